Context: an optimization exercise on an open-source flow, tuned for small area and a short achievable clock period. The choices shown serve that exercise and are no tape-out recipe.
Where RTL was checked, it was by simulation tests only, not by an equivalence proof against the original.
Order is by start time. A run may have started before the one above it ended, and the first run may already hold edits.
Not every run is shown, and edits may drop behaviour that the tests do not exercise.
For runs 2 to 16, 23, 24, 30 and 40 to 42, only the layout was checked, not whether the RTL still works.
No activity file was given, so power comes from the tool's default toggle rates.

==> design/flow/design.v <==
package FPU_pkg;
    parameter F_LENGHT=16;
    parameter F_SIGN=1;
    parameter F_MANT=7;
    parameter F_EXP= 8;
    parameter F_EXP_BIAS=(2 ** (F_EXP-1))-1;
    parameter EXP_MAX= (2**F_EXP)-1;
    parameter INF_E_F			=	15'b111111110000000;  
	parameter SNAN_E_F			=	15'b111111110111111;  
	parameter QNAN_E_F			=	15'b111111111000000;  
	parameter ZERO_E_F			=	15'b000000000000000;  
endpackage 
import FPU_pkg::*;
module lampFPU_FMA( clk,rst,
sign_op1_i,mant_op1_i,exp_op1_i,isZ_op1_i,isInf_op1_i, isSNAN_op1_i, isQNAN_op1_i,
sign_op2_i,mant_op2_i,exp_op2_i,isZ_op2_i,isInf_op2_i, isSNAN_op2_i, isQNAN_op2_i,
sign_op3_i,mant_op3_i,exp_op3_i,isInf_op3_i, isSNAN_op3_i, isQNAN_op3_i,
doFMU_i,is_mult_sub_i,is_add_sub_i,  
res_sign_o,res_mant_o, res_exp_o,
is_Overflow_o,is_Underflow_o,is_to_round_o,valid_o
);
input clk,rst;
input [F_SIGN-1:0]          sign_op1_i;
input [(F_MANT-1)+1:0]      mant_op1_i;  
input [(F_EXP-1)+1:0]       exp_op1_i;
input                       isZ_op1_i;
input						isInf_op1_i;
input						isSNAN_op1_i;
input						isQNAN_op1_i;
input [F_SIGN-1:0]          sign_op2_i;
input [(F_MANT-1)+1:0]      mant_op2_i;  
input [(F_EXP-1)+1:0]       exp_op2_i;
input                       isZ_op2_i;
input						isInf_op2_i;
input						isSNAN_op2_i;
input						isQNAN_op2_i;
input [F_SIGN-1:0]          sign_op3_i;
input [(F_MANT-1)+1:0]      mant_op3_i;  
input [(F_EXP+1)-1:0]       exp_op3_i;
input						isInf_op3_i;
input						isSNAN_op3_i;
input						isQNAN_op3_i;
input                       doFMU_i;
input                       is_mult_sub_i;
input                       is_add_sub_i;
output logic [F_SIGN-1:0]          res_sign_o;
output logic [5+(F_MANT-1):0]      res_mant_o;  
output logic [F_EXP-1:0]           res_exp_o;
output logic                       is_Overflow_o;
output logic                       is_Underflow_o;
output logic                       is_to_round_o;
output logic                       valid_o;
logic [2*(F_MANT+1)-1:0]        ext_mult_mant_temp; 
logic [F_SIGN-1:0]              mult_sign;  
logic [F_EXP-1+1:0]             biased_mult_exp_denorm,biased_out_exp_denorm;  
logic [F_EXP-1+1:0]             op3_mant_allign;
logic [3*(F_MANT+1)-1:0]        op3_mant_shift_temp;  
logic                         op3GreaterProd;                                                    
logic [3*(F_MANT+1)-1:0]      mant_small_temp;  
logic [3*(F_MANT+1)-1:0]      mant_high_temp;
logic [3*(F_MANT+1)-1+1:0]    mant_small_temp_comp2;
logic [3*(F_MANT+1)-1+1:0]        out_mant_denorm,out_mant_denorm_r;  
logic [3*(F_MANT+1)-1:0]          out_mant_norm;
logic [F_EXP-1+1:0]               res_exp_o_denorm,res_exp_o_denorm_r;
logic [F_EXP-1+1:0]               res_exp_o_norm;
logic                             sign_postnorm,sign_postnorm_r;
logic                           doOpSub;
logic                           mult_GT_op3;
logic                           sign_initial_temp;
logic [F_EXP-1+1:0]             norm_left_shift;
logic [F_EXP-1+1:0]             norm_right_shift;
logic                           sticky_allign,sticky_allign_r;
logic                           sticky_denorm;
logic                           sticky_norm;
logic [F_SIGN-1:0]              res_sign;
logic [(F_MANT-1)+5:0]          res_mant;
logic [F_EXP-1:0]               res_exp; 
logic                           is_Overflow_postnorm,is_Overflow_postmult,is_Overflow;
logic                           is_Underflow_postnorm,is_Underflow;
logic                           is_to_round;
logic                           doFMU_r;
logic							is_mult_sub_r;
logic							is_add_sub_r;
logic                           isZ_op1_r;
logic							isInf_op1_r;
logic							isSNAN_op1_r;
logic							isQNAN_op1_r;
logic                           isZ_op2_r;
logic							isInf_op2_r;
logic							isSNAN_op2_r;
logic							isQNAN_op2_r;
logic							isInf_op3_r;
logic							isSNAN_op3_r;
logic							isQNAN_op3_r;
logic                           mult_sign_r;
logic                           op3_sign_r;
logic							isCheckNanInfValid;
logic							isZeroRes;
logic							isCheckInfRes;
logic							isCheckNanRes;
logic							isCheckSignRes;
logic                           valid;
    function automatic logic[$clog2(F_MANT+3)-1:0 ] FUNC_left_LeadingZeroes(input [F_MANT+3-1:0] up_denorm_mant);
        casez(up_denorm_mant)
            10'b0000000000: FUNC_left_LeadingZeroes = 0;
            10'b0000000001: FUNC_left_LeadingZeroes = 0;   
            10'b000000001?: FUNC_left_LeadingZeroes = 1;
            10'b00000001??: FUNC_left_LeadingZeroes = 2;
            10'b0000001???: FUNC_left_LeadingZeroes = 3;
            10'b000001????: FUNC_left_LeadingZeroes = 4;
            10'b00001?????: FUNC_left_LeadingZeroes = 5;   
            10'b0001??????: FUNC_left_LeadingZeroes = 6;   
            10'b001???????: FUNC_left_LeadingZeroes = 7;   
            10'b01????????: FUNC_left_LeadingZeroes = 8;   
            10'b1?????????: FUNC_left_LeadingZeroes = 9;   
        endcase
    endfunction
     function automatic logic[$clog2(2*F_MANT)-1:0 ] FUNC_right_LeadingZeroes(input [2*F_MANT-1:0] low_denorm_mant);
        casez(low_denorm_mant)
            14'b1?????????????: FUNC_right_LeadingZeroes = 1;
            14'b01????????????: FUNC_right_LeadingZeroes = 2;
            14'b001???????????: FUNC_right_LeadingZeroes = 3;
            14'b0001??????????: FUNC_right_LeadingZeroes = 4;
            14'b00001?????????: FUNC_right_LeadingZeroes = 5;
            14'b000001????????: FUNC_right_LeadingZeroes = 6;
            14'b0000001???????: FUNC_right_LeadingZeroes = 7;
            14'b00000001??????: FUNC_right_LeadingZeroes = 8;
            14'b000000001?????: FUNC_right_LeadingZeroes = 9;
            14'b0000000001????: FUNC_right_LeadingZeroes = 10;
            14'b00000000001???: FUNC_right_LeadingZeroes = 11;
            14'b000000000001??: FUNC_right_LeadingZeroes = 12;
            14'b0000000000001?: FUNC_right_LeadingZeroes = 13;
            14'b00000000000001: FUNC_right_LeadingZeroes = 14;
            default: FUNC_right_LeadingZeroes = 0;
        endcase 
     endfunction
     function automatic logic FUNC_allign_StickyBit(input [F_EXP-1:0] right_shift,
     input [3*(F_MANT+1)-1:0] mant);
        case(right_shift)
            8'd0: FUNC_allign_StickyBit = 1'b0;
            8'd1: FUNC_allign_StickyBit = 1'b0;
            8'd2: FUNC_allign_StickyBit = 1'b0;
            8'd3: FUNC_allign_StickyBit = 1'b0;
            8'd4: FUNC_allign_StickyBit = 1'b0;
            8'd5: FUNC_allign_StickyBit = 1'b0;
            8'd6: FUNC_allign_StickyBit = 1'b0;
            8'd7: FUNC_allign_StickyBit = 1'b0;
            8'd8: FUNC_allign_StickyBit = mant[7];
            8'd9: FUNC_allign_StickyBit = |mant[7+:1];
            8'd10: FUNC_allign_StickyBit = |mant[7+:2];
            8'd11: FUNC_allign_StickyBit = |mant[7+:3];
            8'd12: FUNC_allign_StickyBit = |mant[7+:4];
            8'd13: FUNC_allign_StickyBit = |mant[7+:5];
            8'd14: FUNC_allign_StickyBit = |mant[7+:6];
            8'd15: FUNC_allign_StickyBit = |mant[7+:7];
            default: FUNC_allign_StickyBit = |mant[7+:7];
        endcase
     endfunction
     function automatic logic FUNC_calcStickyBit(input [F_MANT-1-2:0] lower_bits);  
        FUNC_calcStickyBit = |lower_bits;
     endfunction
	function automatic logic[3:0] FUNC_calcInfNanRes (
				input isMultSub_i, input isOpSub_i,
				input isZero_op1_i, isInf_op1_i,  input isSNan_op1_i, input isQNan_op1_i,
				input isZero_op2_i, isInf_op2_i,  input isSNan_op2_i, input isQNan_op2_i,
				input sign_mult_i,input sign_op3_i,
				input isInf_op3_i, input isSNan_op3_i, input isQNan_op3_i
			);
		logic realMult_sign,realOp3_sign;
		logic isNan_op1;
		logic isNan_op2;
		logic isNan_op3;
		logic isValidRes, isInfRes, isNanRes, signRes;
		isNan_op1 = isSNan_op1_i || isQNan_op1_i;
		isNan_op2 = isSNan_op2_i || isQNan_op2_i;
		isNan_op3 = isSNan_op3_i || isQNan_op3_i;
		isNanRes = 0; isInfRes = 0; signRes = 0;
		realMult_sign   = sign_mult_i ^ isMultSub_i;
		realOp3_sign 	= sign_op3_i ^ isOpSub_i;
		isValidRes 		= (isZero_op1_i|| isZero_op2_i ||isInf_op1_i || isInf_op2_i ||isInf_op3_i|| isNan_op1 || isNan_op2||isNan_op3) ? 1 : 0;
		if (isNan_op1)
		begin  
			isInfRes = 0; isNanRes = 1; signRes = sign_mult_i;
		end
		else if (isNan_op2)
		begin
			isInfRes = 0; isNanRes = 1; signRes = sign_mult_i;
		end
		else if (isNan_op3)
		begin
			isInfRes = 0; isNanRes = 1; signRes = sign_op3_i;
		end
		else  
		begin
			case({isZero_op1_i,isZero_op2_i,isInf_op1_i,isInf_op2_i,realMult_sign,realOp3_sign,isInf_op3_i})
			     7'b00_00_00_0:begin isNanRes = 0; isInfRes = 0; signRes = 0;   end
			     7'b00_00_00_1:begin isNanRes = 0; isInfRes = 1; signRes = 0;   end
			     7'b00_00_01_0:begin isNanRes = 0; isInfRes = 0; signRes = 0;   end
			     7'b00_00_01_1:begin isNanRes = 0; isInfRes = 1; signRes = 1;   end
			     7'b00_00_10_0:begin isNanRes = 0; isInfRes = 0; signRes = 0;   end
			     7'b00_00_10_1:begin isNanRes = 0; isInfRes = 1; signRes = 1;   end
			     7'b00_00_11_0:begin isNanRes = 0; isInfRes = 0; signRes = 0;   end
			     7'b00_00_11_1:begin isNanRes = 0; isInfRes = 1; signRes = 0;   end
			     7'b00_01_00_0:begin isNanRes = 0; isInfRes = 1; signRes = 0;   end
			     7'b00_01_00_1:begin isNanRes = 0; isInfRes = 1; signRes = 0;   end
			     7'b00_01_01_0:begin isNanRes = 0; isInfRes = 1; signRes = 0;   end
			     7'b00_01_01_1:begin isNanRes = 1; isInfRes = 0; signRes = 1;   end
			     7'b00_01_10_0:begin isNanRes = 0; isInfRes = 1; signRes = 1;   end
			     7'b00_01_10_1:begin isNanRes = 1; isInfRes = 0; signRes = 1;   end
			     7'b00_01_11_0:begin isNanRes = 0; isInfRes = 1; signRes = 1;   end
			     7'b00_01_11_1:begin isNanRes = 0; isInfRes = 1; signRes = 1;   end
			     7'b00_10_00_0:begin isNanRes = 0; isInfRes = 1; signRes = 0;   end
			     7'b00_10_00_1:begin isNanRes = 0; isInfRes = 1; signRes = 0;   end
			     7'b00_10_01_0:begin isNanRes = 0; isInfRes = 1; signRes = 0;   end
			     7'b00_10_01_1:begin isNanRes = 1; isInfRes = 0; signRes = 1;   end
				 7'b00_10_10_0:begin isNanRes = 0; isInfRes = 1; signRes = 1;   end
			     7'b00_10_10_1:begin isNanRes = 1; isInfRes = 0; signRes = 1;   end
			     7'b00_10_11_0:begin isNanRes = 0; isInfRes = 1; signRes = 1;   end
			     7'b00_10_11_1:begin isNanRes = 0; isInfRes = 1; signRes = 1;   end
			     7'b00_11_00_0:begin isNanRes = 0; isInfRes = 1; signRes = 0;   end
			     7'b00_11_00_1:begin isNanRes = 0; isInfRes = 1; signRes = 0;   end
			     7'b00_11_01_0:begin isNanRes = 0; isInfRes = 1; signRes = 0;   end			     
			     7'b00_11_01_1:begin isNanRes = 1; isInfRes = 0; signRes = 1;   end
			     7'b00_11_10_0:begin isNanRes = 0; isInfRes = 1; signRes = 1;   end
			     7'b00_11_10_1:begin isNanRes = 1; isInfRes = 0; signRes = 1;   end
			     7'b00_11_11_0:begin isNanRes = 0; isInfRes = 1; signRes = 1;   end
			     7'b00_11_11_1:begin isNanRes = 0; isInfRes = 1; signRes = 1;   end
			     7'b01_00_00_0:begin isNanRes = 0; isInfRes = 0; signRes = 0;   end
			     7'b01_00_00_1:begin isNanRes = 0; isInfRes = 1; signRes = 0;   end
			     7'b01_00_01_0:begin isNanRes = 0; isInfRes = 0; signRes = 1;   end
			     7'b01_00_01_1:begin isNanRes = 0; isInfRes = 1; signRes = 1;   end
			     7'b01_00_10_0:begin isNanRes = 0; isInfRes = 0; signRes = 0;   end
			     7'b01_00_10_1:begin isNanRes = 0; isInfRes = 1; signRes = 0;   end
			     7'b01_00_11_0:begin isNanRes = 0; isInfRes = 0; signRes = 1;   end
			     7'b01_00_11_1:begin isNanRes = 0; isInfRes = 1; signRes = 1;   end
			     7'b01_01_00_0:begin isNanRes = 1; isInfRes = 0; signRes = 0;   end
			     7'b01_01_00_1:begin isNanRes = 1; isInfRes = 0; signRes = 0;   end
			     7'b01_01_01_0:begin isNanRes = 1; isInfRes = 0; signRes = 1;   end
			     7'b01_01_01_1:begin isNanRes = 0; isInfRes = 0; signRes = 1;   end
			     7'b01_01_10_0:begin isNanRes = 1; isInfRes = 0; signRes = 1;   end
			     7'b01_01_10_1:begin isNanRes = 1; isInfRes = 0; signRes = 0;   end
			     7'b01_01_11_1:begin isNanRes = 1; isInfRes = 0; signRes = 1;   end
			     7'b01_10_00_0:begin isNanRes = 1; isInfRes = 0; signRes = 0;   end
			     7'b01_10_00_1:begin isNanRes = 1; isInfRes = 0; signRes = 0;   end
			     7'b01_10_01_0:begin isNanRes = 1; isInfRes = 0; signRes = 1;   end
			     7'b01_10_01_1:begin isNanRes = 1; isInfRes = 0; signRes = 1;   end
			     7'b01_10_10_0:begin isNanRes = 1; isInfRes = 0; signRes = 1;   end
			     7'b01_10_10_1:begin isNanRes = 1; isInfRes = 0; signRes = 1;   end
			     7'b01_10_11_0:begin isNanRes = 1; isInfRes = 0; signRes = 1;   end
			     7'b01_10_11_1:begin isNanRes = 1; isInfRes = 0; signRes = 1;   end
			     7'b01_11_00_0:begin isNanRes = 1; isInfRes = 0; signRes = 0;   end
			     7'b01_11_00_1:begin isNanRes = 1; isInfRes = 0; signRes = 0;   end
			     7'b01_11_01_0:begin isNanRes = 1; isInfRes = 0; signRes = 1;   end
			     7'b01_11_01_1:begin isNanRes = 1; isInfRes = 0; signRes = 1;   end
			     7'b01_11_10_0:begin isNanRes = 1; isInfRes = 0; signRes = 1;   end
			     7'b01_11_10_1:begin isNanRes = 1; isInfRes = 0; signRes = 1;   end
			     7'b01_11_11_1:begin isNanRes = 1; isInfRes = 0; signRes = 1;   end
			     7'b10_00_00_0:begin isNanRes = 0; isInfRes = 0; signRes = 0;   end
			     7'b10_00_00_1:begin isNanRes = 0; isInfRes = 1; signRes = 0;   end
			     7'b10_00_01_0:begin isNanRes = 0; isInfRes = 0; signRes = 1;   end
			     7'b10_00_01_1:begin isNanRes = 0; isInfRes = 1; signRes = 1;   end
			     7'b10_00_10_0:begin isNanRes = 0; isInfRes = 0; signRes = 0;   end
			     7'b10_00_10_1:begin isNanRes = 0; isInfRes = 1; signRes = 0;   end
			     7'b10_00_11_0:begin isNanRes = 0; isInfRes = 0; signRes = 1;   end
			     7'b10_00_11_1:begin isNanRes = 0; isInfRes = 1; signRes = 1;   end
			     7'b10_01_00_0:begin isNanRes = 1; isInfRes = 0; signRes = 0;   end
			     7'b10_01_00_1:begin isNanRes = 1; isInfRes = 0; signRes = 0;   end
			     7'b10_01_01_0:begin isNanRes = 1; isInfRes = 0; signRes = 1;   end
			     7'b10_01_01_1:begin isNanRes = 1; isInfRes = 0; signRes = 1;   end
			     7'b10_01_10_0:begin isNanRes = 1; isInfRes = 0; signRes = 1;   end
			     7'b10_01_10_1:begin isNanRes = 1; isInfRes = 0; signRes = 1;   end
			     7'b10_01_11_0:begin isNanRes = 1; isInfRes = 0; signRes = 1;   end
			     7'b10_01_11_1:begin isNanRes = 1; isInfRes = 0; signRes = 1;   end
			     7'b10_10_00_0:begin isNanRes = 1; isInfRes = 0; signRes = 0;   end
			     7'b10_10_00_1:begin isNanRes = 1; isInfRes = 0; signRes = 0;   end
			     7'b10_10_01_0:begin isNanRes = 1; isInfRes = 0; signRes = 1;   end
			     7'b10_10_01_1:begin isNanRes = 1; isInfRes = 0; signRes = 1;   end
			     7'b10_10_10_0:begin isNanRes = 1; isInfRes = 0; signRes = 1;   end
			     7'b10_10_10_1:begin isNanRes = 1; isInfRes = 0; signRes = 1;   end
			     7'b10_10_11_0:begin isNanRes = 1; isInfRes = 0; signRes = 1;   end
			     7'b10_10_11_1:begin isNanRes = 1; isInfRes = 0; signRes = 1;   end
			     7'b10_11_00_0:begin isNanRes = 1; isInfRes = 0; signRes = 0;   end
			     7'b10_11_00_1:begin isNanRes = 1; isInfRes = 0; signRes = 0;   end
			     7'b10_11_01_0:begin isNanRes = 1; isInfRes = 0; signRes = 1;   end
			     7'b10_11_01_1:begin isNanRes = 1; isInfRes = 0; signRes = 1;   end
			     7'b10_11_10_0:begin isNanRes = 1; isInfRes = 0; signRes = 1;   end
			     7'b10_11_10_1:begin isNanRes = 1; isInfRes = 0; signRes = 1;   end
			     7'b10_11_11_0:begin isNanRes = 1; isInfRes = 0; signRes = 1;   end
			     7'b10_11_11_1:begin isNanRes = 1; isInfRes = 0; signRes = 1;   end
			     7'b11_00_00_0:begin isNanRes = 0; isInfRes = 0; signRes = 0;   end
			     7'b11_00_00_1:begin isNanRes = 0; isInfRes = 1; signRes = 0;   end
			     7'b11_00_01_0:begin isNanRes = 0; isInfRes = 0; signRes = 1;   end
			     7'b11_00_01_1:begin isNanRes = 0; isInfRes = 1; signRes = 1;   end
			     7'b11_00_10_0:begin isNanRes = 0; isInfRes = 0; signRes = 0;   end
			     7'b11_00_10_1:begin isNanRes = 0; isInfRes = 1; signRes = 0;   end
			     7'b11_00_11_0:begin isNanRes = 0; isInfRes = 0; signRes = 1;   end
			     7'b11_00_11_1:begin isNanRes = 0; isInfRes = 1; signRes = 1;   end
			     7'b11_01_00_0:begin isNanRes = 1; isInfRes = 0; signRes = 0;   end
			     7'b11_01_00_1:begin isNanRes = 1; isInfRes = 0; signRes = 0;   end
			     7'b11_01_01_0:begin isNanRes = 1; isInfRes = 0; signRes = 1;   end
			     7'b11_01_01_1:begin isNanRes = 1; isInfRes = 0; signRes = 1;   end
			     7'b11_01_10_0:begin isNanRes = 1; isInfRes = 0; signRes = 1;   end
			     7'b11_01_10_1:begin isNanRes = 1; isInfRes = 0; signRes = 1;   end
			     7'b11_01_11_0:begin isNanRes = 1; isInfRes = 0; signRes = 1;   end
			     7'b11_01_11_1:begin isNanRes = 1; isInfRes = 0; signRes = 1;   end
			     7'b11_10_00_0:begin isNanRes = 1; isInfRes = 0; signRes = 0;   end
			     7'b11_10_00_1:begin isNanRes = 1; isInfRes = 0; signRes = 0;   end
			     7'b11_10_01_0:begin isNanRes = 1; isInfRes = 0; signRes = 1;   end
			     7'b11_10_01_1:begin isNanRes = 1; isInfRes = 0; signRes = 1;   end
			     7'b11_10_10_0:begin isNanRes = 1; isInfRes = 0; signRes = 1;   end
			     7'b11_10_10_1:begin isNanRes = 1; isInfRes = 0; signRes = 1;   end
			     7'b11_10_11_1:begin isNanRes = 1; isInfRes = 0; signRes = 1;   end
			     7'b11_11_00_0:begin isNanRes = 1; isInfRes = 0; signRes = 0;   end
			     7'b11_11_00_1:begin isNanRes = 1; isInfRes = 0; signRes = 0;   end
			     7'b11_11_01_0:begin isNanRes = 1; isInfRes = 0; signRes = 1;   end
			     7'b11_11_01_1:begin isNanRes = 1; isInfRes = 0; signRes = 1;   end
			     7'b11_11_10_0:begin isNanRes = 1; isInfRes = 0; signRes = 1;   end
			     7'b11_11_10_1:begin isNanRes = 1; isInfRes = 0; signRes = 1;   end
			     7'b11_11_11_0:begin isNanRes = 1; isInfRes = 0; signRes = 1;   end
			     7'b11_11_11_1:begin isNanRes = 1; isInfRes = 0; signRes = 1;   end
			endcase
		end
		FUNC_calcInfNanRes = {isValidRes, isInfRes, isNanRes, signRes};
	endfunction    
always @(posedge clk) begin
    if(rst) begin
        out_mant_denorm_r       <=  '0;
        sticky_allign_r         <=  '0;
        res_exp_o_denorm_r      <=  '0;
        doFMU_r                 <=  '0;
        is_mult_sub_r			<=	'0;
        is_add_sub_r			<=	'0;
        isZ_op1_r               <=  '0;
		isInf_op1_r				<=	'0;
		isSNAN_op1_r			<=	'0;
		isQNAN_op1_r			<=	'0;
		isZ_op2_r               <=  '0;
		isInf_op2_r				<=	'0;
		isSNAN_op2_r			<=	'0;
		isQNAN_op2_r			<=	'0;
	    isInf_op3_r				<=	'0;
		isSNAN_op3_r			<=	'0;
		isQNAN_op3_r			<=	'0;
        mult_sign_r             <=  '0;
        op3_sign_r              <=  '0;
        sign_postnorm_r         <=  '0;
        res_sign_o              <=  '0;
        res_mant_o              <=  '0;
        res_exp_o               <=  '0;
        is_Overflow_o           <=  '0;
		is_Underflow_o          <=  '0;
		is_to_round_o           <=  '0;
		valid_o                 <=  '0;
    end 
    else begin
        out_mant_denorm_r       <=  out_mant_denorm;
        sticky_allign_r         <=  sticky_allign;
        res_exp_o_denorm_r      <=  res_exp_o_denorm;
        doFMU_r                 <=  doFMU_i;
        is_mult_sub_r			<=	is_mult_sub_i;
        is_add_sub_r            <=  is_add_sub_i;
        isZ_op1_r               <=  isZ_op1_i;
		isInf_op1_r				<=	isInf_op1_i;
		isSNAN_op1_r			<=	isSNAN_op1_i;
		isQNAN_op1_r			<=	isQNAN_op1_i;
        isZ_op2_r               <=  isZ_op2_i;
		isInf_op2_r				<=	isInf_op2_i;
		isSNAN_op2_r			<=	isSNAN_op2_i;
		isQNAN_op2_r			<=	isQNAN_op2_i;
		isInf_op3_r				<=	isInf_op3_i;
		isSNAN_op3_r			<=	isSNAN_op3_i;
		isQNAN_op3_r			<=	isQNAN_op3_i;
        mult_sign_r             <=  mult_sign;
        op3_sign_r              <=  sign_op3_i;
        sign_postnorm_r         <=  sign_postnorm;
        res_mant_o              <=  res_mant;
        res_exp_o               <=  res_exp;
        res_sign_o              <=  res_sign;
        is_Overflow_o           <=  is_Overflow;
        is_Underflow_o          <=  is_Underflow;
        is_to_round_o           <=  is_to_round;
        valid_o                 <=  valid;
    end
end
always @ (*) begin
    op3_mant_allign='0;
    sticky_allign=1'b0;
    mult_GT_op3=1'b0;
    mant_small_temp='0;
    mant_high_temp='0;
    doOpSub=1'b0;
    mant_small_temp_comp2='0;
    norm_left_shift='0;
    norm_right_shift='0;
    sticky_norm=1'b0;
    is_Overflow=1'b0;
    is_Underflow=1'b0;
    is_to_round=1'b0;
    valid=doFMU_r;
    mult_sign=sign_op1_i^sign_op2_i;
    ext_mult_mant_temp=mant_op1_i*mant_op2_i;
    biased_mult_exp_denorm=exp_op1_i+exp_op2_i-F_EXP_BIAS;
    op3_mant_shift_temp={9'b0,mant_op3_i,7'b0};
    op3GreaterProd=0;
    if(biased_mult_exp_denorm>exp_op3_i)begin
        op3_mant_allign=biased_mult_exp_denorm-exp_op3_i;
        op3_mant_shift_temp=op3_mant_shift_temp>>op3_mant_allign;  
        sticky_allign=FUNC_allign_StickyBit(op3_mant_allign,op3_mant_shift_temp);
        mult_GT_op3=1;
    end
    else if(biased_mult_exp_denorm<exp_op3_i) begin 
        op3_mant_allign=exp_op3_i-biased_mult_exp_denorm;
        if(op3_mant_allign>F_MANT+2)
            op3GreaterProd=1;
        else begin   
            op3_mant_shift_temp=op3_mant_shift_temp<<op3_mant_allign;  
            mult_GT_op3=0;
        end
    end
    else begin
        if(ext_mult_mant_temp[2*F_MANT-1+1:F_MANT]>mant_op3_i)
            mult_GT_op3=1;
        else
            mult_GT_op3=0;
    end
    if (op3GreaterProd) begin
        res_exp_o_denorm=exp_op3_i;
        out_mant_denorm=op3_mant_shift_temp;
        mult_GT_op3=0;
    end
    else begin
        res_exp_o_denorm=biased_mult_exp_denorm;
        mant_small_temp= mult_GT_op3 ? {op3_mant_shift_temp}:{8'b0,ext_mult_mant_temp};
        mant_high_temp= mult_GT_op3 ? {8'b0,ext_mult_mant_temp}:{op3_mant_shift_temp};
        doOpSub=(!(is_mult_sub_i^is_add_sub_i)&&(mult_sign!=sign_op3_i))||((is_mult_sub_i^is_add_sub_i)&&(mult_sign==sign_op3_i));
        mant_small_temp_comp2=doOpSub? ({1'b0,mant_small_temp}^{(3*(F_MANT+1)){1'b1}})+1'b1:{1'b0,mant_small_temp};
        out_mant_denorm=mant_small_temp_comp2+{1'b0 ,mant_high_temp};
    end
    sign_postnorm=mult_GT_op3 ? (!is_mult_sub_i ? mult_sign : !mult_sign ):(!is_add_sub_i ? sign_op3_i : !sign_op3_i);
    is_Overflow_postnorm		= '0;
    is_Underflow_postnorm	= '0;
    if(res_exp_o_denorm_r[F_EXP+1-1]) begin
        is_Overflow_postmult=1;
        res_exp_o_norm='1;
        out_mant_norm='0;
    end
    else begin 
        is_Overflow_postmult=0;
        norm_right_shift= FUNC_left_LeadingZeroes(out_mant_denorm_r[3*(F_MANT+1)-1:2*F_MANT]);
        sticky_norm=FUNC_calcStickyBit(out_mant_denorm_r[F_MANT-1-2:0])|sticky_allign_r;
        if (norm_right_shift==0 && !out_mant_denorm_r[2*F_MANT]) begin
            norm_left_shift=FUNC_right_LeadingZeroes(out_mant_denorm_r[2*F_MANT-1:0]);
            res_exp_o_norm=res_exp_o_denorm_r-norm_left_shift;
            if(norm_left_shift>res_exp_o_denorm_r) begin
                is_Underflow_postnorm=1;
                res_exp_o_norm='0;
            end
            out_mant_norm=out_mant_denorm_r<<norm_left_shift;               
            sticky_norm=FUNC_calcStickyBit(out_mant_norm[F_MANT-1-2:0])|sticky_allign_r;
       end
        else if (norm_right_shift==0 && out_mant_denorm_r[2*F_MANT]) begin
            res_exp_o_norm=res_exp_o_denorm_r;
            out_mant_norm=out_mant_denorm_r;
        end
        else begin
            res_exp_o_norm=res_exp_o_denorm_r+norm_right_shift;
            if (res_exp_o_denorm_r[F_EXP-1+1]) begin
                is_Overflow_postnorm=1;
                res_exp_o_norm='1;
                out_mant_norm='0;
            end
            else begin
                out_mant_norm=out_mant_denorm_r>>norm_right_shift;
                sticky_norm=FUNC_calcStickyBit(out_mant_norm[F_MANT-1-2:0])|sticky_allign_r;
            end
        end
    end
    {isCheckNanInfValid, isCheckInfRes, isCheckNanRes, isCheckSignRes} = FUNC_calcInfNanRes(
					is_mult_sub_r,is_add_sub_r,												 
					isZ_op1_r, isInf_op1_r,  isSNAN_op1_r, isQNAN_op1_r,		
					isZ_op2_r, isInf_op2_r,  isSNAN_op2_r, isQNAN_op2_r,
					mult_sign_r, op3_sign_r,
					isInf_op3_r,  isSNAN_op3_r, isQNAN_op3_r									
			);
		unique if (isCheckInfRes)
			{res_sign, res_exp, res_mant}	=	{isCheckSignRes, INF_E_F, 5'b0};
		else if (isCheckNanRes)
			{res_sign, res_exp, res_mant}	=	{isCheckSignRes, QNAN_E_F, 5'b0};
		else begin
		  out_mant_norm[F_MANT-1-2]=sticky_norm|out_mant_norm[F_MANT-1-2];
		  {res_sign, res_exp, res_mant}	=	{sign_postnorm_r, res_exp_o_norm[F_EXP-1:0],out_mant_norm[2*(F_MANT+1)-1:F_MANT-1-2]};
		  is_Overflow	= is_Overflow_postnorm||is_Overflow_postmult;
		  is_Underflow	= is_Underflow_postnorm;
		  is_to_round	= ~isCheckNanInfValid;
          valid         = doFMU_r;
	      end    
  end
endmodule
==> design/flow/run.sh <==
#!/bin/bash
# synth_recipe.tcl (not shown) runs the flow's synth.tcl, then flattens the netlist and writes it again
# the make line also repeats each setting of config.mk as NAME=value (left out here)
make -C /OpenROAD-flow-scripts/flow DESIGN_CONFIG=/design/flow/config.mk WORK_HOME=/design/flow/orfs CLKGATE_MAP_FILE= SYNTH_SCRIPT=/design/flow/synth_recipe.tcl finish
==> design/flow/config.mk <==
export PLATFORM = sky130hd
export DESIGN_NAME = lampFPU_FMA
export DESIGN_NICKNAME = lampFPU_FMA
export VERILOG_FILES = /design/flow/design.v
export SDC_FILE = /design/flow/constraint.sdc
export NUM_CORES = 4
export LEC_CHECK = 0
export CAP_MARGIN = 20
export CORE_MARGIN = 2
export CORE_UTILIZATION = 40
export SLEW_MARGIN = 20
==> design/flow/constraint.sdc <==
create_clock -name core_clock -period 10.0 [get_ports {clk}]
set_input_delay 2.0000 -clock core_clock [delete_from_list [all_inputs] [get_ports {clk}]]
set_output_delay 2.0000 -clock core_clock [all_outputs]
set_load 0.01 [all_outputs]
==> impl_results.md, run 1 <==
* Post-layout min period at 9630 ps
* Die height at 171 microns
* Actual slew at the worst max-slew pin at 900 ps
* RR Startpoint: out_mant_denorm_r[6]$_SDFF_PP0_
* Final net count at 1,916
* CP Max Fanout at 7
* Mapped cell area at 11,200 sq um
* Reg2reg setup slack at 5680 ps
* Synthesis Warnings at 1
* Clock root buffer: clkbuf_16
* Worst rel slew slack at 40.0%
* Final wirelength at 34.6 mm
* Slowest CP cell: or4_4
* Metal3 WL at 1.67 mm
* TNS Setup at 0 ps
* #FFs+latches synth at 77
* Worst Path Arrival at 9860 ps
* Post-synthesis async set-or-reset flop share at 0%
* Synth area leaders: dfxtp_1, ha_1, fa_1, a21oi_1, mux2i_1
* Post-route ant nets at 0
* Max layer used: met4
* Layout cells sized above 1 at 17.6%
* Final design utilization at 51.3%
* Worst hold slack at 444 ps
* Synth top area share at 13.8%
* RSZ-0062 raised after global routing: true
* Avg WL per Cell at 16.7 microns
* DRC Markers at 0
* I/O pins at 95
* Core area at 27,600 sq um
* Clk_skew at 13.8 ps
* WP data required at 10,230 ps
* HPWL Detailed at 28.0 mm
* FP Rows at 61
* Routability cong. at 0.917
* Worst Hold Class: flip-flop to flip-flop
* Cts hold-fix bufs at 0
* Hold EP: valid_o$_SDFF_PP0_
* Most frequent CP cell: fa_1
* Delay-heaviest family, CP: adder cells
* Final Cycle Share at 96.3%
* Initial antenna violation count at 0
* Pre-antenna DRT Iters at 7
* Fillcell total at 2,732
* Leakage at 6.40 nW
* Overall Global Routing Usage at 23.4%
* Worst hold path depth at 1
* Htree depth at 3
* Post-Synthesis Cells at 1,483
* Max-slew violations at 0
* R2r endpoint: res_exp_o[4]$_SDFF_PP0_
* CTS Buffer Depth at 2
* Worst Reg2Reg Path Length in Cells at 14
* # diodes at 0
* Setup violators final at 0
* First-pass GRT wire length at 55.2 mm
* Dominant register cell in the synthesized netlist: dfxtp_1
* Worst-Skew Late Latency at 340 ps
* CP Capture Type: flip-flop
* Largest net degree at the start of global routing at 49
* Starting Density at 40.4%
* Grt ovf at 0
* Clock sink total at 77
* Multi-input gate area at 9220 sq um
* Met2 wire len at 16.2 mm
* Pwr Density at 347 nW/um^2
* Status: finished clean
* Netlist cell types at 79
* Detailed Route Iter0 Violations at 823
* Seq. cell area at 1540 sq um
* Wl on met1 at 15.7 mm
* CP Launch Type: input port
* Synth area leader: dfxtp_1
* Max-cap violation count at 0
* Register area share after synthesis at 13.8%
* Via density per instance at 5.50
* Die area at 29,300 sq um
* Most frequent cells in the layout: buf_4, nor2_1, a21oi_1
* Worst-path clk slew at 70 ps
* FMAX at 104 MHz
* Classification of the worst setup path: input port to flip-flop
* PortBufs at 94
* Hold Crit Start: doFMU_r$_SDFF_PP0_
* CP max stage delay at 600 ps
* Final Hold Fails at 0
* Vias at 11,400
* Syn avg cell area at 7.53 sq um
* CP bufs+invs at 6
* Commonest non-fill, non-tap cell in the layout: buf_4
* Vias in the first global route at 10,800
* VDD IR max at 0.208 mV
* Total Power Consumption at 4.91 mW
* Num CTS Buffers at 9
* Synth Net Count at 1,715
* Area delta synth->final at 26.9%
* Number of synthesized flops with an enable pin at 0
* CTS tree: yes
* Die Wd at 171 microns
==> layout make-up <==
| type | instances | share of cell area, % |
|---|---|---|
| Multi-Input combinational cell | 1212 | 65.1 |
| Tap cell | 378 | 3.34 |
| Clock inverter | 7 | 0.804 |
| Timing Repair Buffer | 254 | 14.9 |
| Clock buffer | 9 | 1.59 |
| Inverter | 130 | 3.44 |
| Sequential cell | 77 | 10.9 |
==> where the power goes <==
| group | internal [mW] | switching, mW | leakage (nW) | total, mW |
|---|---|---|---|---|
| Clock | 0.225 | 0.144 | 0.166 | 0.369 |
| Combinational | 1.84 | 2.25 | 5.60 | 4.09 |
| Sequential | 0.364 | 0.0873 | 0.636 | 0.451 |
| Total | 2.43 | 2.48 | 6.40 | 4.91 |
==> sequential cells by signal, indices dropped and copies added, names as in the netlist, 8 cells and up <==
name / cells
out_mant_denorm_r: 25
res_exp_o: 8
res_exp_o_denorm_r: 9
res_mant_o: 12
==> per-stage QoR <==
step | std cells | cell area (sq um) | setup WS, ps
2_1_floorplan | 1483 | 11300 | 3.69
3_3_place_gp | 2039 | 13500 | -480
3_5_place_dp | 2039 | 13500 | -711
4_1_cts | 2060 | 13900 | 0.477
5_1_grt | 2067 | 14200 | -159
6_report | 2067 | 14200 | 367
==> synthesized netlist by cell type, types with 6 or more instances <==
cell      count
ha_1        120
xor2_1       29
inv_1       126
and2_1       68
nor3_1       34
o22ai_1       6
dfxtp_1      77
o221ai_1      6
nand2_1     116
or2_2         7
o21a_1        9
nor2b_1      26
a211o_1       8
a21o_1       16
mux2i_1      60
o211ai_1     11
fa_1         42
a21oi_1     143
clkbuf_1     49
a31oi_1      20
buf_2         8
a211oi_1     26
nor4_1        9
nand4_1      14
o21bai_1     10
nand3_1      15
nor2_1      159
mux2_2       12
or3_1         9
nand2b_1     17
and3_1       14
o21ai_0      70
xnor2_1      43
==> per-layer routing <==
layer | vias to the layer above | global-route usage, %
li1 | 5616 | -
met1 | 5353 | 31.8
met2 | 345 | 38.6
met3 | 64 | 1.80
met4 | 0 | 8.88
met5 | - | 0
==> logic make-up (layout without fill, tap and decap cells) <==
family / after synthesis / in the layout / synth area share (%)
flip-flops: 77 / 77 / 13.8
XOR/XNOR: 74 / 74 / 5.94
buffers and inverters: 194 / 400 / 6.78
AND/OR/NAND/NOR: 503 / 503 / 22.2
AO/OA/AOI/OAI: 394 / 394 / 22.5
adder cells (fa/ha/maj): 162 / 162 / 21.0
multiplexers: 78 / 78 / 7.83
other: 1 / 1 / 0.0336
==> worst max path at each step <==
stage	startpoint	end	cells past startpoint
floorplan	mant_op1_i[0]	out_mant_denorm_r[24]$_SDFF_PP0_	44
detailed placement	mant_op2_i[4]	out_mant_denorm_r[19]$_SDFF_PP0_	36
global placement	mant_op1_i[2]	out_mant_denorm_r[19]$_SDFF_PP0_	38
global route	mant_op2_i[5]	out_mant_denorm_r[24]$_SDFF_PP0_	41
finish	mant_op2_i[3]	out_mant_denorm_r[24]$_SDFF_PP0_	37
CTS	mant_op1_i[3]	out_mant_denorm_r[19]$_SDFF_PP0_	42
==> timing repair <==
action	4_1_cts	5_1_grt
setup endpoints to repair	10	14
pin swaps	26	59
gates resized for setup	25	101
buffers inserted	5	7
==> inputs of run 2 (changes only) <==
==> design/flow/design.v (replaced) <==
package FPU_pkg;
    parameter F_LENGHT=16;
    parameter F_SIGN=1;
    parameter F_MANT=7;
    parameter F_EXP= 8;
    parameter F_EXP_BIAS=(2 ** (F_EXP-1))-1;
    parameter EXP_MAX= (2**F_EXP)-1;
    parameter INF_E_F			=	15'b111111110000000;  
	parameter SNAN_E_F			=	15'b111111110111111;  
	parameter QNAN_E_F			=	15'b111111111000000;  
	parameter ZERO_E_F			=	15'b000000000000000;  
endpackage 
import FPU_pkg::*;
module lampFPU_FMA( clk,rst,
sign_op1_i,mant_op1_i,exp_op1_i,isZ_op1_i,isInf_op1_i, isSNAN_op1_i, isQNAN_op1_i,
sign_op2_i,mant_op2_i,exp_op2_i,isZ_op2_i,isInf_op2_i, isSNAN_op2_i, isQNAN_op2_i,
sign_op3_i,mant_op3_i,exp_op3_i,isInf_op3_i, isSNAN_op3_i, isQNAN_op3_i,
doFMU_i,is_mult_sub_i,is_add_sub_i,  
res_sign_o,res_mant_o, res_exp_o,
is_Overflow_o,is_Underflow_o,is_to_round_o,valid_o
);
input clk,rst;
input [F_SIGN-1:0]          sign_op1_i;
input [(F_MANT-1)+1:0]      mant_op1_i;  
input [(F_EXP-1)+1:0]       exp_op1_i;
input                       isZ_op1_i;
input						isInf_op1_i;
input						isSNAN_op1_i;
input						isQNAN_op1_i;
input [F_SIGN-1:0]          sign_op2_i;
input [(F_MANT-1)+1:0]      mant_op2_i;  
input [(F_EXP-1)+1:0]       exp_op2_i;
input                       isZ_op2_i;
input						isInf_op2_i;
input						isSNAN_op2_i;
input						isQNAN_op2_i;
input [F_SIGN-1:0]          sign_op3_i;
input [(F_MANT-1)+1:0]      mant_op3_i;  
input [(F_EXP+1)-1:0]       exp_op3_i;
input						isInf_op3_i;
input						isSNAN_op3_i;
input						isQNAN_op3_i;
input                       doFMU_i;
input                       is_mult_sub_i;
input                       is_add_sub_i;
output logic [F_SIGN-1:0]          res_sign_o;
output logic [5+(F_MANT-1):0]      res_mant_o;  
output logic [F_EXP-1:0]           res_exp_o;
output logic                       is_Overflow_o;
output logic                       is_Underflow_o;
output logic                       is_to_round_o;
output logic                       valid_o;
	function automatic logic[3:0] FUNC_calcInfNanRes (
				input isMultSub_i, input isOpSub_i,
				input isZero_op1_i, isInf_op1_i,  input isSNan_op1_i, input isQNan_op1_i,
				input isZero_op2_i, isInf_op2_i,  input isSNan_op2_i, input isQNan_op2_i,
				input sign_mult_i,input sign_op3_i,
				input isInf_op3_i, input isSNan_op3_i, input isQNan_op3_i
			);
		logic realMult_sign,realOp3_sign;
		logic isNan_op1;
		logic isNan_op2;
		logic isNan_op3;
		logic isValidRes, isInfRes, isNanRes, signRes;
		isNan_op1 = isSNan_op1_i || isQNan_op1_i;
		isNan_op2 = isSNan_op2_i || isQNan_op2_i;
		isNan_op3 = isSNan_op3_i || isQNan_op3_i;
		isNanRes = 0; isInfRes = 0; signRes = 0;
		realMult_sign   = sign_mult_i ^ isMultSub_i;
		realOp3_sign 	= sign_op3_i ^ isOpSub_i;
		isValidRes 		= (isZero_op1_i|| isZero_op2_i ||isInf_op1_i || isInf_op2_i ||isInf_op3_i|| isNan_op1 || isNan_op2||isNan_op3) ? 1 : 0;
		if (isNan_op1)
		begin  
			isInfRes = 0; isNanRes = 1; signRes = sign_mult_i;
		end
		else if (isNan_op2)
		begin
			isInfRes = 0; isNanRes = 1; signRes = sign_mult_i;
		end
		else if (isNan_op3)
		begin
			isInfRes = 0; isNanRes = 1; signRes = sign_op3_i;
		end
		else  
		begin
			case({isZero_op1_i,isZero_op2_i,isInf_op1_i,isInf_op2_i,realMult_sign,realOp3_sign,isInf_op3_i})
			     7'b00_00_00_0:begin isNanRes = 0; isInfRes = 0; signRes = 0;   end
			     7'b00_00_00_1:begin isNanRes = 0; isInfRes = 1; signRes = 0;   end
			     7'b00_00_01_0:begin isNanRes = 0; isInfRes = 0; signRes = 0;   end
			     7'b00_00_01_1:begin isNanRes = 0; isInfRes = 1; signRes = 1;   end
			     7'b00_00_10_0:begin isNanRes = 0; isInfRes = 0; signRes = 0;   end
			     7'b00_00_10_1:begin isNanRes = 0; isInfRes = 1; signRes = 1;   end
			     7'b00_00_11_0:begin isNanRes = 0; isInfRes = 0; signRes = 0;   end
			     7'b00_00_11_1:begin isNanRes = 0; isInfRes = 1; signRes = 0;   end
			     7'b00_01_00_0:begin isNanRes = 0; isInfRes = 1; signRes = 0;   end
			     7'b00_01_00_1:begin isNanRes = 0; isInfRes = 1; signRes = 0;   end
			     7'b00_01_01_0:begin isNanRes = 0; isInfRes = 1; signRes = 0;   end
			     7'b00_01_01_1:begin isNanRes = 1; isInfRes = 0; signRes = 1;   end
			     7'b00_01_10_0:begin isNanRes = 0; isInfRes = 1; signRes = 1;   end
			     7'b00_01_10_1:begin isNanRes = 1; isInfRes = 0; signRes = 1;   end
			     7'b00_01_11_0:begin isNanRes = 0; isInfRes = 1; signRes = 1;   end
			     7'b00_01_11_1:begin isNanRes = 0; isInfRes = 1; signRes = 1;   end
			     7'b00_10_00_0:begin isNanRes = 0; isInfRes = 1; signRes = 0;   end
			     7'b00_10_00_1:begin isNanRes = 0; isInfRes = 1; signRes = 0;   end
			     7'b00_10_01_0:begin isNanRes = 0; isInfRes = 1; signRes = 0;   end
			     7'b00_10_01_1:begin isNanRes = 1; isInfRes = 0; signRes = 1;   end
				 7'b00_10_10_0:begin isNanRes = 0; isInfRes = 1; signRes = 1;   end
			     7'b00_10_10_1:begin isNanRes = 1; isInfRes = 0; signRes = 1;   end
			     7'b00_10_11_0:begin isNanRes = 0; isInfRes = 1; signRes = 1;   end
			     7'b00_10_11_1:begin isNanRes = 0; isInfRes = 1; signRes = 1;   end
			     7'b00_11_00_0:begin isNanRes = 0; isInfRes = 1; signRes = 0;   end
			     7'b00_11_00_1:begin isNanRes = 0; isInfRes = 1; signRes = 0;   end
			     7'b00_11_01_0:begin isNanRes = 0; isInfRes = 1; signRes = 0;   end			     
			     7'b00_11_01_1:begin isNanRes = 1; isInfRes = 0; signRes = 1;   end
			     7'b00_11_10_0:begin isNanRes = 0; isInfRes = 1; signRes = 1;   end
			     7'b00_11_10_1:begin isNanRes = 1; isInfRes = 0; signRes = 1;   end
			     7'b00_11_11_0:begin isNanRes = 0; isInfRes = 1; signRes = 1;   end
			     7'b00_11_11_1:begin isNanRes = 0; isInfRes = 1; signRes = 1;   end
			     7'b01_00_00_0:begin isNanRes = 0; isInfRes = 0; signRes = 0;   end
			     7'b01_00_00_1:begin isNanRes = 0; isInfRes = 1; signRes = 0;   end
			     7'b01_00_01_0:begin isNanRes = 0; isInfRes = 0; signRes = 1;   end
			     7'b01_00_01_1:begin isNanRes = 0; isInfRes = 1; signRes = 1;   end
			     7'b01_00_10_0:begin isNanRes = 0; isInfRes = 0; signRes = 0;   end
			     7'b01_00_10_1:begin isNanRes = 0; isInfRes = 1; signRes = 0;   end
			     7'b01_00_11_0:begin isNanRes = 0; isInfRes = 0; signRes = 1;   end
			     7'b01_00_11_1:begin isNanRes = 0; isInfRes = 1; signRes = 1;   end
			     7'b01_01_00_0:begin isNanRes = 1; isInfRes = 0; signRes = 0;   end
			     7'b01_01_00_1:begin isNanRes = 1; isInfRes = 0; signRes = 0;   end
			     7'b01_01_01_0:begin isNanRes = 1; isInfRes = 0; signRes = 1;   end
			     7'b01_01_01_1:begin isNanRes = 0; isInfRes = 0; signRes = 1;   end
			     7'b01_01_10_0:begin isNanRes = 1; isInfRes = 0; signRes = 1;   end
			     7'b01_01_10_1:begin isNanRes = 1; isInfRes = 0; signRes = 0;   end
			     7'b01_01_11_1:begin isNanRes = 1; isInfRes = 0; signRes = 1;   end
			     7'b01_10_00_0:begin isNanRes = 1; isInfRes = 0; signRes = 0;   end
			     7'b01_10_00_1:begin isNanRes = 1; isInfRes = 0; signRes = 0;   end
			     7'b01_10_01_0:begin isNanRes = 1; isInfRes = 0; signRes = 1;   end
			     7'b01_10_01_1:begin isNanRes = 1; isInfRes = 0; signRes = 1;   end
			     7'b01_10_10_0:begin isNanRes = 1; isInfRes = 0; signRes = 1;   end
			     7'b01_10_10_1:begin isNanRes = 1; isInfRes = 0; signRes = 1;   end
			     7'b01_10_11_0:begin isNanRes = 1; isInfRes = 0; signRes = 1;   end
			     7'b01_10_11_1:begin isNanRes = 1; isInfRes = 0; signRes = 1;   end
			     7'b01_11_00_0:begin isNanRes = 1; isInfRes = 0; signRes = 0;   end
			     7'b01_11_00_1:begin isNanRes = 1; isInfRes = 0; signRes = 0;   end
			     7'b01_11_01_0:begin isNanRes = 1; isInfRes = 0; signRes = 1;   end
			     7'b01_11_01_1:begin isNanRes = 1; isInfRes = 0; signRes = 1;   end
			     7'b01_11_10_0:begin isNanRes = 1; isInfRes = 0; signRes = 1;   end
			     7'b01_11_10_1:begin isNanRes = 1; isInfRes = 0; signRes = 1;   end
			     7'b01_11_11_1:begin isNanRes = 1; isInfRes = 0; signRes = 1;   end
			     7'b10_00_00_0:begin isNanRes = 0; isInfRes = 0; signRes = 0;   end
			     7'b10_00_00_1:begin isNanRes = 0; isInfRes = 1; signRes = 0;   end
			     7'b10_00_01_0:begin isNanRes = 0; isInfRes = 0; signRes = 1;   end
			     7'b10_00_01_1:begin isNanRes = 0; isInfRes = 1; signRes = 1;   end
			     7'b10_00_10_0:begin isNanRes = 0; isInfRes = 0; signRes = 0;   end
			     7'b10_00_10_1:begin isNanRes = 0; isInfRes = 1; signRes = 0;   end
			     7'b10_00_11_0:begin isNanRes = 0; isInfRes = 0; signRes = 1;   end
			     7'b10_00_11_1:begin isNanRes = 0; isInfRes = 1; signRes = 1;   end
			     7'b10_01_00_0:begin isNanRes = 1; isInfRes = 0; signRes = 0;   end
			     7'b10_01_00_1:begin isNanRes = 1; isInfRes = 0; signRes = 0;   end
			     7'b10_01_01_0:begin isNanRes = 1; isInfRes = 0; signRes = 1;   end
			     7'b10_01_01_1:begin isNanRes = 1; isInfRes = 0; signRes = 1;   end
			     7'b10_01_10_0:begin isNanRes = 1; isInfRes = 0; signRes = 1;   end
			     7'b10_01_10_1:begin isNanRes = 1; isInfRes = 0; signRes = 1;   end
			     7'b10_01_11_0:begin isNanRes = 1; isInfRes = 0; signRes = 1;   end
			     7'b10_01_11_1:begin isNanRes = 1; isInfRes = 0; signRes = 1;   end
			     7'b10_10_00_0:begin isNanRes = 1; isInfRes = 0; signRes = 0;   end
			     7'b10_10_00_1:begin isNanRes = 1; isInfRes = 0; signRes = 0;   end
			     7'b10_10_01_0:begin isNanRes = 1; isInfRes = 0; signRes = 1;   end
			     7'b10_10_01_1:begin isNanRes = 1; isInfRes = 0; signRes = 1;   end
			     7'b10_10_10_0:begin isNanRes = 1; isInfRes = 0; signRes = 1;   end
			     7'b10_10_10_1:begin isNanRes = 1; isInfRes = 0; signRes = 1;   end
			     7'b10_10_11_0:begin isNanRes = 1; isInfRes = 0; signRes = 1;   end
			     7'b10_10_11_1:begin isNanRes = 1; isInfRes = 0; signRes = 1;   end
			     7'b10_11_00_0:begin isNanRes = 1; isInfRes = 0; signRes = 0;   end
			     7'b10_11_00_1:begin isNanRes = 1; isInfRes = 0; signRes = 0;   end
			     7'b10_11_01_0:begin isNanRes = 1; isInfRes = 0; signRes = 1;   end
			     7'b10_11_01_1:begin isNanRes = 1; isInfRes = 0; signRes = 1;   end
			     7'b10_11_10_0:begin isNanRes = 1; isInfRes = 0; signRes = 1;   end
			     7'b10_11_10_1:begin isNanRes = 1; isInfRes = 0; signRes = 1;   end
			     7'b10_11_11_0:begin isNanRes = 1; isInfRes = 0; signRes = 1;   end
			     7'b10_11_11_1:begin isNanRes = 1; isInfRes = 0; signRes = 1;   end
			     7'b11_00_00_0:begin isNanRes = 0; isInfRes = 0; signRes = 0;   end
			     7'b11_00_00_1:begin isNanRes = 0; isInfRes = 1; signRes = 0;   end
			     7'b11_00_01_0:begin isNanRes = 0; isInfRes = 0; signRes = 1;   end
			     7'b11_00_01_1:begin isNanRes = 0; isInfRes = 1; signRes = 1;   end
			     7'b11_00_10_0:begin isNanRes = 0; isInfRes = 0; signRes = 0;   end
			     7'b11_00_10_1:begin isNanRes = 0; isInfRes = 1; signRes = 0;   end
			     7'b11_00_11_0:begin isNanRes = 0; isInfRes = 0; signRes = 1;   end
			     7'b11_00_11_1:begin isNanRes = 0; isInfRes = 1; signRes = 1;   end
			     7'b11_01_00_0:begin isNanRes = 1; isInfRes = 0; signRes = 0;   end
			     7'b11_01_00_1:begin isNanRes = 1; isInfRes = 0; signRes = 0;   end
			     7'b11_01_01_0:begin isNanRes = 1; isInfRes = 0; signRes = 1;   end
			     7'b11_01_01_1:begin isNanRes = 1; isInfRes = 0; signRes = 1;   end
			     7'b11_01_10_0:begin isNanRes = 1; isInfRes = 0; signRes = 1;   end
			     7'b11_01_10_1:begin isNanRes = 1; isInfRes = 0; signRes = 1;   end
			     7'b11_01_11_0:begin isNanRes = 1; isInfRes = 0; signRes = 1;   end
			     7'b11_01_11_1:begin isNanRes = 1; isInfRes = 0; signRes = 1;   end
			     7'b11_10_00_0:begin isNanRes = 1; isInfRes = 0; signRes = 0;   end
			     7'b11_10_00_1:begin isNanRes = 1; isInfRes = 0; signRes = 0;   end
			     7'b11_10_01_0:begin isNanRes = 1; isInfRes = 0; signRes = 1;   end
			     7'b11_10_01_1:begin isNanRes = 1; isInfRes = 0; signRes = 1;   end
			     7'b11_10_10_0:begin isNanRes = 1; isInfRes = 0; signRes = 1;   end
			     7'b11_10_10_1:begin isNanRes = 1; isInfRes = 0; signRes = 1;   end
			     7'b11_10_11_1:begin isNanRes = 1; isInfRes = 0; signRes = 1;   end
			     7'b11_11_00_0:begin isNanRes = 1; isInfRes = 0; signRes = 0;   end
			     7'b11_11_00_1:begin isNanRes = 1; isInfRes = 0; signRes = 0;   end
			     7'b11_11_01_0:begin isNanRes = 1; isInfRes = 0; signRes = 1;   end
			     7'b11_11_01_1:begin isNanRes = 1; isInfRes = 0; signRes = 1;   end
			     7'b11_11_10_0:begin isNanRes = 1; isInfRes = 0; signRes = 1;   end
			     7'b11_11_10_1:begin isNanRes = 1; isInfRes = 0; signRes = 1;   end
			     7'b11_11_11_0:begin isNanRes = 1; isInfRes = 0; signRes = 1;   end
			     7'b11_11_11_1:begin isNanRes = 1; isInfRes = 0; signRes = 1;   end
			endcase
		end
		FUNC_calcInfNanRes = {isValidRes, isInfRes, isNanRes, signRes};
	endfunction    
logic [15:0] prod;
logic [8:0]  exp_prod;
logic signed [10:0] align;       
logic        op3_only;           
logic        exp_gt, exp_eq;
logic        mult_gt;            
logic        mult_sign, do_sub;
logic [23:0] op3_al;
logic [8:0]  exp_pre;
logic        sign_pre;
logic        chk_valid, chk_inf, chk_nan, chk_sign, chk_spec;
logic [15:0] prod_r;             
logic [23:0] op3_r;              
logic        inv_prod_r, sub_r;
logic [7:0]  exp_r;
logic        sign_r, force_ff_r, nan_r, ovf_r, noround_r, valid_r;
always_comb begin
    mult_sign = sign_op1_i ^ sign_op2_i;
    prod      = mant_op1_i * mant_op2_i;
    exp_prod  = exp_op1_i + exp_op2_i - 9'd127;
    align     = $signed({2'b0, exp_prod}) - $signed({2'b0, exp_op3_i}) + 11'sd9;
    op3_only  = align < 0;
    exp_gt    = align > 9;
    exp_eq    = align == 9;
    mult_gt   = exp_gt | (exp_eq & (prod[14:7] > mant_op3_i));
    if (op3_only)
        op3_al = {9'b0, mant_op3_i, 7'b0};
    else if (align > 23)
        op3_al = '0;
    else
        op3_al = {mant_op3_i, 16'b0} >> align[4:0];
    do_sub    = sign_op1_i ^ sign_op2_i ^ sign_op3_i ^ is_mult_sub_i ^ is_add_sub_i;
    exp_pre   = op3_only ? exp_op3_i : exp_prod;
    sign_pre  = mult_gt ? (mult_sign ^ is_mult_sub_i) : (sign_op3_i ^ is_add_sub_i);
    {chk_valid, chk_inf, chk_nan, chk_sign} = FUNC_calcInfNanRes(
        is_mult_sub_i, is_add_sub_i,
        isZ_op1_i, isInf_op1_i, isSNAN_op1_i, isQNAN_op1_i,
        isZ_op2_i, isInf_op2_i, isSNAN_op2_i, isQNAN_op2_i,
        mult_sign, sign_op3_i,
        isInf_op3_i, isSNAN_op3_i, isQNAN_op3_i);
    chk_spec  = chk_inf | chk_nan;
end
always_ff @(posedge clk) begin
    if (rst) begin
        prod_r     <= '0;
        op3_r      <= '0;
        inv_prod_r <= 1'b0;
        sub_r      <= 1'b0;
        exp_r      <= '0;
        sign_r     <= 1'b0;
        force_ff_r <= 1'b0;
        nan_r      <= 1'b0;
        ovf_r      <= 1'b0;
        noround_r  <= 1'b0;
        valid_r    <= 1'b0;
    end else begin
        prod_r     <= op3_only ? 16'b0 : (prod ^ {16{do_sub & ~mult_gt}});
        op3_r      <= op3_al ^ {24{do_sub & mult_gt & ~op3_only}};
        inv_prod_r <= do_sub & ~mult_gt & ~op3_only;
        sub_r      <= do_sub & ~op3_only;
        exp_r      <= exp_pre[7:0];
        sign_r     <= chk_spec ? chk_sign : sign_pre;
        force_ff_r <= chk_spec | exp_pre[8];
        nan_r      <= chk_nan & ~chk_inf;
        ovf_r      <= ~chk_spec & exp_pre[8];
        noround_r  <= chk_spec | chk_valid;
        valid_r    <= doFMU_i;
    end
end
logic [24:0] sum;
logic [31:0] n0, n1, n2, n3, n4, n5;
logic [4:0]  lz;
logic        sum_zero;
logic signed [9:0] exp_adj;
logic        unf;
logic [11:0] mant_n;
logic [7:0]  exp_n;
always_comb begin
    sum = {1'b0, {8{inv_prod_r}}, prod_r} + {1'b0, op3_r} + {24'b0, sub_r};
    n0 = {sum[23:0], 8'b0};
    lz[4] = ~|n0[31:16]; n1 = lz[4] ? {n0[15:0], 16'b0} : n0;
    lz[3] = ~|n1[31:24]; n2 = lz[3] ? {n1[23:0], 8'b0}  : n1;
    lz[2] = ~|n2[31:28]; n3 = lz[2] ? {n2[27:0], 4'b0}  : n2;
    lz[1] = ~|n3[31:30]; n4 = lz[1] ? {n3[29:0], 2'b0}  : n3;
    lz[0] = ~n4[31];     n5 = lz[0] ? {n4[30:0], 1'b0}  : n4;
    sum_zero = ~n5[31];
    exp_adj  = sum_zero ? $signed({2'b0, exp_r}) : $signed({2'b0, exp_r}) + 10'sd9 - $signed({5'b0, lz});
    unf      = exp_adj < 0;
    mant_n   = {sum[24] & (lz == 5'd0), n5[31:22], |n5[21:17]};
    exp_n    = unf ? 8'b0 : exp_adj[7:0];
end
always_ff @(posedge clk) begin
    if (rst) begin
        res_sign_o     <= 1'b0;
        res_mant_o     <= '0;
        res_exp_o      <= '0;
        is_Overflow_o  <= 1'b0;
        is_Underflow_o <= 1'b0;
        is_to_round_o  <= 1'b0;
        valid_o        <= 1'b0;
    end else begin
        res_sign_o     <= sign_r;
        res_mant_o     <= force_ff_r ? {nan_r, 11'b0} : mant_n;
        res_exp_o      <= force_ff_r ? 8'hff : exp_n;
        is_Overflow_o  <= ovf_r;
        is_Underflow_o <= ~force_ff_r & unf;
        is_to_round_o  <= ~noround_r;
        valid_o        <= valid_r;
    end
end
endmodule
==> run 2 against run 1 <==
Compared with the run above:
- clock power down 11%
- sequential share of layout area is 4.0 points higher
- power down 34%
- critical path type unchanged
==> impl_results.md, run 2 <==
* Status: finished clean
* Post-Synthesis Cells at 1,175
* I/O pins at 95
* Initial antenna violation count at 0
* Most frequent cells in the layout: ha_1, inv_1, nand2_1
* Levels on crit path at 26
* Classification of the worst setup path: input port to flip-flop
* Cell area after layout at 10,900 sq um
* Post-route ant nets at 0
* Worst hold slack at 377 ps
* Post-synthesis async set-or-reset flop share at 0%
* Number of synthesized flops with an enable pin at 0
* Synth top area share at 17.2%
* Synth Net Count at 1,395
* Layout cells sized above 1 at 5.45%
* Worst-path clk slew at 60 ps
* Area delta synth->final at 15.6%
* Final worst setup slack at 1410 ps
* Num CTS Buffers at 9
* HPWL Detailed at 19.1 mm
* Synthesis Warnings at 1
* FP Rows at 56
* Delay-heaviest family, CP: adder cells
* Critical Path Source: mant_op2_i[3]
* Vias in the first global route at 7,756
* Worst rel slew slack at 35.1%
* Setup violators final at 0
* Resize count post-CTS at 0
* Die height at 158 microns
* #FFs+latches synth at 81
* Final Cycle Share at 85.9%
* WP data required at 10,200 ps
* Clk_skew at 9.03 ps
* Grt ovf at 0
* Synth area leader: dfxtp_1
* CP max stage delay at 770 ps
* Post-layout min period at 8590 ps
* Syn avg cell area at 8.02 sq um
* First-pass GRT wire length at 38.0 mm
* Max-slew violations at 0
* CTS tree: yes
* Reg2reg setup slack at 2860 ps
* CP Launch Type: input port
* Clock root buffer: clkbuf_16
* RR Startpoint: prod_r[0]$_SDFF_PP0_
* Worst Path Arrival at 8790 ps
* Cts hold-fix bufs at 0
* Starting Density at 40.4%
* Area post-placement at 10,600 sq um
* Final net count at 1,463
* Top post-synthesis cells by count: ha_1, inv_1, nand2_1
* Routability cong. at 0.920
* Pre-antenna DRT Iters at 6
* Register area share after synthesis at 17.2%
* Die Wd at 158 microns
* R2r endpoint: res_exp_o[0]$_SDFF_PP0_
* Biggest regs: op3_r: 24 flops, prod_r: 16 flops, res_mant_o: 12 flops
* Detailed Route Iter0 Violations at 478
* CTS Buffer Depth at 2
* Core area at 23,300 sq um
* Leakage at 4.82 nW
* Die area at 24,800 sq um
* CP Max Fanout at 17
* Via density per instance at 5.30
* Fillcell total at 2,344
* RSZ-0062 raised after global routing: false
* CP bufs+invs at 3
* # diodes at 0
* Max-cap violation count at 0
* Worst Hold Class: flip-flop to flip-flop
* Biggest register: op3_r
* Vias at 8,305
* Total Power Consumption at 3.25 mW
* TNS Setup at 0 ps
* Largest net degree at the start of global routing at 57
* Netlist cell types at 96
* Synth area leaders: dfxtp_1, ha_1, fa_1, a21oi_1, inv_1
* Worst-Skew Late Latency at 350 ps
* Overall Global Routing Usage at 18.8%
* CP Capture Type: flip-flop
* Dominant register cell in the synthesized netlist: dfxtp_1
* Commonest non-fill, non-tap cell in the layout: ha_1
* Actual slew at the worst max-slew pin at 971 ps
* Worst slack, placed at 1060 ps
* Worst Reg2Reg Path Length in Cells at 25
* FMAX at 116 MHz
* VDD IR max at 0.169 mV
* Htree depth at 3
* Setup crit end: prod_r[0]$_SDFF_PP0_
* Most frequent cell after synthesis: ha_1
* Slowest CP cell: nand3_1
* Post-CTS Repair Setup Buffers at 0
* Avg WL per Cell at 14.7 microns
* DRC Markers at 0
* Mapped cell area at 9430 sq um
* Clock sink total at 81
* Pwr Density at 299 nW/um^2
* Final Hold Fails at 0
* Final wirelength at 23.0 mm
* Max reg flops at 24
* PortBufs at 94
run 2: layer usage:
layer / vias up / global-route usage (%) / part of all wire (%) / wire (microns)
met2: 160 / 30.1 / 45 / 10400
li1: 4265 / - / - / -
met1: 3854 / 26.7 / 50 / 11500
met5: - / 0 / 0 / 0
met3: 26 / 2.70 / 3.5 / 802
met4: 0 / 4.50 / 1.3 / 299
run 2: logic make-up (layout without fill, tap and decap cells):
kind of cell    after synthesis  in the layout  share of synthesized area [%]
simple gates                378            378                           20.4
mux                          30             30                           3.30
xor+xnor                     84             84                           7.88
fa+ha+maj                   150            150                           23.2
flops                        81             81                           17.2
buf+inv                     153            226                           6.74
compound gates              299            299                           21.3
run 2: report_power, final:
part	switching, mW	internal (mW)
Sequential	0.0344	0.406
Combinational	1.45	1.03
Clock	0.135	0.194
run 2: worst min path at each step:
stage                                     from                       end  slack, ps  cells past startpoint
after floorplan           noround_r$_SDFF_PP0_  is_to_round_o$_SDFF_PP0_        360                      1
after global placement    noround_r$_SDFF_PP0_  is_to_round_o$_SDFF_PP0_        370                      1
after detailed placement  noround_r$_SDFF_PP0_  is_to_round_o$_SDFF_PP0_        370                      1
after CTS                 noround_r$_SDFF_PP0_  is_to_round_o$_SDFF_PP0_        380                      1
after global routing      noround_r$_SDFF_PP0_  is_to_round_o$_SDFF_PP0_        400                      1
final                     noround_r$_SDFF_PP0_  is_to_round_o$_SDFF_PP0_        380                      1
run 2: through the flow:
step,std cells,util [%]
after global placement,1551,45.4
after floorplan,1175,-
after detailed placement,1551,45.4
after CTS,1567,46.7
final,1567,46.7
after global routing,1567,46.7
run 2: cell type report:
| type | instances | area, sq um | area share, % |
|---|---|---|---|
| multi-input cells | 941 | 7180 | 65.9 |
| repair buffers | 100 | 981 | 9.00 |
| well taps | 319 | 399 | 3.66 |
| flip-flops and latches | 81 | 1620 | 14.9 |
| clock buffers | 10 | 229 | 2.10 |
| inverters | 110 | 415 | 3.81 |
| clock inverters | 6 | 67.6 | 0.620 |
==> inputs of run 3 (changes only) <==
--- a/design/flow/design.v
+++ b/design/flow/design.v
@@ -225,7 +225,5 @@
 logic        sign_pre;
 logic        chk_valid, chk_inf, chk_nan, chk_sign, chk_spec;
-logic [15:0] prod_r;             
-logic [23:0] op3_r;              
-logic        inv_prod_r, sub_r;
+logic [24:0] sum, sum_r;         
 logic [7:0]  exp_r;
 logic        sign_r, force_ff_r, nan_r, ovf_r, noround_r, valid_r;
@@ -255,11 +253,10 @@
         isInf_op3_i, isSNAN_op3_i, isQNAN_op3_i);
     chk_spec  = chk_inf | chk_nan;
+    sum = {1'b0, {8{do_sub & ~mult_gt & ~op3_only}}, op3_only ? 16'b0 : (prod ^ {16{do_sub & ~mult_gt}})}
+        + {1'b0, op3_al ^ {24{do_sub & mult_gt & ~op3_only}}} + {24'b0, do_sub & ~op3_only};
 end
 always_ff @(posedge clk) begin
     if (rst) begin
-        prod_r     <= '0;
-        op3_r      <= '0;
-        inv_prod_r <= 1'b0;
-        sub_r      <= 1'b0;
+        sum_r      <= '0;
         exp_r      <= '0;
         sign_r     <= 1'b0;
@@ -270,8 +267,5 @@
         valid_r    <= 1'b0;
     end else begin
-        prod_r     <= op3_only ? 16'b0 : (prod ^ {16{do_sub & ~mult_gt}});
-        op3_r      <= op3_al ^ {24{do_sub & mult_gt & ~op3_only}};
-        inv_prod_r <= do_sub & ~mult_gt & ~op3_only;
-        sub_r      <= do_sub & ~op3_only;
+        sum_r      <= sum;
         exp_r      <= exp_pre[7:0];
         sign_r     <= chk_spec ? chk_sign : sign_pre;
@@ -283,5 +277,4 @@
     end
 end
-logic [24:0] sum;
 logic [31:0] n0, n1, n2, n3, n4, n5;
 logic [4:0]  lz;
@@ -292,6 +285,5 @@
 logic [7:0]  exp_n;
 always_comb begin
-    sum = {1'b0, {8{inv_prod_r}}, prod_r} + {1'b0, op3_r} + {24'b0, sub_r};
-    n0 = {sum[23:0], 8'b0};
+    n0 = {sum_r[23:0], 8'b0};
     lz[4] = ~|n0[31:16]; n1 = lz[4] ? {n0[15:0], 16'b0} : n0;
     lz[3] = ~|n1[31:24]; n2 = lz[3] ? {n1[23:0], 8'b0}  : n1;
@@ -302,5 +294,5 @@
     exp_adj  = sum_zero ? $signed({2'b0, exp_r}) : $signed({2'b0, exp_r}) + 10'sd9 - $signed({5'b0, lz});
     unf      = exp_adj < 0;
-    mant_n   = {sum[24] & (lz == 5'd0), n5[31:22], |n5[21:17]};
+    mant_n   = {sum_r[24] & (lz == 5'd0), n5[31:22], |n5[21:17]};
     exp_n    = unf ? 8'b0 : exp_adj[7:0];
 end
==> run 3 against run 2 <==
Compared with the run above:
- count of clock-buffer cells in the layout is 1 higher
- die area is 5.3% lower
- cell count increased by 2.4%
- core utilization grew 4.8 points
- register-to-register slack improved by 1700 ps
- synthesized cell count down 1.8%
- final area rose by 3.2%
- combinational power rose by about 10%
- global-route usage up 1.2 points
- fmax down 12%
- non-clock buffer count grew 97
- clock skew down 5.0 ps
==> impl_results.md, run 3 <==
* Status: finished clean
* FP Rows at 54
* Worst slack, placed at -343 ps
* Htree depth at 3
* Detailed Route Iter0 Violations at 476
* Worst hold slack at 372 ps
* Final wirelength at 23.8 mm
* Final worst setup slack at 274 ps
* Synth area leader: ha_1
* Die area at 23,500 sq um
* Final Cycle Share at 97.3%
* Leakage at 5.17 nW
* Synth Net Count at 1,375
* CP Capture Type: flip-flop
* Syn avg cell area at 7.72 sq um
* Max-cap violation count at 0
* Number of synthesized flops with an enable pin at 0
* Largest net degree at the start of global routing at 60
* Die Wd at 153 microns
* Starting Density at 40.8%
* Mapped cell area at 8910 sq um
* I/O pins at 95
* Synth top area share at 15.4%
* TNS Setup at 0 ps
* Total Power Consumption at 3.43 mW
* Biggest register: sum_r
* Classification of the worst setup path: input port to flip-flop
* Initial antenna violation count at 0
* Max reg flops at 25
* Compound-Gate Fraction of Synth Area at 21.9%
* Die height at 153 microns
* CTS Buffer Depth at 2
* Post-Synthesis Cells at 1,154
* Cell area after layout at 11,200 sq um
* Delay-heaviest family, CP: adder cells
* Most frequent cells in the layout: ha_1, inv_1, buf_4
* Final Hold Fails at 0
* Post-synthesis adder-cell area fraction at 24.7%
* Clk_skew at 4.00 ps
* Register area share after synthesis at 14.4%
* Fillcell total at 2,134
* Max-slew violations at 0
* Netlist cell types at 77
* Dominant register cell in the synthesized netlist: dfxtp_1
* Via density per instance at 5.30
* Mux contribution to synthesized area at 2.47%
* Vias in the first global route at 7,932
* Synthesis Warnings at 1
* # diodes at 0
* Seq. cell area at 1280 sq um
* CP Launch Type: input port
* Worst-path clk slew at 50 ps
* Pre-antenna DRT Iters at 5
* Layout cells sized above 1 at 13.3%
* DRC Markers at 0
* Simple-Gate Fraction of Synth Area at 23.0%
* Overall Global Routing Usage at 20.0%
* Most frequent cell after synthesis: ha_1
* Busiest grt layer: met2
* CP max stage delay at 550 ps
* Area post-placement at 10,700 sq um
* Clock root buffer: clkbuf_16
* Worst-Skew Late Latency at 330 ps
* Post-synthesis async set-or-reset flop share at 0%
* Top post-synthesis cells by count: ha_1, inv_1, nor2_1
* Slowest CP cell: fa_1
* HPWL Detailed at 19.7 mm
* Core area at 21,800 sq um
* Largest family of logic cells by synthesized area: adder cells
* Routability cong. at 0.899
* Actual slew at the worst max-slew pin at 852 ps
* Worst Path Arrival at 9920 ps
* Avg WL per Cell at 14.8 microns
* Met3 usage at 1.81%
* Clock sink total at 64
* Num CTS Buffers at 9
* Reg2reg setup slack at 4600 ps
* Worst rel slew slack at 43.0%
* Area delta synth->final at 26.1%
* Worst Hold Class: flip-flop to flip-flop
* Post-route ant nets at 0
* Multi-input gate area at 7170 sq um
* CP bufs+invs at 6
* Grt ovf at 0
* Grt met2 use at 31.2%
* First-pass GRT wire length at 39.3 mm
* Synth area leaders: ha_1, dfxtp_1, fa_1, xnor2_1, a21oi_1
* Synth Area in XOR/XNOR at 6.88%
* VDD IR max at 0.141 mV
* Setup violators final at 0
* Vias at 8,508
* #FFs+latches synth at 64
* Post-layout min period at 9730 ps
* Most frequent CP cell: fa_1
* CTS tree: yes
* Biggest regs: sum_r: 25 flops, res_mant_o: 12 flops
* FMAX at 103 MHz
* Pwr Density at 305 nW/um^2
* PortBufs at 94
* Final net count at 1,540
* GRT met1 Usage at 29.1%
* WP data required at 10,200 ps
* Commonest non-fill, non-tap cell in the layout: ha_1
* CP Max Fanout at 7
* Cts hold-fix bufs at 0
-- run 3: cell count changes in the layout (fill, tap and decap cells not counted), moves of 8 or more --
cell             previous run  this run
xor2_1                     39        22
buf_4                       6       101
nand2_1                   106        88
and2_1                     35        54
a31oi_1                    19         5
a21oi_1                    87        70
a221oi_1                    9         1
dlymetal6s2s_1              0         8
clkdlybuf4s50_1            93        85
o21bai_1                   11         3
dfxtp_1                    81        64
or3_1                       8        22
and3_1                     14         6
-- run 3: worst paths after layout --
check	start	to	cells after the start
setup / recovery	mant_op1_i[1]	sum_r[23]$_SDFF_PP0_	37
hold / removal	noround_r$_SDFF_PP0_	is_to_round_o$_SDFF_PP0_	1
setup reg to reg	sum_r[16]$_SDFF_PP0_	res_exp_o[1]$_SDFF_PP0_	21
hold reg to reg	noround_r$_SDFF_PP0_	is_to_round_o$_SDFF_PP0_	1
-- run 3: timing repair --
action	CTS	global route
gates cloned	0	1
buffers inserted	0	11
setup endpoints to repair	2	15
pin swaps	0	23
gates resized for setup	2	49
-- run 3: power breakdown --
| group | switching [mW] | total (mW) | internal, mW |
|---|---|---|---|
| clock | 0.108 | 0.313 | 0.205 |
| combinational | 1.49 | 2.73 | 1.23 |
| sequential | 0.0539 | 0.385 | 0.332 |
| total | 1.66 | 3.43 | 1.77 |
-- run 3: logic make-up after synthesis --
kind of cell | after synthesis
xor gates and xnor gates | 70
adders and majority gates | 151
AOI/OAI and AO/OA | 301
and+or+nand+nor | 397
buffers and inverters | 150
DFF | 64
muxes | 21
-- run 3: layout make-up --
class | count | share of cell area [%]
Clock buffer | 11 | 2.25
Clock inverter | 5 | 0.490
Inverter | 107 | 3.57
Multi-Input combinational cell | 940 | 63.8
Sequential cell | 64 | 11.4
Tap cell | 280 | 3.12
Timing Repair Buffer | 197 | 15.4
-- run 3: metrics by stage --
stage / std cells / util [%]
CTS: 1592 / 50.5
global placement: 1576 / 49.0
detailed placement: 1576 / 49.0
global route: 1604 / 51.5
floorplan: 1154 / -
finish: 1604 / 51.5
-- run 3: metal layers --
metal  vias up  part of all wire, %
met2       164                   44
met1      3911                   50
met5         -                    0
li1       4405                    -
met3        28                  3.3
met4         0                  2.2
==> inputs of run 4 (changes only) <==
--- a/design/flow/design.v
+++ b/design/flow/design.v
@@ -218,14 +218,16 @@
 logic signed [10:0] align;       
 logic        op3_only;           
-logic        exp_gt, exp_eq;
-logic        mult_gt;            
 logic        mult_sign, do_sub;
 logic [23:0] op3_al;
 logic [8:0]  exp_pre;
-logic        sign_pre;
 logic        chk_valid, chk_inf, chk_nan, chk_sign, chk_spec;
-logic [24:0] sum, sum_r;         
+logic [15:0] prod_r;             
+logic [23:0] op3_r;              
+logic        sub_r;              
+logic        exp_gt_r;           
+logic        exp_eq_r;           
 logic [7:0]  exp_r;
-logic        sign_r, force_ff_r, nan_r, ovf_r, noround_r, valid_r;
+logic        sign_gt_r, sign_le_r;   
+logic        force_ff_r, nan_r, ovf_r, noround_r, valid_r;
 always_comb begin
     mult_sign = sign_op1_i ^ sign_op2_i;
@@ -234,7 +236,4 @@
     align     = $signed({2'b0, exp_prod}) - $signed({2'b0, exp_op3_i}) + 11'sd9;
     op3_only  = align < 0;
-    exp_gt    = align > 9;
-    exp_eq    = align == 9;
-    mult_gt   = exp_gt | (exp_eq & (prod[14:7] > mant_op3_i));
     if (op3_only)
         op3_al = {9'b0, mant_op3_i, 7'b0};
@@ -245,5 +244,4 @@
     do_sub    = sign_op1_i ^ sign_op2_i ^ sign_op3_i ^ is_mult_sub_i ^ is_add_sub_i;
     exp_pre   = op3_only ? exp_op3_i : exp_prod;
-    sign_pre  = mult_gt ? (mult_sign ^ is_mult_sub_i) : (sign_op3_i ^ is_add_sub_i);
     {chk_valid, chk_inf, chk_nan, chk_sign} = FUNC_calcInfNanRes(
         is_mult_sub_i, is_add_sub_i,
@@ -253,12 +251,15 @@
         isInf_op3_i, isSNAN_op3_i, isQNAN_op3_i);
     chk_spec  = chk_inf | chk_nan;
-    sum = {1'b0, {8{do_sub & ~mult_gt & ~op3_only}}, op3_only ? 16'b0 : (prod ^ {16{do_sub & ~mult_gt}})}
-        + {1'b0, op3_al ^ {24{do_sub & mult_gt & ~op3_only}}} + {24'b0, do_sub & ~op3_only};
 end
 always_ff @(posedge clk) begin
     if (rst) begin
-        sum_r      <= '0;
+        prod_r     <= '0;
+        op3_r      <= '0;
+        sub_r      <= 1'b0;
+        exp_gt_r   <= 1'b0;
+        exp_eq_r   <= 1'b0;
         exp_r      <= '0;
-        sign_r     <= 1'b0;
+        sign_gt_r  <= 1'b0;
+        sign_le_r  <= 1'b0;
         force_ff_r <= 1'b0;
         nan_r      <= 1'b0;
@@ -267,7 +268,12 @@
         valid_r    <= 1'b0;
     end else begin
-        sum_r      <= sum;
+        prod_r     <= op3_only ? 16'b0 : prod;
+        op3_r      <= op3_al ^ {24{do_sub & ~op3_only}};
+        sub_r      <= do_sub & ~op3_only;
+        exp_gt_r   <= align > 9;
+        exp_eq_r   <= align == 9;
         exp_r      <= exp_pre[7:0];
-        sign_r     <= chk_spec ? chk_sign : sign_pre;
+        sign_gt_r  <= chk_spec ? chk_sign : (mult_sign ^ is_mult_sub_i);
+        sign_le_r  <= chk_spec ? chk_sign : (sign_op3_i ^ is_add_sub_i);
         force_ff_r <= chk_spec | exp_pre[8];
         nan_r      <= chk_nan & ~chk_inf;
@@ -277,4 +283,6 @@
     end
 end
+logic        mult_gt;
+logic [24:0] add_a, add_b, add_p, add_g, grp_g, grp_p, carry, sum;
 logic [31:0] n0, n1, n2, n3, n4, n5;
 logic [4:0]  lz;
@@ -285,5 +293,22 @@
 logic [7:0]  exp_n;
 always_comb begin
-    n0 = {sum_r[23:0], 8'b0};
+    mult_gt = exp_gt_r | (exp_eq_r & (prod_r[14:7] > (op3_r[14:7] ^ {8{sub_r}})));
+    add_a = {9'b0, prod_r};
+    add_b = {sub_r, op3_r};
+    add_p = add_a ^ add_b;
+    add_g = add_a & add_b;
+    grp_g = add_g;
+    grp_p = add_p;
+    for (int l = 0; l < 5; l++)
+        for (int i = 0; i < 25; i++)
+            if ((i >> l) & 1) begin
+                grp_g[i] = grp_g[i] | (grp_p[i] & grp_g[((i >> l) << l) - 1]);
+                grp_p[i] = grp_p[i] & grp_p[((i >> l) << l) - 1];
+            end
+    carry[0] = sub_r & mult_gt;
+    for (int i = 1; i < 25; i++)
+        carry[i] = grp_g[i-1] | (sub_r & mult_gt & grp_p[i-1]);
+    sum = add_p ^ carry ^ {sub_r & mult_gt, {24{sub_r & ~mult_gt}}};
+    n0 = {sum[23:0], 8'b0};
     lz[4] = ~|n0[31:16]; n1 = lz[4] ? {n0[15:0], 16'b0} : n0;
     lz[3] = ~|n1[31:24]; n2 = lz[3] ? {n1[23:0], 8'b0}  : n1;
@@ -294,5 +319,5 @@
     exp_adj  = sum_zero ? $signed({2'b0, exp_r}) : $signed({2'b0, exp_r}) + 10'sd9 - $signed({5'b0, lz});
     unf      = exp_adj < 0;
-    mant_n   = {sum_r[24] & (lz == 5'd0), n5[31:22], |n5[21:17]};
+    mant_n   = {sum[24] & (lz == 5'd0), n5[31:22], |n5[21:17]};
     exp_n    = unf ? 8'b0 : exp_adj[7:0];
 end
@@ -307,5 +332,5 @@
         valid_o        <= 1'b0;
     end else begin
-        res_sign_o     <= sign_r;
+        res_sign_o     <= mult_gt ? sign_gt_r : sign_le_r;
         res_mant_o     <= force_ff_r ? {nan_r, 11'b0} : mant_n;
         res_exp_o      <= force_ff_r ? 8'hff : exp_n;
==> run 4 against run 3 <==
Compared with the run above:
- fmax rose by 12%
- combinational power decreased by 11%
- flip-flop and latch count is 19 higher
- largest power group unchanged
- synthesized cell count grew 5.7%
- final area decreased by 1.7%
- sequential power grew 22%
- largest cell class unchanged
==> impl_results.md, run 4 <==
* # diodes at 0
* Post-synthesis adder-cell area fraction at 21.8%
* Biggest register: op3_r
* Actual slew at the worst max-slew pin at 966 ps
* Final Cycle Share at 87.1%
* Synth area leader: dfxtp_1
* Largest family of logic cells by synthesized area: compound AO/OA/AOI/OAI gates
* Clock sink total at 83
* Syn avg cell area at 7.81 sq um
* Max reg flops at 24
* Detailed Route Iter0 Violations at 659
* Synth area leaders: dfxtp_1, ha_1, fa_1, xnor2_1, a21oi_1
* Synth Area in XOR/XNOR at 9.18%
* Post-CTS Repair Setup Buffers at 0
* Post-Synthesis Cells at 1,220
* Grt ovf at 0
* Pre-antenna DRT Iters at 5
* Worst Hold Class: flip-flop to flip-flop
* Post-layout min period at 8710 ps
* Max-cap violation count at 0
* Simple-Gate Fraction of Synth Area at 20.0%
* Routability cong. at 0.920
* Final wirelength at 24.9 mm
* Vias at 8,733
* CP Max Fanout at 23
* HPWL Detailed at 20.1 mm
* Area delta synth->final at 16.0%
* Final Hold Fails at 0
* Worst-Skew Late Latency at 350 ps
* Synth Net Count at 1,432
* Largest net degree at the start of global routing at 50
* First-pass GRT wire length at 41.1 mm
* Register area share after synthesis at 17.4%
* Leakage at 4.77 nW
* Overall Global Routing Usage at 20.4%
* Post-synthesis async set-or-reset flop share at 0%
* Layout cells sized above 1 at 3.95%
* Dominant register cell in the synthesized netlist: dfxtp_1
* Initial antenna violation count at 0
* CTS Buffer Depth at 2
* Total Power Consumption at 3.25 mW
* Number of synthesized flops with an enable pin at 0
* Max-slew violations at 0
* Clk_skew at 12.5 ps
* Worst rel slew slack at 35.4%
* Resize count post-CTS at 0
* CTS tree: yes
* FMAX at 115 MHz
* Die height at 158 microns
* Synth top area share at 17.4%
* #FFs+latches synth at 83
* Mux contribution to synthesized area at 2.56%
* Netlist cell types at 78
* Most frequent cells in the layout: inv_1, a21oi_1, ha_1
* Post-route ant nets at 0
* Via density per instance at 5.42
* CP max stage delay at 730 ps
* Top post-synthesis cells by count: inv_1, a21oi_1, ha_1
* RSZ-0062 raised after global routing: false
* TNS Setup at 0 ps
* Core area at 23,400 sq um
* Avg WL per Cell at 15.5 microns
* PortBufs at 94
* Num CTS Buffers at 9
* Classification of the worst setup path: flip-flop to flip-flop
* Clock root buffer: clkbuf_16
* Final net count at 1,498
* Placed Cells at 1,593
* Cts hold-fix bufs at 0
* Slowest CP cell: nor4_1
* FP Rows at 56
* Final worst setup slack at 1290 ps
* VDD IR max at 0.131 mV
* Htree depth at 3
* Setup violators final at 0
* Pwr Density at 294 nW/um^2
* I/O pins at 95
* DRC Markers at 0
* Compound-Gate Fraction of Synth Area at 22.2%
* Worst-path clk slew at 70 ps
* Mapped cell area at 9530 sq um
* Commonest non-fill, non-tap cell in the layout: inv_1
* CP Capture Type: flip-flop
* Worst slack, placed at 1540 ps
* Die Wd at 158 microns
* Most frequent cell after synthesis: inv_1
* Die area at 25,100 sq um
* Starting Density at 40.7%
* Synthesis Warnings at 1
* Worst Path Arrival at 8930 ps
* CP Launch Type: flip-flop
* Layout Cells excl Fill at 1,610
* Vias in the first global route at 8,118
* Fillcell total at 2,403
* Status: finished clean
* Biggest regs: op3_r: 24 flops, prod_r: 16 flops, res_mant_o: 12 flops
* WP data required at 10,220 ps
-- run 4: cell types whose count changed after synthesis, sizes merged, moves of 14 or more --
cell,delta
dfxtp,+19
a21oi,+25
xnor2,+30
a31oi,+14
o21ai,-24
-- run 4: cell type report --
type	instances	area, sq um	share of cell area [%]
Sequential cell	83	1660	15.0
Timing Repair Buffer	102	996	9.01
Clock buffer	11	253	2.29
Clock inverter	5	61.3	0.555
Tap cell	319	399	3.61
Multi-Input combinational cell	968	7220	65.3
Inverter	122	458	4.14
-- run 4: per-stage QoR --
stage	hold WS, ps	instance area [sq um]	util, %
after CTS	378	11000	47.2
after detailed placement	368	10700	45.8
after floorplan	363	9530	-
after global placement	369	10700	45.8
after global routing	402	11000	47.2
final	376	11000	47.2
-- run 4: path summary, 6_finish.rpt --
path / start / cells after the start / slack [ps] / endpoint
worst max-delay path: sub_r$_SDFF_PP0_ / 28 / 1290 / res_exp_o[3]$_SDFF_PP0_
worst min-delay path: noround_r$_SDFF_PP0_ / 1 / 380 / is_to_round_o$_SDFF_PP0_
worst max register to register: sub_r$_SDFF_PP0_ / 28 / 1290 / res_exp_o[3]$_SDFF_PP0_
worst min register to register: noround_r$_SDFF_PP0_ / 1 / 380 / is_to_round_o$_SDFF_PP0_
-- run 4: critical path: cells and delay by family, from the launching register on --
kind                       cells  cell delay [ps]
and+or+nand+nor               10             3080
AOI/OAI and AO/OA             10             2360
xor gates and xnor gates       3              980
DFF                            1              680
buffers and inverters          1              270
adders and majority gates      4             1200
-- run 4: kinds of logic (layout without fill, tap and decap cells) --
kind of cell             Yosys count  after routing
AO/OA/AOI/OAI                    320            320
flip-flops                        83             83
buffers and inverters            169            240
multiplexers                      20             20
AND/OR/NAND/NOR                  387            387
XOR/XNOR                          99             99
adder cells (fa/ha/maj)          142            142
-- run 4: metal layers --
| layer | GRT usage, % | share of wire, % | vias to the layer above |
|---|---|---|---|
| met1 | 28.8 | 48 | 4060 |
| met3 | 2.56 | 4.1 | 36 |
| met4 | 5.66 | 2.1 | 0 |
| li1 | - | - | 4412 |
| met5 | 0 | 0 | - |
| met2 | 32.9 | 45 | 225 |
-- run 4: where the power goes --
group	total [mW]	leakage, nW	switching [mW]	internal, mW
combinational	2.44	3.93	1.49	0.951
clock	0.345	0.156	0.137	0.208
sequential	0.471	0.685	0.0547	0.417
total	3.25	4.77	1.68	1.58
==> inputs of run 5 (changes only) <==
==> design/flow/design.v: back to that of run 2 <==
--- a/design/flow/config.mk
+++ b/design/flow/config.mk
@@ -9,3 +9,4 @@
 export CORE_MARGIN = 2
 export CORE_UTILIZATION = 40
+export SETUP_SLACK_MARGIN = 3
 export SLEW_MARGIN = 20
==> run 5 against run 4 <==
Compared with the run above:
- still clean on timing, DRC and antenna
- register-to-register slack better by 2100 ps
- sequential power is 6.4% lower
- non-clock buffer count rose by 30
- critical endpoint is now op3_r[13]$_SDFF_PP0_
- largest cell class unchanged
- highest routed layer unchanged
==> impl_results.md, run 5 <==
* Status: finished clean
* Clock root buffer: clkbuf_16
* Layout Cells excl Fill at 1,600
* Post-route ant nets at 0
* Placed Cells at 1,549
* Final net count at 1,496
* Worst Path Arrival at 7330 ps
* Total Power Consumption at 3.68 mW
* CTS tree: yes
* Leakage at 5.17 nW
* Starting Density at 40.4%
* Worst-Skew Late Latency at 350 ps
* FMAX at 140 MHz
* Synthesis Warnings at 1
* TNS Setup at 0 ps
* CTS Buffer Depth at 2
* Layout cells sized above 1 at 14.0%
* #FFs+latches synth at 81
* Worst slack, placed at 1900 ps
* VDD IR max at 0.139 mV
* Final wirelength at 24.8 mm
* Via density per instance at 5.37
* PortBufs at 94
* Worst rel slew slack at 33.4%
* Synth top area share at 17.2%
* Cell area after layout at 11,700 sq um
* I/O pins at 95
* DRC Markers at 0
* Htree depth at 3
* RSZ-0062 raised after global routing: true
* Worst Hold Class: flip-flop to flip-flop
* Grt ovf at 0
* Final Cycle Share at 71.2%
* Post-Synthesis Cells at 1,175
* Cts hold-fix bufs at 0
* Initial antenna violation count at 0
* First-pass GRT wire length at 39.6 mm
* Clock sink total at 81
* Worst hold path depth at 1
* Netlist cell types at 96
* CP max stage delay at 530 ps
* Top post-synthesis cells by count: ha_1, inv_1, nand2_1
* WP data required at 10,210 ps
* Overall Global Routing Usage at 19.8%
* HPWL Detailed at 19.2 mm
* Routability cong. at 0.931
* Commonest non-fill, non-tap cell in the layout: ha_1
* Max reg flops at 24
* Synth Net Count at 1,395
* Most frequent cells in the layout: ha_1, inv_1, nand2_1
* Post-synthesis async set-or-reset flop share at 0%
* Num CTS Buffers at 9
* Die area at 24,800 sq um
* CP Launch Type: input port
* Die height at 158 microns
* Worst Reg2Reg Path Length in Cells at 25
* Hold Crit Start: noround_r$_SDFF_PP0_
* Reg2reg setup slack at 3440 ps
* Die Wd at 158 microns
* Synth area leader: dfxtp_1
* Syn avg cell area at 8.02 sq um
* Area delta synth->final at 24.3%
* Largest net degree at the start of global routing at 57
* Post-layout min period at 7120 ps
* Area post-placement at 10,700 sq um
* Detailed Route Iter0 Violations at 566
* Core area at 23,300 sq um
* Slowest CP cell: fa_1
* Actual slew at the worst max-slew pin at 992 ps
* Mapped cell area at 9430 sq um
* Dominant register cell in the synthesized netlist: dfxtp_1
* Classification of the worst setup path: input port to flip-flop
* Final design utilization at 50.2%
* Worst-path clk slew at 60 ps
* Biggest regs: op3_r: 24 flops, prod_r: 16 flops, res_mant_o: 12 flops
* Worst hold slack at 376 ps
* Avg WL per Cell at 15.5 microns
* Number of synthesized flops with an enable pin at 0
* CP Capture Type: flip-flop
* Vias at 8,587
* Final Hold Fails at 0
* RR Startpoint: prod_r[0]$_SDFF_PP0_
* Register area share after synthesis at 17.2%
* Setup violators final at 0
* FP Rows at 56
* Pwr Density at 314 nW/um^2
* Biggest register: op3_r
* # diodes at 0
* Pre-antenna DRT Iters at 6
* CP Max Fanout at 7
* Clk_skew at 10.2 ps
* Max-cap violation count at 0
* Max-slew violations at 0
* Hold EP: is_to_round_o$_SDFF_PP0_
* Synth area leaders: dfxtp_1, ha_1, fa_1, a21oi_1, inv_1
* Final worst setup slack at 2880 ps
* R2r endpoint: res_exp_o[0]$_SDFF_PP0_
* Vias in the first global route at 8,092
* Most frequent cell after synthesis: ha_1
## run 5: per-layer routing
metal	track usage [%]	vias up	wire length, microns
li1	-	4334	-
met1	27.3	4021	11700
met2	32.2	191	11700
met3	2.09	41	859
met4	6.80	0	549
met5	0	-	0
## run 5: critical path: cells and delay by family
kind / cells / cell delay [ps]
AND/OR/NAND/NOR: 5 / 620
adder cells (fa/ha/maj): 6 / 2410
AO/OA/AOI/OAI: 10 / 1490
XOR/XNOR: 1 / 220
buffers and inverters: 7 / 570
## run 5: where the power goes
part / total, mW / internal (mW) / switching [mW]
sequential: 0.441 / 0.406 / 0.0349
clock: 0.377 / 0.245 / 0.132
combinational: 2.86 / 1.23 / 1.63
total: 3.68 / 1.88 / 1.79
## run 5: logic make-up (layout without fill, tap and decap cells)
group	after synthesis	in the layout	share of synthesized area, %
simple gates	378	379	20.4
compound gates	299	299	21.3
buf+inv	153	258	6.74
fa+ha+maj	150	150	23.2
xor+xnor	84	84	7.88
flops	81	81	17.2
mux	30	30	3.30
## run 5: area by class of cell
type / count / area [sq um]
Multi-Input combinational cell: 942 / 7580
Clock buffer: 10 / 229
Sequential cell: 81 / 1620
Tap cell: 319 / 399
Inverter: 110 / 415
Timing Repair Buffer: 132 / 1360
Fill cell: 2258 / 11600
Clock inverter: 6 / 116
## run 5: what timing repair did
item,CTS,global route
buffers inserted,13,16
endpoints found under the setup margin,42,51
cloned,3,3
pin swaps,29,22
gates resized for setup,102,43
## run 5: worst max-delay path by stage
stage               slack, ps     startpoint  depth (start not counted)                   end
detailed placement       1900  mant_op1_i[3]                         27   op3_r[7]$_SDFF_PP0_
CTS                      2900  mant_op1_i[3]                         27   op3_r[7]$_SDFF_PP0_
finish                   2880  mant_op1_i[3]                         29  op3_r[13]$_SDFF_PP0_
floorplan                3000  mant_op2_i[7]                         24  op3_r[12]$_SDFF_PP0_
global placement         1950  mant_op2_i[5]                         24   op3_r[7]$_SDFF_PP0_
global route             2640  mant_op2_i[6]                         26   op3_r[1]$_SDFF_PP0_
==> inputs of run 6 (changes only) <==
==> design/flow/design.v: back to that of run 4 <==
==> run 6 against run 5 <==
Compared with the run above:
- still clean on timing, DRC and antenna
- global-route usage grew 0.73 points
- synthesized cell count up 3.8%
- worst hold slack barely moved
- first-iteration DRC count increased by 11%
- count of clock-buffer cells in the layout up 1
- final area fell by 2.6%
- critical path type is now flip-flop to flip-flop
- largest cell class unchanged
==> impl_results.md, run 6 <==
* Status: finished clean
* CP max stage delay at 630 ps
* Routability cong. at 0.920
* Clock power share at 10.1%
* Seq. cell area at 1670 sq um
* Initial antenna violation count at 0
* Post-Synthesis Cells at 1,220
* Worst Hold Class: flip-flop to flip-flop
* Vias at 8,844
* TNS Setup at 0 ps
* RSZ-0062 raised after global routing: false
* Synth top area share at 17.4%
* Synth area leaders: dfxtp_1, ha_1, fa_1, xnor2_1, a21oi_1
* First-pass GRT wire length at 41.4 mm
* Max-cap violation count at 0
* Worst rel slew slack at 39.9%
* Final net count at 1,517
* Final Hold Fails at 0
* #FFs+latches synth at 83
* Worst hold slack at 376 ps
* Biggest regs: op3_r: 24 flops, prod_r: 16 flops, res_mant_o: 12 flops
* PortBufs at 94
* Sw Share at 51.3%
* Top post-synthesis cells by count: inv_1, a21oi_1, ha_1
* Biggest register: op3_r
* Multi-input gate area at 7410 sq um
* Cell area after layout at 11,400 sq um
* Netlist cell types at 78
* Grt ovf at 0
* Synth area leader: dfxtp_1
* Synth Net Count at 1,432
* VDD IR max at 0.137 mV
* Core area at 23,400 sq um
* CTS Buffer Depth at 2
* CP Max Fanout at 19
* Fillcell total at 2,369
* Final Cycle Share at 66.9%
* Post-route ant nets at 0
* Wl on met1 at 12.3 mm
* Synthesis Warnings at 1
* Number of synthesized flops with an enable pin at 0
* Most frequent CP cell: ha_1
* Max layer used: met4
* Max-slew violations at 0
* Die height at 158 microns
* CP Launch Type: flip-flop
* Worst-path clk slew at 70 ps
* # diodes at 0
* Slowest CP cell: or4_4
* FP Rows at 56
* Area post-placement at 10,700 sq um
* HPWL Detailed at 20.1 mm
* Classification of the worst setup path: flip-flop to flip-flop
* Post-layout min period at 6690 ps
* Clock sink total at 83
* Avg WL per Cell at 15.7 microns
* Cts hold-fix bufs at 0
* Metal3 WL at 1.05 mm
* P_sw at 1.75 mW
* WP data required at 10,220 ps
* Mapped cell area at 9530 sq um
* Overall Global Routing Usage at 20.5%
* Syn avg cell area at 7.81 sq um
* Max reg flops at 24
* DRC Markers at 0
* CTS tree: yes
* Total Power Consumption at 3.42 mW
* Register area share after synthesis at 17.4%
* Most frequent cells in the layout: inv_1, ha_1, a21oi_1
* Via density per instance at 5.43
* Clock root buffer: clkbuf_16
* Worst Path Arrival at 6910 ps
* Htree depth at 3
* Vias in the first global route at 8,179
* Commonest non-fill, non-tap cell in the layout: inv_1
* Sequential Power Share at 13.8%
* Starting Density at 40.7%
* Num CTS Buffers at 9
* Detailed Route Iter0 Violations at 627
* Worst-Skew Late Latency at 350 ps
* Pwr Density at 299 nW/um^2
* Die area at 25,100 sq um
* I/O pins at 95
* Most frequent cell after synthesis: inv_1
* Setup violators final at 0
* Largest net degree at the start of global routing at 50
* Pre-antenna DRT Iters at 5
* Cell-internal power at 1.66 mW
* Met2 wire len at 11.7 mm
* Leakage at 4.99 nW
* Final design utilization at 48.8%
* Final wirelength at 25.6 mm
* Clk_skew at 12.1 ps
* Die Wd at 158 microns
* Layout cells sized above 1 at 7.18%
* FMAX at 149 MHz
* Dominant register cell in the synthesized netlist: dfxtp_1
* CP Capture Type: flip-flop
* Post-synthesis async set-or-reset flop share at 0%
* Area delta synth->final at 19.8%
* Actual slew at the worst max-slew pin at 901 ps
* Combinational Power Share at 76.1%
-- run 6: timing repair --
action,CTS,global route
gates resized for setup,18,29
pin swaps,3,8
cloned,0,1
setup endpoints to repair,9,10
buffers inserted,5,13
-- run 6: cells by family (layout without fill, tap and decap cells) --
| logic type | after synthesis | in the layout | share of synthesized area (%) |
|---|---|---|---|
| AO/OA/AOI/OAI | 320 | 320 | 22.2 |
| XOR/XNOR | 99 | 99 | 9.18 |
| adder cells (fa/ha/maj) | 142 | 142 | 21.8 |
| buffers and inverters | 169 | 258 | 6.76 |
| flip-flops | 83 | 83 | 17.4 |
| multiplexers | 20 | 20 | 2.56 |
| AND/OR/NAND/NOR | 387 | 388 | 20.0 |
-- run 6: layout make-up --
class	count	area share [%]
clock buffer	11	2.21
clock inverter	5	0.537
inverter	122	4.07
multi-input combinational	969	64.9
sequential	83	14.6
tap	319	3.50
timing repair buffer	120	10.2
-- run 6: power groups by stage --
stage	Combinational [mW]	Sequential [mW]	Clock [mW]
floorplan	1.82	0.469	0
global placement	2.41	0.479	0
detailed placement	2.40	0.478	0
CTS	2.47	0.473	0.355
global route	2.88	0.482	0.369
finish	2.60	0.471	0.346
-- run 6: per-layer routing --
layer	global-route usage [%]	vias up
li1	-	4460
met1	28.7	4107
met3	2.89	36
met5	0	-
met4	5.19	0
met2	33.4	241
-- run 6: worst paths after layout --
kind / from / end / slack (ps) / depth (start not counted)
worst max-delay path: sub_r$_SDFF_PP0_ / res_exp_o[3]$_SDFF_PP0_ / 3310 / 28
worst min-delay path: noround_r$_SDFF_PP0_ / is_to_round_o$_SDFF_PP0_ / 380 / 1
worst max register to register: sub_r$_SDFF_PP0_ / res_exp_o[3]$_SDFF_PP0_ / 3310 / 28
worst min register to register: noround_r$_SDFF_PP0_ / is_to_round_o$_SDFF_PP0_ / 380 / 1
-- run 6: critical path, delay by kind of cell, from the launching register on --
| kind | cells | cell delay (ps) |
|---|---|---|
| AO/OA/AOI/OAI | 12 | 2610 |
| AND/OR/NAND/NOR | 8 | 1680 |
| adder cells (fa/ha/maj) | 4 | 1090 |
| XOR/XNOR | 3 | 650 |
| flip-flops | 1 | 390 |
| buffers and inverters | 1 | 120 |
-- run 6: through the flow --
stage	worst slack (ps)	instances
detailed placement	1540	1593
global placement	1760	1593
CTS	3040	1614
floorplan	3250	1220
finish	3310	1629
global route	2890	1629
==> inputs of run 7 (changes only) <==
--- a/design/flow/config.mk
+++ b/design/flow/config.mk
@@ -9,4 +9,4 @@
 export CORE_MARGIN = 2
 export CORE_UTILIZATION = 40
-export SETUP_SLACK_MARGIN = 3
+export SETUP_SLACK_MARGIN = 5
 export SLEW_MARGIN = 20
==> run 7 against run 6 <==
Compared with the run above:
- register-to-register slack improved by 480 ps
- clock skew up 3.5 ps
- cell count up 5.6%
- flip-flop and latch count is the same
- critical endpoint is now res_exp_o[4]$_SDFF_PP0_
- highest routed layer unchanged
==> impl_results.md, run 7 <==
* Max-slew violations at 0
* Most frequent cell after synthesis: inv_1
* Starting Density at 40.7%
* Worst rel slew slack at 44.9%
* Post-layout min period at 6210 ps
* Leakage at 5.69 nW
* Die area at 25,100 sq um
* Worst Path Arrival at 6430 ps
* Area post-placement at 11,100 sq um
* Post-route ant nets at 0
* Vias in the first global route at 9,013
* TNS Setup at 0 ps
* Top post-synthesis cells by count: inv_1, a21oi_1, ha_1
* CP Launch Type: flip-flop
* Area delta synth->final at 41.2%
* Clock power share at 8.8%
* Syn avg cell area at 7.81 sq um
* Synth area leaders: dfxtp_1, ha_1, fa_1, xnor2_1, a21oi_1
* Classification of the worst setup path: flip-flop to flip-flop
* Most frequent cells in the layout: inv_1, nor2_1, buf_4
* CTS Buffer Depth at 2
* CP Max Fanout at 8
* Worst Hold Class: flip-flop to flip-flop
* Biggest regs: op3_r: 24 flops, prod_r: 16 flops, res_mant_o: 12 flops
* FP Rows at 56
* Die Wd at 158 microns
* Clock root buffer: clkbuf_16
* Worst-path clk slew at 80 ps
* Final Hold Fails at 0
* Clock sink total at 83
* I/O pins at 95
* Register area share after synthesis at 17.4%
* P_sw at 2.16 mW
* Synth area leader: dfxtp_1
* Detailed Route Iter0 Violations at 647
* Via density per instance at 5.52
* Pwr Density at 319 nW/um^2
* RSZ-0062 raised after global routing: true
* Post-synthesis async set-or-reset flop share at 0%
* Setup violators final at 0
* Layout cells sized above 1 at 26.7%
* Sequential Power Share at 11.1%
* Num CTS Buffers at 9
* Post-Synthesis Cells at 1,220
* Slowest CP cell: or4_1
* DRC Markers at 0
* Pre-antenna DRT Iters at 5
* Actual slew at the worst max-slew pin at 826 ps
* Biggest register: op3_r
* Dominant register cell in the synthesized netlist: dfxtp_1
* # diodes at 0
* Fillcell total at 2,107
* PortBufs at 94
* Synthesis Warnings at 1
* Final Cycle Share at 62.1%
* Overall Global Routing Usage at 22.9%
* Largest net degree at the start of global routing at 50
* Cts hold-fix bufs at 0
* WP data required at 10,220 ps
* CTS tree: yes
* Die height at 158 microns
* Routability cong. at 0.938
* Synth top area share at 17.4%
* Combinational Power Share at 80.1%
* Core area at 23,400 sq um
* Final net count at 1,609
* Sw Share at 50.4%
* Avg WL per Cell at 16.8 microns
* Max reg flops at 24
* Commonest non-fill, non-tap cell in the layout: inv_1
* #FFs+latches synth at 83
* Worst-Skew Late Latency at 360 ps
* Clk_skew at 15.7 ps
* Status: finished clean
* Initial antenna violation count at 0
* Synth Net Count at 1,432
* VDD IR max at 0.155 mV
* First-pass GRT wire length at 45.8 mm
* Htree depth at 3
* FMAX at 161 MHz
* HPWL Detailed at 21.1 mm
* Grt ovf at 0
* Cell area after layout at 13,400 sq um
* Vias at 9,492
* Mapped cell area at 9530 sq um
* Number of synthesized flops with an enable pin at 0
* CP max stage delay at 480 ps
* CP Capture Type: flip-flop
* Netlist cell types at 78
* Cell-internal power at 2.13 mW
* Max-cap violation count at 0
* Final wirelength at 29.0 mm
==> run 7: cell counts after synthesis <==
No cell type changed its count.
==> run 7: power by group through the flow <==
stage	logic, mW	clock network [mW]	registers (mW)
floorplan	2.02	0	0.471
global placement	2.59	0	0.479
detailed placement	2.58	0	0.480
CTS	3.08	0.382	0.473
global route	3.72	0.395	0.483
finish	3.43	0.377	0.474
==> run 7: through the flow <==
stage | setup slack [ps] | hold slack (ps) | util, % | std cells | total power, mW
2_1_floorplan | 3950 | 363 | - | 1220 | 2.50
3_3_place_gp | 2400 | 370 | 47.6 | 1592 | 3.07
3_5_place_dp | 2240 | 372 | 47.6 | 1592 | 3.06
4_1_cts | 3810 | 382 | 54.5 | 1685 | 3.94
5_1_grt | 3540 | 384 | 57.5 | 1721 | 4.59
6_report | 3790 | 381 | 57.5 | 1721 | 4.28
==> run 7: worst paths after layout <==
path	cells after the start	from	to	slack, ps
worst min register to register	1	noround_r$_SDFF_PP0_	is_to_round_o$_SDFF_PP0_	380
worst min-delay path	1	noround_r$_SDFF_PP0_	is_to_round_o$_SDFF_PP0_	380
worst max-delay path	31	sub_r$_SDFF_PP0_	res_exp_o[4]$_SDFF_PP0_	3790
worst max register to register	31	sub_r$_SDFF_PP0_	res_exp_o[4]$_SDFF_PP0_	3790
==> run 7: critical path: cells and delay by family (launching register included) <==
| family | cells | cell delay, ps |
|---|---|---|
| AOI/OAI and AO/OA | 13 | 2680 |
| and+or+nand+nor | 9 | 1510 |
| adders and majority gates | 4 | 960 |
| buffers and inverters | 4 | 410 |
| DFF | 1 | 390 |
| xor gates and xnor gates | 1 | 130 |
==> run 7: final cells by class <==
cell class	instances	area, sq um	share of cell area, %
clock buffer	9	225	1.67
timing repair buffer	205	1950	14.5
sequential	83	1670	12.4
tap	319	399	2.97
clock inverter	7	110	0.819
inverter	122	483	3.59
multi-input combinational	976	8610	64.0
==> run 7: per-layer routing <==
| layer | up-vias | track usage, % | routed length [microns] |
|---|---|---|---|
| li1 | 4655 | - | - |
| met1 | 4502 | 30.1 | 13000 |
| met2 | 269 | 38.2 | 13800 |
| met3 | 66 | 2.53 | 1110 |
| met4 | 0 | 9.70 | 995 |
| met5 | - | 0 | 0 |
==> run 7: logic make-up (layout without fill, tap and decap cells) <==
logic type	Yosys count	count (layout)	share of synthesized area [%]
compound gates	320	320	22.2
xor+xnor	99	99	9.18
fa+ha+maj	142	142	21.8
buf+inv	169	343	6.76
flops	83	83	17.4
mux	20	20	2.56
simple gates	387	395	20.0
==> run 7: repair_timing <==
item	4_1_cts	5_1_grt
pin swaps	70	79
gates resized for setup	260	85
gates cloned	7	1
buffers inserted	70	35
endpoints found under the setup margin	73	73
hold endpoints to repair	0	0
==> inputs of run 8 (changes only) <==
--- a/design/flow/config.mk
+++ b/design/flow/config.mk
@@ -9,4 +9,4 @@
 export CORE_MARGIN = 2
 export CORE_UTILIZATION = 40
-export SETUP_SLACK_MARGIN = 5
+export SETUP_SLACK_MARGIN = 4
 export SLEW_MARGIN = 20
==> run 8 against run 7 <==
Compared with the run above:
- synthesized cell count stayed put
- worst hold slack better by 2.8 ps
- critical path type unchanged
- routed wire length is 5.1% lower
- largest cell class unchanged
- still clean
- core utilization is 3.7 points lower
- register-to-register slack worse by 120 ps
- highest routed layer unchanged
==> impl_results.md, run 8 <==
* Worst Reg2Reg Path Length in Cells at 30
* Worst hold path depth at 1
* Cts hold-fix bufs at 0
* First-pass GRT wire length at 42.8 mm
* Post-layout min period at 6330 ps
* Worst-Skew Late Latency at 350 ps
* Num CTS Buffers at 9
* Netlist cell types at 78
* Max-slew violations at 0
* Post-synthesis async set-or-reset flop share at 0%
* Detailed Route Iter0 Violations at 456
* Classification of the worst setup path: flip-flop to flip-flop
* Synth area leaders: dfxtp_1, ha_1, fa_1, xnor2_1, a21oi_1
* Synth Net Count at 1,432
* Placed Cells at 1,594
* Pwr Density at 312 nW/um^2
* Layout cells sized above 1 at 20.6%
* Die area at 25,100 sq um
* CP Launch Type: flip-flop
* Area post-placement at 10,900 sq um
* Post-route ant nets at 0
* Biggest register: op3_r
* Vias at 9,257
* Max reg flops at 24
* Leakage at 5.34 nW
* Worst slack, placed at 2200 ps
* Setup violators final at 0
* FP Rows at 56
* Overall Global Routing Usage at 21.1%
* Biggest regs: op3_r: 24 flops, prod_r: 16 flops, res_mant_o: 12 flops
* Slowest CP cell: o211ai_1
* FMAX at 158 MHz
* PortBufs at 94
* Final wirelength at 27.5 mm
* Syn avg cell area at 7.81 sq um
* Die Wd at 158 microns
* Synthesis Warnings at 1
* VDD IR max at 0.185 mV
* Delay-heaviest family, CP: compound AO/OA/AOI/OAI gates
* Largest net degree at the start of global routing at 50
* Vias in the first global route at 8,587
* HPWL Detailed at 20.3 mm
* Clock root buffer: clkbuf_16
* Final Hold Fails at 0
* Avg WL per Cell at 16.4 microns
* Grt ovf at 0
* Clock sink total at 83
* Mapped cell area at 9530 sq um
* Pre-antenna DRT Iters at 5
* Final design utilization at 53.8%
* Worst hold slack at 384 ps
* WP data required at 10,220 ps
* Number of synthesized flops with an enable pin at 0
* Hold Crit Start: noround_r$_SDFF_PP0_
* Area delta synth->final at 32.2%
* RR Startpoint: sub_r$_SDFF_PP0_
* Commonest non-fill, non-tap cell in the layout: inv_1
* Die height at 158 microns
* RSZ-0062 raised after global routing: true
* Register area share after synthesis at 17.4%
* R2r endpoint: res_exp_o[5]$_SDFF_PP0_
* Worst rel slew slack at 42.3%
* Post-Synthesis Cells at 1,220
* Status: finished clean
* Core area at 23,400 sq um
* Max-cap violation count at 0
* CP Capture Type: flip-flop
* Most frequent CP cell: o31a_1
* Top post-synthesis cells by count: inv_1, a21oi_1, ha_1
* TNS Setup at 0 ps
* Worst Hold Class: flip-flop to flip-flop
* CP max stage delay at 410 ps
* Most frequent cells in the layout: inv_1, nor2_1, nand2_1
* Cell area after layout at 12,600 sq um
* Total Power Consumption at 3.93 mW
* CP Max Fanout at 6
* Worst-path clk slew at 70 ps
* Via density per instance at 5.51
* CTS Buffer Depth at 2
* DRC Markers at 0
* Routability cong. at 0.936
* CTS tree: yes
* #FFs+latches synth at 83
* I/O pins at 95
* Synth top area share at 17.4%
* Final worst setup slack at 3670 ps
* # diodes at 0
* Clk_skew at 9.52 ps
* Final net count at 1,568
* Htree depth at 3
* Starting Density at 40.7%
* Initial antenna violation count at 0
* Hold EP: is_to_round_o$_SDFF_PP0_
* Dominant register cell in the synthesized netlist: dfxtp_1
* Synth area leader: dfxtp_1
* Final Cycle Share at 63.3%
* Actual slew at the worst max-slew pin at 860 ps
* Reg2reg setup slack at 3670 ps
* CP bufs+invs at 3
* Worst Path Arrival at 6550 ps
* Layout Cells excl Fill at 1,680
* Most frequent cell after synthesis: inv_1
-- run 8: changes by cell type in the layout (fill, tap and decap cells not counted), moves of 7 or more --
cell | before | now
o21ai_0 | 24 | 32
buf_12 | 12 | 2
a21oi_1 | 67 | 76
inv_1 | 104 | 111
buf_4 | 90 | 65
-- run 8: logic make-up after synthesis --
group	count (synthesis)	synth area share, %
multiplexers	20	2.56
AND/OR/NAND/NOR	387	20.0
flip-flops	83	17.4
buffers and inverters	169	6.76
AO/OA/AOI/OAI	320	22.2
XOR/XNOR	99	9.18
adder cells (fa/ha/maj)	142	21.8
-- run 8: area by class of cell --
cell class                      instances  area (sq um)
Fill cell                            2209         10800
Multi-Input combinational cell        972          8170
Sequential cell                        83          1670
Timing Repair Buffer                  168          1550
Inverter                              122           483
Tap cell                              319           399
Clock buffer                            9           225
Clock inverter                          7          98.8
-- run 8: repair_timing --
item                                    4_1_cts  5_1_grt
gates cloned                                  2        2
pin swaps                                    41       69
gates resized for setup                     147      147
buffers inserted                             35       31
endpoints found under the setup margin       55       35
-- run 8: per-layer routing --
layer / vias up / track usage [%] / part of all wire, %
li1: 4553 / - / -
met1: 4351 / 28.5 / 45
met2: 285 / 35.6 / 48
met3: 68 / 2.61 / 4.4
met4: 0 / 5.53 / 2.5
met5: - / 0 / 0
-- run 8: report_power, final --
part	leakage [nW]	switching (mW)	total [mW]	internal [mW]
clock	0.157	0.143	0.364	0.221
sequential	0.686	0.0539	0.471	0.417
combinational	4.50	1.78	3.09	1.31
-- run 8: worst register-to-register path, delay by kind of cell, from the launching register on --
| family | cells | cell delay, ps |
|---|---|---|
| xor gates and xnor gates | 2 | 260 |
| AOI/OAI and AO/OA | 13 | 2930 |
| adders and majority gates | 4 | 990 |
| and+or+nand+nor | 8 | 1280 |
| buffers and inverters | 3 | 370 |
| DFF | 1 | 380 |
-- run 8: worst max-delay path by stage --
stage,startpoint,end,cells past startpoint
3_3_place_gp,sub_r$_SDFF_PP0_,res_exp_o[5]$_SDFF_PP0_,29
3_5_place_dp,sub_r$_SDFF_PP0_,res_exp_o[5]$_SDFF_PP0_,29
4_1_cts,sub_r$_SDFF_PP0_,res_exp_o[3]$_SDFF_PP0_,29
6_report,sub_r$_SDFF_PP0_,res_exp_o[5]$_SDFF_PP0_,30
2_1_floorplan,sub_r$_SDFF_PP0_,res_exp_o[1]$_SDFF_PP0_,31
5_1_grt,sub_r$_SDFF_PP0_,res_exp_o[5]$_SDFF_PP0_,29
==> run 9: too many edits to list; what changed since run 8 <==
design/flow/design.v: 343 -> 494 lines; modules unchanged: 0
  lampFPU_FMA: edited, 330 -> 481 lines, shown in part
==> module lampFPU_FMA, changes in run 9, first 48 of 290 lines <==
@@ -201,34 +201,172 @@
 		FUNC_calcInfNanRes = {isValidRes, isInfRes, isNanRes, signRes};
 	endfunction    
-logic [15:0] prod;
-logic [8:0]  exp_prod;
-logic signed [10:0] align;       
+function automatic logic [32:0] FUNC_ksAdd(input logic [31:0] a, input logic [31:0] b, input logic cin);
+    logic [31:0] g, p, gg, pp;
+    g  = a & b;
+    p  = a ^ b;
+    gg = g;
+    pp = p;
+    gg[0] = g[0] | (p[0] & cin);
+    for (int d = 1; d < 32; d = d * 2)
+        for (int i = 31; i >= d; i--) begin
+            gg[i] = gg[i] | (pp[i] & gg[i-d]);
+            pp[i] = pp[i] & pp[i-d];
+        end
+    FUNC_ksAdd = {gg[31], p ^ {gg[30:0], cin}};
+endfunction
+logic [83:0] dd_w;               
+logic [15:0] prod_s, prod_c;     
+logic [32:0] exp_sum, align_sum, e9_prod, e9_op3;
+logic [11:0] exp_a, exp_b, exp_c;
+logic [11:0] align;              
+logic [8:0]  exp_prod;           
 logic        op3_only;           
 logic        mult_sign, do_sub;
 logic [23:0] op3_al;
-logic [8:0]  exp_pre;
 logic        chk_valid, chk_inf, chk_nan, chk_sign, chk_spec;
-logic [15:0] prod_r;             
+logic [15:0] prod_s_r, prod_c_r;     
 logic [23:0] op3_r;              
 logic        sub_r;              
 logic        exp_gt_r;           
 logic        exp_eq_r;           
-logic [7:0]  exp_r;
+logic [8:0]  exp9_r;             
 logic        sign_gt_r, sign_le_r;   
 logic        force_ff_r, nan_r, ovf_r, noround_r, valid_r;
 always_comb begin
     mult_sign = sign_op1_i ^ sign_op2_i;
-    prod      = mant_op1_i * mant_op2_i;
-    exp_prod  = exp_op1_i + exp_op2_i - 9'd127;
-    align     = $signed({2'b0, exp_prod}) - $signed({2'b0, exp_op3_i}) + 11'sd9;
-    op3_only  = align < 0;
+    dd_w[0] = (mant_op1_i[0] & mant_op2_i[6]) ^ (mant_op1_i[1] & mant_op2_i[5]);
--- a/design/flow/config.mk
+++ b/design/flow/config.mk
@@ -9,4 +9,4 @@
 export CORE_MARGIN = 2
 export CORE_UTILIZATION = 40
-export SETUP_SLACK_MARGIN = 4
+export SETUP_SLACK_MARGIN = 3
 export SLEW_MARGIN = 20
==> run 9 against run 8 <==
Compared with the run above:
- die area is 10% higher
- core utilization is 2.7 points lower
- clock skew is 2.9 ps higher
- sequential power is 21% higher
- non-clock buffer count is 15 higher
- sequential share of layout area is 1.4 points higher
- worst setup slack worse by 1400 ps
==> impl_results.md, run 9 <==
* Setup violators final at 0
* Avg WL per Cell at 16.8 microns
* Max-cap violation count at 0
* Pwr Density at 324 nW/um^2
* Classification of the worst setup path: flip-flop to flip-flop
* I/O pins at 95
* Initial antenna violation count at 0
* Synth area leaders: dfxtp_1, fa_1, ha_1, xnor2_1, and2_1
* Synthesis Warnings at 1
* Max reg flops at 24
* Post-layout min period at 7690 ps
* Clk_skew at 12.4 ps
* Leakage at 5.59 nW
* Final wirelength at 29.9 mm
* Starting Density at 40.5%
* Placed Cells at 1,687
* Worst Hold Class: flip-flop to flip-flop
* Top post-synthesis cells by count: nor2_1, dfxtp_1, inv_1
* Die Wd at 166 microns
* Register area share after synthesis at 18.4%
* Setup crit end: res_exp_o[7]$_SDFF_PP0_
* Via density per instance at 5.43
* RR Startpoint: prod_c_r[4]$_SDFF_PP0_
* Pre-antenna DRT Iters at 6
* Clock sink total at 97
* PortBufs at 94
* HPWL Detailed at 23.1 mm
* #FFs+latches synth at 97
* Final Hold Fails at 0
* Final worst setup slack at 2310 ps
* Die height at 166 microns
* Worst Reg2Reg Path Length in Cells at 39
* Most frequent cell after synthesis: nor2_1
* CP Launch Type: flip-flop
* Area post-placement at 11,800 sq um
* FMAX at 130 MHz
* Max-slew violations at 0
* Largest net degree at the start of global routing at 33
* Dominant register cell in the synthesized netlist: dfxtp_1
* VDD IR max at 0.218 mV
* Commonest non-fill, non-tap cell in the layout: nor2_1
* Syn avg cell area at 8.14 sq um
* Worst-path clk slew at 80 ps
* Post-synthesis async set-or-reset flop share at 0%
* Biggest register: op3_r
* Actual slew at the worst max-slew pin at 1010 ps
* Critical Path Source: prod_c_r[4]$_SDFF_PP0_
* FP Rows at 59
* Post-Synthesis Cells at 1,293
* Core area at 26,000 sq um
* Status: finished clean
* Most frequent cells in the layout: nor2_1, dfxtp_1, inv_1, clkdlybuf4s50_1
* R2r endpoint: res_exp_o[7]$_SDFF_PP0_
* Layout cells sized above 1 at 16.1%
* # diodes at 0
* Overall Global Routing Usage at 21.3%
* CP Capture Type: flip-flop
* Synth area leader: dfxtp_1
* Slowest CP cell: a211o_4
* WP data required at 10,250 ps
* Vias in the first global route at 9,343
* Worst-Skew Late Latency at 360 ps
* Netlist cell types at 82
* Clock root buffer: clkbuf_16
* Num CTS Buffers at 9
* First-pass GRT wire length at 48.4 mm
* Mapped cell area at 10,500 sq um
* Number of synthesized flops with an enable pin at 0
* Worst slack, placed at 1140 ps
* Die area at 27,600 sq um
* Detailed Route Iter0 Violations at 674
* Area delta synth->final at 26.1%
* Routability cong. at 0.942
* Worst rel slew slack at 32.1%
* Most frequent CP cell: o21a_1
* Final Cycle Share at 76.9%
* RSZ-0062 raised after global routing: true
* CP max stage delay at 450 ps
* Cell area after layout at 13,300 sq um
* Cts hold-fix bufs at 0
* Worst Path Arrival at 7940 ps
* CTS Buffer Depth at 2
* TNS Setup at 0 ps
* Grt ovf at 0
* Layout Cells excl Fill at 1,784
* Final net count at 1,655
* Reg2reg setup slack at 2310 ps
* Synth Net Count at 1,504
* CTS tree: yes
* Biggest regs: op3_r: 24 flops, prod_s_r: 15 flops, prod_c_r: 14 flops
* Vias at 9,695
* Synth top area share at 18.4%
* DRC Markers at 0
* Htree depth at 3
* Post-route ant nets at 0
* CP Max Fanout at 6
## run 9: cell types whose count changed after synthesis, moves of 10 or more
cell	change
and2_1	+37
a21oi_1	-29
nor2_1	+25
ha_1	-23
inv_1	-23
fa_1	+22
nand3_1	+16
xor2_1	+16
nand2_1	-15
dfxtp_1	+14
xnor2_1	+12
o21ai_0	+11
o31a_1	-10
## run 9: cell type report
type	instances	area [sq um]
fillers	2505	12700
multi-input cells	1055	8610
flip-flops and latches	97	1950
repair buffers	183	1640
well taps	335	419
inverters	98	372
clock buffers	9	225
clock inverters	7	61.3
## run 9: cell families (layout without fill, tap and decap cells)
family,count (synthesis),after routing,share of synthesized area (%)
multiplexers,26,26,2.78
flip-flops,97,97,18.4
adder cells (fa/ha/maj),141,141,21.2
AO/OA/AOI/OAI,297,298,19.3
buffers and inverters,142,297,5.33
AND/OR/NAND/NOR,463,463,22.3
XOR/XNOR,127,127,10.6
## run 9: how the worst min path moves through the flow
| stage | startpoint | to | slack [ps] | depth (start not counted) |
|---|---|---|---|---|
| after floorplan | noround_r$_SDFF_PP0_ | is_to_round_o$_SDFF_PP0_ | 360 | 1 |
| after global placement | noround_r$_SDFF_PP0_ | is_to_round_o$_SDFF_PP0_ | 370 | 1 |
| after detailed placement | noround_r$_SDFF_PP0_ | is_to_round_o$_SDFF_PP0_ | 370 | 1 |
| after CTS | noround_r$_SDFF_PP0_ | is_to_round_o$_SDFF_PP0_ | 380 | 1 |
| after global routing | noround_r$_SDFF_PP0_ | is_to_round_o$_SDFF_PP0_ | 420 | 1 |
| final | noround_r$_SDFF_PP0_ | is_to_round_o$_SDFF_PP0_ | 380 | 1 |
## run 9: metal layers
metal	wire length (microns)	GRT usage (%)	vias to the layer above
met5	0	0	-
met4	702	6.60	0
met3	1120	2.38	60
met2	14100	35.5	269
met1	14000	29.1	4543
li1	-	-	4823
## run 9: metrics by stage
step           util [%]  hold WS [ps]  power, mW
2_1_floorplan         -           363       2.66
3_5_place_dp       45.6           372       3.35
5_1_grt            51.1           420       4.63
3_3_place_gp       45.6           375       3.36
6_report           51.1           379       4.29
4_1_cts            49.7           383       4.09
## run 9: where the power goes
group	leakage [nW]	internal [mW]	switching, mW
registers	0.802	0.481	0.0882
clock network	0.141	0.174	0.161
logic	4.65	1.47	1.92
total	5.59	2.13	2.17
## run 9: worst max-delay path, delay by kind of cell, from the launching register on
family                     cells  cell delay [ps]
xor gates and xnor gates       1               90
DFF                            1              340
and+or+nand+nor               14             2300
AOI/OAI and AO/OA             17             3610
adders and majority gates      3              730
buffers and inverters          4              510
## run 9: repair_timing
| action | 4_1_cts | 5_1_grt |
|---|---|---|
| setup buffers | 57 | 23 |
| endpoints found under the setup margin | 84 | 85 |
| pin swaps | 49 | 34 |
| resized for setup | 68 | 46 |
| cloned | 1 | 0 |
==> inputs of run 10 (changes only) <==
--- a/design/flow/design.v
+++ b/design/flow/design.v
@@ -228,22 +228,40 @@
     FUNC_ksAdd = {gg[31], p ^ {gg[30:0], cin}};
 endfunction
+function automatic logic [32:0] FUNC_skAdd(input logic [31:0] a, input logic [31:0] b, input logic cin);
+    logic [31:0] g, p, gg, pp;
+    g  = a & b;
+    p  = a ^ b;
+    gg = g;
+    pp = p;
+    gg[0] = g[0] | (p[0] & cin);
+    for (int l = 0; l < 5; l++)
+        for (int i = 0; i < 32; i++)
+            if ((i >> l) & 1) begin
+                gg[i] = gg[i] | (pp[i] & gg[((i >> l) << l) - 1]);
+                pp[i] = pp[i] & pp[((i >> l) << l) - 1];
+            end
+    FUNC_skAdd = {gg[31], p ^ {gg[30:0], cin}};
+endfunction
+function automatic logic [63:0] FUNC_csa(input logic [31:0] a, input logic [31:0] b, input logic [31:0] c);
+    FUNC_csa = {((a & b) | (a & c) | (b & c)) << 1, a ^ b ^ c};
+endfunction
 logic [83:0] dd_w;               
 logic [15:0] prod_s, prod_c;     
-logic [32:0] exp_sum, align_sum, e9_prod, e9_op3;
-logic [11:0] exp_a, exp_b, exp_c;
+logic [63:0] cs_e, cs_a1, cs_a2, cs_z;
+logic [32:0] exp_sum, align_sum, e9_prod, e9_op3, low_sum, z_sum;
 logic [11:0] align;              
 logic [8:0]  exp_prod;           
 logic        op3_only;           
+logic        exp_gt, exp_eq, mant_gt, mult_gt;
 logic        mult_sign, do_sub;
 logic [23:0] op3_al;
 logic        chk_valid, chk_inf, chk_nan, chk_sign, chk_spec;
-logic [15:0] prod_s_r, prod_c_r;     
-logic [23:0] op3_r;              
-logic        sub_r;              
-logic        exp_gt_r;           
-logic        exp_eq_r;           
+logic [14:0] prod_s_r;           
+logic [14:1] prod_c_r;           
+logic [24:0] op3_r;              
+logic        cin_r;              
+logic        inv_r;              
 logic [8:0]  exp9_r;             
-logic        sign_gt_r, sign_le_r;   
-logic        force_ff_r, nan_r, ovf_r, noround_r, valid_r;
+logic        sign_r, force_ff_r, nan_r, ovf_r, noround_r, valid_r;
 always_comb begin
     mult_sign = sign_op1_i ^ sign_op2_i;
@@ -364,13 +382,14 @@
     prod_s[15] = 1'b0;
     prod_c[15] = 1'b0;
-    exp_sum  = FUNC_ksAdd({23'b0, exp_op1_i}, {23'b0, exp_op2_i} + 32'd385, 1'b0);
+    cs_e     = FUNC_csa({23'b0, exp_op1_i}, {23'b0, exp_op2_i}, 32'd385);
+    exp_sum  = FUNC_ksAdd(cs_e[31:0], cs_e[63:32], 1'b0);
     exp_prod = exp_sum[8:0];
-    exp_a = {3'b0, exp_op1_i};
-    exp_b = {3'b0, exp_op2_i};
-    exp_c = ~{3'b0, exp_op3_i};
-    align_sum = FUNC_ksAdd({20'b0, exp_a ^ exp_b ^ exp_c},
-                           {20'b0, ((exp_a & exp_b) | (exp_a & exp_c) | (exp_b & exp_c)), 1'b0} + 32'd395, 1'b0);
-    align = {align_sum[11:9] - {1'b0, exp_sum[10:9]}, align_sum[8:0]};
-    op3_only = align[11];
+    cs_a1     = FUNC_csa({23'b0, exp_op1_i}, {23'b0, exp_op2_i}, {20'b0, ~{3'b0, exp_op3_i}});
+    cs_a2     = FUNC_csa(cs_a1[31:0], cs_a1[63:32], 32'd395);
+    align_sum = FUNC_ksAdd(cs_a2[31:0], cs_a2[63:32], 1'b0);
+    align     = {align_sum[11:9] - {1'b0, exp_sum[10:9]}, align_sum[8:0]};
+    op3_only  = align[11];
+    exp_gt    = ~align[11] & (align > 12'd9);
+    exp_eq    = align == 12'd9;
     if (op3_only)
         op3_al = {9'b0, mant_op3_i, 7'b0};
@@ -379,4 +398,9 @@
     else
         op3_al = {mant_op3_i, 16'b0} >> align[4:0];
+    low_sum = FUNC_ksAdd({17'b0, prod_s[14:0]}, {17'b0, prod_c[14:0]}, 1'b0);
+    cs_z    = FUNC_csa({17'b0, prod_s[14:0]}, {17'b0, prod_c[14:0]}, {17'b0, ~mant_op3_i, 7'b0});
+    z_sum   = FUNC_ksAdd(cs_z[31:0], cs_z[63:32], 1'b0);
+    mant_gt = z_sum[16] | (z_sum[15] & ~low_sum[15]);
+    mult_gt = exp_gt | (exp_eq & mant_gt);
     do_sub  = sign_op1_i ^ sign_op2_i ^ sign_op3_i ^ is_mult_sub_i ^ is_add_sub_i;
     e9_prod = FUNC_ksAdd({24'b0, exp_prod[7:0]}, 32'd9, 1'b0);
@@ -395,10 +419,8 @@
         prod_c_r   <= '0;
         op3_r      <= '0;
-        sub_r      <= 1'b0;
-        exp_gt_r   <= 1'b0;
-        exp_eq_r   <= 1'b0;
+        cin_r      <= 1'b0;
+        inv_r      <= 1'b0;
         exp9_r     <= '0;
-        sign_gt_r  <= 1'b0;
-        sign_le_r  <= 1'b0;
+        sign_r     <= 1'b0;
         force_ff_r <= 1'b0;
         nan_r      <= 1'b0;
@@ -407,13 +429,11 @@
         valid_r    <= 1'b0;
     end else begin
-        prod_s_r   <= op3_only ? 16'b0 : prod_s;
-        prod_c_r   <= op3_only ? 16'b0 : prod_c;
-        op3_r      <= op3_al ^ {24{do_sub & ~op3_only}};
-        sub_r      <= do_sub & ~op3_only;
-        exp_gt_r   <= ~align[11] & (align > 12'd9);
-        exp_eq_r   <= align == 12'd9;
+        prod_s_r   <= op3_only ? 15'b0 : prod_s[14:0];
+        prod_c_r   <= op3_only ? 14'b0 : prod_c[14:1];
+        op3_r      <= {1'b0, op3_al} ^ {25{do_sub & ~op3_only}};
+        cin_r      <= do_sub & ~op3_only & mult_gt;
+        inv_r      <= do_sub & ~op3_only & ~mult_gt;
         exp9_r     <= (op3_only ? e9_op3[8:0] : e9_prod[8:0]) ^ 9'd9;
-        sign_gt_r  <= chk_spec ? chk_sign : (mult_sign ^ is_mult_sub_i);
-        sign_le_r  <= chk_spec ? chk_sign : (sign_op3_i ^ is_add_sub_i);
+        sign_r     <= chk_spec ? chk_sign : (mult_gt ? (mult_sign ^ is_mult_sub_i) : (sign_op3_i ^ is_add_sub_i));
         force_ff_r <= chk_spec | (op3_only ? exp_op3_i[8] : exp_prod[8]);
         nan_r      <= chk_nan & ~chk_inf;
@@ -423,8 +443,7 @@
     end
 end
-logic [32:0] prod_full, cmp_sum, exp_v;
-logic [7:0]  cmp_b;
-logic        mult_gt, late_cin;
-logic [24:0] csa_s, csa_c, add_a, add_b, add_p, add_g, grp_g, grp_p, carry, sum;
+logic [63:0] cs_m;
+logic [32:0] add_t, exp_v;
+logic [24:0] sum;
 logic [31:0] n0, n1, n2, n3, n4, n5;
 logic [4:0]  lz;
@@ -436,27 +455,7 @@
 logic [7:0]  exp_n;
 always_comb begin
-    prod_full = FUNC_ksAdd({16'b0, prod_s_r}, {16'b0, prod_c_r}, 1'b0);
-    cmp_b     = op3_r[14:7] ^ {8{~sub_r}};       
-    cmp_sum   = FUNC_ksAdd({24'b0, prod_full[14:7]}, {24'b0, cmp_b}, 1'b0);
-    mult_gt   = exp_gt_r | (exp_eq_r & cmp_sum[8]);
-    late_cin  = sub_r & mult_gt;
-    csa_s = {9'b0, prod_s_r} ^ {9'b0, prod_c_r} ^ {sub_r, op3_r};
-    csa_c = {({8'b0, prod_s_r} & {8'b0, prod_c_r}) | ({8'b0, prod_s_r} & op3_r[23:0]) | ({8'b0, prod_c_r} & op3_r[23:0]), 1'b0};
-    add_a = csa_s;
-    add_b = csa_c;
-    add_p = add_a ^ add_b;
-    add_g = add_a & add_b;
-    grp_g = add_g;
-    grp_p = add_p;
-    for (int l = 0; l < 5; l++)
-        for (int i = 0; i < 25; i++)
-            if ((i >> l) & 1) begin
-                grp_g[i] = grp_g[i] | (grp_p[i] & grp_g[((i >> l) << l) - 1]);
-                grp_p[i] = grp_p[i] & grp_p[((i >> l) << l) - 1];
-            end
-    carry[0] = late_cin;
-    for (int i = 1; i < 25; i++)
-        carry[i] = grp_g[i-1] | (late_cin & grp_p[i-1]);
-    sum = add_p ^ carry ^ {late_cin, {24{sub_r & ~mult_gt}}};
+    cs_m  = FUNC_csa({17'b0, prod_s_r}, {17'b0, prod_c_r, 1'b0}, {7'b0, op3_r});
+    add_t = FUNC_skAdd({7'b0, cs_m[24:0]}, {7'b0, cs_m[56:32]}, cin_r);
+    sum   = add_t[24:0] ^ {cin_r, {24{inv_r}}};
     sum_zero = ~|sum[23:0];
     n0 = {sum[23:0], 8'b0};
@@ -483,5 +482,5 @@
         valid_o        <= 1'b0;
     end else begin
-        res_sign_o     <= mult_gt ? sign_gt_r : sign_le_r;
+        res_sign_o     <= sign_r;
         res_mant_o     <= force_ff_r ? {nan_r, 11'b0} : mant_n;
         res_exp_o      <= force_ff_r ? 8'hff : exp_n;
==> run 10 against run 9 <==
Compared with the run above:
- clock power up 5%
- register-to-register slack gained 950 ps
- core utilization decreased by 2.4 points
- critical endpoint is now sign_r$_SDFF_PP0_
- largest power group unchanged
==> impl_results.md, run 10 <==
* Status: finished clean
* # diodes at 0
* #FFs+latches synth at 96
* Largest net degree at the start of global routing at 50
* Detailed Route Iter0 Violations at 454
* Post-route ant nets at 0
* Leakage at 5.77 nW
* Final Cycle Share at 67.9%
* Post-Synthesis Cells at 1,270
* CP bufs+invs at 4
* Clock root buffer: clkbuf_16
* Die height at 167 microns
* Synth area leaders: dfxtp_1, fa_1, ha_1, inv_1, nor2_1
* Most frequent cells in the layout: inv_1, nor2_1, dfxtp_1
* Area post-placement at 11,800 sq um
* Mapped cell area at 10,600 sq um
* Sequential Power Share at 14.7%
* CP Launch Type: input port
* CP max stage delay at 620 ps
* Commonest non-fill, non-tap cell in the layout: inv_1
* Initial antenna violation count at 0
* Vias in the first global route at 8,733
* Max-cap violation count at 0
* FP Rows at 59
* Pre-antenna DRT Iters at 5
* Synthesis Warnings at 1
* Critical path, cell by cell: clkdlybuf4s50_1, inv_2, fa_2, clkinvlp_4, ha_4, fa_2, a21o_1, a21oi_2, o21bai_1, a21oi_2, o21bai_1, a21oi_1, xor2_1, ha_2, fa_2, xor2_1, buf_6, a2111o_2, nor2_4, nand4_1, o21ai_4, mux2i_1, a211oi_1
* Synth area leader: dfxtp_1
* Overall Global Routing Usage at 18.9%
* First-pass GRT wire length at 43.2 mm
* DRC Markers at 0
* Final Hold Fails at 0
* Biggest register: op3_r
* Dominant register cell in the synthesized netlist: dfxtp_1
* Actual slew at the worst max-slew pin at 907 ps
* PortBufs at 94
* HPWL Detailed at 21.3 mm
* Sw Share at 48.3%
* Htree depth at 3
* WP data required at 10,200 ps
* Worst Hold Class: flip-flop to flip-flop
* FMAX at 147 MHz
* Seq. cell area at 1920 sq um
* Multi-input gate area at 8200 sq um
* Die Wd at 167 microns
* TNS Setup at 0 ps
* Most frequent CP cell: fa_2
* Worst rel slew slack at 39.1%
* Max reg flops at 25
* Synth Net Count at 1,513
* Cell area after layout at 12,700 sq um
* Pwr Density at 282 nW/um^2
* Vias at 9,000
* P_sw at 1.72 mW
* Post-synthesis async set-or-reset flop share at 0%
* Syn avg cell area at 8.32 sq um
* Worst-Skew Late Latency at 350 ps
* Avg WL per Cell at 15.4 microns
* Netlist cell types at 90
* Final net count at 1,618
* Number of synthesized flops with an enable pin at 0
* Die area at 27,700 sq um
* Top post-synthesis cells by count: inv_1, nor2_1, ha_1
* Biggest regs: op3_r: 25 flops, prod_s_r: 15 flops, prod_c_r: 14 flops
* Slowest CP cell: fa_2
* Cts hold-fix bufs at 0
* Final wirelength at 26.4 mm
* CTS Buffer Depth at 2
* Worst-path clk slew at 70 ps
* Total Power Consumption at 3.56 mW
* Max-slew violations at 0
* Cell-internal power at 1.84 mW
* Core area at 26,000 sq um
* Combinational Power Share at 75.4%
* CTS tree: yes
* Starting Density at 40.7%
* Layout cells sized above 1 at 12.0%
* Fillcell total at 2,544
* Classification of the worst setup path: input port to flip-flop
* I/O pins at 95
* Worst Path Arrival at 6990 ps
* Setup violators final at 0
* Clk_skew at 15.2 ps
* Final design utilization at 48.7%
* RSZ-0062 raised after global routing: false
* Delay-heaviest family, CP: adder cells
* Via density per instance at 5.25
* Num CTS Buffers at 9
* CP Max Fanout at 6
* Synth top area share at 18.2%
* Clock sink total at 96
* Routability cong. at 0.892
* CP Capture Type: flip-flop
* VDD IR max at 0.280 mV
* Grt ovf at 0
* Clock power share at 9.8%
* Worst hold slack at 376 ps
* Area delta synth->final at 19.8%
* Register area share after synthesis at 18.2%
* Post-layout min period at 6790 ps
* Most frequent cell after synthesis: inv_1
-- run 10: changes by cell type in the layout (fill, tap and decap cells not counted), moves of 9 or more --
cell / previous run / this run
inv_1: 91 / 150
buf_4: 84 / 38
xnor2_1: 82 / 42
mux2i_1: 17 / 35
nand3_1: 33 / 15
and2_1: 80 / 63
nor2_1: 115 / 132
clkdlybuf4s50_1: 91 / 75
ha_1: 74 / 89
fa_1: 59 / 70
o21ai_1: 12 / 3
-- run 10: path summary, 6_finish.rpt --
check / slack [ps] / depth (start not counted) / start / end
worst min-delay path: 380 / 1 / noround_r$_SDFF_PP0_ / is_to_round_o$_SDFF_PP0_
worst min register to register: 380 / 1 / noround_r$_SDFF_PP0_ / is_to_round_o$_SDFF_PP0_
worst max-delay path: 3210 / 23 / exp_op2_i[0] / sign_r$_SDFF_PP0_
worst max register to register: 3260 / 29 / prod_s_r[9]$_SDFF_PP0_ / res_exp_o[5]$_SDFF_PP0_
-- run 10: stage by stage --
stage	instances	worst slack [ps]
floorplan	1270	3030
finish	1714	3210
global route	1714	2970
global placement	1669	1450
detailed placement	1669	1350
CTS	1696	2980
-- run 10: logic make-up after synthesis --
| kind of cell | share of synthesized area, % |
|---|---|
| and+or+nand+nor | 19.1 |
| xor gates and xnor gates | 7.04 |
| buffers and inverters | 7.49 |
| AOI/OAI and AO/OA | 17.2 |
| muxes | 5.01 |
| adders and majority gates | 26.0 |
| DFF | 18.2 |
-- run 10: routing by layer --
layer	wire [microns]	track usage [%]
met5	0	0
met2	12600	31.8
met3	959	2.52
met1	12200	25.2
met4	538	5.73
-- run 10: final cells by class --
cell class,count,share of cell area [%]
clock buffers,10,1.89
clock inverters,5,0.514
inverters,158,4.74
multi-input cells,975,64.8
flip-flops and latches,96,15.2
well taps,335,3.31
repair buffers,135,9.59
-- run 10: power groups by stage --
stage               Sequential [mW]  Combinational [mW]  Clock (mW)
finish                        0.524                2.69       0.351
global route                  0.536                2.98       0.377
CTS                           0.525                2.52       0.363
detailed placement            0.534                2.42           0
global placement              0.533                2.40           0
floorplan                     0.531                1.88           0
-- run 10: what timing repair did --
item	in CTS	in global routing
hold endpoints to repair	0	0
pin swaps	9	31
gates cloned	0	0
buffers inserted	12	18
endpoints found under the setup margin	67	41
gates resized for setup	46	67
==> inputs of run 11 (changes only) <==
==> design/flow/design.v (replaced) <==
package FPU_pkg;
    parameter F_LENGHT=16;
    parameter F_SIGN=1;
    parameter F_MANT=7;
    parameter F_EXP= 8;
    parameter F_EXP_BIAS=(2 ** (F_EXP-1))-1;
    parameter EXP_MAX= (2**F_EXP)-1;
    parameter INF_E_F			=	15'b111111110000000;  
	parameter SNAN_E_F			=	15'b111111110111111;  
	parameter QNAN_E_F			=	15'b111111111000000;  
	parameter ZERO_E_F			=	15'b000000000000000;  
endpackage 
import FPU_pkg::*;
module lampFPU_FMA( clk,rst,
sign_op1_i,mant_op1_i,exp_op1_i,isZ_op1_i,isInf_op1_i, isSNAN_op1_i, isQNAN_op1_i,
sign_op2_i,mant_op2_i,exp_op2_i,isZ_op2_i,isInf_op2_i, isSNAN_op2_i, isQNAN_op2_i,
sign_op3_i,mant_op3_i,exp_op3_i,isInf_op3_i, isSNAN_op3_i, isQNAN_op3_i,
doFMU_i,is_mult_sub_i,is_add_sub_i,  
res_sign_o,res_mant_o, res_exp_o,
is_Overflow_o,is_Underflow_o,is_to_round_o,valid_o
);
input clk,rst;
input [F_SIGN-1:0]          sign_op1_i;
input [(F_MANT-1)+1:0]      mant_op1_i;  
input [(F_EXP-1)+1:0]       exp_op1_i;
input                       isZ_op1_i;
input						isInf_op1_i;
input						isSNAN_op1_i;
input						isQNAN_op1_i;
input [F_SIGN-1:0]          sign_op2_i;
input [(F_MANT-1)+1:0]      mant_op2_i;  
input [(F_EXP-1)+1:0]       exp_op2_i;
input                       isZ_op2_i;
input						isInf_op2_i;
input						isSNAN_op2_i;
input						isQNAN_op2_i;
input [F_SIGN-1:0]          sign_op3_i;
input [(F_MANT-1)+1:0]      mant_op3_i;  
input [(F_EXP+1)-1:0]       exp_op3_i;
input						isInf_op3_i;
input						isSNAN_op3_i;
input						isQNAN_op3_i;
input                       doFMU_i;
input                       is_mult_sub_i;
input                       is_add_sub_i;
output logic [F_SIGN-1:0]          res_sign_o;
output logic [5+(F_MANT-1):0]      res_mant_o;  
output logic [F_EXP-1:0]           res_exp_o;
output logic                       is_Overflow_o;
output logic                       is_Underflow_o;
output logic                       is_to_round_o;
output logic                       valid_o;
	function automatic logic[3:0] FUNC_calcInfNanRes (
				input isMultSub_i, input isOpSub_i,
				input isZero_op1_i, isInf_op1_i,  input isSNan_op1_i, input isQNan_op1_i,
				input isZero_op2_i, isInf_op2_i,  input isSNan_op2_i, input isQNan_op2_i,
				input sign_mult_i,input sign_op3_i,
				input isInf_op3_i, input isSNan_op3_i, input isQNan_op3_i
			);
		logic realMult_sign,realOp3_sign;
		logic isNan_op1;
		logic isNan_op2;
		logic isNan_op3;
		logic isValidRes, isInfRes, isNanRes, signRes;
		isNan_op1 = isSNan_op1_i || isQNan_op1_i;
		isNan_op2 = isSNan_op2_i || isQNan_op2_i;
		isNan_op3 = isSNan_op3_i || isQNan_op3_i;
		isNanRes = 0; isInfRes = 0; signRes = 0;
		realMult_sign   = sign_mult_i ^ isMultSub_i;
		realOp3_sign 	= sign_op3_i ^ isOpSub_i;
		isValidRes 		= (isZero_op1_i|| isZero_op2_i ||isInf_op1_i || isInf_op2_i ||isInf_op3_i|| isNan_op1 || isNan_op2||isNan_op3) ? 1 : 0;
		if (isNan_op1)
		begin  
			isInfRes = 0; isNanRes = 1; signRes = sign_mult_i;
		end
		else if (isNan_op2)
		begin
			isInfRes = 0; isNanRes = 1; signRes = sign_mult_i;
		end
		else if (isNan_op3)
		begin
			isInfRes = 0; isNanRes = 1; signRes = sign_op3_i;
		end
		else  
		begin
			case({isZero_op1_i,isZero_op2_i,isInf_op1_i,isInf_op2_i,realMult_sign,realOp3_sign,isInf_op3_i})
			     7'b00_00_00_0:begin isNanRes = 0; isInfRes = 0; signRes = 0;   end
			     7'b00_00_00_1:begin isNanRes = 0; isInfRes = 1; signRes = 0;   end
			     7'b00_00_01_0:begin isNanRes = 0; isInfRes = 0; signRes = 0;   end
			     7'b00_00_01_1:begin isNanRes = 0; isInfRes = 1; signRes = 1;   end
			     7'b00_00_10_0:begin isNanRes = 0; isInfRes = 0; signRes = 0;   end
			     7'b00_00_10_1:begin isNanRes = 0; isInfRes = 1; signRes = 1;   end
			     7'b00_00_11_0:begin isNanRes = 0; isInfRes = 0; signRes = 0;   end
			     7'b00_00_11_1:begin isNanRes = 0; isInfRes = 1; signRes = 0;   end
			     7'b00_01_00_0:begin isNanRes = 0; isInfRes = 1; signRes = 0;   end
			     7'b00_01_00_1:begin isNanRes = 0; isInfRes = 1; signRes = 0;   end
			     7'b00_01_01_0:begin isNanRes = 0; isInfRes = 1; signRes = 0;   end
			     7'b00_01_01_1:begin isNanRes = 1; isInfRes = 0; signRes = 1;   end
			     7'b00_01_10_0:begin isNanRes = 0; isInfRes = 1; signRes = 1;   end
			     7'b00_01_10_1:begin isNanRes = 1; isInfRes = 0; signRes = 1;   end
			     7'b00_01_11_0:begin isNanRes = 0; isInfRes = 1; signRes = 1;   end
			     7'b00_01_11_1:begin isNanRes = 0; isInfRes = 1; signRes = 1;   end
			     7'b00_10_00_0:begin isNanRes = 0; isInfRes = 1; signRes = 0;   end
			     7'b00_10_00_1:begin isNanRes = 0; isInfRes = 1; signRes = 0;   end
			     7'b00_10_01_0:begin isNanRes = 0; isInfRes = 1; signRes = 0;   end
			     7'b00_10_01_1:begin isNanRes = 1; isInfRes = 0; signRes = 1;   end
				 7'b00_10_10_0:begin isNanRes = 0; isInfRes = 1; signRes = 1;   end
			     7'b00_10_10_1:begin isNanRes = 1; isInfRes = 0; signRes = 1;   end
			     7'b00_10_11_0:begin isNanRes = 0; isInfRes = 1; signRes = 1;   end
			     7'b00_10_11_1:begin isNanRes = 0; isInfRes = 1; signRes = 1;   end
			     7'b00_11_00_0:begin isNanRes = 0; isInfRes = 1; signRes = 0;   end
			     7'b00_11_00_1:begin isNanRes = 0; isInfRes = 1; signRes = 0;   end
			     7'b00_11_01_0:begin isNanRes = 0; isInfRes = 1; signRes = 0;   end			     
			     7'b00_11_01_1:begin isNanRes = 1; isInfRes = 0; signRes = 1;   end
			     7'b00_11_10_0:begin isNanRes = 0; isInfRes = 1; signRes = 1;   end
			     7'b00_11_10_1:begin isNanRes = 1; isInfRes = 0; signRes = 1;   end
			     7'b00_11_11_0:begin isNanRes = 0; isInfRes = 1; signRes = 1;   end
			     7'b00_11_11_1:begin isNanRes = 0; isInfRes = 1; signRes = 1;   end
			     7'b01_00_00_0:begin isNanRes = 0; isInfRes = 0; signRes = 0;   end
			     7'b01_00_00_1:begin isNanRes = 0; isInfRes = 1; signRes = 0;   end
			     7'b01_00_01_0:begin isNanRes = 0; isInfRes = 0; signRes = 1;   end
			     7'b01_00_01_1:begin isNanRes = 0; isInfRes = 1; signRes = 1;   end
			     7'b01_00_10_0:begin isNanRes = 0; isInfRes = 0; signRes = 0;   end
			     7'b01_00_10_1:begin isNanRes = 0; isInfRes = 1; signRes = 0;   end
			     7'b01_00_11_0:begin isNanRes = 0; isInfRes = 0; signRes = 1;   end
			     7'b01_00_11_1:begin isNanRes = 0; isInfRes = 1; signRes = 1;   end
			     7'b01_01_00_0:begin isNanRes = 1; isInfRes = 0; signRes = 0;   end
			     7'b01_01_00_1:begin isNanRes = 1; isInfRes = 0; signRes = 0;   end
			     7'b01_01_01_0:begin isNanRes = 1; isInfRes = 0; signRes = 1;   end
			     7'b01_01_01_1:begin isNanRes = 0; isInfRes = 0; signRes = 1;   end
			     7'b01_01_10_0:begin isNanRes = 1; isInfRes = 0; signRes = 1;   end
			     7'b01_01_10_1:begin isNanRes = 1; isInfRes = 0; signRes = 0;   end
			     7'b01_01_11_1:begin isNanRes = 1; isInfRes = 0; signRes = 1;   end
			     7'b01_10_00_0:begin isNanRes = 1; isInfRes = 0; signRes = 0;   end
			     7'b01_10_00_1:begin isNanRes = 1; isInfRes = 0; signRes = 0;   end
			     7'b01_10_01_0:begin isNanRes = 1; isInfRes = 0; signRes = 1;   end
			     7'b01_10_01_1:begin isNanRes = 1; isInfRes = 0; signRes = 1;   end
			     7'b01_10_10_0:begin isNanRes = 1; isInfRes = 0; signRes = 1;   end
			     7'b01_10_10_1:begin isNanRes = 1; isInfRes = 0; signRes = 1;   end
			     7'b01_10_11_0:begin isNanRes = 1; isInfRes = 0; signRes = 1;   end
			     7'b01_10_11_1:begin isNanRes = 1; isInfRes = 0; signRes = 1;   end
			     7'b01_11_00_0:begin isNanRes = 1; isInfRes = 0; signRes = 0;   end
			     7'b01_11_00_1:begin isNanRes = 1; isInfRes = 0; signRes = 0;   end
			     7'b01_11_01_0:begin isNanRes = 1; isInfRes = 0; signRes = 1;   end
			     7'b01_11_01_1:begin isNanRes = 1; isInfRes = 0; signRes = 1;   end
			     7'b01_11_10_0:begin isNanRes = 1; isInfRes = 0; signRes = 1;   end
			     7'b01_11_10_1:begin isNanRes = 1; isInfRes = 0; signRes = 1;   end
			     7'b01_11_11_1:begin isNanRes = 1; isInfRes = 0; signRes = 1;   end
			     7'b10_00_00_0:begin isNanRes = 0; isInfRes = 0; signRes = 0;   end
			     7'b10_00_00_1:begin isNanRes = 0; isInfRes = 1; signRes = 0;   end
			     7'b10_00_01_0:begin isNanRes = 0; isInfRes = 0; signRes = 1;   end
			     7'b10_00_01_1:begin isNanRes = 0; isInfRes = 1; signRes = 1;   end
			     7'b10_00_10_0:begin isNanRes = 0; isInfRes = 0; signRes = 0;   end
			     7'b10_00_10_1:begin isNanRes = 0; isInfRes = 1; signRes = 0;   end
			     7'b10_00_11_0:begin isNanRes = 0; isInfRes = 0; signRes = 1;   end
			     7'b10_00_11_1:begin isNanRes = 0; isInfRes = 1; signRes = 1;   end
			     7'b10_01_00_0:begin isNanRes = 1; isInfRes = 0; signRes = 0;   end
			     7'b10_01_00_1:begin isNanRes = 1; isInfRes = 0; signRes = 0;   end
			     7'b10_01_01_0:begin isNanRes = 1; isInfRes = 0; signRes = 1;   end
			     7'b10_01_01_1:begin isNanRes = 1; isInfRes = 0; signRes = 1;   end
			     7'b10_01_10_0:begin isNanRes = 1; isInfRes = 0; signRes = 1;   end
			     7'b10_01_10_1:begin isNanRes = 1; isInfRes = 0; signRes = 1;   end
			     7'b10_01_11_0:begin isNanRes = 1; isInfRes = 0; signRes = 1;   end
			     7'b10_01_11_1:begin isNanRes = 1; isInfRes = 0; signRes = 1;   end
			     7'b10_10_00_0:begin isNanRes = 1; isInfRes = 0; signRes = 0;   end
			     7'b10_10_00_1:begin isNanRes = 1; isInfRes = 0; signRes = 0;   end
			     7'b10_10_01_0:begin isNanRes = 1; isInfRes = 0; signRes = 1;   end
			     7'b10_10_01_1:begin isNanRes = 1; isInfRes = 0; signRes = 1;   end
			     7'b10_10_10_0:begin isNanRes = 1; isInfRes = 0; signRes = 1;   end
			     7'b10_10_10_1:begin isNanRes = 1; isInfRes = 0; signRes = 1;   end
			     7'b10_10_11_0:begin isNanRes = 1; isInfRes = 0; signRes = 1;   end
			     7'b10_10_11_1:begin isNanRes = 1; isInfRes = 0; signRes = 1;   end
			     7'b10_11_00_0:begin isNanRes = 1; isInfRes = 0; signRes = 0;   end
			     7'b10_11_00_1:begin isNanRes = 1; isInfRes = 0; signRes = 0;   end
			     7'b10_11_01_0:begin isNanRes = 1; isInfRes = 0; signRes = 1;   end
			     7'b10_11_01_1:begin isNanRes = 1; isInfRes = 0; signRes = 1;   end
			     7'b10_11_10_0:begin isNanRes = 1; isInfRes = 0; signRes = 1;   end
			     7'b10_11_10_1:begin isNanRes = 1; isInfRes = 0; signRes = 1;   end
			     7'b10_11_11_0:begin isNanRes = 1; isInfRes = 0; signRes = 1;   end
			     7'b10_11_11_1:begin isNanRes = 1; isInfRes = 0; signRes = 1;   end
			     7'b11_00_00_0:begin isNanRes = 0; isInfRes = 0; signRes = 0;   end
			     7'b11_00_00_1:begin isNanRes = 0; isInfRes = 1; signRes = 0;   end
			     7'b11_00_01_0:begin isNanRes = 0; isInfRes = 0; signRes = 1;   end
			     7'b11_00_01_1:begin isNanRes = 0; isInfRes = 1; signRes = 1;   end
			     7'b11_00_10_0:begin isNanRes = 0; isInfRes = 0; signRes = 0;   end
			     7'b11_00_10_1:begin isNanRes = 0; isInfRes = 1; signRes = 0;   end
			     7'b11_00_11_0:begin isNanRes = 0; isInfRes = 0; signRes = 1;   end
			     7'b11_00_11_1:begin isNanRes = 0; isInfRes = 1; signRes = 1;   end
			     7'b11_01_00_0:begin isNanRes = 1; isInfRes = 0; signRes = 0;   end
			     7'b11_01_00_1:begin isNanRes = 1; isInfRes = 0; signRes = 0;   end
			     7'b11_01_01_0:begin isNanRes = 1; isInfRes = 0; signRes = 1;   end
			     7'b11_01_01_1:begin isNanRes = 1; isInfRes = 0; signRes = 1;   end
			     7'b11_01_10_0:begin isNanRes = 1; isInfRes = 0; signRes = 1;   end
			     7'b11_01_10_1:begin isNanRes = 1; isInfRes = 0; signRes = 1;   end
			     7'b11_01_11_0:begin isNanRes = 1; isInfRes = 0; signRes = 1;   end
			     7'b11_01_11_1:begin isNanRes = 1; isInfRes = 0; signRes = 1;   end
			     7'b11_10_00_0:begin isNanRes = 1; isInfRes = 0; signRes = 0;   end
			     7'b11_10_00_1:begin isNanRes = 1; isInfRes = 0; signRes = 0;   end
			     7'b11_10_01_0:begin isNanRes = 1; isInfRes = 0; signRes = 1;   end
			     7'b11_10_01_1:begin isNanRes = 1; isInfRes = 0; signRes = 1;   end
			     7'b11_10_10_0:begin isNanRes = 1; isInfRes = 0; signRes = 1;   end
			     7'b11_10_10_1:begin isNanRes = 1; isInfRes = 0; signRes = 1;   end
			     7'b11_10_11_1:begin isNanRes = 1; isInfRes = 0; signRes = 1;   end
			     7'b11_11_00_0:begin isNanRes = 1; isInfRes = 0; signRes = 0;   end
			     7'b11_11_00_1:begin isNanRes = 1; isInfRes = 0; signRes = 0;   end
			     7'b11_11_01_0:begin isNanRes = 1; isInfRes = 0; signRes = 1;   end
			     7'b11_11_01_1:begin isNanRes = 1; isInfRes = 0; signRes = 1;   end
			     7'b11_11_10_0:begin isNanRes = 1; isInfRes = 0; signRes = 1;   end
			     7'b11_11_10_1:begin isNanRes = 1; isInfRes = 0; signRes = 1;   end
			     7'b11_11_11_0:begin isNanRes = 1; isInfRes = 0; signRes = 1;   end
			     7'b11_11_11_1:begin isNanRes = 1; isInfRes = 0; signRes = 1;   end
			endcase
		end
		FUNC_calcInfNanRes = {isValidRes, isInfRes, isNanRes, signRes};
	endfunction    
logic [15:0] prod;
logic [8:0]  exp_prod;
logic signed [10:0] align;       
logic        op3_only;           
logic        mult_sign, do_sub;
logic [23:0] op3_al;
logic [8:0]  exp_pre;
logic        chk_valid, chk_inf, chk_nan, chk_sign, chk_spec;
logic [15:0] prod_r;             
logic [23:0] op3_r;              
logic        sub_r;              
logic        exp_gt_r;           
logic        exp_eq_r;           
logic [7:0]  exp_r;
logic        sign_gt_r, sign_le_r;   
logic        force_ff_r, nan_r, ovf_r, noround_r, valid_r;
logic        rst_r;              
always_comb begin
    mult_sign = sign_op1_i ^ sign_op2_i;
    prod      = mant_op1_i * mant_op2_i;
    exp_prod  = exp_op1_i + exp_op2_i - 9'd127;
    align     = $signed({2'b0, exp_prod}) - $signed({2'b0, exp_op3_i}) + 11'sd9;
    op3_only  = align < 0;
    if (op3_only)
        op3_al = {9'b0, mant_op3_i, 7'b0};
    else if (align > 23)
        op3_al = '0;
    else
        op3_al = {mant_op3_i, 16'b0} >> align[4:0];
    do_sub    = sign_op1_i ^ sign_op2_i ^ sign_op3_i ^ is_mult_sub_i ^ is_add_sub_i;
    exp_pre   = op3_only ? exp_op3_i : exp_prod;
    {chk_valid, chk_inf, chk_nan, chk_sign} = FUNC_calcInfNanRes(
        is_mult_sub_i, is_add_sub_i,
        isZ_op1_i, isInf_op1_i, isSNAN_op1_i, isQNAN_op1_i,
        isZ_op2_i, isInf_op2_i, isSNAN_op2_i, isQNAN_op2_i,
        mult_sign, sign_op3_i,
        isInf_op3_i, isSNAN_op3_i, isQNAN_op3_i);
    chk_spec  = chk_inf | chk_nan;
end
always_ff @(posedge clk) begin
    rst_r      <= rst;
    prod_r     <= op3_only ? 16'b0 : prod;
    op3_r      <= op3_al ^ {24{do_sub & ~op3_only}};
    sub_r      <= do_sub & ~op3_only;
    exp_gt_r   <= align > 9;
    exp_eq_r   <= align == 9;
    exp_r      <= exp_pre[7:0];
    sign_gt_r  <= chk_spec ? chk_sign : (mult_sign ^ is_mult_sub_i);
    sign_le_r  <= chk_spec ? chk_sign : (sign_op3_i ^ is_add_sub_i);
    force_ff_r <= chk_spec | exp_pre[8];
    nan_r      <= chk_nan & ~chk_inf;
    ovf_r      <= ~chk_spec & exp_pre[8];
    noround_r  <= chk_spec | chk_valid;
    valid_r    <= doFMU_i;
end
logic        mult_gt;
logic [24:0] add_a, add_b, add_p, add_g, grp_g, grp_p, carry, sum;
logic [31:0] n0, n1, n2, n3, n4, n5;
logic [4:0]  lz;
logic        sum_zero;
logic signed [9:0] exp_adj;
logic        unf;
logic [11:0] mant_n;
logic [7:0]  exp_n;
always_comb begin
    mult_gt = exp_gt_r | (exp_eq_r & (prod_r[14:7] > (op3_r[14:7] ^ {8{sub_r}})));
    add_a = {9'b0, prod_r};
    add_b = {sub_r, op3_r};
    add_p = add_a ^ add_b;
    add_g = add_a & add_b;
    grp_g = add_g;
    grp_p = add_p;
    for (int l = 0; l < 5; l++)
        for (int i = 0; i < 25; i++)
            if ((i >> l) & 1) begin
                grp_g[i] = grp_g[i] | (grp_p[i] & grp_g[((i >> l) << l) - 1]);
                grp_p[i] = grp_p[i] & grp_p[((i >> l) << l) - 1];
            end
    carry[0] = sub_r & mult_gt;
    for (int i = 1; i < 25; i++)
        carry[i] = grp_g[i-1] | (sub_r & mult_gt & grp_p[i-1]);
    sum = add_p ^ carry ^ {sub_r & mult_gt, {24{sub_r & ~mult_gt}}};
    n0 = {sum[23:0], 8'b0};
    lz[4] = ~|n0[31:16]; n1 = lz[4] ? {n0[15:0], 16'b0} : n0;
    lz[3] = ~|n1[31:24]; n2 = lz[3] ? {n1[23:0], 8'b0}  : n1;
    lz[2] = ~|n2[31:28]; n3 = lz[2] ? {n2[27:0], 4'b0}  : n2;
    lz[1] = ~|n3[31:30]; n4 = lz[1] ? {n3[29:0], 2'b0}  : n3;
    lz[0] = ~n4[31];     n5 = lz[0] ? {n4[30:0], 1'b0}  : n4;
    sum_zero = ~n5[31];
    exp_adj  = sum_zero ? $signed({2'b0, exp_r}) : $signed({2'b0, exp_r}) + 10'sd9 - $signed({5'b0, lz});
    unf      = exp_adj < 0;
    mant_n   = {sum[24] & (lz == 5'd0), n5[31:22], |n5[21:17]};
    exp_n    = unf ? 8'b0 : exp_adj[7:0];
end
always_ff @(posedge clk) begin
    if (rst | rst_r) begin
        res_sign_o     <= 1'b0;
        res_mant_o     <= '0;
        res_exp_o      <= '0;
        is_Overflow_o  <= 1'b0;
        is_Underflow_o <= 1'b0;
        is_to_round_o  <= ~rst;
        valid_o        <= 1'b0;
    end else begin
        res_sign_o     <= mult_gt ? sign_gt_r : sign_le_r;
        res_mant_o     <= force_ff_r ? {nan_r, 11'b0} : mant_n;
        res_exp_o      <= force_ff_r ? 8'hff : exp_n;
        is_Overflow_o  <= ovf_r;
        is_Underflow_o <= ~force_ff_r & unf;
        is_to_round_o  <= ~noround_r;
        valid_o        <= valid_r;
    end
end
endmodule
==> run 11 against run 10 <==
Compared with the run above:
- sequential share of layout area is 0.73 points lower
- worst hold slack better by 35 ps
- core utilization decreased by 0.91 points
- die area fell by 5.3%
- sequential power barely moved
- synthesized area shrank 5.4%
- cell count is 5.7% lower
- routed wire length shrank 1.2%
- highest routed layer unchanged
- flip-flop and latch count down 12
- power increased by 13%
==> impl_results.md, run 11 <==
* Status: finished clean
* Vias in the first global route at 8,344
* Synth top area share at 16.8%
* Overall Global Routing Usage at 20.1%
* Mapped cell area at 9990 sq um
* Die Wd at 162 microns
* CP Max Fanout at 12
* # diodes at 0
* TNS Setup at 0 ps
* Dominant register cell in the synthesized netlist: dfxtp_1
* Area post-placement at 11,100 sq um
* FP Rows at 57
* Sw Share at 51.3%
* #FFs+latches synth at 84
* Clock sink total at 84
* Leakage at 5.07 nW
* Pre-antenna DRT Iters at 5
* Worst rel slew slack at 38.3%
* Max reg flops at 24
* PortBufs at 94
* Htree depth at 3
* Commonest non-fill, non-tap cell in the layout: nor2_1
* Core area at 24,400 sq um
* Most frequent cells in the layout: nor2_1, inv_1, ha_1
* Max-slew violations at 0
* Compound-Gate Fraction of Synth Area at 20.8%
* Final design utilization at 47.8%
* P_sw at 2.07 mW
* First-pass GRT wire length at 43.0 mm
* RSZ-0062 raised after global routing: false
* Post-Synthesis Cells at 1,216
* Final net count at 1,499
* Fillcell total at 2,437
* Clk_skew at 12.3 ps
* Post-synthesis adder-cell area fraction at 20.8%
* Starting Density at 41.0%
* Setup violators final at 0
* Biggest regs: op3_r: 24 flops, prod_r: 16 flops, res_mant_o: 12 flops
* HPWL Detailed at 21.3 mm
* Grt met2 use at 33.3%
* Largest net degree at the start of global routing at 34
* Synth area leaders: dfxtp_1, ha_1, fa_1, xnor2_1, nor2_1
* Synthesis Warnings at 1
* Actual slew at the worst max-slew pin at 920 ps
* Met3 usage at 1.63%
* Largest family of logic cells by synthesized area: compound AO/OA/AOI/OAI gates
* Syn avg cell area at 8.22 sq um
* Post-synthesis async set-or-reset flop share at 0%
* Multi-input gate area at 7690 sq um
* Top post-synthesis cells by count: nor2_1, inv_1, ha_1
* Seq. cell area at 1690 sq um
* Cell area after layout at 11,700 sq um
* Num CTS Buffers at 9
* Clock power share at 9.1%
* Busiest grt layer: met2
* Initial antenna violation count at 0
* Final Hold Fails at 0
* Worst Path Arrival at 6820 ps
* Detailed Route Iter0 Violations at 541
* Placed Cells at 1,586
* Final wirelength at 26.0 mm
* Max-cap violation count at 0
* Biggest register: op3_r
* Cts hold-fix bufs at 0
* Worst Hold Class: flip-flop to flip-flop
* Synth Net Count at 1,428
* Combinational Power Share at 77.9%
* Vias at 8,658
* Post-route ant nets at 0
* WP data required at 10,240 ps
* GRT met1 Usage at 28.3%
* Via density per instance at 5.36
* Sequential Power Share at 13.0%
* CTS tree: yes
* Register area share after synthesis at 16.8%
* Worst-Skew Late Latency at 340 ps
* Post-layout min period at 6580 ps
* Netlist cell types at 100
* VDD IR max at 0.225 mV
* Layout cells sized above 1 at 7.59%
* Synth area leader: dfxtp_1
* Avg WL per Cell at 16.1 microns
* Number of synthesized flops with an enable pin at 0
* I/O pins at 95
* DRC Markers at 0
* FMAX at 152 MHz
* Routability cong. at 0.904
* Mux contribution to synthesized area at 4.96%
* CP Launch Type: flip-flop
* Most frequent cell after synthesis: nor2_1
* Die height at 162 microns
* Worst-path clk slew at 70 ps
* Grt ovf at 0
* Area delta synth->final at 16.7%
* CTS Buffer Depth at 2
* Final Cycle Share at 65.8%
* Cell-internal power at 1.97 mW
* Classification of the worst setup path: flip-flop to flip-flop
* Simple-Gate Fraction of Synth Area at 19.7%
* Die area at 26,300 sq um
* Synth Area in XOR/XNOR at 9.98%
* Clock root buffer: clkbuf_16
* CP Capture Type: flip-flop
* Pwr Density at 347 nW/um^2
* Layout Cells excl Fill at 1,616
==> run 11: metrics by stage <==
step / hold slack, ps / power [mW] / worst slack, ps
floorplan: 383 / 2.89 / 3550
global placement: 400 / 3.49 / 2580
detailed placement: 402 / 3.50 / 2400
CTS: 414 / 3.90 / 3020
global route: 433 / 4.41 / 3000
finish: 411 / 4.04 / 3420
==> run 11: logic make-up after synthesis <==
kind of cell,count (synthesis)
simple gates,386
compound gates,285
buf+inv,164
fa+ha+maj,142
xor+xnor,109
flops,84
mux,46
==> run 11: final cells by class <==
class | count | area share (%)
inverter | 110 | 3.56
multi-input combinational | 968 | 66.0
sequential | 84 | 14.5
tap | 324 | 3.48
clock inverter | 7 | 0.901
clock buffer | 9 | 1.93
timing repair buffer | 114 | 9.69
==> run 11: power by group through the flow <==
| stage | logic [mW] | clock network [mW] | registers (mW) |
|---|---|---|---|
| floorplan | 2.42 | 0 | 0.466 |
| CTS | 3.00 | 0.375 | 0.522 |
| detailed placement | 2.97 | 0 | 0.529 |
| global placement | 2.96 | 0 | 0.528 |
| global route | 3.49 | 0.388 | 0.535 |
| finish | 3.15 | 0.369 | 0.524 |
==> run 11: worst paths after layout <==
path                            depth (start not counted)            startpoint                      end  slack, ps
worst min-delay path                                    1     noround_r$_DFF_P_    is_to_round_o$_DFF_P_        410
worst max-delay path                                   24  prod_r[1]$_SDFF_PN0_  res_exp_o[5]$_SDFF_PP0_       3420
worst min register to register                          1     noround_r$_DFF_P_    is_to_round_o$_DFF_P_        410
worst max register to register                         24  prod_r[1]$_SDFF_PN0_  res_exp_o[5]$_SDFF_PP0_       3420
==> run 11: worst max-delay path, stage by stage (launching register included) <==
cell and delay (ps):
dfxtp_1 310, ha_1 430, a21oi_4 280, o21ai_4 120, a211o_1 470, a221o_1 470
o21ai_2 220, mux2i_1 390, nand4b_4 250, o31ai_2 100, a2111o_1 470, a211oi_4 360
a21o_1 240, o21ai_4 150, ha_1 230, ha_1 210, fa_1 410, a21o_1 190
a21oi_1 160, nor2b_1 80, o21ai_0 140, nand2b_1 140, a21boi_4 300, o311ai_0 180
o311a_1 170
==> run 11: routing by layer <==
| layer | part of all wire (%) | up-vias | wire [microns] |
|---|---|---|---|
| li1 | - | 4386 | - |
| met1 | 50 | 4063 | 13000 |
| met4 | 1.6 | 0 | 428 |
| met5 | 0 | - | 0 |
| met3 | 2.6 | 35 | 683 |
| met2 | 46 | 174 | 11900 |
==> run 11: timing repair <==
item                                    in CTS  in global routing
gates resized for setup                      4                 22
pin swaps                                    1                  5
setup buffers                                2                 12
endpoints found under the setup margin       9                 12
==> inputs of run 12 (changes only) <==
--- a/design/flow/design.v
+++ b/design/flow/design.v
@@ -230,5 +230,4 @@
 logic        sign_gt_r, sign_le_r;   
 logic        force_ff_r, nan_r, ovf_r, noround_r, valid_r;
-logic        rst_r;              
 always_comb begin
     mult_sign = sign_op1_i ^ sign_op2_i;
@@ -254,18 +253,33 @@
 end
 always_ff @(posedge clk) begin
-    rst_r      <= rst;
-    prod_r     <= op3_only ? 16'b0 : prod;
-    op3_r      <= op3_al ^ {24{do_sub & ~op3_only}};
-    sub_r      <= do_sub & ~op3_only;
-    exp_gt_r   <= align > 9;
-    exp_eq_r   <= align == 9;
-    exp_r      <= exp_pre[7:0];
-    sign_gt_r  <= chk_spec ? chk_sign : (mult_sign ^ is_mult_sub_i);
-    sign_le_r  <= chk_spec ? chk_sign : (sign_op3_i ^ is_add_sub_i);
-    force_ff_r <= chk_spec | exp_pre[8];
-    nan_r      <= chk_nan & ~chk_inf;
-    ovf_r      <= ~chk_spec & exp_pre[8];
-    noround_r  <= chk_spec | chk_valid;
-    valid_r    <= doFMU_i;
+    if (rst) begin
+        prod_r     <= '0;
+        op3_r      <= '0;
+        sub_r      <= 1'b0;
+        exp_gt_r   <= 1'b0;
+        exp_eq_r   <= 1'b0;
+        exp_r      <= '0;
+        sign_gt_r  <= 1'b0;
+        sign_le_r  <= 1'b0;
+        force_ff_r <= 1'b0;
+        nan_r      <= 1'b0;
+        ovf_r      <= 1'b0;
+        noround_r  <= 1'b0;
+        valid_r    <= 1'b0;
+    end else begin
+        prod_r     <= op3_only ? 16'b0 : prod;
+        op3_r      <= op3_al ^ {24{do_sub & ~op3_only}};
+        sub_r      <= do_sub & ~op3_only;
+        exp_gt_r   <= align > 9;
+        exp_eq_r   <= align == 9;
+        exp_r      <= exp_pre[7:0];
+        sign_gt_r  <= chk_spec ? chk_sign : (mult_sign ^ is_mult_sub_i);
+        sign_le_r  <= chk_spec ? chk_sign : (sign_op3_i ^ is_add_sub_i);
+        force_ff_r <= chk_spec | exp_pre[8];
+        nan_r      <= chk_nan & ~chk_inf;
+        ovf_r      <= ~chk_spec & exp_pre[8];
+        noround_r  <= chk_spec | chk_valid;
+        valid_r    <= doFMU_i;
+    end
 end
 logic        mult_gt;
@@ -309,5 +323,5 @@
 end
 always_ff @(posedge clk) begin
-    if (rst | rst_r) begin
+    if (rst) begin
         res_sign_o     <= 1'b0;
         res_mant_o     <= '0;
@@ -315,5 +329,5 @@
         is_Overflow_o  <= 1'b0;
         is_Underflow_o <= 1'b0;
-        is_to_round_o  <= ~rst;
+        is_to_round_o  <= 1'b0;
         valid_o        <= 1'b0;
     end else begin
--- a/design/flow/config.mk
+++ b/design/flow/config.mk
@@ -8,5 +8,5 @@
 export CAP_MARGIN = 20
 export CORE_MARGIN = 2
-export CORE_UTILIZATION = 40
+export CORE_UTILIZATION = 65
 export SETUP_SLACK_MARGIN = 3
 export SLEW_MARGIN = 20
==> run 12 against run 11 <==
Compared with the run above:
- clock power down 12%
- fmax shrank 3.9%
- worst setup slack got worse by 270 ps
- cell count is 7.4% lower
- synthesized cell count is 0.33% higher
- combinational power is 12% lower
- via count up 12%
- global-route usage increased by 15 points
- register-to-register slack worse by 270 ps
- final area down 3.3%
- largest power group unchanged
==> impl_results.md, run 12 <==
* Number of synthesized flops with an enable pin at 0
* Most frequent cells in the layout: inv_1, ha_1, a21oi_1
* First-pass GRT wire length at 45.1 mm
* Die height at 125 microns
* I/O pins at 95
* Slowest CP cell: or4_4
* Final wirelength at 28.4 mm
* Worst-Skew Late Latency at 350 ps
* Max reg flops at 24
* Actual slew at the worst max-slew pin at 942 ps
* Clk_skew at 9.86 ps
* Multi-input gate area at 7450 sq um
* CTS Buffer Depth at 2
* PortBufs at 94
* Seq. cell area at 1670 sq um
* Htree depth at 3
* Die area at 15,600 sq um
* Dominant register cell in the synthesized netlist: dfxtp_1
* Worst Path Arrival at 7030 ps
* Post-Synthesis Cells at 1,220
* Layout Cells excl Fill at 1,497
* Biggest regs: op3_r: 24 flops, prod_r: 16 flops, res_mant_o: 12 flops
* Avg WL per Cell at 19.0 microns
* Final Cycle Share at 68.5%
* HPWL Detailed at 21.0 mm
* Mapped cell area at 9530 sq um
* Placed Cells at 1,456
* Grt ovf at 0
* Post-layout min period at 6850 ps
* Pre-antenna DRT Iters at 6
* Max-cap violation count at 0
* Synthesis Warnings at 1
* Synth area leader: dfxtp_1
* Top post-synthesis cells by count: inv_1, a21oi_1, ha_1
* Vias in the first global route at 9,244
* Synth Net Count at 1,432
* VDD IR max at 0.194 mV
* Pwr Density at 317 nW/um^2
* Leakage at 4.99 nW
* Worst Hold Class: flip-flop to flip-flop
* Worst-path clk slew at 70 ps
* Worst rel slew slack at 37.2%
* # diodes at 0
* Largest net degree at the start of global routing at 50
* CTS tree: yes
* DRC Markers at 0
* Die Wd at 125 microns
* Cts hold-fix bufs at 0
* Max-slew violations at 0
* WP data required at 10,190 ps
* Final Hold Fails at 0
* Vias at 9,655
* CP Max Fanout at 19
* Layout cells sized above 1 at 8.00%
* Num CTS Buffers at 9
* Syn avg cell area at 7.81 sq um
* FMAX at 146 MHz
* Clock root buffer: clkbuf_16
* Commonest non-fill, non-tap cell in the layout: inv_1
* Clock sink total at 83
* Post-route ant nets at 0
* TNS Setup at 0 ps
* Final net count at 1,520
* CP Launch Type: flip-flop
* FP Rows at 44
* Most frequent cell after synthesis: inv_1
* Overall Global Routing Usage at 34.9%
* Netlist cell types at 78
* Biggest register: op3_r
* #FFs+latches synth at 83
* Total Power Consumption at 3.58 mW
* Fillcell total at 951
* CP max stage delay at 610 ps
* Register area share after synthesis at 17.4%
* Synth area leaders: dfxtp_1, ha_1, fa_1, xnor2_1, a21oi_1
* Classification of the worst setup path: flip-flop to flip-flop
* Synth top area share at 17.4%
* Via density per instance at 6.45
* Starting Density at 66.0%
* Post-synthesis async set-or-reset flop share at 0%
* Initial antenna violation count at 0
* Status: finished clean
* Routability cong. at 1.01
* CP Capture Type: flip-flop
* Core area at 14,400 sq um
* RSZ-0062 raised after global routing: false
* Detailed Route Iter0 Violations at 867
* Setup violators final at 0
* Area delta synth->final at 18.4%
run 12: cell count changes after synthesis, sizes merged, moves of 6 or more:
cell,delta
a21oi,+34
mux2i,-24
nor2,-16
a211oi,+15
or3,+12
inv,+11
buf,-10
xnor2,-10
nand3,+9
o31a,+8
nand2,+6
run 12: report_power, final:
part	total (mW)	switching [mW]	leakage (nW)	internal, mW
Clock	0.323	0.150	0.139	0.173
Sequential	0.480	0.0627	0.686	0.417
Combinational	2.78	1.69	4.16	1.08
Total	3.58	1.91	4.99	1.67
run 12: area by class of cell:
type / count / area share (%)
Clock buffer: 9 / 2.00
Clock inverter: 7 / 0.521
Tap cell: 184 / 2.04
Multi-Input combinational cell: 969 / 66.1
Timing Repair Buffer: 123 / 10.4
Inverter: 122 / 4.15
Sequential cell: 83 / 14.8
run 12: per-layer routing:
| layer | global-route usage (%) | vias up | wire, microns |
|---|---|---|---|
| met5 | 0 | - | 0 |
| met4 | 16.9 | 0 | 1530 |
| met3 | 4.92 | 131 | 2240 |
| met2 | 60.7 | 534 | 13900 |
| met1 | 42.4 | 4523 | 10700 |
| li1 | - | 4467 | - |
run 12: path summary, 6_finish.rpt:
path	endpoint	startpoint	slack (ps)	cells after the start
worst max-delay path	res_exp_o[6]$_SDFF_PP0_	sub_r$_SDFF_PP0_	3150	28
worst min-delay path	is_to_round_o$_SDFF_PP0_	noround_r$_SDFF_PP0_	380	1
worst max register to register	res_exp_o[6]$_SDFF_PP0_	sub_r$_SDFF_PP0_	3150	28
worst min register to register	is_to_round_o$_SDFF_PP0_	noround_r$_SDFF_PP0_	380	1
run 12: worst max-delay path, delay by kind of cell (launching register included):
| kind | cells | cell delay [ps] |
|---|---|---|
| adder cells (fa/ha/maj) | 4 | 1130 |
| XOR/XNOR | 2 | 460 |
| AO/OA/AOI/OAI | 12 | 2650 |
| AND/OR/NAND/NOR | 9 | 1920 |
| buffers and inverters | 1 | 110 |
| flip-flops | 1 | 390 |
run 12: timing repair:
| item | in CTS | in global routing |
|---|---|---|
| setup buffers | 14 | 10 |
| gates resized for setup | 21 | 37 |
| setup endpoints to repair | 9 | 17 |
| cloned | 0 | 1 |
| pin swaps | 3 | 12 |
run 12: per-stage QoR:
stage	hold slack [ps]	cell area, sq um	utilization [%]	setup WS [ps]
2_1_floorplan	363	9530	-	3250
3_5_place_dp	379	10500	73.1	1420
6_report	385	11300	78.2	3150
4_1_cts	388	11000	76.4	3010
5_1_grt	414	11300	78.2	2950
3_3_place_gp	370	10500	73.1	1710
run 12: logic make-up (layout without fill, tap and decap cells):
kind of cell	after synthesis	count (layout)	share of synthesized area [%]
xor gates and xnor gates	99	99	9.18
DFF	83	83	17.4
buffers and inverters	169	261	6.76
muxes	20	20	2.56
and+or+nand+nor	387	388	20.0
adders and majority gates	142	142	21.8
AOI/OAI and AO/OA	320	320	22.2
==> inputs of run 13 (changes only) <==
--- a/design/flow/config.mk
+++ b/design/flow/config.mk
@@ -6,7 +6,8 @@
 export NUM_CORES = 4
 export LEC_CHECK = 0
+export ABC_AREA = 1
 export CAP_MARGIN = 20
 export CORE_MARGIN = 2
-export CORE_UTILIZATION = 65
+export CORE_UTILIZATION = 40
 export SETUP_SLACK_MARGIN = 3
 export SLEW_MARGIN = 20
==> run 13 against run 12 <==
Compared with the run above:
- cell count increased by 30%
- synthesized cell count increased by 28%
- sequential power decreased by 4%
- die area increased by 66%
- non-clock buffer count decreased by 26
==> impl_results.md, run 13 <==
* Die area at 26,000 sq um
* CP Capture Type: flip-flop
* Worst hold path depth at 1
* Post-route ant nets at 0
* Actual slew at the worst max-slew pin at 988 ps
* Starting Density at 40.6%
* Slowest CP cell: clkdlybuf4s50_1
* Final net count at 1,827
* Worst Reg2Reg Path Length in Cells at 41
* CP max stage delay at 680 ps
* Detailed Route Iter0 Violations at 440
* Status: finished clean
* Dominant register cell in the synthesized netlist: dfxtp_1
* WP data required at 10,250 ps
* Via density per instance at 4.81
* Commonest non-fill, non-tap cell in the layout: nand2_1
* Clock sink total at 83
* Register area share after synthesis at 16.8%
* FMAX at 153 MHz
* Initial antenna violation count at 0
* Synth top area share at 16.8%
* Final wirelength at 23.7 mm
* Overall Global Routing Usage at 18.6%
* Area delta synth->final at 14.8%
* Mapped cell area at 9880 sq um
* TNS Setup at 0 ps
* # diodes at 0
* Worst-Skew Late Latency at 350 ps
* DRC Markers at 0
* HPWL Detailed at 19.7 mm
* I/O pins at 95
* Leakage at 6.06 nW
* First-pass GRT wire length at 40.1 mm
* FP Rows at 57
* Clock root buffer: clkbuf_16
* Setup violators final at 0
* Most frequent cell after synthesis: nand2_1
* Synthesis Warnings at 1
* Hold Crit Start: noround_r$_SDFF_PP0_
* Synth area leaders: dfxtp_1, nand2_1, ha_1, inv_1, fa_1
* Post-Synthesis Cells at 1,557
* Fillcell total at 2,554
* Number of synthesized flops with an enable pin at 0
* Htree depth at 3
* Biggest regs: op3_r: 24 flops, prod_r: 16 flops, res_mant_o: 12 flops
* Top post-synthesis cells by count: nand2_1, inv_1, nor2_1
* Layout cells sized above 1 at 5.49%
* Worst-path clk slew at 60 ps
* CP Launch Type: input port
* Synth Net Count at 1,769
* CP bufs+invs at 6
* Netlist cell types at 56
* #FFs+latches synth at 83
* Largest net degree at the start of global routing at 40
* Synth area leader: dfxtp_1
* Max-slew violations at 0
* Grt ovf at 0
* Avg WL per Cell at 12.2 microns
* Vias at 9,356
* RSZ-0062 raised after global routing: true
* Critical path, cell by cell: clkdlybuf4s50_1, nand2_1, fa_1, fa_1, inv_1, fa_1, inv_1, fa_1, inv_1, ha_1, nand2_1, inv_1, nor2_1, o21ai_0, nand3_1, a21boi_0, o21ai_0, nand2_1, nand2_1, inv_1, o21ai_0, nand2_1, a21oi_1, o21a_1
* Post-layout min period at 6520 ps
* CP Max Fanout at 8
* Final Hold Fails at 0
* Biggest register: op3_r
* Delay-heaviest family, CP: adder cells
* R2r endpoint: res_exp_o[7]$_SDFF_PP0_
* Post-synthesis async set-or-reset flop share at 0%
* Die Wd at 161 microns
* Pwr Density at 258 nW/um^2
* Worst rel slew slack at 33.7%
* Syn avg cell area at 6.35 sq um
* Pre-antenna DRT Iters at 5
* Total Power Consumption at 2.93 mW
* Max reg flops at 24
* PortBufs at 94
* Max-cap violation count at 0
* Clk_skew at 7.31 ps
* CTS tree: yes
* CTS Buffer Depth at 2
* Routability cong. at 0.907
* Worst Hold Class: flip-flop to flip-flop
* VDD IR max at 0.179 mV
* Classification of the worst setup path: input port to flip-flop
* Most frequent cells in the layout: nand2_1, inv_1, nor2_1
* Die height at 161 microns
* Core area at 24,300 sq um
* Hold EP: is_to_round_o$_SDFF_PP0_
* Final Cycle Share at 65.2%
* Worst Path Arrival at 6760 ps
* Vias in the first global route at 8,645
* Num CTS Buffers at 9
* RR Startpoint: sub_r$_SDFF_PP0_
* Reg2reg setup slack at 3630 ps
run 13: cell count changes after synthesis, sizes merged, moves of 22 or more:
cell    delta
a21oi     -27
xnor2     -58
nand3     +68
and2      -43
o21ai     +63
inv      +178
a211oi    -22
nor2      +48
nand2    +313
run 13: worst max path at each step:
stage,start,cells past startpoint,endpoint
2_1_floorplan,sub_r$_SDFF_PP0_,42,res_exp_o[7]$_SDFF_PP0_
3_3_place_gp,exp_op1_i[0],26,op3_r[12]$_SDFF_PP0_
3_5_place_dp,exp_op1_i[0],26,op3_r[12]$_SDFF_PP0_
4_1_cts,sub_r$_SDFF_PP0_,43,res_exp_o[7]$_SDFF_PP0_
5_1_grt,exp_op1_i[0],26,op3_r[10]$_SDFF_PP0_
6_report,mant_op1_i[5],24,prod_r[15]$_SDFF_PP0_
run 13: report_power, final:
part / total, mW / internal [mW] / leakage (nW) / switching, mW
Combinational: 2.13 / 0.762 / 5.23 / 1.37
Clock: 0.338 / 0.202 / 0.147 / 0.136
Sequential: 0.463 / 0.412 / 0.685 / 0.0503
Total: 2.93 / 1.38 / 6.06 / 1.55
run 13: layout make-up:
class / instances / area [sq um] / share of cell area [%]
inverters: 301 / 1150 / 10.1
flip-flops and latches: 83 / 1660 / 14.6
well taps: 324 / 405 / 3.57
clock inverters: 5 / 60.1 / 0.529
repair inverters: 1 / 7.51 / 0.0662
repair buffers: 97 / 976 / 8.60
clock buffers: 11 / 243 / 2.14
multi-input cells: 1122 / 6840 / 60.3
run 13: repair_timing:
| action | in CTS | in global routing |
|---|---|---|
| buffers inserted | 0 | 0 |
| hold endpoints to repair | 0 | 0 |
| resized for setup | 0 | 14 |
| setup endpoints to repair | 0 | 31 |
| hold buffers | 0 | 0 |
run 13: metrics by stage:
step | instances | cell area [sq um] | setup WS, ps | hold WS [ps] | utilization (%)
after floorplan | 1557 | 9880 | 3900 | 363 | -
after global placement | 1926 | 11000 | 3040 | 373 | 45.2
after detailed placement | 1926 | 11000 | 2910 | 372 | 45.2
after CTS | 1942 | 11300 | 3150 | 382 | 46.4
after global routing | 1944 | 11300 | 2970 | 408 | 46.7
final | 1944 | 11300 | 3480 | 379 | 46.7
run 13: cells by family (layout without fill, tap and decap cells):
group | count (synthesis) | in the layout | share of synthesized area [%]
and+or+nand+nor | 702 | 703 | 30.6
buffers and inverters | 353 | 415 | 14.2
AOI/OAI and AO/OA | 229 | 229 | 13.0
adders and majority gates | 142 | 142 | 21.0
DFF | 83 | 83 | 16.8
xor gates and xnor gates | 46 | 46 | 4.15
muxes | 2 | 2 | 0.203
run 13: per-layer routing:
layer / GRT usage, % / vias up / share of wire (%)
met4: 4.83 / 0 / 1.4
met1: 25.8 / 4188 / 50
met3: 1.67 / 23 / 3.5
met5: 0 / - / 0
met2: 31.1 / 155 / 46
li1: - / 4990 / -
==> inputs of run 14 (changes only) <==
--- a/design/flow/config.mk
+++ b/design/flow/config.mk
@@ -6,8 +6,7 @@
 export NUM_CORES = 4
 export LEC_CHECK = 0
-export ABC_AREA = 1
 export CAP_MARGIN = 20
 export CORE_MARGIN = 2
 export CORE_UTILIZATION = 40
-export SETUP_SLACK_MARGIN = 3
+export SETUP_SLACK_MARGIN = 3.5
 export SLEW_MARGIN = 20
==> run 14 against run 13 <==
Compared with the run above:
- cell count shrank 15%
- routed wire length grew 13%
- register-to-register slack lost 80 ps
- count of clock-buffer cells in the layout shrank 1
- combinational power grew 38%
- synthesized area shrank 3.6%
- first-iteration DRC count grew 27%
- synthesized cell count shrank 22%
- sequential power grew 2%
- worst setup slack gained 66 ps
- core utilization grew 4.3 points
- via count shrank 2.4%
- critical path type is now flip-flop to flip-flop
- critical endpoint is now res_exp_o[1]$_SDFF_PP0_
==> impl_results.md, run 14 <==
* Status: finished clean
* Worst-path clk slew at 70 ps
* I/O pins at 95
* Area delta synth->final at 25.2%
* Wl on met1 at 12.3 mm
* FP Rows at 56
* Number of synthesized flops with an enable pin at 0
* Final Cycle Share at 64.5%
* CP Max Fanout at 7
* Met2 wire len at 12.4 mm
* R2r endpoint: res_exp_o[1]$_SDFF_PP0_
* Final wirelength at 26.7 mm
* Biggest regs: op3_r: 24 flops, prod_r: 16 flops, res_mant_o: 12 flops
* Post-synthesis async set-or-reset flop share at 0%
* Largest net degree at the start of global routing at 50
* Final Hold Fails at 0
* Synth Area in XOR/XNOR at 9.18%
* Overall Global Routing Usage at 21.7%
* Worst Reg2Reg Path Length in Cells at 29
* Register area share after synthesis at 17.4%
* Area post-placement at 10,700 sq um
* CTS tree: yes
* Biggest register: op3_r
* CP Launch Type: flip-flop
* Synthesis Warnings at 1
* Via density per instance at 5.53
* RR Startpoint: sub_r$_SDFF_PP0_
* Synth top area share at 17.4%
* Post-route ant nets at 0
* Clock root buffer: clkbuf_16
* Largest family of logic cells by synthesized area: compound AO/OA/AOI/OAI gates
* Actual slew at the worst max-slew pin at 873 ps
* Max-cap violation count at 0
* Post-synthesis adder-cell area fraction at 21.8%
* Final net count at 1,539
* Mux contribution to synthesized area at 2.56%
* Max reg flops at 24
* Max layer used: met4
* Die height at 158 microns
* Max-slew violations at 0
* Routability cong. at 0.925
* RSZ-0062 raised after global routing: true
* Worst-Skew Late Latency at 370 ps
* Pre-antenna DRT Iters at 5
* Vias at 9,136
* Setup violators final at 0
* DRC Markers at 0
* Clk_skew at 21.1 ps
* Reg2reg setup slack at 3550 ps
* CP Capture Type: flip-flop
* CP max stage delay at 560 ps
* # diodes at 0
* Vias in the first global route at 8,634
* #FFs+latches synth at 83
* WP data required at 10,220 ps
* Netlist cell types at 78
* Pwr Density at 315 nW/um^2
* Slowest CP cell: or4_4
* Syn avg cell area at 7.81 sq um
* VDD IR max at 0.146 mV
* Hold EP: is_to_round_o$_SDFF_PP0_
* Post-layout min period at 6450 ps
* Worst Path Arrival at 6670 ps
* Synth area leaders: dfxtp_1, ha_1, fa_1, xnor2_1, a21oi_1
* Num CTS Buffers at 9
* Die area at 25,100 sq um
* Htree depth at 3
* First-pass GRT wire length at 43.7 mm
* Detailed Route Iter0 Violations at 559
* Commonest non-fill, non-tap cell in the layout: inv_1
* Fillcell total at 2,344
* PortBufs at 94
* HPWL Detailed at 20.5 mm
* Synth area leader: dfxtp_1
* Most frequent cells in the layout: inv_1, ha_1, nand2_1
* Hold Crit Start: noround_r$_SDFF_PP0_
* Core area at 23,400 sq um
* Starting Density at 40.7%
* Simple-Gate Fraction of Synth Area at 20.0%
* Classification of the worst setup path: flip-flop to flip-flop
* Cts hold-fix bufs at 0
* Most frequent cell after synthesis: inv_1
* Die Wd at 158 microns
* TNS Setup at 0 ps
* Post-Synthesis Cells at 1,220
* CTS Buffer Depth at 2
* Cell area after layout at 11,900 sq um
* Avg WL per Cell at 16.1 microns
* Initial antenna violation count at 0
* Metal3 WL at 1.20 mm
* Worst hold path depth at 1
* Mapped cell area at 9530 sq um
* Top post-synthesis cells by count: inv_1, a21oi_1, ha_1
* Leakage at 5.14 nW
* Dominant register cell in the synthesized netlist: dfxtp_1
* Worst Hold Class: flip-flop to flip-flop
* Worst rel slew slack at 41.4%
* Synth Net Count at 1,432
* Clock sink total at 83
* Compound-Gate Fraction of Synth Area at 22.2%
* Layout cells sized above 1 at 13.4%
* FMAX at 155 MHz
* Grt ovf at 0
[run 14: cell count changes after synthesis, sizes merged, moves of 16 or more]
cell / before / now
a211oi: 4 / 26
a21o: 4 / 21
a21oi: 78 / 105
a31oi: 3 / 19
and2: 0 / 43
inv: 298 / 120
nand2: 415 / 102
nand3: 87 / 19
nor2: 146 / 98
nor3: 13 / 30
o21ai: 110 / 47
or3: 0 / 19
xnor2: 20 / 78
[run 14: through the flow]
stage	utilization, %	cells	power [mW]	worst slack [ps]	hold slack (ps)
4_1_cts	48.9	1629	3.44	3510	386
5_1_grt	51.0	1651	4.08	3310	401
3_5_place_dp	45.9	1594	2.89	1470	375
6_report	51.0	1651	3.76	3550	384
3_3_place_gp	45.9	1594	2.90	1780	367
2_1_floorplan	-	1220	2.29	3530	363
[run 14: critical path: cells and delay by family (launching register included)]
family / cells / cell delay [ps]
compound gates: 12 / 2520
xor+xnor: 2 / 330
fa+ha+maj: 4 / 1030
buf+inv: 2 / 260
flops: 1 / 390
simple gates: 9 / 1750
[run 14: per-layer routing]
| metal | global-route usage (%) | vias to the layer above |
|---|---|---|
| li1 | - | 4494 |
| met1 | 29.7 | 4330 |
| met2 | 34.7 | 251 |
| met3 | 3.48 | 61 |
| met4 | 7.76 | 0 |
| met5 | 0 | - |
[run 14: how the worst max path moves through the flow]
stage / from / end / slack [ps] / cells past startpoint
5_1_grt: sub_r$_SDFF_PP0_ / res_exp_o[1]$_SDFF_PP0_ / 3310 / 29
4_1_cts: mant_op1_i[3] / prod_r[15]$_SDFF_PP0_ / 3510 / 22
2_1_floorplan: sub_r$_SDFF_PP0_ / res_exp_o[1]$_SDFF_PP0_ / 3530 / 31
3_5_place_dp: sub_r$_SDFF_PP0_ / res_exp_o[1]$_SDFF_PP0_ / 1470 / 29
6_report: sub_r$_SDFF_PP0_ / res_exp_o[1]$_SDFF_PP0_ / 3550 / 29
3_3_place_gp: sub_r$_SDFF_PP0_ / res_exp_o[1]$_SDFF_PP0_ / 1780 / 29
[run 14: cells by family (layout without fill, tap and decap cells)]
group / after synthesis / after routing
AO/OA/AOI/OAI: 320 / 320
XOR/XNOR: 99 / 99
adder cells (fa/ha/maj): 142 / 142
buffers and inverters: 169 / 279
flip-flops: 83 / 83
multiplexers: 20 / 20
AND/OR/NAND/NOR: 387 / 389
[run 14: power by group]
part | total, mW | switching (mW) | internal [mW]
registers | 0.473 | 0.0560 | 0.417
clock network | 0.350 | 0.147 | 0.203
logic | 2.94 | 1.71 | 1.23
total | 3.76 | 1.91 | 1.85
[run 14: final cells by class]
class | count | area, sq um | share of cell area [%]
clock inverter | 6 | 72.6 | 0.609
inverter | 122 | 467 | 3.91
sequential | 83 | 1670 | 14.0
multi-input combinational | 970 | 7800 | 65.4
timing repair buffer | 141 | 1280 | 10.7
clock buffer | 10 | 239 | 2.00
tap | 319 | 399 | 3.35
[run 14: what timing repair did]
item / in CTS / in global routing
setup buffers: 18 / 20
pin swaps: 10 / 44
resized for setup: 60 / 91
endpoints found under the setup margin: 23 / 48
gates cloned: 1 / 2
==> inputs of run 15 (changes only) <==
==> design/flow/flow/run.sh (new file) <==
#!/bin/bash
# Standard layout, except that the port buffers are buf_1 cells instead of
# the delay-cell buffers buffer_ports picks by default. Every port still gets a buffer.
set -euo pipefail
bash standard.sh BUFFER_PORTS_ARGS="-buffer_cell sky130_fd_sc_hd__buf_1" finish > standard_make.log 2>&1
==> design/flow/standard.sh (new file) <==
#!/bin/bash
# synth_recipe.tcl (not shown) runs the flow's synth.tcl, then flattens the netlist and writes it again
# the make line also repeats each setting of config.mk as NAME=value (left out here)
make -C /OpenROAD-flow-scripts/flow DESIGN_CONFIG=/design/flow/config.mk WORK_HOME=/design/flow/orfs CLKGATE_MAP_FILE= SYNTH_SCRIPT=/design/flow/synth_recipe.tcl "${@:-finish}"
--- a/design/flow/config.mk
+++ b/design/flow/config.mk
@@ -6,7 +6,8 @@
 export NUM_CORES = 4
 export LEC_CHECK = 0
+export ABC_AREA = 1
 export CAP_MARGIN = 20
 export CORE_MARGIN = 2
 export CORE_UTILIZATION = 40
-export SETUP_SLACK_MARGIN = 3.5
+export SETUP_SLACK_MARGIN = 3
 export SLEW_MARGIN = 20
removed: design/flow/run.sh
==> run 15 against run 14 <==
Compared with the run above:
- non-clock buffer count decreased by 43
- sequential share of layout area increased by 1.5 points
- die area increased by 3.7%
- routed wire length decreased by 10%
- worst setup slack got worse by 8.6 ps
- sequential power decreased by 2%
- clock power decreased by 3%
- global-route usage decreased by 3.1 points
- via count increased by 3.2%
- critical path depth decreased by 5
- critical path type is now input port to flip-flop
- critical endpoint is now op3_r[11]$_SDFF_PP0_
- highest routed layer unchanged
==> impl_results.md, run 15 <==
* Status: finished clean
* Synth top area share at 16.8%
* Synth Net Count at 1,769
* Vias at 9,430
* Synth Area in XOR/XNOR at 4.15%
* Starting Density at 40.6%
* Biggest regs: op3_r: 24 flops, prod_r: 16 flops, res_mant_o: 12 flops
* HPWL Detailed at 19.8 mm
* Largest family of logic cells by synthesized area: simple AND/OR/NAND/NOR gates
* Most frequent cell after synthesis: nand2_1
* R2r endpoint: res_exp_o[7]$_SDFF_PP0_
* Pre-antenna DRT Iters at 5
* Grt ovf at 0
* CP Max Fanout at 31
* Die Wd at 161 microns
* Reg2reg setup slack at 3690 ps
* Synthesis Warnings at 1
* Netlist cell types at 56
* CP max stage delay at 410 ps
* Seq. cell area at 1660 sq um
* Avg WL per Cell at 12.3 microns
* Leakage at 5.82 nW
* FP Rows at 57
* CP Launch Type: input port
* Worst hold path depth at 1
* RSZ-0062 raised after global routing: true
* TNS Setup at 0 ps
* Worst-path clk slew at 60 ps
* Biggest register: op3_r
* Fillcell total at 2,605
* Number of synthesized flops with an enable pin at 0
* Via density per instance at 4.85
* Die height at 161 microns
* Register area share after synthesis at 16.8%
* Most frequent cells in the layout: nand2_1, inv_1, nor2_1
* CP Capture Type: flip-flop
* Mux contribution to synthesized area at 0.203%
* Max-cap violation count at 0
* Num CTS Buffers at 9
* Slowest CP cell: fa_1
* Largest net degree at the start of global routing at 39
* Die area at 26,000 sq um
* Clock root buffer: clkbuf_16
* Top post-synthesis cells by count: nand2_1, inv_1, nor2_1
* Final worst setup slack at 3540 ps
* Cts hold-fix bufs at 0
* Post-CTS Repair Setup Buffers at 0
* CP bufs+invs at 7
* Post-synthesis adder-cell area fraction at 21.0%
* Htree depth at 3
* Vias in the first global route at 8,718
* #FFs+latches synth at 83
* VDD IR max at 0.148 mV
* Pwr Density at 271 nW/um^2
* PortBufs at 94
* Resize count post-CTS at 0
* Overall Global Routing Usage at 18.6%
* Actual slew at the worst max-slew pin at 639 ps
* Delay-heaviest family, CP: compound AO/OA/AOI/OAI gates
* Post-route ant nets at 0
* CTS tree: yes
* Worst Reg2Reg Path Length in Cells at 42
* Worst-Skew Late Latency at 350 ps
* Worst rel slew slack at 57.2%
* Worst Hold Class: flip-flop to flip-flop
* Critical path, cell by cell: buf_1, ha_1, ha_1, inv_1, fa_1, xnor2_1, ha_1, nand2_1, o21ai_0, a21oi_1, o21ai_0, a21oi_1, o21bai_1, xnor2_1, inv_1, nand2_1, nand2_1, buf_4, clkinv_1, nor2_4, clkinvlp_4, o21ai_0, inv_1, a211oi_1
* Post-layout min period at 6460 ps
* # diodes at 0
* Classification of the worst setup path: input port to flip-flop
* Synth area leaders: dfxtp_1, nand2_1, ha_1, inv_1, fa_1
* Initial antenna violation count at 0
* Detailed Route Iter0 Violations at 538
* Clock sink total at 83
* Hold EP: is_to_round_o$_SDFF_PP0_
* Multi-input gate area at 6840 sq um
* DRC Markers at 0
* Worst slack, placed at 2950 ps
* Syn avg cell area at 6.35 sq um
* CTS Buffer Depth at 2
* Compound-Gate Fraction of Synth Area at 13.0%
* Post-Synthesis Cells at 1,557
* RR Startpoint: sub_r$_SDFF_PP0_
* Final net count at 1,828
* Layout cells sized above 1 at 5.49%
* Mapped cell area at 9880 sq um
* Core area at 24,300 sq um
* Final Hold Fails at 0
* WP data required at 10,250 ps
* Post-synthesis async set-or-reset flop share at 0%
* Final wirelength at 23.9 mm
* Synth area leader: dfxtp_1
* Worst Path Arrival at 6710 ps
* Clk_skew at 5.74 ps
* Max reg flops at 24
* Commonest non-fill, non-tap cell in the layout: nand2_1
* Area delta synth->final at 8.81%
* Hold Crit Start: noround_r$_SDFF_PP0_
* Max-slew violations at 0
* FMAX at 155 MHz
* Setup violators final at 0
* First-pass GRT wire length at 40.6 mm
* I/O pins at 95
* Final Cycle Share at 64.6%
* Simple-Gate Fraction of Synth Area at 30.6%
* Routability cong. at 0.902
* Dominant register cell in the synthesized netlist: dfxtp_1
==> run 15: changes by cell type after synthesis, moves of 43 or more <==
cell	change
o21ai_0	+48
and2_1	-43
xnor2_1	-58
nand3_1	+65
inv_1	+163
nand2_1	+298
==> run 15: kinds of logic after synthesis <==
logic type	count (synthesis)
fa+ha+maj	142
flops	83
xor+xnor	46
mux	2
buf+inv	353
compound gates	229
simple gates	702
==> run 15: where the power goes <==
part / switching, mW / total, mW / internal [mW]
clock network: 0.138 / 0.339 / 0.202
registers: 0.0498 / 0.462 / 0.412
logic: 1.40 / 2.11 / 0.713
==> run 15: layout make-up <==
cell class              count  share of cell area (%)
multi-input cells        1122                    63.6
flip-flops and latches     83                    15.5
inverters                 301                    10.6
well taps                 324                    3.77
repair buffers             98                    3.62
clock buffers              11                    2.26
clock inverters             5                   0.558
repair inverters            1                  0.0698
==> run 15: worst max path at each step <==
stage,from,end,slack (ps),depth (start not counted)
floorplan,sub_r$_SDFF_PP0_,res_exp_o[7]$_SDFF_PP0_,3900,42
finish,exp_op1_i[1],op3_r[11]$_SDFF_PP0_,3540,24
detailed placement,exp_op1_i[1],op3_r[11]$_SDFF_PP0_,2950,24
global route,sub_r$_SDFF_PP0_,res_exp_o[6]$_SDFF_PP0_,2990,48
global placement,exp_op1_i[1],op3_r[11]$_SDFF_PP0_,3070,24
CTS,exp_op1_i[1],op3_r[11]$_SDFF_PP0_,3300,24
==> run 15: per-stage QoR <==
stage / std cells / hold slack, ps / cell area, sq um / util [%] / power, mW
after global routing: 1945 / 413 / 10800 / 44.2 / 3.28
final: 1945 / 387 / 10800 / 44.2 / 2.92
after detailed placement: 1927 / 374 / 10400 / 42.8 / 2.55
after global placement: 1927 / 368 / 10400 / 42.8 / 2.55
after CTS: 1943 / 392 / 10700 / 44.0 / 2.91
after floorplan: 1557 / 363 / 9880 / - / 2.17
==> run 15: worst register-to-register path, delay by kind of cell (launching register included) <==
family,cells,cell delay (ps)
AOI/OAI and AO/OA,5,690
adders and majority gates,4,1390
DFF,1,320
xor gates and xnor gates,2,300
buffers and inverters,8,870
and+or+nand+nor,23,2670
==> run 15: metal layers <==
metal | GRT usage, % | wire length, microns | vias up
met5 | 0 | 0 | -
met4 | 4.55 | 355 | 0
met3 | 2.08 | 867 | 26
met2 | 30.7 | 10900 | 164
met1 | 26.2 | 11900 | 4262
li1 | - | - | 4978
==> inputs of run 16 (changes only) <==
==> design/flow/flow/run.sh (replaced) <==
#!/bin/bash
# Standard layout, except that the port buffers are buf_2 cells instead of
# the delay-cell buffers buffer_ports picks by default. Every port still gets a buffer.
set -euo pipefail
bash standard.sh BUFFER_PORTS_ARGS="-buffer_cell sky130_fd_sc_hd__buf_2" finish > standard_make.log 2>&1
==> run 16 against run 15 <==
Compared with the run above:
- routed wire length down 0.59%
- clock skew about the same
- critical path depth unchanged
- still clean on timing, DRC and antenna
- register-to-register slack worse by 70 ps
- global-route usage about the same
- die area unchanged
- worst hold slack better by 4.5 ps
- power down 0.18%
- fmax down 0.57%
- critical endpoint is now op3_r[10]$_SDFF_PP0_
- first-iteration DRC count up 4.6%
- sequential share of layout area down 0.15 points
- via count down 0.52%
==> impl_results.md, run 16 <==
* Synth area leaders: dfxtp_1, nand2_1, ha_1, inv_1, fa_1
* Num CTS Buffers at 9
* Core area at 24,300 sq um
* # diodes at 0
* Worst hold slack at 392 ps
* Top post-synthesis cells by count: nand2_1, inv_1, nor2_1
* Htree depth at 3
* Status: finished clean
* Via density per instance at 4.83
* TNS Setup at 0 ps
* Worst Reg2Reg Path Length in Cells at 41
* Synthesis Warnings at 1
* Classification of the worst setup path: input port to flip-flop
* Worst slack, placed at 3090 ps
* Worst-Skew Late Latency at 340 ps
* DRC Markers at 0
* Area delta synth->final at 9.91%
* Number of synthesized flops with an enable pin at 0
* I/O pins at 95
* CP Capture Type: flip-flop
* #FFs+latches synth at 83
* Detailed Route Iter0 Violations at 563
* Setup violators final at 0
* RR Startpoint: sub_r$_SDFF_PP0_
* Netlist cell types at 56
* Critical path, cell by cell: buf_2, ha_1, ha_1, inv_1, fa_1, xnor2_1, ha_1, nand2_1, o21ai_0, a21oi_1, o21ai_0, a21oi_1, o21bai_1, xnor2_1, inv_1, nand2_1, nand2_1, buf_4, clkinv_1, nor2_2, clkinvlp_4, o21ai_0, inv_1, a211oi_1
* Leakage at 6.09 nW
* Biggest regs: op3_r: 24 flops, prod_r: 16 flops, res_mant_o: 12 flops
* Actual slew at the worst max-slew pin at 662 ps
* HPWL Detailed at 19.6 mm
* Final Cycle Share at 65.0%
* PortBufs at 94
* Post-layout min period at 6500 ps
* Routability cong. at 0.901
* Cell area after layout at 10,900 sq um
* CTS Buffer Depth at 2
* Layout cells sized above 1 at 11.2%
* Worst hold path depth at 1
* Pre-antenna DRT Iters at 5
* Overall Global Routing Usage at 18.6%
* Vias in the first global route at 8,799
* Grt ovf at 0
* FP Rows at 57
* RSZ-0062 raised after global routing: false
* Area post-placement at 10,500 sq um
* Biggest register: op3_r
* Hold Crit Start: noround_r$_SDFF_PP0_
* Final net count at 1,827
* Total Power Consumption at 2.91 mW
* FMAX at 154 MHz
* Most frequent cells in the layout: nand2_1, inv_1, nor2_1
* Worst Path Arrival at 6750 ps
* Die height at 161 microns
* Synth Net Count at 1,769
* Vias at 9,381
* Synth area leader: dfxtp_1
* WP data required at 10,250 ps
* Avg WL per Cell at 12.2 microns
* Mapped cell area at 9880 sq um
* Fillcell total at 2,547
* VDD IR max at 0.154 mV
* Max-slew violations at 0
* Die Wd at 161 microns
* Worst Hold Class: flip-flop to flip-flop
* CTS tree: yes
* CP Launch Type: input port
* Clock sink total at 83
* Synth top area share at 16.8%
* Die area at 26,000 sq um
* Worst rel slew slack at 55.7%
* Worst-path clk slew at 60 ps
* Register area share after synthesis at 16.8%
* Max-cap violation count at 0
* Final Hold Fails at 0
* Cts hold-fix bufs at 0
* Post-Synthesis Cells at 1,557
* Final wirelength at 23.8 mm
* Slowest CP cell: nor2_2
* Syn avg cell area at 6.35 sq um
* Largest net degree at the start of global routing at 36
* CP Max Fanout at 31
* Commonest non-fill, non-tap cell in the layout: nand2_1
* Starting Density at 40.6%
* Max reg flops at 24
* Clk_skew at 5.83 ps
* First-pass GRT wire length at 40.7 mm
* Initial antenna violation count at 0
* Critical Path Source: exp_op1_i[1]
* Dominant register cell in the synthesized netlist: dfxtp_1
* Final worst setup slack at 3500 ps
* Post-synthesis async set-or-reset flop share at 0%
* Pwr Density at 268 nW/um^2
* Clock root buffer: clkbuf_16
* Most frequent cell after synthesis: nand2_1
* Post-route ant nets at 0
* CP max stage delay at 420 ps
run 16: cell counts after synthesis:
No cell type changed its count.
run 16: layer usage:
layer  part of all wire (%)  GRT usage, %
met2                     45          30.6
met1                     50          26.4
met5                      0             0
met4                    1.1          4.02
met3                    3.4          2.05
run 16: cell type report:
class / count / area, sq um / area share (%)
timing repair inverter: 1 / 7.51 / 0.0691
timing repair buffer: 97 / 499 / 4.60
tap: 324 / 405 / 3.73
clock inverter: 6 / 72.6 / 0.668
inverter: 301 / 1140 / 10.5
clock buffer: 10 / 229 / 2.11
multi-input combinational: 1122 / 6840 / 63.0
sequential: 83 / 1660 / 15.3
run 16: worst paths after layout:
check / end / slack, ps
setup / recovery: op3_r[10]$_SDFF_PP0_ / 3500
hold / removal: is_to_round_o$_SDFF_PP0_ / 390
setup reg to reg: res_exp_o[6]$_SDFF_PP0_ / 3620
hold reg to reg: is_to_round_o$_SDFF_PP0_ / 390
run 16: logic make-up (layout without fill, tap and decap cells):
group / count (synthesis) / in the layout / share of synthesized area, %
adders and majority gates: 142 / 142 / 21.0
muxes: 2 / 2 / 0.203
AOI/OAI and AO/OA: 229 / 229 / 13.0
DFF: 83 / 83 / 16.8
buffers and inverters: 353 / 415 / 14.2
and+or+nand+nor: 702 / 703 / 30.6
xor gates and xnor gates: 46 / 46 / 4.15
run 16: critical path: cells and delay by family:
family,cells,cell delay (ps)
AO/OA/AOI/OAI,7,1320
XOR/XNOR,2,270
adder cells (fa/ha/maj),4,1210
AND/OR/NAND/NOR,4,600
buffers and inverters,7,1320
run 16: repair_timing:
item                       CTS  global route
setup endpoints to repair    0            11
gates resized for setup      0            10
setup buffers                0             0
run 16: power by group:
group	leakage (nW)	switching [mW]	internal, mW
Combinational	5.27	1.39	0.724
Clock	0.137	0.139	0.196
Sequential	0.685	0.0479	0.412
run 16: metrics by stage:
step / util [%] / cells
global route: 44.7 / 1944
detailed placement: 43.2 / 1926
global placement: 43.2 / 1926
finish: 44.7 / 1944
CTS: 44.5 / 1942
floorplan: - / 1557
==> inputs of run 17 (changes only) <==
--- a/design/flow/design.v
+++ b/design/flow/design.v
@@ -216,5 +216,5 @@
 logic [15:0] prod;
 logic [8:0]  exp_prod;
-logic signed [10:0] align;       
+logic [10:0] align;              
 logic        op3_only;           
 logic        mult_sign, do_sub;
@@ -234,9 +234,9 @@
     prod      = mant_op1_i * mant_op2_i;
     exp_prod  = exp_op1_i + exp_op2_i - 9'd127;
-    align     = $signed({2'b0, exp_prod}) - $signed({2'b0, exp_op3_i}) + 11'sd9;
-    op3_only  = align < 0;
+    align     = {2'b0, exp_prod} - {2'b0, exp_op3_i} + 11'd9;
+    op3_only  = align[10];
     if (op3_only)
         op3_al = {9'b0, mant_op3_i, 7'b0};
-    else if (align > 23)
+    else if (align > 11'd23)
         op3_al = '0;
     else
@@ -271,6 +271,6 @@
         op3_r      <= op3_al ^ {24{do_sub & ~op3_only}};
         sub_r      <= do_sub & ~op3_only;
-        exp_gt_r   <= align > 9;
-        exp_eq_r   <= align == 9;
+        exp_gt_r   <= ~align[10] & (align > 11'd9);
+        exp_eq_r   <= align == 11'd9;
         exp_r      <= exp_pre[7:0];
         sign_gt_r  <= chk_spec ? chk_sign : (mult_sign ^ is_mult_sub_i);
@@ -288,5 +288,5 @@
 logic [4:0]  lz;
 logic        sum_zero;
-logic signed [9:0] exp_adj;
+logic [9:0]  exp_adj;            
 logic        unf;
 logic [11:0] mant_n;
@@ -317,6 +317,6 @@
     lz[0] = ~n4[31];     n5 = lz[0] ? {n4[30:0], 1'b0}  : n4;
     sum_zero = ~n5[31];
-    exp_adj  = sum_zero ? $signed({2'b0, exp_r}) : $signed({2'b0, exp_r}) + 10'sd9 - $signed({5'b0, lz});
-    unf      = exp_adj < 0;
+    exp_adj  = sum_zero ? {2'b0, exp_r} : {2'b0, exp_r} + 10'd9 - {5'b0, lz};
+    unf      = exp_adj[9];
     mant_n   = {sum[24] & (lz == 5'd0), n5[31:22], |n5[21:17]};
     exp_n    = unf ? 8'b0 : exp_adj[7:0];
==> design/flow/flow/run.sh (replaced) <==
#!/bin/bash
# Standard layout, except that the port buffers are buf_1 cells instead of
# the delay-cell buffers buffer_ports picks by default. Every port still gets a buffer.
set -euo pipefail
bash standard.sh BUFFER_PORTS_ARGS="-buffer_cell sky130_fd_sc_hd__buf_1" finish > standard_make.log 2>&1
==> run 17 against run 16 <==
Compared with the run above:
- critical path type is now flip-flop to flip-flop
- still clean on timing, DRC and antenna
- clock skew increased by 6.5 ps
- largest power group unchanged
- via count down 0.13%
- core utilization is essentially flat
- worst hold slack got worse by 2.4 ps
- sequential power is essentially flat
- non-clock buffer count is 4 higher
- count of clock-buffer cells in the layout unchanged
- first-iteration DRC count is the same
- fmax decreased by 0.34%
- flip-flop and latch count unchanged
- largest cell class unchanged
- synthesized cell count shrank 0.45%
- critical path depth is 18 higher
==> impl_results.md, run 17 <==
* Status: finished clean
* CTS Buffer Depth at 2
* Post-layout min period at 6520 ps
* Leakage at 5.87 nW
* Initial antenna violation count at 0
* Register area share after synthesis at 16.8%
* Most frequent cell after synthesis: nand2_1
* Overall Global Routing Usage at 18.9%
* I/O pins at 95
* Synth top area share at 16.8%
* Via density per instance at 4.83
* Synth Net Count at 1,762
* Top post-synthesis cells by count: nand2_1, inv_1, nor2_1
* Pre-antenna DRT Iters at 7
* Clk_skew at 12.4 ps
* VDD IR max at 0.145 mV
* Max-slew violations at 0
* Synthesis Warnings at 1
* Area delta synth->final at 9.51%
* Worst Reg2Reg Path Length in Cells at 42
* PortBufs at 94
* Mapped cell area at 9920 sq um
* Hold Crit Start: noround_r$_SDFF_PP0_
* Cts hold-fix bufs at 0
* Worst Path Arrival at 6750 ps
* Largest net degree at the start of global routing at 36
* Actual slew at the worst max-slew pin at 961 ps
* Htree depth at 3
* Wl on met1 at 11.7 mm
* Most frequent CP cell: nand2_1
* Post-route ant nets at 0
* CTS tree: yes
* Delay-heaviest family, CP: simple AND/OR/NAND/NOR gates
* Most frequent cells in the layout: nand2_1, inv_1, nor2_1
* Worst Hold Class: flip-flop to flip-flop
* DRC Markers at 0
* Vias in the first global route at 9,001
* Worst rel slew slack at 35.8%
* CP Capture Type: flip-flop
* RSZ-0062 raised after global routing: false
* Synth area leader: dfxtp_1
* Dominant register cell in the synthesized netlist: dfxtp_1
* CP bufs+invs at 7
* Starting Density at 40.8%
* TNS Setup at 0 ps
* P_sw at 1.71 mW
* Slowest CP cell: fa_1
* Core area at 24,300 sq um
* Hold EP: is_to_round_o$_SDFF_PP0_
* Classification of the worst setup path: flip-flop to flip-flop
* CP Max Fanout at 20
* CP max stage delay at 410 ps
* Worst-path clk slew at 60 ps
* Final wirelength at 23.8 mm
* Die Wd at 161 microns
* Fillcell total at 2,570
* Die height at 161 microns
* Max-cap violation count at 0
* Biggest regs: op3_r: 24 flops, prod_r: 16 flops, res_mant_o: 12 flops
* Worst hold path depth at 1
* Max reg flops at 24
* Routability cong. at 0.917
* R2r endpoint: res_exp_o[3]$_SDFF_PP0_
* Final Hold Fails at 0
* Max layer used: met4
* Final net count at 1,823
* Synth area leaders: dfxtp_1, nand2_1, ha_1, inv_1, fa_1
* Detailed Route Iter0 Violations at 563
* Clock sink total at 83
* Syn avg cell area at 6.40 sq um
* Sequential Power Share at 14.9%
* Grt ovf at 0
* Layout Cells excl Fill at 1,940
* Num CTS Buffers at 9
* Avg WL per Cell at 12.3 microns
* Sw Share at 55.4%
* Final Cycle Share at 65.2%
* CP Launch Type: flip-flop
* #FFs+latches synth at 83
* Netlist cell types at 55
* Reg2reg setup slack at 3480 ps
* Worst-Skew Late Latency at 350 ps
* HPWL Detailed at 19.2 mm
* Placed Cells at 1,917
* Post-Synthesis Cells at 1,550
* Vias at 9,369
* Number of synthesized flops with an enable pin at 0
* FMAX at 153 MHz
* Met2 wire len at 10.9 mm
* Die area at 26,100 sq um
* Clock power share at 10.3%
* Setup violators final at 0
* First-pass GRT wire length at 41.2 mm
* Pwr Density at 284 nW/um^2
* Metal3 WL at 884 microns
* WP data required at 10,240 ps
* Biggest register: op3_r
* RR Startpoint: sub_r$_SDFF_PP0_
* Post-synthesis async set-or-reset flop share at 0%
* # diodes at 0
* Layout cells sized above 1 at 5.88%
* Commonest non-fill, non-tap cell in the layout: nand2_1
* Cell-internal power at 1.37 mW
* FP Rows at 57
* Clock root buffer: clkbuf_16
* Combinational Power Share at 74.8%
[run 17: repair_timing]
| action | in CTS | in global routing |
|---|---|---|
| setup endpoints to repair | 10 | 22 |
| pin swaps | 0 | 4 |
| setup buffers | 0 | 3 |
| hold endpoints to repair | 0 | 0 |
| resized for setup | 4 | 17 |
| cloned | 1 | 3 |
[run 17: worst max path at each step]
stage / slack [ps] / cells after the start / end / start
floorplan: 3670 / 30 / prod_r[15]$_SDFF_PP0_ / mant_op2_i[4]
global placement: 2490 / 46 / res_exp_o[6]$_SDFF_PP0_ / sub_r$_SDFF_PP0_
detailed placement: 2500 / 46 / res_exp_o[6]$_SDFF_PP0_ / sub_r$_SDFF_PP0_
CTS: 3010 / 46 / res_exp_o[3]$_SDFF_PP0_ / sub_r$_SDFF_PP0_
global route: 2970 / 46 / res_exp_o[6]$_SDFF_PP0_ / sub_r$_SDFF_PP0_
finish: 3480 / 42 / res_exp_o[3]$_SDFF_PP0_ / sub_r$_SDFF_PP0_
[run 17: layout make-up]
cell class / count / area, sq um / share of cell area, %
Multi-Input combinational cell: 1126 / 6980 / 64.2
Timing Repair Buffer: 101 / 435 / 4.01
Clock buffer: 10 / 239 / 2.20
Clock inverter: 6 / 46.3 / 0.426
Sequential cell: 83 / 1660 / 15.3
Inverter: 290 / 1090 / 10.1
Tap cell: 324 / 405 / 3.73
[run 17: layer usage]
layer,GRT usage (%),vias to the layer above
li1,-,4934
met1,26.0,4242
met2,31.8,172
met3,2.05,21
met4,4.14,0
met5,0,-
[run 17: cells by family after synthesis]
family          after synthesis  share of synthesized area (%)
simple gates                708                           31.2
compound gates              212                           12.0
fa+ha+maj                   142                           20.9
xor+xnor                     60                           5.30
buf+inv                     344                           13.7
mux                           1                          0.101
flops                        83                           16.8
[run 17: stage by stage]
stage / hold WS (ps) / power [mW] / cell area, sq um / util (%) / setup WS [ps]
3_3_place_gp: 377 / 2.69 / 10400 / 42.9 / 2490
6_report: 390 / 3.08 / 10900 / 44.7 / 3480
3_5_place_dp: 384 / 2.70 / 10400 / 42.9 / 2500
4_1_cts: 394 / 3.05 / 10700 / 44.2 / 3010
2_1_floorplan: 363 / 2.34 / 9920 / - / 3670
5_1_grt: 411 / 3.49 / 10900 / 44.7 / 2970
[run 17: power groups by stage]
| stage | clock (mW) | sequential [mW] | combinational (mW) |
|---|---|---|---|
| floorplan | 0 | 0.463 | 1.88 |
| global placement | 0 | 0.465 | 2.23 |
| detailed placement | 0 | 0.466 | 2.24 |
| CTS | 0.324 | 0.459 | 2.26 |
| global route | 0.337 | 0.467 | 2.69 |
| finish | 0.316 | 0.460 | 2.30 |
==> inputs of run 18 (changes only) <==
--- a/design/flow/design.v
+++ b/design/flow/design.v
@@ -221,4 +221,5 @@
 logic [23:0] op3_al;
 logic [8:0]  exp_pre;
+logic [8:0]  exp9_prod, exp9_op3;
 logic        chk_valid, chk_inf, chk_nan, chk_sign, chk_spec;
 logic [15:0] prod_r;             
@@ -227,5 +228,5 @@
 logic        exp_gt_r;           
 logic        exp_eq_r;           
-logic [7:0]  exp_r;
+logic [8:0]  exp9_r;             
 logic        sign_gt_r, sign_le_r;   
 logic        force_ff_r, nan_r, ovf_r, noround_r, valid_r;
@@ -244,4 +245,6 @@
     do_sub    = sign_op1_i ^ sign_op2_i ^ sign_op3_i ^ is_mult_sub_i ^ is_add_sub_i;
     exp_pre   = op3_only ? exp_op3_i : exp_prod;
+    exp9_prod = {1'b0, exp_prod[7:0]} + 9'd9;
+    exp9_op3  = {1'b0, exp_op3_i[7:0]} + 9'd9;
     {chk_valid, chk_inf, chk_nan, chk_sign} = FUNC_calcInfNanRes(
         is_mult_sub_i, is_add_sub_i,
@@ -259,5 +262,5 @@
         exp_gt_r   <= 1'b0;
         exp_eq_r   <= 1'b0;
-        exp_r      <= '0;
+        exp9_r     <= '0;
         sign_gt_r  <= 1'b0;
         sign_le_r  <= 1'b0;
@@ -273,5 +276,5 @@
         exp_gt_r   <= ~align[10] & (align > 11'd9);
         exp_eq_r   <= align == 11'd9;
-        exp_r      <= exp_pre[7:0];
+        exp9_r     <= (op3_only ? exp9_op3 : exp9_prod) ^ 9'd9;
         sign_gt_r  <= chk_spec ? chk_sign : (mult_sign ^ is_mult_sub_i);
         sign_le_r  <= chk_spec ? chk_sign : (sign_op3_i ^ is_add_sub_i);
@@ -288,4 +291,6 @@
 logic [4:0]  lz;
 logic        sum_zero;
+logic [8:0]  exp9;
+logic [7:0]  exp_z;
 logic [9:0]  exp_adj;            
 logic        unf;
@@ -316,9 +321,11 @@
     lz[1] = ~|n3[31:30]; n4 = lz[1] ? {n3[29:0], 2'b0}  : n3;
     lz[0] = ~n4[31];     n5 = lz[0] ? {n4[30:0], 1'b0}  : n4;
-    sum_zero = ~n5[31];
-    exp_adj  = sum_zero ? {2'b0, exp_r} : {2'b0, exp_r} + 10'd9 - {5'b0, lz};
-    unf      = exp_adj[9];
+    sum_zero = ~|sum[23:0];
+    exp9     = exp9_r ^ 9'd9;
+    exp_z    = exp9[7:0] - 8'd9;
+    exp_adj  = {1'b0, exp9} - {5'b0, lz};
+    unf      = ~sum_zero & exp_adj[9];
     mant_n   = {sum[24] & (lz == 5'd0), n5[31:22], |n5[21:17]};
-    exp_n    = unf ? 8'b0 : exp_adj[7:0];
+    exp_n    = sum_zero ? exp_z : (unf ? 8'b0 : exp_adj[7:0]);
 end
 always_ff @(posedge clk) begin
==> run 18 against run 17 <==
Compared with the run above:
- still clean
- critical path depth down 17
- register-to-register slack better by 230 ps
- routed wire length up 1.0%
- non-clock buffer count down 2
- sequential share of layout area down 0.095 points
- worst hold slack worse by 4.0 ps
- cell count up 4.4%
- worst setup slack better by 82 ps
- core utilization down 0.39 points
- combinational power down 7%
- power down 2.8%
- sequential power up 4%
- highest routed layer unchanged
==> impl_results.md, run 18 <==
* Worst rel slew slack at 44.2%
* Core area at 25,000 sq um
* Num CTS Buffers at 9
* Syn avg cell area at 6.19 sq um
* CP Capture Type: flip-flop
* Met3 usage at 3.16%
* Synth area leader: nand2_1
* Worst Hold Class: flip-flop to flip-flop
* Grt met2 use at 30.8%
* Number of synthesized flops with an enable pin at 0
* Post-layout min period at 6440 ps
* Grt ovf at 0
* Die area at 26,500 sq um
* CTS tree: yes
* Clock root buffer: clkbuf_16
* Worst-Skew Late Latency at 350 ps
* Cell area after layout at 11,100 sq um
* GRT met1 Usage at 25.7%
* Synthesis Warnings at 1
* Vias in the first global route at 8,927
* Post-Synthesis Cells at 1,630
* Avg WL per Cell at 11.9 microns
* Final wirelength at 24.1 mm
* WP data required at 10,230 ps
* Critical Path Source: exp_op1_i[1]
* HPWL Detailed at 19.7 mm
* VDD IR max at 0.151 mV
* Max reg flops at 24
* Commonest non-fill, non-tap cell in the layout: nand2_1
* Status: finished clean
* First-pass GRT wire length at 41.2 mm
* Routability cong. at 0.892
* Placed Cells at 2,006
* Htree depth at 3
* RSZ-0062 raised after global routing: false
* Leakage at 6.04 nW
* CP Launch Type: input port
* Setup violators final at 0
* Vias at 9,781
* Max-slew violations at 0
* Busiest grt layer: met2
* Overall Global Routing Usage at 18.7%
* Worst slack, placed at 2880 ps
* Synth top area share at 17.0%
* Via density per instance at 4.83
* Biggest regs: op3_r: 24 flops, prod_r: 16 flops, res_mant_o: 12 flops
* Cts hold-fix bufs at 0
* DRC Markers at 0
* Area post-placement at 10,700 sq um
* CTS Buffer Depth at 2
* Initial antenna violation count at 0
* Total Power Consumption at 2.99 mW
* Fillcell total at 2,769
* Seq. cell area at 1680 sq um
* Most frequent cells in the layout: nand2_1, inv_1, nor2_1
* Die height at 163 microns
* Biggest register: op3_r
* Top post-synthesis cells by count: nand2_1, inv_1, nor2_1
* Pwr Density at 271 nW/um^2
* Max-cap violation count at 0
* Most frequent cell after synthesis: nand2_1
* Detailed Route Iter0 Violations at 570
* Multi-input gate area at 7040 sq um
* Final worst setup slack at 3560 ps
* FP Rows at 58
* Hold Crit Start: noround_r$_SDFF_PP0_
* Classification of the worst setup path: input port to flip-flop
* Worst Path Arrival at 6670 ps
* Layout Cells excl Fill at 2,026
* Worst-path clk slew at 60 ps
* Largest net degree at the start of global routing at 33
* Mapped cell area at 10,100 sq um
* TNS Setup at 0 ps
* Clock sink total at 84
* Clk_skew at 7.30 ps
* FMAX at 155 MHz
* Post-synthesis async set-or-reset flop share at 0%
* Starting Density at 40.4%
* Synth area leaders: nand2_1, dfxtp_1, ha_1, inv_1, fa_1
* CP Max Fanout at 15
* Final net count at 1,898
* RR Startpoint: sub_r$_SDFF_PP0_
* I/O pins at 95
* Synth Net Count at 1,837
* Final Cycle Share at 64.4%
* Layout cells sized above 1 at 4.25%
* PortBufs at 94
* Die Wd at 163 microns
* # diodes at 0
* Actual slew at the worst max-slew pin at 834 ps
* Post-route ant nets at 0
* Netlist cell types at 49
* Pre-antenna DRT Iters at 5
* Final Hold Fails at 0
* #FFs+latches synth at 84
* Dominant register cell in the synthesized netlist: dfxtp_1
* Register area share after synthesis at 16.7%
* Area delta synth->final at 9.49%
==> run 18: changes by cell type after synthesis, moves of 6 or more <==
cell / delta
a21oi_1: -10
inv_1: +25
inv_2: -7
nand2_1: +45
nand4_1: +6
nor3_1: +6
o21ai_0: +28
o21ai_1: -12
xor2_1: -7
==> run 18: cells by family after synthesis <==
logic type | share of synthesized area, %
AO/OA/AOI/OAI | 11.5
XOR/XNOR | 5.03
adder cells (fa/ha/maj) | 20.0
buffers and inverters | 13.9
flip-flops | 16.7
multiplexers | 0.198
AND/OR/NAND/NOR | 32.8
==> run 18: metrics by stage <==
| step | hold WS (ps) | util, % |
|---|---|---|
| final | 386 | 44.3 |
| after global routing | 409 | 44.3 |
| after CTS | 384 | 44.0 |
| after detailed placement | 370 | 42.7 |
| after global placement | 374 | 42.7 |
| after floorplan | 363 | - |
==> run 18: layout make-up <==
cell class	instances	share of cell area [%]
flip-flops and latches	84	15.2
repair buffers	99	3.59
inverters	311	10.6
clock inverters	6	0.860
well taps	330	3.74
repair inverters	1	0.0679
multi-input cells	1185	63.7
clock buffers	10	2.16
==> run 18: power breakdown <==
part           total (mW)  internal [mW]  switching, mW
sequential          0.477          0.424         0.0531
combinational        2.15          0.732           1.42
clock               0.367          0.228          0.140
==> run 18: path summary, 6_finish.rpt <==
check	to	slack (ps)	cells after the start
setup reg to reg	res_exp_o[6]$_SDFF_PP0_	3710	41
hold / removal	is_to_round_o$_SDFF_PP0_	390	1
hold reg to reg	is_to_round_o$_SDFF_PP0_	390	1
setup / recovery	op3_r[12]$_SDFF_PP0_	3560	25
==> run 18: metal layers <==
layer  wire (microns)  share of wire [%]
met4              243                1.0
met5                0                  0
met1            12000                 50
met3              956                4.0
met2            10900                 45
==> run 18: timing repair <==
item	4_1_cts	5_1_grt
setup buffers	0	2
gates resized for setup	0	11
hold endpoints to repair	0	0
setup endpoints to repair	0	33
==> run 18: critical path: stages <==
cell	delay, ps
buf_1	70
ha_1	270
ha_1	160
inv_1	50
fa_1	480
inv_1	50
ha_1	330
a21oi_1	170
o31ai_1	110
or2_2	280
nand2_1	90
inv_1	50
or2_2	280
nand2_1	370
inv_1	320
o21ai_0	180
a21oi_1	100
nand2_1	140
clkinv_1	260
nand2_1	170
inv_1	190
o21ai_0	210
o21ai_0	190
nand2_1	90
a21oi_1	70
==> inputs of run 19 (changes only) <==
--- a/design/flow/config.mk
+++ b/design/flow/config.mk
@@ -9,5 +9,5 @@
 export CAP_MARGIN = 20
 export CORE_MARGIN = 2
-export CORE_UTILIZATION = 40
+export CORE_UTILIZATION = 55
 export SETUP_SLACK_MARGIN = 3
 export SLEW_MARGIN = 20
==> run 19 against run 18 <==
Compared with the run above:
- still clean
- synthesized area is the same
- register-to-register slack lost 50 ps
- core utilization up 16 points
- fmax increased by 0.35%
- largest cell class unchanged
- combinational power about the same
- die area shrank 27%
- clock skew up 8.6 ps
==> impl_results.md, run 19 <==
* Worst slack, placed at 2670 ps
* Avg WL per Cell at 12.8 microns
* Max reg flops at 24
* WP data required at 10,280 ps
* RSZ-0062 raised after global routing: false
* Dominant register cell in the synthesized netlist: dfxtp_1
* Grt ovf at 0
* Synthesis Warnings at 1
* Layout cells sized above 1 at 4.30%
* CTS tree: yes
* Final worst setup slack at 3590 ps
* DRC Markers at 0
* Max-slew violations at 0
* Area delta synth->final at 7.86%
* Num CTS Buffers at 9
* Worst rel slew slack at 38.5%
* Commonest non-fill, non-tap cell in the layout: nand2_1
* Biggest register: op3_r
* Overall Global Routing Usage at 25.6%
* Pre-antenna DRT Iters at 8
* VDD IR max at 0.245 mV
* Vias at 9,898
* Pwr Density at 275 nW/um^2
* Via density per instance at 5.14
* Met2 wire len at 10.7 mm
* Status: finished clean
* Largest net degree at the start of global routing at 32
* Register area share after synthesis at 16.7%
* Final Cycle Share at 64.1%
* TNS Setup at 0 ps
* Core area at 18,000 sq um
* CP Launch Type: input port
* Syn avg cell area at 6.19 sq um
* Metal3 WL at 1.53 mm
* Setup violators final at 0
* Post-Synthesis Cells at 1,630
* Detailed Route Iter0 Violations at 735
* Classification of the worst setup path: input port to flip-flop
* Max-cap violation count at 0
* I/O pins at 95
* Die Wd at 139 microns
* Leakage at 6.02 nW
* Top post-synthesis cells by count: nand2_1, inv_1, nor2_1
* Post-synthesis async set-or-reset flop share at 0%
* CP Capture Type: flip-flop
* First-pass GRT wire length at 41.9 mm
* Most frequent cell after synthesis: nand2_1
* Post-route ant nets at 0
* Worst-path clk slew at 60 ps
* Starting Density at 56.2%
* Die height at 139 microns
* FP Rows at 49
* Initial antenna violation count at 0
* Synth area leader: nand2_1
* PortBufs at 94
* #FFs+latches synth at 84
* Total Power Consumption at 3.00 mW
* Vias in the first global route at 9,011
* Clock sink total at 84
* Clock root buffer: clkbuf_16
* FMAX at 156 MHz
* # diodes at 0
* Mapped cell area at 10,100 sq um
* Cts hold-fix bufs at 0
* Actual slew at the worst max-slew pin at 921 ps
* CP Max Fanout at 21
* Routability cong. at 0.930
* Slowest CP cell: fa_1
* Wl on met1 at 12.0 mm
* Worst Path Arrival at 6690 ps
* Clk_skew at 15.9 ps
* Final wirelength at 24.7 mm
* Synth Net Count at 1,837
* Number of synthesized flops with an enable pin at 0
* Netlist cell types at 49
* Placed Cells at 1,904
* Worst-Skew Late Latency at 360 ps
* Die area at 19,500 sq um
* CTS Buffer Depth at 2
* Most frequent CP cell: nand2_1
* Post-layout min period at 6410 ps
* HPWL Detailed at 20.0 mm
* Final Hold Fails at 0
* Layout Cells excl Fill at 1,925
* Biggest regs: op3_r: 24 flops, prod_r: 16 flops, res_mant_o: 12 flops
* Final net count at 1,898
* Synth area leaders: nand2_1, dfxtp_1, ha_1, inv_1, fa_1
* Worst Hold Class: flip-flop to flip-flop
* Htree depth at 3
* Max layer used: met4
* Delay-heaviest family, CP: simple AND/OR/NAND/NOR gates
* CP max stage delay at 390 ps
* Most frequent cells in the layout: nand2_1, inv_1, nor2_1
* Synth top area share at 17.0%
* CP bufs+invs at 3
==> run 19: cell counts after synthesis <==
No cell type changed its count.
==> run 19: where the power goes <==
part	internal, mW	switching (mW)	leakage, nW
combinational	0.731	1.43	5.18
sequential	0.424	0.0611	0.693
clock	0.203	0.151	0.153
==> run 19: cell families after synthesis <==
| group | share of synthesized area (%) |
|---|---|
| flip-flops | 16.7 |
| AND/OR/NAND/NOR | 32.8 |
| adder cells (fa/ha/maj) | 20.0 |
| XOR/XNOR | 5.03 |
| multiplexers | 0.198 |
| AO/OA/AOI/OAI | 11.5 |
| buffers and inverters | 13.9 |
==> run 19: area by class of cell <==
class | count | area (sq um)
sequential | 84 | 1690
clock inverter | 6 | 70.1
timing repair buffer | 99 | 390
inverter | 311 | 1170
tap | 229 | 287
timing repair inverter | 1 | 7.51
multi-input combinational | 1185 | 7030
clock buffer | 10 | 239
fill | 1831 | 7080
==> run 19: through the flow <==
step,area (sq um),util (%),hold WS (ps)
floorplan,10100,-,363
global placement,10500,58.5,375
detailed placement,10500,58.5,370
CTS,10800,60.3,379
global route,10900,60.6,396
finish,10900,60.6,376
==> run 19: timing repair <==
item	CTS	global route
setup buffers	0	3
setup endpoints to repair	0	33
resized for setup	0	8
==> run 19: final timing paths <==
check                             from                        to  slack [ps]  depth (start not counted)
setup / recovery          exp_op1_i[1]      exp9_r[6]$_SDFF_PP0_        3590                         28
hold reg to reg   noround_r$_SDFF_PP0_  is_to_round_o$_SDFF_PP0_         380                          1
hold / removal    noround_r$_SDFF_PP0_  is_to_round_o$_SDFF_PP0_         380                          1
setup reg to reg      sub_r$_SDFF_PP0_   res_exp_o[6]$_SDFF_PP0_        3660                         37
==> run 19: worst reg2reg max path, delay by kind of cell (launching register included) <==
family	cells	cell delay [ps]
XOR/XNOR	4	720
adder cells (fa/ha/maj)	4	1200
buffers and inverters	6	510
AND/OR/NAND/NOR	17	2200
AO/OA/AOI/OAI	6	1080
flip-flops	1	520
==> run 19: per-layer routing <==
metal	vias to the layer above	track usage, %
met5	-	0
met4	0	5.48
met3	39	4.13
met2	265	40.4
met1	4410	37.1
li1	5184	-
==> inputs of run 20 (changes only) <==
--- a/design/flow/config.mk
+++ b/design/flow/config.mk
@@ -9,5 +9,6 @@
 export CAP_MARGIN = 20
 export CORE_MARGIN = 2
-export CORE_UTILIZATION = 55
+export CORE_UTILIZATION = 65
+export CTS_BUF_LIST = sky130_fd_sc_hd__clkbuf_8
 export SETUP_SLACK_MARGIN = 3
 export SLEW_MARGIN = 20
==> run 20 against run 19 <==
Compared with the run above:
- fmax about the same
- via count increased by 0.23%
- core utilization rose by 10 points
- synthesized area unchanged
- die area down 15%
- worst setup slack improved by 3.1 ps
- highest routed layer unchanged
- combinational power about the same
- cell count shrank 2.2%
- still clean
- flip-flop and latch count is the same
- clock power decreased by 25%
==> impl_results.md, run 20 <==
* Worst slack, placed at 2930 ps
* Worst Hold Class: flip-flop to flip-flop
* Post-route ant nets at 0
* Die height at 129 microns
* CP Max Fanout at 21
* CTS Buffer Depth at 2
* Top post-synthesis cells by count: nand2_1, inv_1, nor2_1
* Clk_skew at 8.28 ps
* Max-slew violations at 0
* FMAX at 156 MHz
* Synth area leaders: nand2_1, dfxtp_1, ha_1, inv_1, fa_1
* Post-synthesis async set-or-reset flop share at 0%
* Htree depth at 3
* Starting Density at 66.4%
* Most frequent cell after synthesis: nand2_1
* Vias at 9,921
* Synth area leader: nand2_1
* Sequential Power Share at 16.4%
* Cell-internal power at 1.30 mW
* Post-Synthesis Cells at 1,630
* Max reg flops at 24
* Number of synthesized flops with an enable pin at 0
* Status: finished clean
* Vias in the first global route at 9,128
* Final net count at 1,897
* CP Launch Type: input port
* Biggest regs: op3_r: 24 flops, prod_r: 16 flops, res_mant_o: 12 flops
* Final wirelength at 23.6 mm
* Worst-Skew Late Latency at 360 ps
* DRC Markers at 0
* TNS Setup at 0 ps
* P_sw at 1.60 mW
* CP max stage delay at 390 ps
* Synthesis Warnings at 1
* CTS tree: yes
* Leakage at 5.99 nW
* Dominant register cell in the synthesized netlist: dfxtp_1
* CP Capture Type: flip-flop
* Worst-path clk slew at 80 ps
* Final Hold Fails at 0
* Synth top area share at 17.0%
* Slowest CP cell: fa_1
* Overall Global Routing Usage at 29.6%
* I/O pins at 95
* Die area at 16,500 sq um
* Cts hold-fix bufs at 0
* Actual slew at the worst max-slew pin at 848 ps
* #FFs+latches synth at 84
* Num CTS Buffers at 9
* Sw Share at 55.1%
* Via density per instance at 5.27
* Post-layout min period at 6410 ps
* Max-cap violation count at 0
* Worst rel slew slack at 43.3%
* Initial antenna violation count at 0
* Placed Cells at 1,864
* Layout cells sized above 1 at 4.13%
* Setup violators final at 0
* Final worst setup slack at 3590 ps
* Combinational Power Share at 74.4%
* First-pass GRT wire length at 40.7 mm
* Avg WL per Cell at 12.6 microns
* Grt ovf at 0
* Final Cycle Share at 64.1%
* Clock sink total at 84
* Most frequent cells in the layout: nand2_1, inv_1, nor2_1
* # diodes at 0
* FP Rows at 45
* Worst hold slack at 384 ps
* PortBufs at 94
* Most frequent CP cell: nand2_1
* HPWL Detailed at 19.1 mm
* Commonest non-fill, non-tap cell in the layout: nand2_1
* Worst Path Arrival at 6710 ps
* Pre-antenna DRT Iters at 6
* Mapped cell area at 10,100 sq um
* Netlist cell types at 49
* Area delta synth->final at 6.52%
* Core area at 15,200 sq um
* RSZ-0062 raised after global routing: false
* Syn avg cell area at 6.19 sq um
* Die Wd at 129 microns
* VDD IR max at 0.178 mV
* Largest net degree at the start of global routing at 33
* Detailed Route Iter0 Violations at 645
* Pwr Density at 270 nW/um^2
* Register area share after synthesis at 16.7%
* Layout Cells excl Fill at 1,882
* Routability cong. at 0.955
* WP data required at 10,300 ps
* Synth Net Count at 1,837
* Clock power share at 9.2%
* Biggest register: op3_r
* Clock root buffer: clkbuf_8
* Classification of the worst setup path: input port to flip-flop
==> run 20: cell types whose count changed in the layout (fill, tap and decap cells not counted), sizes merged <==
cell,previous run,this run
inv,306,305
bufinv,1,2
clkinvlp,3,1
==> run 20: critical path: cells and delay by family <==
| kind | cells | cell delay [ps] |
|---|---|---|
| AND/OR/NAND/NOR | 11 | 1500 |
| AO/OA/AOI/OAI | 7 | 990 |
| XOR/XNOR | 2 | 330 |
| adder cells (fa/ha/maj) | 5 | 1410 |
| buffers and inverters | 3 | 460 |
==> run 20: cell families after synthesis <==
group	after synthesis	synth area share (%)
AO/OA/AOI/OAI	213	11.5
AND/OR/NAND/NOR	774	32.8
multiplexers	2	0.198
buffers and inverters	362	13.9
adder cells (fa/ha/maj)	137	20.0
XOR/XNOR	58	5.03
flip-flops	84	16.7
==> run 20: worst paths after layout <==
path,from,to,slack [ps],depth (start not counted)
min reg2reg,noround_r$_SDFF_PP0_,is_to_round_o$_SDFF_PP0_,380,1
max reg2reg,sub_r$_SDFF_PP0_,res_exp_o[3]$_SDFF_PP0_,3660,43
min,noround_r$_SDFF_PP0_,is_to_round_o$_SDFF_PP0_,380,1
max,exp_op2_i[1],exp9_r[6]$_SDFF_PP0_,3590,28
==> run 20: area by class of cell <==
class / instances / area [sq um]
multi-input combinational: 1185 / 7050
fill: 1393 / 4450
sequential: 84 / 1680
inverter: 311 / 1170
timing repair buffer: 99 / 394
tap: 188 / 235
clock buffer: 10 / 138
clock inverter: 5 / 77.6
==> run 20: timing repair <==
item / CTS / global route
setup endpoints to repair: 0 / 22
gates resized for setup: 0 / 10
setup buffers: 0 / 2
==> run 20: power by group through the flow <==
stage / Sequential, mW / Combinational, mW / Clock [mW]
6_report: 0.477 / 2.16 / 0.266
5_1_grt: 0.486 / 2.49 / 0.284
4_1_cts: 0.477 / 2.12 / 0.270
3_5_place_dp: 0.485 / 2.10 / 0
3_3_place_gp: 0.483 / 2.07 / 0
2_1_floorplan: 0.483 / 1.72 / 0
==> run 20: metrics by stage <==
step | area, sq um | power, mW | utilization, %
2_1_floorplan | 10100 | 2.20 | -
3_3_place_gp | 10500 | 2.55 | 68.9
3_5_place_dp | 10500 | 2.58 | 68.9
4_1_cts | 10700 | 2.86 | 70.3
5_1_grt | 10800 | 3.26 | 70.7
6_report | 10800 | 2.90 | 70.7
==> run 20: per-layer routing <==
metal | part of all wire (%) | track usage [%] | vias to the layer above
met3 | 6.0 | 4.20 | 31
met4 | 1.5 | 6.71 | 0
li1 | - | - | 5182
met5 | 0 | 0 | -
met1 | 47 | 41.1 | 4401
met2 | 45 | 49.3 | 307
==> inputs of run 21 (changes only) <==
--- a/design/flow/config.mk
+++ b/design/flow/config.mk
@@ -9,6 +9,5 @@
 export CAP_MARGIN = 20
 export CORE_MARGIN = 2
-export CORE_UTILIZATION = 65
-export CTS_BUF_LIST = sky130_fd_sc_hd__clkbuf_8
-export SETUP_SLACK_MARGIN = 3
+export CORE_UTILIZATION = 40
+export SETUP_SLACK_MARGIN = 5
 export SLEW_MARGIN = 20
==> run 21 against run 20 <==
Compared with the run above:
- power is 74% higher
- global-route usage decreased by 5.7 points
- via count increased by 18%
- count of clock-buffer cells in the layout is 1 higher
- fmax grew 10%
- critical endpoint is now op3_r[8]$_SDFF_PP0_
- routed wire length is 45% higher
- critical path type unchanged
- highest routed layer unchanged
- critical path depth down 2
- still clean on timing, DRC and antenna
- die area increased by 60%
==> impl_results.md, run 21 <==
* Biggest regs: op3_r: 24 flops, prod_r: 16 flops, res_mant_o: 12 flops
* CTS tree: yes
* Multi-input gate area at 8780 sq um
* Vias in the first global route at 10,900
* Routability cong. at 0.884
* Post-synthesis adder-cell area fraction at 20.0%
* FMAX at 172 MHz
* Worst Path Arrival at 6110 ps
* Overall Global Routing Usage at 23.9%
* Initial antenna violation count at 0
* Vias at 11,700
* Clk_skew at 7.02 ps
* RSZ-0062 raised after global routing: true
* CP Launch Type: input port
* Register area share after synthesis at 16.7%
* HPWL Detailed at 20.7 mm
* Max-slew violations at 0
* Final worst setup slack at 4190 ps
* Worst slack, placed at 3380 ps
* Biggest register: op3_r
* Top post-synthesis cells by count: nand2_1, inv_1, nor2_1
* Area delta synth->final at 52.3%
* CTS Buffer Depth at 2
* Setup violators final at 0
* Met3 usage at 3.06%
* Via density per instance at 5.14
* Synth area leaders: nand2_1, dfxtp_1, ha_1, inv_1, fa_1
* Post-layout min period at 5810 ps
* VDD IR max at 0.205 mV
* Post-synthesis async set-or-reset flop share at 0%
* Dominant register cell in the synthesized netlist: dfxtp_1
* PortBufs at 94
* Final wirelength at 34.3 mm
* Starting Density at 40.4%
* Netlist cell types at 49
* GRT met1 Usage at 29.2%
* Total Power Consumption at 5.04 mW
* Seq. cell area at 1690 sq um
* # diodes at 0
* Commonest non-fill, non-tap cell in the layout: nand2_1
* Largest family of logic cells by synthesized area: simple AND/OR/NAND/NOR gates
* Post-Synthesis Cells at 1,630
* Synth Area in XOR/XNOR at 5.03%
* Simple-Gate Fraction of Synth Area at 32.8%
* Fillcell total at 2,155
* Synth top area share at 17.0%
* Avg WL per Cell at 15.1 microns
* Pwr Density at 328 nW/um^2
* Post-route ant nets at 0
* Synth Net Count at 1,837
* Reg2reg setup slack at 4370 ps
* Clock root buffer: clkbuf_16
* Compound-Gate Fraction of Synth Area at 11.5%
* Final net count at 2,144
* Core area at 25,000 sq um
* CP Capture Type: flip-flop
* Grt met2 use at 42.4%
* Worst rel slew slack at 16.3%
* TNS Setup at 0 ps
* DRC Markers at 0
* Actual slew at the worst max-slew pin at 1250 ps
* Most frequent cell after synthesis: nand2_1
* Htree depth at 3
* Leakage at 7.88 nW
* I/O pins at 95
* Number of synthesized flops with an enable pin at 0
* Synth area leader: nand2_1
* WP data required at 10,300 ps
* Syn avg cell area at 6.19 sq um
* Layout cells sized above 1 at 33.3%
* Die Wd at 163 microns
* Clock sink total at 84
* First-pass GRT wire length at 51.7 mm
* FP Rows at 58
* Max reg flops at 24
* Synthesis Warnings at 1
* Final Hold Fails at 0
* Worst-Skew Late Latency at 350 ps
* Largest net degree at the start of global routing at 33
* Max-cap violation count at 0
* Classification of the worst setup path: input port to flip-flop
* Worst Hold Class: flip-flop to flip-flop
* Detailed Route Iter0 Violations at 670
* Status: finished clean
* Worst-path clk slew at 60 ps
* Busiest grt layer: met2
* #FFs+latches synth at 84
* CP Max Fanout at 5
* Final Cycle Share at 58.1%
* Die height at 163 microns
* Die area at 26,500 sq um
* Num CTS Buffers at 9
* Mapped cell area at 10,100 sq um
* Mux contribution to synthesized area at 0.198%
* Grt ovf at 0
* Most frequent cells in the layout: nand2_1, inv_1, buf_6
* Pre-antenna DRT Iters at 6
run 21: cell counts after synthesis:
No cell type changed its count.
run 21: worst max-delay path, cell delays in order:
cell and delay (ps):
buf_6 90, ha_4 260, ha_4 120, inv_2 40, fa_2 400, xnor2_4 260, ha_4 260, a21oi_2 150
o21ai_2 90, a21oi_2 160, o21bai_2 100, nand2_1 80, nand2_1 60, a21oi_2 120, xor2_1 110, nor2_2 180
nand4_1 200, buf_4 200, a21o_1 170, nor2_4 150, nand2_2 90, buf_4 140, buf_6 110, nor4_1 300
o21ai_1 170, inv_1 100
run 21: cell type report:
cell class | instances | share of cell area, %
Timing Repair Buffer | 339 | 19.1
Clock inverter | 4 | 0.480
Inverter | 311 | 7.97
Tap cell | 330 | 2.69
Timing Repair inverter | 1 | 0.0570
Sequential cell | 84 | 11.0
Multi-Input combinational cell | 1191 | 57.1
Clock buffer | 11 | 1.58
run 21: per-stage QoR:
step                      hold WS (ps)  cells  instance area (sq um)  utilization [%]
after global routing               386   2271                  15400             61.6
final                              378   2271                  15400             61.6
after global placement             373   2005                  11100             44.4
after detailed placement           378   2005                  11100             44.4
after CTS                          383   2220                  14200             57.0
after floorplan                    363   1630                  10700                -
run 21: cell families after synthesis:
family	after synthesis
mux	2
fa+ha+maj	137
simple gates	774
xor+xnor	58
flops	84
compound gates	213
buf+inv	362
run 21: timing repair:
item,CTS,global route
gates resized for setup,339,190
pin swaps,150,154
hold buffers,0,0
cloned,9,1
setup buffers,191,50
setup endpoints to repair,73,73
run 21: path summary, 6_finish.rpt:
| path | from | cells past startpoint | end |
|---|---|---|---|
| min | noround_r$_SDFF_PP0_ | 1 | is_to_round_o$_SDFF_PP0_ |
| max reg2reg | sub_r$_SDFF_PP0_ | 44 | res_exp_o[3]$_SDFF_PP0_ |
| max | exp_op2_i[1] | 26 | op3_r[8]$_SDFF_PP0_ |
| min reg2reg | noround_r$_SDFF_PP0_ | 1 | is_to_round_o$_SDFF_PP0_ |
run 21: where the power goes:
part | leakage (nW) | total (mW) | internal [mW] | switching (mW)
registers | 0.693 | 0.492 | 0.424 | 0.0674
clock network | 0.156 | 0.366 | 0.224 | 0.142
logic | 7.03 | 4.19 | 1.88 | 2.30
total | 7.88 | 5.04 | 2.53 | 2.51
run 21: per-layer routing:
layer | wire [microns] | share of wire [%]
met5 | 0 | 0
met4 | 1400 | 4.1
met3 | 1790 | 5.2
met2 | 17300 | 50
met1 | 13800 | 40
==> inputs of run 22 (changes only) <==
--- a/design/flow/config.mk
+++ b/design/flow/config.mk
@@ -9,5 +9,6 @@
 export CAP_MARGIN = 20
 export CORE_MARGIN = 2
-export CORE_UTILIZATION = 40
-export SETUP_SLACK_MARGIN = 5
+export CORE_UTILIZATION = 65
+export CTS_BUF_LIST = sky130_fd_sc_hd__clkbuf_8
+export SETUP_SLACK_MARGIN = 4
 export SLEW_MARGIN = 20
==> run 22 against run 21 <==
Compared with the run above:
- still clean on timing, DRC and antenna
- power down 32%
- critical path type is now flip-flop to flip-flop
- global-route usage up 6.9 points
- count of clock-buffer cells in the layout down 1
- register-to-register slack worse by 200 ps
- via count down 8.9%
- synthesized area unchanged
- clock skew up 3.5 ps
- largest power group unchanged
- highest routed layer unchanged
- cell count down 14%
==> impl_results.md, run 22 <==
* Status: finished clean
* Netlist cell types at 49
* Final design utilization at 77.7%
* Avg WL per Cell at 13.7 microns
* Clock root buffer: clkbuf_8
* Simple-Gate Fraction of Synth Area at 32.8%
* CP Max Fanout at 8
* Final net count at 1,960
* First-pass GRT wire length at 41.7 mm
* Htree depth at 3
* I/O pins at 95
* Final wirelength at 26.7 mm
* Synth Area in XOR/XNOR at 5.03%
* Starting Density at 66.4%
* Via density per instance at 5.47
* Slowest CP cell: fa_2
* FP Rows at 45
* CTS Buffer Depth at 2
* Die height at 129 microns
* Reg2reg setup slack at 4170 ps
* Core area at 15,200 sq um
* Worst hold slack at 373 ps
* Worst-Skew Late Latency at 380 ps
* Detailed Route Iter0 Violations at 909
* Synth area leader: nand2_1
* Dominant register cell in the synthesized netlist: dfxtp_1
* R2r endpoint: res_exp_o[6]$_SDFF_PP0_
* Vias in the first global route at 9,264
* Max-cap violation count at 0
* WP data required at 10,270 ps
* Final Hold Fails at 0
* #FFs+latches synth at 84
* Worst Reg2Reg Path Length in Cells at 41
* Most frequent cell after synthesis: nand2_1
* Number of synthesized flops with an enable pin at 0
* Vias at 10,600
* Num CTS Buffers at 9
* Biggest register: op3_r
* Max-slew violations at 0
* Mapped cell area at 10,100 sq um
* Mux contribution to synthesized area at 0.198%
* Worst hold path depth at 1
* Post-synthesis adder-cell area fraction at 20.0%
* Synth Net Count at 1,837
* Compound-Gate Fraction of Synth Area at 11.5%
* Pre-antenna DRT Iters at 8
* Clock sink total at 84
* RSZ-0062 raised after global routing: false
* Max reg flops at 24
* Worst Path Arrival at 6100 ps
* Final Cycle Share at 58.3%
* CP Capture Type: flip-flop
* Leakage at 6.39 nW
* Most frequent CP cell: nand2_1
* Layout Cells excl Fill at 1,945
* Most frequent cells in the layout: nand2_1, inv_1, nor2_1
* # diodes at 0
* Area post-placement at 10,500 sq um
* TNS Setup at 0 ps
* Register area share after synthesis at 16.7%
* CP max stage delay at 380 ps
* Clk_skew at 10.5 ps
* Fillcell total at 1,232
* Placed Cells at 1,864
* Largest family of logic cells by synthesized area: simple AND/OR/NAND/NOR gates
* Commonest non-fill, non-tap cell in the layout: nand2_1
* HPWL Detailed at 19.2 mm
* Syn avg cell area at 6.19 sq um
* Post-layout min period at 5830 ps
* Worst Hold Class: flip-flop to flip-flop
* Largest net degree at the start of global routing at 32
* DRC Markers at 0
* VDD IR max at 0.217 mV
* Synth area leaders: nand2_1, dfxtp_1, ha_1, inv_1, fa_1
* Post-route ant nets at 0
* Worst rel slew slack at 45.6%
* Routability cong. at 0.954
* Hold EP: is_to_round_o$_SDFF_PP0_
* Die Wd at 129 microns
* RR Startpoint: sub_r$_SDFF_PP0_
* Classification of the worst setup path: flip-flop to flip-flop
* Layout cells sized above 1 at 13.6%
* Synth top area share at 17.0%
* FMAX at 172 MHz
* Top post-synthesis cells by count: nand2_1, inv_1, nor2_1
* CP Launch Type: flip-flop
* Overall Global Routing Usage at 30.8%
* Biggest regs: op3_r: 24 flops, prod_r: 16 flops, res_mant_o: 12 flops
* PortBufs at 94
* Grt ovf at 0
* Synthesis Warnings at 1
* Post-Synthesis Cells at 1,630
* Post-synthesis async set-or-reset flop share at 0%
* Worst-path clk slew at 90 ps
* Cell area after layout at 11,800 sq um
* Actual slew at the worst max-slew pin at 812 ps
* Pwr Density at 291 nW/um^2
* CTS tree: yes
* Area delta synth->final at 17.0%
* Setup violators final at 0
* Cts hold-fix bufs at 0
* Initial antenna violation count at 0
* Die area at 16,500 sq um
* Hold Crit Start: noround_r$_SDFF_PP0_
run 22: worst max-delay path, delay by kind of cell, from the launching register on:
kind | cells | cell delay [ps]
AOI/OAI and AO/OA | 6 | 860
xor gates and xnor gates | 2 | 280
adders and majority gates | 3 | 830
buffers and inverters | 7 | 660
DFF | 1 | 360
and+or+nand+nor | 23 | 2700
run 22: repair_timing:
action	4_1_cts	5_1_grt
cloned	3	2
pin swaps	5	71
setup buffers	15	46
resized for setup	35	158
setup endpoints to repair	42	51
run 22: worst max path at each step:
| stage | slack (ps) | cells after the start | to | start |
|---|---|---|---|---|
| 2_1_floorplan | 4010 | 24 | prod_r[15]$_SDFF_PP0_ | mant_op2_i[6] |
| 3_3_place_gp | 3010 | 24 | op3_r[10]$_SDFF_PP0_ | exp_op1_i[1] |
| 3_5_place_dp | 2880 | 24 | op3_r[10]$_SDFF_PP0_ | exp_op1_i[1] |
| 4_1_cts | 4000 | 28 | exp9_r[6]$_SDFF_PP0_ | exp_op1_i[3] |
| 5_1_grt | 3760 | 44 | res_exp_o[2]$_SDFF_PP0_ | sub_r$_SDFF_PP0_ |
| 6_report | 4170 | 41 | res_exp_o[6]$_SDFF_PP0_ | sub_r$_SDFF_PP0_ |
run 22: logic make-up (layout without fill, tap and decap cells):
logic type | Yosys count | in the layout
DFF | 84 | 84
and+or+nand+nor | 774 | 777
adders and majority gates | 137 | 137
AOI/OAI and AO/OA | 213 | 213
buffers and inverters | 362 | 486
muxes | 2 | 2
xor gates and xnor gates | 58 | 58
run 22: stage by stage:
step | setup slack [ps] | power, mW
after CTS | 4000 | 2.94
after global routing | 3760 | 3.77
final | 4170 | 3.44
after floorplan | 4010 | 2.20
after global placement | 3010 | 2.55
after detailed placement | 2880 | 2.58
run 22: layout make-up:
cell class	count	area, sq um	share of cell area, %
Multi-Input combinational cell	1187	7540	63.8
Inverter	311	1200	10.1
Timing Repair Buffer	160	967	8.19
Tap cell	188	235	1.99
Clock buffer	10	138	1.17
Sequential cell	84	1690	14.3
Clock inverter	5	53.8	0.455
run 22: layer usage:
layer,global-route usage (%),part of all wire (%)
met1,41.5,44
met2,51.6,47
met3,5.11,6.9
met4,7.99,2.5
met5,0,0
run 22: power breakdown:
part           switching (mW)  total, mW  internal, mW
Sequential             0.0573      0.481         0.423
Clock                   0.128      0.247         0.119
Combinational            1.69       2.71          1.02
==> inputs of run 23 (changes only) <==
--- a/design/flow/design.v
+++ b/design/flow/design.v
@@ -215,5 +215,7 @@
 	endfunction    
 logic [15:0] prod;
-logic [8:0]  exp_prod;
+logic [8:0]  exp_prod;           
+logic [10:0] ecs_s, ecs_c, exp_sum;
+logic [10:0] acs_s1, acs_c1, acs_s2, acs_c2, align_u;
 logic [10:0] align;              
 logic        op3_only;           
@@ -234,6 +236,14 @@
     mult_sign = sign_op1_i ^ sign_op2_i;
     prod      = mant_op1_i * mant_op2_i;
-    exp_prod  = exp_op1_i + exp_op2_i - 9'd127;
-    align     = {2'b0, exp_prod} - {2'b0, exp_op3_i} + 11'd9;
+    ecs_s     = {2'b0, exp_op1_i} ^ {2'b0, exp_op2_i} ^ 11'd385;
+    ecs_c     = {(({2'b0, exp_op1_i} & {2'b0, exp_op2_i}) | ({2'b0, exp_op1_i} & 11'd385) | ({2'b0, exp_op2_i} & 11'd385)), 1'b0};
+    exp_sum   = ecs_s + ecs_c;
+    exp_prod  = exp_sum[8:0];
+    acs_s1    = {2'b0, exp_op1_i} ^ {2'b0, exp_op2_i} ^ ~{2'b0, exp_op3_i};
+    acs_c1    = {(({2'b0, exp_op1_i} & {2'b0, exp_op2_i}) | ({2'b0, exp_op1_i} & ~{2'b0, exp_op3_i}) | ({2'b0, exp_op2_i} & ~{2'b0, exp_op3_i})), 1'b0};
+    acs_s2    = acs_s1 ^ acs_c1 ^ 11'd395;
+    acs_c2    = {((acs_s1 & acs_c1) | (acs_s1 & 11'd395) | (acs_c1 & 11'd395)), 1'b0};
+    align_u   = acs_s2 + acs_c2;
+    align     = {align_u[10:9] - exp_sum[10:9], align_u[8:0]};
     op3_only  = align[10];
     if (op3_only)
--- a/design/flow/config.mk
+++ b/design/flow/config.mk
@@ -9,6 +9,5 @@
 export CAP_MARGIN = 20
 export CORE_MARGIN = 2
-export CORE_UTILIZATION = 65
-export CTS_BUF_LIST = sky130_fd_sc_hd__clkbuf_8
+export CORE_UTILIZATION = 40
 export SETUP_SLACK_MARGIN = 4
 export SLEW_MARGIN = 20
==> run 23 against run 22 <==
Compared with the run above:
- combinational power grew 12%
- die area up 65%
- routed wire length is 4.5% lower
- global-route usage shrank 12 points
- register-to-register slack gained 290 ps
- core utilization decreased by 29 points
- worst hold slack improved by 13 ps
- power grew 12%
- count of clock-buffer cells in the layout unchanged
- worst setup slack got worse by 280 ps
- critical endpoint is now op3_r[10]$_SDFF_PP0_
==> impl_results.md, run 23 <==
* PortBufs at 94
* Synth Area in XOR/XNOR at 4.63%
* Worst-path clk slew at 60 ps
* Cell area after layout at 12,700 sq um
* Htree depth at 3
* Largest net degree at the start of global routing at 33
* CTS tree: yes
* Seq. cell area at 1690 sq um
* Avg WL per Cell at 12.2 microns
* Max reg flops at 24
* Grt ovf at 0
* Vias in the first global route at 9,335
* Clock power share at 8.6%
* Cell-internal power at 1.80 mW
* Worst-Skew Late Latency at 340 ps
* Critical Path Source: exp_op2_i[1]
* CTS Buffer Depth at 2
* Worst Path Arrival at 6400 ps
* Max-cap violation count at 0
* Worst Reg2Reg Path Length in Cells at 42
* Die height at 165 microns
* Final worst setup slack at 3890 ps
* Worst Hold Class: flip-flop to flip-flop
* Final Cycle Share at 61.1%
* Setup violators final at 0
* Classification of the worst setup path: input port to flip-flop
* I/O pins at 95
* Biggest register: op3_r
* Biggest regs: op3_r: 24 flops, prod_r: 16 flops, res_mant_o: 12 flops
* Clk_skew at 5.83 ps
* Core area at 25,800 sq um
* Post-synthesis adder-cell area fraction at 22.3%
* Initial antenna violation count at 0
* Reg2reg setup slack at 4460 ps
* Slowest CP cell: fa_2
* CP Max Fanout at 6
* Post-synthesis async set-or-reset flop share at 0%
* Pre-antenna DRT Iters at 5
* Sw Share at 53.4%
* Largest family of logic cells by synthesized area: simple AND/OR/NAND/NOR gates
* Fillcell total at 2,624
* Vias at 10,100
* Pwr Density at 304 nW/um^2
* Starting Density at 40.3%
* TNS Setup at 0 ps
* Die area at 27,300 sq um
* Area post-placement at 11,000 sq um
* Final net count at 1,977
* Most frequent cells in the layout: nand2_1, inv_1, nor2_1
* Syn avg cell area at 6.42 sq um
* FMAX at 164 MHz
* Final wirelength at 25.5 mm
* Dominant register cell in the synthesized netlist: dfxtp_1
* WP data required at 10,290 ps
* CP Launch Type: input port
* Area delta synth->final at 21.8%
* Routability cong. at 0.888
* Cts hold-fix bufs at 0
* Post-layout min period at 6110 ps
* Most frequent CP cell: a21oi_2
* First-pass GRT wire length at 42.3 mm
* Synth Net Count at 1,848
* Num CTS Buffers at 9
* Via density per instance at 4.85
* Final Hold Fails at 0
* Compound-Gate Fraction of Synth Area at 11.8%
* RSZ-0062 raised after global routing: true
* Worst slack, placed at 2520 ps
* CP Capture Type: flip-flop
* Worst rel slew slack at 47.7%
* Post-route ant nets at 0
* Clock sink total at 84
* Overall Global Routing Usage at 18.7%
* Die Wd at 165 microns
* P_sw at 2.06 mW
* Register area share after synthesis at 16.1%
* HPWL Detailed at 19.8 mm
* Number of synthesized flops with an enable pin at 0
* Synthesis Warnings at 1
* Final design utilization at 49.1%
* Synth area leaders: dfxtp_1, nand2_1, ha_1, inv_1, fa_1
* Leakage at 6.62 nW
* Max-slew violations at 0
* Top post-synthesis cells by count: nand2_1, inv_1, nor2_1
* Most frequent cell after synthesis: nand2_1
* Post-Synthesis Cells at 1,622
* Synth area leader: dfxtp_1
* VDD IR max at 0.173 mV
* Synth top area share at 16.1%
* R2r endpoint: res_exp_o[2]$_SDFF_PP0_
* Multi-input gate area at 8000 sq um
* Layout cells sized above 1 at 17.7%
* Simple-Gate Fraction of Synth Area at 31.2%
* #FFs+latches synth at 84
* Netlist cell types at 53
* Setup crit end: op3_r[10]$_SDFF_PP0_
* # diodes at 0
* Commonest non-fill, non-tap cell in the layout: nand2_1
* Detailed Route Iter0 Violations at 497
* FP Rows at 59
* Actual slew at the worst max-slew pin at 781 ps
* Mapped cell area at 10,400 sq um
* Clock root buffer: clkbuf_16
* DRC Markers at 0
* Combinational Power Share at 78.7%
* Mux contribution to synthesized area at 0.288%
* Sequential Power Share at 12.7%
* Status: finished clean
* CP max stage delay at 450 ps
* RR Startpoint: sub_r$_SDFF_PP0_
==> run 23: logic make-up (layout without fill, tap and decap cells) <==
logic type / after synthesis / after routing
xor gates and xnor gates: 55 / 55
DFF: 84 / 84
adders and majority gates: 156 / 156
and+or+nand+nor: 735 / 740
muxes: 3 / 3
buffers and inverters: 367 / 496
AOI/OAI and AO/OA: 222 / 222
==> run 23: per-layer routing <==
metal / global-route usage [%] / wire length, microns / up-vias
li1: - / - / 5320
met1: 26.0 / 12300 / 4603
met2: 31.6 / 11900 / 191
met3: 2.12 / 1030 / 24
met4: 3.76 / 272 / 0
met5: 0 / 0 / -
==> run 23: critical path, delay by kind of cell <==
family | cells | cell delay [ps]
and+or+nand+nor | 3 | 510
adders and majority gates | 5 | 1520
buffers and inverters | 9 | 780
xor gates and xnor gates | 3 | 450
AOI/OAI and AO/OA | 8 | 1130
==> run 23: per-stage QoR <==
stage               hold WS (ps)  std cells  total power, mW
global route                 414       2091             4.32
finish                       386       2091             3.86
global placement             377       2001             2.95
detailed placement           384       2001             2.97
floorplan                    363       1622             2.55
CTS                          393       2049             3.47
==> run 23: how the worst min path moves through the flow <==
stage	from	endpoint	slack, ps	cells past startpoint
after floorplan	noround_r$_SDFF_PP0_	is_to_round_o$_SDFF_PP0_	360	1
after global placement	noround_r$_SDFF_PP0_	is_to_round_o$_SDFF_PP0_	380	1
after detailed placement	noround_r$_SDFF_PP0_	is_to_round_o$_SDFF_PP0_	380	1
after CTS	noround_r$_SDFF_PP0_	is_to_round_o$_SDFF_PP0_	390	1
after global routing	valid_r$_SDFF_PP0_	valid_o$_SDFF_PP0_	410	2
final	noround_r$_SDFF_PP0_	is_to_round_o$_SDFF_PP0_	390	1
==> run 23: timing repair <==
action / 4_1_cts / 5_1_grt
gates cloned: 5 / 4
setup buffers: 27 / 38
endpoints found under the setup margin: 43 / 58
gates resized for setup: 41 / 204
pin swaps: 19 / 76
==> run 23: power by group through the flow <==
| stage | clock network, mW | logic, mW | registers [mW] |
|---|---|---|---|
| 6_report | 0.332 | 3.04 | 0.491 |
| 5_1_grt | 0.355 | 3.46 | 0.502 |
| 4_1_cts | 0.341 | 2.64 | 0.490 |
| 3_5_place_dp | 0 | 2.47 | 0.501 |
| 3_3_place_gp | 0 | 2.45 | 0.500 |
| 2_1_floorplan | 0 | 2.06 | 0.488 |
==> run 23: cell type report <==
type / count / area share (%)
multi-input cells: 1176 / 63.0
flip-flops and latches: 84 / 13.3
inverters: 314 / 9.66
repair buffers: 162 / 8.11
well taps: 335 / 3.30
clock buffers: 10 / 1.81
clock inverters: 6 / 0.562
repair inverters: 4 / 0.227
==> inputs of run 24 (changes only) <==
--- a/design/flow/design.v
+++ b/design/flow/design.v
@@ -215,7 +215,5 @@
 	endfunction    
 logic [15:0] prod;
-logic [8:0]  exp_prod;           
-logic [10:0] ecs_s, ecs_c, exp_sum;
-logic [10:0] acs_s1, acs_c1, acs_s2, acs_c2, align_u;
+logic [8:0]  exp_prod;
 logic [10:0] align;              
 logic        op3_only;           
@@ -236,14 +234,6 @@
     mult_sign = sign_op1_i ^ sign_op2_i;
     prod      = mant_op1_i * mant_op2_i;
-    ecs_s     = {2'b0, exp_op1_i} ^ {2'b0, exp_op2_i} ^ 11'd385;
-    ecs_c     = {(({2'b0, exp_op1_i} & {2'b0, exp_op2_i}) | ({2'b0, exp_op1_i} & 11'd385) | ({2'b0, exp_op2_i} & 11'd385)), 1'b0};
-    exp_sum   = ecs_s + ecs_c;
-    exp_prod  = exp_sum[8:0];
-    acs_s1    = {2'b0, exp_op1_i} ^ {2'b0, exp_op2_i} ^ ~{2'b0, exp_op3_i};
-    acs_c1    = {(({2'b0, exp_op1_i} & {2'b0, exp_op2_i}) | ({2'b0, exp_op1_i} & ~{2'b0, exp_op3_i}) | ({2'b0, exp_op2_i} & ~{2'b0, exp_op3_i})), 1'b0};
-    acs_s2    = acs_s1 ^ acs_c1 ^ 11'd395;
-    acs_c2    = {((acs_s1 & acs_c1) | (acs_s1 & 11'd395) | (acs_c1 & 11'd395)), 1'b0};
-    align_u   = acs_s2 + acs_c2;
-    align     = {align_u[10:9] - exp_sum[10:9], align_u[8:0]};
+    exp_prod  = exp_op1_i + exp_op2_i - 9'd127;
+    align     = {2'b0, exp_prod} - {2'b0, exp_op3_i} + 11'd9;
     op3_only  = align[10];
     if (op3_only)
@@ -304,4 +294,6 @@
 logic [7:0]  exp_z;
 logic [9:0]  exp_adj;            
+logic [7:0]  exp_hi, exp_hi_m1;   
+logic [2:0]  exp_lo;             
 logic        unf;
 logic [11:0] mant_n;
@@ -334,5 +326,8 @@
     exp9     = exp9_r ^ 9'd9;
     exp_z    = exp9[7:0] - 8'd9;
-    exp_adj  = {1'b0, exp9} - {5'b0, lz};
+    exp_hi    = {1'b0, exp9[8:2]} - {5'b0, lz[4:2]};
+    exp_hi_m1 = exp_hi - 8'd1;
+    exp_lo    = {1'b0, exp9[1:0]} - {1'b0, lz[1:0]};
+    exp_adj   = {exp_lo[2] ? exp_hi_m1 : exp_hi, exp_lo[1:0]};
     unf      = ~sum_zero & exp_adj[9];
     mant_n   = {sum[24] & (lz == 5'd0), n5[31:22], |n5[21:17]};
==> run 24 against run 23 <==
Compared with the run above:
- still clean
- flip-flop and latch count stayed put
- first-iteration DRC count is 19% higher
- via count is 0.24% higher
- combinational power hardly changed
- fmax is 1.8% higher
- sequential power is 1% lower
- worst setup slack better by 110 ps
- worst hold slack better by 6.1 ps
- global-route usage is 1.1 points higher
- critical path type is now flip-flop to flip-flop
- largest cell class unchanged
- largest power group unchanged
- highest routed layer unchanged
==> impl_results.md, run 24 <==
* #FFs+latches synth at 84
* Setup violators final at 0
* VDD IR max at 0.170 mV
* Worst Hold Class: flip-flop to flip-flop
* Avg WL per Cell at 12.6 microns
* Num CTS Buffers at 9
* Reg2reg setup slack at 4000 ps
* Worst-Skew Late Latency at 350 ps
* Syn avg cell area at 6.25 sq um
* TNS Setup at 0 ps
* Final net count at 1,955
* Post-synthesis async set-or-reset flop share at 0%
* Via density per instance at 4.90
* Area delta synth->final at 25.1%
* Overall Global Routing Usage at 19.8%
* I/O pins at 95
* Number of synthesized flops with an enable pin at 0
* Largest net degree at the start of global routing at 35
* Synthesis Warnings at 1
* Leakage at 6.47 nW
* Post-Synthesis Cells at 1,604
* Biggest register: op3_r
* Post-route ant nets at 0
* Slowest CP cell: dfxtp_4
* Synth area leaders: dfxtp_1, nand2_1, ha_1, inv_1, fa_1
* CTS Buffer Depth at 2
* Htree depth at 3
* Dominant register cell in the synthesized netlist: dfxtp_1
* Synth top area share at 16.8%
* Most frequent CP cell: nand2_2
* Register area share after synthesis at 16.8%
* Final wirelength at 26.2 mm
* Fillcell total at 2,453
* Grt ovf at 0
* HPWL Detailed at 19.6 mm
* Die height at 162 microns
* Layout Cells excl Fill at 2,075
* Worst rel slew slack at 46.9%
* FP Rows at 57
* Max-slew violations at 0
* Detailed Route Iter0 Violations at 592
* Biggest regs: op3_r: 24 flops, prod_r: 16 flops, res_mant_o: 12 flops
* Final Hold Fails at 0
* Max reg flops at 24
* Worst-path clk slew at 60 ps
* Mapped cell area at 10,000 sq um
* Vias in the first global route at 9,523
* Clock root buffer: clkbuf_16
* Commonest non-fill, non-tap cell in the layout: nand2_1
* Vias at 10,200
* Routability cong. at 0.900
* Pre-antenna DRT Iters at 6
* Netlist cell types at 53
* PortBufs at 94
* Initial antenna violation count at 0
* CTS tree: yes
* RSZ-0062 raised after global routing: true
* Post-layout min period at 6000 ps
* CP max stage delay at 370 ps
* Top post-synthesis cells by count: nand2_1, inv_1, nor2_1
* Starting Density at 41.0%
* Synth area leader: dfxtp_1
* FMAX at 167 MHz
* CP Capture Type: flip-flop
* Worst Path Arrival at 6240 ps
* First-pass GRT wire length at 43.8 mm
* Final Cycle Share at 60.0%
* Layout cells sized above 1 at 18.7%
* CP Max Fanout at 7
* DRC Markers at 0
* Most frequent cell after synthesis: nand2_1
* Max-cap violation count at 0
* Status: finished clean
* Classification of the worst setup path: flip-flop to flip-flop
* WP data required at 10,240 ps
* # diodes at 0
* Most frequent cells in the layout: nand2_1, inv_1, nor2_1
* Synth Net Count at 1,812
* Clock sink total at 84
* Clk_skew at 5.56 ps
* Core area at 24,500 sq um
* Pwr Density at 305 nW/um^2
* Total Power Consumption at 3.82 mW
* Die Wd at 162 microns
* Actual slew at the worst max-slew pin at 794 ps
* Die area at 26,400 sq um
* CP Launch Type: flip-flop
* Placed Cells at 1,972
run 24: changes by cell type in the layout (fill, tap and decap cells not counted), sizes merged, moves of 5 or more:
cell   delta
ha       -10
buf      +18
fa        -8
nor2      -5
inv      -17
nand2    +11
run 24: per-layer routing:
layer | wire [microns] | global-route usage (%) | share of wire, % | vias up
li1 | - | - | - | 5326
met1 | 12800 | 27.1 | 49 | 4627
met3 | 742 | 2.14 | 2.8 | 42
met5 | 0 | 0 | 0 | -
met4 | 486 | 4.95 | 1.9 | 0
met2 | 12200 | 33.3 | 47 | 167
run 24: stage by stage:
step	setup WS, ps	utilization [%]	cell area, sq um	hold slack [ps]
6_report	4000	51.3	12500	392
5_1_grt	3640	51.3	12500	417
4_1_cts	3990	47.4	11600	391
3_3_place_gp	2320	43.3	10600	369
3_5_place_dp	2300	43.3	10600	382
2_1_floorplan	4000	-	10100	363
run 24: final timing paths:
| path | cells past startpoint | end | from |
|---|---|---|---|
| worst max-delay path | 47 | res_exp_o[6]$_SDFF_PP0_ | sub_r$_SDFF_PP0_ |
| worst min-delay path | 1 | is_to_round_o$_SDFF_PP0_ | noround_r$_SDFF_PP0_ |
| worst max register to register | 47 | res_exp_o[6]$_SDFF_PP0_ | sub_r$_SDFF_PP0_ |
| worst min register to register | 1 | is_to_round_o$_SDFF_PP0_ | noround_r$_SDFF_PP0_ |
run 24: power by group:
group,leakage [nW],internal (mW),switching (mW),total (mW)
clock,0.136,0.192,0.133,0.325
combinational,5.64,1.20,1.81,3.01
sequential,0.693,0.424,0.0615,0.485
run 24: cell families after synthesis:
kind of cell	count (synthesis)	synth area share [%]
xor gates and xnor gates	55	4.80
AOI/OAI and AO/OA	227	12.8
DFF	84	16.8
buffers and inverters	353	13.7
and+or+nand+nor	746	31.5
muxes	1	0.0998
adders and majority gates	138	20.3
run 24: worst max-delay path, delay by kind of cell (launching register included):
kind / cells / cell delay [ps]
simple gates: 28 / 3040
flops: 1 / 370
fa+ha+maj: 3 / 800
compound gates: 6 / 730
xor+xnor: 2 / 330
buf+inv: 8 / 630
run 24: final cells by class:
cell class	count	area [sq um]	area share [%]
Multi-Input combinational cell	1175	7900	63.0
Timing Repair Buffer	177	1100	8.81
Clock inverter	4	51.3	0.409
Clock buffer	11	233	1.85
Tap cell	324	405	3.23
Sequential cell	84	1690	13.4
Inverter	300	1160	9.27
run 24: repair_timing:
action | in CTS | in global routing
cloned | 7 | 3
resized for setup | 95 | 190
setup endpoints to repair | 52 | 44
hold buffers | 0 | 0
pin swaps | 33 | 86
buffers inserted | 40 | 38
==> inputs of run 25 (changes only) <==
--- a/design/flow/design.v
+++ b/design/flow/design.v
@@ -294,6 +294,4 @@
 logic [7:0]  exp_z;
 logic [9:0]  exp_adj;            
-logic [7:0]  exp_hi, exp_hi_m1;   
-logic [2:0]  exp_lo;             
 logic        unf;
 logic [11:0] mant_n;
@@ -326,8 +324,5 @@
     exp9     = exp9_r ^ 9'd9;
     exp_z    = exp9[7:0] - 8'd9;
-    exp_hi    = {1'b0, exp9[8:2]} - {5'b0, lz[4:2]};
-    exp_hi_m1 = exp_hi - 8'd1;
-    exp_lo    = {1'b0, exp9[1:0]} - {1'b0, lz[1:0]};
-    exp_adj   = {exp_lo[2] ? exp_hi_m1 : exp_hi, exp_lo[1:0]};
+    exp_adj  = {1'b0, exp9} - {5'b0, lz};
     unf      = ~sum_zero & exp_adj[9];
     mant_n   = {sum[24] & (lz == 5'd0), n5[31:22], |n5[21:17]};
--- a/design/flow/config.mk
+++ b/design/flow/config.mk
@@ -12,2 +12,3 @@
 export SETUP_SLACK_MARGIN = 4
 export SLEW_MARGIN = 20
+export TNS_END_PERCENT = 10
==> run 25 against run 24 <==
Compared with the run above:
- global-route usage fell by 1.0 points
- synthesized cell count grew 1.6%
- non-clock buffer count decreased by 47
- via count is 1.7% lower
- clock power hardly changed
- highest routed layer unchanged
- cell count fell by 0.77%
- first-iteration DRC count up 3.9%
- largest power group unchanged
- combinational power shrank 18%
- power shrank 14%
- die area up 0.60%
==> impl_results.md, run 25 <==
* Status: finished clean
* Vias in the first global route at 9,087
* Cts hold-fix bufs at 0
* Pre-antenna DRT Iters at 5
* Netlist cell types at 49
* Final Cycle Share at 57.9%
* Largest net degree at the start of global routing at 34
* Post-route ant nets at 0
* Vias at 9,989
* Post-synthesis async set-or-reset flop share at 0%
* Worst Path Arrival at 5980 ps
* Die height at 163 microns
* Routability cong. at 0.905
* CTS tree: yes
* DRC Markers at 0
* Biggest register: op3_r
* Synth Net Count at 1,837
* Seq. cell area at 1690 sq um
* Fillcell total at 2,626
* Initial antenna violation count at 0
* Via density per instance at 4.85
* Final worst setup slack at 4210 ps
* Final wirelength at 24.8 mm
* Register area share after synthesis at 16.7%
* Die Wd at 163 microns
* Post-layout min period at 5790 ps
* CP Max Fanout at 15
* Number of synthesized flops with an enable pin at 0
* #FFs+latches synth at 84
* Layout cells sized above 1 at 11.3%
* Classification of the worst setup path: input port to flip-flop
* WP data required at 10,190 ps
* I/O pins at 95
* Synth area leader: nand2_1
* Clock sink total at 84
* Starting Density at 40.4%
* Grt ovf at 0
* Actual slew at the worst max-slew pin at 856 ps
* Max-cap violation count at 0
* Synthesis Warnings at 1
* Top post-synthesis cells by count: nand2_1, inv_1, nor2_1
* HPWL Detailed at 19.5 mm
* Commonest non-fill, non-tap cell in the layout: nand2_1
* Multi-input gate area at 7460 sq um
* Dominant register cell in the synthesized netlist: dfxtp_1
* Max-slew violations at 0
* Setup violators final at 0
* Num CTS Buffers at 9
* Clk_skew at 8.22 ps
* Overall Global Routing Usage at 18.8%
* Avg WL per Cell at 12.1 microns
* Syn avg cell area at 6.19 sq um
* Final net count at 1,932
* First-pass GRT wire length at 41.7 mm
* Area delta synth->final at 16.3%
* Final Hold Fails at 0
* Mapped cell area at 10,100 sq um
* Most frequent cell after synthesis: nand2_1
* CTS Buffer Depth at 2
* PortBufs at 94
* TNS Setup at 0 ps
* Detailed Route Iter0 Violations at 615
* Worst slack, placed at 2810 ps
* Post-Synthesis Cells at 1,630
* # diodes at 0
* Htree depth at 3
* Pwr Density at 279 nW/um^2
* Worst-path clk slew at 60 ps
* RSZ-0062 raised after global routing: true
* Worst Hold Class: flip-flop to flip-flop
* Biggest regs: op3_r: 24 flops, prod_r: 16 flops, res_mant_o: 12 flops
* Die area at 26,500 sq um
* Most frequent cells in the layout: nand2_1, inv_1, nor2_1
* CP Launch Type: input port
* Worst-Skew Late Latency at 350 ps
* Synth top area share at 17.0%
* CP Capture Type: flip-flop
* Worst rel slew slack at 42.8%
* FP Rows at 58
* Synth area leaders: nand2_1, dfxtp_1, ha_1, inv_1, fa_1
* FMAX at 173 MHz
* Total Power Consumption at 3.27 mW
* Clock root buffer: clkbuf_16
* Max reg flops at 24
* VDD IR max at 0.132 mV
* Leakage at 6.27 nW
* Core area at 25,000 sq um
## run 25: path summary, 6_finish.rpt
check	startpoint	to	slack (ps)	cells past startpoint
setup / recovery	exp_op1_i[1]	op3_r[4]$_SDFF_PP0_	4210	22
hold / removal	noround_r$_SDFF_PP0_	is_to_round_o$_SDFF_PP0_	390	1
setup reg to reg	sub_r$_SDFF_PP0_	res_exp_o[5]$_SDFF_PP0_	4320	41
hold reg to reg	noround_r$_SDFF_PP0_	is_to_round_o$_SDFF_PP0_	390	1
## run 25: worst max-delay path: stages
cell and delay, ps:
buf_1 70, ha_1 280, ha_1 210, inv_1 80, fa_2 430, inv_1 110, ha_4 220, a21oi_2 140
o31ai_1 100, or2_2 280, nand2_1 100, inv_1 60, or2_2 290, nand2_2 260, clkinvlp_4 150, buf_4 190
nor2_1 120, inv_2 100, o21ai_0 330, nand2_1 120, xor2_1 240, nor2_1 80
## run 25: stage by stage
stage	cell area [sq um]	instances	util, %	hold slack (ps)
3_3_place_gp	10700	2006	42.7	375
6_report	11700	2059	47.0	392
5_1_grt	11700	2059	47.0	413
2_1_floorplan	10100	1630	-	363
4_1_cts	11200	2037	44.7	397
3_5_place_dp	10700	2006	42.7	383
## run 25: cell families after synthesis
logic type / Yosys count / share of synthesized area [%]
multiplexers: 2 / 0.198
flip-flops: 84 / 16.7
XOR/XNOR: 58 / 5.03
AND/OR/NAND/NOR: 774 / 32.8
buffers and inverters: 362 / 13.9
AO/OA/AOI/OAI: 213 / 11.5
adder cells (fa/ha/maj): 137 / 20.0
## run 25: routing by layer
| metal | wire [microns] | global-route usage (%) | vias up |
|---|---|---|---|
| met5 | 0 | 0 | - |
| met4 | 264 | 3.38 | 0 |
| met3 | 988 | 2.24 | 22 |
| met2 | 11500 | 31.1 | 207 |
| met1 | 12100 | 26.5 | 4504 |
| li1 | - | - | 5256 |
## run 25: power breakdown
part | internal, mW | switching, mW
logic | 0.904 | 1.56
clock network | 0.192 | 0.135
registers | 0.424 | 0.0544
## run 25: timing repair
action | in CTS | in global routing
gates resized for setup | 26 | 128
cloned | 4 | 2
pin swaps | 8 | 28
setup endpoints to repair | 47 | 59
buffers inserted | 12 | 20
## run 25: cell type report
cell class              count  share of cell area (%)
multi-input cells        1188                    63.5
clock buffers               9                    1.92
inverters                 311                    10.1
repair buffers            130                    5.95
clock inverters             6                   0.554
flip-flops and latches     84                    14.4
well taps                 330                    3.52
repair inverters            1                  0.0639
==> inputs of run 26 (changes only) <==
--- a/design/flow/config.mk
+++ b/design/flow/config.mk
@@ -12,3 +12,2 @@
 export SETUP_SLACK_MARGIN = 4
 export SLEW_MARGIN = 20
-export TNS_END_PERCENT = 10
==> run 26 against run 25 <==
Compared with the run above:
- register-to-register slack is essentially flat
- largest power group unchanged
- sequential power is essentially flat
- core utilization grew 0.29 points
- power grew 0.63%
- critical path type unchanged
- flip-flop and latch count is the same
==> impl_results.md, run 26 <==
* Max-slew violations at 0
* Synth area leader: nand2_1
* Largest net degree at the start of global routing at 34
* Cts hold-fix bufs at 0
* Layout cells sized above 1 at 12.2%
* VDD IR max at 0.132 mV
* Overall Global Routing Usage at 18.8%
* Combinational Power Share at 75.6%
* First-pass GRT wire length at 41.7 mm
* Synthesis Warnings at 1
* Register area share after synthesis at 16.7%
* Final wirelength at 24.8 mm
* #FFs+latches synth at 84
* Mapped cell area at 10,100 sq um
* Area delta synth->final at 17.0%
* Biggest regs: op3_r: 24 flops, prod_r: 16 flops, res_mant_o: 12 flops
* Detailed Route Iter0 Violations at 647
* Largest family of logic cells by synthesized area: simple AND/OR/NAND/NOR gates
* Post-Synthesis Cells at 1,630
* Initial antenna violation count at 0
* Most frequent cells in the layout: nand2_1, inv_1, nor2_1
* CTS Buffer Depth at 2
* Worst hold slack at 390 ps
* Post-synthesis async set-or-reset flop share at 0%
* Worst-Skew Late Latency at 340 ps
* Vias in the first global route at 9,088
* Via density per instance at 4.84
* Synth top area share at 17.0%
* CP Max Fanout at 15
* Post-route ant nets at 0
* Actual slew at the worst max-slew pin at 822 ps
* FP Rows at 58
* Worst Path Arrival at 5990 ps
* Metal3 WL at 909 microns
* Wl on met1 at 12.1 mm
* Top post-synthesis cells by count: nand2_1, inv_1, nor2_1
* Post-synthesis adder-cell area fraction at 20.0%
* Core area at 25,000 sq um
* PortBufs at 94
* Die area at 26,500 sq um
* Vias at 9,956
* Synth area leaders: nand2_1, dfxtp_1, ha_1, inv_1, fa_1
* Clock power share at 9.9%
* Starting Density at 40.4%
* CTS tree: yes
* Max reg flops at 24
* Final Hold Fails at 0
* Clock sink total at 84
* Cell-internal power at 1.53 mW
* Max layer used: met4
* Die height at 163 microns
* Post-layout min period at 5780 ps
* Biggest register: op3_r
* Clk_skew at 7.03 ps
* Worst Hold Class: flip-flop to flip-flop
* Sequential Power Share at 14.5%
* Die Wd at 163 microns
* TNS Setup at 0 ps
* CP Launch Type: input port
* Num CTS Buffers at 9
* Synth Area in XOR/XNOR at 5.03%
* Simple-Gate Fraction of Synth Area at 32.8%
* DRC Markers at 0
* Mux contribution to synthesized area at 0.198%
* Max-cap violation count at 0
* Final net count at 1,932
* Placed Cells at 2,006
* I/O pins at 95
* HPWL Detailed at 19.5 mm
* Synth Net Count at 1,837
* CP Capture Type: flip-flop
* Pwr Density at 279 nW/um^2
* Avg WL per Cell at 12.1 microns
* Htree depth at 3
* Worst rel slew slack at 45.0%
* Grt ovf at 0
* Worst-path clk slew at 60 ps
* WP data required at 10,210 ps
* Sw Share at 53.5%
* Fillcell total at 2,622
* Classification of the worst setup path: input port to flip-flop
* Compound-Gate Fraction of Synth Area at 11.5%
* Layout Cells excl Fill at 2,059
* Syn avg cell area at 6.19 sq um
* P_sw at 1.76 mW
* RSZ-0062 raised after global routing: true
* Clock root buffer: clkbuf_16
* FMAX at 173 MHz
* Setup violators final at 0
* Netlist cell types at 49
* Leakage at 6.27 nW
* Commonest non-fill, non-tap cell in the layout: nand2_1
* Met2 wire len at 11.6 mm
* # diodes at 0
* Dominant register cell in the synthesized netlist: dfxtp_1
* Most frequent cell after synthesis: nand2_1
* Status: finished clean
* Final Cycle Share at 57.8%
* Routability cong. at 0.905
* Pre-antenna DRT Iters at 5
* Number of synthesized flops with an enable pin at 0
-- run 26: cell counts after synthesis --
No cell type changed its count.
-- run 26: worst max-delay path, cell delays in order --
cell and delay [ps]:
buf_1 70, ha_1 280, ha_2 170, inv_1 50
fa_2 520, inv_1 70, ha_4 240, a21oi_2 160
o31ai_2 100, or2_2 280, nand2_1 100, inv_1 60
or2_2 290, nand2_2 260, clkinvlp_4 150, buf_4 190
nor2_1 120, inv_2 100, o21ai_0 340, nand2_1 120
xor2_1 250, nor2_1 90
-- run 26: layout make-up --
class | instances | area, sq um | share of cell area (%)
Timing Repair inverter | 1 | 7.51 | 0.0636
Clock buffer | 9 | 225 | 1.91
Sequential cell | 84 | 1690 | 14.3
Multi-Input combinational cell | 1188 | 7500 | 63.5
Timing Repair Buffer | 130 | 729 | 6.18
Tap cell | 330 | 413 | 3.50
Clock inverter | 6 | 65.1 | 0.551
Inverter | 311 | 1190 | 10.0
-- run 26: cells by family after synthesis --
| group | after synthesis |
|---|---|
| AO/OA/AOI/OAI | 213 |
| AND/OR/NAND/NOR | 774 |
| XOR/XNOR | 58 |
| multiplexers | 2 |
| adder cells (fa/ha/maj) | 137 |
| flip-flops | 84 |
| buffers and inverters | 362 |
-- run 26: final timing paths --
| check | from | to | slack, ps | cells after the start |
|---|---|---|---|---|
| worst min-delay path | noround_r$_SDFF_PP0_ | is_to_round_o$_SDFF_PP0_ | 390 | 1 |
| worst max-delay path | exp_op1_i[1] | op3_r[4]$_SDFF_PP0_ | 4220 | 22 |
| worst min register to register | noround_r$_SDFF_PP0_ | is_to_round_o$_SDFF_PP0_ | 390 | 1 |
| worst max register to register | sub_r$_SDFF_PP0_ | res_exp_o[5]$_SDFF_PP0_ | 4310 | 41 |
-- run 26: per-layer routing --
| layer | track usage [%] | vias up |
|---|---|---|
| li1 | - | 5253 |
| met1 | 26.5 | 4496 |
| met2 | 31.1 | 189 |
| met3 | 2.24 | 18 |
| met4 | 3.38 | 0 |
| met5 | 0 | - |
-- run 26: what timing repair did --
item / CTS / global route
setup buffers: 12 / 20
pin swaps: 8 / 38
endpoints found under the setup margin: 47 / 58
resized for setup: 30 / 159
cloned: 4 / 2
-- run 26: metrics by stage --
step | setup WS [ps] | total power [mW] | area [sq um] | util, %
6_report | 4220 | 3.29 | 11800 | 47.3
5_1_grt | 3880 | 3.68 | 11800 | 47.3
4_1_cts | 4000 | 3.01 | 11200 | 44.7
3_5_place_dp | 2810 | 2.60 | 10700 | 42.7
3_3_place_gp | 3010 | 2.58 | 10700 | 42.7
2_1_floorplan | 4010 | 2.20 | 10100 | -
-- run 26: power groups by stage --
stage / logic [mW] / clock network (mW) / registers, mW
floorplan: 1.72 / 0 / 0.483
global placement: 2.10 / 0 / 0.484
detailed placement: 2.11 / 0 / 0.484
CTS: 2.20 / 0.334 / 0.477
global route: 2.84 / 0.348 / 0.489
finish: 2.49 / 0.326 / 0.479
==> inputs of run 27 (changes only) <==
--- a/design/flow/config.mk
+++ b/design/flow/config.mk
@@ -10,4 +10,5 @@
 export CORE_MARGIN = 2
 export CORE_UTILIZATION = 40
-export SETUP_SLACK_MARGIN = 4
+export SETUP_SLACK_MARGIN = 4.3
 export SLEW_MARGIN = 20
+export TNS_END_PERCENT = 10
==> run 27 against run 26 <==
Compared with the run above:
- combinational power is about 10% higher
- fmax is 1.4% higher
- clock power is 3% lower
- global-route usage is 0.65 points higher
- count of clock-buffer cells in the layout is 1 higher
- sequential share of layout area is 0.57 points lower
- via count is 2.9% higher
- core utilization is 2.0 points higher
- worst setup slack better by 81 ps
- register-to-register slack better by 180 ps
- clock skew hardly changed
- largest cell class unchanged
- largest power group unchanged
==> impl_results.md, run 27 <==
* Vias in the first global route at 9,313
* Biggest register: op3_r
* Post-route ant nets at 0
* Classification of the worst setup path: input port to flip-flop
* CP Capture Type: flip-flop
* WP data required at 10,280 ps
* #FFs+latches synth at 84
* Number of synthesized flops with an enable pin at 0
* Synth Net Count at 1,837
* FP Rows at 58
* Via density per instance at 4.87
* Max-slew violations at 0
* VDD IR max at 0.177 mV
* Final Cycle Share at 57.0%
* Die area at 26,500 sq um
* Sw Share at 53.1%
* Final wirelength at 26.1 mm
* Initial antenna violation count at 0
* Register area share after synthesis at 16.7%
* Worst Reg2Reg Path Length in Cells at 41
* Routability cong. at 0.927
* Worst hold path depth at 1
* Die height at 163 microns
* Synth top area share at 17.0%
* Final worst setup slack at 4300 ps
* Clock power share at 8.9%
* Worst rel slew slack at 41.3%
* Vias at 10,200
* Cell area after layout at 12,300 sq um
* Dominant register cell in the synthesized netlist: dfxtp_1
* Max reg flops at 24
* Top post-synthesis cells by count: nand2_1, inv_1, nor2_1
* Actual slew at the worst max-slew pin at 879 ps
* Largest net degree at the start of global routing at 32
* Worst Path Arrival at 5980 ps
* RSZ-0062 raised after global routing: true
* First-pass GRT wire length at 42.9 mm
* Cell-internal power at 1.66 mW
* Avg WL per Cell at 12.4 microns
* Mapped cell area at 10,100 sq um
* Syn avg cell area at 6.19 sq um
* Num CTS Buffers at 9
* Clk_skew at 6.87 ps
* Post-synthesis async set-or-reset flop share at 0%
* # diodes at 0
* Status: finished clean
* Combinational Power Share at 77.4%
* Biggest regs: op3_r: 24 flops, prod_r: 16 flops, res_mant_o: 12 flops
* Pre-antenna DRT Iters at 5
* DRC Markers at 0
* Worst Hold Class: flip-flop to flip-flop
* PortBufs at 94
* Worst slack, placed at 2790 ps
* P_sw at 1.88 mW
* Detailed Route Iter0 Violations at 463
* Core area at 25,000 sq um
* Most frequent cell after synthesis: nand2_1
* CTS tree: yes
* Layout cells sized above 1 at 16.4%
* Post-Synthesis Cells at 1,630
* I/O pins at 95
* Commonest non-fill, non-tap cell in the layout: nand2_1
* Overall Global Routing Usage at 19.4%
* Synth area leader: nand2_1
* Area delta synth->final at 21.9%
* CTS Buffer Depth at 2
* Synthesis Warnings at 1
* Htree depth at 3
* Clock sink total at 84
* CP Max Fanout at 5
* Starting Density at 40.4%
* Max-cap violation count at 0
* CP Launch Type: input port
* HPWL Detailed at 20.1 mm
* FMAX at 175 MHz
* Synth area leaders: nand2_1, dfxtp_1, ha_1, inv_1, fa_1
* Leakage at 6.47 nW
* Netlist cell types at 49
* Worst-Skew Late Latency at 350 ps
* Area post-placement at 10,700 sq um
* Worst-path clk slew at 60 ps
* Die Wd at 163 microns
* Most frequent cells in the layout: nand2_1, inv_1, nor2_1
* Clock root buffer: clkbuf_16
* Final design utilization at 49.3%
* Setup violators final at 0
* Grt ovf at 0
* Final net count at 1,975
* TNS Setup at 0 ps
* Sequential Power Share at 13.7%
* Post-layout min period at 5700 ps
* Fillcell total at 2,606
* Pwr Density at 288 nW/um^2
* Final Hold Fails at 0
==> run 27: worst paths after layout <==
check | startpoint | endpoint | slack [ps]
worst min-delay path | noround_r$_SDFF_PP0_ | is_to_round_o$_SDFF_PP0_ | 400
worst max register to register | sub_r$_SDFF_PP0_ | res_exp_o[6]$_SDFF_PP0_ | 4490
worst min register to register | noround_r$_SDFF_PP0_ | is_to_round_o$_SDFF_PP0_ | 400
worst max-delay path | exp_op1_i[1] | exp9_r[6]$_SDFF_PP0_ | 4300
==> run 27: critical path, cell delays in order <==
cell      delay (ps)
buf_1             70
ha_1             280
ha_2             180
inv_2             40
fa_2             360
xnor2_2          220
ha_4             250
a21oi_2          140
o21ai_2           90
a21oi_2          200
o21bai_4          80
nand2_1           70
nand2_1           60
a21oi_2          170
xor2_2           100
nor2_2           120
nand4_1          200
nand2_4          150
clkinv_4          70
or2_4            240
o21ai_4           90
ha_4             170
nand2_2           60
nand2_1           90
nand2_2           80
nor2_4           150
o21ai_2           70
a21oi_2          170
==> run 27: logic make-up after synthesis <==
kind of cell             share of synthesized area, %
AO/OA/AOI/OAI                                    11.5
adder cells (fa/ha/maj)                          20.0
XOR/XNOR                                         5.03
buffers and inverters                            13.9
flip-flops                                       16.7
multiplexers                                    0.198
AND/OR/NAND/NOR                                  32.8
==> run 27: power groups by stage <==
| stage | registers, mW | logic (mW) | clock network, mW |
|---|---|---|---|
| floorplan | 0.483 | 1.74 | 0 |
| global placement | 0.491 | 2.13 | 0 |
| detailed placement | 0.491 | 2.14 | 0 |
| CTS | 0.483 | 2.28 | 0.324 |
| global route | 0.494 | 3.10 | 0.338 |
| finish | 0.484 | 2.75 | 0.316 |
==> run 27: what timing repair did <==
item,in CTS,in global routing
hold buffers,0,0
gates resized for setup,72,147
gates cloned,4,4
setup buffers,22,52
endpoints found under the setup margin,60,60
endpoints found under the hold margin,0,0
pin swaps,18,85
==> run 27: layer usage <==
layer | vias up | global-route usage [%] | part of all wire [%]
li1 | 5351 | - | -
met3 | 43 | 2.01 | 3.0
met2 | 161 | 32.6 | 47
met1 | 4687 | 26.6 | 48
met4 | 0 | 5.07 | 2.0
met5 | - | 0 | 0
==> run 27: final cells by class <==
class                   count  area, sq um  area share, %
well taps                 330          413           3.36
flip-flops and latches     84         1690           13.7
clock buffers              10          239           1.94
repair buffers            170          960           7.80
inverters                 311         1200           9.78
repair inverters            1         7.51         0.0610
multi-input cells        1191         7750           63.0
clock inverters             6         46.3          0.376
==> run 27: metrics by stage <==
step / hold WS [ps] / cells / total power [mW]
3_5_place_dp: 377 / 2005 / 2.63
3_3_place_gp: 372 / 2005 / 2.62
2_1_floorplan: 363 / 1630 / 2.22
6_report: 403 / 2103 / 3.55
4_1_cts: 403 / 2047 / 3.09
5_1_grt: 419 / 2103 / 3.93
==> inputs of run 28 (changes only) <==
--- a/design/flow/config.mk
+++ b/design/flow/config.mk
@@ -10,5 +10,6 @@
 export CORE_MARGIN = 2
 export CORE_UTILIZATION = 40
-export SETUP_SLACK_MARGIN = 4.3
+export PLACE_DENSITY = 0.8
+export SETUP_SLACK_MARGIN = 4
 export SLEW_MARGIN = 20
 export TNS_END_PERCENT = 10
==> run 28 against run 27 <==
Compared with the run above:
- first-iteration DRC count up 120%
- critical endpoint is now res_exp_o[2]$_SDFF_PP0_
- sequential power barely moved
- critical path type is now flip-flop to flip-flop
- worst setup slack worse by 210 ps
- largest power group unchanged
- power grew 2.3%
- routed wire length rose by 4.0%
- clock skew increased by 1.1 ps
- sequential share of layout area increased by 0.12 points
- global-route usage down 0.63 points
- register-to-register slack worse by 400 ps
- non-clock buffer count is 5 lower
==> impl_results.md, run 28 <==
* Clock root buffer: clkbuf_16
* Final Cycle Share at 59.1%
* Leakage at 6.47 nW
* VDD IR max at 0.164 mV
* Via density per instance at 5.13
* Cts hold-fix bufs at 0
* Placed Cells at 2,005
* Max-slew violations at 0
* Final design utilization at 48.9%
* DRC Markers at 0
* Commonest non-fill, non-tap cell in the layout: nand2_1
* Slowest CP cell: dfxtp_4
* Pwr Density at 297 nW/um^2
* Die Wd at 163 microns
* CP Max Fanout at 12
* Vias at 10,700
* Worst rel slew slack at 43.5%
* P_sw at 1.92 mW
* Number of synthesized flops with an enable pin at 0
* Avg WL per Cell at 13.0 microns
* CTS Buffer Depth at 2
* Area delta synth->final at 20.9%
* Synth top area share at 17.0%
* Worst Hold Class: flip-flop to flip-flop
* # diodes at 0
* Biggest register: op3_r
* TNS Setup at 0 ps
* Register area share after synthesis at 16.7%
* Vias in the first global route at 9,554
* Top post-synthesis cells by count: nand2_1, inv_1, nor2_1
* Routability cong. at 0.963
* RSZ-0062 raised after global routing: true
* Worst slack, placed at 2740 ps
* Dominant register cell in the synthesized netlist: dfxtp_1
* Mapped cell area at 10,100 sq um
* Initial antenna violation count at 0
* Post-layout min period at 5910 ps
* PortBufs at 94
* Clk_skew at 7.96 ps
* Status: finished clean
* Num CTS Buffers at 9
* Setup violators final at 0
* Core area at 25,000 sq um
* CP max stage delay at 370 ps
* Die area at 26,500 sq um
* First-pass GRT wire length at 42.1 mm
* Final worst setup slack at 4090 ps
* Detailed Route Iter0 Violations at 1,035
* Sequential Power Share at 13.3%
* Clock power share at 9.2%
* Cell area after layout at 12,200 sq um
* Final Hold Fails at 0
* Post-synthesis async set-or-reset flop share at 0%
* Biggest regs: op3_r: 24 flops, prod_r: 16 flops, res_mant_o: 12 flops
* Area post-placement at 10,600 sq um
* Actual slew at the worst max-slew pin at 844 ps
* Netlist cell types at 49
* Cell-internal power at 1.71 mW
* Largest net degree at the start of global routing at 34
* Post-route ant nets at 0
* Most frequent CP cell: nand2_1
* Total Power Consumption at 3.63 mW
* Worst Path Arrival at 6150 ps
* Pre-antenna DRT Iters at 7
* #FFs+latches synth at 84
* I/O pins at 95
* Worst-path clk slew at 60 ps
* Reg2reg setup slack at 4090 ps
* Combinational Power Share at 77.5%
* Clock sink total at 84
* Final net count at 1,968
* Sw Share at 52.9%
* Overall Global Routing Usage at 18.8%
* Layout Cells excl Fill at 2,096
* WP data required at 10,240 ps
* Starting Density at 40.4%
* CTS tree: yes
* Die height at 163 microns
* FMAX at 169 MHz
* Worst hold slack at 376 ps
* Max-cap violation count at 0
* HPWL Detailed at 19.2 mm
* Classification of the worst setup path: flip-flop to flip-flop
* Layout cells sized above 1 at 14.7%
* Worst-Skew Late Latency at 360 ps
* Synth area leader: nand2_1
* Post-Synthesis Cells at 1,630
* Htree depth at 3
* Syn avg cell area at 6.19 sq um
* Most frequent cells in the layout: nand2_1, inv_1, nor2_1
* CP Capture Type: flip-flop
* Most frequent cell after synthesis: nand2_1
* Max reg flops at 24
* Grt ovf at 0
* CP Launch Type: flip-flop
* Synth area leaders: nand2_1, dfxtp_1, ha_1, inv_1, fa_1
* Synth Net Count at 1,837
* Synthesis Warnings at 1
* FP Rows at 58
* Final wirelength at 27.2 mm
run 28: cell counts after synthesis:
No cell type changed its count.
run 28: worst max-delay path, delay by kind of cell, from the launching register on:
family	cells	cell delay [ps]
buf+inv	7	820
compound gates	5	800
xor+xnor	1	140
simple gates	28	2990
fa+ha+maj	2	610
flops	1	370
run 28: power groups by stage:
stage               Combinational (mW)  Sequential (mW)  Clock, mW
floorplan                         1.72            0.483          0
global placement                  2.05            0.485          0
detailed placement                2.11            0.485          0
global route                      3.13            0.490      0.351
CTS                               2.19            0.479      0.336
finish                            2.81            0.482      0.332
run 28: cells by family after synthesis:
| group | Yosys count | share of synthesized area (%) |
|---|---|---|
| adders and majority gates | 137 | 20.0 |
| muxes | 2 | 0.198 |
| and+or+nand+nor | 774 | 32.8 |
| DFF | 84 | 16.7 |
| buffers and inverters | 362 | 13.9 |
| AOI/OAI and AO/OA | 213 | 11.5 |
| xor gates and xnor gates | 58 | 5.03 |
run 28: worst paths after layout:
check                                   to            startpoint  depth (start not counted)
setup / recovery   res_exp_o[2]$_SDFF_PP0_      sub_r$_SDFF_PP0_                         43
hold / removal    is_to_round_o$_SDFF_PP0_  noround_r$_SDFF_PP0_                          1
setup reg to reg   res_exp_o[2]$_SDFF_PP0_      sub_r$_SDFF_PP0_                         43
hold reg to reg   is_to_round_o$_SDFF_PP0_  noround_r$_SDFF_PP0_                          1
run 28: what timing repair did:
item                                   in CTS  in global routing
resized for setup                          28                183
setup buffers                              10                 58
cloned                                      2                  5
setup endpoints to repair                  50                 55
pin swaps                                   6                 73
endpoints found under the hold margin       0                  0
run 28: per-layer routing:
metal | vias to the layer above | global-route usage (%) | share of wire, %
met5 | - | 0 | 0
met4 | 0 | 5.31 | 2.6
met3 | 77 | 2.14 | 5.8
met2 | 392 | 33.2 | 50
met1 | 4944 | 24.2 | 42
li1 | 5333 | - | -
run 28: final cells by class:
| class | count | area [sq um] |
|---|---|---|
| clock buffers | 9 | 225 |
| clock inverters | 7 | 73.8 |
| fillers | 2365 | 12800 |
| inverters | 311 | 1190 |
| multi-input cells | 1189 | 7610 |
| flip-flops and latches | 84 | 1690 |
| well taps | 330 | 413 |
| repair buffers | 165 | 997 |
| repair inverters | 1 | 7.51 |
==> inputs of run 29 (changes only) <==
--- a/design/flow/config.mk
+++ b/design/flow/config.mk
@@ -7,9 +7,9 @@
 export LEC_CHECK = 0
 export ABC_AREA = 1
-export CAP_MARGIN = 20
+export CAP_MARGIN = 0
 export CORE_MARGIN = 2
 export CORE_UTILIZATION = 40
-export PLACE_DENSITY = 0.8
+export CTS_BUF_LIST = sky130_fd_sc_hd__clkbuf_8
 export SETUP_SLACK_MARGIN = 4
-export SLEW_MARGIN = 20
+export SLEW_MARGIN = 0
 export TNS_END_PERCENT = 10
==> run 29 against run 28 <==
Compared with the run above:
- fmax increased by 2.8%
- routed wire length fell by 7.5%
- critical endpoint is now prod_r[15]$_SDFF_PP0_
- global-route usage grew 0.050 points
- final area fell by 4.2%
- synthesized area is the same
- still clean on timing, DRC and antenna
- synthesized cell count did not move
- combinational power decreased by about 10%
- largest power group unchanged
==> impl_results.md, run 29 <==
* Status: finished clean
* Leakage at 6.23 nW
* Avg WL per Cell at 12.2 microns
* Worst Path Arrival at 6010 ps
* Detailed Route Iter0 Violations at 529
* Overall Global Routing Usage at 18.8%
* Max-slew violations at 0
* CTS tree: yes
* Pwr Density at 277 nW/um^2
* Die height at 163 microns
* Grt ovf at 0
* Total Power Consumption at 3.23 mW
* RR Startpoint: sub_r$_SDFF_PP0_
* Starting Density at 40.4%
* VDD IR max at 0.134 mV
* Post-layout min period at 5750 ps
* TNS Setup at 0 ps
* Mapped cell area at 10,100 sq um
* Clock sink total at 84
* Commonest non-fill, non-tap cell in the layout: nand2_1
* Fillcell total at 2,645
* First-pass GRT wire length at 41.8 mm
* Biggest register: op3_r
* Post-synthesis async set-or-reset flop share at 0%
* Worst-path clk slew at 80 ps
* Layout cells sized above 1 at 11.9%
* Max reg flops at 24
* Cell area after layout at 11,700 sq um
* Synth top area share at 17.0%
* Vias at 9,998
* Worst Hold Class: flip-flop to flip-flop
* # diodes at 0
* R2r endpoint: res_exp_o[2]$_SDFF_PP0_
* Post-Synthesis Cells at 1,630
* Most frequent cell after synthesis: nand2_1
* Syn avg cell area at 6.19 sq um
* Synthesis Warnings at 1
* Synth Net Count at 1,837
* DRC Markers at 0
* Die area at 26,500 sq um
* Area delta synth->final at 15.7%
* Biggest regs: op3_r: 24 flops, prod_r: 16 flops, res_mant_o: 12 flops
* Routability cong. at 0.905
* Seq. cell area at 1690 sq um
* #FFs+latches synth at 84
* Dominant register cell in the synthesized netlist: dfxtp_1
* Htree depth at 3
* Top post-synthesis cells by count: nand2_1, inv_1, nor2_1
* Setup crit end: prod_r[15]$_SDFF_PP0_
* Number of synthesized flops with an enable pin at 0
* CP Capture Type: flip-flop
* Reg2reg setup slack at 4290 ps
* Netlist cell types at 49
* Synth area leaders: nand2_1, dfxtp_1, ha_1, inv_1, fa_1
* FP Rows at 58
* Die Wd at 163 microns
* Via density per instance at 4.84
* Final wirelength at 25.1 mm
* CP Launch Type: input port
* Worst Reg2Reg Path Length in Cells at 41
* Clock root buffer: clkbuf_8
* WP data required at 10,270 ps
* Largest net degree at the start of global routing at 34
* CTS Buffer Depth at 2
* Classification of the worst setup path: input port to flip-flop
* Final net count at 1,937
* Area post-placement at 10,700 sq um
* FMAX at 174 MHz
* Num CTS Buffers at 9
* Initial antenna violation count at 0
* Worst-Skew Late Latency at 370 ps
* Max-cap violation count at 0
* Setup violators final at 0
* Pre-antenna DRT Iters at 5
* Layout Cells excl Fill at 2,064
* Worst rel slew slack at 44.0%
* Final Cycle Share at 57.5%
* Core area at 25,000 sq um
* Final Hold Fails at 0
* Vias in the first global route at 9,133
* Post-route ant nets at 0
* CP Max Fanout at 8
* Critical Path Source: mant_op1_i[0]
* Placed Cells at 2,006
* RSZ-0062 raised after global routing: true
* Most frequent cells in the layout: nand2_1, inv_1, nor2_1
* Actual slew at the worst max-slew pin at 837 ps
* Clk_skew at 6.48 ps
* Synth area leader: nand2_1
* I/O pins at 95
* HPWL Detailed at 19.5 mm
* PortBufs at 94
* Register area share after synthesis at 16.7%
* Multi-input gate area at 7480 sq um
-- run 29: cell count changes in the layout (fill, tap and decap cells not counted), sizes merged --
cell      change
clkinvlp      +1
nand2         +1
buf          -31
clkinv        -2
nor2          -1
-- run 29: critical path: stages --
cell and delay (ps):
buf_2 180, nand2_1 100, fa_1 510, fa_1 550, inv_1 60, fa_1 500, fa_1 490, ha_1 340
nand2_1 80, inv_1 50, o21ai_1 110, nand2_1 90, nand2_1 60, inv_1 50, nor2_1 90, nor2_1 60
nor2_2 120, o21ai_1 90, nand2_1 60, inv_1 50, o21ai_1 110, nand2_1 80, o21bai_1 140, a21oi_1 50
-- run 29: per-stage QoR --
stage,hold slack (ps),worst slack (ps),util [%]
final,395,4250,46.8
after global routing,414,3880,46.8
after CTS,399,3930,44.3
after detailed placement,383,2810,42.7
after global placement,375,3010,42.7
after floorplan,363,4010,-
-- run 29: worst min path at each step --
stage / end / depth (start not counted) / startpoint
after floorplan: is_to_round_o$_SDFF_PP0_ / 1 / noround_r$_SDFF_PP0_
final: is_to_round_o$_SDFF_PP0_ / 1 / noround_r$_SDFF_PP0_
after global placement: is_to_round_o$_SDFF_PP0_ / 1 / noround_r$_SDFF_PP0_
after CTS: is_to_round_o$_SDFF_PP0_ / 1 / noround_r$_SDFF_PP0_
after detailed placement: is_to_round_o$_SDFF_PP0_ / 1 / noround_r$_SDFF_PP0_
after global routing: is_to_round_o$_SDFF_PP0_ / 1 / noround_r$_SDFF_PP0_
-- run 29: repair_timing --
item	in CTS	in global routing
hold buffers	0	0
pin swaps	7	41
setup endpoints to repair	43	59
resized for setup	24	130
buffers inserted	12	24
cloned	4	3
-- run 29: cell families (layout without fill, tap and decap cells) --
logic type | Yosys count | count (layout) | share of synthesized area (%)
fa+ha+maj | 137 | 137 | 20.0
xor+xnor | 58 | 58 | 5.03
mux | 2 | 2 | 0.198
compound gates | 213 | 213 | 11.5
flops | 84 | 84 | 16.7
buf+inv | 362 | 461 | 13.9
simple gates | 774 | 779 | 32.8
-- run 29: metal layers --
metal / vias to the layer above / GRT usage (%) / wire length, microns
met1: 4500 / 26.5 / 12200
met5: - / 0 / 0
li1: 5264 / - / -
met3: 27 / 2.06 / 912
met2: 207 / 31.3 / 11700
met4: 0 / 3.90 / 359
-- run 29: power by group --
group	total (mW)	internal [mW]	switching, mW
registers	0.478	0.424	0.0545
logic	2.52	0.934	1.58
clock network	0.239	0.114	0.124
total	3.23	1.47	1.76
-- run 29: layout make-up --
cell class	instances	area share [%]
inverters	311	10.2
flip-flops and latches	84	14.4
well taps	330	3.53
clock buffers	9	1.06
clock inverters	6	0.557
multi-input cells	1189	64.0
repair buffers	134	6.17
repair inverters	1	0.0643
==> inputs of run 30 (changes only) <==
--- a/design/flow/design.v
+++ b/design/flow/design.v
@@ -220,4 +220,5 @@
 logic        mult_sign, do_sub;
 logic [23:0] op3_al;
+logic [47:0] op3_sh;
 logic [8:0]  exp_pre;
 logic [8:0]  exp9_prod, exp9_op3;
@@ -237,11 +238,12 @@
     align     = {2'b0, exp_prod} - {2'b0, exp_op3_i} + 11'd9;
     op3_only  = align[10];
+    do_sub    = sign_op1_i ^ sign_op2_i ^ sign_op3_i ^ is_mult_sub_i ^ is_add_sub_i;
+    op3_sh    = {{24{do_sub}}, mant_op3_i ^ {8{do_sub}}, {16{do_sub}}} >> align[4:0];
     if (op3_only)
         op3_al = {9'b0, mant_op3_i, 7'b0};
     else if (align > 11'd23)
-        op3_al = '0;
+        op3_al = {24{do_sub}};
     else
-        op3_al = {mant_op3_i, 16'b0} >> align[4:0];
-    do_sub    = sign_op1_i ^ sign_op2_i ^ sign_op3_i ^ is_mult_sub_i ^ is_add_sub_i;
+        op3_al = op3_sh[23:0];
     exp_pre   = op3_only ? exp_op3_i : exp_prod;
     exp9_prod = {1'b0, exp_prod[7:0]} + 9'd9;
@@ -272,5 +274,5 @@
     end else begin
         prod_r     <= op3_only ? 16'b0 : prod;
-        op3_r      <= op3_al ^ {24{do_sub & ~op3_only}};
+        op3_r      <= op3_al;
         sub_r      <= do_sub & ~op3_only;
         exp_gt_r   <= ~align[10] & (align > 11'd9);
--- a/design/flow/config.mk
+++ b/design/flow/config.mk
@@ -7,9 +7,9 @@
 export LEC_CHECK = 0
 export ABC_AREA = 1
-export CAP_MARGIN = 0
+export CAP_MARGIN = 20
 export CORE_MARGIN = 2
 export CORE_UTILIZATION = 40
 export CTS_BUF_LIST = sky130_fd_sc_hd__clkbuf_8
 export SETUP_SLACK_MARGIN = 4
-export SLEW_MARGIN = 0
+export SLEW_MARGIN = 20
 export TNS_END_PERCENT = 10
==> run 30 against run 29 <==
Compared with the run above:
- clock power grew 14%
- cell count grew 2.4%
- synthesized cell count rose by 0.74%
- sequential share of layout area is 0.96 points lower
- critical path type unchanged
- core utilization is 2.6 points higher
- critical endpoint is now op3_r[19]$_SDFF_PP0_
- still clean
- routed wire length is 6.2% higher
- largest cell class unchanged
==> impl_results.md, run 30 <==
* CP Max Fanout at 8
* Classification of the worst setup path: input port to flip-flop
* Area delta synth->final at 20.9%
* CP bufs+invs at 7
* #FFs+latches synth at 84
* Sequential Power Share at 12.9%
* Die area at 27,200 sq um
* Pwr Density at 303 nW/um^2
* Worst Hold Class: flip-flop to flip-flop
* Layout cells sized above 1 at 16.0%
* Most frequent CP cell: inv_1
* Synth area leaders: nand2_1, dfxtp_1, ha_1, inv_1, fa_1
* Status: finished clean
* Max-slew violations at 0
* DRC Markers at 0
* Final net count at 1,987
* Clock sink total at 84
* Combinational Power Share at 79.9%
* CTS tree: yes
* WP data required at 10,270 ps
* Cell area after layout at 12,500 sq um
* PortBufs at 94
* Clock root buffer: clkbuf_8
* Initial antenna violation count at 0
* Final worst setup slack at 4170 ps
* Pre-antenna DRT Iters at 6
* FMAX at 172 MHz
* Starting Density at 40.9%
* CP Launch Type: input port
* Most frequent cells in the layout: nand2_1, inv_1, nor2_1
* P_sw at 2.03 mW
* Actual slew at the worst max-slew pin at 876 ps
* Commonest non-fill, non-tap cell in the layout: nand2_1
* Synth area leader: nand2_1
* Worst-Skew Late Latency at 370 ps
* Area post-placement at 10,900 sq um
* Final Hold Fails at 0
* Syn avg cell area at 6.30 sq um
* Top post-synthesis cells by count: nand2_1, inv_1, nor2_1
* Clock power share at 7.2%
* Clk_skew at 6.83 ps
* Worst Path Arrival at 6110 ps
* Slowest CP cell: fa_2
* Sw Share at 53.6%
* Overall Global Routing Usage at 18.5%
* Most frequent cell after synthesis: nand2_1
* Vias at 10,400
* Mapped cell area at 10,300 sq um
* Die Wd at 165 microns
* CP max stage delay at 360 ps
* TNS Setup at 0 ps
* Delay-heaviest family, CP: adder cells
* Worst rel slew slack at 41.5%
* Leakage at 6.66 nW
* Core area at 25,300 sq um
* Number of synthesized flops with an enable pin at 0
* Synthesis Warnings at 1
* Dominant register cell in the synthesized netlist: dfxtp_1
* Worst slack, placed at 3010 ps
* CTS Buffer Depth at 2
* First-pass GRT wire length at 41.3 mm
* Htree depth at 3
* Max-cap violation count at 0
* Setup violators final at 0
* Final wirelength at 26.7 mm
* Grt ovf at 0
* Largest net degree at the start of global routing at 33
* Netlist cell types at 54
* CP Capture Type: flip-flop
* Total Power Consumption at 3.79 mW
* Worst-path clk slew at 80 ps
* Routability cong. at 0.893
* Via density per instance at 4.90
* VDD IR max at 0.179 mV
* Max reg flops at 24
* # diodes at 0
* Post-layout min period at 5830 ps
* HPWL Detailed at 20.1 mm
* FP Rows at 58
* Die height at 165 microns
* Cell-internal power at 1.76 mW
* Post-synthesis async set-or-reset flop share at 0%
* Detailed Route Iter0 Violations at 611
* Num CTS Buffers at 9
* Vias in the first global route at 8,869
* Synth Net Count at 1,849
* Final Cycle Share at 58.3%
* Biggest register: op3_r
* I/O pins at 95
* Post-Synthesis Cells at 1,642
* Post-route ant nets at 0
* Synth top area share at 16.4%
* RSZ-0062 raised after global routing: true
* Avg WL per Cell at 12.6 microns
* Biggest regs: op3_r: 24 flops, prod_r: 16 flops, res_mant_o: 12 flops
* Register area share after synthesis at 16.2%
[run 30: cell count changes in the layout (fill, tap and decap cells not counted), moves of 8 or more]
cell / change
buf_4: +34
nor3_1: -14
nand2_1: -12
nand2_4: +9
nand3_2: +9
nor2_1: -9
nand2_2: +8
o211ai_1: +8
[run 30: worst reg2reg max path, delay by kind of cell (launching register included)]
kind                     cells  cell delay [ps]
buffers and inverters        6              660
XOR/XNOR                     2              330
flip-flops                   1              370
AO/OA/AOI/OAI                4              670
AND/OR/NAND/NOR             28             3090
adder cells (fa/ha/maj)      2              530
[run 30: logic make-up (layout without fill, tap and decap cells)]
family	count (synthesis)	in the layout	share of synthesized area [%]
fa+ha+maj	137	137	19.5
buf+inv	366	500	13.9
simple gates	765	773	32.6
xor+xnor	59	59	4.99
flops	84	84	16.2
mux	6	6	0.580
compound gates	225	225	12.2
[run 30: worst paths after layout]
path / from / depth (start not counted) / to / slack [ps]
setup / recovery: exp_op1_i[1] / 25 / op3_r[19]$_SDFF_PP0_ / 4170
hold / removal: noround_r$_SDFF_PP0_ / 1 / is_to_round_o$_SDFF_PP0_ / 390
setup reg to reg: sub_r$_SDFF_PP0_ / 42 / res_exp_o[1]$_SDFF_PP0_ / 4240
hold reg to reg: noround_r$_SDFF_PP0_ / 1 / is_to_round_o$_SDFF_PP0_ / 390
[run 30: power by group through the flow]
stage | registers [mW] | logic (mW) | clock network [mW]
after CTS | 0.483 | 2.41 | 0.280
after global placement | 0.489 | 2.33 | 0
after floorplan | 0.486 | 1.92 | 0
after detailed placement | 0.489 | 2.34 | 0
final | 0.489 | 3.03 | 0.273
after global routing | 0.500 | 3.39 | 0.293
[run 30: metal layers]
metal	GRT usage, %	vias to the layer above	part of all wire, %
li1	-	5402	-
met1	26.2	4689	48
met2	29.9	214	46
met3	1.86	50	3.1
met4	4.94	0	2.2
met5	0	-	0
[run 30: what timing repair did]
action,CTS,global route
gates resized for setup,16,183
hold buffers,0,0
pin swaps,3,70
endpoints found under the setup margin,47,55
gates cloned,1,10
buffers inserted,7,62
[run 30: final cells by class]
| class | instances | area [sq um] |
|---|---|---|
| clock buffers | 10 | 138 |
| repair buffers | 169 | 1060 |
| clock inverters | 5 | 85.1 |
| repair inverters | 1 | 5.00 |
| well taps | 330 | 413 |
| inverters | 315 | 1230 |
| multi-input cells | 1200 | 7890 |
| fillers | 2560 | 12800 |
| flip-flops and latches | 84 | 1690 |
[run 30: through the flow]
step                cells  hold WS [ps]  util (%)
finish               2114           389      49.4
global route         2114           409      49.4
CTS                  2042           393      44.4
detailed placement   2019           382      43.0
global placement     2019           370      43.0
floorplan            1642           363         -
==> inputs of run 31 (changes only) <==
--- a/design/flow/design.v
+++ b/design/flow/design.v
@@ -220,5 +220,4 @@
 logic        mult_sign, do_sub;
 logic [23:0] op3_al;
-logic [47:0] op3_sh;
 logic [8:0]  exp_pre;
 logic [8:0]  exp9_prod, exp9_op3;
@@ -238,12 +237,11 @@
     align     = {2'b0, exp_prod} - {2'b0, exp_op3_i} + 11'd9;
     op3_only  = align[10];
-    do_sub    = sign_op1_i ^ sign_op2_i ^ sign_op3_i ^ is_mult_sub_i ^ is_add_sub_i;
-    op3_sh    = {{24{do_sub}}, mant_op3_i ^ {8{do_sub}}, {16{do_sub}}} >> align[4:0];
     if (op3_only)
         op3_al = {9'b0, mant_op3_i, 7'b0};
     else if (align > 11'd23)
-        op3_al = {24{do_sub}};
+        op3_al = '0;
     else
-        op3_al = op3_sh[23:0];
+        op3_al = {mant_op3_i, 16'b0} >> align[4:0];
+    do_sub    = sign_op1_i ^ sign_op2_i ^ sign_op3_i ^ is_mult_sub_i ^ is_add_sub_i;
     exp_pre   = op3_only ? exp_op3_i : exp_prod;
     exp9_prod = {1'b0, exp_prod[7:0]} + 9'd9;
@@ -274,5 +272,5 @@
     end else begin
         prod_r     <= op3_only ? 16'b0 : prod;
-        op3_r      <= op3_al;
+        op3_r      <= op3_al ^ {24{do_sub & ~op3_only}};
         sub_r      <= do_sub & ~op3_only;
         exp_gt_r   <= ~align[10] & (align > 11'd9);
--- a/design/flow/config.mk
+++ b/design/flow/config.mk
@@ -11,4 +11,5 @@
 export CORE_UTILIZATION = 40
 export CTS_BUF_LIST = sky130_fd_sc_hd__clkbuf_8
+export GPL_ROUTABILITY_DRIVEN = 0
 export SETUP_SLACK_MARGIN = 4
 export SLEW_MARGIN = 20
==> run 31 against run 30 <==
Compared with the run above:
- still clean
- core utilization is 1.3 points lower
- worst hold slack worse by 7.6 ps
- fmax is 1.2% higher
- synthesized cell count is 0.73% lower
- sequential share of layout area is 0.56 points higher
- non-clock buffer count is 6 lower
==> impl_results.md, run 31 <==
* Grt ovf at 0
* Max-slew violations at 0
* Final Cycle Share at 57.6%
* Syn avg cell area at 6.19 sq um
* Dominant register cell in the synthesized netlist: dfxtp_1
* Most frequent cells in the layout: nand2_1, inv_1, nor2_1
* I/O pins at 95
* Fillcell total at 2,611
* Slowest CP cell: dfxtp_4
* Initial antenna violation count at 0
* Die area at 26,500 sq um
* Overall Global Routing Usage at 18.9%
* Num CTS Buffers at 9
* Number of synthesized flops with an enable pin at 0
* Biggest regs: op3_r: 24 flops, prod_r: 16 flops, res_mant_o: 12 flops
* Synth top area share at 17.0%
* Die Wd at 163 microns
* Max reg flops at 24
* CP Max Fanout at 16
* Pre-antenna DRT Iters at 5
* Largest net degree at the start of global routing at 35
* Post-route ant nets at 0
* First-pass GRT wire length at 42.1 mm
* Classification of the worst setup path: flip-flop to flip-flop
* Layout cells sized above 1 at 13.9%
* Actual slew at the worst max-slew pin at 820 ps
* Setup violators final at 0
* PortBufs at 94
* Biggest register: op3_r
* Synth area leaders: nand2_1, dfxtp_1, ha_1, inv_1, fa_1
* Multi-input gate area at 7580 sq um
* VDD IR max at 0.153 mV
* Worst-path clk slew at 90 ps
* Worst rel slew slack at 45.1%
* Final wirelength at 25.6 mm
* Worst-Skew Late Latency at 380 ps
* Status: finished clean
* # diodes at 0
* Core area at 25,000 sq um
* DRC Markers at 0
* Commonest non-fill, non-tap cell in the layout: nand2_1
* Register area share after synthesis at 16.7%
* CP max stage delay at 360 ps
* Seq. cell area at 1690 sq um
* Area delta synth->final at 19.0%
* Most frequent cell after synthesis: nand2_1
* Leakage at 6.39 nW
* CTS Buffer Depth at 2
* RSZ-0062 raised after global routing: true
* Placed Cells at 2,006
* Worst Hold Class: flip-flop to flip-flop
* Final Hold Fails at 0
* TNS Setup at 0 ps
* #FFs+latches synth at 84
* Worst Path Arrival at 6030 ps
* Clock root buffer: clkbuf_8
* Starting Density at 40.4%
* Cts hold-fix bufs at 0
* Clock sink total at 84
* Via density per instance at 4.84
* CP Capture Type: flip-flop
* Post-Synthesis Cells at 1,630
* WP data required at 10,270 ps
* CTS tree: yes
* Vias at 10,100
* Synth area leader: nand2_1
* CP Launch Type: flip-flop
* Synthesis Warnings at 1
* Most frequent CP cell: nand2_1
* Final design utilization at 48.1%
* Layout Cells excl Fill at 2,095
* Final net count at 1,967
* Max-cap violation count at 0
* Detailed Route Iter0 Violations at 587
* Pwr Density at 282 nW/um^2
* Post-synthesis async set-or-reset flop share at 0%
* Synth Net Count at 1,837
* Clk_skew at 11.6 ps
* Avg WL per Cell at 12.2 microns
* Post-layout min period at 5760 ps
* Netlist cell types at 49
* Vias in the first global route at 9,164
* Die height at 163 microns
* Mapped cell area at 10,100 sq um
* Top post-synthesis cells by count: nand2_1, inv_1, nor2_1
* Htree depth at 3
* FMAX at 174 MHz
* Reg2reg setup slack at 4240 ps
* FP Rows at 58
* HPWL Detailed at 19.4 mm
## run 31: worst paths after layout
kind,start,to,depth (start not counted)
hold / removal,noround_r$_SDFF_PP0_,is_to_round_o$_SDFF_PP0_,1
hold reg to reg,noround_r$_SDFF_PP0_,is_to_round_o$_SDFF_PP0_,1
setup reg to reg,sub_r$_SDFF_PP0_,res_exp_o[3]$_SDFF_PP0_,44
setup / recovery,sub_r$_SDFF_PP0_,res_exp_o[3]$_SDFF_PP0_,44
## run 31: worst max-delay path, delay by kind of cell, from the launching register on
family                   cells  cell delay, ps
adder cells (fa/ha/maj)      2             510
flip-flops                   1             360
buffers and inverters        7             780
XOR/XNOR                     1             140
AO/OA/AOI/OAI                5             760
AND/OR/NAND/NOR             29            3080
## run 31: power breakdown
part | internal, mW | total, mW | switching (mW)
registers | 0.424 | 0.479 | 0.0553
clock network | 0.114 | 0.239 | 0.125
logic | 1.03 | 2.67 | 1.64
total | 1.56 | 3.38 | 1.82
## run 31: timing repair
item	4_1_cts	5_1_grt
setup endpoints to repair	43	59
pin swaps	6	58
gates cloned	4	4
setup buffers	12	53
resized for setup	24	155
## run 31: layer usage
metal	share of wire (%)	vias to the layer above	GRT usage [%]
met3	3.6	29	2.29
met2	47	201	31.1
met1	48	4558	26.5
li1	-	5347	-
met5	0	-	0
met4	1.5	0	4.26
## run 31: final cells by class
class / count / share of cell area, %
timing repair buffer: 163 / 7.86
multi-input combinational: 1190 / 63.1
clock buffer: 9 / 1.03
clock inverter: 7 / 0.573
sequential: 84 / 14.0
timing repair inverter: 1 / 0.0625
tap: 330 / 3.44
inverter: 311 / 9.94
## run 31: logic make-up after synthesis
kind of cell | after synthesis | share of synthesized area, %
adder cells (fa/ha/maj) | 137 | 20.0
AO/OA/AOI/OAI | 213 | 11.5
multiplexers | 2 | 0.198
AND/OR/NAND/NOR | 774 | 32.8
flip-flops | 84 | 16.7
buffers and inverters | 362 | 13.9
XOR/XNOR | 58 | 5.03
## run 31: metrics by stage
step | power, mW | setup slack [ps] | hold WS [ps] | instance area [sq um]
final | 3.38 | 4240 | 381 | 12000
after global routing | 3.76 | 3860 | 399 | 12000
after CTS | 2.93 | 3940 | 387 | 11000
after detailed placement | 2.59 | 2870 | 374 | 10700
after global placement | 2.58 | 3080 | 370 | 10700
after floorplan | 2.20 | 4010 | 363 | 10100
==> inputs of run 32 (changes only) <==
--- a/design/flow/config.mk
+++ b/design/flow/config.mk
@@ -11,5 +11,4 @@
 export CORE_UTILIZATION = 40
 export CTS_BUF_LIST = sky130_fd_sc_hd__clkbuf_8
-export GPL_ROUTABILITY_DRIVEN = 0
 export SETUP_SLACK_MARGIN = 4
 export SLEW_MARGIN = 20
==> run 32 against run 31 <==
Compared with the run above:
- sequential power about the same
- via count decreased by 1.4%
- clock power about the same
- flip-flop and latch count unchanged
- routed wire length decreased by 1.9%
- non-clock buffer count decreased by 29
- worst hold slack improved by 14 ps
- synthesized cell count unchanged
- cell count decreased by 1.5%
- combinational power decreased by 6%
- register-to-register slack improved by 50 ps
- fmax increased by 0.19%
- critical path type is now input port to flip-flop
==> impl_results.md, run 32 <==
* Final Cycle Share at 57.5%
* FMAX at 174 MHz
* Worst rel slew slack at 44.0%
* Reg2reg setup slack at 4290 ps
* Synth top area share at 17.0%
* Starting Density at 40.4%
* Die height at 163 microns
* Commonest non-fill, non-tap cell in the layout: nand2_1
* Pwr Density at 277 nW/um^2
* Seq. cell area at 1690 sq um
* Final Hold Fails at 0
* Largest net degree at the start of global routing at 34
* Multi-input gate area at 7480 sq um
* Classification of the worst setup path: input port to flip-flop
* Post-Synthesis Cells at 1,630
* Max-slew violations at 0
* Final design utilization at 46.8%
* Worst hold slack at 395 ps
* PortBufs at 94
* Register area share after synthesis at 16.7%
* Grt ovf at 0
* CP Capture Type: flip-flop
* Synth area leaders: nand2_1, dfxtp_1, ha_1, inv_1, fa_1
* Clock root buffer: clkbuf_8
* Core area at 25,000 sq um
* HPWL Detailed at 19.5 mm
* WP data required at 10,270 ps
* Overall Global Routing Usage at 18.8%
* Clk_skew at 6.48 ps
* TNS Setup at 0 ps
* Max reg flops at 24
* Most frequent cells in the layout: nand2_1, inv_1, nor2_1
* Post-layout min period at 5750 ps
* Placed Cells at 2,006
* Layout cells sized above 1 at 11.9%
* CP Max Fanout at 8
* Mapped cell area at 10,100 sq um
* Synth area leader: nand2_1
* Leakage at 6.23 nW
* Area delta synth->final at 15.7%
* Avg WL per Cell at 12.2 microns
* Worst-Skew Late Latency at 370 ps
* Die Wd at 163 microns
* Number of synthesized flops with an enable pin at 0
* Pre-antenna DRT Iters at 5
* CP Launch Type: input port
* Via density per instance at 4.84
* Hold Crit Start: noround_r$_SDFF_PP0_
* Final net count at 1,937
* First-pass GRT wire length at 41.8 mm
* Worst-path clk slew at 80 ps
* Dominant register cell in the synthesized netlist: dfxtp_1
* Worst Path Arrival at 6010 ps
* Top post-synthesis cells by count: nand2_1, inv_1, nor2_1
* Layout Cells excl Fill at 2,064
* Critical Path Source: mant_op1_i[0]
* Area post-placement at 10,700 sq um
* Initial antenna violation count at 0
* Syn avg cell area at 6.19 sq um
* Worst Hold Class: flip-flop to flip-flop
* Most frequent cell after synthesis: nand2_1
* FP Rows at 58
* Num CTS Buffers at 9
* Cell area after layout at 11,700 sq um
* # diodes at 0
* DRC Markers at 0
* CTS tree: yes
* Clock sink total at 84
* Final wirelength at 25.1 mm
* Vias in the first global route at 9,133
* Vias at 9,998
* Actual slew at the worst max-slew pin at 837 ps
* I/O pins at 95
* Biggest register: op3_r
* Htree depth at 3
* Synth Net Count at 1,837
* Biggest regs: op3_r: 24 flops, prod_r: 16 flops, res_mant_o: 12 flops
* CTS Buffer Depth at 2
* Cts hold-fix bufs at 0
* Routability cong. at 0.905
* #FFs+latches synth at 84
* Max-cap violation count at 0
* Synthesis Warnings at 1
* RR Startpoint: sub_r$_SDFF_PP0_
* Detailed Route Iter0 Violations at 529
* Netlist cell types at 49
* Status: finished clean
* Fillcell total at 2,645
* Post-route ant nets at 0
* VDD IR max at 0.134 mV
* RSZ-0062 raised after global routing: true
* Post-synthesis async set-or-reset flop share at 0%
* Die area at 26,500 sq um
* Setup violators final at 0
run 32: worst paths after layout:
check / to / cells after the start
min: is_to_round_o$_SDFF_PP0_ / 1
max reg2reg: res_exp_o[2]$_SDFF_PP0_ / 41
max: prod_r[15]$_SDFF_PP0_ / 24
min reg2reg: is_to_round_o$_SDFF_PP0_ / 1
run 32: power by group:
group	switching, mW	internal (mW)	leakage (nW)
Sequential	0.0545	0.424	0.693
Clock	0.124	0.114	0.0955
Combinational	1.58	0.934	5.44
Total	1.76	1.47	6.23
run 32: layout make-up:
| class | instances | area share [%] |
|---|---|---|
| tap | 330 | 3.53 |
| timing repair buffer | 134 | 6.17 |
| clock inverter | 6 | 0.557 |
| sequential | 84 | 14.4 |
| multi-input combinational | 1189 | 64.0 |
| timing repair inverter | 1 | 0.0643 |
| clock buffer | 9 | 1.06 |
| inverter | 311 | 10.2 |
run 32: repair_timing:
item                                    in CTS  in global routing
pin swaps                                    7                 41
resized for setup                           24                130
buffers inserted                            12                 24
endpoints found under the setup margin      43                 59
gates cloned                                 4                  3
run 32: logic make-up after synthesis:
group / share of synthesized area [%]
AO/OA/AOI/OAI: 11.5
XOR/XNOR: 5.03
adder cells (fa/ha/maj): 20.0
buffers and inverters: 13.9
flip-flops: 16.7
multiplexers: 0.198
AND/OR/NAND/NOR: 32.8
run 32: through the flow:
stage	total power, mW	setup slack, ps
6_report	3.23	4250
5_1_grt	3.62	3880
4_1_cts	2.94	3930
3_5_place_dp	2.60	2810
3_3_place_gp	2.58	3010
2_1_floorplan	2.20	4010
run 32: metal layers:
layer / share of wire [%] / vias up / GRT usage [%] / wire (microns)
met2: 46 / 207 / 31.3 / 11700
met5: 0 / - / 0 / 0
met3: 3.6 / 27 / 2.06 / 912
li1: - / 5264 / - / -
met1: 49 / 4500 / 26.5 / 12200
met4: 1.4 / 0 / 3.90 / 359
run 32: worst max-delay path: stages:
cell and delay, ps:
buf_2 180, nand2_1 100, fa_1 510, fa_1 550, inv_1 60, fa_1 500, fa_1 490, ha_1 340
nand2_1 80, inv_1 50, o21ai_1 110, nand2_1 90, nand2_1 60, inv_1 50, nor2_1 90, nor2_1 60
nor2_2 120, o21ai_1 90, nand2_1 60, inv_1 50, o21ai_1 110, nand2_1 80, o21bai_1 140, a21oi_1 50
==> inputs of run 33 (changes only) <==
--- a/design/flow/config.mk
+++ b/design/flow/config.mk
@@ -11,5 +11,5 @@
 export CORE_UTILIZATION = 40
 export CTS_BUF_LIST = sky130_fd_sc_hd__clkbuf_8
-export SETUP_SLACK_MARGIN = 4
+export SETUP_SLACK_MARGIN = 3.7
 export SLEW_MARGIN = 20
 export TNS_END_PERCENT = 10
==> run 33 against run 32 <==
Compared with the run above:
- sequential power barely moved
- synthesized cell count did not move
- still clean
- clock power rose by 18%
- worst hold slack got worse by 5.7 ps
- flip-flop and latch count did not move
- largest power group unchanged
- count of clock-buffer cells in the layout rose by 1
- register-to-register slack got worse by 200 ps
- power fell by 4.8%
==> impl_results.md, run 33 <==
* VDD IR max at 0.162 mV
* Final wirelength at 24.5 mm
* Worst slack, placed at 2880 ps
* WP data required at 10,250 ps
* Max-cap violation count at 0
* CP Max Fanout at 8
* Commonest non-fill, non-tap cell in the layout: nand2_1
* Combinational Power Share at 75.4%
* Clock power share at 9.1%
* Actual slew at the worst max-slew pin at 835 ps
* Worst Path Arrival at 6210 ps
* Sequential Power Share at 15.5%
* Routability cong. at 0.892
* Initial antenna violation count at 0
* Htree depth at 3
* Die height at 163 microns
* Synth Net Count at 1,837
* Mapped cell area at 10,100 sq um
* Final Hold Fails at 0
* Pre-antenna DRT Iters at 5
* Clk_skew at 8.32 ps
* Vias at 9,920
* I/O pins at 95
* Synthesis Warnings at 1
* Grt ovf at 0
* FP Rows at 58
* Post-synthesis async set-or-reset flop share at 0%
* Biggest regs: op3_r: 24 flops, prod_r: 16 flops, res_mant_o: 12 flops
* CP Launch Type: input port
* Synth area leader: nand2_1
* Max reg flops at 24
* Post-route ant nets at 0
* Starting Density at 40.4%
* PortBufs at 94
* Vias in the first global route at 8,956
* CTS Buffer Depth at 2
* Final Cycle Share at 59.6%
* Worst rel slew slack at 44.2%
* Total Power Consumption at 3.08 mW
* Layout cells sized above 1 at 7.68%
* Detailed Route Iter0 Violations at 568
* Most frequent CP cell: inv_1
* Avg WL per Cell at 12.0 microns
* Die Wd at 163 microns
* Synth area leaders: nand2_1, dfxtp_1, ha_1, inv_1, fa_1
* Most frequent cells in the layout: nand2_1, inv_1, nor2_1
* TNS Setup at 0 ps
* Clock sink total at 84
* # diodes at 0
* Syn avg cell area at 6.19 sq um
* Register area share after synthesis at 16.7%
* Seq. cell area at 1680 sq um
* Classification of the worst setup path: input port to flip-flop
* Final net count at 1,921
* Core area at 25,000 sq um
* CP max stage delay at 550 ps
* Multi-input gate area at 7230 sq um
* Worst Hold Class: flip-flop to flip-flop
* Worst-Skew Late Latency at 390 ps
* Area delta synth->final at 12.5%
* Sw Share at 54.6%
* Die area at 26,500 sq um
* Cell-internal power at 1.40 mW
* Top post-synthesis cells by count: nand2_1, inv_1, nor2_1
* Dominant register cell in the synthesized netlist: dfxtp_1
* Leakage at 6.15 nW
* Overall Global Routing Usage at 18.8%
* Biggest register: op3_r
* Number of synthesized flops with an enable pin at 0
* Fillcell total at 2,742
* CTS tree: yes
* Netlist cell types at 49
* CP Capture Type: flip-flop
* Final worst setup slack at 4040 ps
* Post-layout min period at 5960 ps
* DRC Markers at 0
* Post-Synthesis Cells at 1,630
* Most frequent cell after synthesis: nand2_1
* Clock root buffer: clkbuf_8
* Max-slew violations at 0
* Synth top area share at 17.0%
* Num CTS Buffers at 9
* Setup violators final at 0
* Slowest CP cell: fa_1
* Via density per instance at 4.84
* Pwr Density at 271 nW/um^2
* HPWL Detailed at 19.7 mm
* RSZ-0062 raised after global routing: true
* First-pass GRT wire length at 41.3 mm
* P_sw at 1.68 mW
* Largest net degree at the start of global routing at 34
* Worst-path clk slew at 90 ps
* FMAX at 168 MHz
* Status: finished clean
* #FFs+latches synth at 84
-- run 33: path summary, 6_finish.rpt --
path / slack [ps] / end / startpoint / cells past startpoint
setup / recovery: 4040 / prod_r[14]$_SDFF_PP0_ / mant_op1_i[1] / 27
hold / removal: 390 / is_to_round_o$_SDFF_PP0_ / noround_r$_SDFF_PP0_ / 1
setup reg to reg: 4090 / res_exp_o[7]$_SDFF_PP0_ / sub_r$_SDFF_PP0_ / 43
hold reg to reg: 390 / is_to_round_o$_SDFF_PP0_ / noround_r$_SDFF_PP0_ / 1
-- run 33: power by group through the flow --
stage | logic [mW] | clock network [mW] | registers [mW]
floorplan | 1.72 | 0 | 0.483
global placement | 2.10 | 0 | 0.484
detailed placement | 2.12 | 0 | 0.485
CTS | 2.14 | 0.288 | 0.477
global route | 2.67 | 0.302 | 0.488
finish | 2.32 | 0.281 | 0.478
-- run 33: worst max-delay path: cells and delay by family --
family	cells	cell delay, ps
AND/OR/NAND/NOR	8	540
AO/OA/AOI/OAI	4	650
adder cells (fa/ha/maj)	5	2310
XOR/XNOR	1	140
buffers and inverters	9	570
-- run 33: cells by family after synthesis --
logic type / after synthesis / share of synthesized area [%]
flip-flops: 84 / 16.7
XOR/XNOR: 58 / 5.03
buffers and inverters: 362 / 13.9
AND/OR/NAND/NOR: 774 / 32.8
AO/OA/AOI/OAI: 213 / 11.5
multiplexers: 2 / 0.198
adder cells (fa/ha/maj): 137 / 20.0
-- run 33: cell type report --
| cell class | count | area share [%] |
|---|---|---|
| clock buffer | 10 | 1.21 |
| sequential | 84 | 14.8 |
| timing repair inverter | 1 | 0.0661 |
| inverter | 311 | 10.5 |
| timing repair buffer | 120 | 5.28 |
| multi-input combinational | 1187 | 63.7 |
| clock inverter | 6 | 0.838 |
| tap | 330 | 3.64 |
-- run 33: repair_timing --
action                     CTS  global route
pin swaps                    0            12
resized for setup            7            65
hold endpoints to repair     0             0
buffers inserted             2            20
cloned                       2             3
hold buffers                 0             0
setup endpoints to repair   33            38
-- run 33: metal layers --
layer  routed length (microns)  GRT usage, %  up-vias  share of wire [%]
li1                          -             -     5241                  -
met1                     11900          25.9     4462                 48
met2                     11200          30.8      188                 46
met3                      1100          2.60       29                4.5
met4                       370          5.15        0                1.5
met5                         0             0        -                  0
-- run 33: through the flow --
step                      utilization (%)  hold slack [ps]  area (sq um)  instances
final                                45.5              389         11400       2049
after global placement               42.7              374         10700       2006
after floorplan                         -              363         10100       1630
after CTS                            43.8              388         10900       2026
after global routing                 45.5              413         11400       2049
after detailed placement             42.7              370         10700       2006
==> inputs of run 34 (changes only) <==
--- a/design/flow/config.mk
+++ b/design/flow/config.mk
@@ -11,5 +11,7 @@
 export CORE_UTILIZATION = 40
 export CTS_BUF_LIST = sky130_fd_sc_hd__clkbuf_8
-export SETUP_SLACK_MARGIN = 3.7
+export CTS_CLUSTER_DIAMETER = 150
+export CTS_CLUSTER_SIZE = 40
+export SETUP_SLACK_MARGIN = 4
 export SLEW_MARGIN = 20
 export TNS_END_PERCENT = 10
==> run 34 against run 33 <==
Compared with the run above:
- still clean on timing, DRC and antenna
- register-to-register slack better by 200 ps
- worst setup slack better by 210 ps
- clock skew down 1.8 ps
- flip-flop and latch count unchanged
- largest power group unchanged
==> impl_results.md, run 34 <==
* Status: finished clean
* Vias at 9,998
* Actual slew at the worst max-slew pin at 837 ps
* Critical Path Source: mant_op1_i[0]
* Seq. cell area at 1690 sq um
* Post-Synthesis Cells at 1,630
* Die area at 26,500 sq um
* # diodes at 0
* Synth area leaders: nand2_1, dfxtp_1, ha_1, inv_1, fa_1
* Synthesis Warnings at 1
* Vias in the first global route at 9,133
* Core area at 25,000 sq um
* Worst-Skew Late Latency at 370 ps
* Die height at 163 microns
* Largest net degree at the start of global routing at 34
* Top post-synthesis cells by count: nand2_1, inv_1, nor2_1
* Netlist cell types at 49
* Number of synthesized flops with an enable pin at 0
* Worst Path Arrival at 6010 ps
* Via density per instance at 4.84
* Clock root buffer: clkbuf_8
* Synth top area share at 17.0%
* Biggest register: op3_r
* #FFs+latches synth at 84
* Register area share after synthesis at 16.7%
* Starting Density at 40.4%
* CP Launch Type: input port
* Reg2reg setup slack at 4290 ps
* WP data required at 10,270 ps
* FP Rows at 58
* Pwr Density at 277 nW/um^2
* CP Max Fanout at 8
* DRC Markers at 0
* VDD IR max at 0.134 mV
* Final Cycle Share at 57.5%
* Synth area leader: nand2_1
* Max reg flops at 24
* Num CTS Buffers at 9
* Dominant register cell in the synthesized netlist: dfxtp_1
* TNS Setup at 0 ps
* Fillcell total at 2,645
* Most frequent cells in the layout: nand2_1, inv_1, nor2_1
* CP Capture Type: flip-flop
* Synth Net Count at 1,837
* Final net count at 1,937
* Max-cap violation count at 0
* Post-layout min period at 5750 ps
* Area delta synth->final at 15.7%
* Most frequent cell after synthesis: nand2_1
* Post-synthesis async set-or-reset flop share at 0%
* Classification of the worst setup path: input port to flip-flop
* Final wirelength at 25.1 mm
* Worst Hold Class: flip-flop to flip-flop
* R2r endpoint: res_exp_o[2]$_SDFF_PP0_
* Final Hold Fails at 0
* Post-route ant nets at 0
* Detailed Route Iter0 Violations at 529
* CTS tree: yes
* Setup crit end: prod_r[15]$_SDFF_PP0_
* PortBufs at 94
* Syn avg cell area at 6.19 sq um
* Setup violators final at 0
* Worst Reg2Reg Path Length in Cells at 41
* Routability cong. at 0.905
* HPWL Detailed at 19.5 mm
* FMAX at 174 MHz
* Clock sink total at 84
* CTS Buffer Depth at 2
* Htree depth at 3
* Grt ovf at 0
* Pre-antenna DRT Iters at 5
* RR Startpoint: sub_r$_SDFF_PP0_
* RSZ-0062 raised after global routing: true
* Die Wd at 163 microns
* Leakage at 6.23 nW
* I/O pins at 95
* Mapped cell area at 10,100 sq um
* First-pass GRT wire length at 41.8 mm
* Commonest non-fill, non-tap cell in the layout: nand2_1
* Area post-placement at 10,700 sq um
* Biggest regs: op3_r: 24 flops, prod_r: 16 flops, res_mant_o: 12 flops
* Clk_skew at 6.48 ps
* Overall Global Routing Usage at 18.8%
* Max-slew violations at 0
* Worst rel slew slack at 44.0%
* Worst-path clk slew at 80 ps
* Cell area after layout at 11,700 sq um
* Avg WL per Cell at 12.2 microns
* Multi-input gate area at 7480 sq um
* Initial antenna violation count at 0
* Layout cells sized above 1 at 11.9%
==> run 34: worst min path at each step <==
| stage | from | cells past startpoint | end |
|---|---|---|---|
| after CTS | noround_r$_SDFF_PP0_ | 1 | is_to_round_o$_SDFF_PP0_ |
| after floorplan | noround_r$_SDFF_PP0_ | 1 | is_to_round_o$_SDFF_PP0_ |
| after global routing | noround_r$_SDFF_PP0_ | 1 | is_to_round_o$_SDFF_PP0_ |
| after detailed placement | noround_r$_SDFF_PP0_ | 1 | is_to_round_o$_SDFF_PP0_ |
| after global placement | noround_r$_SDFF_PP0_ | 1 | is_to_round_o$_SDFF_PP0_ |
| final | noround_r$_SDFF_PP0_ | 1 | is_to_round_o$_SDFF_PP0_ |
==> run 34: kinds of logic after synthesis <==
kind of cell,synth area share [%]
xor+xnor,5.03
flops,16.7
buf+inv,13.9
mux,0.198
simple gates,32.8
compound gates,11.5
fa+ha+maj,20.0
==> run 34: power breakdown <==
group	switching, mW	leakage, nW	internal, mW
combinational	1.58	5.44	0.934
sequential	0.0545	0.693	0.424
clock	0.124	0.0955	0.114
==> run 34: what timing repair did <==
| action | in CTS | in global routing |
|---|---|---|
| hold buffers | 0 | 0 |
| setup buffers | 12 | 24 |
| cloned | 4 | 3 |
| pin swaps | 7 | 41 |
| endpoints found under the setup margin | 43 | 59 |
| gates resized for setup | 24 | 130 |
==> run 34: final cells by class <==
class	instances	share of cell area, %
Tap cell	330	3.53
Multi-Input combinational cell	1189	64.0
Clock inverter	6	0.557
Sequential cell	84	14.4
Timing Repair inverter	1	0.0643
Timing Repair Buffer	134	6.17
Inverter	311	10.2
Clock buffer	9	1.06
==> run 34: per-layer routing <==
| layer | global-route usage, % | routed length (microns) | vias up |
|---|---|---|---|
| met3 | 2.06 | 912 | 27 |
| met4 | 3.90 | 359 | 0 |
| met2 | 31.3 | 11700 | 207 |
| met5 | 0 | 0 | - |
| met1 | 26.5 | 12200 | 4500 |
| li1 | - | - | 5264 |
==> run 34: worst max-delay path, cell delays in order <==
cell,delay [ps]
buf_2,180
nand2_1,100
fa_1,510
fa_1,550
inv_1,60
fa_1,500
fa_1,490
ha_1,340
nand2_1,80
inv_1,50
o21ai_1,110
nand2_1,90
nand2_1,60
inv_1,50
nor2_1,90
nor2_1,60
nor2_2,120
o21ai_1,90
nand2_1,60
inv_1,50
o21ai_1,110
nand2_1,80
o21bai_1,140
a21oi_1,50
==> run 34: metrics by stage <==
step	worst slack, ps	cells	power [mW]	util, %	hold WS [ps]
finish	4250	2064	3.23	46.8	395
global route	3880	2064	3.62	46.8	414
CTS	3930	2037	2.94	44.3	399
detailed placement	2810	2006	2.60	42.7	383
global placement	3010	2006	2.58	42.7	375
floorplan	4010	1630	2.20	-	363
==> inputs of run 35 (changes only) <==
--- a/design/flow/config.mk
+++ b/design/flow/config.mk
@@ -9,8 +9,6 @@
 export CAP_MARGIN = 20
 export CORE_MARGIN = 2
-export CORE_UTILIZATION = 40
+export CORE_UTILIZATION = 50
 export CTS_BUF_LIST = sky130_fd_sc_hd__clkbuf_8
-export CTS_CLUSTER_DIAMETER = 150
-export CTS_CLUSTER_SIZE = 40
 export SETUP_SLACK_MARGIN = 4
 export SLEW_MARGIN = 20
==> run 35 against run 34 <==
Compared with the run above:
- critical endpoint is now op3_r[9]$_SDFF_PP0_
- synthesized cell count unchanged
- flip-flop and latch count unchanged
- register-to-register slack worse by 80 ps
- still clean
==> impl_results.md, run 35 <==
* Hold Crit Start: noround_r$_SDFF_PP0_
* Worst Hold Class: flip-flop to flip-flop
* Top post-synthesis cells by count: nand2_1, inv_1, nor2_1
* Most frequent cells in the layout: nand2_1, inv_1, nor2_1
* Biggest regs: op3_r: 24 flops, prod_r: 16 flops, res_mant_o: 12 flops
* Via density per instance at 5.03
* Sw Share at 53.6%
* CP Max Fanout at 7
* Most frequent cell after synthesis: nand2_1
* CP bufs+invs at 6
* Cell-internal power at 1.56 mW
* Routability cong. at 0.924
* Final Hold Fails at 0
* CP max stage delay at 380 ps
* CTS tree: yes
* Commonest non-fill, non-tap cell in the layout: nand2_1
* CP Capture Type: flip-flop
* #FFs+latches synth at 84
* Most frequent CP cell: nand2_1
* Die height at 146 microns
* First-pass GRT wire length at 43.3 mm
* RSZ-0062 raised after global routing: true
* Leakage at 6.36 nW
* Max-cap violation count at 0
* Synthesis Warnings at 1
* Largest net degree at the start of global routing at 34
* Worst hold path depth at 1
* Synth area leaders: nand2_1, dfxtp_1, ha_1, inv_1, fa_1
* Combinational Power Share at 77.8%
* RR Startpoint: sub_r$_SDFF_PP0_
* PortBufs at 94
* CP Launch Type: input port
* Die Wd at 146 microns
* Pre-antenna DRT Iters at 5
* Actual slew at the worst max-slew pin at 887 ps
* Vias at 10,100
* Worst Path Arrival at 6110 ps
* VDD IR max at 0.162 mV
* Clock root buffer: clkbuf_8
* Fillcell total at 1,977
* Setup violators final at 0
* Max reg flops at 24
* DRC Markers at 0
* Critical Path Source: exp_op1_i[1]
* I/O pins at 95
* Reg2reg setup slack at 4210 ps
* Number of synthesized flops with an enable pin at 0
* Synth area leader: nand2_1
* Status: finished clean
* Clock sink total at 84
* Register area share after synthesis at 16.7%
* # diodes at 0
* Sequential Power Share at 14.2%
* Multi-input gate area at 7580 sq um
* Worst Reg2Reg Path Length in Cells at 41
* Vias in the first global route at 9,261
* Mapped cell area at 10,100 sq um
* Cts hold-fix bufs at 0
* Levels on crit path at 29
* Layout cells sized above 1 at 12.9%
* FP Rows at 51
* HPWL Detailed at 20.0 mm
* Final net count at 1,952
* Core area at 19,700 sq um
* Post-synthesis async set-or-reset flop share at 0%
* Delay-heaviest family, CP: compound AO/OA/AOI/OAI gates
* Post-layout min period at 5850 ps
* CTS Buffer Depth at 2
* Synth Net Count at 1,837
* Post-Synthesis Cells at 1,630
* Post-route ant nets at 0
* Max-slew violations at 0
* Final Cycle Share at 58.5%
* Area post-placement at 10,600 sq um
* FMAX at 171 MHz
* Final wirelength at 26.0 mm
* Clk_skew at 7.76 ps
* Htree depth at 3
* Worst-Skew Late Latency at 370 ps
* Syn avg cell area at 6.19 sq um
* Starting Density at 51.4%
* Final design utilization at 60.4%
* WP data required at 10,270 ps
* Worst rel slew slack at 40.7%
* Overall Global Routing Usage at 24.1%
* Worst hold slack at 383 ps
* Grt ovf at 0
* Clock power share at 7.9%
* Num CTS Buffers at 9
* Seq. cell area at 1690 sq um
* Classification of the worst setup path: input port to flip-flop
* Initial antenna violation count at 0
* Slowest CP cell: fa_2
* Die area at 21,300 sq um
* Pwr Density at 283 nW/um^2
* Hold EP: is_to_round_o$_SDFF_PP0_
* Netlist cell types at 49
* TNS Setup at 0 ps
* Synth top area share at 17.0%
* Worst-path clk slew at 80 ps
* Biggest register: op3_r
* Dominant register cell in the synthesized netlist: dfxtp_1
* P_sw at 1.80 mW
* R2r endpoint: res_exp_o[6]$_SDFF_PP0_
* Detailed Route Iter0 Violations at 541
* Cell area after layout at 11,900 sq um
* Avg WL per Cell at 12.9 microns
* Area delta synth->final at 17.7%
run 35: cell counts after synthesis:
No cell type changed its count.
run 35: cell families after synthesis:
kind of cell,count (synthesis),share of synthesized area (%)
AOI/OAI and AO/OA,213,11.5
xor gates and xnor gates,58,5.03
adders and majority gates,137,20.0
buffers and inverters,362,13.9
DFF,84,16.7
muxes,2,0.198
and+or+nand+nor,774,32.8
run 35: power groups by stage:
stage,registers (mW),clock network (mW),logic [mW]
floorplan,0.483,0,1.72
global route,0.489,0.288,2.97
CTS,0.477,0.276,2.19
detailed placement,0.484,0,2.12
global placement,0.484,0,2.12
finish,0.479,0.266,2.62
run 35: final cells by class:
cell class / count / share of cell area, %
timing repair buffer: 149 / 7.34
multi-input combinational: 1189 / 63.8
clock inverter: 5 / 0.653
sequential: 84 / 14.2
clock buffer: 10 / 1.16
inverter: 311 / 10.0
tap: 265 / 2.79
timing repair inverter: 1 / 0.0632
run 35: worst max path at each step:
stage                     slack [ps]                      end
final                           4150      op3_r[9]$_SDFF_PP0_
after global routing            3820  res_exp_o[6]$_SDFF_PP0_
after CTS                       3930    prod_r[15]$_SDFF_PP0_
after detailed placement        2820     op3_r[10]$_SDFF_PP0_
after global placement          3100     op3_r[10]$_SDFF_PP0_
after floorplan                 4010    prod_r[15]$_SDFF_PP0_
run 35: routing by layer:
layer,track usage [%],wire length [microns],up-vias
li1,-,-,5322
met1,35.0,12600,4511
met2,38.3,11600,257
met3,2.72,1250,34
met4,6.02,453,0
met5,0,0,-
run 35: repair_timing:
item / CTS / global route
endpoints found under the setup margin: 49 / 55
pin swaps: 4 / 57
cloned: 3 / 4
gates resized for setup: 26 / 156
buffers inserted: 9 / 42
endpoints found under the hold margin: 0 / 0
run 35: per-stage QoR:
step | total power [mW] | setup slack (ps) | std cells
floorplan | 2.20 | 4010 | 1630
global placement | 2.60 | 3100 | 1941
detailed placement | 2.60 | 2820 | 1941
CTS | 2.95 | 3930 | 1968
global route | 3.75 | 3820 | 2014
finish | 3.36 | 4150 | 2014
==> inputs of run 36 (changes only) <==
--- a/design/flow/config.mk
+++ b/design/flow/config.mk
@@ -9,7 +9,7 @@
 export CAP_MARGIN = 20
 export CORE_MARGIN = 2
-export CORE_UTILIZATION = 50
+export CORE_UTILIZATION = 40
 export CTS_BUF_LIST = sky130_fd_sc_hd__clkbuf_8
 export SETUP_SLACK_MARGIN = 4
 export SLEW_MARGIN = 20
-export TNS_END_PERCENT = 10
+export TNS_END_PERCENT = 30
==> run 36 against run 35 <==
Compared with the run above:
- via count decreased by 1.3%
- critical path depth decreased by 7
- power decreased by 4.1%
- die area increased by 24%
- flip-flop and latch count unchanged
- clock power decreased by 11%
- worst hold slack improved by 12 ps
- sequential power about the same
- clock skew decreased by 1.5 ps
- routed wire length decreased by 3.5%
- worst setup slack improved by 68 ps
==> impl_results.md, run 36 <==
* CP Launch Type: input port
* Via density per instance at 4.83
* Post-synthesis adder-cell area fraction at 20.0%
* Netlist cell types at 49
* Vias at 9,992
* Status: finished clean
* WP data required at 10,220 ps
* Post-synthesis async set-or-reset flop share at 0%
* Pre-antenna DRT Iters at 5
* Top post-synthesis cells by count: nand2_1, inv_1, nor2_1
* CP Capture Type: flip-flop
* Compound-Gate Fraction of Synth Area at 11.5%
* Max-cap violation count at 0
* Vias in the first global route at 9,137
* Final Hold Fails at 0
* Post-Synthesis Cells at 1,630
* Routability cong. at 0.905
* CTS Buffer Depth at 2
* Final worst setup slack at 4220 ps
* Grt ovf at 0
* Synth area leader: nand2_1
* Final wirelength at 25.1 mm
* Worst Path Arrival at 6000 ps
* Number of synthesized flops with an enable pin at 0
* HPWL Detailed at 19.5 mm
* Fillcell total at 2,630
* Placed Cells at 2,006
* Biggest register: op3_r
* Area post-placement at 10,700 sq um
* Layout Cells excl Fill at 2,070
* Most frequent CP cell: inv_1
* First-pass GRT wire length at 41.8 mm
* Commonest non-fill, non-tap cell in the layout: nand2_1
* Dominant register cell in the synthesized netlist: dfxtp_1
* Most frequent cell after synthesis: nand2_1
* Die height at 163 microns
* Cts hold-fix bufs at 0
* Core area at 25,000 sq um
* Area delta synth->final at 16.5%
* Wl on met1 at 12.4 mm
* Syn avg cell area at 6.19 sq um
* Met2 wire len at 11.7 mm
* Biggest regs: op3_r: 24 flops, prod_r: 16 flops, res_mant_o: 12 flops
* CTS tree: yes
* Delay-heaviest family, CP: simple AND/OR/NAND/NOR gates
* Simple-Gate Fraction of Synth Area at 32.8%
* Max layer used: met4
* Largest net degree at the start of global routing at 34
* Register area share after synthesis at 16.7%
* Synth area leaders: nand2_1, dfxtp_1, ha_1, inv_1, fa_1
* Final Cycle Share at 57.8%
* Avg WL per Cell at 12.1 microns
* Actual slew at the worst max-slew pin at 827 ps
* Synth Area in XOR/XNOR at 5.03%
* Leakage at 6.26 nW
* Overall Global Routing Usage at 18.8%
* CP max stage delay at 430 ps
* Die area at 26,500 sq um
* Die Wd at 163 microns
* Classification of the worst setup path: input port to flip-flop
* Clock sink total at 84
* Post-route ant nets at 0
* Post-layout min period at 5780 ps
* Metal3 WL at 756 microns
* TNS Setup at 0 ps
* Cell area after layout at 11,800 sq um
* Starting Density at 40.4%
* Htree depth at 3
* Initial antenna violation count at 0
* Critical path, cell by cell: buf_1, ha_1, ha_1, inv_1, fa_2, inv_1, ha_4, a21oi_2, o31ai_1, or2_2, nand2_1, inv_1, or2_2, nand2_2, clkinvlp_4, buf_4, nor2_1, inv_2, o21ai_0, nand2_1, xor2_1, nor2_1
* Synth Net Count at 1,837
* Seq. cell area at 1690 sq um
* Clock root buffer: clkbuf_8
* Setup violators final at 0
* Most frequent cells in the layout: nand2_1, inv_1, nor2_1
* Synth top area share at 17.0%
* FMAX at 173 MHz
* DRC Markers at 0
* Largest family of logic cells by synthesized area: simple AND/OR/NAND/NOR gates
* Worst-path clk slew at 80 ps
* Mux contribution to synthesized area at 0.198%
* Worst-Skew Late Latency at 370 ps
* VDD IR max at 0.132 mV
* I/O pins at 95
* Final net count at 1,943
* FP Rows at 58
* Mapped cell area at 10,100 sq um
* Max-slew violations at 0
* Num CTS Buffers at 9
* Detailed Route Iter0 Violations at 544
* Total Power Consumption at 3.23 mW
* Multi-input gate area at 7500 sq um
* CP Max Fanout at 15
* CP bufs+invs at 7
* Worst rel slew slack at 44.8%
* PortBufs at 94
* RSZ-0062 raised after global routing: true
* Max reg flops at 24
* Slowest CP cell: fa_2
* Clk_skew at 6.31 ps
* Worst hold slack at 395 ps
* Pwr Density at 275 nW/um^2
* Synthesis Warnings at 1
* Layout cells sized above 1 at 12.5%
* #FFs+latches synth at 84
* # diodes at 0
* Worst Hold Class: flip-flop to flip-flop
* Final design utilization at 47.1%
* Worst slack, placed at 2810 ps
-- run 36: area by class of cell --
type                       instances  area share [%]
clock inverter                     6           0.553
sequential                        84            14.3
timing repair buffer             140            6.62
inverter                         311            10.1
clock buffer                       9            1.05
multi-input combinational       1189            63.8
tap                              330            3.51
timing repair inverter             1          0.0639
-- run 36: final timing paths --
check | start | to | slack, ps | cells past startpoint
max | exp_op1_i[1] | op3_r[4]$_SDFF_PP0_ | 4220 | 22
min | noround_r$_SDFF_PP0_ | is_to_round_o$_SDFF_PP0_ | 400 | 1
max reg2reg | sub_r$_SDFF_PP0_ | res_exp_o[2]$_SDFF_PP0_ | 4330 | 41
min reg2reg | noround_r$_SDFF_PP0_ | is_to_round_o$_SDFF_PP0_ | 400 | 1
-- run 36: power by group --
| group | internal, mW | switching, mW |
|---|---|---|
| Clock | 0.114 | 0.124 |
| Sequential | 0.424 | 0.0544 |
| Combinational | 0.928 | 1.58 |
-- run 36: layer usage --
layer | global-route usage, % | vias up
li1 | - | 5274
met1 | 26.5 | 4521
met2 | 31.3 | 170
met5 | 0 | -
met4 | 3.90 | 0
met3 | 2.06 | 27
-- run 36: cells by family after synthesis --
kind of cell | count (synthesis)
AND/OR/NAND/NOR | 774
AO/OA/AOI/OAI | 213
multiplexers | 2
adder cells (fa/ha/maj) | 137
flip-flops | 84
buffers and inverters | 362
XOR/XNOR | 58
-- run 36: worst reg2reg max path, delay by kind of cell (launching register included) --
| family | cells | cell delay (ps) |
|---|---|---|
| and+or+nand+nor | 27 | 3080 |
| AOI/OAI and AO/OA | 5 | 720 |
| buffers and inverters | 6 | 680 |
| adders and majority gates | 2 | 580 |
| DFF | 1 | 370 |
| xor gates and xnor gates | 1 | 130 |
-- run 36: what timing repair did --
| item | 4_1_cts | 5_1_grt |
|---|---|---|
| buffers inserted | 13 | 29 |
| pin swaps | 7 | 44 |
| setup endpoints to repair | 43 | 59 |
| gates resized for setup | 27 | 139 |
| cloned | 4 | 3 |
==> inputs of run 37 (changes only) <==
--- a/design/flow/config.mk
+++ b/design/flow/config.mk
@@ -13,3 +13,3 @@
 export SETUP_SLACK_MARGIN = 4
 export SLEW_MARGIN = 20
-export TNS_END_PERCENT = 30
+export TNS_END_PERCENT = 0
==> run 37 against run 36 <==
Compared with the run above:
- still clean
- register-to-register slack better by 40 ps
- synthesized area stayed put
- worst setup slack better by 35 ps
- first-iteration DRC count is 17% higher
- flip-flop and latch count stayed put
- clock skew hardly changed
- final area is 0.22% higher
- sequential share of layout area hardly changed
- fmax is 0.61% higher
- core utilization is 0.11 points higher
- critical endpoint unchanged
- highest routed layer unchanged
==> impl_results.md, run 37 <==
* Status: finished clean
* Synthesis Warnings at 1
* Core area at 25,000 sq um
* Max-cap violation count at 0
* CTS tree: yes
* Area post-placement at 10,700 sq um
* Post-Synthesis Cells at 1,630
* Via density per instance at 4.85
* Biggest regs: op3_r: 24 flops, prod_r: 16 flops, res_mant_o: 12 flops
* I/O pins at 95
* Max reg flops at 24
* VDD IR max at 0.137 mV
* Post-synthesis async set-or-reset flop share at 0%
* Pre-antenna DRT Iters at 5
* Final Cycle Share at 57.4%
* HPWL Detailed at 19.5 mm
* Area delta synth->final at 16.7%
* Final net count at 1,947
* Vias at 10,100
* Worst-path clk slew at 80 ps
* Die height at 163 microns
* Num CTS Buffers at 9
* Synth area leader: nand2_1
* Pwr Density at 275 nW/um^2
* Largest net degree at the start of global routing at 34
* Post-route ant nets at 0
* Cell area after layout at 11,800 sq um
* Final Hold Fails at 0
* Placed Cells at 2,006
* Synth Net Count at 1,837
* Most frequent cells in the layout: nand2_1, inv_1, nor2_1
* Clk_skew at 6.52 ps
* Register area share after synthesis at 16.7%
* CP Launch Type: input port
* Worst-Skew Late Latency at 380 ps
* Die area at 26,500 sq um
* Syn avg cell area at 6.19 sq um
* Leakage at 6.29 nW
* Most frequent CP cell: inv_1
* Dominant register cell in the synthesized netlist: dfxtp_1
* TNS Setup at 0 ps
* Biggest register: op3_r
* Final wirelength at 25.2 mm
* Worst rel slew slack at 44.8%
* Synth area leaders: nand2_1, dfxtp_1, ha_1, inv_1, fa_1
* CP Max Fanout at 15
* Delay-heaviest family, CP: simple AND/OR/NAND/NOR gates
* Worst Path Arrival at 5970 ps
* Clock sink total at 84
* RSZ-0062 raised after global routing: true
* WP data required at 10,230 ps
* Netlist cell types at 49
* Mapped cell area at 10,100 sq um
* Final worst setup slack at 4260 ps
* Htree depth at 3
* Synth top area share at 17.0%
* Number of synthesized flops with an enable pin at 0
* Starting Density at 40.4%
* FP Rows at 58
* Worst slack, placed at 2810 ps
* Avg WL per Cell at 12.2 microns
* Max-slew violations at 0
* Commonest non-fill, non-tap cell in the layout: nand2_1
* CP bufs+invs at 7
* Total Power Consumption at 3.23 mW
* Classification of the worst setup path: input port to flip-flop
* CP Capture Type: flip-flop
* Layout Cells excl Fill at 2,074
* Slowest CP cell: fa_2
* Critical path, cell by cell: buf_1, ha_1, ha_2, inv_1, fa_2, inv_1, ha_4, a21oi_2, o31ai_1, or2_2, nand2_1, inv_1, or2_2, nand2_2, clkinvlp_4, buf_4, nor2_1, inv_2, o21ai_0, nand2_1, xor2_1, nor2_1
* FMAX at 174 MHz
* Setup violators final at 0
* Initial antenna violation count at 0
* Die Wd at 163 microns
* #FFs+latches synth at 84
* Layout cells sized above 1 at 12.5%
* Clock root buffer: clkbuf_8
* Actual slew at the worst max-slew pin at 826 ps
* # diodes at 0
* CTS Buffer Depth at 2
* First-pass GRT wire length at 41.6 mm
* PortBufs at 94
* Routability cong. at 0.905
* Vias in the first global route at 9,035
* Fillcell total at 2,615
* CP max stage delay at 520 ps
* Worst Hold Class: flip-flop to flip-flop
* Grt ovf at 0
* Post-layout min period at 5740 ps
* Top post-synthesis cells by count: nand2_1, inv_1, nor2_1
* Overall Global Routing Usage at 18.8%
* DRC Markers at 0
* Most frequent cell after synthesis: nand2_1
* Detailed Route Iter0 Violations at 634
## run 37: cell types whose count changed in the layout (fill, tap and decap cells not counted), moves of 3 or more
cell and delta:
o21ai_0 +3, nand2_2 -3, buf_2 +3, clkbuf_4 -3
o21ai_2 -3
## run 37: timing repair
action	4_1_cts	5_1_grt
endpoints found under the setup margin	43	59
hold buffers	0	0
pin swaps	4	53
setup buffers	7	38
cloned	3	5
gates resized for setup	22	134
## run 37: final cells by class
type,instances,area (sq um),share of cell area [%]
Clock inverter,6,65.1,0.552
Clock buffer,9,124,1.05
Timing Repair Buffer,143,792,6.72
Sequential cell,84,1690,14.3
Inverter,311,1180,10.0
Multi-Input combinational cell,1190,7510,63.8
Tap cell,330,413,3.50
Timing Repair inverter,1,7.51,0.0637
## run 37: worst paths after layout
check | startpoint | end | slack [ps] | cells after the start
worst max-delay path | exp_op1_i[1] | op3_r[4]$_SDFF_PP0_ | 4260 | 22
worst min register to register | noround_r$_SDFF_PP0_ | is_to_round_o$_SDFF_PP0_ | 400 | 1
worst min-delay path | noround_r$_SDFF_PP0_ | is_to_round_o$_SDFF_PP0_ | 400 | 1
worst max register to register | sub_r$_SDFF_PP0_ | res_exp_o[2]$_SDFF_PP0_ | 4370 | 42
## run 37: power breakdown
part | switching, mW | total (mW) | internal (mW) | leakage (nW)
clock network | 0.125 | 0.240 | 0.114 | 0.0955
logic | 1.59 | 2.52 | 0.930 | 5.50
registers | 0.0540 | 0.477 | 0.424 | 0.693
total | 1.77 | 3.23 | 1.47 | 6.29
## run 37: through the flow
stage / util [%] / hold WS (ps)
floorplan: - / 363
global placement: 42.7 / 375
detailed placement: 42.7 / 383
CTS: 44.1 / 399
global route: 47.2 / 414
finish: 47.2 / 395
## run 37: layer usage
layer	vias to the layer above	track usage [%]	part of all wire [%]
met2	202	31.1	46
met1	4542	26.4	49
li1	5290	-	-
met4	0	3.02	1.3
met3	28	2.50	3.6
met5	-	0	0
## run 37: cell families after synthesis
logic type | count (synthesis) | synth area share [%]
AO/OA/AOI/OAI | 213 | 11.5
AND/OR/NAND/NOR | 774 | 32.8
XOR/XNOR | 58 | 5.03
flip-flops | 84 | 16.7
multiplexers | 2 | 0.198
adder cells (fa/ha/maj) | 137 | 20.0
buffers and inverters | 362 | 13.9
==> inputs of run 38 (changes only) <==
==> design/flow/flow/run.sh (replaced) <==
#!/bin/bash
# Standard layout, except that the port buffers are buf_1 cells instead of
# the delay-cell buffers buffer_ports picks by default (every port still gets
# a buffer), and that after global routing non-critical gates are downsized
# (ORFS's power recovery step).
set -euo pipefail
bash standard.sh BUFFER_PORTS_ARGS="-buffer_cell sky130_fd_sc_hd__buf_1" RECOVER_POWER=100 finish > standard_make.log 2>&1
--- a/design/flow/config.mk
+++ b/design/flow/config.mk
@@ -13,3 +13,3 @@
 export SETUP_SLACK_MARGIN = 4
 export SLEW_MARGIN = 20
-export TNS_END_PERCENT = 0
+export TNS_END_PERCENT = 10
==> run 38 against run 37 <==
Compared with the run above:
- non-clock buffer count down 9
- critical path type is now flip-flop to flip-flop
- critical path depth up 18
- worst setup slack worse by 1500 ps
- core utilization decreased by 0.96 points
- register-to-register slack got worse by 1600 ps
- clock skew fell by 0.52 ps
- fmax shrank 21%
==> impl_results.md, run 38 <==
* Synthesis Warnings at 1
* Clock power share at 7.5%
* Die Wd at 163 microns
* Top post-synthesis cells by count: nand2_1, inv_1, nor2_1
* Sequential Power Share at 15.0%
* Met2 wire len at 11.6 mm
* Synth area leader: nand2_1
* Grt ovf at 0
* Htree depth at 3
* Clock sink total at 84
* Via density per instance at 4.86
* TNS Setup at 0 ps
* Worst rel slew slack at 36.2%
* Post-synthesis async set-or-reset flop share at 0%
* Core area at 25,000 sq um
* Cts hold-fix bufs at 0
* Combinational Power Share at 77.4%
* Placed Cells at 2,006
* Avg WL per Cell at 12.2 microns
* Worst Hold Class: flip-flop to flip-flop
* WP data required at 10,270 ps
* Fillcell total at 2,667
* Num CTS Buffers at 9
* VDD IR max at 0.128 mV
* Starting Density at 40.4%
* Worst Reg2Reg Path Length in Cells at 40
* Final net count at 1,937
* Final Cycle Share at 72.5%
* Largest net degree at the start of global routing at 34
* Pwr Density at 274 nW/um^2
* Clk_skew at 6.00 ps
* Detailed Route Iter0 Violations at 508
* Synth Net Count at 1,837
* Max layer used: met4
* Layout Cells excl Fill at 2,064
* First-pass GRT wire length at 41.8 mm
* FP Rows at 58
* Slowest CP cell: nor2_1
* Die height at 163 microns
* Synth area leaders: nand2_1, dfxtp_1, ha_1, inv_1, fa_1
* I/O pins at 95
* Reg2reg setup slack at 2750 ps
* Netlist cell types at 49
* # diodes at 0
* HPWL Detailed at 19.5 mm
* Area delta synth->final at 14.4%
* P_sw at 1.73 mW
* RSZ-0062 raised after global routing: true
* Final wirelength at 25.1 mm
* DRC Markers at 0
* CP Launch Type: flip-flop
* Syn avg cell area at 6.19 sq um
* Post-Synthesis Cells at 1,630
* Most frequent cells in the layout: nand2_1, inv_1, nor2_1
* Synth top area share at 17.0%
* Cell area after layout at 11,500 sq um
* Biggest register: op3_r
* Hold Crit Start: noround_r$_SDFF_PP0_
* Classification of the worst setup path: flip-flop to flip-flop
* Worst Path Arrival at 7520 ps
* Status: finished clean
* CP max stage delay at 480 ps
* Mapped cell area at 10,100 sq um
* Sw Share at 54.6%
* Routability cong. at 0.905
* Vias in the first global route at 9,133
* R2r endpoint: res_exp_o[2]$_SDFF_PP0_
* PortBufs at 94
* Final Hold Fails at 0
* Max reg flops at 24
* Pre-antenna DRT Iters at 5
* #FFs+latches synth at 84
* Actual slew at the worst max-slew pin at 957 ps
* Max-cap violation count at 0
* Die area at 26,500 sq um
* Max-slew violations at 0
* CTS Buffer Depth at 2
* CP Capture Type: flip-flop
* Wl on met1 at 12.2 mm
* Leakage at 6.18 nW
* Layout cells sized above 1 at 10.4%
* Post-layout min period at 7250 ps
* Number of synthesized flops with an enable pin at 0
* Post-route ant nets at 0
* Most frequent CP cell: nand2_1
* Worst hold path depth at 1
* Worst-Skew Late Latency at 370 ps
* Clock root buffer: clkbuf_8
* Worst hold slack at 394 ps
* Area post-placement at 10,700 sq um
* Biggest regs: op3_r: 24 flops, prod_r: 16 flops, res_mant_o: 12 flops
* Dominant register cell in the synthesized netlist: dfxtp_1
* Commonest non-fill, non-tap cell in the layout: nand2_1
* Worst-path clk slew at 80 ps
* CTS tree: yes
* Initial antenna violation count at 0
* Final design utilization at 46.2%
* Metal3 WL at 939 microns
* Most frequent cell after synthesis: nand2_1
* Cell-internal power at 1.44 mW
* Register area share after synthesis at 16.7%
* Hold EP: is_to_round_o$_SDFF_PP0_
* Overall Global Routing Usage at 18.8%
* CP Max Fanout at 18
* Vias at 10,000
* Setup violators final at 0
* FMAX at 138 MHz
* RR Startpoint: sub_r$_SDFF_PP0_
## run 38: area by class of cell
cell class	instances	area (sq um)	area share, %
multi-input combinational	1189	7360	63.7
sequential	84	1680	14.6
inverter	311	1180	10.2
timing repair buffer	134	713	6.18
tap	330	413	3.58
clock buffer	9	124	1.07
clock inverter	6	65.1	0.564
timing repair inverter	1	7.51	0.0650
## run 38: what timing repair did
action | 4_1_cts | 5_1_grt
setup buffers | 12 | 24
gates resized for setup | 24 | 130
pin swaps | 7 | 41
gates cloned | 4 | 3
endpoints found under the setup margin | 43 | 59
## run 38: per-layer routing
metal / up-vias / global-route usage [%]
li1: 5265 / -
met1: 4533 / 26.5
met2: 198 / 31.3
met3: 32 / 2.06
met4: 0 / 3.90
met5: - / 0
## run 38: power by group through the flow
stage | Sequential [mW] | Combinational, mW | Clock, mW
global route | 0.488 | 2.81 | 0.258
CTS | 0.477 | 2.22 | 0.247
detailed placement | 0.484 | 2.11 | 0
floorplan | 0.483 | 1.72 | 0
global placement | 0.484 | 2.10 | 0
finish | 0.477 | 2.45 | 0.239
## run 38: logic make-up after synthesis
kind of cell | after synthesis | share of synthesized area (%)
AO/OA/AOI/OAI | 213 | 11.5
XOR/XNOR | 58 | 5.03
adder cells (fa/ha/maj) | 137 | 20.0
buffers and inverters | 362 | 13.9
flip-flops | 84 | 16.7
multiplexers | 2 | 0.198
AND/OR/NAND/NOR | 774 | 32.8
## run 38: worst max-delay path by stage
stage | start | endpoint | slack, ps | cells after the start
floorplan | mant_op2_i[6] | prod_r[15]$_SDFF_PP0_ | 4010 | 24
global placement | exp_op1_i[1] | op3_r[10]$_SDFF_PP0_ | 3010 | 24
detailed placement | exp_op1_i[1] | op3_r[10]$_SDFF_PP0_ | 2810 | 24
CTS | exp_op1_i[3] | exp9_r[6]$_SDFF_PP0_ | 3930 | 28
global route | sub_r$_SDFF_PP0_ | res_exp_o[6]$_SDFF_PP0_ | 2200 | 43
finish | sub_r$_SDFF_PP0_ | res_exp_o[2]$_SDFF_PP0_ | 2750 | 40
## run 38: stage by stage
stage / total power [mW] / setup slack (ps)
after floorplan: 2.20 / 4010
after global placement: 2.58 / 3010
after detailed placement: 2.60 / 2810
after CTS: 2.94 / 3930
after global routing: 3.55 / 2200
final: 3.17 / 2750
## run 38: critical path, delay by kind of cell, from the launching register on
kind | cells | cell delay, ps
flops | 1 | 450
buf+inv | 7 | 1150
compound gates | 5 | 790
simple gates | 25 | 3950
xor+xnor | 1 | 130
fa+ha+maj | 2 | 640
==> inputs of run 39 (changes only) <==
==> design/flow/flow/run.sh (replaced) <==
#!/bin/bash
# Standard layout, except that the port buffers are buf_1 cells instead of
# the delay-cell buffers buffer_ports picks by default (every port still gets
# a buffer), and that after global routing non-critical gates are downsized
# while the setup margin is kept (flow/post_grt.tcl).
set -euo pipefail
bash standard.sh BUFFER_PORTS_ARGS="-buffer_cell sky130_fd_sc_hd__buf_1" POST_GLOBAL_ROUTE_TCL="$PWD/flow/post_grt.tcl" finish > standard_make.log 2>&1
==> design/flow/flow/post_grt.tcl (new file) <==
# After ORFS's global-route timing repair: downsize gates off the critical
# paths while keeping the setup margin, then redo the incremental global route
# and the route guides for the detailed router.
global_route -start_incremental
repair_timing -recover_power 100 -setup_margin $::env(SETUP_SLACK_MARGIN) -verbose
global_route -end_incremental
estimate_parasitics -global_routing
report_wns
report_tns
write_guides $::env(RESULTS_DIR)/route.guide
==> run 39 against run 38 <==
Compared with the run above:
- first-iteration DRC count rose by 6.3%
- still clean
- sequential power barely moved
- worst hold slack barely moved
==> impl_results.md, run 39 <==
* Status: finished clean
* Die Wd at 163 microns
* Worst-Skew Late Latency at 370 ps
* Vias in the first global route at 9,133
* Final Cycle Share at 73.8%
* Total Power Consumption at 3.17 mW
* Reg2reg setup slack at 2620 ps
* Post-synthesis async set-or-reset flop share at 0%
* Multi-input gate area at 7360 sq um
* Die area at 26,500 sq um
* Number of synthesized flops with an enable pin at 0
* CTS tree: yes
* Final net count at 1,937
* Routability cong. at 0.905
* VDD IR max at 0.127 mV
* Max reg flops at 24
* Clock sink total at 84
* Most frequent CP cell: nand2_1
* Htree depth at 3
* Synth Net Count at 1,837
* Max-slew violations at 0
* Num CTS Buffers at 9
* Area delta synth->final at 14.4%
* CP bufs+invs at 6
* Max-cap violation count at 0
* Grt ovf at 0
* Layout cells sized above 1 at 10.4%
* FMAX at 135 MHz
* Post-layout min period at 7380 ps
* Worst Path Arrival at 7650 ps
* Levels on crit path at 40
* Avg WL per Cell at 12.2 microns
* Delay-heaviest family, CP: simple AND/OR/NAND/NOR gates
* PortBufs at 94
* Synthesis Warnings at 1
* DRC Markers at 0
* CP Launch Type: flip-flop
* Worst hold slack at 394 ps
* Critical Path Source: sub_r$_SDFF_PP0_
* CTS Buffer Depth at 2
* Clk_skew at 6.02 ps
* Most frequent cells in the layout: nand2_1, inv_1, nor2_1
* CP Capture Type: flip-flop
* Initial antenna violation count at 0
* Largest net degree at the start of global routing at 34
* Vias at 10,100
* Final Hold Fails at 0
* #FFs+latches synth at 84
* Netlist cell types at 49
* Post-CTS Repair Setup Buffers at 12
* Starting Density at 40.4%
* Worst-path clk slew at 80 ps
* Synth area leader: nand2_1
* Mapped cell area at 10,100 sq um
* Biggest regs: op3_r: 24 flops, prod_r: 16 flops, res_mant_o: 12 flops
* CP max stage delay at 500 ps
* Fillcell total at 2,669
* Register area share after synthesis at 16.7%
* Area post-placement at 10,700 sq um
* Seq. cell area at 1680 sq um
* Commonest non-fill, non-tap cell in the layout: nand2_1
* Worst Hold Class: flip-flop to flip-flop
* Worst Reg2Reg Path Length in Cells at 40
* Classification of the worst setup path: flip-flop to flip-flop
* Post-Synthesis Cells at 1,630
* Slowest CP cell: nor2_1
* Final wirelength at 25.2 mm
* Via density per instance at 4.87
* HPWL Detailed at 19.5 mm
* Most frequent cell after synthesis: nand2_1
* Overall Global Routing Usage at 18.8%
* Dominant register cell in the synthesized netlist: dfxtp_1
* RR Startpoint: sub_r$_SDFF_PP0_
* Pwr Density at 274 nW/um^2
* Synth top area share at 17.0%
* Detailed Route Iter0 Violations at 540
* Syn avg cell area at 6.19 sq um
* First-pass GRT wire length at 41.8 mm
* Top post-synthesis cells by count: nand2_1, inv_1, nor2_1
* WP data required at 10,270 ps
* TNS Setup at 0 ps
* # diodes at 0
* Worst rel slew slack at 36.7%
* Cell area after layout at 11,500 sq um
* Actual slew at the worst max-slew pin at 950 ps
* R2r endpoint: res_exp_o[2]$_SDFF_PP0_
* Core area at 25,000 sq um
* FP Rows at 58
* CP Max Fanout at 18
* Setup violators final at 0
* Biggest register: op3_r
* Die height at 163 microns
* Cts hold-fix bufs at 0
* I/O pins at 95
* Pre-antenna DRT Iters at 5
* Setup crit end: res_exp_o[2]$_SDFF_PP0_
* Resize count post-CTS at 24
* Post-route ant nets at 0
* Leakage at 6.18 nW
* Clock root buffer: clkbuf_8
* Synth area leaders: nand2_1, dfxtp_1, ha_1, inv_1, fa_1
[run 39: cell counts after synthesis]
Identical to the previous run, type by type.
[run 39: layout make-up]
type | instances | share of cell area, %
flip-flops and latches | 84 | 14.6
inverters | 311 | 10.2
repair buffers | 134 | 6.18
multi-input cells | 1189 | 63.7
clock inverters | 6 | 0.564
clock buffers | 9 | 1.07
repair inverters | 1 | 0.0650
well taps | 330 | 3.58
[run 39: worst min-delay path by stage]
stage,from,to,slack [ps],cells after the start
CTS,noround_r$_SDFF_PP0_,is_to_round_o$_SDFF_PP0_,400,1
floorplan,noround_r$_SDFF_PP0_,is_to_round_o$_SDFF_PP0_,360,1
detailed placement,noround_r$_SDFF_PP0_,is_to_round_o$_SDFF_PP0_,380,1
finish,noround_r$_SDFF_PP0_,is_to_round_o$_SDFF_PP0_,390,1
global placement,noround_r$_SDFF_PP0_,is_to_round_o$_SDFF_PP0_,380,1
[run 39: kinds of logic (layout without fill, tap and decap cells)]
logic type | after synthesis | count (layout) | synth area share [%]
AND/OR/NAND/NOR | 774 | 779 | 32.8
buffers and inverters | 362 | 461 | 13.9
AO/OA/AOI/OAI | 213 | 213 | 11.5
adder cells (fa/ha/maj) | 137 | 137 | 20.0
flip-flops | 84 | 84 | 16.7
XOR/XNOR | 58 | 58 | 5.03
multiplexers | 2 | 2 | 0.198
[run 39: worst register-to-register path, delay by kind of cell, from the launching register on]
kind            cells  cell delay (ps)
flops               1              450
xor+xnor            1               80
fa+ha+maj           2              680
buf+inv             6              960
simple gates       27             4520
compound gates      4              620
[run 39: through the flow]
stage | setup WS [ps] | std cells | util [%]
floorplan | 4010 | 1630 | -
global placement | 3010 | 2006 | 42.7
detailed placement | 2810 | 2006 | 42.7
CTS | 3930 | 2037 | 44.3
finish | 2620 | 2064 | 46.2
[run 39: power breakdown]
| group | total, mW | switching [mW] | internal, mW |
|---|---|---|---|
| Clock | 0.238 | 0.124 | 0.114 |
| Sequential | 0.477 | 0.0535 | 0.423 |
| Combinational | 2.45 | 1.55 | 0.901 |
| Total | 3.17 | 1.73 | 1.44 |
[run 39: layer usage]
metal	vias to the layer above	global-route usage (%)	wire length (microns)
met5	-	0	0
met3	29	2.06	943
met1	4551	26.5	12200
met2	206	31.3	11700
li1	5267	-	-
met4	0	3.90	386
==> inputs of run 40 (changes only) <==
--- a/design/flow/design.v
+++ b/design/flow/design.v
@@ -294,4 +294,6 @@
 logic [7:0]  exp_z;
 logic [9:0]  exp_adj;            
+logic [7:0]  exp_hi, exp_hi_m1;   
+logic [2:0]  exp_lo;             
 logic        unf;
 logic [11:0] mant_n;
@@ -324,5 +326,8 @@
     exp9     = exp9_r ^ 9'd9;
     exp_z    = exp9[7:0] - 8'd9;
-    exp_adj  = {1'b0, exp9} - {5'b0, lz};
+    exp_hi    = {1'b0, exp9[8:2]} - {5'b0, lz[4:2]};
+    exp_hi_m1 = exp_hi - 8'd1;
+    exp_lo    = {1'b0, exp9[1:0]} - {1'b0, lz[1:0]};
+    exp_adj   = {exp_lo[2] ? exp_hi_m1 : exp_hi, exp_lo[1:0]};
     unf      = ~sum_zero & exp_adj[9];
     mant_n   = {sum[24] & (lz == 5'd0), n5[31:22], |n5[21:17]};
==> design/flow/flow/run.sh (replaced) <==
#!/bin/bash
# Standard layout, except that the port buffers are buf_1 cells instead of
# the delay-cell buffers buffer_ports picks by default. Every port still gets a buffer.
set -euo pipefail
bash standard.sh BUFFER_PORTS_ARGS="-buffer_cell sky130_fd_sc_hd__buf_1" finish > standard_make.log 2>&1
removed: design/flow/flow/post_grt.tcl
==> run 40 against run 39 <==
Compared with the run above:
- fmax up 23%
- sequential share of layout area down 0.60 points
- combinational power up 21%
- first-iteration DRC count up 0.19%
- worst setup slack better by 1400 ps
- critical endpoint unchanged
==> impl_results.md, run 40 <==
* Status: finished clean
* Register area share after synthesis at 16.8%
* Layout Cells excl Fill at 2,066
* First-pass GRT wire length at 43.6 mm
* Die height at 162 microns
* Synth Net Count at 1,812
* Synth top area share at 16.8%
* Area delta synth->final at 20.3%
* Layout cells sized above 1 at 15.2%
* Vias at 10,100
* Routability cong. at 0.897
* PortBufs at 94
* CP Launch Type: flip-flop
* Worst-Skew Late Latency at 370 ps
* Netlist cell types at 53
* Overall Global Routing Usage at 19.7%
* Detailed Route Iter0 Violations at 541
* VDD IR max at 0.161 mV
* Pre-antenna DRT Iters at 7
* Most frequent cell after synthesis: nand2_1
* Max-cap violation count at 0
* RR Startpoint: sub_r$_SDFF_PP0_
* FMAX at 166 MHz
* # diodes at 0
* Met3 usage at 2.11%
* Syn avg cell area at 6.25 sq um
* Post-route ant nets at 0
* Worst hold slack at 377 ps
* GRT met1 Usage at 27.0%
* I/O pins at 95
* HPWL Detailed at 19.8 mm
* Fillcell total at 2,460
* CTS tree: yes
* Synthesis Warnings at 1
* Num CTS Buffers at 9
* Dominant register cell in the synthesized netlist: dfxtp_1
* Biggest register: op3_r
* Core area at 24,500 sq um
* Biggest regs: op3_r: 24 flops, prod_r: 16 flops, res_mant_o: 12 flops
* Final Hold Fails at 0
* Setup crit end: res_exp_o[2]$_SDFF_PP0_
* Worst Path Arrival at 6280 ps
* Largest net degree at the start of global routing at 35
* #FFs+latches synth at 84
* Clock sink total at 84
* Final net count at 1,945
* RSZ-0062 raised after global routing: true
* Vias in the first global route at 9,387
* Worst Hold Class: flip-flop to flip-flop
* Final Cycle Share at 60.1%
* CP Capture Type: flip-flop
* R2r endpoint: res_exp_o[2]$_SDFF_PP0_
* Number of synthesized flops with an enable pin at 0
* Busiest grt layer: met2
* WP data required at 10,270 ps
* Critical Path Source: sub_r$_SDFF_PP0_
* Clk_skew at 13.2 ps
* Top post-synthesis cells by count: nand2_1, inv_1, nor2_1
* Actual slew at the worst max-slew pin at 729 ps
* Starting Density at 41.0%
* Post-layout min period at 6010 ps
* Classification of the worst setup path: flip-flop to flip-flop
* CP max stage delay at 380 ps
* Most frequent CP cell: nand2_2
* Via density per instance at 4.88
* DRC Markers at 0
* Final wirelength at 26.1 mm
* Multi-input gate area at 7570 sq um
* Clock root buffer: clkbuf_8
* Grt met2 use at 33.2%
* Hold Crit Start: noround_r$_SDFF_PP0_
* Seq. cell area at 1690 sq um
* Synth area leader: dfxtp_1
* Max reg flops at 24
* Final design utilization at 49.3%
* Worst-path clk slew at 80 ps
* Grt ovf at 0
* Commonest non-fill, non-tap cell in the layout: nand2_1
* Reg2reg setup slack at 3990 ps
* Max-slew violations at 0
* Htree depth at 3
* Post-Synthesis Cells at 1,604
* Avg WL per Cell at 12.6 microns
* Die area at 26,400 sq um
* Synth area leaders: dfxtp_1, nand2_1, ha_1, inv_1, fa_1
* Initial antenna violation count at 0
* Setup violators final at 0
* Slowest CP cell: dfxtp_4
* Die Wd at 162 microns
* Worst Reg2Reg Path Length in Cells at 46
* Most frequent cells in the layout: nand2_1, inv_1, nor2_1
* TNS Setup at 0 ps
* Leakage at 6.31 nW
* Mapped cell area at 10,000 sq um
* FP Rows at 57
* Cts hold-fix bufs at 0
* CP Max Fanout at 7
* Worst rel slew slack at 51.2%
* Placed Cells at 1,972
* Pwr Density at 308 nW/um^2
* Post-synthesis async set-or-reset flop share at 0%
* CTS Buffer Depth at 2
run 40: changes by cell type in the layout (fill, tap and decap cells not counted), sizes merged, moves of 3 or more:
cell      before  now
a211oi         2    6
o21ai        116  105
clkinvlp       7    3
inv          303  298
o211ai         2    7
clkinv         7    4
a21oi         59   69
nand2        477  451
buf          124  157
run 40: worst min-delay path by stage:
stage,end,cells past startpoint
6_report,is_to_round_o$_SDFF_PP0_,1
4_1_cts,is_to_round_o$_SDFF_PP0_,1
3_5_place_dp,is_to_round_o$_SDFF_PP0_,1
5_1_grt,is_to_round_o$_SDFF_PP0_,1
3_3_place_gp,is_to_round_o$_SDFF_PP0_,1
2_1_floorplan,is_to_round_o$_SDFF_PP0_,1
run 40: metrics by stage:
step                power [mW]  cell area (sq um)  worst slack, ps
floorplan                 2.31              10100             3980
global placement          2.72              10600             2240
detailed placement        2.74              10600             2160
CTS                       3.36              11500             3900
global route              4.14              12100             3610
finish                    3.72              12100             3990
run 40: kinds of logic after synthesis:
logic type,Yosys count,share of synthesized area [%]
multiplexers,1,0.0998
AND/OR/NAND/NOR,746,31.5
AO/OA/AOI/OAI,227,12.8
adder cells (fa/ha/maj),138,20.3
XOR/XNOR,55,4.80
flip-flops,84,16.8
buffers and inverters,353,13.7
run 40: area by class of cell:
cell class              instances  area share, %
repair inverters                1         0.0519
flip-flops and latches         84           14.0
multi-input cells            1174           62.7
clock inverters                 6          0.716
repair buffers                167           8.41
well taps                     324           3.36
inverters                     300           9.62
clock buffers                  10           1.14
run 40: report_power, final:
| group | total, mW | internal [mW] | switching, mW |
|---|---|---|---|
| Clock | 0.273 | 0.148 | 0.125 |
| Combinational | 2.96 | 1.19 | 1.78 |
| Sequential | 0.486 | 0.423 | 0.0634 |
run 40: critical path, delay by kind of cell (launching register included):
family                   cells  cell delay [ps]
AND/OR/NAND/NOR             26             2760
AO/OA/AOI/OAI                7              950
buffers and inverters        9              920
adder cells (fa/ha/maj)      3              770
flip-flops                   1              380
XOR/XNOR                     1              120
run 40: what timing repair did:
action / CTS / global route
pin swaps: 28 / 63
cloned: 7 / 3
setup buffers: 39 / 29
resized for setup: 78 / 96
setup endpoints to repair: 49 / 46
run 40: routing by layer:
metal | up-vias | wire [microns]
met1 | 4546 | 12500
met5 | - | 0
met3 | 35 | 923
met4 | 0 | 450
met2 | 186 | 12200
li1 | 5309 | -
==> inputs of run 41 (changes only) <==
--- a/design/flow/design.v
+++ b/design/flow/design.v
@@ -220,4 +220,5 @@
 logic        mult_sign, do_sub;
 logic [23:0] op3_al;
+logic [47:0] op3_sh;
 logic [8:0]  exp_pre;
 logic [8:0]  exp9_prod, exp9_op3;
@@ -237,11 +238,12 @@
     align     = {2'b0, exp_prod} - {2'b0, exp_op3_i} + 11'd9;
     op3_only  = align[10];
+    do_sub    = sign_op1_i ^ sign_op2_i ^ sign_op3_i ^ is_mult_sub_i ^ is_add_sub_i;
+    op3_sh    = {{24{do_sub}}, mant_op3_i ^ {8{do_sub}}, {16{do_sub}}} >> align[4:0];
     if (op3_only)
         op3_al = {9'b0, mant_op3_i, 7'b0};
     else if (align > 11'd23)
-        op3_al = '0;
+        op3_al = {24{do_sub}};
     else
-        op3_al = {mant_op3_i, 16'b0} >> align[4:0];
-    do_sub    = sign_op1_i ^ sign_op2_i ^ sign_op3_i ^ is_mult_sub_i ^ is_add_sub_i;
+        op3_al = op3_sh[23:0];
     exp_pre   = op3_only ? exp_op3_i : exp_prod;
     exp9_prod = {1'b0, exp_prod[7:0]} + 9'd9;
@@ -272,5 +274,5 @@
     end else begin
         prod_r     <= op3_only ? 16'b0 : prod;
-        op3_r      <= op3_al ^ {24{do_sub & ~op3_only}};
+        op3_r      <= op3_al;
         sub_r      <= do_sub & ~op3_only;
         exp_gt_r   <= ~align[10] & (align > 11'd9);
==> run 41 against run 40 <==
Compared with the run above:
- still clean on timing, DRC and antenna
- synthesized cell count up 2.2%
- sequential share of layout area is 0.17 points lower
- via count up 2.4%
- routed wire length increased by 3.2%
- synthesized area increased by 2.9%
- critical path depth fell by 18
- cell count is 1.1% higher
- count of clock-buffer cells in the layout is 1 lower
- non-clock buffer count fell by 17
- die area grew 2.8%
- first-iteration DRC count rose by 13%
- largest power group unchanged
==> impl_results.md, run 41 <==
* Status: finished clean
* CP Launch Type: input port
* Post-Synthesis Cells at 1,640
* Post-route ant nets at 0
* Final wirelength at 26.9 mm
* Area delta synth->final at 18.3%
* Most frequent cell after synthesis: nand2_1
* Setup violators final at 0
* Worst-Skew Late Latency at 370 ps
* VDD IR max at 0.251 mV
* Die height at 165 microns
* Post-layout min period at 5820 ps
* Synth Net Count at 1,848
* Vias in the first global route at 9,172
* Classification of the worst setup path: input port to flip-flop
* Total Power Consumption at 3.78 mW
* Most frequent cells in the layout: nand2_1, inv_1, nor2_1
* Die Wd at 165 microns
* Pre-antenna DRT Iters at 5
* Number of synthesized flops with an enable pin at 0
* Pwr Density at 310 nW/um^2
* P_sw at 2.07 mW
* Netlist cell types at 51
* Clock power share at 7.1%
* Mapped cell area at 10,300 sq um
* Most frequent CP cell: inv_2
* HPWL Detailed at 20.8 mm
* Avg WL per Cell at 12.9 microns
* Grt ovf at 0
* CP Capture Type: flip-flop
* Clock root buffer: clkbuf_8
* Cell-internal power at 1.71 mW
* Detailed Route Iter0 Violations at 614
* I/O pins at 95
* Die area at 27,100 sq um
* Max reg flops at 24
* Overall Global Routing Usage at 19.4%
* Via density per instance at 4.94
* Register area share after synthesis at 16.3%
* FMAX at 172 MHz
* Worst Hold Class: flip-flop to flip-flop
* Worst Path Arrival at 6100 ps
* Final net count at 1,962
* DRC Markers at 0
* Num CTS Buffers at 9
* Biggest regs: op3_r: 24 flops, prod_r: 16 flops, res_mant_o: 12 flops
* Core area at 25,300 sq um
* Top post-synthesis cells by count: nand2_1, inv_1, nor2_1
* Max-slew violations at 0
* TNS Setup at 0 ps
* First-pass GRT wire length at 43.4 mm
* Leakage at 6.42 nW
* Actual slew at the worst max-slew pin at 910 ps
* Starting Density at 40.9%
* Max-cap violation count at 0
* Final Hold Fails at 0
* Final Cycle Share at 58.2%
* Commonest non-fill, non-tap cell in the layout: nand2_1
* #FFs+latches synth at 84
* Fillcell total at 2,614
* Worst-path clk slew at 80 ps
* Sequential Power Share at 12.8%
* CTS tree: yes
* Combinational Power Share at 80.1%
* Syn avg cell area at 6.29 sq um
* Largest net degree at the start of global routing at 30
* Layout cells sized above 1 at 15.4%
* CP max stage delay at 530 ps
* Worst hold slack at 387 ps
* Initial antenna violation count at 0
* CTS Buffer Depth at 2
* RSZ-0062 raised after global routing: true
* Vias at 10,300
* Dominant register cell in the synthesized netlist: dfxtp_1
* PortBufs at 94
* Synthesis Warnings at 1
* Clk_skew at 22.5 ps
* Cts hold-fix bufs at 0
* FP Rows at 58
* Synth area leaders: dfxtp_1, nand2_1, ha_1, inv_1, fa_1
* WP data required at 10,280 ps
* Slowest CP cell: fa_1
* Htree depth at 3
* Synth top area share at 16.3%
* Post-synthesis async set-or-reset flop share at 0%
* Sw Share at 54.8%
* Worst rel slew slack at 39.2%
* CP Max Fanout at 8
* Biggest register: op3_r
* # diodes at 0
* Clock sink total at 84
* Routability cong. at 0.949
* Synth area leader: dfxtp_1
-- run 41: cell types whose count changed after synthesis, moves of 6 or more --
cell,before,now
inv_2,5,15
nor3_1,22,15
nand3_1,88,82
nand4_1,16,28
o22ai_1,1,8
o21ai_0,95,101
nand2_1,431,447
inv_1,290,284
-- run 41: per-stage QoR --
step | worst slack (ps) | instances | util [%] | cell area (sq um)
finish | 4180 | 2089 | 48.4 | 12200
global route | 3860 | 2089 | 48.4 | 12200
CTS | 3940 | 2049 | 45.1 | 11400
detailed placement | 2980 | 2014 | 43.0 | 10900
global placement | 3140 | 2014 | 43.0 | 10900
floorplan | 3910 | 1640 | - | 10300
-- run 41: what timing repair did --
item	CTS	global route
gates resized for setup	35	174
setup endpoints to repair	52	52
buffers inserted	12	37
pin swaps	6	58
cloned	7	3
-- run 41: per-layer routing --
metal,GRT usage [%],vias to the layer above,routed length (microns)
met5,0,-,0
met4,3.75,0,373
met3,2.24,33,961
met2,31.8,200,12600
met1,27.7,4679,13000
li1,-,5407,-
-- run 41: power groups by stage --
| stage | sequential [mW] | combinational [mW] | clock (mW) |
|---|---|---|---|
| finish | 0.484 | 3.03 | 0.269 |
| global route | 0.494 | 3.40 | 0.290 |
| CTS | 0.483 | 2.58 | 0.276 |
| detailed placement | 0.489 | 2.46 | 0 |
| global placement | 0.490 | 2.45 | 0 |
| floorplan | 0.482 | 2.00 | 0 |
-- run 41: final timing paths --
| kind | from | end | slack (ps) | cells past startpoint |
|---|---|---|---|---|
| max | mant_op2_i[2] | prod_r[15]$_SDFF_PP0_ | 4180 | 28 |
| min | noround_r$_SDFF_PP0_ | is_to_round_o$_SDFF_PP0_ | 390 | 1 |
| max reg2reg | sub_r$_SDFF_PP0_ | res_exp_o[2]$_SDFF_PP0_ | 4240 | 40 |
| min reg2reg | noround_r$_SDFF_PP0_ | is_to_round_o$_SDFF_PP0_ | 390 | 1 |
-- run 41: kinds of logic after synthesis --
| group | synth area share, % |
|---|---|
| xor gates and xnor gates | 5.18 |
| muxes | 0.691 |
| buffers and inverters | 13.5 |
| and+or+nand+nor | 31.9 |
| DFF | 16.3 |
| adders and majority gates | 19.7 |
| AOI/OAI and AO/OA | 12.8 |
-- run 41: cell type report --
cell class	count	area, sq um	share of cell area, %
clock buffer	9	124	1.01
clock inverter	7	92.6	0.758
inverter	300	1160	9.51
multi-input combinational	1207	7810	63.9
sequential	84	1690	13.8
tap	330	413	3.38
timing repair buffer	150	921	7.54
timing repair inverter	2	12.5	0.102
-- run 41: worst max-delay path: cells and delay by family --
family / cells / cell delay, ps
adders and majority gates: 5 / 2160
buffers and inverters: 8 / 460
AOI/OAI and AO/OA: 6 / 840
and+or+nand+nor: 9 / 640
==> inputs of run 42 (changes only) <==
--- a/design/flow/design.v
+++ b/design/flow/design.v
@@ -220,7 +220,5 @@
 logic        mult_sign, do_sub;
 logic [23:0] op3_al;
-logic [47:0] op3_sh;
 logic [8:0]  exp_pre;
-logic [8:0]  exp9_prod, exp9_op3;
 logic        chk_valid, chk_inf, chk_nan, chk_sign, chk_spec;
 logic [15:0] prod_r;             
@@ -229,5 +227,5 @@
 logic        exp_gt_r;           
 logic        exp_eq_r;           
-logic [8:0]  exp9_r;             
+logic [7:0]  exp_r;              
 logic        sign_gt_r, sign_le_r;   
 logic        force_ff_r, nan_r, ovf_r, noround_r, valid_r;
@@ -238,15 +236,12 @@
     align     = {2'b0, exp_prod} - {2'b0, exp_op3_i} + 11'd9;
     op3_only  = align[10];
-    do_sub    = sign_op1_i ^ sign_op2_i ^ sign_op3_i ^ is_mult_sub_i ^ is_add_sub_i;
-    op3_sh    = {{24{do_sub}}, mant_op3_i ^ {8{do_sub}}, {16{do_sub}}} >> align[4:0];
     if (op3_only)
         op3_al = {9'b0, mant_op3_i, 7'b0};
     else if (align > 11'd23)
-        op3_al = {24{do_sub}};
+        op3_al = '0;
     else
-        op3_al = op3_sh[23:0];
+        op3_al = {mant_op3_i, 16'b0} >> align[4:0];
+    do_sub    = sign_op1_i ^ sign_op2_i ^ sign_op3_i ^ is_mult_sub_i ^ is_add_sub_i;
     exp_pre   = op3_only ? exp_op3_i : exp_prod;
-    exp9_prod = {1'b0, exp_prod[7:0]} + 9'd9;
-    exp9_op3  = {1'b0, exp_op3_i[7:0]} + 9'd9;
     {chk_valid, chk_inf, chk_nan, chk_sign} = FUNC_calcInfNanRes(
         is_mult_sub_i, is_add_sub_i,
@@ -264,5 +259,5 @@
         exp_gt_r   <= 1'b0;
         exp_eq_r   <= 1'b0;
-        exp9_r     <= '0;
+        exp_r      <= '0;
         sign_gt_r  <= 1'b0;
         sign_le_r  <= 1'b0;
@@ -274,9 +269,9 @@
     end else begin
         prod_r     <= op3_only ? 16'b0 : prod;
-        op3_r      <= op3_al;
+        op3_r      <= op3_al ^ {24{do_sub & ~op3_only}};
         sub_r      <= do_sub & ~op3_only;
         exp_gt_r   <= ~align[10] & (align > 11'd9);
         exp_eq_r   <= align == 11'd9;
-        exp9_r     <= (op3_only ? exp9_op3 : exp9_prod) ^ 9'd9;
+        exp_r      <= exp_pre[7:0];
         sign_gt_r  <= chk_spec ? chk_sign : (mult_sign ^ is_mult_sub_i);
         sign_le_r  <= chk_spec ? chk_sign : (sign_op3_i ^ is_add_sub_i);
@@ -294,8 +289,5 @@
 logic        sum_zero;
 logic [8:0]  exp9;
-logic [7:0]  exp_z;
 logic [9:0]  exp_adj;            
-logic [7:0]  exp_hi, exp_hi_m1;   
-logic [2:0]  exp_lo;             
 logic        unf;
 logic [11:0] mant_n;
@@ -326,13 +318,9 @@
     lz[0] = ~n4[31];     n5 = lz[0] ? {n4[30:0], 1'b0}  : n4;
     sum_zero = ~|sum[23:0];
-    exp9     = exp9_r ^ 9'd9;
-    exp_z    = exp9[7:0] - 8'd9;
-    exp_hi    = {1'b0, exp9[8:2]} - {5'b0, lz[4:2]};
-    exp_hi_m1 = exp_hi - 8'd1;
-    exp_lo    = {1'b0, exp9[1:0]} - {1'b0, lz[1:0]};
-    exp_adj   = {exp_lo[2] ? exp_hi_m1 : exp_hi, exp_lo[1:0]};
+    exp9     = {1'b0, exp_r} + 9'd9;
+    exp_adj  = {1'b0, exp9} - {5'b0, lz};
     unf      = ~sum_zero & exp_adj[9];
     mant_n   = {sum[24] & (lz == 5'd0), n5[31:22], |n5[21:17]};
-    exp_n    = sum_zero ? exp_z : (unf ? 8'b0 : exp_adj[7:0]);
+    exp_n    = sum_zero ? exp_r : (unf ? 8'b0 : exp_adj[7:0]);
 end
 always_ff @(posedge clk) begin
==> run 42 against run 41 <==
Compared with the run above:
- still clean on timing, DRC and antenna
- sequential share of layout area rose by 0.28 points
- clock skew shrank 4.9 ps
- routed wire length fell by 5.3%
- via count decreased by 5.0%
- global-route usage decreased by 0.65 points
- fmax is 0.97% lower
- non-clock buffer count up 11
- synthesized area is 4.7% lower
- power decreased by 12%
- final area is 3.2% lower
- critical path type is now flip-flop to flip-flop
- critical endpoint is now res_exp_o[4]$_SDFF_PP0_
- highest routed layer unchanged
==> impl_results.md, run 42 <==
* Syn avg cell area at 6.37 sq um
* Synthesis Warnings at 1
* Avg WL per Cell at 12.7 microns
* Layout cells sized above 1 at 16.7%
* Final net count at 1,888
* Slowest CP cell: dfxtp_4
* Initial antenna violation count at 0
* Worst Hold Class: flip-flop to flip-flop
* Die height at 161 microns
* Area delta synth->final at 20.2%
* Synth area leaders: dfxtp_1, nand2_1, ha_1, inv_1, fa_1
* Clock sink total at 83
* Overall Global Routing Usage at 18.8%
* Post-synthesis async set-or-reset flop share at 0%
* Detailed Route Iter0 Violations at 532
* CTS Buffer Depth at 2
* RSZ-0062 raised after global routing: true
* Max-slew violations at 0
* PortBufs at 94
* FMAX at 170 MHz
* Biggest register: op3_r
* Worst Reg2Reg Path Length in Cells at 47
* Reg2reg setup slack at 4120 ps
* CP max stage delay at 370 ps
* CP Max Fanout at 8
* Post-layout min period at 5880 ps
* Classification of the worst setup path: flip-flop to flip-flop
* Pre-antenna DRT Iters at 5
* CTS tree: yes
* Vias at 9,801
* Most frequent cells in the layout: nand2_1, inv_1, nor2_1
* Worst-path clk slew at 80 ps
* Final worst setup slack at 4120 ps
* Critical Path Source: sub_r$_SDFF_PP0_
* Mapped cell area at 9840 sq um
* DRC Markers at 0
* Worst hold path depth at 1
* Netlist cell types at 53
* #FFs+latches synth at 83
* Dominant register cell in the synthesized netlist: dfxtp_1
* Starting Density at 40.6%
* Core area at 24,200 sq um
* Most frequent cell after synthesis: nand2_1
* Routability cong. at 0.897
* Final Cycle Share at 58.8%
* Worst Path Arrival at 6180 ps
* Final wirelength at 25.5 mm
* Most frequent CP cell: nand2_2
* First-pass GRT wire length at 40.8 mm
* Vias in the first global route at 8,824
* Post-route ant nets at 0
* Synth Net Count at 1,757
* Die area at 25,900 sq um
* Grt ovf at 0
* Register area share after synthesis at 16.9%
* Final Hold Fails at 0
* Max reg flops at 24
* Worst rel slew slack at 45.3%
* Hold Crit Start: noround_r$_SDFF_PP0_
* Worst-Skew Late Latency at 380 ps
* Number of synthesized flops with an enable pin at 0
* Commonest non-fill, non-tap cell in the layout: nand2_1
* I/O pins at 95
* Synth area leader: dfxtp_1
* VDD IR max at 0.131 mV
* # diodes at 0
* CP Capture Type: flip-flop
* Die Wd at 161 microns
* Via density per instance at 4.89
* Synth top area share at 16.9%
* RR Startpoint: sub_r$_SDFF_PP0_
* Num CTS Buffers at 9
* Max-cap violation count at 0
* Largest net degree at the start of global routing at 29
* Setup violators final at 0
* Actual slew at the worst max-slew pin at 813 ps
* Post-Synthesis Cells at 1,545
* HPWL Detailed at 19.2 mm
* Worst slack, placed at 2890 ps
* TNS Setup at 0 ps
* WP data required at 10,300 ps
* Hold EP: is_to_round_o$_SDFF_PP0_
* Top post-synthesis cells by count: nand2_1, inv_1, nor2_1
* CP Launch Type: flip-flop
* R2r endpoint: res_exp_o[4]$_SDFF_PP0_
* Pwr Density at 282 nW/um^2
* Leakage at 6.19 nW
* Htree depth at 3
* Biggest regs: op3_r: 24 flops, prod_r: 16 flops, res_mant_o: 12 flops
* Status: finished clean
* FP Rows at 57
* Clock root buffer: clkbuf_8
* Cts hold-fix bufs at 0
* Clk_skew at 17.6 ps
[run 42: cell types whose count changed in the layout (fill, tap and decap cells not counted), moves of 7 or more]
| cell | delta |
|---|---|
| inv_1 | -28 |
| nand2_1 | -28 |
| nand4_1 | -12 |
| nor2_1 | +11 |
| buf_4 | +10 |
| a21oi_1 | +9 |
| ha_1 | +8 |
| nand3_1 | -8 |
| nor2_2 | -8 |
| o211ai_1 | -8 |
| nand2_4 | +7 |
| o21bai_1 | -7 |
| o22ai_1 | -7 |
[run 42: area by class of cell]
class                   instances  area [sq um]
inverters                     269          1050
clock inverters                 5          60.1
flip-flops and latches         83          1670
repair buffers                161           996
well taps                     324           405
repair inverters                4          26.3
multi-input cells            1148          7470
fillers                      2525         12400
clock buffers                  11           151
[run 42: critical path, delay by kind of cell, from the launching register on]
family	cells	cell delay (ps)
adders and majority gates	3	780
AOI/OAI and AO/OA	5	570
and+or+nand+nor	29	3000
DFF	1	370
buffers and inverters	9	990
xor gates and xnor gates	1	130
[run 42: layer usage]
metal  track usage, %  vias up  part of all wire, %
li1                 -     5101                    -
met1             26.0     4503                   48
met2             31.4      175                   48
met3             2.51       22                  3.4
met4             3.73        0                  1.0
met5                0        -                    0
[run 42: cells by family after synthesis]
kind of cell               synth area share [%]
AOI/OAI and AO/OA                          12.2
xor gates and xnor gates                   4.81
adders and majority gates                  21.1
buffers and inverters                      12.7
DFF                                        16.9
and+or+nand+nor                            32.2
[run 42: how the worst max path moves through the flow]
stage,endpoint,slack [ps]
after floorplan,prod_r[15]$_SDFF_PP0_,4010
after global placement,res_exp_o[4]$_SDFF_PP0_,2950
after detailed placement,res_exp_o[4]$_SDFF_PP0_,2890
after CTS,res_exp_o[4]$_SDFF_PP0_,3990
after global routing,res_exp_o[4]$_SDFF_PP0_,3750
final,res_exp_o[4]$_SDFF_PP0_,4120
[run 42: stage by stage]
stage          power (mW)  instance area, sq um  std cells  hold slack (ps)  util (%)
2_1_floorplan        2.16                  9910       1545              363         -
3_3_place_gp         2.54                 10400       1915              370      42.9
3_5_place_dp         2.55                 10400       1915              370      42.9
4_1_cts              2.92                 10900       1956              382      45.1
5_1_grt              3.70                 11800       2005              401      48.8
6_report             3.34                 11800       2005              380      48.8
[run 42: repair_timing]
item                       4_1_cts  5_1_grt
resized for setup               31      155
gates cloned                     3        8
buffers inserted                22       41
pin swaps                        7       89
setup endpoints to repair       32       43
[run 42: power by group]
part           switching [mW]  internal [mW]  total [mW]
sequential             0.0475          0.409       0.457
combinational            1.62           1.01        2.63
clock                   0.125          0.130       0.254
total                    1.79           1.55        3.34
==> inputs of run 43 (changes only) <==
--- a/design/flow/design.v
+++ b/design/flow/design.v
@@ -221,4 +221,5 @@
 logic [23:0] op3_al;
 logic [8:0]  exp_pre;
+logic [8:0]  exp9_prod, exp9_op3;
 logic        chk_valid, chk_inf, chk_nan, chk_sign, chk_spec;
 logic [15:0] prod_r;             
@@ -227,5 +228,5 @@
 logic        exp_gt_r;           
 logic        exp_eq_r;           
-logic [7:0]  exp_r;              
+logic [8:0]  exp9_r;             
 logic        sign_gt_r, sign_le_r;   
 logic        force_ff_r, nan_r, ovf_r, noround_r, valid_r;
@@ -244,4 +245,6 @@
     do_sub    = sign_op1_i ^ sign_op2_i ^ sign_op3_i ^ is_mult_sub_i ^ is_add_sub_i;
     exp_pre   = op3_only ? exp_op3_i : exp_prod;
+    exp9_prod = {1'b0, exp_prod[7:0]} + 9'd9;
+    exp9_op3  = {1'b0, exp_op3_i[7:0]} + 9'd9;
     {chk_valid, chk_inf, chk_nan, chk_sign} = FUNC_calcInfNanRes(
         is_mult_sub_i, is_add_sub_i,
@@ -259,5 +262,5 @@
         exp_gt_r   <= 1'b0;
         exp_eq_r   <= 1'b0;
-        exp_r      <= '0;
+        exp9_r     <= '0;
         sign_gt_r  <= 1'b0;
         sign_le_r  <= 1'b0;
@@ -273,5 +276,5 @@
         exp_gt_r   <= ~align[10] & (align > 11'd9);
         exp_eq_r   <= align == 11'd9;
-        exp_r      <= exp_pre[7:0];
+        exp9_r     <= (op3_only ? exp9_op3 : exp9_prod) ^ 9'd9;
         sign_gt_r  <= chk_spec ? chk_sign : (mult_sign ^ is_mult_sub_i);
         sign_le_r  <= chk_spec ? chk_sign : (sign_op3_i ^ is_add_sub_i);
@@ -289,4 +292,5 @@
 logic        sum_zero;
 logic [8:0]  exp9;
+logic [7:0]  exp_z;
 logic [9:0]  exp_adj;            
 logic        unf;
@@ -318,9 +322,10 @@
     lz[0] = ~n4[31];     n5 = lz[0] ? {n4[30:0], 1'b0}  : n4;
     sum_zero = ~|sum[23:0];
-    exp9     = {1'b0, exp_r} + 9'd9;
+    exp9     = exp9_r ^ 9'd9;
+    exp_z    = exp9[7:0] - 8'd9;
     exp_adj  = {1'b0, exp9} - {5'b0, lz};
     unf      = ~sum_zero & exp_adj[9];
     mant_n   = {sum[24] & (lz == 5'd0), n5[31:22], |n5[21:17]};
-    exp_n    = sum_zero ? exp_r : (unf ? 8'b0 : exp_adj[7:0]);
+    exp_n    = sum_zero ? exp_z : (unf ? 8'b0 : exp_adj[7:0]);
 end
 always_ff @(posedge clk) begin
--- a/design/flow/config.mk
+++ b/design/flow/config.mk
@@ -11,4 +11,5 @@
 export CORE_UTILIZATION = 40
 export CTS_BUF_LIST = sky130_fd_sc_hd__clkbuf_8
+export PLACE_DENSITY = 0.5
 export SETUP_SLACK_MARGIN = 4
 export SLEW_MARGIN = 20
==> run 43 against run 42 <==
Compared with the run above:
- global-route usage up 1.9 points
- non-clock buffer count down 15
- still clean on timing, DRC and antenna
- critical endpoint is now op3_r[9]$_SDFF_PP0_
- core utilization down 1.7 points
- flip-flop and latch count up 1
==> impl_results.md, run 43 <==
* Biggest regs: op3_r: 24 flops, prod_r: 16 flops, res_mant_o: 12 flops
* Register area share after synthesis at 16.7%
* Fillcell total at 2,743
* Synth area leaders: nand2_1, dfxtp_1, ha_1, inv_1, fa_1
* Vias at 9,911
* FMAX at 171 MHz
* FP Rows at 58
* Final net count at 1,948
* DRC Markers at 0
* Area delta synth->final at 16.5%
* Routability cong. at 0.879
* #FFs+latches synth at 84
* Worst slack, placed at 2480 ps
* HPWL Detailed at 21.4 mm
* Max-slew violations at 0
* Vias in the first global route at 9,268
* Syn avg cell area at 6.19 sq um
* Pre-antenna DRT Iters at 6
* CTS Buffer Depth at 2
* Mapped cell area at 10,100 sq um
* Classification of the worst setup path: input port to flip-flop
* Number of synthesized flops with an enable pin at 0
* Die height at 163 microns
* # diodes at 0
* Dominant register cell in the synthesized netlist: dfxtp_1
* Max reg flops at 24
* Post-layout min period at 5850 ps
* Synthesis Warnings at 1
* Avg WL per Cell at 13.0 microns
* Htree depth at 3
* Post-route ant nets at 0
* Die Wd at 163 microns
* Worst Reg2Reg Path Length in Cells at 44
* Core area at 25,000 sq um
* Clock root buffer: clkbuf_8
* Worst Path Arrival at 6130 ps
* Worst Hold Class: flip-flop to flip-flop
* Final Hold Fails at 0
* CTS tree: yes
* Actual slew at the worst max-slew pin at 982 ps
* Post-synthesis async set-or-reset flop share at 0%
* PortBufs at 94
* Max-cap violation count at 0
* Cts hold-fix bufs at 0
* R2r endpoint: res_exp_o[7]$_SDFF_PP0_
* Setup violators final at 0
* Layout cells sized above 1 at 11.7%
* VDD IR max at 0.175 mV
* Synth top area share at 17.0%
* Largest net degree at the start of global routing at 32
* TNS Setup at 0 ps
* Layout Cells excl Fill at 2,076
* Netlist cell types at 49
* Multi-input gate area at 7460 sq um
* Clk_skew at 11.7 ps
* Worst hold slack at 385 ps
* Pwr Density at 277 nW/um^2
* Top post-synthesis cells by count: nand2_1, inv_1, nor2_1
* Post-Synthesis Cells at 1,630
* Overall Global Routing Usage at 20.6%
* Starting Density at 40.4%
* CP Launch Type: input port
* Reg2reg setup slack at 4370 ps
* Biggest register: op3_r
* Synth Net Count at 1,837
* Hold Crit Start: noround_r$_SDFF_PP0_
* Seq. cell area at 1690 sq um
* Leakage at 6.31 nW
* Grt ovf at 0
* Final worst setup slack at 4150 ps
* WP data required at 10,270 ps
* Detailed Route Iter0 Violations at 576
* I/O pins at 95
* Die area at 26,500 sq um
* Worst-path clk slew at 90 ps
* RR Startpoint: sub_r$_SDFF_PP0_
* Commonest non-fill, non-tap cell in the layout: nand2_1
* RSZ-0062 raised after global routing: true
* Most frequent cells in the layout: nand2_1, inv_1, nor2_1
* Worst hold path depth at 1
* Worst-Skew Late Latency at 380 ps
* Placed Cells at 2,005
* First-pass GRT wire length at 44.9 mm
* CP Max Fanout at 7
* Via density per instance at 4.77
* Synth area leader: nand2_1
* Num CTS Buffers at 9
* Worst rel slew slack at 34.3%
* Status: finished clean
* Initial antenna violation count at 0
* Hold EP: is_to_round_o$_SDFF_PP0_
* Final Cycle Share at 58.5%
* CP Capture Type: flip-flop
* Clock sink total at 84
* Most frequent cell after synthesis: nand2_1
* Final wirelength at 27.0 mm
==> run 43: worst max-delay path: stages <==
cell and delay (ps):
buf_1 80, ha_1 270, ha_2 170, inv_1 50
fa_2 390, nand3b_1 170, and2_4 160, o21bai_1 120
a21oi_1 90, xor2_1 180, ha_1 340, a21oi_1 210
xor2_1 270, nor2_1 100, buf_4 140, nand2_1 60
xnor2_1 60, a21o_1 190, nor2_4 110, nand2_2 90
inv_4 80, nand2_2 100, inv_4 120, o211ai_1 100
a22oi_1 140, o21ai_0 140, nand2_1 120, inv_1 70
==> run 43: power by group <==
group | total (mW) | internal (mW) | switching [mW]
Sequential | 0.486 | 0.424 | 0.0621
Clock | 0.247 | 0.114 | 0.132
Combinational | 2.53 | 0.930 | 1.60
==> run 43: repair_timing <==
| action | 4_1_cts | 5_1_grt |
|---|---|---|
| gates cloned | 2 | 4 |
| gates resized for setup | 31 | 119 |
| setup endpoints to repair | 59 | 60 |
| pin swaps | 4 | 28 |
| setup buffers | 13 | 36 |
==> run 43: worst max path at each step <==
stage | to | startpoint | slack [ps] | cells after the start
3_5_place_dp | op3_r[10]$_SDFF_PP0_ | exp_op1_i[1] | 2480 | 24
3_3_place_gp | op3_r[10]$_SDFF_PP0_ | exp_op1_i[1] | 2450 | 24
2_1_floorplan | prod_r[15]$_SDFF_PP0_ | mant_op2_i[6] | 4010 | 24
6_report | op3_r[9]$_SDFF_PP0_ | exp_op1_i[1] | 4150 | 28
4_1_cts | prod_r[15]$_SDFF_PP0_ | mant_op1_i[0] | 3960 | 24
5_1_grt | op3_r[9]$_SDFF_PP0_ | exp_op1_i[0] | 3810 | 30
==> run 43: cells by family after synthesis <==
group | Yosys count | share of synthesized area [%]
muxes | 2 | 0.198
buffers and inverters | 362 | 13.9
DFF | 84 | 16.7
AOI/OAI and AO/OA | 213 | 11.5
adders and majority gates | 137 | 20.0
xor gates and xnor gates | 58 | 5.03
and+or+nand+nor | 774 | 32.8
==> run 43: final cells by class <==
| cell class | instances | area share, % |
|---|---|---|
| Multi-Input combinational cell | 1188 | 63.5 |
| Sequential cell | 84 | 14.3 |
| Inverter | 311 | 10.2 |
| Timing Repair Buffer | 146 | 6.85 |
| Tap cell | 330 | 3.51 |
| Clock buffer | 9 | 1.05 |
| Clock inverter | 7 | 0.585 |
| Timing Repair inverter | 1 | 0.0638 |
==> run 43: routing by layer <==
metal | track usage [%] | up-vias | share of wire (%)
li1 | - | 5293 | -
met5 | 0 | - | 0
met2 | 32.9 | 157 | 44
met3 | 2.62 | 23 | 3.6
met1 | 29.8 | 4438 | 52
met4 | 4.38 | 0 | 1.1
==> run 43: through the flow <==
stage / util [%] / cell area [sq um] / power (mW)
floorplan: - / 10100 / 2.20
detailed placement: 42.6 / 10600 / 2.65
global route: 47.1 / 11800 / 3.66
global placement: 42.6 / 10600 / 2.67
CTS: 44.3 / 11100 / 3.00
finish: 47.1 / 11800 / 3.26
==> inputs of run 44 (changes only) <==
--- a/design/flow/config.mk
+++ b/design/flow/config.mk
@@ -9,7 +9,6 @@
 export CAP_MARGIN = 20
 export CORE_MARGIN = 2
-export CORE_UTILIZATION = 40
+export CORE_UTILIZATION = 35
 export CTS_BUF_LIST = sky130_fd_sc_hd__clkbuf_8
-export PLACE_DENSITY = 0.5
 export SETUP_SLACK_MARGIN = 4
 export SLEW_MARGIN = 20
==> run 44 against run 43 <==
Compared with the run above:
- still clean
- synthesized cell count did not move
- cell count rose by 3.6%
- worst setup slack improved by 98 ps
- via count rose by 1.8%
- critical path type unchanged
- critical endpoint is now op3_r[3]$_SDFF_PP0_
==> impl_results.md, run 44 <==
* Netlist cell types at 49
* Largest net degree at the start of global routing at 34
* FP Rows at 62
* Clk_skew at 12.4 ps
* Die area at 30,200 sq um
* CTS tree: yes
* Max reg flops at 24
* Combinational Power Share at 78.2%
* Worst slack, placed at 2790 ps
* Reg2reg setup slack at 4310 ps
* PortBufs at 94
* Synthesis Warnings at 1
* Via density per instance at 4.69
* Clock root buffer: clkbuf_8
* Max-slew violations at 0
* Final Cycle Share at 57.5%
* Final worst setup slack at 4250 ps
* Htree depth at 3
* CP Max Fanout at 15
* Synth area leaders: nand2_1, dfxtp_1, ha_1, inv_1, fa_1
* RR Startpoint: sub_r$_SDFF_PP0_
* Synth area leader: nand2_1
* DRC Markers at 0
* Routability cong. at 0.902
* Synth top area share at 17.0%
* Worst-path clk slew at 90 ps
* Post-route ant nets at 0
* Detailed Route Iter0 Violations at 518
* Pre-antenna DRT Iters at 4
* Starting Density at 35.4%
* RSZ-0062 raised after global routing: true
* Mapped cell area at 10,100 sq um
* Cell area after layout at 12,100 sq um
* Leakage at 6.40 nW
* Post-synthesis async set-or-reset flop share at 0%
* Classification of the worst setup path: input port to flip-flop
* Clock sink total at 84
* Worst hold path depth at 1
* Vias at 10,100
* P_sw at 1.82 mW
* Post-Synthesis Cells at 1,630
* Syn avg cell area at 6.19 sq um
* FMAX at 174 MHz
* Max-cap violation count at 0
* I/O pins at 95
* Commonest non-fill, non-tap cell in the layout: nand2_1
* Final wirelength at 25.5 mm
* Fillcell total at 3,064
* Area post-placement at 10,700 sq um
* HPWL Detailed at 19.4 mm
* Overall Global Routing Usage at 16.4%
* Setup violators final at 0
* Most frequent cells in the layout: nand2_1, inv_1, nor2_1
* CP Capture Type: flip-flop
* CTS Buffer Depth at 2
* WP data required at 10,260 ps
* Status: finished clean
* Worst Hold Class: flip-flop to flip-flop
* Grt ovf at 0
* Post-layout min period at 5750 ps
* Layout cells sized above 1 at 14.1%
* Num CTS Buffers at 9
* Biggest register: op3_r
* Most frequent cell after synthesis: nand2_1
* Initial antenna violation count at 0
* Worst Reg2Reg Path Length in Cells at 39
* R2r endpoint: res_exp_o[2]$_SDFF_PP0_
* Biggest regs: op3_r: 24 flops, prod_r: 16 flops, res_mant_o: 12 flops
* Pwr Density at 280 nW/um^2
* Core area at 28,500 sq um
* Dominant register cell in the synthesized netlist: dfxtp_1
* Area delta synth->final at 19.8%
* Clock power share at 7.6%
* Register area share after synthesis at 16.7%
* Final Hold Fails at 0
* Worst Path Arrival at 6020 ps
* Cell-internal power at 1.56 mW
* Setup crit end: op3_r[3]$_SDFF_PP0_
* TNS Setup at 0 ps
* Synth Net Count at 1,837
* Worst rel slew slack at 45.9%
* Actual slew at the worst max-slew pin at 809 ps
* #FFs+latches synth at 84
* VDD IR max at 0.123 mV
* Sequential Power Share at 14.2%
* Final net count at 1,967
* Die height at 174 microns
* Number of synthesized flops with an enable pin at 0
* Critical Path Source: exp_op1_i[1]
* Vias in the first global route at 9,291
* Worst-Skew Late Latency at 390 ps
* CP Launch Type: input port
* Avg WL per Cell at 11.9 microns
* Sw Share at 53.8%
* Die Wd at 174 microns
* Final design utilization at 42.3%
* First-pass GRT wire length at 41.9 mm
* Top post-synthesis cells by count: nand2_1, inv_1, nor2_1
## run 44: cell counts after synthesis
No cell type changed its count.
## run 44: worst min-delay path by stage
stage | end | from
global route | is_to_round_o$_SDFF_PP0_ | noround_r$_SDFF_PP0_
CTS | is_to_round_o$_SDFF_PP0_ | noround_r$_SDFF_PP0_
floorplan | is_to_round_o$_SDFF_PP0_ | noround_r$_SDFF_PP0_
detailed placement | is_to_round_o$_SDFF_PP0_ | noround_r$_SDFF_PP0_
finish | is_to_round_o$_SDFF_PP0_ | noround_r$_SDFF_PP0_
global placement | is_to_round_o$_SDFF_PP0_ | noround_r$_SDFF_PP0_
## run 44: final cells by class
cell class                      instances  area (sq um)  area share [%]
Sequential cell                        84          1690            13.9
Timing Repair Buffer                  161           937            7.75
Clock buffer                           10           138            1.14
Inverter                              311          1190            9.89
Antenna cell                            1          2.50          0.0207
Timing Repair inverter                  2          15.0           0.124
Multi-Input combinational cell       1191          7570            62.6
Tap cell                              384           480            3.97
Clock inverter                          6          68.8           0.569
## run 44: critical path, stage by stage
cell	delay, ps
buf_1	70
ha_1	280
ha_1	210
inv_1	80
fa_2	430
inv_1	120
ha_4	220
a21oi_2	140
o31ai_1	100
or2_2	280
nand2_1	90
inv_1	50
or2_2	290
nand2_2	230
clkinvlp_4	180
buf_4	170
nor2_1	110
inv_2	100
o21ai_0	290
nand2_1	120
xor2_1	150
nor2_1	280
## run 44: kinds of logic (layout without fill, tap and decap cells)
kind of cell             count (synthesis)  count (layout)  synth area share, %
AND/OR/NAND/NOR                        774             781                 32.8
buffers and inverters                  362             490                 13.9
AO/OA/AOI/OAI                          213             213                 11.5
adder cells (fa/ha/maj)                137             137                 20.0
flip-flops                              84              84                 16.7
XOR/XNOR                                58              58                 5.03
multiplexers                             2               2                0.198
other                                    0               1                    0
## run 44: per-stage QoR
step	hold WS, ps	instances	power, mW
detailed placement	369	2059	2.59
floorplan	363	1630	2.20
finish	381	2150	3.39
global route	402	2149	3.77
CTS	383	2095	2.97
global placement	367	2059	2.58
## run 44: routing by layer
metal,track usage (%),vias up,part of all wire (%)
li1,-,5342,-
met3,1.54,32,2.5
met5,0,-,0
met1,22.5,4570,49
met2,27.4,143,47
met4,4.59,0,1.7
## run 44: what timing repair did
action	in CTS	in global routing
setup endpoints to repair	42	53
resized for setup	24	150
hold buffers	0	0
setup buffers	16	48
cloned	4	6
pin swaps	6	57
## run 44: power groups by stage
stage	clock (mW)	sequential [mW]	combinational, mW
detailed placement	0	0.486	2.11
global route	0.275	0.491	3.00
CTS	0.265	0.478	2.23
global placement	0	0.485	2.09
floorplan	0	0.483	1.72
finish	0.257	0.480	2.65

==> afterwards: timing with drivers on the ports <==
Ports are ideal in the flow. The routed layouts listed here were re-timed in OpenROAD. Step 1: set_driving_cell puts a clkbuf_16 on clk and a buf_2 on each other input, an assumption about the parent block. Step 2, shift: input delay + t, output delay - t, t = (earliest + latest rising clock arrival at the registers) / 2. This alone moves slack from input paths to output paths. Slacks: no drivers / after step 1 / after step 2; pairs: no drivers / after step 1.
run | t (ns) | setup slack, ns | worst register clock-pin slew, ns | cell pins on the clock port's net
run 1 | 0.379 | 0.367 / 0.375 / -0.004 | 0.07 / 0.07 | 1
run 2 | 0.389 | 1.415 / 1.437 / 1.049 | 0.06 / 0.06 | 1
run 3 | 0.365 | 0.274 / 0.285 / -0.080 | 0.05 / 0.05 | 1
run 4 | 0.393 | 1.293 / 1.293 / 1.293 | 0.07 / 0.07 | 1
run 5 | 0.391 | 2.876 / 2.884 / 2.493 | 0.06 / 0.06 | 1
run 6 | 0.393 | 3.307 / 3.307 / 3.023 | 0.07 / 0.07 | 1
run 7 | 0.399 | 3.791 / 3.791 / 3.791 | 0.08 / 0.08 | 1
run 8 | 0.396 | 3.667 / 3.667 / 3.667 | 0.07 / 0.07 | 1
run 9 | 0.399 | 2.308 / 2.308 / 2.308 | 0.08 / 0.08 | 1
run 10 | 0.387 | 3.209 / 3.231 / 2.844 | 0.08 / 0.08 | 1
run 11 | 0.380 | 3.419 / 3.419 / 3.066 | 0.07 / 0.07 | 1
run 12 | 0.383 | 3.154 / 3.154 / 2.990 | 0.07 / 0.07 | 1
run 13 | 0.388 | 3.484 / 3.501 / 3.113 | 0.06 / 0.06 | 1
run 14 | 0.402 | 3.550 / 3.550 / 3.435 | 0.08 / 0.08 | 1
run 15 | 0.390 | 3.542 / 3.564 / 3.174 | 0.06 / 0.06 | 1
run 16 | 0.383 | 3.505 / 3.529 / 3.146 | 0.07 / 0.07 | 1
run 17 | 0.381 | 3.483 / 3.483 / 3.259 | 0.07 / 0.07 | 1
run 18 | 0.392 | 3.565 / 3.587 / 3.195 | 0.06 / 0.06 | 1
run 19 | 0.389 | 3.587 / 3.607 / 3.218 | 0.07 / 0.07 | 1
run 20 | 0.392 | 3.590 / 3.604 / 3.213 | 0.08 / 0.08 | 1
run 21 | 0.398 | 4.190 / 4.203 / 3.805 | 0.07 / 0.07 | 1
run 22 | 0.416 | 4.172 / 4.172 / 3.832 | 0.09 / 0.09 | 1
run 23 | 0.384 | 3.892 / 3.897 / 3.513 | 0.06 / 0.06 | 1
run 24 | 0.387 | 4.001 / 4.001 / 3.850 | 0.06 / 0.06 | 1
run 25 | 0.382 | 4.209 / 4.228 / 3.846 | 0.06 / 0.06 | 1
run 26 | 0.381 | 4.218 / 4.237 / 3.857 | 0.06 / 0.06 | 1
run 27 | 0.395 | 4.299 / 4.325 / 3.930 | 0.06 / 0.06 | 1
run 28 | 0.396 | 4.093 / 4.093 / 3.795 | 0.06 / 0.06 | 1
run 29 | 0.405 | 4.252 / 4.269 / 3.863 | 0.08 / 0.08 | 1
run 30 | 0.409 | 4.169 / 4.188 / 3.779 | 0.09 / 0.09 | 1
run 31 | 0.408 | 4.241 / 4.241 / 3.861 | 0.09 / 0.09 | 1
run 32 | 0.405 | 4.252 / 4.269 / 3.863 | 0.08 / 0.08 | 1
run 33 | 0.421 | 4.042 / 4.061 / 3.639 | 0.09 / 0.09 | 1
run 34 | 0.405 | 4.252 / 4.269 / 3.863 | 0.08 / 0.08 | 1
run 35 | 0.405 | 4.154 / 4.173 / 3.767 | 0.08 / 0.08 | 1
run 36 | 0.405 | 4.222 / 4.241 / 3.835 | 0.08 / 0.08 | 1
run 37 | 0.410 | 4.258 / 4.273 / 3.863 | 0.08 / 0.08 | 1
run 38 | 0.407 | 2.745 / 2.745 / 2.745 | 0.08 / 0.08 | 1
run 39 | 0.406 | 2.616 / 2.616 / 2.616 | 0.08 / 0.08 | 1
run 40 | 0.406 | 3.988 / 3.988 / 3.675 | 0.09 / 0.09 | 1
run 41 | 0.402 | 4.177 / 4.169 / 3.767 | 0.10 / 0.10 | 1
run 42 | 0.405 | 4.120 / 4.120 / 3.837 | 0.10 / 0.10 | 1
run 43 | 0.411 | 4.147 / 4.165 / 3.754 | 0.09 / 0.09 | 1
run 44 | 0.422 | 4.245 / 4.260 / 3.838 | 0.10 / 0.10 | 1
Met with ideal ports but missed after step 2: setup timing in run 1 and run 3. The setup slack of run 41, which loses most, moves by -0.008 ns with the drivers and by -0.410 ns with both steps.
